This is an optimization exercise on Yosys and OpenROAD, whose aim is small area, not a production implementation.
Where RTL was checked, it was by simulation tests only, not by an equivalence proof against the original.
Order is by start time. A run may have started before the one above it ended, and the first run may already hold edits.
Not every run is shown, and edits may drop behaviour that the tests do not exercise.
For runs 7 to 10, 12, 21, 26, 33 and 35, only the layout was checked, not whether the RTL still works.
The clock port is modelled as an ideal driver; clocking choices that lean on that would not hold on a real chip.

## config.mk

```make
export PLATFORM = sky130hd
export DESIGN_NAME = rp_acq
export DESIGN_NICKNAME = rp_acq
export VERILOG_FILES = /design/flow/design.v
export SDC_FILE = /design/flow/constraint.sdc
export NUM_CORES = 8
export LEC_CHECK = 0
export CAP_MARGIN = 20
export CORE_MARGIN = 2
export CORE_UTILIZATION = 40
export SLEW_MARGIN = 20
```

## constraint.sdc

```tcl
create_clock -name core_clock -period 8.0 [get_ports {clk}]
set_input_delay 1.6000 -clock core_clock [delete_from_list [all_inputs] [get_ports {clk}]]
set_output_delay 1.6000 -clock core_clock [all_outputs]
set_load 0.01 [all_outputs]
```

## design.v

```verilog
`timescale 1ns / 1ps
module controller(
    input clk,
    input rst_n,
    input [31:0] data_input,
    output reg cpu_trig,
    output reg [23:0] repetitions,
    output reg [23:0] samples,
    output reg [23:0] generator_hops,
    output reg [7:0] led_o
);
reg state;
reg prev_new_data_flag;
always @(posedge clk) begin
  if (!rst_n) begin
    state <= 1'd0;
    prev_new_data_flag <= 1'b0;
    cpu_trig <= 1'b0;
    repetitions <= 24'd0;
    samples <= 24'd0;
    generator_hops <= 24'd0;
    led_o <= 8'b0;
  end else begin
    prev_new_data_flag <= data_input[31];
    led_o[7] <= data_input[31];
    case (state)
        1'b0: 
            begin 
                cpu_trig <= 0;             
                if (data_input[31] != prev_new_data_flag)  
                    state <=  1'b1;               
                else                
                    state <= 1'b0;               
            end
        1'b1: 
            begin
                if (data_input[30:25] == 0 && data_input[24] == 1)  
                    begin
                    cpu_trig <= 1;
                    led_o[6:0] <= {1'b1, 6'b0};
                    state <= 1'b0;
                    end
                else if (data_input[30:25] == 6'b111111)  
                    begin
                    cpu_trig <= 0;
                    repetitions <= data_input[23:0];
                    led_o[6:0] <= {1'b0, data_input[5:0]};
                    state <= 1'b0;
                    end
                else if (data_input[30:25] == 6'b111110)  
                    begin
                    cpu_trig <= 0;
                    samples <= data_input[23:0];
                    led_o[6:0] <= {1'b0, data_input[5:0]};
                    state <= 1'b0;
                    end
                else if (data_input[30:25] == 6'b111101)  
                    begin
                    cpu_trig <= 0; 
                    generator_hops <= data_input[23:0];
                    led_o[6:0] <= {1'b0, data_input[5:0]};
                    state <= 1'b0;
                    end
                else  
                    begin
                    state <= 1'b0;
                    led_o[6:0] <= 7'b0;
                    end
            end
    endcase
  end
end
endmodule
`timescale 1ns / 1ps
module trigger_FSM(
    input clk,
    input rst_n,
    input [13:0] adc_A,  
    input trig,
    input sniff_trig,
    input [23:0] max_sample_cnt,  
    input [23:0] max_repetition_cnt,
    output reg [13:0] data_out_A,
    output reg write_enable,
    output [7:0] led
);
reg [1:0] state;
reg last_trig;
reg [23:0] sample_cnt;
reg [23:0] rep_cnt;
assign led[1:0] = state; 
assign led[7:2] = 6'd0;
always @(posedge clk) begin
    last_trig <= trig;
  if (!rst_n) begin
    state <= 2'd0;
    sample_cnt <= 24'd0;
    rep_cnt <= 24'd0;
    data_out_A <= 14'd0;
    write_enable <= 1'd0;
  end else begin
    case (state)
        2'b0: 
            begin
                rep_cnt <= max_repetition_cnt;
                if (sniff_trig == 1)
                begin
                    state <=  2'b1;
                end
                else
                begin
                    state <= 2'b0;
                end
                write_enable <= 1'b0;
            end
        2'b1: 
            begin
                sample_cnt <= 24'd5;     
                write_enable <= 1'b0;
                if (rep_cnt == 0)
                    state <= 2'b0;
                else if (trig == 1'b1 && last_trig == 1'b0)
                    state <= 2'b10;
                else
                    state <= 2'b1;
            end
        2'b10:
            begin 
                if (sample_cnt == 24'd0)
                    begin
                    state <= 2'b11;  
                    sample_cnt <= max_sample_cnt;
                    data_out_A <= adc_A;
                    write_enable <= 1'b1;
                    end
                else
                    begin
                    state <= 2'b10;
                    sample_cnt <= sample_cnt - 24'd1;
                    write_enable <= 1'b0;
                    end
            end
        2'b11:
            begin 
            if (sample_cnt == 24'd0)
                begin
                state <= 2'b1;
                write_enable <= 1'b0;
                rep_cnt <= rep_cnt - 24'd1;
                end
            else
                begin
                state <= 2'b11;
                sample_cnt <= sample_cnt - 24'd1;
                write_enable <= 1'b1;
                end
            data_out_A <= adc_A;
            end
    endcase
  end
end
endmodule
`timescale 1ps / 1ps
module sin_cos_gen #(
    parameter OUTPUT_WIDTH = 16,
    parameter lut_path = "values.hex"
) (
    input gen_clk,
    input [5:0] hop_amount,
    input rst_active_low,
    output reg [OUTPUT_WIDTH-1:0] sine_value,
    output reg [OUTPUT_WIDTH-1:0] cosine_value
);
reg [5:0] sine_phase;
reg [5:0] cosine_phase;
reg [OUTPUT_WIDTH-1:0] trig_table [0:63];
initial	begin
	$readmemh("values.hex", trig_table);
end
always @(posedge gen_clk) begin
    if (rst_active_low != 0) begin
        sine_phase <= sine_phase + hop_amount;
        cosine_phase <= cosine_phase + hop_amount;
    end else begin
        sine_phase <= 6'd0;
        cosine_phase <= 6'd17;
    end
    sine_value <= trig_table[sine_phase];
    cosine_value <= trig_table[cosine_phase];
end
endmodule
`timescale 1ns / 1ps
module mult_gen_0 (
    input CLK,
    input signed [13:0] A,
    input signed [15:0] B,
    output reg signed [31:0] P
);
always @(posedge CLK) begin
    P <= A * B;
end
endmodule
`timescale 1ns / 1ps
module multiplier_wrapper(
    input clk,
    input write_enable_in,
    input [13:0] adc_in,
    input [15:0] trigonometry_in,
    output [31:0] product,
    output write_enable_out
);
mult_gen_0 u0 (clk, {adc_in[13], ~adc_in[12:0]}, trigonometry_in, product);
assign write_enable_out = write_enable_in;
endmodule
`timescale 1ns / 1ps
module BRAM_Store(
    input clk,
    input rst_n,
    input [31:0] data_in,
    input write_enable,
    output reg [31:0] BRAM_write_address,
    output [31:0] BRAM_write_data,
    output [3:0] BRAM_wren
);
always @(posedge clk) begin
    if (!rst_n) begin
        BRAM_write_address <= 32'd0 - 32'd4;
    end else if (write_enable == 1'b1) begin
        BRAM_write_address <= BRAM_write_address + 32'd4;
    end else begin
        BRAM_write_address <= 32'd0 - 32'd4;
    end 
end
    assign BRAM_write_data = data_in;
    assign BRAM_wren[0] = write_enable;
    assign BRAM_wren[1] = write_enable;
    assign BRAM_wren[2] = write_enable;
    assign BRAM_wren[3] = write_enable;
endmodule
`timescale 1ns / 1ps
module rp_acq #(
    parameter TRIGONOMETRY_GENERATOR_OUTPUT_WIDTH = 16
) (
    input clk,
    input rst_n,
    input [31:0] gpio_data,
    input [13:0] adc_dat_a_in,
    input ext_trig,
    output [7:0] led_o,
    output [31:0] BRAM_write_address,
    output [31:0] BRAM_write_data,
    output [3:0] BRAM_wren
);
    wire controller_trigger_to_trigger_fsm;
    wire [23:0] sample_cnt;
    wire [23:0] repetition_cnt;
    wire [23:0] trigonometry_sample_hop_cnt;
    wire trigger_fsm_wr_en_to_muliplier;
    wire [13:0] trigger_fsm_adc_dat_to_multiplier;
    wire [TRIGONOMETRY_GENERATOR_OUTPUT_WIDTH-1:0] sine_value;
    wire [31:0] value_to_bram;
    wire muliplier_wr_en_to_bram_store_controller;
    controller u_controller (
        .clk(clk),
        .rst_n(rst_n),
        .data_input(gpio_data),
        .cpu_trig(controller_trigger_to_trigger_fsm),
        .repetitions(repetition_cnt),
        .samples(sample_cnt),
        .generator_hops(trigonometry_sample_hop_cnt),
        .led_o()
    );
    trigger_FSM u_trigger_fsm (
        .clk(clk),
        .rst_n(rst_n),
        .adc_A(adc_dat_a_in),
        .trig(ext_trig),
        .sniff_trig(controller_trigger_to_trigger_fsm),
        .max_sample_cnt(sample_cnt),
        .max_repetition_cnt(repetition_cnt),
        .data_out_A(trigger_fsm_adc_dat_to_multiplier),
        .write_enable(trigger_fsm_wr_en_to_muliplier),
        .led(led_o)
    );
    sin_cos_gen #(
        .OUTPUT_WIDTH(TRIGONOMETRY_GENERATOR_OUTPUT_WIDTH)
    ) u_sin_cos_gen (
        .gen_clk(clk),
        .hop_amount(trigonometry_sample_hop_cnt[5:0]),
        .rst_active_low(rst_n),
        .sine_value(sine_value),
        .cosine_value()
    );
    multiplier_wrapper u_multiplier (
        .clk(clk),
        .write_enable_in(trigger_fsm_wr_en_to_muliplier),
        .adc_in(trigger_fsm_adc_dat_to_multiplier),
        .trigonometry_in(sine_value),
        .product(value_to_bram),
        .write_enable_out(muliplier_wr_en_to_bram_store_controller)
    );
    BRAM_Store u_bram_store (
        .clk(clk),
        .rst_n(rst_n),
        .data_in(value_to_bram),
        .write_enable(muliplier_wr_en_to_bram_store_controller),
        .BRAM_write_address(BRAM_write_address),
        .BRAM_write_data(BRAM_write_data),
        .BRAM_wren(BRAM_wren)
    );
endmodule
```

## values.hex

```
@0000
0000
0664
0cb7
12ea
18ec
1eaf
2423
293b
2de9
3222
35db
390a
3ba7
3dab
3f12
3fd7
4000
3fae
3eb9
3d24
3af3
382a
34d2
30f3
2c97
27c8
2294
1d08
1731
111f
0ae1
0487
0000
f99c
f349
ed16
e714
e151
dbdd
d6c5
d217
cdde
ca25
c6f6
c459
c255
c0ee
c029
c000
c052
c147
c2dc
c50d
c7d6
cb2e
cf0d
d369
d838
dd6c
e2f8
e8cf
eee1
f51f
fb79
```

## run.sh

```bash
#!/bin/bash
# synth_recipe.tcl (not shown) runs the flow's synth.tcl, then flattens the netlist and writes it again
# the make line also repeats each setting of config.mk as NAME=value (left out here)
make -C /OpenROAD-flow-scripts/flow DESIGN_CONFIG=/design/flow/config.mk WORK_HOME=/design/flow/orfs CLKGATE_MAP_FILE= SYNTH_SCRIPT=/design/flow/synth_recipe.tcl finish
```

==> reports/qor_table.md, run 1 <==
| Item | Value | Unit |
|:---|:---|:---|
| Pin count of the biggest net entering global routing | 67 | - |
| Worst setup skew after layout | 0.0291 | ns |
| # diodes | 0 | - |
| CTS H-Tree Depth | 1 | - |
| Final layout net count | 2595 | - |
| Hold Violations, Final | 0 | - |
| Worst min path class | flop to flop | - |
| Cell type contributing the most total cell area after synthesis | sky130_fd_sc_hd__fa_1 | - |
| Total Routing Usage GR | 0.203 | - |
| Total Routed Length | 47.7 | mm |
| Routed len/inst | 16.7 | um |
| Overall die area | 48300 | um^2 |
| Proportion of layout cells with a drive suffix above 1 | 0.0414 | - |
| Sequential share of the synthesized area | 0.220 | - |
| Number of buffers created by CTS | 26 | - |
| Total negative setup slack | 0 | ns |
| Boundary pin count | 125 | - |
| Number of non-filler instances in the completed layout | 2852 | - |
| Required @ worst endpoint | 8.43 | ns |
| CP endpoint | u_multiplier.u0.P[30] | - |
| Number of antenna violations at the first check in global routing | 0 | - |
| Synthesized flop and latch total | 205 | - |
| Initial DRC count | 911 | - |
| Main synth FF type | sky130_fd_sc_hd__dfxtp_1 | - |
| Clock sink count | 205 | - |
| Minimum clock period after layout | 6.97 | ns |
| Synth warnings | 5 | - |
| Dominant combinational cell family by area after synthesis | adder cells | - |
| Overflow after GRT | 0 | - |
| Placeable core region | 46300 | um^2 |
| Initial Utilization | 0.403 | - |
| DRC violations left | 0 | - |
| Number of max-slew violations in the final report | 0 | - |
| Final setup violating endpoints | 0 | - |
| Cell types with the largest area share after synthesis | sky130_fd_sc_hd__fa_1 24%, sky130_fd_sc_hd__dfxtp_1 22%, sky130_fd_sc_hd__ha_1 6.7% | - |
| Routability congestion estimate from global placement | 0.848 | - |
| Xor and xnor fraction of the mapped netlist area | 0.0282 | - |
| Synthesized-area fraction occupied by ao, oa, aoi and oai cells | 0.139 | - |
| Synthesized-area fraction occupied by and/or/nand/nor cells | 0.212 | - |
| Remaining number of nets flagged by the antenna check after routing | 0 | - |
| TritonCTS clock tree | yes | - |
| Adder-cell share of the synthesized area | 0.304 | - |
| Via-per-instance ratio | 5.28 | - |
| Launch point of the worst reg-to-reg path | u_trigger_fsm.data_out_A[0] | - |
| Critical-path maximum fanout | 17 | - |
| Via count of the first global-routing pass | 15300 | - |
| PortBufs | 116 | - |
| Worst slew margin | 0.245 | - |
| Setup slack of the worst register-to-register path | 1.03 | ns |
| Launching element of the worst setup path | u_trigger_fsm.data_out_A[0] | - |
| Number of synthesized flops with an enable pin | 0 | - |
| Area share of the leading cell type in the synthesized netlist | 0.236 | - |
| Cells on worst reg2reg path | 19 | - |
| Pre-antenna DRT Iters | 5 | - |
| Maxcap violations | 0 | - |
| Setup repair bufs after CTS | 0 | - |
| Yosys cell types | 87 | - |
| Endpoint class of the critical path | flop | - |
| Peak Freq | 143 | MHz |
| Post-synthesis instance total | 2190 | - |
| Element type at the critical path start | flop | - |
| Cell at the root of the clock tree | sky130_fd_sc_hd__clkbuf_16 | - |
| Height of the die | 220 | um |
| Share of the clock period used by the worst path after layout | 0.872 | - |
| Post-synth design cell area | 18600 | um^2 |
| Horizontal extent of the die | 220 | um |
| Clock Pin Slew Worst Setup and Hold Paths | 0.06 | ns |
| Measured slew at the worst slew-check pin | 1.12 | ns |
| Multiplexer fraction of the synthesized cell area | 0.0129 | - |
| Num rows | 79 | - |
| Mean area per synthesized cell | 8.51 | um^2 |
| Count of placed standard cells including taps | 2805 | - |
| Number of instances resized during post-cts repair | 0 | - |
| Async S/R FF share, synth | 0 | - |
| Clk buf depth | 3 | - |
| HPWL after detailed placement | 35.8 | mm |
| Layout overhead on the synthesized area | 12.4 | % |
| RR Endpoint | u_multiplier.u0.P[30] | - |
| Result of the run | no timing/DRC/antenna violations | - |
| Setup repair after global routing missed its margin | no | - |
| Endpoint arrival time on the critical path | 7.40 | ns |
| Via count of the routed design | 15100 | - |
| Global-route wire length before repair | 78.9 | mm |
| Hold Buf Count CTS | 0 | - |
| Clock latency reported for the late side of the worst-skew pair | 0.57 | ns |
| Setup Crit Path Kind | flop to flop | - |
[layer usage]
| layer | vias to the layer above | share of wire | track usage |
|---|---|---|---|
| met5 | - | 0 | 0 |
| met4 | 0 | 0.020 | 0.0494 |
| met3 | 63 | 0.058 | 0.0288 |
| met2 | 417 | 0.49 | 0.352 |
| met1 | 7383 | 0.43 | 0.266 |
| li1 | 7208 | - | - |
[worst max-delay path: stages, from the launching register on]
cell,delay [ns]
sky130_fd_sc_hd__dfxtp_1,0.78
sky130_fd_sc_hd__nor2b_1,0.16
sky130_fd_sc_hd__ha_1,0.48
sky130_fd_sc_hd__inv_1,0.10
sky130_fd_sc_hd__fa_1,0.72
sky130_fd_sc_hd__inv_1,0.21
sky130_fd_sc_hd__fa_1,0.49
sky130_fd_sc_hd__fa_1,0.45
sky130_fd_sc_hd__fa_1,0.51
sky130_fd_sc_hd__inv_1,0.05
sky130_fd_sc_hd__fa_1,0.49
sky130_fd_sc_hd__inv_1,0.04
sky130_fd_sc_hd__ha_1,0.39
sky130_fd_sc_hd__nand4_1,0.23
sky130_fd_sc_hd__nor3_1,0.64
sky130_fd_sc_hd__nand4b_1,0.44
sky130_fd_sc_hd__nand4bb_1,0.28
sky130_fd_sc_hd__a31o_2,0.18
sky130_fd_sc_hd__a21oi_1,0.07
sky130_fd_sc_hd__xnor2_1,0.12
[through the flow]
| stage | utilization | cell area (um^2) | hold slack, ns | worst slack, ns |
|---|---|---|---|---|
| floorplan | - | 18700 | 0.412 | 2.26 |
| global placement | 0.434 | 20100 | 0.421 | 1.10 |
| detailed placement | 0.435 | 20100 | 0.421 | 1.03 |
| CTS | 0.453 | 20900 | 0.435 | 1.00 |
| global route | 0.453 | 20900 | 0.447 | 0.564 |
| finish | 0.453 | 20900 | 0.436 | 1.03 |
[cells by family after synthesis]
family / Yosys count
compound gates: 428
buf+inv: 389
xor+xnor: 60
mux: 20
other cells: 1
simple gates: 767
flops: 205
fa+ha+maj: 320
[registers in the layout (all words and copies together), names as in the netlist]
name                             flops
u_bram_store.BRAM_write_address     30
u_controller.cpu_trig                1
u_controller.generator_hops          6
u_controller.prev_new_data_flag      1
u_controller.repetitions            24
u_controller.samples                24
u_controller.state                   1
u_multiplier.u0.P                   30
u_sin_cos_gen.sine_phase             6
u_sin_cos_gen.sine_value            16
u_trigger_fsm.data_out_A            14
u_trigger_fsm.last_trig              1
u_trigger_fsm.rep_cnt               24
u_trigger_fsm.sample_cnt            24
u_trigger_fsm.state                  2
u_trigger_fsm.write_enable           1
[how the worst min path moves through the flow]
stage	startpoint	cells past startpoint	to
after global placement	u_bram_store.BRAM_write_address[2]	1	u_bram_store.BRAM_write_address[2]
after CTS	u_bram_store.BRAM_write_address[2]	1	u_bram_store.BRAM_write_address[2]
after floorplan	u_controller.state	2	u_controller.cpu_trig
after detailed placement	u_bram_store.BRAM_write_address[2]	1	u_bram_store.BRAM_write_address[2]
after global routing	u_bram_store.BRAM_write_address[2]	1	u_bram_store.BRAM_write_address[2]
final	u_bram_store.BRAM_write_address[2]	1	u_bram_store.BRAM_write_address[2]
[cells in the mapped netlist (18+ instances only)]
master and n:
sky130_fd_sc_hd__a21oi_1 171, sky130_fd_sc_hd__and3_1 18, sky130_fd_sc_hd__nor2b_1 126, sky130_fd_sc_hd__nor3_1 37, sky130_fd_sc_hd__fa_1 220, sky130_fd_sc_hd__nor2_1 128, sky130_fd_sc_hd__dfxtp_1 205, sky130_fd_sc_hd__ha_1 100
sky130_fd_sc_hd__xor2_1 26, sky130_fd_sc_hd__xnor2_1 34, sky130_fd_sc_hd__nand2_1 229, sky130_fd_sc_hd__nand3_1 33, sky130_fd_sc_hd__nand2b_1 108, sky130_fd_sc_hd__o21ai_0 102, sky130_fd_sc_hd__inv_1 260, sky130_fd_sc_hd__clkbuf_1 89
[layout by cell type, fill, tap and decap left out, types with 6 or more instances in the layout]
cell type	netlist	final
sky130_fd_sc_hd__or3_1	9	9
sky130_fd_sc_hd__o22ai_1	13	13
sky130_fd_sc_hd__xnor2_1	34	34
sky130_fd_sc_hd__or2_2	10	10
sky130_fd_sc_hd__nor3_1	37	36
sky130_fd_sc_hd__nand2b_1	108	108
sky130_fd_sc_hd__fa_1	220	220
sky130_fd_sc_hd__nor2b_1	126	126
sky130_fd_sc_hd__nand2_1	229	229
sky130_fd_sc_hd__a21o_1	15	15
sky130_fd_sc_hd__clkbuf_16	0	26
sky130_fd_sc_hd__mux2i_1	15	15
sky130_fd_sc_hd__clkdlybuf4s50_1	0	116
sky130_fd_sc_hd__a21oi_1	171	171
sky130_fd_sc_hd__a221oi_1	9	9
sky130_fd_sc_hd__xor2_1	26	26
sky130_fd_sc_hd__nor4_1	8	8
sky130_fd_sc_hd__nor2_1	128	128
sky130_fd_sc_hd__nand4_1	12	12
sky130_fd_sc_hd__inv_1	260	260
sky130_fd_sc_hd__conb_1	1	8
sky130_fd_sc_hd__buf_4	15	10
sky130_fd_sc_hd__o21ai_0	102	102
sky130_fd_sc_hd__and3_1	18	18
sky130_fd_sc_hd__and2_1	13	13
sky130_fd_sc_hd__nand3_1	33	33
sky130_fd_sc_hd__a211oi_1	14	14
sky130_fd_sc_hd__a32oi_1	6	6
sky130_fd_sc_hd__o31ai_1	7	7
sky130_fd_sc_hd__o311a_1	6	6
sky130_fd_sc_hd__a31oi_1	13	13
sky130_fd_sc_hd__ha_1	100	99
sky130_fd_sc_hd__dfxtp_1	205	205
sky130_fd_sc_hd__o211ai_1	10	10
sky130_fd_sc_hd__a21boi_0	8	8
sky130_fd_sc_hd__clkbuf_1	89	10
[area by class of cell]
class	count	area [um^2]
repair buffers	126	1240
inverters	264	991
flip-flops and latches	205	4100
multi-input cells	1603	13000
fillers	4576	25300
well taps	607	759
clock buffers	40	743
clock inverters	7	98.8
Power of run 1 is not shown: the default activity estimate is doubtful for this run.
==> inputs of run 2 (changes only) <==
==> design.v (replaced) <==
`timescale 1ns / 1ps
module rp_acq (
    input clk,
    input rst_n,
    input [31:0] gpio_data,
    input [13:0] adc_dat_a_in,
    input ext_trig,
    output [7:0] led_o,
    output [31:0] BRAM_write_address,
    output [31:0] BRAM_write_data,
    output [3:0] BRAM_wren
);
    reg c_st;             
    reg c_prev;           
    reg c_start;          
    reg [23:0] samples;
    reg [23:0] reps;
    reg [5:0] hops;       
    always @(posedge clk) begin
        c_prev <= rst_n & gpio_data[31];
        if (!rst_n) begin
            c_st <= 1'b0;
            c_start <= 1'b0;
            samples <= 24'd0;
            reps <= 24'd0;
            hops <= 6'd0;
        end else begin
            c_st <= ~c_st & (gpio_data[31] ^ c_prev);
            c_start <= c_st & (gpio_data[30:24] == 7'b0000001);
            if (c_st && gpio_data[30:25] == 6'b111110) samples <= gpio_data[23:0];
            if (c_st && gpio_data[30:25] == 6'b111111) reps <= gpio_data[23:0];
            if (c_st && gpio_data[30:25] == 6'b111101) hops <= gpio_data[5:0];
        end
    end
    reg [1:0] st;
    reg last_trig;
    reg [2:0] pc;         
    reg [23:0] slat;      
    reg [23:0] rcnt;      
    reg [13:0] x;         
    reg [24:0] widx;      
    wire run = st[1] & st[0];
    wire [25:0] wc;
    wire [24:0] winc;
    assign wc[0] = 1'b1;
    genvar gi;
    generate for (gi = 0; gi < 25; gi = gi + 1) begin : g_winc
        assign winc[gi] = widx[gi] ^ wc[gi];
        assign wc[gi + 1] = widx[gi] & wc[gi];
    end endgenerate
    wire last = (winc[23:0] == slat);
    wire [24:0] rb;
    wire [23:0] rdec;
    assign rb[0] = 1'b1;
    generate for (gi = 0; gi < 24; gi = gi + 1) begin : g_rdec
        assign rdec[gi] = rcnt[gi] ^ rb[gi];
        assign rb[gi + 1] = rb[gi] & ~rcnt[gi];
    end endgenerate
    always @(posedge clk) begin
        last_trig <= ext_trig;
        if (!rst_n) begin
            st <= 2'd0;
            x <= 14'h1fff;
        end else begin
            case (st)
                2'd0: begin
                    rcnt <= reps;
                    if (c_start) st <= 2'd1;
                end
                2'd1: begin
                    pc <= 3'd0;
                    if (rcnt == 24'd0) st <= 2'd0;
                    else if (ext_trig & ~last_trig) st <= 2'd2;
                end
                2'd2: begin
                    if (pc == 3'd5) begin
                        st <= 2'd3;
                        slat <= samples;
                        x <= {adc_dat_a_in[13], ~adc_dat_a_in[12:0]};
                    end else begin
                        pc <= pc + 3'd1;
                    end
                end
                2'd3: begin
                    x <= {adc_dat_a_in[13], ~adc_dat_a_in[12:0]};
                    if (last) begin
                        st <= 2'd1;
                        rcnt <= rdec;
                    end
                end
            endcase
        end
    end
    always @(posedge clk) begin
        if (rst_n & run) widx <= winc;
        else widx <= {25{1'b1}};
    end
    reg [5:0] ph;         
    reg [5:0] ph1;        
    wire [6:0] pcy;
    wire [5:0] pnext;
    assign pcy[0] = 1'b0;
    generate for (gi = 0; gi < 6; gi = gi + 1) begin : g_ph
        assign pnext[gi] = ph[gi] ^ hops[gi] ^ pcy[gi];
        assign pcy[gi + 1] = (ph[gi] & hops[gi]) | (ph[gi] & pcy[gi]) | (hops[gi] & pcy[gi]);
    end endgenerate
    always @(posedge clk) begin
        if (!rst_n) ph <= 6'd0;
        else ph <= pnext;
        ph1 <= ph;
    end
    reg [14:0] mag;
    always @(*) begin
        case (ph1[4:0])
            5'd0: mag = 15'd0;
            5'd1: mag = 15'd1636;
            5'd2: mag = 15'd3255;
            5'd3: mag = 15'd4842;
            5'd4: mag = 15'd6380;
            5'd5: mag = 15'd7855;
            5'd6: mag = 15'd9251;
            5'd7: mag = 15'd10555;
            5'd8: mag = 15'd11753;
            5'd9: mag = 15'd12834;
            5'd10: mag = 15'd13787;
            5'd11: mag = 15'd14602;
            5'd12: mag = 15'd15271;
            5'd13: mag = 15'd15787;
            5'd14: mag = 15'd16146;
            5'd15: mag = 15'd16343;
            5'd16: mag = 15'd16384;
            5'd17: mag = 15'd16302;
            5'd18: mag = 15'd16057;
            5'd19: mag = 15'd15652;
            5'd20: mag = 15'd15091;
            5'd21: mag = 15'd14378;
            5'd22: mag = 15'd13522;
            5'd23: mag = 15'd12531;
            5'd24: mag = 15'd11415;
            5'd25: mag = 15'd10184;
            5'd26: mag = 15'd8852;
            5'd27: mag = 15'd7432;
            5'd28: mag = 15'd5937;
            5'd29: mag = 15'd4383;
            5'd30: mag = 15'd2785;
            5'd31: mag = 15'd1159;
        endcase
    end
    wire s = ph1[5];
    wire [14:0] xb = {x, 1'b0};
    wire one0 = xb[1] ^ xb[0];
    wire two0 = (xb[2] & ~xb[1] & ~xb[0]) | (~xb[2] & xb[1] & xb[0]);
    wire neg0 = xb[2] ^ s;
    wire one1 = xb[3] ^ xb[2];
    wire two1 = (xb[4] & ~xb[3] & ~xb[2]) | (~xb[4] & xb[3] & xb[2]);
    wire neg1 = xb[4] ^ s;
    wire one2 = xb[5] ^ xb[4];
    wire two2 = (xb[6] & ~xb[5] & ~xb[4]) | (~xb[6] & xb[5] & xb[4]);
    wire neg2 = xb[6] ^ s;
    wire one3 = xb[7] ^ xb[6];
    wire two3 = (xb[8] & ~xb[7] & ~xb[6]) | (~xb[8] & xb[7] & xb[6]);
    wire neg3 = xb[8] ^ s;
    wire one4 = xb[9] ^ xb[8];
    wire two4 = (xb[10] & ~xb[9] & ~xb[8]) | (~xb[10] & xb[9] & xb[8]);
    wire neg4 = xb[10] ^ s;
    wire one5 = xb[11] ^ xb[10];
    wire two5 = (xb[12] & ~xb[11] & ~xb[10]) | (~xb[12] & xb[11] & xb[10]);
    wire neg5 = xb[12] ^ s;
    wire one6 = xb[13] ^ xb[12];
    wire two6 = (xb[14] & ~xb[13] & ~xb[12]) | (~xb[14] & xb[13] & xb[12]);
    wire neg6 = xb[14] ^ s;
    wire w0 = ((one0 & mag[0]) | (two0 & 1'b0)) ^ neg0;
    wire w1 = ((one0 & mag[1]) | (two0 & mag[0])) ^ neg0;
    wire w2 = ((one0 & mag[2]) | (two0 & mag[1])) ^ neg0;
    wire w3 = ((one0 & mag[3]) | (two0 & mag[2])) ^ neg0;
    wire w4 = ((one0 & mag[4]) | (two0 & mag[3])) ^ neg0;
    wire w5 = ((one0 & mag[5]) | (two0 & mag[4])) ^ neg0;
    wire w6 = ((one0 & mag[6]) | (two0 & mag[5])) ^ neg0;
    wire w7 = ((one0 & mag[7]) | (two0 & mag[6])) ^ neg0;
    wire w8 = ((one0 & mag[8]) | (two0 & mag[7])) ^ neg0;
    wire w9 = ((one0 & mag[9]) | (two0 & mag[8])) ^ neg0;
    wire w10 = ((one0 & mag[10]) | (two0 & mag[9])) ^ neg0;
    wire w11 = ((one0 & mag[11]) | (two0 & mag[10])) ^ neg0;
    wire w12 = ((one0 & mag[12]) | (two0 & mag[11])) ^ neg0;
    wire w13 = ((one0 & mag[13]) | (two0 & mag[12])) ^ neg0;
    wire w14 = ((one0 & mag[14]) | (two0 & mag[13])) ^ neg0;
    wire w15 = ((one0 & 1'b0) | (two0 & mag[14])) ^ neg0;
    wire w16 = ~neg0;
    wire w17 = ((one1 & mag[0]) | (two1 & 1'b0)) ^ neg1;
    wire w18 = ((one1 & mag[1]) | (two1 & mag[0])) ^ neg1;
    wire w19 = ((one1 & mag[2]) | (two1 & mag[1])) ^ neg1;
    wire w20 = ((one1 & mag[3]) | (two1 & mag[2])) ^ neg1;
    wire w21 = ((one1 & mag[4]) | (two1 & mag[3])) ^ neg1;
    wire w22 = ((one1 & mag[5]) | (two1 & mag[4])) ^ neg1;
    wire w23 = ((one1 & mag[6]) | (two1 & mag[5])) ^ neg1;
    wire w24 = ((one1 & mag[7]) | (two1 & mag[6])) ^ neg1;
    wire w25 = ((one1 & mag[8]) | (two1 & mag[7])) ^ neg1;
    wire w26 = ((one1 & mag[9]) | (two1 & mag[8])) ^ neg1;
    wire w27 = ((one1 & mag[10]) | (two1 & mag[9])) ^ neg1;
    wire w28 = ((one1 & mag[11]) | (two1 & mag[10])) ^ neg1;
    wire w29 = ((one1 & mag[12]) | (two1 & mag[11])) ^ neg1;
    wire w30 = ((one1 & mag[13]) | (two1 & mag[12])) ^ neg1;
    wire w31 = ((one1 & mag[14]) | (two1 & mag[13])) ^ neg1;
    wire w32 = ((one1 & 1'b0) | (two1 & mag[14])) ^ neg1;
    wire w33 = ~neg1;
    wire w34 = ((one2 & mag[0]) | (two2 & 1'b0)) ^ neg2;
    wire w35 = ((one2 & mag[1]) | (two2 & mag[0])) ^ neg2;
    wire w36 = ((one2 & mag[2]) | (two2 & mag[1])) ^ neg2;
    wire w37 = ((one2 & mag[3]) | (two2 & mag[2])) ^ neg2;
    wire w38 = ((one2 & mag[4]) | (two2 & mag[3])) ^ neg2;
    wire w39 = ((one2 & mag[5]) | (two2 & mag[4])) ^ neg2;
    wire w40 = ((one2 & mag[6]) | (two2 & mag[5])) ^ neg2;
    wire w41 = ((one2 & mag[7]) | (two2 & mag[6])) ^ neg2;
    wire w42 = ((one2 & mag[8]) | (two2 & mag[7])) ^ neg2;
    wire w43 = ((one2 & mag[9]) | (two2 & mag[8])) ^ neg2;
    wire w44 = ((one2 & mag[10]) | (two2 & mag[9])) ^ neg2;
    wire w45 = ((one2 & mag[11]) | (two2 & mag[10])) ^ neg2;
    wire w46 = ((one2 & mag[12]) | (two2 & mag[11])) ^ neg2;
    wire w47 = ((one2 & mag[13]) | (two2 & mag[12])) ^ neg2;
    wire w48 = ((one2 & mag[14]) | (two2 & mag[13])) ^ neg2;
    wire w49 = ((one2 & 1'b0) | (two2 & mag[14])) ^ neg2;
    wire w50 = ~neg2;
    wire w51 = ((one3 & mag[0]) | (two3 & 1'b0)) ^ neg3;
    wire w52 = ((one3 & mag[1]) | (two3 & mag[0])) ^ neg3;
    wire w53 = ((one3 & mag[2]) | (two3 & mag[1])) ^ neg3;
    wire w54 = ((one3 & mag[3]) | (two3 & mag[2])) ^ neg3;
    wire w55 = ((one3 & mag[4]) | (two3 & mag[3])) ^ neg3;
    wire w56 = ((one3 & mag[5]) | (two3 & mag[4])) ^ neg3;
    wire w57 = ((one3 & mag[6]) | (two3 & mag[5])) ^ neg3;
    wire w58 = ((one3 & mag[7]) | (two3 & mag[6])) ^ neg3;
    wire w59 = ((one3 & mag[8]) | (two3 & mag[7])) ^ neg3;
    wire w60 = ((one3 & mag[9]) | (two3 & mag[8])) ^ neg3;
    wire w61 = ((one3 & mag[10]) | (two3 & mag[9])) ^ neg3;
    wire w62 = ((one3 & mag[11]) | (two3 & mag[10])) ^ neg3;
    wire w63 = ((one3 & mag[12]) | (two3 & mag[11])) ^ neg3;
    wire w64 = ((one3 & mag[13]) | (two3 & mag[12])) ^ neg3;
    wire w65 = ((one3 & mag[14]) | (two3 & mag[13])) ^ neg3;
    wire w66 = ((one3 & 1'b0) | (two3 & mag[14])) ^ neg3;
    wire w67 = ~neg3;
    wire w68 = ((one4 & mag[0]) | (two4 & 1'b0)) ^ neg4;
    wire w69 = ((one4 & mag[1]) | (two4 & mag[0])) ^ neg4;
    wire w70 = ((one4 & mag[2]) | (two4 & mag[1])) ^ neg4;
    wire w71 = ((one4 & mag[3]) | (two4 & mag[2])) ^ neg4;
    wire w72 = ((one4 & mag[4]) | (two4 & mag[3])) ^ neg4;
    wire w73 = ((one4 & mag[5]) | (two4 & mag[4])) ^ neg4;
    wire w74 = ((one4 & mag[6]) | (two4 & mag[5])) ^ neg4;
    wire w75 = ((one4 & mag[7]) | (two4 & mag[6])) ^ neg4;
    wire w76 = ((one4 & mag[8]) | (two4 & mag[7])) ^ neg4;
    wire w77 = ((one4 & mag[9]) | (two4 & mag[8])) ^ neg4;
    wire w78 = ((one4 & mag[10]) | (two4 & mag[9])) ^ neg4;
    wire w79 = ((one4 & mag[11]) | (two4 & mag[10])) ^ neg4;
    wire w80 = ((one4 & mag[12]) | (two4 & mag[11])) ^ neg4;
    wire w81 = ((one4 & mag[13]) | (two4 & mag[12])) ^ neg4;
    wire w82 = ((one4 & mag[14]) | (two4 & mag[13])) ^ neg4;
    wire w83 = ((one4 & 1'b0) | (two4 & mag[14])) ^ neg4;
    wire w84 = ~neg4;
    wire w85 = ((one5 & mag[0]) | (two5 & 1'b0)) ^ neg5;
    wire w86 = ((one5 & mag[1]) | (two5 & mag[0])) ^ neg5;
    wire w87 = ((one5 & mag[2]) | (two5 & mag[1])) ^ neg5;
    wire w88 = ((one5 & mag[3]) | (two5 & mag[2])) ^ neg5;
    wire w89 = ((one5 & mag[4]) | (two5 & mag[3])) ^ neg5;
    wire w90 = ((one5 & mag[5]) | (two5 & mag[4])) ^ neg5;
    wire w91 = ((one5 & mag[6]) | (two5 & mag[5])) ^ neg5;
    wire w92 = ((one5 & mag[7]) | (two5 & mag[6])) ^ neg5;
    wire w93 = ((one5 & mag[8]) | (two5 & mag[7])) ^ neg5;
    wire w94 = ((one5 & mag[9]) | (two5 & mag[8])) ^ neg5;
    wire w95 = ((one5 & mag[10]) | (two5 & mag[9])) ^ neg5;
    wire w96 = ((one5 & mag[11]) | (two5 & mag[10])) ^ neg5;
    wire w97 = ((one5 & mag[12]) | (two5 & mag[11])) ^ neg5;
    wire w98 = ((one5 & mag[13]) | (two5 & mag[12])) ^ neg5;
    wire w99 = ((one5 & mag[14]) | (two5 & mag[13])) ^ neg5;
    wire w100 = ((one5 & 1'b0) | (two5 & mag[14])) ^ neg5;
    wire w101 = ~neg5;
    wire w102 = ((one6 & mag[0]) | (two6 & 1'b0)) ^ neg6;
    wire w103 = ((one6 & mag[1]) | (two6 & mag[0])) ^ neg6;
    wire w104 = ((one6 & mag[2]) | (two6 & mag[1])) ^ neg6;
    wire w105 = ((one6 & mag[3]) | (two6 & mag[2])) ^ neg6;
    wire w106 = ((one6 & mag[4]) | (two6 & mag[3])) ^ neg6;
    wire w107 = ((one6 & mag[5]) | (two6 & mag[4])) ^ neg6;
    wire w108 = ((one6 & mag[6]) | (two6 & mag[5])) ^ neg6;
    wire w109 = ((one6 & mag[7]) | (two6 & mag[6])) ^ neg6;
    wire w110 = ((one6 & mag[8]) | (two6 & mag[7])) ^ neg6;
    wire w111 = ((one6 & mag[9]) | (two6 & mag[8])) ^ neg6;
    wire w112 = ((one6 & mag[10]) | (two6 & mag[9])) ^ neg6;
    wire w113 = ((one6 & mag[11]) | (two6 & mag[10])) ^ neg6;
    wire w114 = ((one6 & mag[12]) | (two6 & mag[11])) ^ neg6;
    wire w115 = ((one6 & mag[13]) | (two6 & mag[12])) ^ neg6;
    wire w116 = ((one6 & mag[14]) | (two6 & mag[13])) ^ neg6;
    wire w117 = ((one6 & 1'b0) | (two6 & mag[14])) ^ neg6;
    wire w118 = ~neg6;
    wire w119 = neg5 ^ w10;
    wire w120 = neg5 & w10;
    wire w121 = w11 ^ w26;
    wire w122 = w11 & w26;
    wire w123 = neg6 ^ w12 ^ w27;
    wire w124 = (neg6 & w12) | (neg6 & w27) | (w12 & w27);
    wire w125 = w42 ^ w57;
    wire w126 = w42 & w57;
    wire w127 = w13 ^ w28 ^ w43;
    wire w128 = (w13 & w28) | (w13 & w43) | (w28 & w43);
    wire w129 = w58 ^ w73;
    wire w130 = w58 & w73;
    wire w131 = w14 ^ w29 ^ w44;
    wire w132 = (w14 & w29) | (w14 & w44) | (w29 & w44);
    wire w133 = w59 ^ w74;
    wire w134 = w59 & w74;
    wire w135 = w15 ^ w30 ^ w45;
    wire w136 = (w15 & w30) | (w15 & w45) | (w30 & w45);
    wire w137 = w60 ^ w75;
    wire w138 = w60 & w75;
    wire w139 = neg0 ^ w31 ^ w46;
    wire w140 = (neg0 & w31) | (neg0 & w46) | (w31 & w46);
    wire w141 = w61 ^ w76;
    wire w142 = w61 & w76;
    wire w143 = neg0 ^ w32 ^ w47;
    wire w144 = (neg0 & w32) | (neg0 & w47) | (w32 & w47);
    wire w145 = w62 ^ w77;
    wire w146 = w62 & w77;
    wire w147 = w16 ^ w33 ^ w48;
    wire w148 = (w16 & w33) | (w16 & w48) | (w33 & w48);
    wire w149 = w63 ^ w78;
    wire w150 = w63 & w78;
    wire w151 = 1'b1 ^ w49 ^ w64;
    wire w152 = (1'b1 & w49) | (1'b1 & w64) | (w49 & w64);
    wire w153 = neg3 ^ w6;
    wire w154 = neg3 & w6;
    wire w155 = w7 ^ w22;
    wire w156 = w7 & w22;
    wire w157 = neg4 ^ w8 ^ w23;
    wire w158 = (neg4 & w8) | (neg4 & w23) | (w8 & w23);
    wire w159 = w38 ^ w53;
    wire w160 = w38 & w53;
    wire w161 = w9 ^ w24 ^ w39;
    wire w162 = (w9 & w24) | (w9 & w39) | (w24 & w39);
    wire w163 = w54 ^ w69;
    wire w164 = w54 & w69;
    wire w165 = w25 ^ w40 ^ w55;
    wire w166 = (w25 & w40) | (w25 & w55) | (w40 & w55);
    wire w167 = w70 ^ w85 ^ w119;
    wire w168 = (w70 & w85) | (w70 & w119) | (w85 & w119);
    wire w169 = w41 ^ w56 ^ w71;
    wire w170 = (w41 & w56) | (w41 & w71) | (w56 & w71);
    wire w171 = w86 ^ w120 ^ w121;
    wire w172 = (w86 & w120) | (w86 & w121) | (w120 & w121);
    wire w173 = w72 ^ w87 ^ w102;
    wire w174 = (w72 & w87) | (w72 & w102) | (w87 & w102);
    wire w175 = w122 ^ w125 ^ w123;
    wire w176 = (w122 & w125) | (w122 & w123) | (w125 & w123);
    wire w177 = w88 ^ w103 ^ w126;
    wire w178 = (w88 & w103) | (w88 & w126) | (w103 & w126);
    wire w179 = w129 ^ w124 ^ w127;
    wire w180 = (w129 & w124) | (w129 & w127) | (w124 & w127);
    wire w181 = w89 ^ w104 ^ w130;
    wire w182 = (w89 & w104) | (w89 & w130) | (w104 & w130);
    wire w183 = w133 ^ w128 ^ w131;
    wire w184 = (w133 & w128) | (w133 & w131) | (w128 & w131);
    wire w185 = w90 ^ w105 ^ w134;
    wire w186 = (w90 & w105) | (w90 & w134) | (w105 & w134);
    wire w187 = w137 ^ w132 ^ w135;
    wire w188 = (w137 & w132) | (w137 & w135) | (w132 & w135);
    wire w189 = w91 ^ w106 ^ w138;
    wire w190 = (w91 & w106) | (w91 & w138) | (w106 & w138);
    wire w191 = w141 ^ w136 ^ w139;
    wire w192 = (w141 & w136) | (w141 & w139) | (w136 & w139);
    wire w193 = w92 ^ w107 ^ w142;
    wire w194 = (w92 & w107) | (w92 & w142) | (w107 & w142);
    wire w195 = w145 ^ w140 ^ w143;
    wire w196 = (w145 & w140) | (w145 & w143) | (w140 & w143);
    wire w197 = w93 ^ w108 ^ w146;
    wire w198 = (w93 & w108) | (w93 & w146) | (w108 & w146);
    wire w199 = w149 ^ w144 ^ w147;
    wire w200 = (w149 & w144) | (w149 & w147) | (w144 & w147);
    wire w201 = w79 ^ w94 ^ w109;
    wire w202 = (w79 & w94) | (w79 & w109) | (w94 & w109);
    wire w203 = w150 ^ w148 ^ w151;
    wire w204 = (w150 & w148) | (w150 & w151) | (w148 & w151);
    wire w205 = w50 ^ w65 ^ w80;
    wire w206 = (w50 & w65) | (w50 & w80) | (w65 & w80);
    wire w207 = w95 ^ w110 ^ w152;
    wire w208 = (w95 & w110) | (w95 & w152) | (w110 & w152);
    wire w209 = 1'b1 ^ w66 ^ w81;
    wire w210 = (1'b1 & w66) | (1'b1 & w81) | (w66 & w81);
    wire w211 = w96 ^ w111;
    wire w212 = w96 & w111;
    wire w213 = w67 ^ w82 ^ w97;
    wire w214 = (w67 & w82) | (w67 & w97) | (w82 & w97);
    wire w215 = 1'b1 ^ w83;
    wire w216 = 1'b1 & w83;
    wire w217 = neg2 ^ w4;
    wire w218 = neg2 & w4;
    wire w219 = w5 ^ w20;
    wire w220 = w5 & w20;
    wire w221 = w21 ^ w36 ^ w51;
    wire w222 = (w21 & w36) | (w21 & w51) | (w36 & w51);
    wire w223 = w37 ^ w52 ^ w154;
    wire w224 = (w37 & w52) | (w37 & w154) | (w52 & w154);
    wire w225 = w68 ^ w156 ^ w159;
    wire w226 = (w68 & w156) | (w68 & w159) | (w156 & w159);
    wire w227 = w160 ^ w163 ^ w158;
    wire w228 = (w160 & w163) | (w160 & w158) | (w163 & w158);
    wire w229 = w164 ^ w162 ^ w165;
    wire w230 = (w164 & w162) | (w164 & w165) | (w162 & w165);
    wire w231 = w166 ^ w169 ^ w168;
    wire w232 = (w166 & w169) | (w166 & w168) | (w169 & w168);
    wire w233 = w170 ^ w173 ^ w172;
    wire w234 = (w170 & w173) | (w170 & w172) | (w173 & w172);
    wire w235 = w174 ^ w177 ^ w176;
    wire w236 = (w174 & w177) | (w174 & w176) | (w177 & w176);
    wire w237 = w178 ^ w181 ^ w180;
    wire w238 = (w178 & w181) | (w178 & w180) | (w181 & w180);
    wire w239 = w182 ^ w185 ^ w184;
    wire w240 = (w182 & w185) | (w182 & w184) | (w185 & w184);
    wire w241 = w186 ^ w189 ^ w188;
    wire w242 = (w186 & w189) | (w186 & w188) | (w189 & w188);
    wire w243 = w190 ^ w193 ^ w192;
    wire w244 = (w190 & w193) | (w190 & w192) | (w193 & w192);
    wire w245 = w194 ^ w197 ^ w196;
    wire w246 = (w194 & w197) | (w194 & w196) | (w197 & w196);
    wire w247 = w201 ^ w198 ^ w200;
    wire w248 = (w201 & w198) | (w201 & w200) | (w198 & w200);
    wire w249 = w202 ^ w205 ^ w204;
    wire w250 = (w202 & w205) | (w202 & w204) | (w205 & w204);
    wire w251 = w211 ^ w206 ^ w209;
    wire w252 = (w211 & w206) | (w211 & w209) | (w206 & w209);
    wire w253 = w112 ^ w212 ^ w210;
    wire w254 = (w112 & w212) | (w112 & w210) | (w212 & w210);
    wire w255 = w98 ^ w113 ^ w215;
    wire w256 = (w98 & w113) | (w98 & w215) | (w113 & w215);
    wire w257 = w84 ^ w99 ^ w114;
    wire w258 = (w84 & w99) | (w84 & w114) | (w99 & w114);
    wire w259 = 1'b1 ^ w100;
    wire w260 = 1'b1 & w100;
    wire w261 = neg1 ^ w2;
    wire w262 = neg1 & w2;
    wire w263 = w3 ^ w18;
    wire w264 = w3 & w18;
    wire w265 = w19 ^ w34 ^ w217;
    wire w266 = (w19 & w34) | (w19 & w217) | (w34 & w217);
    wire w267 = w35 ^ w218 ^ w219;
    wire w268 = (w35 & w218) | (w35 & w219) | (w218 & w219);
    wire w269 = w220 ^ w153 ^ w221;
    wire w270 = (w220 & w153) | (w220 & w221) | (w153 & w221);
    wire w271 = w155 ^ w222 ^ w223;
    wire w272 = (w155 & w222) | (w155 & w223) | (w222 & w223);
    wire w273 = w157 ^ w224 ^ w225;
    wire w274 = (w157 & w224) | (w157 & w225) | (w224 & w225);
    wire w275 = w161 ^ w226 ^ w227;
    wire w276 = (w161 & w226) | (w161 & w227) | (w226 & w227);
    wire w277 = w167 ^ w228 ^ w229;
    wire w278 = (w167 & w228) | (w167 & w229) | (w228 & w229);
    wire w279 = w171 ^ w230 ^ w231;
    wire w280 = (w171 & w230) | (w171 & w231) | (w230 & w231);
    wire w281 = w175 ^ w232 ^ w233;
    wire w282 = (w175 & w232) | (w175 & w233) | (w232 & w233);
    wire w283 = w179 ^ w234 ^ w235;
    wire w284 = (w179 & w234) | (w179 & w235) | (w234 & w235);
    wire w285 = w183 ^ w236 ^ w237;
    wire w286 = (w183 & w236) | (w183 & w237) | (w236 & w237);
    wire w287 = w187 ^ w238 ^ w239;
    wire w288 = (w187 & w238) | (w187 & w239) | (w238 & w239);
    wire w289 = w191 ^ w240 ^ w241;
    wire w290 = (w191 & w240) | (w191 & w241) | (w240 & w241);
    wire w291 = w195 ^ w242 ^ w243;
    wire w292 = (w195 & w242) | (w195 & w243) | (w242 & w243);
    wire w293 = w199 ^ w244 ^ w245;
    wire w294 = (w199 & w244) | (w199 & w245) | (w244 & w245);
    wire w295 = w203 ^ w246 ^ w247;
    wire w296 = (w203 & w246) | (w203 & w247) | (w246 & w247);
    wire w297 = w207 ^ w248 ^ w249;
    wire w298 = (w207 & w248) | (w207 & w249) | (w248 & w249);
    wire w299 = w208 ^ w251 ^ w250;
    wire w300 = (w208 & w251) | (w208 & w250) | (w251 & w250);
    wire w301 = w213 ^ w252 ^ w253;
    wire w302 = (w213 & w252) | (w213 & w253) | (w252 & w253);
    wire w303 = w214 ^ w255 ^ w254;
    wire w304 = (w214 & w255) | (w214 & w254) | (w255 & w254);
    wire w305 = w216 ^ w257 ^ w256;
    wire w306 = (w216 & w257) | (w216 & w256) | (w257 & w256);
    wire w307 = w115 ^ w259 ^ w258;
    wire w308 = (w115 & w259) | (w115 & w258) | (w259 & w258);
    wire w309 = w101 ^ w116 ^ w260;
    wire w310 = (w101 & w116) | (w101 & w260) | (w116 & w260);
    wire w311 = 1'b1 ^ w117;
    wire w312 = 1'b1 & w117;
    wire w313 = neg0 ^ w0;
    wire w314 = neg0 & w0;
    wire w315 = w1 ^ w314;
    wire w316 = w1 & w314;
    wire w317 = w17 ^ w261 ^ w316;
    wire w318 = (w17 & w261) | (w17 & w316) | (w261 & w316);
    wire w319 = w262 ^ w263 ^ w318;
    wire w320 = (w262 & w263) | (w262 & w318) | (w263 & w318);
    wire w321 = w264 ^ w265 ^ w320;
    wire w322 = (w264 & w265) | (w264 & w320) | (w265 & w320);
    wire w323 = w266 ^ w267 ^ w322;
    wire w324 = (w266 & w267) | (w266 & w322) | (w267 & w322);
    wire w325 = w268 ^ w269 ^ w324;
    wire w326 = (w268 & w269) | (w268 & w324) | (w269 & w324);
    wire w327 = w270 ^ w271 ^ w326;
    wire w328 = (w270 & w271) | (w270 & w326) | (w271 & w326);
    wire w329 = w272 ^ w273 ^ w328;
    wire w330 = (w272 & w273) | (w272 & w328) | (w273 & w328);
    wire w331 = w274 ^ w275;
    wire w332 = w274 & w275;
    wire w333 = w276 ^ w277 ^ w332;
    wire w334 = (w276 & w277) | (w276 & w332) | (w277 & w332);
    wire w335 = w278 ^ w279 ^ w334;
    wire w336 = (w278 & w279) | (w278 & w334) | (w279 & w334);
    wire w337 = w280 ^ w281 ^ w336;
    wire w338 = (w280 & w281) | (w280 & w336) | (w281 & w336);
    wire w339 = w282 ^ w283 ^ w338;
    wire w340 = (w282 & w283) | (w282 & w338) | (w283 & w338);
    wire w341 = w331 ^ w330;
    wire w342 = w330 & w331;
    wire w343 = w333 ^ w342;
    wire w344 = w331 & w333;
    wire w345 = w330 & w344;
    wire w346 = w335 ^ w345;
    wire w347 = w344 & w335;
    wire w348 = w330 & w347;
    wire w349 = w337 ^ w348;
    wire w350 = w347 & w337;
    wire w351 = w330 & w350;
    wire w352 = w339 ^ w351;
    wire w353 = w350 & w339;
    wire w354 = w330 & w353;
    wire w355 = w340 | w354;
    wire w356 = w284 ^ w285;
    wire w357 = w284 & w285;
    wire w358 = w286 ^ w287 ^ w357;
    wire w359 = (w286 & w287) | (w286 & w357) | (w287 & w357);
    wire w360 = w288 ^ w289 ^ w359;
    wire w361 = (w288 & w289) | (w288 & w359) | (w289 & w359);
    wire w362 = w290 ^ w291 ^ w361;
    wire w363 = (w290 & w291) | (w290 & w361) | (w291 & w361);
    wire w364 = w292 ^ w293 ^ w363;
    wire w365 = (w292 & w293) | (w292 & w363) | (w293 & w363);
    wire w366 = w356 ^ w355;
    wire w367 = w355 & w356;
    wire w368 = w358 ^ w367;
    wire w369 = w356 & w358;
    wire w370 = w355 & w369;
    wire w371 = w360 ^ w370;
    wire w372 = w369 & w360;
    wire w373 = w355 & w372;
    wire w374 = w362 ^ w373;
    wire w375 = w372 & w362;
    wire w376 = w355 & w375;
    wire w377 = w364 ^ w376;
    wire w378 = w375 & w364;
    wire w379 = w355 & w378;
    wire w380 = w365 | w379;
    wire w381 = w294 ^ w295;
    wire w382 = w294 & w295;
    wire w383 = w296 ^ w297 ^ w382;
    wire w384 = (w296 & w297) | (w296 & w382) | (w297 & w382);
    wire w385 = w298 ^ w299 ^ w384;
    wire w386 = (w298 & w299) | (w298 & w384) | (w299 & w384);
    wire w387 = w301 ^ w300 ^ w386;
    wire w388 = (w301 & w300) | (w301 & w386) | (w300 & w386);
    wire w389 = w302 ^ w303 ^ w388;
    wire w390 = (w302 & w303) | (w302 & w388) | (w303 & w388);
    wire w391 = w381 ^ w380;
    wire w392 = w380 & w381;
    wire w393 = w383 ^ w392;
    wire w394 = w381 & w383;
    wire w395 = w380 & w394;
    wire w396 = w385 ^ w395;
    wire w397 = w394 & w385;
    wire w398 = w380 & w397;
    wire w399 = w387 ^ w398;
    wire w400 = w397 & w387;
    wire w401 = w380 & w400;
    wire w402 = w389 ^ w401;
    wire w403 = w400 & w389;
    wire w404 = w380 & w403;
    wire w405 = w390 | w404;
    wire w406 = w305 ^ w304;
    wire w407 = w305 & w304;
    wire w408 = w307 ^ w306 ^ w407;
    wire w409 = (w307 & w306) | (w307 & w407) | (w306 & w407);
    wire w410 = w309 ^ w308 ^ w409;
    wire w411 = (w309 & w308) | (w309 & w409) | (w308 & w409);
    wire w412 = w311 ^ w310 ^ w411;
    wire w413 = (w311 & w310) | (w311 & w411) | (w310 & w411);
    wire w414 = w118 ^ w312 ^ w413;
    wire w415 = (w118 & w312) | (w118 & w413) | (w312 & w413);
    wire w416 = w406 ^ w405;
    wire w417 = w405 & w406;
    wire w418 = w408 ^ w417;
    wire w419 = w406 & w408;
    wire w420 = w405 & w419;
    wire w421 = w410 ^ w420;
    wire w422 = w419 & w410;
    wire w423 = w405 & w422;
    wire w424 = w412 ^ w423;
    wire w425 = w422 & w412;
    wire w426 = w405 & w425;
    wire w427 = w414 ^ w426;
    wire w428 = w425 & w414;
    wire [28:0] pm = {w427, w424, w421, w418, w416, w402, w399, w396, w393, w391, w377, w374, w371, w368, w366, w352, w349, w346, w343, w341, w329, w327, w325, w323, w321, w319, w317, w315, w313};
    reg [28:0] prod;
    always @(posedge clk) prod <= pm;
    assign led_o = {6'd0, st};
    assign BRAM_wren = {4{run}};
    assign BRAM_write_address = {{5{widx[24]}}, widx, 2'b00};
    assign BRAM_write_data = {{3{prod[28]}}, prod};
endmodule
--- a/config.mk
+++ b/config.mk
@@ -6,4 +6,5 @@
 export NUM_CORES = 8
 export LEC_CHECK = 0
+export ABC_AREA = 1
 export CAP_MARGIN = 20
 export CORE_MARGIN = 2
removed: values.hex
==> run 2 against run 1 <==
Against the previous run:
- cell count decreased by 25%
- cell area is 24% lower
- still clean
- register-to-register slack improved by 0.30 ns
- routed wire length fell by 31%
- area after synthesis shrank 26%
- critical path depth is 4 higher
- sequential share of layout area increased by 8.9 points
- sequential cell count down 4
- critical path type unchanged
- maximum frequency increased by 4.5%
- worst hold slack worse by 0.021 ns
==> reports/qor_table.md, run 2 <==
| Item | Value | Unit |
|:---|:---|:---|
| Result of the run | no timing/DRC/antenna violations | - |
| Setup repair bufs after CTS | 0 | - |
| Placeable core region | 33700 | um^2 |
| Measured slew at the worst slew-check pin | 0.901 | ns |
| Synthesized flop and latch total | 201 | - |
| DRC violations left | 0 | - |
| Via-per-instance ratio | 4.88 | - |
| Post-placement worst setup slack | 1.29 | ns |
| Endpoint class of the critical path | flop | - |
| Mean area per synthesized cell | 8.66 | um^2 |
| Crit-path max cell delay | 0.71 | ns |
| Async S/R FF share, synth | 0 | - |
| Initial DRC count | 813 | - |
| Routability congestion estimate from global placement | 0.897 | - |
| HPWL after detailed placement | 24.2 | mm |
| Peak Freq | 150 | MHz |
| Remaining number of nets flagged by the antenna check after routing | 0 | - |
| Clock sink count | 201 | - |
| Main synth FF type | sky130_fd_sc_hd__dfxtp_1 | - |
| Cell types with the largest area share after synthesis | sky130_fd_sc_hd__dfxtp_1 22%, sky130_fd_sc_hd__fa_1 14%, sky130_fd_sc_hd__edfxtp_1 11% | - |
| Share of the clock period used by the worst path after layout | 0.834 | - |
| Proportion of layout cells with a drive suffix above 1 | 0.0495 | - |
| Worst min path class | flop to flop | - |
| Worst slew margin | 0.399 | - |
| Setup repair after global routing missed its margin | no | - |
| Yosys cell types | 47 | - |
| Most numerous cell in the Yosys netlist | sky130_fd_sc_hd__inv_1 | - |
| Overflow after GRT | 0 | - |
| Global-route wire length before repair | 53.2 | mm |
| Most used cells in the layout excluding fill and tap cells | 301 x sky130_fd_sc_hd__inv_1, 222 x sky130_fd_sc_hd__nand2_1, 150 x sky130_fd_sc_hd__dfxtp_1 | - |
| Setup Crit Path Kind | flop to flop | - |
| Sequential share of the synthesized area | 0.330 | - |
| Num rows | 67 | - |
| Overall die area | 35800 | um^2 |
| Clk buf depth | 3 | - |
| Final setup violating endpoints | 0 | - |
| Horizontal extent of the die | 189 | um |
| Total negative setup slack | 0 | ns |
| Hold Buf Count CTS | 0 | - |
| PortBufs | 116 | - |
| Most common cell after layout, fill and taps aside | sky130_fd_sc_hd__inv_1 | - |
| Area share of the leading cell type in the synthesized netlist | 0.219 | - |
| Register with the highest flop count | prod | - |
| CTS H-Tree Depth | 1 | - |
| Top post-synthesis cells by count | 301 x sky130_fd_sc_hd__inv_1, 222 x sky130_fd_sc_hd__nand2_1, 150 x sky130_fd_sc_hd__dfxtp_1 | - |
| Max FFs per register | 29 | - |
| Element type at the critical path start | flop | - |
| Number of buffers created by CTS | 24 | - |
| Final layout net count | 1900 | - |
| Initial Utilization | 0.408 | - |
| Post-synthesis instance total | 1587 | - |
| Via count of the routed design | 10400 | - |
| Endpoint arrival time on the critical path | 7.10 | ns |
| Cell-by-cell trace of the critical path | xor2_2 -> inv_2 -> xor2_1 -> fa_1 -> fa_1 -> fa_1 -> inv_1 -> fa_1 -> ha_1 -> inv_1 -> fa_1 -> inv_1 -> fa_1 -> inv_1 -> fa_1 -> fa_1 -> nor2_1 -> nand2_1 -> nand2_2 -> nand2_1 -> nand2_1 -> ha_1 -> xor2_1 | - |
| Post-synth design cell area | 13700 | um^2 |
| Least setup slack across all paths after layout | 1.33 | ns |
| Boundary pin count | 125 | - |
| FILL cells | 3287 | - |
| Number of antenna violations at the first check in global routing | 0 | - |
| Number of synthesized flops with an enable pin | 51 | - |
| Total Routed Length | 32.7 | mm |
| Height of the die | 189 | um |
| Pin count of the biggest net entering global routing | 81 | - |
| Clock latency reported for the late side of the worst-skew pair | 0.56 | ns |
| Via count of the first global-routing pass | 10200 | - |
| Cell at the root of the clock tree | sky130_fd_sc_hd__clkbuf_16 | - |
| # diodes | 0 | - |
| Clock Pin Slew Worst Setup and Hold Paths | 0.06 | ns |
| Crit-path slowest cell | sky130_fd_sc_hd__dfxtp_1 | - |
| Total Routing Usage GR | 0.186 | - |
| Layout overhead on the synthesized area | 15.8 | % |
| Required @ worst endpoint | 8.43 | ns |
| Cell type contributing the most total cell area after synthesis | sky130_fd_sc_hd__dfxtp_1 | - |
| Maxcap violations | 0 | - |
| Synth warnings | 1 | - |
| Largest registers ranked by flip-flop count | prod (29), widx (25) | - |
| Pre-antenna DRT Iters | 5 | - |
| Worst path most repeated cell | sky130_fd_sc_hd__fa_1 | - |
| Routed len/inst | 15.4 | um |
| Critical-path maximum fanout | 12 | - |
| Number of max-slew violations in the final report | 0 | - |
| Minimum clock period after layout | 6.67 | ns |
| Worst setup skew after layout | 0.0268 | ns |
| Number of instances resized during post-cts repair | 0 | - |
| Hold Violations, Final | 0 | - |
| TritonCTS clock tree | yes | - |
run 2: area by class of cell:
class	count	area, um^2	share of cell area
sequential	201	4530	0.285
tap	448	561	0.0352
timing repair buffer	129	1250	0.0788
multi-input combinational	992	7590	0.477
clock buffer	28	626	0.0393
inverter	311	1170	0.0734
clock inverter	16	178	0.0112
run 2: worst max-delay path, delay by kind of cell (launching register included):
| kind | cells | cell delay (ns) |
|---|---|---|
| flip-flops | 1 | 0.71 |
| AND/OR/NAND/NOR | 5 | 0.43 |
| adder cells (fa/ha/maj) | 10 | 4.03 |
| XOR/XNOR | 3 | 0.86 |
| buffers and inverters | 5 | 0.51 |
run 2: logic make-up (layout without fill, tap and decap cells):
group,after synthesis,count (layout),share of synthesized area
buf+inv,401,484,0.119
simple gates,362,362,0.106
compound gates,293,293,0.123
flops,201,201,0.330
fa+ha+maj,192,192,0.228
xor+xnor,137,137,0.0931
other cells,1,8,0.000273
run 2: routing by layer:
| layer | global-route usage | routed length [um] |
|---|---|---|
| met2 | 0.295 | 14300 |
| met3 | 0.0237 | 1770 |
| met1 | 0.265 | 15800 |
| met5 | 0 | 0 |
| met4 | 0.0519 | 762 |
run 2: worst paths after layout:
kind,startpoint,end,slack [ns],cells past startpoint
worst max-delay path,ph1[5],prod[25],1.33,23
worst min-delay path,ph[5],ph1[5],0.41,0
worst max register to register,ph1[5],prod[25],1.33,23
worst min register to register,ph[5],ph1[5],0.41,0
run 2: metrics by stage:
stage               cell area [um^2]  instances  utilization  hold WS [ns]
finish                         15900       2125        0.472         0.415
floorplan                      13800       1594            -         0.349
global placement               15100       2081        0.448         0.390
CTS                            15900       2125        0.472         0.403
detailed placement             15100       2081        0.448         0.389
global route                   15900       2125        0.472         0.413
Power of run 2 is not shown: the default activity estimate is doubtful for this run.
==> inputs of run 3 (changes only) <==
--- a/config.mk
+++ b/config.mk
@@ -9,4 +9,4 @@
 export CAP_MARGIN = 20
 export CORE_MARGIN = 2
-export CORE_UTILIZATION = 40
+export CORE_UTILIZATION = 65
 export SLEW_MARGIN = 20
==> run 3 against run 2 <==
Against the previous run:
- area after synthesis stayed put
- worst hold slack got worse by 0.043 ns
- clock-buffer cell count grew 2
- routed wire length down 5.9%
- cell count shrank 8.3%
- maximum frequency up 0.93%
- critical path depth grew 11
- synthesized cell count unchanged
==> reports/qor_table.md, run 3 <==
| Item | Value | Unit |
|:---|:---|:---|
| Cell types with the largest area share after synthesis | sky130_fd_sc_hd__dfxtp_1 22%, sky130_fd_sc_hd__fa_1 14%, sky130_fd_sc_hd__edfxtp_1 11% | - |
| Worst setup skew after layout | 0.0238 | ns |
| Maxcap violations | 0 | - |
| Top post-synthesis cells by count | 301 x sky130_fd_sc_hd__inv_1, 222 x sky130_fd_sc_hd__nand2_1, 150 x sky130_fd_sc_hd__dfxtp_1 | - |
| Minimum clock period after layout | 6.61 | ns |
| Element type at the critical path start | flop | - |
| Height of the die | 149 | um |
| Cells on worst reg2reg path | 34 | - |
| Overflow after GRT | 0 | - |
| Number of synthesized flops with an enable pin | 51 | - |
| Clock Pin Slew Worst Setup and Hold Paths | 0.06 | ns |
| Launch point of the worst reg-to-reg path | widx[0] | - |
| TritonCTS clock tree | yes | - |
| HPWL after detailed placement | 22.9 | mm |
| Worst path most repeated cell | sky130_fd_sc_hd__ha_1 | - |
| Result of the run | no timing/DRC/antenna violations | - |
| Routed len/inst | 15.8 | um |
| Yosys cell types | 47 | - |
| Final layout net count | 1897 | - |
| CTS H-Tree Depth | 1 | - |
| Crit-path slowest cell | sky130_fd_sc_hd__nor2_1 | - |
| Main synth FF type | sky130_fd_sc_hd__dfxtp_1 | - |
| Most numerous cell in the Yosys netlist | sky130_fd_sc_hd__inv_1 | - |
| Register with the highest flop count | prod | - |
| FILL cells | 1566 | - |
| Synth warnings | 1 | - |
| Mean area per synthesized cell | 8.66 | um^2 |
| Number of max-slew violations in the final report | 0 | - |
| Peak Freq | 151 | MHz |
| Hold Buf Count CTS | 0 | - |
| Global-route wire length before repair | 50.6 | mm |
| Pre-antenna DRT Iters | 6 | - |
| Worst slew margin | 0.429 | - |
| Async S/R FF share, synth | 0 | - |
| Clk buf depth | 3 | - |
| Endpoint arrival time on the critical path | 6.82 | ns |
| Routability congestion estimate from global placement | 0.909 | - |
| Number of buffers created by CTS | 23 | - |
| Endpoint class of the critical path | flop | - |
| Synthesized flop and latch total | 201 | - |
| Clock sink count | 201 | - |
| Num rows | 53 | - |
| Via count of the first global-routing pass | 10200 | - |
| Number of instances resized during post-cts repair | 0 | - |
| Via-per-instance ratio | 5.44 | - |
| Pin count of the biggest net entering global routing | 51 | - |
| Measured slew at the worst slew-check pin | 0.856 | ns |
| Proportion of layout cells with a drive suffix above 1 | 0.0484 | - |
| Largest registers ranked by flip-flop count | prod (29), widx (25) | - |
| Remaining number of nets flagged by the antenna check after routing | 0 | - |
| Worst hold path stage count | 0 | - |
| Overall die area | 22300 | um^2 |
| Hold Violations, Final | 0 | - |
| PortBufs | 116 | - |
| Initial Utilization | 0.658 | - |
| Post-synthesis instance total | 1587 | - |
| Cell type contributing the most total cell area after synthesis | sky130_fd_sc_hd__dfxtp_1 | - |
| Total Routing Usage GR | 0.284 | - |
| Clock latency reported for the late side of the worst-skew pair | 0.52 | ns |
| Boundary pin count | 125 | - |
| Max FFs per register | 29 | - |
| Layout overhead on the synthesized area | 14.1 | % |
| DRC violations left | 0 | - |
| Sequential share of the synthesized area | 0.330 | - |
| Setup Crit Path Kind | flop to flop | - |
| Cell at the root of the clock tree | sky130_fd_sc_hd__clkbuf_16 | - |
| Setup repair after global routing missed its margin | no | - |
| Setup repair bufs after CTS | 0 | - |
| Post-synth design cell area | 13700 | um^2 |
| Initial DRC count | 826 | - |
| Final setup violating endpoints | 0 | - |
| Worst Min Path Start | ph[5] | - |
| Critical-path maximum fanout | 15 | - |
| Storage cell area | 4530 | um^2 |
| Area share of the leading cell type in the synthesized netlist | 0.219 | - |
| Required @ worst endpoint | 8.20 | ns |
| Total Routed Length | 30.7 | mm |
| Number of antenna violations at the first check in global routing | 1 | - |
| Crit-path max cell delay | 0.56 | ns |
| Area of combinational cells with multiple inputs | 7600 | um^2 |
| Total negative setup slack | 0 | ns |
| Horizontal extent of the die | 149 | um |
| Share of the clock period used by the worst path after layout | 0.827 | - |
| Worst min path class | flop to flop | - |
| Most common cell after layout, fill and taps aside | sky130_fd_sc_hd__inv_1 | - |
| Via count of the routed design | 10600 | - |
| Most used cells in the layout excluding fill and tap cells | 301 x sky130_fd_sc_hd__inv_1, 222 x sky130_fd_sc_hd__nand2_1, 150 x sky130_fd_sc_hd__dfxtp_1 | - |
| Launching element of the worst setup path | widx[0] | - |
| Placeable core region | 20900 | um^2 |
[run 3: cell types whose count changed in the layout (fill, tap and decap cells not counted), sizes merged]
cell      previous run  this run
inv                308       313
clkinvlp             2         4
clkinv              15         5
clkbuf              28        30
diode                0         1
bufinv               2         1
buf                 14        12
[run 3: cells by family after synthesis]
logic type | Yosys count | share of synthesized area
compound gates | 293 | 0.123
flops | 201 | 0.330
xor+xnor | 137 | 0.0931
simple gates | 362 | 0.106
other cells | 1 | 0.000273
fa+ha+maj | 192 | 0.228
buf+inv | 401 | 0.119
[run 3: per-layer routing]
layer	vias up	part of all wire	global-route usage	wire length, um
met5	-	0	0	0
met4	0	0.027	0.0890	826
met3	72	0.067	0.0492	2070
met2	435	0.45	0.445	13800
met1	4934	0.46	0.403	14100
li1	5154	-	-	-
[run 3: final timing paths]
kind                            endpoint  slack, ns
worst min register to register    ph1[5]       0.37
worst min-delay path              ph1[5]       0.37
worst max-delay path             rcnt[4]       1.39
worst max register to register   rcnt[4]       1.39
[run 3: cell type report]
cell class	count	share of cell area
multi-input cells	992	0.485
diodes	1	0.000160
clock buffers	30	0.0430
flip-flops and latches	201	0.289
clock inverters	12	0.00734
repair buffers	127	0.0790
well taps	275	0.0220
inverters	311	0.0745
[run 3: critical path: cells and delay by family, from the launching register on]
kind | cells | cell delay [ns]
AND/OR/NAND/NOR | 9 | 1.18
flip-flops | 1 | 0.35
adder cells (fa/ha/maj) | 23 | 4.36
buffers and inverters | 2 | 0.42
[run 3: per-stage QoR]
step	setup slack [ns]	cell area, um^2	util	hold WS [ns]	cells
final	1.39	15700	0.750	0.372	1949
after global routing	0.951	15700	0.750	0.380	1949
after CTS	1.35	15700	0.750	0.374	1948
after detailed placement	1.41	14900	0.712	0.364	1906
after global placement	1.55	14900	0.712	0.360	1906
after floorplan	1.61	13800	-	0.349	1594
Power of run 3 is not shown: the default activity estimate is doubtful for this run.
==> inputs of run 4 (changes only) <==
--- a/config.mk
+++ b/config.mk
@@ -9,4 +9,6 @@
 export CAP_MARGIN = 20
 export CORE_MARGIN = 2
-export CORE_UTILIZATION = 65
+export CORE_UTILIZATION = 40
+export CTS_BUF_LIST = sky130_fd_sc_hd__clkbuf_2 sky130_fd_sc_hd__clkbuf_4
+export CTS_CLUSTER_SIZE = 30
 export SLEW_MARGIN = 20
==> run 4 against run 3 <==
Against the previous run:
- still clean on timing, DRC and antenna
- global-route usage down 9.7 points
- setup slack better by 0.032 ns
- clock-buffer cell count up 50
- critical path depth down 11
- register-to-register slack better by 0.03 ns
- via count down 0.51%
- highest routed layer is now met5
- largest cell class unchanged
- utilization down 28 points
- routed wire length up 6.2%
- worst hold slack better by 0.022 ns
- critical endpoint is now prod[25]
==> reports/qor_table.md, run 4 <==
| Item | Value | Unit |
|:---|:---|:---|
| Number of synthesized flops with an enable pin | 51 | - |
| Number of antenna violations at the first check in global routing | 2 | - |
| Boundary pin count | 125 | - |
| Area after DPL | 15100 | um^2 |
| Clk buf depth | 3 | - |
| PortBufs | 116 | - |
| Top post-synthesis cells by count | 301 x sky130_fd_sc_hd__inv_1, 222 x sky130_fd_sc_hd__nand2_1, 150 x sky130_fd_sc_hd__dfxtp_1 | - |
| Worst setup skew after layout | 0.0597 | ns |
| Total negative setup slack | 0 | ns |
| Via-per-instance ratio | 4.84 | - |
| Overall die area | 35800 | um^2 |
| Clock latency reported for the late side of the worst-skew pair | 0.72 | ns |
| Max FFs per register | 29 | - |
| Global-route wire length before repair | 53.6 | mm |
| Pre-antenna DRT Iters | 5 | - |
| Finished Cell Area | 15800 | um^2 |
| Initial Utilization | 0.408 | - |
| Remaining number of nets flagged by the antenna check after routing | 0 | - |
| Crit-path max cell delay | 0.72 | ns |
| Hold Violations, Final | 0 | - |
| Overflow after GRT | 0 | - |
| Height of the die | 189 | um |
| Most used cells in the layout excluding fill and tap cells | 301 x sky130_fd_sc_hd__inv_1, 222 x sky130_fd_sc_hd__nand2_1, 150 x sky130_fd_sc_hd__dfxtp_1 | - |
| Cell type contributing the most total cell area after synthesis | sky130_fd_sc_hd__dfxtp_1 | - |
| Mean area per synthesized cell | 8.66 | um^2 |
| Total Routed Length | 32.6 | mm |
| Num rows | 67 | - |
| Critical-path maximum fanout | 12 | - |
| Hold_ws | 0.394 | ns |
| Async S/R FF share, synth | 0 | - |
| Worst min path class | flop to flop | - |
| Proportion of layout cells with a drive suffix above 1 | 0.0740 | - |
| Maxcap violations | 0 | - |
| Post-synth design cell area | 13700 | um^2 |
| FILL cells | 3324 | - |
| Clock sink count | 201 | - |
| Number of instances resized during post-cts repair | 0 | - |
| Synth warnings | 1 | - |
| Layout overhead on the synthesized area | 15.1 | % |
| Yosys cell types | 47 | - |
| Number of max-slew violations in the final report | 0 | - |
| Element type at the critical path start | flop | - |
| CTS H-Tree Depth | 2 | - |
| Measured slew at the worst slew-check pin | 0.889 | ns |
| Total Routing Usage GR | 0.187 | - |
| Area share of the leading cell type in the synthesized netlist | 0.219 | - |
| Clock Pin Slew Worst Setup and Hold Paths | 0.06 | ns |
| Via count of the routed design | 10500 | - |
| Peak Freq | 152 | MHz |
| Storage cell area | 4530 | um^2 |
| HPWL after detailed placement | 24.2 | mm |
| Setup repair bufs after CTS | 0 | - |
| Placeable core region | 33700 | um^2 |
| Hold Buf Count CTS | 0 | - |
| Most common cell after layout, fill and taps aside | sky130_fd_sc_hd__inv_1 | - |
| Cell at the root of the clock tree | sky130_fd_sc_hd__clkbuf_4 | - |
| Routability congestion estimate from global placement | 0.897 | - |
| Cell-by-cell trace of the critical path | xor2_2 -> inv_2 -> xor2_1 -> fa_1 -> fa_1 -> fa_1 -> inv_1 -> fa_1 -> ha_1 -> inv_1 -> fa_1 -> inv_1 -> fa_1 -> inv_1 -> fa_1 -> fa_1 -> nor2_1 -> nand2_1 -> nand2_2 -> nand2_1 -> nand2_1 -> ha_1 -> xor2_1 | - |
| Area of combinational cells with multiple inputs | 7590 | um^2 |
| TritonCTS clock tree | yes | - |
| Synthesized flop and latch total | 201 | - |
| Sequential share of the synthesized area | 0.330 | - |
| Post-route core utilization | 0.469 | - |
| Number of buffers created by CTS | 53 | - |
| Pin count of the biggest net entering global routing | 81 | - |
| Via count of the first global-routing pass | 10500 | - |
| Worst path most repeated cell | sky130_fd_sc_hd__fa_1 | - |
| Main synth FF type | sky130_fd_sc_hd__dfxtp_1 | - |
| Largest registers ranked by flip-flop count | prod (29), widx (25) | - |
| Register with the highest flop count | prod | - |
| Routed len/inst | 15.0 | um |
| Worst slew margin | 0.408 | - |
| Minimum clock period after layout | 6.58 | ns |
| Setup repair after global routing missed its margin | no | - |
| Crit-path slowest cell | sky130_fd_sc_hd__dfxtp_1 | - |
| Result of the run | no timing/DRC/antenna violations | - |
| Final setup violating endpoints | 0 | - |
| Setup Crit Path Kind | flop to flop | - |
| Cell types with the largest area share after synthesis | sky130_fd_sc_hd__dfxtp_1 22%, sky130_fd_sc_hd__fa_1 14%, sky130_fd_sc_hd__edfxtp_1 11% | - |
| DRC violations left | 0 | - |
| Required @ worst endpoint | 8.61 | ns |
| Horizontal extent of the die | 189 | um |
| Endpoint class of the critical path | flop | - |
| Initial DRC count | 782 | - |
| Most numerous cell in the Yosys netlist | sky130_fd_sc_hd__inv_1 | - |
| Share of the clock period used by the worst path after layout | 0.823 | - |
| Post-synthesis instance total | 1587 | - |
| Final layout net count | 1929 | - |
| Endpoint arrival time on the critical path | 7.19 | ns |
run 4: logic make-up (layout without fill, tap and decap cells):
logic type                 after synthesis  count (layout)  synth area share
and+or+nand+nor                        362             362             0.106
other                                    1               9          0.000273
AOI/OAI and AO/OA                      293             293             0.123
buffers and inverters                  401             537             0.119
xor gates and xnor gates               137             137            0.0931
adders and majority gates              192             192             0.228
DFF                                    201             201             0.330
run 4: worst paths after layout:
kind	cells after the start	slack (ns)	start	endpoint
worst min register to register	0	0.39	samples[0]	slat[0]
worst max register to register	23	1.42	ph1[5]	prod[25]
worst min-delay path	0	0.39	samples[0]	slat[0]
worst max-delay path	23	1.42	ph1[5]	prod[25]
run 4: area by class of cell:
type	instances	area share
sequential	201	0.287
inverter	311	0.0738
antenna	1	0.000158
clock inverter	17	0.00617
timing repair buffer	129	0.0793
clock buffer	80	0.0380
tap	448	0.0355
multi-input combinational	992	0.480
run 4: through the flow:
step / worst slack [ns] / std cells
after floorplan: 1.61 / 1594
after global placement: 1.45 / 2081
after detailed placement: 1.29 / 2081
after CTS: 1.33 / 2178
after global routing: 0.997 / 2179
final: 1.42 / 2179
run 4: critical path: cells and delay by family, from the launching register on:
kind / cells / cell delay (ns)
xor+xnor: 3 / 0.84
fa+ha+maj: 10 / 4.03
buf+inv: 5 / 0.51
flops: 1 / 0.72
simple gates: 5 / 0.43
run 4: routing by layer:
layer / global-route usage / part of all wire / vias to the layer above
li1: - / - / 5262
met1: 0.260 / 0.48 / 4902
met2: 0.296 / 0.44 / 308
met3: 0.0317 / 0.060 / 67
met4: 0.0599 / 0.026 / 2
met5: 0 / 0.00040 / -
Power of run 4 is not shown: the default activity estimate is doubtful for this run.
==> inputs of run 5 (changes only) <==
==> flow/run.sh (new file) <==
#!/bin/bash
# Own layout flow: the standard synthesis, then the combinational logic
# between the standard synthesis's registers and adder cells is re-mapped for
# area with ABC (registers, full and half adders and tie cells are kept as
# they are), then the standard layout with a minimum-size buffer on every
# port.  Each tool writes its full output to a log file in this folder.
set -euo pipefail
W=$PWD
F=$W/flow
R=$W/orfs/results/${FLOW_PLATFORM}/rp_acq/base
YOSYS=${FLOW_HOME}/../tools/install/yosys/bin/yosys
[ -x "$YOSYS" ] || YOSYS=yosys
LIB=${FLOW_HOME}/platforms/${FLOW_PLATFORM}/lib/sky130_fd_sc_hd__tt_025C_1v80.lib

bash standard.sh synth > $W/log_1_standard_synth.log 2>&1
cp $R/1_2_yosys.v $W/standard_synth.v

python3 $F/reopt.py $W/standard_synth.v $W/reopt_in.v > $W/log_2_reopt_py.log 2>&1
$YOSYS -p "read_liberty -lib $LIB; read_verilog $W/reopt_in.v; hierarchy -top ${FLOW_TOP}; opt -purge; techmap; opt -fast; abc -liberty $LIB -dont_use *probe* -dont_use *lpflow* -script $F/reopt.abc; opt_clean -purge; setundef -zero; hilomap -singleton -hicell sky130_fd_sc_hd__conb_1 HI -locell sky130_fd_sc_hd__conb_1 LO; splitnets; opt_clean -purge; check; stat -liberty $LIB; write_verilog -noattr -nohex -nodec $W/reopt_out.v" > $W/log_3_reopt_yosys.log 2>&1
cp $W/reopt_out.v $R/1_2_yosys.v

bash standard.sh BUFFER_PORTS_ARGS="-buffer_cell sky130_fd_sc_hd__buf_1" finish > $W/log_4_standard_layout.log 2>&1
==> flow/libfunc.py (new file) <==
"""Read combinational cell functions from the sky130hd liberty file and turn
an ABC-mapped gate netlist into Verilog assign statements."""
import re

def lib_functions(path):
    txt = open(path).read()
    funcs = {}
    for m in re.finditer(r'\n\s*cell\s*\(\s*"?(\w+)"?\s*\)\s*\{', txt):
        name = m.group(1)
        start = m.end()
        nxt = txt.find('\n    cell (', start)
        body = txt[start:nxt if nxt > 0 else len(txt)]
        outs = {}
        for pm in re.finditer(r'pin\s*\(\s*"?(\w+)"?\s*\)\s*\{', body):
            pb = body[pm.end():pm.end() + 4000]
            d = re.search(r'direction\s*:\s*"?(\w+)"?', pb)
            f = re.search(r'function\s*:\s*"([^"]*)"', pb)
            if d and d.group(1) == 'output' and f:
                outs[pm.group(1)] = f.group(1)
        if outs:
            funcs[name] = outs
    return funcs

def to_verilog_expr(f, pins):
    # liberty: ! not, & or space and, | or + or, ^ xor
    e = f.replace('!', '~').replace('+', '|')
    e = re.sub(r'\)\s+\(', ')&(', e)
    e = re.sub(r'(\w)\s+(\w)', r'\1&\2', e)
    e = re.sub(r'(\w)\s+\(', r'\1&(', e)
    e = re.sub(r'\)\s+(\w)', r')&\1', e)
    e = re.sub(r'\b([A-Z]\w*)\b', lambda m: '(%s)' % pins[m.group(1)] if m.group(1) in pins else m.group(0), e)
    return e

import subprocess, os, tempfile
ABC = '/OpenROAD-flow-scripts/tools/install/yosys/bin/yosys-abc'
LIB = '/OpenROAD-flow-scripts/flow/platforms/sky130hd/lib/sky130_fd_sc_hd__tt_025C_1v80.lib'
DONT = ['sky130_fd_sc_hd__probe_p_8', 'sky130_fd_sc_hd__probec_p_8']

def abc_map(blif_text, script, prefix):
    """Optimize and map a BLIF with ABC; return (verilog assign lines, area)."""
    d = tempfile.mkdtemp()
    fi = os.path.join(d, 'in.blif'); fo = os.path.join(d, 'out.blif')
    open(fi, 'w').write(blif_text)
    cmd = 'read_lib -w %s; read %s; %s; print_stats; write_blif %s' % (LIB, fi, script, fo)
    r = subprocess.run([ABC, '-c', cmd], capture_output=True, text=True)
    area = re.findall(r'area\s*=\s*([0-9.]+)', r.stdout)
    funcs = lib_functions(LIB)
    lines = []
    txt = open(fo).read().replace('\\\n', ' ')
    n = 0
    for ln in txt.split('\n'):
        ln = ln.strip()
        if ln.startswith('.gate'):
            parts = ln.split()[1:]
            cell = parts[0]
            pins = dict(p.split('=') for p in parts[1:])
            outs = funcs[cell]
            for op, f in outs.items():
                if op in pins:
                    lines.append('    assign %s = %s;' % (pins[op], to_verilog_expr(f, pins)))
        elif ln.startswith('.names'):
            parts = ln.split()[1:]
            lines.append(('NAMES', parts))
    # handle .names (constants / buffers) simply
    out = []
    tl = txt.split('\n')
    i = 0
    while i < len(tl):
        ln = tl[i].strip()
        if ln.startswith('.names'):
            parts = ln.split()[1:]
            rows = []
            i += 1
            while i < len(tl) and tl[i].strip() and not tl[i].strip().startswith('.'):
                rows.append(tl[i].strip()); i += 1
            if len(parts) == 1:
                out.append("    assign %s = 1'b%d;" % (parts[0], 1 if rows and rows[0] == '1' else 0))
            elif len(parts) == 2 and rows in (['1 1'],):
                out.append('    assign %s = %s;' % (parts[1], parts[0]))
            elif len(parts) == 2 and rows in (['0 1'],):
                out.append('    assign %s = ~%s;' % (parts[1], parts[0]))
            else:
                raise Exception('names %s %s' % (parts, rows))
            continue
        i += 1
    return [l for l in lines if not isinstance(l, tuple)] + out, float(area[-1]) if area else None
==> flow/reopt.abc (new file) <==
strash
&get -n
&dch
&nf -a
&put
==> flow/reopt.py (new file) <==
#!/usr/bin/env python3
"""Turn a mapped sky130 netlist (flat, one module) into Verilog where the
combinational single-output cells become assign statements, while flip-flops,
full/half adders and tie cells stay as cell instances.  Also normalizes full
adders whose inputs are mostly inverted (FA(~a,~b,c) = ~FA(a,b,~c)).
usage: reopt.py in.v out.v"""
import re, sys
sys.path.insert(0, __file__.rsplit('/', 1)[0])
import libfunc

KEEP = re.compile(r'sky130_fd_sc_hd__(fa|ha|dfxtp|edfxtp|dfrtp|conb|dfstp|sdf|edf)')

def parse(net):
    m = re.search(r'module\s+(\w+)\s*\((.*?)\);(.*)endmodule', net, re.S)
    top, ports, body = m.group(1), m.group(2), m.group(3)
    stmts = [s.strip() for s in body.split(';')]
    return top, ports, stmts

def main(fi, fo):
    net = open(fi).read()
    funcs = libfunc.lib_functions(libfunc.LIB)
    top, ports, stmts = parse(net)
    out = ['module %s(%s);' % (top, ports)]
    for s in stmts:
        if not s:
            continue
        mi = re.match(r'(sky130_fd_sc_hd__\w+)\s+(\S+)\s*\((.*)\)$', s, re.S)
        if mi and not KEEP.match(mi.group(1)):
            cell = mi.group(1)
            pins = dict((a, b.strip() + (' ' if b.strip().startswith('\\') else '')) for a, b in re.findall(r'\.(\w+)\(([^()]*)\)', mi.group(3)))
            for op, f in funcs[cell].items():
                if op in pins and pins[op]:
                    out.append('  assign %s = %s;' % (pins[op], libfunc.to_verilog_expr(f, pins)))
        else:
            out.append('  ' + s + ' ;')
    out.append('endmodule')
    open(fo, 'w').write('\n'.join(out) + '\n')

if __name__ == '__main__':
    main(sys.argv[1], sys.argv[2])
==> standard.sh (new file) <==
#!/bin/bash
# synth_recipe.tcl (not shown) runs the flow's synth.tcl, then flattens the netlist and writes it again
# the make line also repeats each setting of config.mk as NAME=value (left out here)
make -C /OpenROAD-flow-scripts/flow DESIGN_CONFIG=/design/flow/config.mk WORK_HOME=/design/flow/orfs CLKGATE_MAP_FILE= SYNTH_SCRIPT=/design/flow/synth_recipe.tcl "${@:-finish}"
--- a/config.mk
+++ b/config.mk
@@ -10,5 +10,3 @@
 export CORE_MARGIN = 2
 export CORE_UTILIZATION = 40
-export CTS_BUF_LIST = sky130_fd_sc_hd__clkbuf_2 sky130_fd_sc_hd__clkbuf_4
-export CTS_CLUSTER_SIZE = 30
 export SLEW_MARGIN = 20
removed: run.sh
==> run 5 against run 4 <==
Against the previous run:
- maximum frequency decreased by 8.0%
- routed wire length fell by 5.2%
- register-to-register slack worse by 0.57 ns
- clock-buffer cell count down 49
- still clean
- utilization up 0.40 points
- highest routed layer is now met4
- non-clock buffer count is 20 higher
==> reports/qor_table.md, run 5 <==
| Item | Value | Unit |
|:---|:---|:---|
| Required @ worst endpoint | 8.16 | ns |
| Clock latency reported for the late side of the worst-skew pair | 0.54 | ns |
| Pin count of the biggest net entering global routing | 55 | - |
| Layout overhead on the synthesized area | 16.5 | % |
| Endpoint arrival time on the critical path | 7.31 | ns |
| Endpoint class of the critical path | flop | - |
| Cell at the root of the clock tree | sky130_fd_sc_hd__clkbuf_16 | - |
| Via-per-instance ratio | 5.12 | - |
| Worst slew margin | 0.311 | - |
| Hold Violations, Final | 0 | - |
| Share of the clock period used by the worst path after layout | 0.894 | - |
| HPWL after detailed placement | 23.1 | mm |
| Total Routing Usage GR | 0.187 | - |
| Clock Pin Slew Worst Setup and Hold Paths | 0.06 | ns |
| DRC violations left | 0 | - |
| # diodes | 0 | - |
| Number of instances resized during post-cts repair | 0 | - |
| Register with the highest flop count | prod | - |
| Measured slew at the worst slew-check pin | 1.03 | ns |
| Post-synthesis instance total | 1290 | - |
| Routability congestion estimate from global placement | 0.868 | - |
| Area after DPL | 14000 | um^2 |
| Number of antenna violations at the first check in global routing | 0 | - |
| Via count of the first global-routing pass | 9422 | - |
| Global-route wire length before repair | 50.2 | mm |
| Overflow after GRT | 0 | - |
| Post-synth design cell area | 12800 | um^2 |
| Number of max-slew violations in the final report | 0 | - |
| Routed len/inst | 16.4 | um |
| CTS H-Tree Depth | 1 | - |
| Via count of the routed design | 9681 | - |
| Setup Crit Path Kind | flop to flop | - |
| Proportion of layout cells with a drive suffix above 1 | 0.0510 | - |
| Placeable core region | 31500 | um^2 |
| Number of buffers created by CTS | 24 | - |
| Remaining number of nets flagged by the antenna check after routing | 0 | - |
| Final layout net count | 1713 | - |
| Most used cells in the layout excluding fill and tap cells | 161 x sky130_fd_sc_hd__nor2_1, 150 x sky130_fd_sc_hd__dfxtp_1, 149 x sky130_fd_sc_hd__clkinv_1 | - |
| Setup repair after global routing missed its margin | no | - |
| Total Routed Length | 31.0 | mm |
| Worst min path class | flop to flop | - |
| Crit-path max cell delay | 0.89 | ns |
| Final setup violating endpoints | 0 | - |
| Boundary pin count | 125 | - |
| Initial DRC count | 672 | - |
| Mean area per synthesized cell | 9.91 | um^2 |
| PortBufs | 116 | - |
| Total negative setup slack | 0 | ns |
| Crit-path slowest cell | sky130_fd_sc_hd__o211a_1 | - |
| Largest registers ranked by flip-flop count | prod (29), widx (25) | - |
| Synth warnings | 1 | - |
| Overall die area | 33400 | um^2 |
| Maxcap violations | 0 | - |
| Minimum clock period after layout | 7.15 | ns |
| Max FFs per register | 29 | - |
| Setup repair bufs after CTS | 0 | - |
| Element type at the critical path start | flop | - |
| Worst setup skew after layout | 0.0228 | ns |
| Clk buf depth | 3 | - |
| Initial Utilization | 0.406 | - |
| TritonCTS clock tree | yes | - |
| Num rows | 65 | - |
| Result of the run | no timing/DRC/antenna violations | - |
| Clock sink count | 201 | - |
| Critical-path maximum fanout | 24 | - |
| Hold Buf Count CTS | 0 | - |
| Worst path most repeated cell | sky130_fd_sc_hd__ha_1 | - |
| Finished Cell Area | 14900 | um^2 |
| Peak Freq | 140 | MHz |
| Height of the die | 183 | um |
| Horizontal extent of the die | 183 | um |
| Pre-antenna DRT Iters | 5 | - |
| Most common cell after layout, fill and taps aside | sky130_fd_sc_hd__nor2_1 | - |
## run 5: critical path, delay by kind of cell (launching register included)
family / cells / cell delay, ns
fa+ha+maj: 23 / 4.31
compound gates: 2 / 1.54
simple gates: 2 / 0.40
flops: 1 / 0.35
xor+xnor: 1 / 0.17
## run 5: final timing paths
path,slack (ns),endpoint,from,depth (start not counted)
max,0.85,rcnt[2],widx[0],28
max reg2reg,0.85,rcnt[2],widx[0],28
min,0.43,slat[23],samples[23],0
min reg2reg,0.43,slat[23],samples[23],0
## run 5: through the flow
stage | cells | hold slack, ns | worst slack, ns | util
2_1_floorplan | 1297 | 0.349 | 0.975 | -
6_report | 1891 | 0.430 | 0.846 | 0.473
3_3_place_gp | 1847 | 0.416 | 0.873 | 0.445
5_1_grt | 1891 | 0.447 | 0.444 | 0.473
4_1_cts | 1890 | 0.434 | 0.783 | 0.472
3_5_place_dp | 1847 | 0.418 | 0.806 | 0.445
## run 5: area by class of cell
cell class	instances	area (um^2)
fillers	2984	16600
well taps	402	503
clock inverters	12	191
multi-input cells	948	7750
flip-flops and latches	201	4530
inverters	148	556
repair buffers	149	692
clock buffers	31	658
## run 5: per-layer routing
layer,share of wire,GRT usage,routed length [um],vias up
met3,0.060,0.0312,1870,35
met2,0.46,0.302,14200,260
li1,-,-,-,4739
met1,0.46,0.264,14400,4647
met5,0,0,0,-
met4,0.017,0.0445,538,0
Power of run 5 is not shown: default switching activity piles up to over one toggle a cycle in this logic, so the estimate is an artifact.
==> inputs of run 6 (changes only) <==
==> run.sh (new file) <==
#!/bin/bash
# synth_recipe.tcl (not shown) runs the flow's synth.tcl, then flattens the netlist and writes it again
# the make line also repeats each setting of config.mk as NAME=value (left out here)
make -C /OpenROAD-flow-scripts/flow DESIGN_CONFIG=/design/flow/config.mk WORK_HOME=/design/flow/orfs CLKGATE_MAP_FILE= SYNTH_SCRIPT=/design/flow/synth_recipe.tcl finish
--- a/config.mk
+++ b/config.mk
@@ -10,3 +10,6 @@
 export CORE_MARGIN = 2
 export CORE_UTILIZATION = 40
+export CTS_BUF_LIST = sky130_fd_sc_hd__clkbuf_8
+export CTS_CLUSTER_DIAMETER = 60
+export CTS_CLUSTER_SIZE = 40
 export SLEW_MARGIN = 20
removed: flow/run.sh
removed: flow/libfunc.py
removed: flow/reopt.abc
removed: flow/reopt.py
removed: standard.sh
==> run 6 against run 5 <==
Against the previous run:
- cell count up 12%
- maximum frequency increased by 7.1%
- routed wire length increased by 4.4%
- first-iteration DRC count increased by 21%
- utilization is 0.67 points lower
- global-route usage shrank 0.35 points
- critical path depth decreased by 5
- critical endpoint is now prod[25]
==> reports/qor_table.md, run 6 <==
| Item | Value | Unit |
|:---|:---|:---|
| Number of max-slew violations in the final report | 0 | - |
| TritonCTS clock tree | yes | - |
| Pre-antenna DRT Iters | 5 | - |
| Routed len/inst | 15.2 | um |
| Area of combinational cells with multiple inputs | 7590 | um^2 |
| Most numerous cell in the Yosys netlist | sky130_fd_sc_hd__inv_1 | - |
| Setup repair bufs after CTS | 0 | - |
| # diodes | 0 | - |
| Sequential share of the synthesized area | 0.330 | - |
| Endpoint arrival time on the critical path | 7.16 | ns |
| Global Route met2 Usage | 0.293 | - |
| Met1 global-route usage | 0.263 | - |
| Remaining number of nets flagged by the antenna check after routing | 0 | - |
| Measured slew at the worst slew-check pin | 0.875 | ns |
| Pin count of the biggest net entering global routing | 81 | - |
| Total Routed Length | 32.3 | mm |
| CP delay by family, top | adder cells | - |
| Mean area per synthesized cell | 8.66 | um^2 |
| Initial DRC count | 811 | - |
| Overflow after GRT | 0 | - |
| Main synth FF type | sky130_fd_sc_hd__dfxtp_1 | - |
| Num rows | 67 | - |
| Global-route track usage on met3 | 0.0258 | - |
| Crit-path slowest cell | sky130_fd_sc_hd__dfxtp_1 | - |
| Worst setup skew after layout | 0.0212 | ns |
| Peak Freq | 150 | MHz |
| Placeable core region | 33700 | um^2 |
| Setup Crit Path Kind | flop to flop | - |
| Minimum clock period after layout | 6.68 | ns |
| FILL cells | 3311 | - |
| Proportion of layout cells with a drive suffix above 1 | 0.0530 | - |
| HPWL after detailed placement | 24.2 | mm |
| Final layout net count | 1901 | - |
| Number of instances resized during post-cts repair | 0 | - |
| Via count of the first global-routing pass | 10200 | - |
| Via-per-instance ratio | 4.86 | - |
| Total negative setup slack | 0 | ns |
| Clock sink count | 201 | - |
| Top post-synthesis cells by count | 301 x sky130_fd_sc_hd__inv_1, 222 x sky130_fd_sc_hd__nand2_1, 150 x sky130_fd_sc_hd__dfxtp_1 | - |
| Share of the clock period used by the worst path after layout | 0.835 | - |
| Clk buf depth | 3 | - |
| Async S/R FF share, synth | 0 | - |
| Number of antenna violations at the first check in global routing | 0 | - |
| Required @ worst endpoint | 8.48 | ns |
| Combined buffer and inverter count along the critical path | 5 | - |
| Endpoint class of the critical path | flop | - |
| Area share of the leading cell type in the synthesized netlist | 0.219 | - |
| Height of the die | 189 | um |
| Storage cell area | 4530 | um^2 |
| Number of buffers created by CTS | 25 | - |
| Synthesized flop and latch total | 201 | - |
| Maxcap violations | 0 | - |
| Cell types with the largest area share after synthesis | sky130_fd_sc_hd__dfxtp_1 22%, sky130_fd_sc_hd__fa_1 14%, sky130_fd_sc_hd__edfxtp_1 11% | - |
| Most used cells in the layout excluding fill and tap cells | 301 x sky130_fd_sc_hd__inv_1, 222 x sky130_fd_sc_hd__nand2_1, 150 x sky130_fd_sc_hd__dfxtp_1 | - |
| Routing layer with the top usage in global route | met2 | - |
| Clock Pin Slew Worst Setup and Hold Paths | 0.10 | ns |
| Hold Buf Count CTS | 0 | - |
| DRC violations left | 0 | - |
| Synth warnings | 1 | - |
| Setup repair after global routing missed its margin | no | - |
| Number of synthesized flops with an enable pin | 51 | - |
| Worst slew margin | 0.417 | - |
| Cell-by-cell trace of the critical path | xor2_2 -> inv_2 -> xor2_1 -> fa_1 -> fa_1 -> fa_1 -> inv_1 -> fa_1 -> ha_1 -> inv_1 -> fa_1 -> inv_1 -> fa_1 -> inv_1 -> fa_1 -> fa_1 -> nor2_1 -> nand2_1 -> nand2_2 -> nand2_1 -> nand2_1 -> ha_1 -> xor2_1 | - |
| Layout overhead on the synthesized area | 14.4 | % |
| Result of the run | no timing/DRC/antenna violations | - |
| Final setup violating endpoints | 0 | - |
| Setup slack of the worst register-to-register path | 1.32 | ns |
| Post-synth design cell area | 13700 | um^2 |
| Total Routing Usage GR | 0.184 | - |
| Horizontal extent of the die | 189 | um |
| PortBufs | 116 | - |
| Largest registers ranked by flip-flop count | prod (29), widx (25) | - |
| Register with the highest flop count | prod | - |
| Hold Violations, Final | 0 | - |
| Cell type contributing the most total cell area after synthesis | sky130_fd_sc_hd__dfxtp_1 | - |
| Critical-path maximum fanout | 12 | - |
| Yosys cell types | 47 | - |
| Routability congestion estimate from global placement | 0.897 | - |
| Overall die area | 35800 | um^2 |
| Cell at the root of the clock tree | sky130_fd_sc_hd__clkbuf_8 | - |
| Boundary pin count | 125 | - |
| Count of placed standard cells including taps | 2081 | - |
| Initial Utilization | 0.408 | - |
| Number of non-filler instances in the completed layout | 2127 | - |
| Element type at the critical path start | flop | - |
| Global-route wire length before repair | 53.0 | mm |
| Most common cell after layout, fill and taps aside | sky130_fd_sc_hd__inv_1 | - |
| Max FFs per register | 29 | - |
| Crit-path max cell delay | 0.73 | ns |
| CTS H-Tree Depth | 1 | - |
| Post-synthesis instance total | 1587 | - |
| Worst path most repeated cell | sky130_fd_sc_hd__fa_1 | - |
| Worst min path class | flop to flop | - |
| Clock latency reported for the late side of the worst-skew pair | 0.60 | ns |
| Via count of the routed design | 10300 | - |
run 6: final cells by class:
type,instances,share of cell area
Clock buffer,25,0.0219
Clock inverter,21,0.0168
Inverter,311,0.0743
Multi-Input combinational cell,992,0.483
Sequential cell,201,0.289
Tap cell,448,0.0357
Timing Repair Buffer,129,0.0798
run 6: path summary, 6_finish.rpt:
check               from  endpoint  cells past startpoint
hold / removal     ph[5]    ph1[5]                      0
setup / recovery  ph1[5]  prod[25]                     23
setup reg to reg  ph1[5]  prod[25]                     23
hold reg to reg    ph[5]    ph1[5]                      0
run 6: cell families (layout without fill, tap and decap cells):
group	after synthesis	in the layout	share of synthesized area
flip-flops	201	201	0.330
AO/OA/AOI/OAI	293	293	0.123
XOR/XNOR	137	137	0.0931
buffers and inverters	401	486	0.119
other	1	8	0.000273
adder cells (fa/ha/maj)	192	192	0.228
AND/OR/NAND/NOR	362	362	0.106
run 6: through the flow:
stage	cell area, um^2	utilization	setup WS, ns	hold WS (ns)
after global routing	15700	0.466	0.901	0.423
after floorplan	13800	-	1.61	0.349
after CTS	15700	0.466	1.28	0.399
after global placement	15100	0.448	1.45	0.390
final	15700	0.466	1.32	0.402
after detailed placement	15100	0.448	1.29	0.389
run 6: layer usage:
metal / vias up / share of wire
met5: - / 0
met4: 0 / 0.020
met3: 49 / 0.059
met2: 285 / 0.44
met1: 4842 / 0.48
li1: 5171 / -
Power of run 6 is not shown: the default activity estimate is doubtful for this run.
==> inputs of run 7 (changes only) <==
--- a/design.v
+++ b/design.v
@@ -15,5 +15,5 @@
     reg c_start;          
     reg [23:0] samples;
-    reg [23:0] reps;
+    reg [23:0] repsn;     
     reg [5:0] hops;       
     always @(posedge clk) begin
@@ -23,5 +23,5 @@
             c_start <= 1'b0;
             samples <= 24'd0;
-            reps <= 24'd0;
+            repsn <= 24'hffffff;
             hops <= 6'd0;
         end else begin
@@ -29,5 +29,5 @@
             c_start <= c_st & (gpio_data[30:24] == 7'b0000001);
             if (c_st && gpio_data[30:25] == 6'b111110) samples <= gpio_data[23:0];
-            if (c_st && gpio_data[30:25] == 6'b111111) reps <= gpio_data[23:0];
+            if (c_st && gpio_data[30:25] == 6'b111111) repsn <= ~gpio_data[23:0];
             if (c_st && gpio_data[30:25] == 6'b111101) hops <= gpio_data[5:0];
         end
@@ -37,6 +37,6 @@
     reg [2:0] pc;         
     reg [23:0] slat;      
-    reg [23:0] rcnt;      
-    reg [13:0] x;         
+    reg [23:0] rcn;       
+    reg [13:0] xr;        
     reg [24:0] widx;      
     wire run = st[1] & st[0];
@@ -54,37 +54,37 @@
     assign rb[0] = 1'b1;
     generate for (gi = 0; gi < 24; gi = gi + 1) begin : g_rdec
-        assign rdec[gi] = rcnt[gi] ^ rb[gi];
-        assign rb[gi + 1] = rb[gi] & ~rcnt[gi];
+        assign rdec[gi] = rcn[gi] ^ rb[gi];
+        assign rb[gi + 1] = rcn[gi] & rb[gi];
     end endgenerate
+    wire pc_last = pc[2] & ~pc[1];
     always @(posedge clk) begin
         last_trig <= ext_trig;
         if (!rst_n) begin
             st <= 2'd0;
-            x <= 14'h1fff;
+            xr <= 14'd0;
         end else begin
             case (st)
                 2'd0: begin
-                    rcnt <= reps;
+                    rcn <= repsn;
                     if (c_start) st <= 2'd1;
                 end
                 2'd1: begin
                     pc <= 3'd0;
-                    if (rcnt == 24'd0) st <= 2'd0;
+                    if (&rcn) st <= 2'd0;
                     else if (ext_trig & ~last_trig) st <= 2'd2;
                 end
                 2'd2: begin
-                    if (pc == 3'd5) begin
+                    pc <= {pc[1:0], ~pc[2]};
+                    if (pc_last) begin
                         st <= 2'd3;
                         slat <= samples;
-                        x <= {adc_dat_a_in[13], ~adc_dat_a_in[12:0]};
-                    end else begin
-                        pc <= pc + 3'd1;
+                        xr <= adc_dat_a_in;
                     end
                 end
                 2'd3: begin
-                    x <= {adc_dat_a_in[13], ~adc_dat_a_in[12:0]};
+                    xr <= adc_dat_a_in;
                     if (last) begin
                         st <= 2'd1;
-                        rcnt <= rdec;
+                        rcn <= rdec;
                     end
                 end
@@ -98,4 +98,5 @@
     reg [5:0] ph;         
     reg [5:0] ph1;        
+    wire [13:0] x = {xr[13], ~xr[12:0]};    
     wire [6:0] pcy;
     wire [5:0] pnext;
@@ -110,41 +111,25 @@
         ph1 <= ph;
     end
-    reg [14:0] mag;
-    always @(*) begin
-        case (ph1[4:0])
-            5'd0: mag = 15'd0;
-            5'd1: mag = 15'd1636;
-            5'd2: mag = 15'd3255;
-            5'd3: mag = 15'd4842;
-            5'd4: mag = 15'd6380;
-            5'd5: mag = 15'd7855;
-            5'd6: mag = 15'd9251;
-            5'd7: mag = 15'd10555;
-            5'd8: mag = 15'd11753;
-            5'd9: mag = 15'd12834;
-            5'd10: mag = 15'd13787;
-            5'd11: mag = 15'd14602;
-            5'd12: mag = 15'd15271;
-            5'd13: mag = 15'd15787;
-            5'd14: mag = 15'd16146;
-            5'd15: mag = 15'd16343;
-            5'd16: mag = 15'd16384;
-            5'd17: mag = 15'd16302;
-            5'd18: mag = 15'd16057;
-            5'd19: mag = 15'd15652;
-            5'd20: mag = 15'd15091;
-            5'd21: mag = 15'd14378;
-            5'd22: mag = 15'd13522;
-            5'd23: mag = 15'd12531;
-            5'd24: mag = 15'd11415;
-            5'd25: mag = 15'd10184;
-            5'd26: mag = 15'd8852;
-            5'd27: mag = 15'd7432;
-            5'd28: mag = 15'd5937;
-            5'd29: mag = 15'd4383;
-            5'd30: mag = 15'd2785;
-            5'd31: mag = 15'd1159;
-        endcase
-    end
+    wire [31:0] pdec;
+    genvar gp;
+    generate for (gp = 0; gp < 32; gp = gp + 1) begin : g_pdec
+        assign pdec[gp] = (ph1[4:0] == gp);
+    end endgenerate
+    wire [14:0] mag;
+    assign mag[0] = |(pdec & 32'hf194b5e4);
+    assign mag[1] = |(pdec & 32'ha1f2feec);
+    assign mag[2] = |(pdec & 32'ha50a9036);
+    assign mag[3] = |(pdec & 32'h2a262db8);
+    assign mag[4] = |(pdec & 32'h35d4c484);
+    assign mag[5] = |(pdec & 32'h50be33fe);
+    assign mag[6] = |(pdec & 32'h42d0851a);
+    assign mag[7] = |(pdec & 32'hc7d6b53c);
+    assign mag[8] = |(pdec & 32'h3a0afd80);
+    assign mag[9] = |(pdec & 32'h5616d22a);
+    assign mag[10] = |(pdec & 32'h9b4ee566);
+    assign mag[11] = |(pdec & 32'h493ef9b4);
+    assign mag[12] = |(pdec & 32'h38fefe38);
+    assign mag[13] = |(pdec & 32'h07feffc0);
+    assign mag[14] = |(pdec & 32'h00010000);
     wire s = ph1[5];
     wire [14:0] xb = {x, 1'b0};
==> flow/run.sh (new file) <==
#!/bin/bash
# Own layout flow: the standard synthesis, then the combinational logic
# between the standard synthesis's registers and adder cells is re-mapped for
# area with ABC (registers, full and half adders and tie cells are kept as
# they are), then the standard layout with a minimum-size buffer on every
# port.  Each tool writes its full output to a log file in this folder.
set -euo pipefail
W=$PWD
F=$W/flow
R=$W/orfs/results/${FLOW_PLATFORM}/rp_acq/base
YOSYS=${FLOW_HOME}/../tools/install/yosys/bin/yosys
[ -x "$YOSYS" ] || YOSYS=yosys
LIB=${FLOW_HOME}/platforms/${FLOW_PLATFORM}/lib/sky130_fd_sc_hd__tt_025C_1v80.lib

bash standard.sh synth > $W/log_1_standard_synth.log 2>&1
cp $R/1_2_yosys.v $W/standard_synth.v

python3 $F/reopt.py $W/standard_synth.v $W/reopt_in.v > $W/log_2_reopt_py.log 2>&1
$YOSYS -p "read_liberty -lib $LIB; read_verilog $W/reopt_in.v; hierarchy -top ${FLOW_TOP}; opt -purge; techmap; opt -fast; abc -liberty $LIB -dont_use *probe* -dont_use *lpflow* -script $F/reopt.abc; opt_clean -purge; setundef -zero; hilomap -singleton -hicell sky130_fd_sc_hd__conb_1 HI -locell sky130_fd_sc_hd__conb_1 LO; splitnets; opt_clean -purge; check; stat -liberty $LIB; write_verilog -noattr -nohex -nodec $W/reopt_out.v" > $W/log_3_reopt_yosys.log 2>&1
cp $W/reopt_out.v $R/1_2_yosys.v

bash standard.sh BUFFER_PORTS_ARGS="-buffer_cell sky130_fd_sc_hd__buf_1" finish > $W/log_4_standard_layout.log 2>&1
==> flow/libfunc.py: back to that of run 5 <==
==> flow/reopt.abc (new file) <==
strash
&get -n
&dch
&nf -a
&put
==> flow/reopt.py (new file) <==
#!/usr/bin/env python3
"""Prepare a mapped sky130 netlist (flat, one module) for re-mapping its
combinational logic: single-output combinational cells become assign
statements; flip-flops, full/half adders and tie cells stay as instances.
Full adders with two or three inverted inputs are flipped
(FA(~a,~b,~c) = ~FA(a,b,c)), so the inverters can cancel; half adders with
an unused output become a plain gate.
usage: reopt.py in.v out.v"""
import re, sys
sys.path.insert(0, __file__.rsplit('/', 1)[0])
import libfunc

KEEP = re.compile(r'sky130_fd_sc_hd__(fa|ha|dfxtp|edfxtp|dfrtp|conb|dfstp|sdf|edf)')
INV = re.compile(r'sky130_fd_sc_hd__(inv|clkinv)_\d+$')

def esc(n):
    return n + ' ' if n.startswith('\\') else n

def main(fi, fo):
    net = open(fi).read()
    funcs = libfunc.lib_functions(libfunc.LIB)
    m = re.search(r'module\s+(\w+)\s*\((.*?)\);(.*)endmodule', net, re.S)
    top, ports, body = m.group(1), m.group(2), m.group(3)
    stmts = [s.strip() for s in body.split(';') if s.strip()]
    cells = []   # [type, name, pins dict] or None for plain statements
    other = []
    for s in stmts:
        mi = re.match(r'(sky130_fd_sc_hd__\w+)\s+(\S+)\s*\((.*)\)$', s, re.S)
        if mi:
            pins = dict((a, b.strip()) for a, b in re.findall(r'\.(\w+)\(([^()]*)\)', mi.group(3)))
            cells.append([mi.group(1), mi.group(2), pins])
        else:
            other.append(s)
    outpins = ('X', 'Y', 'Q', 'Q_N', 'SUM', 'COUT', 'HI', 'LO')
    use = {}
    for t, n, p in cells:
        for k, v in p.items():
            if k not in outpins and v:
                use[v] = use.get(v, 0) + 1
    for s in other:
        if s.startswith('assign'):
            rhs = s.split('=', 1)[1]
            for v in re.findall(r'(\\\S+|[A-Za-z_][\w$]*(?:\s*\[\d+\])?)', rhs):
                v = v.strip()
                use[v] = use.get(v, 0) + 1
    inv_of = {}
    for t, n, p in cells:
        if INV.match(t):
            inv_of[p['Y']] = p['A']
    extra = []
    wires = []
    cnt = [0]
    def newnet():
        cnt[0] += 1
        w = 'reopt_n%d' % cnt[0]
        wires.append(w)
        return w
    # Choose a polarity for every full adder (flipped: it gets complemented
    # inputs and gives complemented outputs) to need as few inverters as
    # possible.  A net's value is traced back through inverters to a base
    # net; a base driven by other logic is taken to be free in either
    # polarity, one driven by a flip-flop or half adder is true only.
    drv = {}
    for i, (t, n, p) in enumerate(cells):
        for k, v in p.items():
            if k in outpins and v:
                drv[v] = i
    def base(v):
        r = 0
        while v in inv_of:
            v = inv_of[v]; r ^= 1
        return v, r
    fas = [i for i, c in enumerate(cells) if re.match(r'sky130_fd_sc_hd__fa_\d', c[0])]
    fa_idx = dict((i, j) for j, i in enumerate(fas))
    pol = [0] * len(fas)
    # requirements: base -> list of (kind, fa index or None, parity)
    req = {}
    for i, (t, n, p) in enumerate(cells):
        if INV.match(t):
            continue
        generic = not KEEP.match(t)
        for k, v in p.items():
            if k in outpins or not v:
                continue
            b, r = base(v)
            if i in fa_idx:
                req.setdefault(b, []).append((fa_idx[i], r))
            elif not generic:
                req.setdefault(b, []).append((None, r))
    for s_ in other:
        if s_.startswith('assign'):
            rhs = s_.split('=', 1)[1].strip()
            b, r = base(rhs)
            req.setdefault(b, []).append((None, r))
    def src_pol(b):
        j = drv.get(b)
        if j is None:
            return 0
        if j in fa_idx:
            return ('fa', fa_idx[j])
        if KEEP.match(cells[j][0]):
            return 0
        return None   # generic logic: free
    bases = list(req.keys())
    bsrc = dict((b, src_pol(b)) for b in bases)
    def cost_of(b):
        sp = bsrc[b]
        if sp is None:
            return 0
        have = pol[sp[1]] if isinstance(sp, tuple) else 0
        need = set((r ^ (pol[j] if j is not None else 0)) for j, r in req[b])
        return 1 if any(x != have for x in need) else 0
    touch = {}
    for b in bases:
        sp = bsrc[b]
        if isinstance(sp, tuple):
            touch.setdefault(sp[1], set()).add(b)
        for j, r in req[b]:
            if j is not None:
                touch.setdefault(j, set()).add(b)
    improved = True
    rounds = 0
    while improved and rounds < 50:
        improved = False
        rounds += 1
        for j in range(len(fas)):
            bs = touch.get(j, ())
            before = sum(cost_of(b) for b in bs)
            pol[j] ^= 1
            after = sum(cost_of(b) for b in bs)
            if after < before:
                improved = True
            else:
                pol[j] ^= 1
    flips = 0
    for j, i in enumerate(fas):
        if not pol[j]:
            continue
        flips += 1
        t, n, p = cells[i]
        new = []
        for k in ('A', 'B', 'CIN'):
            w = newnet()
            extra.append('assign %s = ~%s;' % (w, esc(p[k])))
            p[k] = w
        for k in ('SUM', 'COUT'):
            o = p.get(k, '')
            if o:
                w = newnet()
                extra.append('assign %s = ~%s;' % (esc(o), w))
                p[k] = w
    out = ['module %s(%s);' % (top, ports)]
    for s in other:
        out.append('  ' + s + ' ;')
    for w in wires:
        out.append('  wire %s;' % w)
    ha_fixed = 0
    for t, n, p in cells:
        if re.match(r'sky130_fd_sc_hd__ha_\d', t):
            s_, c_ = p.get('SUM', ''), p.get('COUT', '')
            if not s_ or use.get(s_, 0) == 0:
                out.append('  assign %s = %s & %s;' % (esc(c_), esc(p['A']), esc(p['B'])))
                ha_fixed += 1
                continue
            if not c_ or use.get(c_, 0) == 0:
                out.append('  assign %s = %s ^ %s;' % (esc(s_), esc(p['A']), esc(p['B'])))
                ha_fixed += 1
                continue
        if KEEP.match(t):
            out.append('  %s %s (%s);' % (t, n, ', '.join('.%s(%s)' % (k, esc(v)) for k, v in p.items())))
            continue
        pe = dict((k, esc(v)) for k, v in p.items())
        for op, f in funcs[t].items():
            if op in p and p[op]:
                out.append('  assign %s = %s;' % (pe[op], libfunc.to_verilog_expr(f, pe)))
    for s in extra:
        out.append('  ' + s)
    out.append('endmodule')
    open(fo, 'w').write('\n'.join(out) + '\n')
    print('full adders flipped: %d, half adders made plain gates: %d' % (flips, ha_fixed))

if __name__ == '__main__':
    main(sys.argv[1], sys.argv[2])
==> standard.sh (new file) <==
#!/bin/bash
# synth_recipe.tcl (not shown) runs the flow's synth.tcl, then flattens the netlist and writes it again
# the make line also repeats each setting of config.mk as NAME=value (left out here)
make -C /OpenROAD-flow-scripts/flow DESIGN_CONFIG=/design/flow/config.mk WORK_HOME=/design/flow/orfs CLKGATE_MAP_FILE= SYNTH_SCRIPT=/design/flow/synth_recipe.tcl "${@:-finish}"
--- a/config.mk
+++ b/config.mk
@@ -10,6 +10,3 @@
 export CORE_MARGIN = 2
 export CORE_UTILIZATION = 40
-export CTS_BUF_LIST = sky130_fd_sc_hd__clkbuf_8
-export CTS_CLUSTER_DIAMETER = 60
-export CTS_CLUSTER_SIZE = 40
 export SLEW_MARGIN = 20
removed: run.sh
==> run 7 against run 6 <==
Against the previous run:
- sequential cell count fell by 10
- setup slack got worse by 0.93 ns
- sequential share of layout area rose by 1.1 points
- cell count fell by 15%
- critical path depth rose by 2
- worst hold slack got worse by 0.046 ns
- non-clock buffer count rose by 57
- critical path type unchanged
==> reports/qor_table.md, run 7 <==
| Item | Value | Unit |
|:---|:---|:---|
| Initial Utilization | 0.404 | - |
| Maxcap violations | 0 | - |
| Critical-path maximum fanout | 11 | - |
| Number of antenna violations at the first check in global routing | 0 | - |
| Combined buffer and inverter count along the critical path | 5 | - |
| Routed len/inst | 18.0 | um |
| Remaining number of nets flagged by the antenna check after routing | 0 | - |
| Post-synth design cell area | 12300 | um^2 |
| Number of buffers created by CTS | 17 | - |
| Boundary pin count | 125 | - |
| Pin count of the biggest net entering global routing | 49 | - |
| TritonCTS clock tree | yes | - |
| Clock latency reported for the late side of the worst-skew pair | 0.46 | ns |
| Synth warnings | 1 | - |
| Horizontal extent of the die | 179 | um |
| Mean area per synthesized cell | 10.4 | um^2 |
| Via count of the routed design | 9542 | - |
| Overall die area | 32100 | um^2 |
| PortBufs | 116 | - |
| Setup repair bufs after CTS | 0 | - |
| CTS H-Tree Depth | 4 | - |
| Initial DRC count | 645 | - |
| Result of the run | no timing/DRC/antenna violations | - |
| Worst setup skew after layout | 0.0220 | ns |
| Setup repair after global routing missed its margin | no | - |
| Number of max-slew violations in the final report | 0 | - |
| Most common cell after layout, fill and taps aside | sky130_fd_sc_hd__dfxtp_1 | - |
| Overflow after GRT | 0 | - |
| Max FFs per register | 29 | - |
| Pre-antenna DRT Iters | 5 | - |
| Worst slew margin | 0.321 | - |
| Register with the highest flop count | prod | - |
| Peak Freq | 131 | MHz |
| Placeable core region | 30300 | um^2 |
| Required @ worst endpoint | 8.33 | ns |
| Most used cells in the layout excluding fill and tap cells | 137 x sky130_fd_sc_hd__dfxtp_1, 134 x sky130_fd_sc_hd__nor2_1, 130 x sky130_fd_sc_hd__xnor2_1 | - |
| Endpoint class of the critical path | flop | - |
| FILL cells | 2871 | - |
| Share of the clock period used by the worst path after layout | 0.952 | - |
| Final layout net count | 1614 | - |
| # diodes | 0 | - |
| Setup Crit Path Kind | flop to flop | - |
| Clock sink count | 191 | - |
| Via count of the first global-routing pass | 9524 | - |
| Total negative setup slack | 0 | ns |
| HPWL after detailed placement | 25.5 | mm |
| Element type at the critical path start | flop | - |
| Crit-path max cell delay | 0.63 | ns |
| Clk buf depth | 2 | - |
| Post-synthesis instance total | 1178 | - |
| Worst min path class | flop to flop | - |
| Cell at the root of the clock tree | sky130_fd_sc_hd__clkbuf_16 | - |
| Largest registers ranked by flip-flop count | prod (29), widx (25) | - |
| Minimum clock period after layout | 7.61 | ns |
| Worst path most repeated cell | sky130_fd_sc_hd__fa_1 | - |
| DRC violations left | 0 | - |
| Clock Pin Slew Worst Setup and Hold Paths | 0.07 | ns |
| Via-per-instance ratio | 5.30 | - |
| Hold Buf Count CTS | 0 | - |
| CP delay by family, top | adder cells | - |
| Measured slew at the worst slew-check pin | 1.01 | ns |
| Final setup violating endpoints | 0 | - |
| Routability congestion estimate from global placement | 0.923 | - |
| Global-route wire length before repair | 51.5 | mm |
| Endpoint arrival time on the critical path | 7.94 | ns |
| Total Routed Length | 32.4 | mm |
| Proportion of layout cells with a drive suffix above 1 | 0.0855 | - |
| Hold Violations, Final | 0 | - |
| Layout overhead on the synthesized area | 18.0 | % |
| Crit-path slowest cell | sky130_fd_sc_hd__or4_1 | - |
| Height of the die | 179 | um |
| Total Routing Usage GR | 0.210 | - |
| Num rows | 64 | - |
-- run 7: cell count changes in the layout (fill, tap and decap cells not counted), sizes merged, moves of 24 or more --
cell / delta
inv: -314
buf: +171
nand2: -154
clkdlybuf4s50: -115
xnor2: +105
xor2: -74
a21oi: -47
clkinv: +45
o22ai: -39
nor2: +38
o21ai: -37
a22oi: +29
or2: +24
-- run 7: worst paths after layout --
| kind | to | cells after the start | start | slack [ns] |
|---|---|---|---|---|
| worst min register to register | ph1[0] | 0 | ph[0] | 0.36 |
| worst min-delay path | ph1[0] | 0 | ph[0] | 0.36 |
| worst max-delay path | prod[28] | 25 | ph1[3] | 0.39 |
| worst max register to register | prod[28] | 25 | ph1[3] | 0.39 |
-- run 7: worst reg2reg max path: stages, from the launching register on --
cell and delay (ns):
sky130_fd_sc_hd__dfxtp_1 0.43, sky130_fd_sc_hd__buf_4 0.22, sky130_fd_sc_hd__and3_1 0.22, sky130_fd_sc_hd__nand2_1 0.18
sky130_fd_sc_hd__o21ai_1 0.16, sky130_fd_sc_hd__or4_1 0.63, sky130_fd_sc_hd__a22oi_1 0.26, sky130_fd_sc_hd__xnor2_1 0.16
sky130_fd_sc_hd__fa_1 0.47, sky130_fd_sc_hd__fa_1 0.48, sky130_fd_sc_hd__fa_1 0.52, sky130_fd_sc_hd__fa_1 0.49
sky130_fd_sc_hd__clkinv_1 0.06, sky130_fd_sc_hd__ha_1 0.14, sky130_fd_sc_hd__clkinv_1 0.08, sky130_fd_sc_hd__fa_1 0.45
sky130_fd_sc_hd__fa_1 0.46, sky130_fd_sc_hd__fa_1 0.44, sky130_fd_sc_hd__fa_1 0.44, sky130_fd_sc_hd__clkinv_1 0.07
sky130_fd_sc_hd__a31oi_1 0.15, sky130_fd_sc_hd__or3_1 0.40, sky130_fd_sc_hd__o21ai_0 0.18, sky130_fd_sc_hd__buf_4 0.15
sky130_fd_sc_hd__nand3_1 0.11, sky130_fd_sc_hd__xnor2_1 0.15
-- run 7: repair_timing --
action / in CTS / in global routing
endpoints found under the setup margin: 0 / 8
gates resized for setup: 0 / 8
hold endpoints to repair: 0 / 0
-- run 7: routing by layer --
layer,up-vias,share of wire,global-route usage
met3,53,0.045,0.0428
met4,0,0.030,0.0820
met5,-,0,0
li1,4592,-,-
met1,4641,0.43,0.259
met2,256,0.50,0.362
-- run 7: cell type report --
cell class | count | area [um^2] | area share
clock buffer | 18 | 429 | 0.0297
clock inverter | 14 | 174 | 0.0120
inverter | 49 | 184 | 0.0127
multi-input combinational | 945 | 7870 | 0.544
sequential | 191 | 4340 | 0.300
tap | 396 | 495 | 0.0343
timing repair buffer | 186 | 975 | 0.0674
-- run 7: metrics by stage --
stage	worst slack (ns)	utilization	instances	hold WS, ns	instance area, um^2
after floorplan	0.0667	-	1185	0.334	12300
after global placement	0.215	0.456	1767	0.355	13800
after detailed placement	0.124	0.456	1767	0.349	13800
after CTS	0.0789	0.476	1799	0.362	14400
after global routing	0.0251	0.477	1799	0.373	14500
final	0.386	0.477	1799	0.356	14500
Power of run 7 is not shown: the default activity estimate is doubtful for this run.
==> inputs of run 8 (changes only) <==
--- a/flow/run.sh
+++ b/flow/run.sh
@@ -20,3 +20,4 @@
 cp $W/reopt_out.v $R/1_2_yosys.v
 
-bash standard.sh BUFFER_PORTS_ARGS="-buffer_cell sky130_fd_sc_hd__buf_1" finish > $W/log_4_standard_layout.log 2>&1
+CTS="-sink_clustering_enable -repair_clock_nets -dont_use_dummy_load -buf_list sky130_fd_sc_hd__clkbuf_8 -sink_clustering_size 30 -sink_clustering_max_diameter 60"
+bash standard.sh BUFFER_PORTS_ARGS="-buffer_cell sky130_fd_sc_hd__buf_1" CTS_ARGS="$CTS" finish > $W/log_4_standard_layout.log 2>&1
==> run 8 against run 7 <==
Against the previous run:
- die area is the same
- worst hold slack worse by 0.0029 ns
- register-to-register slack lost 0.04 ns
- cell count is 0.83% lower
- clock-buffer cell count is 1 lower
- maximum frequency shrank 0.58%
- utilization is 1.2 points lower
- sequential share of layout area grew 0.79 points
- routed wire length decreased by 0.58%
- critical endpoint unchanged
- largest cell class unchanged
==> reports/qor_table.md, run 8 <==
| Item | Value | Unit |
|:---|:---|:---|
| Setup Crit Path Kind | flop to flop | - |
| Hold Violations, Final | 0 | - |
| Worst Min Path Start | ph[0] | - |
| Total Routed Length | 32.2 | mm |
| Setup slack of the worst register-to-register path | 0.34 | ns |
| Measured slew at the worst slew-check pin | 0.997 | ns |
| Critical-path maximum fanout | 11 | - |
| Max FFs per register | 29 | - |
| Worst hold path stage count | 0 | - |
| Result of the run | no timing/DRC/antenna violations | - |
| RR Endpoint | prod[28] | - |
| Launch point of the worst reg-to-reg path | ph1[3] | - |
| TritonCTS clock tree | yes | - |
| Required @ worst endpoint | 8.33 | ns |
| Layout overhead on the synthesized area | 15.0 | % |
| Mean area per synthesized cell | 10.4 | um^2 |
| Cell at the root of the clock tree | sky130_fd_sc_hd__clkbuf_8 | - |
| Peak Freq | 131 | MHz |
| Via-per-instance ratio | 5.32 | - |
| Endpoint arrival time on the critical path | 7.99 | ns |
| Most common cell after layout, fill and taps aside | sky130_fd_sc_hd__dfxtp_1 | - |
| Clock latency reported for the late side of the worst-skew pair | 0.48 | ns |
| Placeable core region | 30300 | um^2 |
| Crit-path slowest cell | sky130_fd_sc_hd__or4_1 | - |
| Clock Pin Slew Worst Setup and Hold Paths | 0.06 | ns |
| Synth warnings | 1 | - |
| Horizontal extent of the die | 179 | um |
| Global-route wire length before repair | 51.2 | mm |
| Pre-antenna DRT Iters | 5 | - |
| Endpoint, Worst Hold | ph1[0] | - |
| Number of cells on the critical path | 25 | - |
| Final layout net count | 1614 | - |
| Share of the clock period used by the worst path after layout | 0.957 | - |
| Num rows | 64 | - |
| Hold Buf Count CTS | 0 | - |
| Setup repair after global routing missed its margin | no | - |
| CTS H-Tree Depth | 4 | - |
| Endpoint class of the critical path | flop | - |
| Worst path most repeated cell | sky130_fd_sc_hd__fa_1 | - |
| Maxcap violations | 0 | - |
| DRC violations left | 0 | - |
| Number of max-slew violations in the final report | 0 | - |
| Largest registers ranked by flip-flop count | prod (29), widx (25) | - |
| Proportion of layout cells with a drive suffix above 1 | 0.0764 | - |
| Cells on worst reg2reg path | 25 | - |
| Element type at the critical path start | flop | - |
| Via count of the routed design | 9490 | - |
| Register with the highest flop count | prod | - |
| Clock sink count | 191 | - |
| HPWL after detailed placement | 25.5 | mm |
| Final setup violating endpoints | 0 | - |
| Combined buffer and inverter count along the critical path | 5 | - |
| Minimum clock period after layout | 7.66 | ns |
| Hold_ws | 0.353 | ns |
| Boundary pin count | 125 | - |
| Routability congestion estimate from global placement | 0.923 | - |
| Remaining number of nets flagged by the antenna check after routing | 0 | - |
| Initial DRC count | 653 | - |
| Worst setup skew after layout | 0.0403 | ns |
| Total negative setup slack | 0 | ns |
| Total Routing Usage GR | 0.209 | - |
| Routed len/inst | 18.1 | um |
| Number of buffers created by CTS | 17 | - |
| Post-synth design cell area | 12300 | um^2 |
| Post-synthesis instance total | 1178 | - |
| FILL cells | 2906 | - |
| # diodes | 0 | - |
| CP delay by family, top | adder cells | - |
| Worst slew margin | 0.333 | - |
| Most used cells in the layout excluding fill and tap cells | 137 x sky130_fd_sc_hd__dfxtp_1, 134 x sky130_fd_sc_hd__nor2_1, 130 x sky130_fd_sc_hd__xnor2_1 | - |
| Pin count of the biggest net entering global routing | 49 | - |
| Clk buf depth | 2 | - |
| Initial Utilization | 0.404 | - |
| Overall die area | 32100 | um^2 |
| Overflow after GRT | 0 | - |
| Number of antenna violations at the first check in global routing | 0 | - |
| Height of the die | 179 | um |
| Crit-path max cell delay | 0.64 | ns |
| Via count of the first global-routing pass | 9475 | - |
| Worst min path class | flop to flop | - |
| PortBufs | 116 | - |
==> run 8: layer usage <==
metal | vias up | routed length (um) | GRT usage
met3 | 62 | 1350 | 0.0358
met2 | 243 | 15900 | 0.359
met4 | 0 | 1090 | 0.0877
li1 | 4578 | - | -
met1 | 4607 | 13900 | 0.259
met5 | - | 0 | 0
==> run 8: cell type report <==
class,instances,area (um^2),share of cell area
Clock buffer,17,234,0.0166
Inverter,49,184,0.0131
Multi-Input combinational cell,945,7870,0.558
Sequential cell,191,4340,0.308
Tap cell,396,495,0.0352
Timing Repair Buffer,186,975,0.0692
==> run 8: stage by stage <==
step	instance area [um^2]	worst slack, ns	std cells	utilization
after floorplan	12300	0.0667	1185	-
after global placement	13800	0.215	1767	0.456
after detailed placement	13800	0.124	1767	0.456
after CTS	14100	0.0717	1784	0.463
after global routing	14100	0.0175	1784	0.464
final	14100	0.341	1784	0.464
==> run 8: worst max path at each step <==
stage	slack, ns	endpoint	startpoint
final	0.34	prod[28]	ph1[3]
after global routing	0.02	prod[28]	ph1[3]
after CTS	0.07	prod[28]	ph1[0]
after detailed placement	0.12	prod[28]	ph1[0]
after global placement	0.22	prod[25]	ph1[0]
after floorplan	0.07	prod[28]	ph1[1]
==> run 8: what timing repair did <==
item | CTS | global route
buffers inserted | 0 | 0
gates resized for setup | 0 | 8
endpoints found under the setup margin | 0 | 7
Power of run 8 is not shown: the default activity estimate is doubtful for this run.
==> inputs of run 9 (changes only) <==
--- a/config.mk
+++ b/config.mk
@@ -7,6 +7,7 @@
 export LEC_CHECK = 0
 export ABC_AREA = 1
-export CAP_MARGIN = 20
+export CAP_MARGIN = 0
 export CORE_MARGIN = 2
 export CORE_UTILIZATION = 40
-export SLEW_MARGIN = 20
+export GPL_TIMING_DRIVEN = 0
+export SLEW_MARGIN = 0
==> run 9 against run 8 <==
Against the previous run:
- critical path depth down 2
- highest routed layer unchanged
- sequential share of layout area up 0.42 points
- worst hold slack better by 0.013 ns
- register-to-register slack better by 0.09 ns
- global-route usage down 1.1 points
- area after synthesis unchanged
- sequential cell count unchanged
- utilization down 0.45 points
- cell count down 2.6%
- die area unchanged
- largest cell class unchanged
- clock-buffer cell count unchanged
==> reports/qor_table.md, run 9 <==
| Item | Value | Unit |
|:---|:---|:---|
| Post-synth design cell area | 12300 | um^2 |
| Height of the die | 179 | um |
| Share of the clock period used by the worst path after layout | 0.947 | - |
| Worst min path class | flop to flop | - |
| Total Routed Length | 30.2 | mm |
| Clk buf depth | 2 | - |
| PortBufs | 116 | - |
| Setup repair after global routing missed its margin | no | - |
| Horizontal extent of the die | 179 | um |
| Remaining number of nets flagged by the antenna check after routing | 0 | - |
| Number of antenna violations at the first check in global routing | 0 | - |
| Peak Freq | 132 | MHz |
| Total Routing Usage GR | 0.198 | - |
| Final setup violating endpoints | 0 | - |
| DRC violations left | 0 | - |
| Placeable core region | 30300 | um^2 |
| Pre-antenna DRT Iters | 5 | - |
| Global-route wire length before repair | 49.0 | mm |
| Routed len/inst | 17.4 | um |
| TritonCTS clock tree | yes | - |
| Most common cell after layout, fill and taps aside | sky130_fd_sc_hd__dfxtp_1 | - |
| Required @ worst endpoint | 8.33 | ns |
| Endpoint class of the critical path | flop | - |
| Largest registers ranked by flip-flop count | prod (29), widx (25) | - |
| Clock latency reported for the late side of the worst-skew pair | 0.50 | ns |
| Worst setup skew after layout | 0.0531 | ns |
| Worst path most repeated cell | sky130_fd_sc_hd__fa_1 | - |
| Total negative setup slack | 0 | ns |
| Most used cells in the layout excluding fill and tap cells | 134 x sky130_fd_sc_hd__dfxtp_1, 133 x sky130_fd_sc_hd__nor2_1, 128 x sky130_fd_sc_hd__xnor2_1 | - |
| Cell at the root of the clock tree | sky130_fd_sc_hd__clkbuf_8 | - |
| Proportion of layout cells with a drive suffix above 1 | 0.0552 | - |
| Routability congestion estimate from global placement | 0.895 | - |
| Cell-by-cell trace of the critical path | nor2_1 -> nand2_1 -> o21ai_0 -> or4_4 -> a22oi_1 -> xnor2_1 -> fa_1 -> fa_1 -> fa_1 -> fa_1 -> clkinv_1 -> ha_1 -> clkinv_1 -> fa_1 -> fa_1 -> fa_1 -> fa_1 -> clkinv_1 -> a31oi_1 -> or3_1 -> o21ai_2 -> nand3_1 -> xnor2_1 | - |
| Combined buffer and inverter count along the critical path | 3 | - |
| Layout overhead on the synthesized area | 13.9 | % |
| Overflow after GRT | 0 | - |
| Setup Crit Path Kind | flop to flop | - |
| HPWL after detailed placement | 23.1 | mm |
| Mean area per synthesized cell | 10.4 | um^2 |
| Minimum clock period after layout | 7.57 | ns |
| CTS H-Tree Depth | 4 | - |
| Post-placement worst setup slack | -1.13 | ns |
| Max FFs per register | 29 | - |
| Pin count of the biggest net entering global routing | 46 | - |
| Crit-path max cell delay | 0.73 | ns |
| Final layout net count | 1567 | - |
| Area after DPL | 13500 | um^2 |
| Hold Violations, Final | 0 | - |
| Element type at the critical path start | flop | - |
| CP delay by family, top | adder cells | - |
| Least setup slack across all paths after layout | 0.427 | ns |
| Initial Utilization | 0.404 | - |
| Finished Cell Area | 14000 | um^2 |
| Clock sink count | 191 | - |
| Number of buffers created by CTS | 17 | - |
| Number of max-slew violations in the final report | 0 | - |
| Register with the highest flop count | prod | - |
| Boundary pin count | 125 | - |
| Overall die area | 32100 | um^2 |
| Endpoint arrival time on the critical path | 7.90 | ns |
| Crit-path slowest cell | sky130_fd_sc_hd__or4_4 | - |
| Clock Pin Slew Worst Setup and Hold Paths | 0.08 | ns |
| Via count of the routed design | 9350 | - |
| Setup slack of the worst register-to-register path | 0.43 | ns |
| Via count of the first global-routing pass | 9233 | - |
| Num rows | 64 | - |
| Critical-path maximum fanout | 20 | - |
| Result of the run | no timing/DRC/antenna violations | - |
| Via-per-instance ratio | 5.38 | - |
| Post-synthesis instance total | 1178 | - |
| Synth warnings | 1 | - |
| Maxcap violations | 0 | - |
| Measured slew at the worst slew-check pin | 1.20 | ns |
| Initial DRC count | 780 | - |
| Worst slew margin | 0.189 | - |
run 9: cell types whose count changed in the layout (fill, tap and decap cells not counted), moves of 2 or more:
| cell | previous run | this run |
|---|---|---|
| sky130_fd_sc_hd__buf_4 | 69 | 13 |
| sky130_fd_sc_hd__buf_6 | 0 | 5 |
| sky130_fd_sc_hd__dfxtp_4 | 0 | 5 |
| sky130_fd_sc_hd__buf_8 | 0 | 3 |
| sky130_fd_sc_hd__dfxtp_1 | 137 | 134 |
| sky130_fd_sc_hd__nor4_2 | 5 | 2 |
| sky130_fd_sc_hd__nor4_4 | 2 | 5 |
| sky130_fd_sc_hd__xor2_1 | 35 | 32 |
| sky130_fd_sc_hd__dfxtp_2 | 3 | 1 |
| sky130_fd_sc_hd__xnor2_1 | 130 | 128 |
| sky130_fd_sc_hd__xor2_2 | 1 | 3 |
run 9: layer usage:
layer / wire length, um / up-vias / global-route usage / part of all wire
met5: 0 / - / 0 / 0
met4: 845 / 0 / 0.0772 / 0.028
met3: 1550 / 59 / 0.0327 / 0.051
met2: 14400 / 302 / 0.326 / 0.48
met1: 13400 / 4500 / 0.260 / 0.45
li1: - / 4489 / - / -
run 9: final timing paths:
| path | start | end | cells past startpoint |
|---|---|---|---|
| worst max register to register | ph1[0] | prod[28] | 23 |
| worst min-delay path | ph[5] | ph1[5] | 0 |
| worst max-delay path | ph1[0] | prod[28] | 23 |
| worst min register to register | ph[5] | ph1[5] | 0 |
run 9: stage by stage:
stage | utilization | std cells | hold WS [ns]
after CTS | 0.456 | 1734 | 0.372
after global placement | 0.435 | 1697 | 0.360
after global routing | 0.460 | 1737 | 0.376
after floorplan | - | 1185 | 0.334
after detailed placement | 0.445 | 1714 | 0.366
final | 0.460 | 1738 | 0.366
run 9: cell type report:
cell class / instances / area [um^2]
fillers: 2925 / 16400
multi-input cells: 945 / 8000
flip-flops and latches: 191 / 4350
repair buffers: 139 / 683
well taps: 396 / 495
clock buffers: 17 / 234
inverters: 49 / 185
diodes: 1 / 2.50
run 9: repair_timing:
item | in CTS | in global routing
pin swaps | 1 | 5
buffers inserted | 3 | 3
setup endpoints to repair | 12 | 6
hold buffers | 0 | 0
endpoints found under the hold margin | 0 | 0
gates resized for setup | 17 | 16
gates cloned | 0 | 0
run 9: worst register-to-register path, cell delays in order, from the launching register on:
cell                       delay (ns)
sky130_fd_sc_hd__dfxtp_4         0.48
sky130_fd_sc_hd__nor2_1          0.18
sky130_fd_sc_hd__nand2_1         0.16
sky130_fd_sc_hd__o21ai_0         0.25
sky130_fd_sc_hd__or4_4           0.73
sky130_fd_sc_hd__a22oi_1         0.27
sky130_fd_sc_hd__xnor2_1         0.18
sky130_fd_sc_hd__fa_1            0.48
sky130_fd_sc_hd__fa_1            0.47
sky130_fd_sc_hd__fa_1            0.52
sky130_fd_sc_hd__fa_1            0.48
sky130_fd_sc_hd__clkinv_1        0.06
sky130_fd_sc_hd__ha_1            0.14
sky130_fd_sc_hd__clkinv_1        0.08
sky130_fd_sc_hd__fa_1            0.45
sky130_fd_sc_hd__fa_1            0.46
sky130_fd_sc_hd__fa_1            0.44
sky130_fd_sc_hd__fa_1            0.43
sky130_fd_sc_hd__clkinv_1        0.08
sky130_fd_sc_hd__a31oi_1         0.15
sky130_fd_sc_hd__or3_1           0.42
sky130_fd_sc_hd__o21ai_2         0.21
sky130_fd_sc_hd__nand3_1         0.15
sky130_fd_sc_hd__xnor2_1         0.16
Power of run 9 is not shown: the default activity estimate is doubtful for this run.
==> inputs of run 10 (changes only) <==
--- a/design.v
+++ b/design.v
@@ -50,13 +50,18 @@
     end endgenerate
     wire last = (winc[23:0] == slat);
+    wire rdc = run & last;
     wire [24:0] rb;
-    wire [23:0] rdec;
-    assign rb[0] = 1'b1;
+    wire [23:0] rnext;
+    assign rb[0] = rdc;
     generate for (gi = 0; gi < 24; gi = gi + 1) begin : g_rdec
-        assign rdec[gi] = rcn[gi] ^ rb[gi];
+        assign rnext[gi] = rcn[gi] ^ rb[gi];
         assign rb[gi + 1] = rcn[gi] & rb[gi];
     end endgenerate
     wire pc_last = pc[2] & ~pc[1];
     always @(posedge clk) begin
+        if (st == 2'd0) rcn <= repsn;
+        else rcn <= rnext;
+    end
+    always @(posedge clk) begin
         last_trig <= ext_trig;
         if (!rst_n) begin
@@ -66,5 +71,4 @@
             case (st)
                 2'd0: begin
-                    rcn <= repsn;
                     if (c_start) st <= 2'd1;
                 end
@@ -86,5 +90,4 @@
                     if (last) begin
                         st <= 2'd1;
-                        rcn <= rdec;
                     end
                 end
--- a/flow/run.sh
+++ b/flow/run.sh
@@ -20,4 +20,4 @@
 cp $W/reopt_out.v $R/1_2_yosys.v
 
-CTS="-sink_clustering_enable -repair_clock_nets -dont_use_dummy_load -buf_list sky130_fd_sc_hd__clkbuf_8 -sink_clustering_size 30 -sink_clustering_max_diameter 60"
+CTS="-sink_clustering_enable -repair_clock_nets -dont_use_dummy_load -buf_list sky130_fd_sc_hd__clkbuf_8 -sink_clustering_size 24 -sink_clustering_max_diameter 50"
 bash standard.sh BUFFER_PORTS_ARGS="-buffer_cell sky130_fd_sc_hd__buf_1" CTS_ARGS="$CTS" finish > $W/log_4_standard_layout.log 2>&1
==> run 10 against run 9 <==
Against the previous run:
- the layout now fails its checks (setup timing)
- first-iteration DRC count shrank 9.7%
- sequential cell count is the same
- synthesized cell count grew 0.25%
- die area shrank 2.2%
- non-clock buffer count grew 1
- highest routed layer unchanged
- cell count shrank 0.17%
- critical endpoint is now rcn[22]
- via count shrank 1.0%
- setup slack lost 0.97 ns
==> reports/qor_table.md, run 10 <==
| Item | Value | Unit |
|:---|:---|:---|
| Number of max-slew violations in the final report | 0 | - |
| Remaining number of nets flagged by the antenna check after routing | 0 | - |
| DRC violations left | 0 | - |
| Clock latency reported for the late side of the worst-skew pair | 0.48 | ns |
| Initial DRC count | 704 | - |
| Height of the die | 177 | um |
| Most used cells in the layout excluding fill and tap cells | 157 x sky130_fd_sc_hd__dfxtp_1, 119 x sky130_fd_sc_hd__nor2_1, 115 x sky130_fd_sc_hd__buf_1 | - |
| Endpoint arrival time on the critical path | 8.92 | ns |
| Via-per-instance ratio | 5.33 | - |
| Post-synthesis instance total | 1181 | - |
| Number of buffers created by CTS | 17 | - |
| DRT met1 WL | 13.1 | mm |
| Crit-path max cell delay | 0.36 | ns |
| Clock Pin Slew Worst Setup and Hold Paths | 0.09 | ns |
| Worst setup skew after layout | 0.0268 | ns |
| Number of antenna violations at the first check in global routing | 0 | - |
| Worst path most repeated cell | sky130_fd_sc_hd__ha_4 | - |
| Mean area per synthesized cell | 10.1 | um^2 |
| Final setup violating endpoints | 5 | - |
| TritonCTS clock tree | yes | - |
| Synth warnings | 1 | - |
| FILL cells | 2833 | - |
| Routed len/inst | 17.2 | um |
| HPWL after detailed placement | 22.9 | mm |
| Total Routed Length | 29.8 | mm |
| Num rows | 63 | - |
| Least setup slack across all paths after layout | -0.544 | ns |
| Length of routed met2 wiring | 14.5 | mm |
| Measured slew at the worst slew-check pin | 1.24 | ns |
| Most common cell after layout, fill and taps aside | sky130_fd_sc_hd__dfxtp_1 | - |
| Setup slack of the worst register-to-register path | -0.54 | ns |
| Worst slew margin | 0.174 | - |
| Initial Utilization | 0.405 | - |
| PortBufs | 116 | - |
| Total negative setup slack | -1.80 | ns |
| Via count of the first global-routing pass | 9169 | - |
| Final layout net count | 1572 | - |
| Cell at the root of the clock tree | sky130_fd_sc_hd__clkbuf_8 | - |
| Peak Freq | 117 | MHz |
| Worst min path class | flop to flop | - |
| Result of the run | finished with violations | - |
| Pin count of the biggest net entering global routing | 56 | - |
| CTS H-Tree Depth | 4 | - |
| Failed layout checks | setup timing | - |
| Share of the clock period used by the worst path after layout | 1.07 | - |
| Element type at the critical path start | flop | - |
| Post-synth design cell area | 12000 | um^2 |
| Endpoint class of the critical path | flop | - |
| Clock sink count | 191 | - |
| Via count of the routed design | 9255 | - |
| Setup Crit Path Kind | flop to flop | - |
| Overall die area | 31400 | um^2 |
| Maxcap violations | 0 | - |
| Pre-antenna DRT Iters | 5 | - |
| Proportion of layout cells with a drive suffix above 1 | 0.0907 | - |
| Layout overhead on the synthesized area | 18.7 | % |
| Setup repair after global routing missed its margin | yes | - |
| Total Routing Usage GR | 0.198 | - |
| # diodes | 0 | - |
| Boundary pin count | 125 | - |
| Critical-path maximum fanout | 3 | - |
| Highest metal used | met4 | - |
| Max FFs per register | 29 | - |
| Sum of met3 wire segment lengths after detailed routing | 1.46 | mm |
| Placeable core region | 29600 | um^2 |
| Clk buf depth | 2 | - |
| Overflow after GRT | 0 | - |
| Hold Violations, Final | 0 | - |
| Global-route wire length before repair | 48.6 | mm |
| Register with the highest flop count | prod | - |
| Horizontal extent of the die | 177 | um |
| Largest registers ranked by flip-flop count | prod (29), widx (25) | - |
| Routability congestion estimate from global placement | 0.857 | - |
| Crit-path slowest cell | sky130_fd_sc_hd__dfxtp_4 | - |
| Minimum clock period after layout | 8.54 | ns |
| Required @ worst endpoint | 8.37 | ns |
==> run 10: final timing paths <==
check	to	cells after the start	startpoint
max	rcn[22]	51	widx[1]
max reg2reg	rcn[22]	51	widx[1]
min	ph1[0]	0	ph[0]
min reg2reg	ph1[0]	0	ph[0]
==> run 10: timing repair <==
action,4_1_cts,5_1_grt
pin swaps,24,4
hold buffers,0,0
endpoints found under the setup margin,17,17
buffers inserted,3,3
gates resized for setup,16,12
==> run 10: final cells by class <==
type	count	area (um^2)	share of cell area
Multi-Input combinational cell	933	8480	0.596
Clock buffer	17	234	0.0165
Inverter	64	240	0.0169
Tap cell	390	488	0.0343
Sequential cell	191	4110	0.289
Timing Repair Buffer	140	668	0.0470
==> run 10: critical path, delay by kind of cell, from the launching register on <==
family | cells | cell delay (ns)
compound gates | 2 | 0.14
fa+ha+maj | 46 | 7.20
flops | 1 | 0.36
mux | 1 | 0.26
simple gates | 2 | 0.43
==> run 10: per-stage QoR <==
step                std cells  hold slack, ns  setup WS (ns)  utilization  cell area, um^2
detailed placement       1712           0.363         -0.780        0.467            13800
floorplan                1188           0.334         -0.431            -            12600
CTS                      1732           0.378         -0.577        0.478            14100
global placement         1694           0.352          -2.22        0.457            13500
global route             1735           0.388         -0.732        0.481            14200
finish                   1735           0.369         -0.544        0.481            14200
==> run 10: metal layers <==
metal / up-vias / track usage
li1: 4506 / -
met1: 4454 / 0.254
met2: 246 / 0.331
met3: 49 / 0.0397
met4: 0 / 0.0692
met5: - / 0
Power of run 10 is not shown: the default activity estimate is doubtful for this run.
==> inputs of run 11 (changes only) <==
--- a/design.v
+++ b/design.v
@@ -53,7 +53,7 @@
     wire [24:0] rb;
     wire [23:0] rnext;
-    assign rb[0] = rdc;
+    assign rb[0] = 1'b1;
     generate for (gi = 0; gi < 24; gi = gi + 1) begin : g_rdec
-        assign rnext[gi] = rcn[gi] ^ rb[gi];
+        assign rnext[gi] = rcn[gi] ^ (rb[gi] & rdc);
         assign rb[gi + 1] = rcn[gi] & rb[gi];
     end endgenerate
--- a/flow/run.sh
+++ b/flow/run.sh
@@ -20,4 +20,4 @@
 cp $W/reopt_out.v $R/1_2_yosys.v
 
-CTS="-sink_clustering_enable -repair_clock_nets -dont_use_dummy_load -buf_list sky130_fd_sc_hd__clkbuf_8 -sink_clustering_size 24 -sink_clustering_max_diameter 50"
+CTS="-sink_clustering_enable -repair_clock_nets -dont_use_dummy_load -buf_list sky130_fd_sc_hd__clkbuf_8 -sink_clustering_size 20 -sink_clustering_max_diameter 40"
 bash standard.sh BUFFER_PORTS_ARGS="-buffer_cell sky130_fd_sc_hd__buf_1" CTS_ARGS="$CTS" finish > $W/log_4_standard_layout.log 2>&1
==> run 11 against run 10 <==
Against the previous run:
- now clean on timing, DRC and antenna
- clock skew grew 0.016 ns
- worst hold slack lost 0.0079 ns
- utilization shrank 2.2 points
- cell count grew 2.4%
- routed wire length grew 2.5%
- synthesized cell count grew 4.1%
- cell area shrank 4.0%
- critical endpoint is now prod[25]
==> reports/qor_table.md, run 11 <==
| Item | Value | Unit |
|:---|:---|:---|
| TritonCTS clock tree | yes | - |
| Setup slack of the worst register-to-register path | 0.40 | ns |
| Mean area per synthesized cell | 9.87 | um^2 |
| Cell at the root of the clock tree | sky130_fd_sc_hd__clkbuf_8 | - |
| Post-placement worst setup slack | -0.587 | ns |
| Max FFs per register | 29 | - |
| Setup repair after global routing missed its margin | no | - |
| Minimum clock period after layout | 7.60 | ns |
| Num rows | 63 | - |
| Hold Violations, Final | 0 | - |
| Height of the die | 178 | um |
| Worst min path class | flop to flop | - |
| Number of non-filler instances in the completed layout | 1776 | - |
| Count of placed standard cells including taps | 1753 | - |
| Area after DPL | 13300 | um^2 |
| Initial DRC count | 711 | - |
| Pre-antenna DRT Iters | 5 | - |
| Number of max-slew violations in the final report | 0 | - |
| Worst setup skew after layout | 0.0424 | ns |
| Final setup violating endpoints | 0 | - |
| Register with the highest flop count | prod | - |
| Total Routed Length | 30.6 | mm |
| Most common cell after layout, fill and taps aside | sky130_fd_sc_hd__dfxtp_1 | - |
| Boundary pin count | 125 | - |
| Clk buf depth | 2 | - |
| Proportion of layout cells with a drive suffix above 1 | 0.0440 | - |
| Required @ worst endpoint | 8.39 | ns |
| PortBufs | 116 | - |
| # diodes | 0 | - |
| RR Endpoint | prod[25] | - |
| Total Routing Usage GR | 0.203 | - |
| DRC violations left | 0 | - |
| Critical-path maximum fanout | 19 | - |
| Finished Cell Area | 13700 | um^2 |
| Routed len/inst | 17.2 | um |
| Measured slew at the worst slew-check pin | 1.25 | ns |
| Remaining number of nets flagged by the antenna check after routing | 0 | - |
| Cells on worst reg2reg path | 22 | - |
| Peak Freq | 132 | MHz |
| Global-route wire length before repair | 50.0 | mm |
| Horizontal extent of the die | 178 | um |
| Element type at the critical path start | flop | - |
| Launch point of the worst reg-to-reg path | ph1[2] | - |
| Setup Crit Path Kind | flop to flop | - |
| CTS H-Tree Depth | 4 | - |
| Least setup slack across all paths after layout | 0.404 | ns |
| Clock latency reported for the late side of the worst-skew pair | 0.50 | ns |
| Worst slew margin | 0.163 | - |
| Via count of the first global-routing pass | 9309 | - |
| Placeable core region | 29700 | um^2 |
| Routability congestion estimate from global placement | 0.926 | - |
| Most used cells in the layout excluding fill and tap cells | 159 x sky130_fd_sc_hd__dfxtp_1, 149 x sky130_fd_sc_hd__xnor2_1, 135 x sky130_fd_sc_hd__nor2_1 | - |
| Initial Utilization | 0.408 | - |
| Share of the clock period used by the worst path after layout | 0.949 | - |
| Post-synthesis instance total | 1229 | - |
| Clock Pin Slew Worst Setup and Hold Paths | 0.07 | ns |
| Via-per-instance ratio | 5.33 | - |
| FILL cells | 2895 | - |
| Overflow after GRT | 0 | - |
| Endpoint arrival time on the critical path | 7.98 | ns |
| Result of the run | no timing/DRC/antenna violations | - |
| Pin count of the biggest net entering global routing | 51 | - |
| Clock sink count | 191 | - |
| Maxcap violations | 0 | - |
| Number of buffers created by CTS | 17 | - |
| Launching element of the worst setup path | ph1[2] | - |
| Total negative setup slack | 0 | ns |
| Overall die area | 31700 | um^2 |
| Synth warnings | 1 | - |
| Via count of the routed design | 9473 | - |
| Final layout net count | 1591 | - |
| Endpoint class of the critical path | flop | - |
| Post-synth design cell area | 12100 | um^2 |
| Layout overhead on the synthesized area | 12.6 | % |
| Hold Buf Count CTS | 0 | - |
| Largest registers ranked by flip-flop count | prod (29), widx (25) | - |
| HPWL after detailed placement | 23.6 | mm |
| CP endpoint | prod[25] | - |
| Number of antenna violations at the first check in global routing | 0 | - |
-- run 11: layout make-up --
cell class,instances,area [um^2],share of cell area
clock buffer,17,234,0.0171
tap,390,488,0.0357
multi-input combinational,989,7990,0.585
timing repair buffer,133,623,0.0456
sequential,191,4110,0.301
inverter,56,210,0.0154
-- run 11: how the worst min path moves through the flow --
stage / from / endpoint / slack (ns) / cells after the start
after floorplan: ph[0] / ph1[0] / 0.33 / 0
after global placement: ph[0] / ph1[0] / 0.36 / 0
after detailed placement: ph[0] / ph1[0] / 0.35 / 0
after CTS: ph[0] / ph1[0] / 0.37 / 0
after global routing: ph[1] / ph1[1] / 0.38 / 0
final: ph[0] / ph1[0] / 0.36 / 0
-- run 11: metal layers --
layer,vias to the layer above,share of wire,track usage
met5,-,0,0
met4,0,0.018,0.0686
met3,36,0.045,0.0322
met2,246,0.48,0.332
met1,4552,0.46,0.272
li1,4639,-,-
-- run 11: repair_timing --
item	CTS	global route
setup endpoints to repair	10	10
setup buffers	0	6
gates resized for setup	10	14
pin swaps	0	3
hold endpoints to repair	0	0
gates cloned	0	0
-- run 11: worst max-delay path, cell delays in order (launching register included) --
cell and delay [ns]:
sky130_fd_sc_hd__dfxtp_2 0.54, sky130_fd_sc_hd__or3b_1 0.46, sky130_fd_sc_hd__nor2_1 0.30, sky130_fd_sc_hd__nor2_1 0.15, sky130_fd_sc_hd__nand4_1 0.11, sky130_fd_sc_hd__or3_1 0.51
sky130_fd_sc_hd__a22oi_1 0.16, sky130_fd_sc_hd__xor2_1 0.23, sky130_fd_sc_hd__fa_1 0.55, sky130_fd_sc_hd__clkinv_1 0.09, sky130_fd_sc_hd__fa_1 0.51, sky130_fd_sc_hd__fa_1 0.57
sky130_fd_sc_hd__fa_1 0.18, sky130_fd_sc_hd__clkinv_1 0.09, sky130_fd_sc_hd__fa_1 0.45, sky130_fd_sc_hd__fa_1 0.47, sky130_fd_sc_hd__fa_1 0.54, sky130_fd_sc_hd__o31ai_2 0.42
sky130_fd_sc_hd__nand4bb_1 0.29, sky130_fd_sc_hd__o31ai_4 0.37, sky130_fd_sc_hd__a21bo_1 0.22, sky130_fd_sc_hd__ha_1 0.17, sky130_fd_sc_hd__xor2_1 0.14
-- run 11: through the flow --
stage,util,hold slack [ns]
2_1_floorplan,-,0.334
3_3_place_gp,0.440,0.355
3_5_place_dp,0.447,0.352
4_1_cts,0.456,0.366
5_1_grt,0.459,0.384
6_report,0.459,0.361
Power of run 11 is not shown: the default activity estimate is doubtful for this run.
==> inputs of run 12 (changes only) <==
--- a/design.v
+++ b/design.v
@@ -50,18 +50,13 @@
     end endgenerate
     wire last = (winc[23:0] == slat);
-    wire rdc = run & last;
     wire [24:0] rb;
-    wire [23:0] rnext;
+    wire [23:0] rdec;
     assign rb[0] = 1'b1;
     generate for (gi = 0; gi < 24; gi = gi + 1) begin : g_rdec
-        assign rnext[gi] = rcn[gi] ^ (rb[gi] & rdc);
+        assign rdec[gi] = rcn[gi] ^ rb[gi];
         assign rb[gi + 1] = rcn[gi] & rb[gi];
     end endgenerate
     wire pc_last = pc[2] & ~pc[1];
     always @(posedge clk) begin
-        if (st == 2'd0) rcn <= repsn;
-        else rcn <= rnext;
-    end
-    always @(posedge clk) begin
         last_trig <= ext_trig;
         if (!rst_n) begin
@@ -71,4 +66,5 @@
             case (st)
                 2'd0: begin
+                    rcn <= repsn;
                     if (c_start) st <= 2'd1;
                 end
@@ -90,4 +86,5 @@
                     if (last) begin
                         st <= 2'd1;
+                        rcn <= rdec;
                     end
                 end
==> run 12 against run 11 <==
Against the previous run:
- register-to-register slack better by 0.02 ns
- utilization about the same
- via count decreased by 1.3%
- setup slack better by 0.023 ns
- die area rose by 1.1%
- critical path depth increased by 1
- highest routed layer unchanged
- largest cell class unchanged
- maximum frequency grew 0.30%
- cell area grew 2.2%
- cell count is 2.1% lower
- critical path type unchanged
- non-clock buffer count is 6 higher
==> reports/qor_table.md, run 12 <==
| Item | Value | Unit |
|:---|:---|:---|
| Initial DRC count | 780 | - |
| Pin count of the biggest net entering global routing | 46 | - |
| Post-synth design cell area | 12300 | um^2 |
| Hold Violations, Final | 0 | - |
| Share of the clock period used by the worst path after layout | 0.947 | - |
| Worst min path class | flop to flop | - |
| Num rows | 64 | - |
| TritonCTS clock tree | yes | - |
| Least setup slack across all paths after layout | 0.427 | ns |
| Cell at the root of the clock tree | sky130_fd_sc_hd__clkbuf_8 | - |
| Layout overhead on the synthesized area | 13.9 | % |
| Clock latency reported for the late side of the worst-skew pair | 0.50 | ns |
| Most common cell after layout, fill and taps aside | sky130_fd_sc_hd__dfxtp_1 | - |
| CTS H-Tree Depth | 4 | - |
| Largest registers ranked by flip-flop count | prod (29), widx (25) | - |
| Clock sink count | 191 | - |
| Boundary pin count | 125 | - |
| Post-placement worst setup slack | -1.13 | ns |
| Setup slack of the worst register-to-register path | 0.43 | ns |
| DRC violations left | 0 | - |
| Via count of the routed design | 9350 | - |
| Endpoint arrival time on the critical path | 7.90 | ns |
| Register with the highest flop count | prod | - |
| HPWL after detailed placement | 23.1 | mm |
| Number of antenna violations at the first check in global routing | 0 | - |
| Post-synthesis instance total | 1178 | - |
| Setup Crit Path Kind | flop to flop | - |
| Horizontal extent of the die | 179 | um |
| Overall die area | 32100 | um^2 |
| Area after DPL | 13500 | um^2 |
| Final setup violating endpoints | 0 | - |
| Endpoint class of the critical path | flop | - |
| Mean area per synthesized cell | 10.4 | um^2 |
| Final layout net count | 1567 | - |
| Initial Utilization | 0.404 | - |
| Number of max-slew violations in the final report | 0 | - |
| Global-route wire length before repair | 49.0 | mm |
| Clk buf depth | 2 | - |
| Peak Freq | 132 | MHz |
| Setup repair after global routing missed its margin | no | - |
| Max FFs per register | 29 | - |
| Routed len/inst | 17.4 | um |
| Height of the die | 179 | um |
| Via-per-instance ratio | 5.38 | - |
| Total Routed Length | 30.2 | mm |
| Pre-antenna DRT Iters | 5 | - |
| Clock Pin Slew Worst Setup and Hold Paths | 0.08 | ns |
| Post-route core utilization | 0.460 | - |
| Minimum clock period after layout | 7.57 | ns |
| Total Routing Usage GR | 0.198 | - |
| Number of buffers created by CTS | 17 | - |
| PortBufs | 116 | - |
| Hold Buf Count CTS | 0 | - |
| Synth warnings | 1 | - |
| Proportion of layout cells with a drive suffix above 1 | 0.0552 | - |
| Remaining number of nets flagged by the antenna check after routing | 0 | - |
| Measured slew at the worst slew-check pin | 1.20 | ns |
| Element type at the critical path start | flop | - |
| Required @ worst endpoint | 8.33 | ns |
| Maxcap violations | 0 | - |
| Critical-path maximum fanout | 20 | - |
| Via count of the first global-routing pass | 9233 | - |
| Result of the run | no timing/DRC/antenna violations | - |
| Worst slew margin | 0.189 | - |
| Placeable core region | 30300 | um^2 |
| Routability congestion estimate from global placement | 0.895 | - |
| Overflow after GRT | 0 | - |
| Worst setup skew after layout | 0.0531 | ns |
| Finished Cell Area | 14000 | um^2 |
| Most used cells in the layout excluding fill and tap cells | 134 x sky130_fd_sc_hd__dfxtp_1, 133 x sky130_fd_sc_hd__nor2_1, 128 x sky130_fd_sc_hd__xnor2_1 | - |
## run 12: per-layer routing
metal,track usage,vias to the layer above,part of all wire
met5,0,-,0
met4,0.0772,0,0.028
met3,0.0327,59,0.051
met2,0.326,302,0.48
met1,0.260,4500,0.45
li1,-,4489,-
## run 12: worst paths after layout
| check | startpoint | to | cells past startpoint |
|---|---|---|---|
| worst max-delay path | ph1[0] | prod[28] | 23 |
| worst min-delay path | ph[5] | ph1[5] | 0 |
| worst max register to register | ph1[0] | prod[28] | 23 |
| worst min register to register | ph[5] | ph1[5] | 0 |
## run 12: area by class of cell
class / count / area (um^2)
repair buffers: 139 / 683
clock buffers: 17 / 234
inverters: 49 / 185
multi-input cells: 945 / 8000
well taps: 396 / 495
flip-flops and latches: 191 / 4350
fillers: 2925 / 16400
diodes: 1 / 2.50
## run 12: critical path, stage by stage (launching register included)
cell	delay (ns)
sky130_fd_sc_hd__dfxtp_4	0.48
sky130_fd_sc_hd__nor2_1	0.17
sky130_fd_sc_hd__nand2_1	0.16
sky130_fd_sc_hd__o21ai_0	0.25
sky130_fd_sc_hd__or4_4	0.73
sky130_fd_sc_hd__a22oi_1	0.27
sky130_fd_sc_hd__xnor2_1	0.18
sky130_fd_sc_hd__fa_1	0.48
sky130_fd_sc_hd__fa_1	0.47
sky130_fd_sc_hd__fa_1	0.52
sky130_fd_sc_hd__fa_1	0.48
sky130_fd_sc_hd__clkinv_1	0.06
sky130_fd_sc_hd__ha_1	0.14
sky130_fd_sc_hd__clkinv_1	0.08
sky130_fd_sc_hd__fa_1	0.45
sky130_fd_sc_hd__fa_1	0.46
sky130_fd_sc_hd__fa_1	0.44
sky130_fd_sc_hd__fa_1	0.43
sky130_fd_sc_hd__clkinv_1	0.08
sky130_fd_sc_hd__a31oi_1	0.15
sky130_fd_sc_hd__or3_1	0.42
sky130_fd_sc_hd__o21ai_2	0.21
sky130_fd_sc_hd__nand3_1	0.15
sky130_fd_sc_hd__xnor2_1	0.16
## run 12: metrics by stage
| stage | hold slack [ns] | std cells | setup TNS [ns] |
|---|---|---|---|
| finish | 0.366 | 1738 | 0 |
| global route | 0.376 | 1737 | 0 |
| CTS | 0.372 | 1734 | 0 |
| detailed placement | 0.366 | 1714 | -7.49 |
| global placement | 0.360 | 1697 | -23.92 |
| floorplan | 0.334 | 1185 | 0 |
## run 12: timing repair
action | 4_1_cts | 5_1_grt
setup buffers | 3 | 3
endpoints found under the setup margin | 12 | 6
hold endpoints to repair | 0 | 0
resized for setup | 17 | 16
pin swaps | 1 | 5
Power of run 12 is not shown: the default activity estimate is doubtful for this run.
==> inputs of run 13 (changes only) <==
--- a/design.v
+++ b/design.v
@@ -50,13 +50,18 @@
     end endgenerate
     wire last = (winc[23:0] == slat);
+    wire rdc = run & last;
     wire [24:0] rb;
-    wire [23:0] rdec;
+    wire [23:0] rnext;
     assign rb[0] = 1'b1;
     generate for (gi = 0; gi < 24; gi = gi + 1) begin : g_rdec
-        assign rdec[gi] = rcn[gi] ^ rb[gi];
+        assign rnext[gi] = rcn[gi] ^ (rb[gi] & rdc);
         assign rb[gi + 1] = rcn[gi] & rb[gi];
     end endgenerate
     wire pc_last = pc[2] & ~pc[1];
     always @(posedge clk) begin
+        if (st == 2'd0) rcn <= repsn;
+        else rcn <= rnext;
+    end
+    always @(posedge clk) begin
         last_trig <= ext_trig;
         if (!rst_n) begin
@@ -66,5 +71,4 @@
             case (st)
                 2'd0: begin
-                    rcn <= repsn;
                     if (c_start) st <= 2'd1;
                 end
@@ -86,5 +90,4 @@
                     if (last) begin
                         st <= 2'd1;
-                        rcn <= rdec;
                     end
                 end
--- a/flow/run.sh
+++ b/flow/run.sh
@@ -20,4 +20,4 @@
 cp $W/reopt_out.v $R/1_2_yosys.v
 
-CTS="-sink_clustering_enable -repair_clock_nets -dont_use_dummy_load -buf_list sky130_fd_sc_hd__clkbuf_8 -sink_clustering_size 20 -sink_clustering_max_diameter 40"
+CTS="-sink_clustering_enable -repair_clock_nets -dont_use_dummy_load -buf_list sky130_fd_sc_hd__clkbuf_16"
 bash standard.sh BUFFER_PORTS_ARGS="-buffer_cell sky130_fd_sc_hd__buf_1" CTS_ARGS="$CTS" finish > $W/log_4_standard_layout.log 2>&1
==> run 13 against run 12 <==
Against the previous run:
- register-to-register slack about the same
- cell area decreased by 0.81%
- worst hold slack got worse by 0.010 ns
- still clean
- critical path depth decreased by 1
- area after synthesis decreased by 1.1%
- sequential cell count unchanged
- critical path type unchanged
- critical endpoint is now prod[25]
==> reports/qor_table.md, run 13 <==
| Item | Value | Unit |
|:---|:---|:---|
| PortBufs | 116 | - |
| Remaining number of nets flagged by the antenna check after routing | 0 | - |
| Routed len/inst | 17.2 | um |
| Pin count of the biggest net entering global routing | 51 | - |
| Setup Crit Path Kind | flop to flop | - |
| Cell at the root of the clock tree | sky130_fd_sc_hd__clkbuf_16 | - |
| Largest registers ranked by flip-flop count | prod (29), widx (25) | - |
| Horizontal extent of the die | 178 | um |
| Endpoint arrival time on the critical path | 7.93 | ns |
| Total Routed Length | 30.5 | mm |
| Clock sink count | 191 | - |
| Max FFs per register | 29 | - |
| Final setup violating endpoints | 0 | - |
| Peak Freq | 132 | MHz |
| Clk buf depth | 2 | - |
| Initial Utilization | 0.408 | - |
| Cell-by-cell trace of the critical path | or3b_1 -> nor2_1 -> nor2_1 -> nand4_1 -> or3_1 -> a22oi_1 -> xor2_1 -> fa_1 -> clkinv_1 -> fa_1 -> fa_1 -> fa_1 -> clkinv_1 -> fa_1 -> fa_1 -> fa_1 -> o31ai_2 -> nand4bb_1 -> o31ai_4 -> a21bo_1 -> ha_1 -> xor2_1 | - |
| Num rows | 63 | - |
| DRC violations left | 0 | - |
| Synth warnings | 1 | - |
| Proportion of layout cells with a drive suffix above 1 | 0.0440 | - |
| Via count of the first global-routing pass | 9308 | - |
| Initial DRC count | 672 | - |
| Measured slew at the worst slew-check pin | 1.29 | ns |
| Number of buffers created by CTS | 17 | - |
| Number of max-slew violations in the final report | 0 | - |
| Routability congestion estimate from global placement | 0.926 | - |
| Post-synth design cell area | 12100 | um^2 |
| Most common cell after layout, fill and taps aside | sky130_fd_sc_hd__dfxtp_1 | - |
| Height of the die | 178 | um |
| Least setup slack across all paths after layout | 0.424 | ns |
| Post-placement worst setup slack | -0.587 | ns |
| Via-per-instance ratio | 5.34 | - |
| Worst path most repeated cell | sky130_fd_sc_hd__fa_1 | - |
| Hold Violations, Final | 0 | - |
| Maxcap violations | 0 | - |
| Most used cells in the layout excluding fill and tap cells | 159 x sky130_fd_sc_hd__dfxtp_1, 149 x sky130_fd_sc_hd__xnor2_1, 135 x sky130_fd_sc_hd__nor2_1 | - |
| Via count of the routed design | 9477 | - |
| CP delay by family, top | adder cells | - |
| Share of the clock period used by the worst path after layout | 0.947 | - |
| Worst slew margin | 0.136 | - |
| Crit-path slowest cell | sky130_fd_sc_hd__fa_1 | - |
| Register with the highest flop count | prod | - |
| Overall die area | 31700 | um^2 |
| Overflow after GRT | 0 | - |
| Required @ worst endpoint | 8.36 | ns |
| Clock latency reported for the late side of the worst-skew pair | 0.46 | ns |
| Setup repair after global routing missed its margin | no | - |
| Total Routing Usage GR | 0.203 | - |
| Layout overhead on the synthesized area | 14.2 | % |
| Worst min path class | flop to flop | - |
| Boundary pin count | 125 | - |
| Critical-path maximum fanout | 19 | - |
| Crit-path max cell delay | 0.57 | ns |
| Worst setup skew after layout | 0.0261 | ns |
| Placeable core region | 29700 | um^2 |
| # diodes | 0 | - |
| Combined buffer and inverter count along the critical path | 2 | - |
| Global-route wire length before repair | 50.2 | mm |
| Final layout net count | 1591 | - |
| TritonCTS clock tree | yes | - |
| Result of the run | no timing/DRC/antenna violations | - |
| Clock Pin Slew Worst Setup and Hold Paths | 0.05 | ns |
| Hold Buf Count CTS | 0 | - |
| Mean area per synthesized cell | 9.87 | um^2 |
| HPWL after detailed placement | 23.6 | mm |
| CTS H-Tree Depth | 4 | - |
| Number of antenna violations at the first check in global routing | 0 | - |
| Endpoint class of the critical path | flop | - |
| Pre-antenna DRT Iters | 6 | - |
| Element type at the critical path start | flop | - |
| Minimum clock period after layout | 7.58 | ns |
| Post-route core utilization | 0.466 | - |
| Post-synthesis instance total | 1229 | - |
[run 13: cell types whose count changed in the layout (fill, tap and decap cells not counted), moves of 22 or more]
| cell | before | now |
|---|---|---|
| sky130_fd_sc_hd__nand2_1 | 73 | 97 |
| sky130_fd_sc_hd__a22oi_1 | 31 | 85 |
| sky130_fd_sc_hd__ha_1 | 77 | 55 |
| sky130_fd_sc_hd__dfxtp_1 | 134 | 159 |
| sky130_fd_sc_hd__edfxtp_1 | 51 | 27 |
| sky130_fd_sc_hd__o22ai_1 | 59 | 15 |
[run 13: path summary, 6_finish.rpt]
check          from  endpoint  slack, ns  cells after the start
min           ph[0]    ph1[0]       0.36                      0
max          ph1[2]  prod[25]       0.42                     22
min reg2reg   ph[0]    ph1[0]       0.36                      0
max reg2reg  ph1[2]  prod[25]       0.42                     22
[run 13: layout make-up]
class,count,area [um^2]
multi-input combinational,989,7990
clock buffer,17,425
fill,2873,15900
sequential,191,4110
tap,390,488
inverter,56,210
timing repair buffer,133,623
[run 13: metrics by stage]
stage | TNS, ns | hold WS, ns | cells | instance area, um^2
3_5_place_dp | -4.89 | 0.352 | 1753 | 13300
2_1_floorplan | 0 | 0.334 | 1236 | 12200
6_report | 0 | 0.356 | 1776 | 13800
4_1_cts | 0 | 0.361 | 1770 | 13700
5_1_grt | 0 | 0.376 | 1776 | 13800
3_3_place_gp | -10.63 | 0.355 | 1742 | 13100
[run 13: what timing repair did]
action | CTS | global route
endpoints found under the hold margin | 0 | 0
resized for setup | 8 | 16
setup buffers | 0 | 6
pin swaps | 0 | 3
setup endpoints to repair | 10 | 10
[run 13: layer usage]
layer / vias to the layer above / GRT usage / routed length (um)
met5: - / 0 / 0
met4: 0 / 0.0714 / 603
li1: 4631 / - / -
met1: 4574 / 0.272 / 14100
met3: 43 / 0.0347 / 1350
met2: 229 / 0.332 / 14500
Power of run 13 is not shown: the default activity estimate is doubtful for this run.
==> inputs of run 14 (changes only) <==
--- a/flow/run.sh
+++ b/flow/run.sh
@@ -20,4 +20,4 @@
 cp $W/reopt_out.v $R/1_2_yosys.v
 
-CTS="-sink_clustering_enable -repair_clock_nets -dont_use_dummy_load -buf_list sky130_fd_sc_hd__clkbuf_16"
+CTS="-sink_clustering_enable -repair_clock_nets -dont_use_dummy_load -buf_list sky130_fd_sc_hd__clkbuf_8 -sink_clustering_size 10 -sink_clustering_max_diameter 30 -sink_clustering_levels 2"
 bash standard.sh BUFFER_PORTS_ARGS="-buffer_cell sky130_fd_sc_hd__buf_1" CTS_ARGS="$CTS" finish > $W/log_4_standard_layout.log 2>&1
==> run 14 against run 13 <==
Against the previous run:
- die area is the same
- critical path depth is the same
- synthesized cell count is the same
- non-clock buffer count is the same
- cell count is the same
- routed wire length grew 0.14%
- first-iteration DRC count grew 5.8%
- highest routed layer unchanged
- utilization shrank 0.64 points
- global-route usage shrank 0.092 points
- register-to-register slack lost 0.02 ns
- setup slack lost 0.020 ns
- still clean
- critical path type unchanged
==> reports/qor_table.md, run 14 <==
| Item | Value | Unit |
|:---|:---|:---|
| Largest registers ranked by flip-flop count | prod (29), widx (25) | - |
| Crit-path max cell delay | 0.57 | ns |
| Worst setup skew after layout | 0.0424 | ns |
| Overflow after GRT | 0 | - |
| CTS H-Tree Depth | 4 | - |
| Number of antenna violations at the first check in global routing | 0 | - |
| Cells on worst reg2reg path | 22 | - |
| Cell-by-cell trace of the critical path | or3b_1 -> nor2_1 -> nor2_1 -> nand4_1 -> or3_1 -> a22oi_1 -> xor2_1 -> fa_1 -> clkinv_1 -> fa_1 -> fa_1 -> fa_1 -> clkinv_1 -> fa_1 -> fa_1 -> fa_1 -> o31ai_2 -> nand4bb_1 -> o31ai_4 -> a21bo_1 -> ha_1 -> xor2_1 | - |
| Register with the highest flop count | prod | - |
| Mean area per synthesized cell | 9.87 | um^2 |
| Endpoint arrival time on the critical path | 7.98 | ns |
| Max FFs per register | 29 | - |
| Boundary pin count | 125 | - |
| PortBufs | 116 | - |
| Result of the run | no timing/DRC/antenna violations | - |
| Number of max-slew violations in the final report | 0 | - |
| Clock Pin Slew Worst Setup and Hold Paths | 0.07 | ns |
| Pin count of the biggest net entering global routing | 51 | - |
| Synth warnings | 1 | - |
| Via count of the routed design | 9473 | - |
| Critical-path maximum fanout | 19 | - |
| Endpoint class of the critical path | flop | - |
| Layout overhead on the synthesized area | 12.6 | % |
| Worst hold path stage count | 0 | - |
| Required @ worst endpoint | 8.39 | ns |
| Setup repair after global routing missed its margin | no | - |
| Crit-path slowest cell | sky130_fd_sc_hd__fa_1 | - |
| Worst path most repeated cell | sky130_fd_sc_hd__fa_1 | - |
| Cell at the root of the clock tree | sky130_fd_sc_hd__clkbuf_8 | - |
| Maxcap violations | 0 | - |
| Num rows | 63 | - |
| Hold Violations, Final | 0 | - |
| Post-synthesis instance total | 1229 | - |
| Height of the die | 178 | um |
| Clk buf depth | 2 | - |
| # diodes | 0 | - |
| Peak Freq | 132 | MHz |
| CP delay by family, top | adder cells | - |
| Placeable core region | 29700 | um^2 |
| Most common cell after layout, fill and taps aside | sky130_fd_sc_hd__dfxtp_1 | - |
| Element type at the critical path start | flop | - |
| Horizontal extent of the die | 178 | um |
| Final layout net count | 1591 | - |
| Overall die area | 31700 | um^2 |
| Number of cells on the critical path | 22 | - |
| Clock latency reported for the late side of the worst-skew pair | 0.50 | ns |
| Global-route wire length before repair | 50.0 | mm |
| Via count of the first global-routing pass | 9309 | - |
| Share of the clock period used by the worst path after layout | 0.949 | - |
| Via-per-instance ratio | 5.33 | - |
| Worst min path class | flop to flop | - |
| Measured slew at the worst slew-check pin | 1.25 | ns |
| Number of buffers created by CTS | 17 | - |
| Final setup violating endpoints | 0 | - |
| Worst slew margin | 0.163 | - |
| Total Routing Usage GR | 0.203 | - |
| Total Routed Length | 30.6 | mm |
| Post-synth design cell area | 12100 | um^2 |
| Hold_ws | 0.361 | ns |
| Minimum clock period after layout | 7.60 | ns |
| Pre-antenna DRT Iters | 5 | - |
| Setup Crit Path Kind | flop to flop | - |
| Remaining number of nets flagged by the antenna check after routing | 0 | - |
| Combined buffer and inverter count along the critical path | 2 | - |
| Initial Utilization | 0.408 | - |
| DRC violations left | 0 | - |
| Hold Buf Count CTS | 0 | - |
| Initial DRC count | 711 | - |
| Proportion of layout cells with a drive suffix above 1 | 0.0440 | - |
| TritonCTS clock tree | yes | - |
| HPWL after detailed placement | 23.6 | mm |
| Routed len/inst | 17.2 | um |
| Routability congestion estimate from global placement | 0.926 | - |
| Most used cells in the layout excluding fill and tap cells | 159 x sky130_fd_sc_hd__dfxtp_1, 149 x sky130_fd_sc_hd__xnor2_1, 135 x sky130_fd_sc_hd__nor2_1 | - |
| Clock sink count | 191 | - |
run 14: worst paths after layout:
check,end,from,slack (ns)
worst max-delay path,prod[25],ph1[2],0.40
worst min register to register,ph1[0],ph[0],0.36
worst min-delay path,ph1[0],ph[0],0.36
worst max register to register,prod[25],ph1[2],0.40
run 14: stage by stage:
stage | cell area, um^2 | worst slack [ns] | setup TNS [ns] | util | cells
floorplan | 12200 | 0.354 | 0 | - | 1236
finish | 13700 | 0.404 | 0 | 0.459 | 1776
CTS | 13500 | 0.000627 | 0 | 0.456 | 1770
global placement | 13100 | -1.14 | -10.63 | 0.440 | 1742
global route | 13700 | 0.0237 | 0 | 0.459 | 1776
detailed placement | 13300 | -0.587 | -4.89 | 0.447 | 1753
run 14: worst reg2reg max path: stages, from the launching register on:
cell and delay [ns]:
sky130_fd_sc_hd__dfxtp_2 0.54, sky130_fd_sc_hd__or3b_1 0.46, sky130_fd_sc_hd__nor2_1 0.30, sky130_fd_sc_hd__nor2_1 0.15, sky130_fd_sc_hd__nand4_1 0.11, sky130_fd_sc_hd__or3_1 0.51
sky130_fd_sc_hd__a22oi_1 0.17, sky130_fd_sc_hd__xor2_1 0.23, sky130_fd_sc_hd__fa_1 0.55, sky130_fd_sc_hd__clkinv_1 0.09, sky130_fd_sc_hd__fa_1 0.51, sky130_fd_sc_hd__fa_1 0.57
sky130_fd_sc_hd__fa_1 0.18, sky130_fd_sc_hd__clkinv_1 0.09, sky130_fd_sc_hd__fa_1 0.45, sky130_fd_sc_hd__fa_1 0.47, sky130_fd_sc_hd__fa_1 0.54, sky130_fd_sc_hd__o31ai_2 0.42
sky130_fd_sc_hd__nand4bb_1 0.29, sky130_fd_sc_hd__o31ai_4 0.37, sky130_fd_sc_hd__a21bo_1 0.22, sky130_fd_sc_hd__ha_1 0.17, sky130_fd_sc_hd__xor2_1 0.14
run 14: cell type report:
| cell class | count | area [um^2] |
|---|---|---|
| multi-input combinational | 989 | 7990 |
| tap | 390 | 488 |
| fill | 2895 | 16100 |
| sequential | 191 | 4110 |
| timing repair buffer | 133 | 623 |
| clock buffer | 17 | 234 |
| inverter | 56 | 210 |
run 14: routing by layer:
| metal | part of all wire | global-route usage | vias up | wire [um] |
|---|---|---|---|---|
| li1 | - | - | 4639 | - |
| met1 | 0.46 | 0.272 | 4552 | 14100 |
| met2 | 0.48 | 0.332 | 246 | 14600 |
| met3 | 0.045 | 0.0322 | 36 | 1370 |
| met4 | 0.018 | 0.0686 | 0 | 564 |
| met5 | 0 | 0 | - | 0 |
run 14: what timing repair did:
action / CTS / global route
pin swaps: 0 / 3
setup buffers: 0 / 6
cloned: 0 / 0
setup endpoints to repair: 10 / 10
gates resized for setup: 10 / 14
Power of run 14 is not shown: the default activity estimate is doubtful for this run.
==> inputs of run 15 (changes only) <==
--- a/flow/run.sh
+++ b/flow/run.sh
@@ -20,4 +20,4 @@
 cp $W/reopt_out.v $R/1_2_yosys.v
 
-CTS="-sink_clustering_enable -repair_clock_nets -dont_use_dummy_load -buf_list sky130_fd_sc_hd__clkbuf_8 -sink_clustering_size 10 -sink_clustering_max_diameter 30 -sink_clustering_levels 2"
+CTS="-sink_clustering_enable -repair_clock_nets -dont_use_dummy_load -buf_list \"sky130_fd_sc_hd__clkbuf_4 sky130_fd_sc_hd__clkbuf_8 sky130_fd_sc_hd__clkbuf_16\""
 bash standard.sh BUFFER_PORTS_ARGS="-buffer_cell sky130_fd_sc_hd__buf_1" CTS_ARGS="$CTS" finish > $W/log_4_standard_layout.log 2>&1
==> run 15 against run 14 <==
Against the previous run:
- the run now fails in clock tree synthesis
- synthesized cell count stayed put
- area after synthesis unchanged
==> reports/qor_table.md, run 15 <==
| Item | Value | Unit |
|:---|:---|:---|
| Last step reached | clock tree synthesis | - |
| Horizontal extent of the die | 178 | um |
| Synth warnings | 1 | - |
| Boundary pin count | 125 | - |
| Initial Utilization | 0.408 | - |
| Post-synth design cell area | 12100 | um^2 |
| Error text reported by the tool | [ERROR STA-0564] clock_tree_synthesis positional arguments not supported. | - |
| HPWL after detailed placement | 23.6 | mm |
| Num rows | 63 | - |
| Height of the die | 178 | um |
| Post-placement worst setup slack | -0.587 | ns |
| Mean area per synthesized cell | 9.87 | um^2 |
| Post-synthesis instance total | 1229 | - |
| Result of the run | did not finish | - |
| Routability congestion estimate from global placement | 0.926 | - |
| PortBufs | 116 | - |
run 15: per-stage QoR:
stage | cell area (um^2) | std cells | TNS, ns | hold WS [ns]
after floorplan | 12200 | 1236 | 0 | 0.334
after global placement | 13100 | 1742 | -10.63 | 0.355
after detailed placement | 13300 | 1753 | -4.89 | 0.352
run 15: worst min path at each step:
stage / start / to / slack (ns)
3_3_place_gp: ph[0] / ph1[0] / 0.36
3_5_place_dp: ph[0] / ph1[0] / 0.35
2_1_floorplan: ph[0] / ph1[0] / 0.33
==> inputs of run 16 (changes only) <==
--- a/flow/run.sh
+++ b/flow/run.sh
@@ -20,4 +20,4 @@
 cp $W/reopt_out.v $R/1_2_yosys.v
 
-CTS="-sink_clustering_enable -repair_clock_nets -dont_use_dummy_load -buf_list \"sky130_fd_sc_hd__clkbuf_4 sky130_fd_sc_hd__clkbuf_8 sky130_fd_sc_hd__clkbuf_16\""
+CTS="-sink_clustering_enable -repair_clock_nets -dont_use_dummy_load -buf_list \"sky130_fd_sc_hd__clkbuf_8 sky130_fd_sc_hd__clkbuf_16\""
 bash standard.sh BUFFER_PORTS_ARGS="-buffer_cell sky130_fd_sc_hd__buf_1" CTS_ARGS="$CTS" finish > $W/log_4_standard_layout.log 2>&1
==> run 16 against run 15 <==
Against the previous run:
- the flow again stops in clock tree synthesis
- area after synthesis is the same
- synthesized cell count is the same
==> reports/qor_table.md, run 16 <==
| Item | Value | Unit |
|:---|:---|:---|
| Result of the run | did not finish | - |
| Last step reached | clock tree synthesis | - |
| Error text reported by the tool | [ERROR STA-0564] clock_tree_synthesis positional arguments not supported. | - |
| Post-placement worst setup slack | -0.587 | ns |
| HPWL after detailed placement | 23.6 | mm |
| Mean area per synthesized cell | 9.87 | um^2 |
| Horizontal extent of the die | 178 | um |
| Count of placed standard cells including taps | 1753 | - |
| PortBufs | 116 | - |
| Post-synth design cell area | 12100 | um^2 |
| Area after DPL | 13300 | um^2 |
| Boundary pin count | 125 | - |
| Routability congestion estimate from global placement | 0.926 | - |
| Synth warnings | 1 | - |
| Post-synthesis instance total | 1229 | - |
| Height of the die | 178 | um |
| Num rows | 63 | - |
| Initial Utilization | 0.408 | - |
[run 16: how the worst max path moves through the flow]
stage	startpoint	end	slack [ns]	cells after the start
detailed placement	ph1[0]	prod[25]	-0.59	22
global placement	ph1[4]	prod[28]	-1.14	22
floorplan	ph1[4]	prod[28]	0.35	22
[run 16: stage by stage]
step / utilization / setup TNS [ns] / hold WS [ns]
floorplan: - / 0 / 0.334
detailed placement: 0.447 / -4.89 / 0.352
global placement: 0.440 / -10.63 / 0.355
==> inputs of run 17 (changes only) <==
--- a/flow/run.sh
+++ b/flow/run.sh
@@ -20,4 +20,4 @@
 cp $W/reopt_out.v $R/1_2_yosys.v
 
-CTS="-sink_clustering_enable -repair_clock_nets -dont_use_dummy_load -buf_list \"sky130_fd_sc_hd__clkbuf_8 sky130_fd_sc_hd__clkbuf_16\""
+CTS="-sink_clustering_enable -repair_clock_nets -dont_use_dummy_load -buf_list {sky130_fd_sc_hd__clkbuf_4 sky130_fd_sc_hd__clkbuf_8 sky130_fd_sc_hd__clkbuf_16}"
 bash standard.sh BUFFER_PORTS_ARGS="-buffer_cell sky130_fd_sc_hd__buf_1" CTS_ARGS="$CTS" finish > $W/log_4_standard_layout.log 2>&1
==> run 17 against run 16 <==
Against the previous run:
- the run now finishes clean
- area after synthesis is the same
- synthesized cell count is the same
==> reports/qor_table.md, run 17 <==
| Item | Value | Unit |
|:---|:---|:---|
| Routability congestion estimate from global placement | 0.926 | - |
| Height of the die | 178 | um |
| PortBufs | 116 | - |
| Hold Violations, Final | 0 | - |
| Max FFs per register | 29 | - |
| Post-placement worst setup slack | -0.587 | ns |
| Global-route wire length before repair | 50.2 | mm |
| Launching element of the worst setup path | ph1[2] | - |
| Crit-path max cell delay | 0.57 | ns |
| Critical-path maximum fanout | 19 | - |
| Measured slew at the worst slew-check pin | 1.29 | ns |
| Peak Freq | 132 | MHz |
| Routed len/inst | 17.2 | um |
| CTS H-Tree Depth | 4 | - |
| Setup Crit Path Kind | flop to flop | - |
| Worst min path class | flop to flop | - |
| Register with the highest flop count | prod | - |
| Setup repair after global routing missed its margin | no | - |
| Clk buf depth | 2 | - |
| Sum of met3 wire segment lengths after detailed routing | 1.35 | mm |
| # diodes | 0 | - |
| Area after DPL | 13300 | um^2 |
| Minimum clock period after layout | 7.58 | ns |
| Launch point of the worst reg-to-reg path | ph1[2] | - |
| Least setup slack across all paths after layout | 0.424 | ns |
| Number of max-slew violations in the final report | 0 | - |
| Proportion of layout cells with a drive suffix above 1 | 0.0440 | - |
| Post-synth design cell area | 12100 | um^2 |
| Num rows | 63 | - |
| Post-route core utilization | 0.466 | - |
| DRT met1 WL | 14.1 | mm |
| Length of routed met2 wiring | 14.5 | mm |
| Finished Cell Area | 13800 | um^2 |
| Boundary pin count | 125 | - |
| Pin count of the biggest net entering global routing | 51 | - |
| Worst path most repeated cell | sky130_fd_sc_hd__fa_1 | - |
| Overflow after GRT | 0 | - |
| Hold Buf Count CTS | 0 | - |
| Hold_ws | 0.356 | ns |
| RR Endpoint | prod[25] | - |
| Number of buffers created by CTS | 17 | - |
| Via count of the first global-routing pass | 9308 | - |
| Endpoint arrival time on the critical path | 7.93 | ns |
| Cell-by-cell trace of the critical path | or3b_1 -> nor2_1 -> nor2_1 -> nand4_1 -> or3_1 -> a22oi_1 -> xor2_1 -> fa_1 -> clkinv_1 -> fa_1 -> fa_1 -> fa_1 -> clkinv_1 -> fa_1 -> fa_1 -> fa_1 -> o31ai_2 -> nand4bb_1 -> o31ai_4 -> a21bo_1 -> ha_1 -> xor2_1 | - |
| Endpoint class of the critical path | flop | - |
| Cells on worst reg2reg path | 22 | - |
| Setup slack of the worst register-to-register path | 0.42 | ns |
| Worst setup skew after layout | 0.0261 | ns |
| Clock latency reported for the late side of the worst-skew pair | 0.46 | ns |
| Total Routed Length | 30.5 | mm |
| Remaining number of nets flagged by the antenna check after routing | 0 | - |
| Element type at the critical path start | flop | - |
| Highest metal used | met4 | - |
| Crit-path slowest cell | sky130_fd_sc_hd__fa_1 | - |
| DRC violations left | 0 | - |
| Final layout net count | 1591 | - |
| Cell at the root of the clock tree | sky130_fd_sc_hd__clkbuf_16 | - |
| Most common cell after layout, fill and taps aside | sky130_fd_sc_hd__dfxtp_1 | - |
| Placeable core region | 29700 | um^2 |
| CP endpoint | prod[25] | - |
| Result of the run | no timing/DRC/antenna violations | - |
| Largest registers ranked by flip-flop count | prod (29), widx (25) | - |
| Most used cells in the layout excluding fill and tap cells | 159 x sky130_fd_sc_hd__dfxtp_1, 149 x sky130_fd_sc_hd__xnor2_1, 135 x sky130_fd_sc_hd__nor2_1 | - |
| Synth warnings | 1 | - |
| Initial DRC count | 672 | - |
| Via-per-instance ratio | 5.34 | - |
| TritonCTS clock tree | yes | - |
| Final setup violating endpoints | 0 | - |
| Number of antenna violations at the first check in global routing | 0 | - |
| Initial Utilization | 0.408 | - |
| Via count of the routed design | 9477 | - |
| Clock sink count | 191 | - |
| Clock Pin Slew Worst Setup and Hold Paths | 0.05 | ns |
| Post-synthesis instance total | 1229 | - |
| Pre-antenna DRT Iters | 6 | - |
| Worst slew margin | 0.136 | - |
| Overall die area | 31700 | um^2 |
| Share of the clock period used by the worst path after layout | 0.947 | - |
| HPWL after detailed placement | 23.6 | mm |
| Maxcap violations | 0 | - |
| Horizontal extent of the die | 178 | um |
| Required @ worst endpoint | 8.36 | ns |
| Total Routing Usage GR | 0.203 | - |
| Mean area per synthesized cell | 9.87 | um^2 |
| Layout overhead on the synthesized area | 14.2 | % |
run 17: stage by stage:
step                TNS [ns]  std cells
floorplan                  0       1236
global placement      -10.63       1742
detailed placement     -4.89       1753
CTS                        0       1770
global route               0       1776
finish                     0       1776
run 17: how the worst min path moves through the flow:
stage	start	to	slack, ns	depth (start not counted)
after floorplan	ph[0]	ph1[0]	0.33	0
after global placement	ph[0]	ph1[0]	0.36	0
after detailed placement	ph[0]	ph1[0]	0.35	0
after CTS	ph[0]	ph1[0]	0.36	0
after global routing	ph[0]	ph1[0]	0.38	0
final	ph[0]	ph1[0]	0.36	0
run 17: layout make-up:
type,instances,area (um^2)
fillers,2873,15900
inverters,56,210
flip-flops and latches,191,4110
well taps,390,488
multi-input cells,989,7990
clock buffers,17,425
repair buffers,133,623
run 17: repair_timing:
item	in CTS	in global routing
pin swaps	0	3
setup endpoints to repair	10	10
resized for setup	8	16
setup buffers	0	6
run 17: per-layer routing:
layer	vias up	track usage
li1	4631	-
met1	4574	0.272
met2	229	0.332
met3	43	0.0347
met4	0	0.0714
met5	-	0
run 17: critical path: cells and delay by family (launching register included):
family                     cells  cell delay (ns)
DFF                            1             0.54
adders and majority gates      8             3.44
xor gates and xnor gates       2             0.37
and+or+nand+nor                6             1.79
AOI/OAI and AO/OA              4             1.16
buffers and inverters          2             0.18
Power of run 17 is not shown: the default activity estimate is doubtful for this run.
==> inputs of run 18 (changes only) <==
--- a/flow/run.sh
+++ b/flow/run.sh
@@ -20,4 +20,4 @@
 cp $W/reopt_out.v $R/1_2_yosys.v
 
-CTS="-sink_clustering_enable -repair_clock_nets -dont_use_dummy_load -buf_list {sky130_fd_sc_hd__clkbuf_4 sky130_fd_sc_hd__clkbuf_8 sky130_fd_sc_hd__clkbuf_16}"
+CTS="-sink_clustering_enable -repair_clock_nets -dont_use_dummy_load -buf_list {sky130_fd_sc_hd__clkbuf_8 sky130_fd_sc_hd__clkbuf_16}"
 bash standard.sh BUFFER_PORTS_ARGS="-buffer_cell sky130_fd_sc_hd__buf_1" CTS_ARGS="$CTS" finish > $W/log_4_standard_layout.log 2>&1
==> run 18 against run 17 <==
Against the previous run:
- still clean on timing, DRC and antenna
- utilization is the same
- critical path type unchanged
- sequential share of layout area is the same
- worst hold slack is the same
- global-route usage is the same
- die area is the same
- register-to-register slack is essentially flat
- clock skew is the same
- non-clock buffer count is the same
- area after synthesis is the same
- setup slack is the same
- cell count is the same
- critical path depth is the same
- largest cell class unchanged
==> reports/qor_table.md, run 18 <==
| Item | Value | Unit |
|:---|:---|:---|
| Result of the run | no timing/DRC/antenna violations | - |
| Most used cells in the layout excluding fill and tap cells | 159 x sky130_fd_sc_hd__dfxtp_1, 149 x sky130_fd_sc_hd__xnor2_1, 135 x sky130_fd_sc_hd__nor2_1 | - |
| Pre-antenna DRT Iters | 6 | - |
| Highest metal used | met4 | - |
| Hold_ws | 0.356 | ns |
| Global-route wire length before repair | 50.2 | mm |
| Total Routed Length | 30.5 | mm |
| FILL cells | 2873 | - |
| Post-synth design cell area | 12100 | um^2 |
| Total negative setup slack | 0 | ns |
| Worst setup skew after layout | 0.0261 | ns |
| Max FFs per register | 29 | - |
| HPWL after detailed placement | 23.6 | mm |
| Cells on worst reg2reg path | 22 | - |
| Area after DPL | 13300 | um^2 |
| Layout overhead on the synthesized area | 14.2 | % |
| DRC violations left | 0 | - |
| Clk buf depth | 2 | - |
| Cell at the root of the clock tree | sky130_fd_sc_hd__clkbuf_16 | - |
| Post-synthesis instance total | 1229 | - |
| Number of max-slew violations in the final report | 0 | - |
| Total Routing Usage GR | 0.203 | - |
| Critical-path maximum fanout | 19 | - |
| Measured slew at the worst slew-check pin | 1.29 | ns |
| Element type at the critical path start | flop | - |
| Peak Freq | 132 | MHz |
| Overflow after GRT | 0 | - |
| Mean area per synthesized cell | 9.87 | um^2 |
| Initial Utilization | 0.408 | - |
| Crit-path max cell delay | 0.57 | ns |
| Sum of met3 wire segment lengths after detailed routing | 1.35 | mm |
| Pin count of the biggest net entering global routing | 51 | - |
| Height of the die | 178 | um |
| Share of the clock period used by the worst path after layout | 0.947 | - |
| Worst min path class | flop to flop | - |
| Endpoint arrival time on the critical path | 7.93 | ns |
| Routability congestion estimate from global placement | 0.926 | - |
| Via count of the first global-routing pass | 9308 | - |
| Remaining number of nets flagged by the antenna check after routing | 0 | - |
| Synth warnings | 1 | - |
| Worst hold path stage count | 0 | - |
| Clock latency reported for the late side of the worst-skew pair | 0.46 | ns |
| Final layout net count | 1591 | - |
| Number of buffers created by CTS | 17 | - |
| Required @ worst endpoint | 8.36 | ns |
| Boundary pin count | 125 | - |
| Initial DRC count | 672 | - |
| Via count of the routed design | 9477 | - |
| Largest registers ranked by flip-flop count | prod (29), widx (25) | - |
| Num rows | 63 | - |
| Setup repair after global routing missed its margin | no | - |
| Final setup violating endpoints | 0 | - |
| Overall die area | 31700 | um^2 |
| Routed len/inst | 17.2 | um |
| Worst path most repeated cell | sky130_fd_sc_hd__fa_1 | - |
| Register with the highest flop count | prod | - |
| Placeable core region | 29700 | um^2 |
| Length of routed met2 wiring | 14.5 | mm |
| PortBufs | 116 | - |
| TritonCTS clock tree | yes | - |
| Minimum clock period after layout | 7.58 | ns |
| Finished Cell Area | 13800 | um^2 |
| Hold Buf Count CTS | 0 | - |
| Setup Crit Path Kind | flop to flop | - |
| Endpoint class of the critical path | flop | - |
| Number of antenna violations at the first check in global routing | 0 | - |
| Clock Pin Slew Worst Setup and Hold Paths | 0.05 | ns |
| Maxcap violations | 0 | - |
| Proportion of layout cells with a drive suffix above 1 | 0.0440 | - |
| # diodes | 0 | - |
| CTS H-Tree Depth | 4 | - |
| Clock sink count | 191 | - |
| Horizontal extent of the die | 178 | um |
| Most common cell after layout, fill and taps aside | sky130_fd_sc_hd__dfxtp_1 | - |
| Crit-path slowest cell | sky130_fd_sc_hd__fa_1 | - |
| Worst slew margin | 0.136 | - |
| Hold Violations, Final | 0 | - |
| Cell-by-cell trace of the critical path | or3b_1 -> nor2_1 -> nor2_1 -> nand4_1 -> or3_1 -> a22oi_1 -> xor2_1 -> fa_1 -> clkinv_1 -> fa_1 -> fa_1 -> fa_1 -> clkinv_1 -> fa_1 -> fa_1 -> fa_1 -> o31ai_2 -> nand4bb_1 -> o31ai_4 -> a21bo_1 -> ha_1 -> xor2_1 | - |
| DRT met1 WL | 14.1 | mm |
| Via-per-instance ratio | 5.34 | - |
==> run 18: final timing paths <==
kind	start	endpoint	slack (ns)
setup / recovery	ph1[2]	prod[25]	0.42
hold / removal	ph[0]	ph1[0]	0.36
setup reg to reg	ph1[2]	prod[25]	0.42
hold reg to reg	ph[0]	ph1[0]	0.36
==> run 18: layer usage <==
layer  vias up  track usage
li1       4631            -
met1      4574        0.272
met2       229        0.332
met3        43       0.0347
met4         0       0.0714
met5         -            0
==> run 18: repair_timing <==
action,in CTS,in global routing
endpoints found under the hold margin,0,0
setup buffers,0,6
resized for setup,8,16
pin swaps,0,3
endpoints found under the setup margin,10,10
==> run 18: layout make-up <==
cell class	count	area [um^2]	share of cell area
multi-input cells	989	7990	0.577
flip-flops and latches	191	4110	0.297
repair buffers	133	623	0.0450
well taps	390	488	0.0353
clock buffers	17	425	0.0307
inverters	56	210	0.0152
==> run 18: worst max-delay path, delay by kind of cell, from the launching register on <==
| kind | cells | cell delay (ns) |
|---|---|---|
| adder cells (fa/ha/maj) | 8 | 3.44 |
| AND/OR/NAND/NOR | 6 | 1.79 |
| flip-flops | 1 | 0.54 |
| buffers and inverters | 2 | 0.18 |
| AO/OA/AOI/OAI | 4 | 1.16 |
| XOR/XNOR | 2 | 0.37 |
==> run 18: through the flow <==
step            util  setup WS (ns)  instances
6_report       0.466          0.424       1776
5_1_grt        0.466         0.0242       1776
4_1_cts        0.462        0.00129       1770
3_5_place_dp   0.447         -0.587       1753
3_3_place_gp   0.440          -1.14       1742
2_1_floorplan      -          0.354       1236
Power of run 18 is not shown: the default activity estimate is doubtful for this run.
==> inputs of run 19 (changes only) <==
--- a/flow/run.sh
+++ b/flow/run.sh
@@ -20,4 +20,7 @@
 cp $W/reopt_out.v $R/1_2_yosys.v
 
-CTS="-sink_clustering_enable -repair_clock_nets -dont_use_dummy_load -buf_list {sky130_fd_sc_hd__clkbuf_8 sky130_fd_sc_hd__clkbuf_16}"
-bash standard.sh BUFFER_PORTS_ARGS="-buffer_cell sky130_fd_sc_hd__buf_1" CTS_ARGS="$CTS" finish > $W/log_4_standard_layout.log 2>&1
+CTS="-sink_clustering_enable -repair_clock_nets -dont_use_dummy_load -buf_list sky130_fd_sc_hd__clkbuf_8 -sink_clustering_size 20 -sink_clustering_max_diameter 40"
+MK=(BUFFER_PORTS_ARGS="-buffer_cell sky130_fd_sc_hd__buf_1" CTS_ARGS="$CTS")
+bash standard.sh "${MK[@]}" cts > $W/log_4_standard_to_cts.log 2>&1
+CTS_ODB=$R/4_cts.odb CTS_BIG=16 CTS_SMALL=8 openroad -no_init -exit $F/cts_resize.tcl > $W/log_5_cts_resize.log 2>&1
+bash standard.sh "${MK[@]}" finish > $W/log_6_standard_layout.log 2>&1
==> flow/cts_resize.tcl (new file) <==
# Size each clock tree buffer by the number of flip-flop clock pins it
# drives, so no clock pin sees a slow edge, then re-legalize the placement.
read_db $::env(CTS_ODB)
set block [ord::get_db_block]
set db [ord::get_db]
proc master {name} { return [[ord::get_db] findMaster $name] }
set changed 0
foreach inst [$block getInsts] {
  set m [[$inst getMaster] getName]
  if {![string match "sky130_fd_sc_hd__clkbuf_*" $m]} { continue }
  set out [$inst findITerm X]
  if {$out == "NULL"} { continue }
  set net [$out getNet]
  if {$net == "NULL" || [$net getSigType] != "CLOCK"} { continue }
  set ff 0
  set bufs 0
  foreach it [$net getITerms] {
    if {[$it isOutputSignal]} { continue }
    set mm [[$it getInst] getMaster]
    if {[string match "*clkbuf*" [$mm getName]]} { incr bufs } else { incr ff }
  }
  if {$bufs > 0} { continue }
  if {$ff >= $::env(CTS_BIG)} {
    set want sky130_fd_sc_hd__clkbuf_16
  } elseif {$ff <= $::env(CTS_SMALL)} {
    set want sky130_fd_sc_hd__clkbuf_4
  } else {
    set want sky130_fd_sc_hd__clkbuf_8
  }
  if {$want != $m} {
    puts "[$inst getName]: $ff flip-flops, $m -> $want"
    $inst swapMaster [master $want]
    incr changed
  }
}
puts "clock buffers resized: $changed"
detailed_placement
check_placement -verbose
write_db $::env(CTS_ODB)
==> run 19 against run 18 <==
Against the previous run:
- register-to-register slack lost 0.02 ns
- critical endpoint unchanged
- synthesized cell count stayed put
- non-clock buffer count unchanged
- critical path depth unchanged
- sequential share of layout area up 0.40 points
- still clean on timing, DRC and antenna
- critical path type unchanged
- area after synthesis did not move
- first-iteration DRC count grew 2.8%
- clock-buffer cell count did not move
- maximum frequency down 0.26%
- cell count unchanged
- cell area is 1.4% lower
==> reports/qor_table.md, run 19 <==
| Item | Value | Unit |
|:---|:---|:---|
| Result of the run | no timing/DRC/antenna violations | - |
| # diodes | 0 | - |
| Layout overhead on the synthesized area | 12.6 | % |
| PortBufs | 116 | - |
| Number of buffers created by CTS | 17 | - |
| Cell at the root of the clock tree | sky130_fd_sc_hd__clkbuf_8 | - |
| Height of the die | 178 | um |
| Crit-path slowest cell | sky130_fd_sc_hd__fa_1 | - |
| TritonCTS clock tree | yes | - |
| HPWL after detailed placement | 23.6 | mm |
| Setup Crit Path Kind | flop to flop | - |
| Share of the clock period used by the worst path after layout | 0.949 | - |
| Endpoint class of the critical path | flop | - |
| Overall die area | 31700 | um^2 |
| Most used cells in the layout excluding fill and tap cells | 159 x sky130_fd_sc_hd__dfxtp_1, 149 x sky130_fd_sc_hd__xnor2_1, 135 x sky130_fd_sc_hd__nor2_1 | - |
| Global-route wire length before repair | 50.0 | mm |
| Pin count of the biggest net entering global routing | 51 | - |
| DRC violations left | 0 | - |
| Worst path most repeated cell | sky130_fd_sc_hd__fa_1 | - |
| Proportion of layout cells with a drive suffix above 1 | 0.0440 | - |
| Storage cell area | 4110 | um^2 |
| Total negative setup slack | 0 | ns |
| Hold Violations, Final | 0 | - |
| Num rows | 63 | - |
| Finished Cell Area | 13700 | um^2 |
| Post-synthesis instance total | 1229 | - |
| Placeable core region | 29700 | um^2 |
| Hold_ws | 0.323 | ns |
| Area after DPL | 13300 | um^2 |
| Via count of the first global-routing pass | 9313 | - |
| Worst setup skew after layout | 0.0300 | ns |
| Measured slew at the worst slew-check pin | 1.25 | ns |
| Element type at the critical path start | flop | - |
| Global-route track usage on met3 | 0.0322 | - |
| Final layout net count | 1591 | - |
| Clock sink count | 191 | - |
| Required @ worst endpoint | 8.43 | ns |
| Routability congestion estimate from global placement | 0.926 | - |
| Crit-path max cell delay | 0.57 | ns |
| Clock latency reported for the late side of the worst-skew pair | 0.50 | ns |
| Number of antenna violations at the first check in global routing | 0 | - |
| Area of combinational cells with multiple inputs | 7980 | um^2 |
| Met1 global-route usage | 0.272 | - |
| Clock Pin Slew Worst Setup and Hold Paths | 0.09 | ns |
| Routed len/inst | 17.2 | um |
| Maxcap violations | 0 | - |
| Global Route met2 Usage | 0.333 | - |
| Setup repair after global routing missed its margin | no | - |
| Minimum clock period after layout | 7.60 | ns |
| Remaining number of nets flagged by the antenna check after routing | 0 | - |
| Number of max-slew violations in the final report | 0 | - |
| Max FFs per register | 29 | - |
| Total Routing Usage GR | 0.203 | - |
| Endpoint arrival time on the critical path | 8.03 | ns |
| Synth warnings | 1 | - |
| Clk buf depth | 2 | - |
| Boundary pin count | 125 | - |
| Largest registers ranked by flip-flop count | prod (29), widx (25) | - |
| Horizontal extent of the die | 178 | um |
| Final setup violating endpoints | 0 | - |
| Mean area per synthesized cell | 9.87 | um^2 |
| Via count of the routed design | 9505 | - |
| Cell-by-cell trace of the critical path | or3b_1 -> nor2_1 -> nor2_1 -> nand4_1 -> or3_1 -> a22oi_1 -> xor2_1 -> fa_1 -> clkinv_1 -> fa_1 -> fa_1 -> fa_1 -> clkinv_1 -> fa_1 -> fa_1 -> fa_1 -> o31ai_2 -> nand4bb_1 -> o31ai_4 -> a21bo_1 -> ha_1 -> xor2_1 | - |
| Critical-path maximum fanout | 19 | - |
| Post-synth design cell area | 12100 | um^2 |
| Initial Utilization | 0.408 | - |
| Post-placement worst setup slack | -0.587 | ns |
| Worst slew margin | 0.167 | - |
| FILL cells | 2895 | - |
| Total Routed Length | 30.5 | mm |
| Most common cell after layout, fill and taps aside | sky130_fd_sc_hd__dfxtp_1 | - |
| CTS H-Tree Depth | 4 | - |
| Worst min path class | flop to flop | - |
| Peak Freq | 132 | MHz |
| Hold Buf Count CTS | 0 | - |
| Routing layer with the top usage in global route | met2 | - |
| Register with the highest flop count | prod | - |
| Initial DRC count | 691 | - |
| Least setup slack across all paths after layout | 0.404 | ns |
| Pre-antenna DRT Iters | 6 | - |
| Via-per-instance ratio | 5.35 | - |
| Overflow after GRT | 0 | - |
==> run 19: worst max-delay path: cells and delay by family (launching register included) <==
| family | cells | cell delay [ns] |
|---|---|---|
| compound gates | 4 | 1.17 |
| xor+xnor | 2 | 0.37 |
| fa+ha+maj | 8 | 3.44 |
| buf+inv | 2 | 0.18 |
| simple gates | 6 | 1.79 |
| flops | 1 | 0.56 |
==> run 19: through the flow <==
stage	utilization	cells
after detailed placement	0.447	1753
after global placement	0.440	1742
final	0.459	1776
after CTS	0.456	1770
after floorplan	-	1236
after global routing	0.459	1776
==> run 19: area by class of cell <==
cell class | instances | area share
Inverter | 56 | 0.0154
Tap cell | 390 | 0.0357
Multi-Input combinational cell | 989 | 0.584
Timing Repair Buffer | 133 | 0.0456
Clock buffer | 17 | 0.0182
Sequential cell | 191 | 0.301
==> run 19: what timing repair did <==
action	CTS	global route
setup endpoints to repair	10	10
buffers inserted	0	6
gates resized for setup	10	12
pin swaps	0	3
==> run 19: final timing paths <==
| path | endpoint | startpoint | slack, ns | cells after the start |
|---|---|---|---|---|
| setup / recovery | prod[25] | ph1[2] | 0.40 | 22 |
| hold / removal | ph1[0] | ph[0] | 0.32 | 0 |
| setup reg to reg | prod[25] | ph1[2] | 0.40 | 22 |
| hold reg to reg | ph1[0] | ph[0] | 0.32 | 0 |
==> run 19: routing by layer <==
layer / share of wire / wire length [um]
met1: 0.46 / 14000
met2: 0.48 / 14600
met3: 0.044 / 1350
met4: 0.019 / 575
met5: 0 / 0
Power of run 19 is not shown: the default activity estimate is doubtful for this run.
==> inputs of run 20 (changes only) <==
==> design.v (replaced) <==
`timescale 1ns / 1ps
module rp_acq (
    input clk,
    input rst_n,
    input [31:0] gpio_data,
    input [13:0] adc_dat_a_in,
    input ext_trig,
    output [7:0] led_o,
    output [31:0] BRAM_write_address,
    output [31:0] BRAM_write_data,
    output [3:0] BRAM_wren
);
    reg c_st;             
    reg c_prev;           
    reg c_start;          
    reg [23:0] samples;
    reg [23:0] repsn;     
    reg [5:0] hops;       
    always @(posedge clk) begin
        c_prev <= rst_n & gpio_data[31];
        if (!rst_n) begin
            c_st <= 1'b0;
            c_start <= 1'b0;
            samples <= 24'd0;
            repsn <= 24'hffffff;
            hops <= 6'd0;
        end else begin
            c_st <= ~c_st & (gpio_data[31] ^ c_prev);
            c_start <= c_st & (gpio_data[30:24] == 7'b0000001);
            if (c_st && gpio_data[30:25] == 6'b111110) samples <= gpio_data[23:0];
            if (c_st && gpio_data[30:25] == 6'b111111) repsn <= ~gpio_data[23:0];
            if (c_st && gpio_data[30:25] == 6'b111101) hops <= gpio_data[5:0];
        end
    end
    reg [1:0] st;
    reg last_trig;
    reg [2:0] pc;         
    reg [23:0] slat;      
    reg [23:0] rcn;       
    reg [13:0] xr;        
    reg [24:0] widx;      
    wire run = st[1] & st[0];
    wire [25:0] wc;
    wire [24:0] winc;
    assign wc[0] = 1'b1;
    genvar gi;
    generate for (gi = 0; gi < 25; gi = gi + 1) begin : g_winc
        assign winc[gi] = widx[gi] ^ wc[gi];
        assign wc[gi + 1] = widx[gi] & wc[gi];
    end endgenerate
    wire last = (winc[23:0] == slat);
    wire rdc = run & last;
    wire [24:0] rb;
    wire [23:0] rnext;
    assign rb[0] = 1'b1;
    generate for (gi = 0; gi < 24; gi = gi + 1) begin : g_rdec
        assign rnext[gi] = rcn[gi] ^ (rb[gi] & rdc);
        assign rb[gi + 1] = rcn[gi] & rb[gi];
    end endgenerate
    wire pc_last = pc[2] & ~pc[1];
    always @(posedge clk) begin
        if (st == 2'd0) rcn <= repsn;
        else rcn <= rnext;
    end
    always @(posedge clk) begin
        last_trig <= ext_trig;
        if (!rst_n) begin
            st <= 2'd0;
            xr <= 14'd0;
        end else begin
            case (st)
                2'd0: begin
                    if (c_start) st <= 2'd1;
                end
                2'd1: begin
                    pc <= 3'd0;
                    if (&rcn) st <= 2'd0;
                    else if (ext_trig & ~last_trig) st <= 2'd2;
                end
                2'd2: begin
                    pc <= {pc[1:0], ~pc[2]};
                    if (pc_last) begin
                        st <= 2'd3;
                        slat <= samples;
                        xr <= adc_dat_a_in;
                    end
                end
                2'd3: begin
                    xr <= adc_dat_a_in;
                    if (last) begin
                        st <= 2'd1;
                    end
                end
            endcase
        end
    end
    always @(posedge clk) begin
        if (rst_n & run) widx <= winc;
        else widx <= {25{1'b1}};
    end
    reg [5:0] ph;         
    reg [5:0] ph1;        
    wire [13:0] x = {xr[13], ~xr[12:0]};    
    wire [6:0] pcy;
    wire [5:0] pnext;
    assign pcy[0] = 1'b0;
    generate for (gi = 0; gi < 6; gi = gi + 1) begin : g_ph
        assign pnext[gi] = ph[gi] ^ hops[gi] ^ pcy[gi];
        assign pcy[gi + 1] = (ph[gi] & hops[gi]) | (ph[gi] & pcy[gi]) | (hops[gi] & pcy[gi]);
    end endgenerate
    always @(posedge clk) begin
        if (!rst_n) ph <= 6'd0;
        else ph <= pnext;
        ph1 <= ph;
    end
    wire [31:0] pdec;
    genvar gp;
    generate for (gp = 0; gp < 32; gp = gp + 1) begin : g_pdec
        assign pdec[gp] = (ph1[4:0] == gp);
    end endgenerate
    wire [14:0] mag;
    assign mag[0] = |(pdec & 32'hf194b5e4);
    assign mag[1] = |(pdec & 32'ha1f2feec);
    assign mag[2] = |(pdec & 32'ha50a9036);
    assign mag[3] = |(pdec & 32'h2a262db8);
    assign mag[4] = |(pdec & 32'h35d4c484);
    assign mag[5] = |(pdec & 32'h50be33fe);
    assign mag[6] = |(pdec & 32'h42d0851a);
    assign mag[7] = |(pdec & 32'hc7d6b53c);
    assign mag[8] = |(pdec & 32'h3a0afd80);
    assign mag[9] = |(pdec & 32'h5616d22a);
    assign mag[10] = |(pdec & 32'h9b4ee566);
    assign mag[11] = |(pdec & 32'h493ef9b4);
    assign mag[12] = |(pdec & 32'h38fefe38);
    assign mag[13] = |(pdec & 32'h07feffc0);
    assign mag[14] = |(pdec & 32'h00010000);
    wire s = ph1[5];
    wire [14:0] xb = {x, 1'b0};
    wire one0 = xb[1] ^ xb[0];
    wire two0 = (xb[2] & ~xb[1] & ~xb[0]) | (~xb[2] & xb[1] & xb[0]);
    wire neg0 = xb[2] ^ s;
    wire one1 = xb[3] ^ xb[2];
    wire two1 = (xb[4] & ~xb[3] & ~xb[2]) | (~xb[4] & xb[3] & xb[2]);
    wire neg1 = xb[4] ^ s;
    wire one2 = xb[5] ^ xb[4];
    wire two2 = (xb[6] & ~xb[5] & ~xb[4]) | (~xb[6] & xb[5] & xb[4]);
    wire neg2 = xb[6] ^ s;
    wire one3 = xb[7] ^ xb[6];
    wire two3 = (xb[8] & ~xb[7] & ~xb[6]) | (~xb[8] & xb[7] & xb[6]);
    wire neg3 = xb[8] ^ s;
    wire one4 = xb[9] ^ xb[8];
    wire two4 = (xb[10] & ~xb[9] & ~xb[8]) | (~xb[10] & xb[9] & xb[8]);
    wire neg4 = xb[10] ^ s;
    wire one5 = xb[11] ^ xb[10];
    wire two5 = (xb[12] & ~xb[11] & ~xb[10]) | (~xb[12] & xb[11] & xb[10]);
    wire neg5 = xb[12] ^ s;
    wire one6 = xb[13] ^ xb[12];
    wire two6 = (xb[14] & ~xb[13] & ~xb[12]) | (~xb[14] & xb[13] & xb[12]);
    wire neg6 = xb[14] ^ s;
    wire w0 = one0 & mag[0];
    wire w1 = neg0 & ~(one0 & mag[0]);
    wire w2 = ((one0 & mag[1]) | (two0 & mag[0])) ^ neg0;
    wire w3 = ((one0 & mag[2]) | (two0 & mag[1])) ^ neg0;
    wire w4 = ((one0 & mag[3]) | (two0 & mag[2])) ^ neg0;
    wire w5 = ((one0 & mag[4]) | (two0 & mag[3])) ^ neg0;
    wire w6 = ((one0 & mag[5]) | (two0 & mag[4])) ^ neg0;
    wire w7 = ((one0 & mag[6]) | (two0 & mag[5])) ^ neg0;
    wire w8 = ((one0 & mag[7]) | (two0 & mag[6])) ^ neg0;
    wire w9 = ((one0 & mag[8]) | (two0 & mag[7])) ^ neg0;
    wire w10 = ((one0 & mag[9]) | (two0 & mag[8])) ^ neg0;
    wire w11 = ((one0 & mag[10]) | (two0 & mag[9])) ^ neg0;
    wire w12 = ((one0 & mag[11]) | (two0 & mag[10])) ^ neg0;
    wire w13 = ((one0 & mag[12]) | (two0 & mag[11])) ^ neg0;
    wire w14 = ((one0 & mag[13]) | (two0 & mag[12])) ^ neg0;
    wire w15 = ((one0 & mag[14]) | (two0 & mag[13])) ^ neg0;
    wire w16 = ((one0 & 1'b0) | (two0 & mag[14])) ^ neg0;
    wire w17 = ~neg0;
    wire w18 = one1 & mag[0];
    wire w19 = neg1 & ~(one1 & mag[0]);
    wire w20 = ((one1 & mag[1]) | (two1 & mag[0])) ^ neg1;
    wire w21 = ((one1 & mag[2]) | (two1 & mag[1])) ^ neg1;
    wire w22 = ((one1 & mag[3]) | (two1 & mag[2])) ^ neg1;
    wire w23 = ((one1 & mag[4]) | (two1 & mag[3])) ^ neg1;
    wire w24 = ((one1 & mag[5]) | (two1 & mag[4])) ^ neg1;
    wire w25 = ((one1 & mag[6]) | (two1 & mag[5])) ^ neg1;
    wire w26 = ((one1 & mag[7]) | (two1 & mag[6])) ^ neg1;
    wire w27 = ((one1 & mag[8]) | (two1 & mag[7])) ^ neg1;
    wire w28 = ((one1 & mag[9]) | (two1 & mag[8])) ^ neg1;
    wire w29 = ((one1 & mag[10]) | (two1 & mag[9])) ^ neg1;
    wire w30 = ((one1 & mag[11]) | (two1 & mag[10])) ^ neg1;
    wire w31 = ((one1 & mag[12]) | (two1 & mag[11])) ^ neg1;
    wire w32 = ((one1 & mag[13]) | (two1 & mag[12])) ^ neg1;
    wire w33 = ((one1 & mag[14]) | (two1 & mag[13])) ^ neg1;
    wire w34 = ((one1 & 1'b0) | (two1 & mag[14])) ^ neg1;
    wire w35 = ~neg1;
    wire w36 = one2 & mag[0];
    wire w37 = neg2 & ~(one2 & mag[0]);
    wire w38 = ((one2 & mag[1]) | (two2 & mag[0])) ^ neg2;
    wire w39 = ((one2 & mag[2]) | (two2 & mag[1])) ^ neg2;
    wire w40 = ((one2 & mag[3]) | (two2 & mag[2])) ^ neg2;
    wire w41 = ((one2 & mag[4]) | (two2 & mag[3])) ^ neg2;
    wire w42 = ((one2 & mag[5]) | (two2 & mag[4])) ^ neg2;
    wire w43 = ((one2 & mag[6]) | (two2 & mag[5])) ^ neg2;
    wire w44 = ((one2 & mag[7]) | (two2 & mag[6])) ^ neg2;
    wire w45 = ((one2 & mag[8]) | (two2 & mag[7])) ^ neg2;
    wire w46 = ((one2 & mag[9]) | (two2 & mag[8])) ^ neg2;
    wire w47 = ((one2 & mag[10]) | (two2 & mag[9])) ^ neg2;
    wire w48 = ((one2 & mag[11]) | (two2 & mag[10])) ^ neg2;
    wire w49 = ((one2 & mag[12]) | (two2 & mag[11])) ^ neg2;
    wire w50 = ((one2 & mag[13]) | (two2 & mag[12])) ^ neg2;
    wire w51 = ((one2 & mag[14]) | (two2 & mag[13])) ^ neg2;
    wire w52 = ((one2 & 1'b0) | (two2 & mag[14])) ^ neg2;
    wire w53 = ~neg2;
    wire w54 = one3 & mag[0];
    wire w55 = neg3 & ~(one3 & mag[0]);
    wire w56 = ((one3 & mag[1]) | (two3 & mag[0])) ^ neg3;
    wire w57 = ((one3 & mag[2]) | (two3 & mag[1])) ^ neg3;
    wire w58 = ((one3 & mag[3]) | (two3 & mag[2])) ^ neg3;
    wire w59 = ((one3 & mag[4]) | (two3 & mag[3])) ^ neg3;
    wire w60 = ((one3 & mag[5]) | (two3 & mag[4])) ^ neg3;
    wire w61 = ((one3 & mag[6]) | (two3 & mag[5])) ^ neg3;
    wire w62 = ((one3 & mag[7]) | (two3 & mag[6])) ^ neg3;
    wire w63 = ((one3 & mag[8]) | (two3 & mag[7])) ^ neg3;
    wire w64 = ((one3 & mag[9]) | (two3 & mag[8])) ^ neg3;
    wire w65 = ((one3 & mag[10]) | (two3 & mag[9])) ^ neg3;
    wire w66 = ((one3 & mag[11]) | (two3 & mag[10])) ^ neg3;
    wire w67 = ((one3 & mag[12]) | (two3 & mag[11])) ^ neg3;
    wire w68 = ((one3 & mag[13]) | (two3 & mag[12])) ^ neg3;
    wire w69 = ((one3 & mag[14]) | (two3 & mag[13])) ^ neg3;
    wire w70 = ((one3 & 1'b0) | (two3 & mag[14])) ^ neg3;
    wire w71 = ~neg3;
    wire w72 = one4 & mag[0];
    wire w73 = neg4 & ~(one4 & mag[0]);
    wire w74 = ((one4 & mag[1]) | (two4 & mag[0])) ^ neg4;
    wire w75 = ((one4 & mag[2]) | (two4 & mag[1])) ^ neg4;
    wire w76 = ((one4 & mag[3]) | (two4 & mag[2])) ^ neg4;
    wire w77 = ((one4 & mag[4]) | (two4 & mag[3])) ^ neg4;
    wire w78 = ((one4 & mag[5]) | (two4 & mag[4])) ^ neg4;
    wire w79 = ((one4 & mag[6]) | (two4 & mag[5])) ^ neg4;
    wire w80 = ((one4 & mag[7]) | (two4 & mag[6])) ^ neg4;
    wire w81 = ((one4 & mag[8]) | (two4 & mag[7])) ^ neg4;
    wire w82 = ((one4 & mag[9]) | (two4 & mag[8])) ^ neg4;
    wire w83 = ((one4 & mag[10]) | (two4 & mag[9])) ^ neg4;
    wire w84 = ((one4 & mag[11]) | (two4 & mag[10])) ^ neg4;
    wire w85 = ((one4 & mag[12]) | (two4 & mag[11])) ^ neg4;
    wire w86 = ((one4 & mag[13]) | (two4 & mag[12])) ^ neg4;
    wire w87 = ((one4 & mag[14]) | (two4 & mag[13])) ^ neg4;
    wire w88 = ((one4 & 1'b0) | (two4 & mag[14])) ^ neg4;
    wire w89 = ~neg4;
    wire w90 = one5 & mag[0];
    wire w91 = neg5 & ~(one5 & mag[0]);
    wire w92 = ((one5 & mag[1]) | (two5 & mag[0])) ^ neg5;
    wire w93 = ((one5 & mag[2]) | (two5 & mag[1])) ^ neg5;
    wire w94 = ((one5 & mag[3]) | (two5 & mag[2])) ^ neg5;
    wire w95 = ((one5 & mag[4]) | (two5 & mag[3])) ^ neg5;
    wire w96 = ((one5 & mag[5]) | (two5 & mag[4])) ^ neg5;
    wire w97 = ((one5 & mag[6]) | (two5 & mag[5])) ^ neg5;
    wire w98 = ((one5 & mag[7]) | (two5 & mag[6])) ^ neg5;
    wire w99 = ((one5 & mag[8]) | (two5 & mag[7])) ^ neg5;
    wire w100 = ((one5 & mag[9]) | (two5 & mag[8])) ^ neg5;
    wire w101 = ((one5 & mag[10]) | (two5 & mag[9])) ^ neg5;
    wire w102 = ((one5 & mag[11]) | (two5 & mag[10])) ^ neg5;
    wire w103 = ((one5 & mag[12]) | (two5 & mag[11])) ^ neg5;
    wire w104 = ((one5 & mag[13]) | (two5 & mag[12])) ^ neg5;
    wire w105 = ((one5 & mag[14]) | (two5 & mag[13])) ^ neg5;
    wire w106 = ((one5 & 1'b0) | (two5 & mag[14])) ^ neg5;
    wire w107 = ~neg5;
    wire w108 = one6 & mag[0];
    wire w109 = neg6 & ~(one6 & mag[0]);
    wire w110 = ((one6 & mag[1]) | (two6 & mag[0])) ^ neg6;
    wire w111 = ((one6 & mag[2]) | (two6 & mag[1])) ^ neg6;
    wire w112 = ((one6 & mag[3]) | (two6 & mag[2])) ^ neg6;
    wire w113 = ((one6 & mag[4]) | (two6 & mag[3])) ^ neg6;
    wire w114 = ((one6 & mag[5]) | (two6 & mag[4])) ^ neg6;
    wire w115 = ((one6 & mag[6]) | (two6 & mag[5])) ^ neg6;
    wire w116 = ((one6 & mag[7]) | (two6 & mag[6])) ^ neg6;
    wire w117 = ((one6 & mag[8]) | (two6 & mag[7])) ^ neg6;
    wire w118 = ((one6 & mag[9]) | (two6 & mag[8])) ^ neg6;
    wire w119 = ((one6 & mag[10]) | (two6 & mag[9])) ^ neg6;
    wire w120 = ((one6 & mag[11]) | (two6 & mag[10])) ^ neg6;
    wire w121 = ((one6 & mag[12]) | (two6 & mag[11])) ^ neg6;
    wire w122 = ((one6 & mag[13]) | (two6 & mag[12])) ^ neg6;
    wire w123 = ((one6 & mag[14]) | (two6 & mag[13])) ^ neg6;
    wire w124 = ((one6 & 1'b0) | (two6 & mag[14])) ^ neg6;
    wire w125 = ~neg6;
    wire w126 = w12 ^ w28;
    wire w127 = w12 & w28;
    wire w128 = w13 ^ w29 ^ w45;
    wire w129 = (w13 & w29) | (w13 & w45) | (w29 & w45);
    wire w130 = w14 ^ w30 ^ w46;
    wire w131 = (w14 & w30) | (w14 & w46) | (w30 & w46);
    wire w132 = w62 ^ w78;
    wire w133 = w62 & w78;
    wire w134 = w15 ^ w31 ^ w47;
    wire w135 = (w15 & w31) | (w15 & w47) | (w31 & w47);
    wire w136 = w63 ^ w79;
    wire w137 = w63 & w79;
    wire w138 = w16 ^ w32 ^ w48;
    wire w139 = (w16 & w32) | (w16 & w48) | (w32 & w48);
    wire w140 = w64 ^ w80;
    wire w141 = w64 & w80;
    wire w142 = neg0 ^ w33 ^ w49;
    wire w143 = (neg0 & w33) | (neg0 & w49) | (w33 & w49);
    wire w144 = w65 ^ w81;
    wire w145 = w65 & w81;
    wire w146 = neg0 ^ w34 ^ w50;
    wire w147 = (neg0 & w34) | (neg0 & w50) | (w34 & w50);
    wire w148 = w66 ^ w82;
    wire w149 = w66 & w82;
    wire w150 = w17 ^ w35 ^ w51;
    wire w151 = (w17 & w35) | (w17 & w51) | (w35 & w51);
    wire w152 = w67 ^ w83;
    wire w153 = w67 & w83;
    wire w154 = 1'b1 ^ w52 ^ w68;
    wire w155 = (1'b1 & w52) | (1'b1 & w68) | (w52 & w68);
    wire w156 = w8 ^ w24;
    wire w157 = w8 & w24;
    wire w158 = w9 ^ w25 ^ w41;
    wire w159 = (w9 & w25) | (w9 & w41) | (w25 & w41);
    wire w160 = w10 ^ w26 ^ w42;
    wire w161 = (w10 & w26) | (w10 & w42) | (w26 & w42);
    wire w162 = w58 ^ w73;
    wire w163 = w58 & w73;
    wire w164 = w11 ^ w27 ^ w43;
    wire w165 = (w11 & w27) | (w11 & w43) | (w27 & w43);
    wire w166 = w59 ^ w75 ^ w90;
    wire w167 = (w59 & w75) | (w59 & w90) | (w75 & w90);
    wire w168 = w44 ^ w60 ^ w76;
    wire w169 = (w44 & w60) | (w44 & w76) | (w60 & w76);
    wire w170 = w91 ^ w92 ^ w126;
    wire w171 = (w91 & w92) | (w91 & w126) | (w92 & w126);
    wire w172 = w61 ^ w77 ^ w93;
    wire w173 = (w61 & w77) | (w61 & w93) | (w77 & w93);
    wire w174 = w108 ^ w127 ^ w128;
    wire w175 = (w108 & w127) | (w108 & w128) | (w127 & w128);
    wire w176 = w94 ^ w109 ^ w110;
    wire w177 = (w94 & w109) | (w94 & w110) | (w109 & w110);
    wire w178 = w132 ^ w129 ^ w130;
    wire w179 = (w132 & w129) | (w132 & w130) | (w129 & w130);
    wire w180 = w95 ^ w111 ^ w133;
    wire w181 = (w95 & w111) | (w95 & w133) | (w111 & w133);
    wire w182 = w136 ^ w131 ^ w134;
    wire w183 = (w136 & w131) | (w136 & w134) | (w131 & w134);
    wire w184 = w96 ^ w112 ^ w137;
    wire w185 = (w96 & w112) | (w96 & w137) | (w112 & w137);
    wire w186 = w140 ^ w135 ^ w138;
    wire w187 = (w140 & w135) | (w140 & w138) | (w135 & w138);
    wire w188 = w97 ^ w113 ^ w141;
    wire w189 = (w97 & w113) | (w97 & w141) | (w113 & w141);
    wire w190 = w144 ^ w139 ^ w142;
    wire w191 = (w144 & w139) | (w144 & w142) | (w139 & w142);
    wire w192 = w98 ^ w114 ^ w145;
    wire w193 = (w98 & w114) | (w98 & w145) | (w114 & w145);
    wire w194 = w148 ^ w143 ^ w146;
    wire w195 = (w148 & w143) | (w148 & w146) | (w143 & w146);
    wire w196 = w99 ^ w115 ^ w149;
    wire w197 = (w99 & w115) | (w99 & w149) | (w115 & w149);
    wire w198 = w152 ^ w147 ^ w150;
    wire w199 = (w152 & w147) | (w152 & w150) | (w147 & w150);
    wire w200 = w84 ^ w100 ^ w116;
    wire w201 = (w84 & w100) | (w84 & w116) | (w100 & w116);
    wire w202 = w153 ^ w151 ^ w154;
    wire w203 = (w153 & w151) | (w153 & w154) | (w151 & w154);
    wire w204 = w53 ^ w69 ^ w85;
    wire w205 = (w53 & w69) | (w53 & w85) | (w69 & w85);
    wire w206 = w101 ^ w117 ^ w155;
    wire w207 = (w101 & w117) | (w101 & w155) | (w117 & w155);
    wire w208 = 1'b1 ^ w70 ^ w86;
    wire w209 = (1'b1 & w70) | (1'b1 & w86) | (w70 & w86);
    wire w210 = w102 ^ w118;
    wire w211 = w102 & w118;
    wire w212 = w71 ^ w87 ^ w103;
    wire w213 = (w71 & w87) | (w71 & w103) | (w87 & w103);
    wire w214 = 1'b1 ^ w88;
    wire w215 = 1'b1 & w88;
    wire w216 = w6 ^ w22;
    wire w217 = w6 & w22;
    wire w218 = w7 ^ w23 ^ w39;
    wire w219 = (w7 & w23) | (w7 & w39) | (w23 & w39);
    wire w220 = w40 ^ w55 ^ w56;
    wire w221 = (w40 & w55) | (w40 & w56) | (w55 & w56);
    wire w222 = w57 ^ w72 ^ w157;
    wire w223 = (w57 & w72) | (w57 & w157) | (w72 & w157);
    wire w224 = w74 ^ w162 ^ w159;
    wire w225 = (w74 & w162) | (w74 & w159) | (w162 & w159);
    wire w226 = w163 ^ w161 ^ w164;
    wire w227 = (w163 & w161) | (w163 & w164) | (w161 & w164);
    wire w228 = w165 ^ w167 ^ w168;
    wire w229 = (w165 & w167) | (w165 & w168) | (w167 & w168);
    wire w230 = w169 ^ w172 ^ w171;
    wire w231 = (w169 & w172) | (w169 & w171) | (w172 & w171);
    wire w232 = w173 ^ w176 ^ w175;
    wire w233 = (w173 & w176) | (w173 & w175) | (w176 & w175);
    wire w234 = w177 ^ w180 ^ w179;
    wire w235 = (w177 & w180) | (w177 & w179) | (w180 & w179);
    wire w236 = w181 ^ w184 ^ w183;
    wire w237 = (w181 & w184) | (w181 & w183) | (w184 & w183);
    wire w238 = w185 ^ w188 ^ w187;
    wire w239 = (w185 & w188) | (w185 & w187) | (w188 & w187);
    wire w240 = w189 ^ w192 ^ w191;
    wire w241 = (w189 & w192) | (w189 & w191) | (w192 & w191);
    wire w242 = w193 ^ w196 ^ w195;
    wire w243 = (w193 & w196) | (w193 & w195) | (w196 & w195);
    wire w244 = w200 ^ w197 ^ w199;
    wire w245 = (w200 & w197) | (w200 & w199) | (w197 & w199);
    wire w246 = w201 ^ w204 ^ w203;
    wire w247 = (w201 & w204) | (w201 & w203) | (w204 & w203);
    wire w248 = w210 ^ w205 ^ w208;
    wire w249 = (w210 & w205) | (w210 & w208) | (w205 & w208);
    wire w250 = w119 ^ w211 ^ w209;
    wire w251 = (w119 & w211) | (w119 & w209) | (w211 & w209);
    wire w252 = w104 ^ w120 ^ w214;
    wire w253 = (w104 & w120) | (w104 & w214) | (w120 & w214);
    wire w254 = w89 ^ w105 ^ w121;
    wire w255 = (w89 & w105) | (w89 & w121) | (w105 & w121);
    wire w256 = 1'b1 ^ w106;
    wire w257 = 1'b1 & w106;
    wire w258 = w4 ^ w19;
    wire w259 = w4 & w19;
    wire w260 = w5 ^ w21 ^ w36;
    wire w261 = (w5 & w21) | (w5 & w36) | (w21 & w36);
    wire w262 = w37 ^ w38 ^ w216;
    wire w263 = (w37 & w38) | (w37 & w216) | (w38 & w216);
    wire w264 = w54 ^ w217 ^ w218;
    wire w265 = (w54 & w217) | (w54 & w218) | (w217 & w218);
    wire w266 = w156 ^ w219 ^ w220;
    wire w267 = (w156 & w219) | (w156 & w220) | (w219 & w220);
    wire w268 = w221 ^ w158 ^ w222;
    wire w269 = (w221 & w158) | (w221 & w222) | (w158 & w222);
    wire w270 = w160 ^ w223 ^ w224;
    wire w271 = (w160 & w223) | (w160 & w224) | (w223 & w224);
    wire w272 = w166 ^ w225 ^ w226;
    wire w273 = (w166 & w225) | (w166 & w226) | (w225 & w226);
    wire w274 = w170 ^ w227 ^ w228;
    wire w275 = (w170 & w227) | (w170 & w228) | (w227 & w228);
    wire w276 = w229 ^ w174 ^ w230;
    wire w277 = (w229 & w174) | (w229 & w230) | (w174 & w230);
    wire w278 = w178 ^ w231 ^ w232;
    wire w279 = (w178 & w231) | (w178 & w232) | (w231 & w232);
    wire w280 = w182 ^ w233 ^ w234;
    wire w281 = (w182 & w233) | (w182 & w234) | (w233 & w234);
    wire w282 = w186 ^ w235 ^ w236;
    wire w283 = (w186 & w235) | (w186 & w236) | (w235 & w236);
    wire w284 = w190 ^ w237 ^ w238;
    wire w285 = (w190 & w237) | (w190 & w238) | (w237 & w238);
    wire w286 = w194 ^ w239 ^ w240;
    wire w287 = (w194 & w239) | (w194 & w240) | (w239 & w240);
    wire w288 = w198 ^ w241 ^ w242;
    wire w289 = (w198 & w241) | (w198 & w242) | (w241 & w242);
    wire w290 = w202 ^ w243 ^ w244;
    wire w291 = (w202 & w243) | (w202 & w244) | (w243 & w244);
    wire w292 = w206 ^ w245 ^ w246;
    wire w293 = (w206 & w245) | (w206 & w246) | (w245 & w246);
    wire w294 = w207 ^ w248 ^ w247;
    wire w295 = (w207 & w248) | (w207 & w247) | (w248 & w247);
    wire w296 = w212 ^ w249 ^ w250;
    wire w297 = (w212 & w249) | (w212 & w250) | (w249 & w250);
    wire w298 = w213 ^ w252 ^ w251;
    wire w299 = (w213 & w252) | (w213 & w251) | (w252 & w251);
    wire w300 = w215 ^ w254 ^ w253;
    wire w301 = (w215 & w254) | (w215 & w253) | (w254 & w253);
    wire w302 = w122 ^ w256 ^ w255;
    wire w303 = (w122 & w256) | (w122 & w255) | (w256 & w255);
    wire w304 = w107 ^ w123 ^ w257;
    wire w305 = (w107 & w123) | (w107 & w257) | (w123 & w257);
    wire w306 = 1'b1 ^ w124;
    wire w307 = 1'b1 & w124;
    wire w308 = w1 ^ w2;
    wire w309 = w1 & w2;
    wire w310 = w3 ^ w18 ^ w309;
    wire w311 = (w3 & w18) | (w3 & w309) | (w18 & w309);
    wire w312 = w20 ^ w258 ^ w311;
    wire w313 = (w20 & w258) | (w20 & w311) | (w258 & w311);
    wire w314 = w259 ^ w260 ^ w313;
    wire w315 = (w259 & w260) | (w259 & w313) | (w260 & w313);
    wire w316 = w261 ^ w262 ^ w315;
    wire w317 = (w261 & w262) | (w261 & w315) | (w262 & w315);
    wire w318 = w263 ^ w264 ^ w317;
    wire w319 = (w263 & w264) | (w263 & w317) | (w264 & w317);
    wire w320 = w265 ^ w266 ^ w319;
    wire w321 = (w265 & w266) | (w265 & w319) | (w266 & w319);
    wire w322 = w267 ^ w268 ^ w321;
    wire w323 = (w267 & w268) | (w267 & w321) | (w268 & w321);
    wire w324 = w269 ^ w270;
    wire w325 = w269 & w270;
    wire w326 = w271 ^ w272 ^ w325;
    wire w327 = (w271 & w272) | (w271 & w325) | (w272 & w325);
    wire w328 = w273 ^ w274 ^ w327;
    wire w329 = (w273 & w274) | (w273 & w327) | (w274 & w327);
    wire w330 = w275 ^ w276 ^ w329;
    wire w331 = (w275 & w276) | (w275 & w329) | (w276 & w329);
    wire w332 = w277 ^ w278 ^ w331;
    wire w333 = (w277 & w278) | (w277 & w331) | (w278 & w331);
    wire w334 = w324 ^ w323;
    wire w335 = w323 & w324;
    wire w336 = w326 ^ w335;
    wire w337 = w324 & w326;
    wire w338 = w323 & w337;
    wire w339 = w328 ^ w338;
    wire w340 = w337 & w328;
    wire w341 = w323 & w340;
    wire w342 = w330 ^ w341;
    wire w343 = w340 & w330;
    wire w344 = w323 & w343;
    wire w345 = w332 ^ w344;
    wire w346 = w343 & w332;
    wire w347 = w323 & w346;
    wire w348 = w333 | w347;
    wire w349 = w279 ^ w280;
    wire w350 = w279 & w280;
    wire w351 = w281 ^ w282 ^ w350;
    wire w352 = (w281 & w282) | (w281 & w350) | (w282 & w350);
    wire w353 = w283 ^ w284 ^ w352;
    wire w354 = (w283 & w284) | (w283 & w352) | (w284 & w352);
    wire w355 = w285 ^ w286 ^ w354;
    wire w356 = (w285 & w286) | (w285 & w354) | (w286 & w354);
    wire w357 = w287 ^ w288 ^ w356;
    wire w358 = (w287 & w288) | (w287 & w356) | (w288 & w356);
    wire w359 = w349 ^ w348;
    wire w360 = w348 & w349;
    wire w361 = w351 ^ w360;
    wire w362 = w349 & w351;
    wire w363 = w348 & w362;
    wire w364 = w353 ^ w363;
    wire w365 = w362 & w353;
    wire w366 = w348 & w365;
    wire w367 = w355 ^ w366;
    wire w368 = w365 & w355;
    wire w369 = w348 & w368;
    wire w370 = w357 ^ w369;
    wire w371 = w368 & w357;
    wire w372 = w348 & w371;
    wire w373 = w358 | w372;
    wire w374 = w289 ^ w290;
    wire w375 = w289 & w290;
    wire w376 = w291 ^ w292 ^ w375;
    wire w377 = (w291 & w292) | (w291 & w375) | (w292 & w375);
    wire w378 = w293 ^ w294 ^ w377;
    wire w379 = (w293 & w294) | (w293 & w377) | (w294 & w377);
    wire w380 = w296 ^ w295 ^ w379;
    wire w381 = (w296 & w295) | (w296 & w379) | (w295 & w379);
    wire w382 = w297 ^ w298 ^ w381;
    wire w383 = (w297 & w298) | (w297 & w381) | (w298 & w381);
    wire w384 = w374 ^ w373;
    wire w385 = w373 & w374;
    wire w386 = w376 ^ w385;
    wire w387 = w374 & w376;
    wire w388 = w373 & w387;
    wire w389 = w378 ^ w388;
    wire w390 = w387 & w378;
    wire w391 = w373 & w390;
    wire w392 = w380 ^ w391;
    wire w393 = w390 & w380;
    wire w394 = w373 & w393;
    wire w395 = w382 ^ w394;
    wire w396 = w393 & w382;
    wire w397 = w373 & w396;
    wire w398 = w383 | w397;
    wire w399 = w300 ^ w299;
    wire w400 = w300 & w299;
    wire w401 = w302 ^ w301 ^ w400;
    wire w402 = (w302 & w301) | (w302 & w400) | (w301 & w400);
    wire w403 = w304 ^ w303 ^ w402;
    wire w404 = (w304 & w303) | (w304 & w402) | (w303 & w402);
    wire w405 = w306 ^ w305 ^ w404;
    wire w406 = (w306 & w305) | (w306 & w404) | (w305 & w404);
    wire w407 = w125 ^ w307 ^ w406;
    wire w408 = (w125 & w307) | (w125 & w406) | (w307 & w406);
    wire w409 = w399 ^ w398;
    wire w410 = w398 & w399;
    wire w411 = w401 ^ w410;
    wire w412 = w399 & w401;
    wire w413 = w398 & w412;
    wire w414 = w403 ^ w413;
    wire w415 = w412 & w403;
    wire w416 = w398 & w415;
    wire w417 = w405 ^ w416;
    wire w418 = w415 & w405;
    wire w419 = w398 & w418;
    wire w420 = w407 ^ w419;
    wire w421 = w418 & w407;
    wire [28:0] pm = {w420, w417, w414, w411, w409, w395, w392, w389, w386, w384, w370, w367, w364, w361, w359, w345, w342, w339, w336, w334, w322, w320, w318, w316, w314, w312, w310, w308, w0};
    reg [28:0] prod;
    always @(posedge clk) prod <= pm;
    assign led_o = {6'd0, st};
    assign BRAM_wren = {4{run}};
    assign BRAM_write_address = {{5{widx[24]}}, widx, 2'b00};
    assign BRAM_write_data = {{3{prod[28]}}, prod};
endmodule
--- a/flow/run.sh
+++ b/flow/run.sh
@@ -17,5 +17,5 @@
 
 python3 $F/reopt.py $W/standard_synth.v $W/reopt_in.v > $W/log_2_reopt_py.log 2>&1
-$YOSYS -p "read_liberty -lib $LIB; read_verilog $W/reopt_in.v; hierarchy -top ${FLOW_TOP}; opt -purge; techmap; opt -fast; abc -liberty $LIB -dont_use *probe* -dont_use *lpflow* -script $F/reopt.abc; opt_clean -purge; setundef -zero; hilomap -singleton -hicell sky130_fd_sc_hd__conb_1 HI -locell sky130_fd_sc_hd__conb_1 LO; splitnets; opt_clean -purge; check; stat -liberty $LIB; write_verilog -noattr -nohex -nodec $W/reopt_out.v" > $W/log_3_reopt_yosys.log 2>&1
+bash $F/reopt.sh $W/reopt_in.v $W/reopt_out.v $W > $W/log_3_reopt.log 2>&1
 cp $W/reopt_out.v $R/1_2_yosys.v
 
==> flow/reopt.sh (new file) <==
#!/bin/bash
# Re-map the combinational logic of $1 (prepared by reopt.py) with several
# ABC scripts in parallel (deepsyn is randomized: several seeds) and keep the
# smallest result as $2.  Each run's full output goes to a log in $3.
set -uo pipefail
IN=$1; OUT=$2; LOGDIR=$3
F=$(cd "$(dirname "$0")" && pwd)
YOSYS=${FLOW_HOME}/../tools/install/yosys/bin/yosys
[ -x "$YOSYS" ] || YOSYS=yosys
LIB=${FLOW_HOME}/platforms/${FLOW_PLATFORM}/lib/sky130_fd_sc_hd__tt_025C_1v80.lib
T=${REOPT_SECONDS:-90}
N=${REOPT_SEEDS:-6}
scripts=("strash; &get -n; &dch -f; &nf -a -R 1000; &put")
for s in $(seq 1 $N); do
  scripts+=("strash; &get -n; &deepsyn -T $T -S $s; &dch -f; &nf -a -R 1000; &put")
done
pids=()
for i in "${!scripts[@]}"; do
  d=$LOGDIR/reopt_$i; mkdir -p $d
  echo "${scripts[$i]}" | tr ';' '\n' | sed 's/^ *//' > $d/script.abc
  ( $YOSYS -p "read_liberty -lib $LIB; read_verilog $IN; hierarchy -top ${FLOW_TOP}; opt -purge; techmap; opt -fast; abc -liberty $LIB -dont_use *probe* -dont_use *lpflow* -script $d/script.abc; opt_clean -purge; setundef -zero; hilomap -singleton -hicell sky130_fd_sc_hd__conb_1 HI -locell sky130_fd_sc_hd__conb_1 LO; splitnets; opt_clean -purge; check; tee -o $d/stat.txt stat -liberty $LIB; write_verilog -noattr -nohex -nodec $d/out.v" > $LOGDIR/log_3_reopt_run$i.log 2>&1 ) &
  pids+=($!)
done
for p in "${pids[@]}"; do wait $p || true; done
best=""; bestA=""
for i in "${!scripts[@]}"; do
  d=$LOGDIR/reopt_$i
  a=$(grep "Chip area" $d/stat.txt 2>/dev/null | awk '{print $NF}')
  [ -n "$a" ] && [ -s $d/out.v ] || continue
  echo "run $i: area $a: ${scripts[$i]}"
  if [ -z "$bestA" ] || awk "BEGIN{exit !($a < $bestA)}"; then best=$i; bestA=$a; fi
done
echo "kept run $best, area $bestA"
cp $LOGDIR/reopt_$best/out.v $OUT
--- a/config.mk
+++ b/config.mk
@@ -7,7 +7,7 @@
 export LEC_CHECK = 0
 export ABC_AREA = 1
-export CAP_MARGIN = 0
+export CAP_MARGIN = 10
 export CORE_MARGIN = 2
 export CORE_UTILIZATION = 40
 export GPL_TIMING_DRIVEN = 0
-export SLEW_MARGIN = 0
+export SLEW_MARGIN = 10
removed: flow/reopt.abc
==> run 20 against run 19 <==
Against the previous run:
- via count shrank 5.3%
- clock-buffer cell count is the same
- sequential cell count is the same
- global-route usage shrank 1.2 points
- utilization grew 2.2 points
==> reports/qor_table.md, run 20 <==
| Item | Value | Unit |
|:---|:---|:---|
| Result of the run | no timing/DRC/antenna violations | - |
| Overflow after GRT | 0 | - |
| Routability congestion estimate from global placement | 0.884 | - |
| TritonCTS clock tree | yes | - |
| Number of cells on the critical path | 28 | - |
| Cell at the root of the clock tree | sky130_fd_sc_hd__clkbuf_8 | - |
| Via count of the routed design | 9005 | - |
| Post-synth design cell area | 11500 | um^2 |
| Final setup violating endpoints | 0 | - |
| Count of placed standard cells including taps | 1609 | - |
| Register with the highest flop count | prod | - |
| Via-per-instance ratio | 5.41 | - |
| Hold Violations, Final | 0 | - |
| Required @ worst endpoint | 8.35 | ns |
| Number of antenna violations at the first check in global routing | 0 | - |
| Crit-path slowest cell | sky130_fd_sc_hd__fa_1 | - |
| Finished Cell Area | 13500 | um^2 |
| Number of non-filler instances in the completed layout | 1666 | - |
| Global-route wire length before repair | 46.1 | mm |
| CP endpoint | prod[28] | - |
| Total Routing Usage GR | 0.190 | - |
| # diodes | 0 | - |
| Post-synthesis instance total | 1092 | - |
| Worst min path class | flop to flop | - |
| Overall die area | 30100 | um^2 |
| Maxcap violations | 0 | - |
| Minimum clock period after layout | 7.84 | ns |
| Clock sink count | 191 | - |
| Most used cells in the layout excluding fill and tap cells | 159 x sky130_fd_sc_hd__dfxtp_1, 115 x sky130_fd_sc_hd__buf_1, 93 x sky130_fd_sc_hd__a22oi_1 | - |
| Worst slew margin | 0.115 | - |
| Launch point of the worst reg-to-reg path | ph1[2] | - |
| Max FFs per register | 29 | - |
| Horizontal extent of the die | 173 | um |
| Setup repair after global routing missed its margin | yes | - |
| DRC violations left | 0 | - |
| Placeable core region | 28000 | um^2 |
| Worst path most repeated cell | sky130_fd_sc_hd__fa_2 | - |
| Setup Crit Path Kind | flop to flop | - |
| Total Routed Length | 28.2 | mm |
| Clk buf depth | 2 | - |
| Via count of the first global-routing pass | 8873 | - |
| Setup slack of the worst register-to-register path | 0.16 | ns |
| HPWL after detailed placement | 21.0 | mm |
| Proportion of layout cells with a drive suffix above 1 | 0.114 | - |
| Height of the die | 173 | um |
| CP delay by family, top | adder cells | - |
| RR Endpoint | prod[28] | - |
| Cells on worst reg2reg path | 28 | - |
| Worst Min Path Start | ph[0] | - |
| Pre-antenna DRT Iters | 5 | - |
| Combined buffer and inverter count along the critical path | 2 | - |
| Routed len/inst | 16.9 | um |
| Launching element of the worst setup path | ph1[2] | - |
| Peak Freq | 128 | MHz |
| Endpoint arrival time on the critical path | 8.19 | ns |
| Area after DPL | 12700 | um^2 |
| Share of the clock period used by the worst path after layout | 0.980 | - |
| Number of buffers created by CTS | 17 | - |
| Pin count of the biggest net entering global routing | 49 | - |
| Remaining number of nets flagged by the antenna check after routing | 0 | - |
| FILL cells | 2649 | - |
| Num rows | 61 | - |
| Initial DRC count | 703 | - |
| Clock latency reported for the late side of the worst-skew pair | 0.49 | ns |
| Measured slew at the worst slew-check pin | 1.32 | ns |
| Final layout net count | 1486 | - |
| Largest registers ranked by flip-flop count | prod (29), widx (25) | - |
| Synth warnings | 1 | - |
| Layout overhead on the synthesized area | 17.4 | % |
| Least setup slack across all paths after layout | 0.157 | ns |
| Mean area per synthesized cell | 10.5 | um^2 |
| Crit-path max cell delay | 0.56 | ns |
| Hold Buf Count CTS | 0 | - |
| CTS H-Tree Depth | 4 | - |
| Element type at the critical path start | flop | - |
| Number of max-slew violations in the final report | 0 | - |
| Boundary pin count | 125 | - |
| Clock Pin Slew Worst Setup and Hold Paths | 0.08 | ns |
| Initial Utilization | 0.410 | - |
| Post-placement worst setup slack | -1.16 | ns |
| Hold_ws | 0.355 | ns |
| Endpoint class of the critical path | flop | - |
| PortBufs | 116 | - |
| Most common cell after layout, fill and taps aside | sky130_fd_sc_hd__dfxtp_1 | - |
| Worst setup skew after layout | 0.0471 | ns |
| Critical-path maximum fanout | 9 | - |
run 20: worst min path at each step:
stage                  end  cells past startpoint
global placement    ph1[0]                      0
CTS                 ph1[5]                      0
finish              ph1[0]                      0
global route        ph1[0]                      0
detailed placement  ph1[0]                      0
floorplan           ph1[0]                      0
run 20: cell type report:
type | instances | area, um^2 | share of cell area
sequential | 191 | 4110 | 0.305
multi-input combinational | 843 | 7480 | 0.555
inverter | 65 | 250 | 0.0186
clock buffer | 17 | 243 | 0.0180
tap | 378 | 473 | 0.0351
timing repair buffer | 172 | 915 | 0.0679
run 20: routing by layer:
layer,vias up,GRT usage,part of all wire
li1,4291,-,-
met1,4391,0.268,0.47
met2,278,0.298,0.46
met3,45,0.0333,0.052
met4,0,0.0611,0.020
met5,-,0,0
run 20: repair_timing:
action                                  in CTS  in global routing
setup buffers                               23                 17
pin swaps                                   16                 42
resized for setup                           21                 43
endpoints found under the setup margin      11                 11
run 20: metrics by stage:
step / utilization / setup TNS, ns
after floorplan: - / 0
after global placement: 0.445 / -9.35
after detailed placement: 0.453 / -7.50
after CTS: 0.470 / 0
after global routing: 0.481 / -0.372
final: 0.481 / 0
Power of run 20 is not shown: the default activity estimate is doubtful for this run.
==> inputs of run 21 (changes only) <==
--- a/design.v
+++ b/design.v
@@ -117,23 +117,28 @@
     genvar gp;
     generate for (gp = 0; gp < 32; gp = gp + 1) begin : g_pdec
-        assign pdec[gp] = (ph1[4:0] == gp);
+        assign pdec[gp] = (ph[4:0] == gp);
     end endgenerate
-    wire [14:0] mag;
-    assign mag[0] = |(pdec & 32'hf194b5e4);
-    assign mag[1] = |(pdec & 32'ha1f2feec);
-    assign mag[2] = |(pdec & 32'ha50a9036);
-    assign mag[3] = |(pdec & 32'h2a262db8);
-    assign mag[4] = |(pdec & 32'h35d4c484);
-    assign mag[5] = |(pdec & 32'h50be33fe);
-    assign mag[6] = |(pdec & 32'h42d0851a);
-    assign mag[7] = |(pdec & 32'hc7d6b53c);
-    assign mag[8] = |(pdec & 32'h3a0afd80);
-    assign mag[9] = |(pdec & 32'h5616d22a);
-    assign mag[10] = |(pdec & 32'h9b4ee566);
-    assign mag[11] = |(pdec & 32'h493ef9b4);
-    assign mag[12] = |(pdec & 32'h38fefe38);
-    assign mag[13] = |(pdec & 32'h07feffc0);
-    assign mag[14] = |(pdec & 32'h00010000);
-    wire s = ph1[5];
+    wire [14:0] mag_d;
+    assign mag_d[0] = |(pdec & 32'hf194b5e4);
+    assign mag_d[1] = |(pdec & 32'ha1f2feec);
+    assign mag_d[2] = |(pdec & 32'ha50a9036);
+    assign mag_d[3] = |(pdec & 32'h2a262db8);
+    assign mag_d[4] = |(pdec & 32'h35d4c484);
+    assign mag_d[5] = |(pdec & 32'h50be33fe);
+    assign mag_d[6] = |(pdec & 32'h42d0851a);
+    assign mag_d[7] = |(pdec & 32'hc7d6b53c);
+    assign mag_d[8] = |(pdec & 32'h3a0afd80);
+    assign mag_d[9] = |(pdec & 32'h5616d22a);
+    assign mag_d[10] = |(pdec & 32'h9b4ee566);
+    assign mag_d[11] = |(pdec & 32'h493ef9b4);
+    assign mag_d[12] = |(pdec & 32'h38fefe38);
+    assign mag_d[13] = |(pdec & 32'h07feffc0);
+    assign mag_d[14] = |(pdec & 32'h00010000);
+    reg [14:0] mag;
+    reg s;
+    always @(posedge clk) begin
+        mag <= mag_d;
+        s <= ph[5];
+    end
     wire [14:0] xb = {x, 1'b0};
     wire one0 = xb[1] ^ xb[0];
@@ -482,103 +487,94 @@
     wire w322 = w267 ^ w268 ^ w321;
     wire w323 = (w267 & w268) | (w267 & w321) | (w268 & w321);
-    wire w324 = w269 ^ w270;
-    wire w325 = w269 & w270;
+    wire w324 = w269 ^ w270 ^ w323;
+    wire w325 = (w269 & w270) | (w269 & w323) | (w270 & w323);
     wire w326 = w271 ^ w272 ^ w325;
     wire w327 = (w271 & w272) | (w271 & w325) | (w272 & w325);
     wire w328 = w273 ^ w274 ^ w327;
     wire w329 = (w273 & w274) | (w273 & w327) | (w274 & w327);
-    wire w330 = w275 ^ w276 ^ w329;
-    wire w331 = (w275 & w276) | (w275 & w329) | (w276 & w329);
+    wire w330 = w275 ^ w276;
+    wire w331 = w275 & w276;
     wire w332 = w277 ^ w278 ^ w331;
     wire w333 = (w277 & w278) | (w277 & w331) | (w278 & w331);
-    wire w334 = w324 ^ w323;
-    wire w335 = w323 & w324;
-    wire w336 = w326 ^ w335;
-    wire w337 = w324 & w326;
-    wire w338 = w323 & w337;
-    wire w339 = w328 ^ w338;
-    wire w340 = w337 & w328;
-    wire w341 = w323 & w340;
-    wire w342 = w330 ^ w341;
-    wire w343 = w340 & w330;
-    wire w344 = w323 & w343;
-    wire w345 = w332 ^ w344;
-    wire w346 = w343 & w332;
-    wire w347 = w323 & w346;
-    wire w348 = w333 | w347;
-    wire w349 = w279 ^ w280;
-    wire w350 = w279 & w280;
-    wire w351 = w281 ^ w282 ^ w350;
-    wire w352 = (w281 & w282) | (w281 & w350) | (w282 & w350);
-    wire w353 = w283 ^ w284 ^ w352;
-    wire w354 = (w283 & w284) | (w283 & w352) | (w284 & w352);
-    wire w355 = w285 ^ w286 ^ w354;
-    wire w356 = (w285 & w286) | (w285 & w354) | (w286 & w354);
-    wire w357 = w287 ^ w288 ^ w356;
-    wire w358 = (w287 & w288) | (w287 & w356) | (w288 & w356);
-    wire w359 = w349 ^ w348;
-    wire w360 = w348 & w349;
-    wire w361 = w351 ^ w360;
-    wire w362 = w349 & w351;
-    wire w363 = w348 & w362;
-    wire w364 = w353 ^ w363;
-    wire w365 = w362 & w353;
-    wire w366 = w348 & w365;
-    wire w367 = w355 ^ w366;
-    wire w368 = w365 & w355;
-    wire w369 = w348 & w368;
-    wire w370 = w357 ^ w369;
-    wire w371 = w368 & w357;
-    wire w372 = w348 & w371;
-    wire w373 = w358 | w372;
-    wire w374 = w289 ^ w290;
-    wire w375 = w289 & w290;
-    wire w376 = w291 ^ w292 ^ w375;
-    wire w377 = (w291 & w292) | (w291 & w375) | (w292 & w375);
-    wire w378 = w293 ^ w294 ^ w377;
-    wire w379 = (w293 & w294) | (w293 & w377) | (w294 & w377);
-    wire w380 = w296 ^ w295 ^ w379;
-    wire w381 = (w296 & w295) | (w296 & w379) | (w295 & w379);
-    wire w382 = w297 ^ w298 ^ w381;
-    wire w383 = (w297 & w298) | (w297 & w381) | (w298 & w381);
-    wire w384 = w374 ^ w373;
-    wire w385 = w373 & w374;
-    wire w386 = w376 ^ w385;
-    wire w387 = w374 & w376;
-    wire w388 = w373 & w387;
-    wire w389 = w378 ^ w388;
-    wire w390 = w387 & w378;
-    wire w391 = w373 & w390;
-    wire w392 = w380 ^ w391;
-    wire w393 = w390 & w380;
-    wire w394 = w373 & w393;
-    wire w395 = w382 ^ w394;
-    wire w396 = w393 & w382;
-    wire w397 = w373 & w396;
-    wire w398 = w383 | w397;
-    wire w399 = w300 ^ w299;
-    wire w400 = w300 & w299;
-    wire w401 = w302 ^ w301 ^ w400;
-    wire w402 = (w302 & w301) | (w302 & w400) | (w301 & w400);
-    wire w403 = w304 ^ w303 ^ w402;
-    wire w404 = (w304 & w303) | (w304 & w402) | (w303 & w402);
-    wire w405 = w306 ^ w305 ^ w404;
-    wire w406 = (w306 & w305) | (w306 & w404) | (w305 & w404);
-    wire w407 = w125 ^ w307 ^ w406;
-    wire w408 = (w125 & w307) | (w125 & w406) | (w307 & w406);
-    wire w409 = w399 ^ w398;
-    wire w410 = w398 & w399;
-    wire w411 = w401 ^ w410;
-    wire w412 = w399 & w401;
-    wire w413 = w398 & w412;
-    wire w414 = w403 ^ w413;
-    wire w415 = w412 & w403;
-    wire w416 = w398 & w415;
-    wire w417 = w405 ^ w416;
-    wire w418 = w415 & w405;
-    wire w419 = w398 & w418;
-    wire w420 = w407 ^ w419;
-    wire w421 = w418 & w407;
-    wire [28:0] pm = {w420, w417, w414, w411, w409, w395, w392, w389, w386, w384, w370, w367, w364, w361, w359, w345, w342, w339, w336, w334, w322, w320, w318, w316, w314, w312, w310, w308, w0};
+    wire w334 = w279 ^ w280 ^ w333;
+    wire w335 = (w279 & w280) | (w279 & w333) | (w280 & w333);
+    wire w336 = w281 ^ w282 ^ w335;
+    wire w337 = (w281 & w282) | (w281 & w335) | (w282 & w335);
+    wire w338 = w283 ^ w284 ^ w337;
+    wire w339 = (w283 & w284) | (w283 & w337) | (w284 & w337);
+    wire w340 = w285 ^ w286 ^ w339;
+    wire w341 = (w285 & w286) | (w285 & w339) | (w286 & w339);
+    wire w342 = w330 ^ w329;
+    wire w343 = w329 & w330;
+    wire w344 = w332 ^ w343;
+    wire w345 = w330 & w332;
+    wire w346 = w329 & w345;
+    wire w347 = w334 ^ w346;
+    wire w348 = w345 & w334;
+    wire w349 = w329 & w348;
+    wire w350 = w336 ^ w349;
+    wire w351 = w348 & w336;
+    wire w352 = w329 & w351;
+    wire w353 = w338 ^ w352;
+    wire w354 = w351 & w338;
+    wire w355 = w329 & w354;
+    wire w356 = w340 ^ w355;
+    wire w357 = w354 & w340;
+    wire w358 = w329 & w357;
+    wire w359 = w341 | w358;
+    wire w360 = w287 ^ w288;
+    wire w361 = w287 & w288;
+    wire w362 = w289 ^ w290 ^ w361;
+    wire w363 = (w289 & w290) | (w289 & w361) | (w290 & w361);
+    wire w364 = w291 ^ w292 ^ w363;
+    wire w365 = (w291 & w292) | (w291 & w363) | (w292 & w363);
+    wire w366 = w293 ^ w294 ^ w365;
+    wire w367 = (w293 & w294) | (w293 & w365) | (w294 & w365);
+    wire w368 = w296 ^ w295 ^ w367;
+    wire w369 = (w296 & w295) | (w296 & w367) | (w295 & w367);
+    wire w370 = w297 ^ w298 ^ w369;
+    wire w371 = (w297 & w298) | (w297 & w369) | (w298 & w369);
+    wire w372 = w360 ^ w359;
+    wire w373 = w359 & w360;
+    wire w374 = w362 ^ w373;
+    wire w375 = w360 & w362;
+    wire w376 = w359 & w375;
+    wire w377 = w364 ^ w376;
+    wire w378 = w375 & w364;
+    wire w379 = w359 & w378;
+    wire w380 = w366 ^ w379;
+    wire w381 = w378 & w366;
+    wire w382 = w359 & w381;
+    wire w383 = w368 ^ w382;
+    wire w384 = w381 & w368;
+    wire w385 = w359 & w384;
+    wire w386 = w370 ^ w385;
+    wire w387 = w384 & w370;
+    wire w388 = w359 & w387;
+    wire w389 = w371 | w388;
+    wire w390 = w300 ^ w299;
+    wire w391 = w300 & w299;
+    wire w392 = w302 ^ w301 ^ w391;
+    wire w393 = (w302 & w301) | (w302 & w391) | (w301 & w391);
+    wire w394 = w304 ^ w303 ^ w393;
+    wire w395 = (w304 & w303) | (w304 & w393) | (w303 & w393);
+    wire w396 = w306 ^ w305 ^ w395;
+    wire w397 = (w306 & w305) | (w306 & w395) | (w305 & w395);
+    wire w398 = w125 ^ w307 ^ w397;
+    wire w399 = (w125 & w307) | (w125 & w397) | (w307 & w397);
+    wire w400 = w390 ^ w389;
+    wire w401 = w389 & w390;
+    wire w402 = w392 ^ w401;
+    wire w403 = w390 & w392;
+    wire w404 = w389 & w403;
+    wire w405 = w394 ^ w404;
+    wire w406 = w403 & w394;
+    wire w407 = w389 & w406;
+    wire w408 = w396 ^ w407;
+    wire w409 = w406 & w396;
+    wire w410 = w389 & w409;
+    wire w411 = w398 ^ w410;
+    wire w412 = w409 & w398;
+    wire [28:0] pm = {w411, w408, w405, w402, w400, w386, w383, w380, w377, w374, w372, w356, w353, w350, w347, w344, w342, w328, w326, w324, w322, w320, w318, w316, w314, w312, w310, w308, w0};
     reg [28:0] prod;
     always @(posedge clk) prod <= pm;
--- a/flow/run.sh
+++ b/flow/run.sh
@@ -23,4 +23,4 @@
 MK=(BUFFER_PORTS_ARGS="-buffer_cell sky130_fd_sc_hd__buf_1" CTS_ARGS="$CTS")
 bash standard.sh "${MK[@]}" cts > $W/log_4_standard_to_cts.log 2>&1
-CTS_ODB=$R/4_cts.odb CTS_BIG=16 CTS_SMALL=8 openroad -no_init -exit $F/cts_resize.tcl > $W/log_5_cts_resize.log 2>&1
+CTS_ODB=$R/4_cts.odb CTS_BIG=13 CTS_SMALL=8 openroad -no_init -exit $F/cts_resize.tcl > $W/log_5_cts_resize.log 2>&1
 bash standard.sh "${MK[@]}" finish > $W/log_6_standard_layout.log 2>&1
==> run 21 against run 20 <==
Against the previous run:
- clock skew increased by 0.048 ns
- highest routed layer unchanged
- via count rose by 2.8%
- critical path type unchanged
- setup slack gained 0.30 ns
- register-to-register slack improved by 0.30 ns
- critical endpoint unchanged
==> reports/qor_table.md, run 21 <==
| Item | Value | Unit |
|:---|:---|:---|
| Global-route wire length before repair | 48.6 | mm |
| Via count of the routed design | 9255 | - |
| Critical-path maximum fanout | 15 | - |
| Initial DRC count | 782 | - |
| Area after DPL | 13000 | um^2 |
| Clock latency reported for the late side of the worst-skew pair | 0.59 | ns |
| Initial Utilization | 0.409 | - |
| PortBufs | 116 | - |
| Total Routing Usage GR | 0.193 | - |
| Placeable core region | 28900 | um^2 |
| Cells on worst reg2reg path | 19 | - |
| Overall die area | 31000 | um^2 |
| Boundary pin count | 125 | - |
| Post-synthesis instance total | 1141 | - |
| Via-per-instance ratio | 5.43 | - |
| DRC violations left | 0 | - |
| Mean area per synthesized cell | 10.4 | um^2 |
| Worst slew margin | 0.347 | - |
| Clk buf depth | 3 | - |
| Post-synth design cell area | 11800 | um^2 |
| Pin count of the biggest net entering global routing | 46 | - |
| Remaining number of nets flagged by the antenna check after routing | 0 | - |
| Endpoint class of the critical path | flop | - |
| TritonCTS clock tree | yes | - |
| Final setup violating endpoints | 0 | - |
| Combined buffer and inverter count along the critical path | 0 | - |
| Height of the die | 176 | um |
| Overflow after GRT | 0 | - |
| Layout overhead on the synthesized area | 14.7 | % |
| Total Routed Length | 29.7 | mm |
| Max FFs per register | 29 | - |
| Clock Pin Slew Worst Setup and Hold Paths | 0.08 | ns |
| Routability congestion estimate from global placement | 0.867 | - |
| Endpoint arrival time on the critical path | 8.02 | ns |
| Worst hold path stage count | 0 | - |
| Synth warnings | 1 | - |
| Number of cells on the critical path | 19 | - |
| Cell at the root of the clock tree | sky130_fd_sc_hd__clkbuf_8 | - |
| Cell-by-cell trace of the critical path | xor2_4 -> a22oi_1 -> xor2_1 -> fa_1 -> fa_1 -> fa_1 -> fa_1 -> fa_1 -> fa_1 -> fa_1 -> fa_1 -> fa_1 -> o31ai_2 -> nand2_1 -> or3_1 -> o41ai_2 -> and3_1 -> nand3_1 -> xnor2_1 | - |
| Crit-path slowest cell | sky130_fd_sc_hd__fa_1 | - |
| Num rows | 62 | - |
| Finished Cell Area | 13600 | um^2 |
| Number of max-slew violations in the final report | 0 | - |
| Final layout net count | 1516 | - |
| Total negative setup slack | 0 | ns |
| Routed len/inst | 17.5 | um |
| CTS H-Tree Depth | 1 | - |
| Hold Violations, Final | 0 | - |
| Most used cells in the layout excluding fill and tap cells | 166 x sky130_fd_sc_hd__dfxtp_1, 116 x sky130_fd_sc_hd__buf_1, 99 x sky130_fd_sc_hd__fa_1 | - |
| Setup repair after global routing missed its margin | no | - |
| Element type at the critical path start | flop | - |
| CP delay by family, top | adder cells | - |
| Number of antenna violations at the first check in global routing | 1 | - |
| Largest registers ranked by flip-flop count | prod (29), widx (25) | - |
| Result of the run | no timing/DRC/antenna violations | - |
| Measured slew at the worst slew-check pin | 0.954 | ns |
| Register with the highest flop count | prod | - |
| Worst setup skew after layout | 0.0949 | ns |
| Pre-antenna DRT Iters | 5 | - |
| Share of the clock period used by the worst path after layout | 0.943 | - |
| Crit-path max cell delay | 0.55 | ns |
| Worst min path class | flop to flop | - |
| Peak Freq | 133 | MHz |
| Clock sink count | 201 | - |
| Via count of the first global-routing pass | 9239 | - |
| Proportion of layout cells with a drive suffix above 1 | 0.0675 | - |
| HPWL after detailed placement | 22.6 | mm |
| Maxcap violations | 0 | - |
| Required @ worst endpoint | 8.48 | ns |
| Setup Crit Path Kind | flop to flop | - |
| Number of buffers created by CTS | 30 | - |
| Minimum clock period after layout | 7.54 | ns |
| Most common cell after layout, fill and taps aside | sky130_fd_sc_hd__dfxtp_1 | - |
| Horizontal extent of the die | 176 | um |
| Worst path most repeated cell | sky130_fd_sc_hd__fa_1 | - |
run 21: cell count changes in the layout (fill, tap and decap cells not counted), moves of 13 or more:
cell and change:
sky130_fd_sc_hd__nor3_1 +17, sky130_fd_sc_hd__clkinv_1 -13, sky130_fd_sc_hd__nor2_1 +16, sky130_fd_sc_hd__fa_1 +14, sky130_fd_sc_hd__fa_2 -13, sky130_fd_sc_hd__nor2b_1 +21, sky130_fd_sc_hd__a21oi_1 +23, sky130_fd_sc_hd__clkbuf_4 +17
sky130_fd_sc_hd__or3_1 +20, sky130_fd_sc_hd__buf_4 -29
run 21: layout make-up:
type	instances	area [um^2]
Tap cell	384	480
Antenna cell	1	2.50
Fill cell	2737	15400
Inverter	49	189
Sequential cell	201	4310
Clock buffer	30	304
Multi-Input combinational cell	898	7620
Timing Repair Buffer	141	676
run 21: worst paths after layout:
path,slack (ns),to,from
max,0.46,prod[28],xr[3]
min,0.40,s,ph[5]
max reg2reg,0.46,prod[28],xr[3]
min reg2reg,0.40,s,ph[5]
run 21: metrics by stage:
step	std cells	hold slack, ns	worst slack [ns]	util
after floorplan	1148	0.349	0.145	-
after global placement	1648	0.362	-1.17	0.442
after detailed placement	1665	0.380	-1.19	0.451
after CTS	1695	0.392	0.00649	0.469
after global routing	1703	0.422	0.00992	0.469
final	1704	0.396	0.459	0.469
run 21: what timing repair did:
action                                  in CTS  in global routing
gates resized for setup                     20                 12
endpoints found under the setup margin      17                  5
setup buffers                                0                  8
pin swaps                                    1                  3
hold buffers                                 0                  0
run 21: metal layers:
metal,vias to the layer above,GRT usage,share of wire
met2,283,0.308,0.45
met5,-,0,0
met3,53,0.0276,0.054
li1,4417,-,-
met4,0,0.0579,0.026
met1,4502,0.273,0.47
Power of run 21 is not shown: the default activity estimate is doubtful for this run.
==> inputs of run 22 (changes only) <==
==> design.v: back to that of run 20 <==
==> run 22 against run 21 <==
Against the previous run:
- still clean
- first-iteration DRC count is 20% lower
- maximum frequency down 4.0%
- non-clock buffer count up 31
- clock skew decreased by 0.048 ns
- area after synthesis is 3.1% lower
- die area down 3.0%
- via count is 2.4% lower
- register-to-register slack lost 0.32 ns
==> reports/qor_table.md, run 22 <==
| Item | Value | Unit |
|:---|:---|:---|
| Mean area per synthesized cell | 10.5 | um^2 |
| Number of antenna violations at the first check in global routing | 0 | - |
| Routing layer with the top usage in global route | met2 | - |
| TritonCTS clock tree | yes | - |
| Global Route met2 Usage | 0.299 | - |
| Total Routing Usage GR | 0.191 | - |
| Routability congestion estimate from global placement | 0.884 | - |
| Cell at the root of the clock tree | sky130_fd_sc_hd__clkbuf_8 | - |
| Via-per-instance ratio | 5.42 | - |
| Result of the run | no timing/DRC/antenna violations | - |
| Count of placed standard cells including taps | 1609 | - |
| Routed len/inst | 17.0 | um |
| Final setup violating endpoints | 0 | - |
| Initial Utilization | 0.410 | - |
| CP endpoint | prod[28] | - |
| Endpoint arrival time on the critical path | 8.23 | ns |
| HPWL after detailed placement | 21.0 | mm |
| Layout overhead on the synthesized area | 17.8 | % |
| Endpoint class of the critical path | flop | - |
| Overall die area | 30100 | um^2 |
| Boundary pin count | 125 | - |
| Largest registers ranked by flip-flop count | prod (29), widx (25) | - |
| Worst slew margin | 0.0931 | - |
| Final layout net count | 1486 | - |
| # diodes | 0 | - |
| Crit-path slowest cell | sky130_fd_sc_hd__fa_1 | - |
| Required @ worst endpoint | 8.37 | ns |
| Pin count of the biggest net entering global routing | 49 | - |
| Setup slack of the worst register-to-register path | 0.14 | ns |
| Initial DRC count | 628 | - |
| RR Endpoint | prod[28] | - |
| Maxcap violations | 0 | - |
| Number of buffers created by CTS | 17 | - |
| Post-synth design cell area | 11500 | um^2 |
| Met1 global-route usage | 0.268 | - |
| Total Routed Length | 28.3 | mm |
| Height of the die | 173 | um |
| Global-route wire length before repair | 46.2 | mm |
| Max FFs per register | 29 | - |
| Critical-path maximum fanout | 9 | - |
| Clock Pin Slew Worst Setup and Hold Paths | 0.08 | ns |
| Clock sink count | 191 | - |
| Launch point of the worst reg-to-reg path | ph1[2] | - |
| Overflow after GRT | 0 | - |
| Setup repair after global routing missed its margin | yes | - |
| Register with the highest flop count | prod | - |
| Global-route track usage on met3 | 0.0327 | - |
| Number of cells on the critical path | 28 | - |
| Launching element of the worst setup path | ph1[2] | - |
| Element type at the critical path start | flop | - |
| Measured slew at the worst slew-check pin | 1.36 | ns |
| Peak Freq | 127 | MHz |
| Proportion of layout cells with a drive suffix above 1 | 0.113 | - |
| Hold Violations, Final | 0 | - |
| Number of max-slew violations in the final report | 0 | - |
| Via count of the first global-routing pass | 8887 | - |
| Worst path most repeated cell | sky130_fd_sc_hd__fa_2 | - |
| Worst setup skew after layout | 0.0471 | ns |
| Most used cells in the layout excluding fill and tap cells | 159 x sky130_fd_sc_hd__dfxtp_1, 115 x sky130_fd_sc_hd__buf_1, 93 x sky130_fd_sc_hd__a22oi_1 | - |
| Worst min path class | flop to flop | - |
| CP delay by family, top | adder cells | - |
| Clock latency reported for the late side of the worst-skew pair | 0.51 | ns |
| Horizontal extent of the die | 173 | um |
| Clk buf depth | 2 | - |
| Remaining number of nets flagged by the antenna check after routing | 0 | - |
| Combined buffer and inverter count along the critical path | 2 | - |
| Setup Crit Path Kind | flop to flop | - |
| Crit-path max cell delay | 0.56 | ns |
| Share of the clock period used by the worst path after layout | 0.982 | - |
| Placeable core region | 28000 | um^2 |
| Minimum clock period after layout | 7.86 | ns |
| Cells on worst reg2reg path | 28 | - |
| Most common cell after layout, fill and taps aside | sky130_fd_sc_hd__dfxtp_1 | - |
| Pre-antenna DRT Iters | 8 | - |
| DRC violations left | 0 | - |
| CTS H-Tree Depth | 4 | - |
| PortBufs | 116 | - |
| Num rows | 61 | - |
| Synth warnings | 1 | - |
| Post-synthesis instance total | 1092 | - |
| Via count of the routed design | 9036 | - |
| Number of non-filler instances in the completed layout | 1666 | - |
## run 22: through the flow
stage	utilization	hold WS (ns)	area [um^2]	setup WS [ns]	setup TNS, ns
after floorplan	-	0.334	11500	0.0191	0
after global placement	0.445	0.350	12500	-1.34	-9.35
after detailed placement	0.453	0.359	12700	-1.16	-7.50
after CTS	0.470	0.362	13200	0.00338	0
after global routing	0.482	0.356	13500	-0.132	-0.371
final	0.482	0.355	13500	0.144	0
## run 22: timing repair
item,in CTS,in global routing
buffers inserted,23,17
hold buffers,0,0
resized for setup,21,42
setup endpoints to repair,11,11
pin swaps,16,42
cloned,0,0
## run 22: worst min path at each step
stage               start     end  slack (ns)  depth (start not counted)
floorplan           ph[0]  ph1[0]        0.33                          0
global placement    ph[0]  ph1[0]        0.35                          0
detailed placement  ph[0]  ph1[0]        0.36                          0
CTS                 ph[5]  ph1[5]        0.36                          0
global route        ph[0]  ph1[0]        0.36                          0
finish              ph[0]  ph1[0]        0.36                          0
## run 22: metal layers
metal | part of all wire | routed length, um
met1 | 0.46 | 13100
met4 | 0.019 | 534
met5 | 0 | 0
met3 | 0.057 | 1620
met2 | 0.46 | 13100
## run 22: worst register-to-register path: cells and delay by family (launching register included)
family / cells / cell delay, ns
AO/OA/AOI/OAI: 7 / 1.67
XOR/XNOR: 2 / 0.28
adder cells (fa/ha/maj): 8 / 3.49
buffers and inverters: 2 / 0.25
flip-flops: 1 / 0.40
AND/OR/NAND/NOR: 9 / 1.67
## run 22: layout make-up
type | count | area [um^2]
clock buffer | 17 | 288
fill | 2648 | 14500
inverter | 65 | 250
multi-input combinational | 843 | 7470
sequential | 191 | 4110
tap | 378 | 473
timing repair buffer | 172 | 915
Power of run 22 is not shown: the default activity estimate is doubtful for this run.
==> inputs of run 23 (changes only) <==
--- a/flow/run.sh
+++ b/flow/run.sh
@@ -23,4 +23,4 @@
 MK=(BUFFER_PORTS_ARGS="-buffer_cell sky130_fd_sc_hd__buf_1" CTS_ARGS="$CTS")
 bash standard.sh "${MK[@]}" cts > $W/log_4_standard_to_cts.log 2>&1
-CTS_ODB=$R/4_cts.odb CTS_BIG=13 CTS_SMALL=8 openroad -no_init -exit $F/cts_resize.tcl > $W/log_5_cts_resize.log 2>&1
+CTS_ODB=$R/4_cts.odb CTS_BIG=50 CTS_SMALL=25 openroad -no_init -exit $F/cts_resize.tcl > $W/log_5_cts_resize.log 2>&1
 bash standard.sh "${MK[@]}" finish > $W/log_6_standard_layout.log 2>&1
--- a/flow/cts_resize.tcl
+++ b/flow/cts_resize.tcl
@@ -15,5 +15,10 @@
   set ff 0
   set bufs 0
+  set xs {}
+  set ys {}
   foreach it [$net getITerms] {
+    set bb [[$it getInst] getBBox]
+    lappend xs [$bb xMin]
+    lappend ys [$bb yMin]
     if {[$it isOutputSignal]} { continue }
     set mm [[$it getInst] getMaster]
@@ -21,7 +26,11 @@
   }
   if {$bufs > 0} { continue }
-  if {$ff >= $::env(CTS_BIG)} {
+  # estimated load in fF: about 2 fF per clock pin and 0.25 fF per um of
+  # the pins' half perimeter
+  set hpwl [expr {([tcl::mathfunc::max {*}$xs] - [tcl::mathfunc::min {*}$xs] + [tcl::mathfunc::max {*}$ys] - [tcl::mathfunc::min {*}$ys]) / 1000.0}]
+  set load [expr {2.0 * $ff + 0.25 * $hpwl}]
+  if {$load > $::env(CTS_BIG)} {
     set want sky130_fd_sc_hd__clkbuf_16
-  } elseif {$ff <= $::env(CTS_SMALL)} {
+  } elseif {$load <= $::env(CTS_SMALL)} {
     set want sky130_fd_sc_hd__clkbuf_4
   } else {
@@ -29,5 +38,5 @@
   }
   if {$want != $m} {
-    puts "[$inst getName]: $ff flip-flops, $m -> $want"
+    puts "[$inst getName]: $ff flip-flops, load about $load fF, $m -> $want"
     $inst swapMaster [master $want]
     incr changed
--- a/config.mk
+++ b/config.mk
@@ -11,3 +11,4 @@
 export CORE_UTILIZATION = 40
 export GPL_TIMING_DRIVEN = 0
+export SETUP_SLACK_MARGIN = 0.1
 export SLEW_MARGIN = 10
==> run 23 against run 22 <==
Against the previous run:
- register-to-register slack improved by 0.15 ns
- die area unchanged
- critical path type unchanged
- critical path depth increased by 3
- sequential cell count unchanged
- area after synthesis unchanged
- utilization increased by 0.26 points
- cell count increased by 0.48%
==> reports/qor_table.md, run 23 <==
| Item | Value | Unit |
|:---|:---|:---|
| Result of the run | no timing/DRC/antenna violations | - |
| Clock sink count | 191 | - |
| FILL cells | 2686 | - |
| Number of buffers created by CTS | 17 | - |
| Total Routed Length | 28.4 | mm |
| Initial Utilization | 0.410 | - |
| DRC violations left | 0 | - |
| Post-synthesis instance total | 1092 | - |
| Mean area per synthesized cell | 10.5 | um^2 |
| Clk buf depth | 2 | - |
| Launching element of the worst setup path | ph1[2] | - |
| CP delay by family, top | adder cells | - |
| Routability congestion estimate from global placement | 0.844 | - |
| Crit-path slowest cell | sky130_fd_sc_hd__fa_1 | - |
| Launch point of the worst reg-to-reg path | ph1[2] | - |
| Synth warnings | 1 | - |
| Max FFs per register | 29 | - |
| Endpoint class of the critical path | flop | - |
| Post-route core utilization | 0.485 | - |
| Cell at the root of the clock tree | sky130_fd_sc_hd__clkbuf_8 | - |
| Overflow after GRT | 0 | - |
| Global-route wire length before repair | 46.8 | mm |
| Most common cell after layout, fill and taps aside | sky130_fd_sc_hd__dfxtp_1 | - |
| Minimum clock period after layout | 7.71 | ns |
| Placeable core region | 28000 | um^2 |
| Worst Min Path Start | ph[5] | - |
| Height of the die | 173 | um |
| TritonCTS clock tree | yes | - |
| Clock Pin Slew Worst Setup and Hold Paths | 0.09 | ns |
| Number of cells on the critical path | 31 | - |
| Hold Violations, Final | 0 | - |
| HPWL after detailed placement | 21.0 | mm |
| Setup Crit Path Kind | flop to flop | - |
| Worst setup skew after layout | 0.0292 | ns |
| Maxcap violations | 0 | - |
| Via count of the routed design | 8997 | - |
| Crit-path max cell delay | 0.52 | ns |
| Initial DRC count | 691 | - |
| Register with the highest flop count | prod | - |
| Clock latency reported for the late side of the worst-skew pair | 0.48 | ns |
| Largest registers ranked by flip-flop count | prod (29), widx (25) | - |
| Final layout net count | 1494 | - |
| Post-synth design cell area | 11500 | um^2 |
| Layout overhead on the synthesized area | 18.4 | % |
| Worst min path class | flop to flop | - |
| Share of the clock period used by the worst path after layout | 0.963 | - |
| Total Routing Usage GR | 0.194 | - |
| Via-per-instance ratio | 5.37 | - |
| Number of max-slew violations in the final report | 0 | - |
| Count of placed standard cells including taps | 1609 | - |
| PortBufs | 116 | - |
| Worst slew margin | 0.171 | - |
| Required @ worst endpoint | 8.35 | ns |
| Most used cells in the layout excluding fill and tap cells | 159 x sky130_fd_sc_hd__dfxtp_1, 115 x sky130_fd_sc_hd__buf_1, 93 x sky130_fd_sc_hd__a22oi_1 | - |
| Worst path most repeated cell | sky130_fd_sc_hd__fa_2 | - |
| Routed len/inst | 17.0 | um |
| # diodes | 0 | - |
| CTS H-Tree Depth | 4 | - |
| Combined buffer and inverter count along the critical path | 4 | - |
| Peak Freq | 130 | MHz |
| Final setup violating endpoints | 0 | - |
| Number of non-filler instances in the completed layout | 1674 | - |
| Measured slew at the worst slew-check pin | 1.24 | ns |
| Via count of the first global-routing pass | 8692 | - |
| Cells on worst reg2reg path | 31 | - |
| Num rows | 61 | - |
| Pre-antenna DRT Iters | 5 | - |
| Element type at the critical path start | flop | - |
| Overall die area | 30100 | um^2 |
| Critical-path maximum fanout | 5 | - |
| Horizontal extent of the die | 173 | um |
| Boundary pin count | 125 | - |
| Number of antenna violations at the first check in global routing | 0 | - |
| Total negative setup slack | 0 | ns |
| Pin count of the biggest net entering global routing | 49 | - |
| Worst hold path stage count | 0 | - |
| Proportion of layout cells with a drive suffix above 1 | 0.123 | - |
| Endpoint arrival time on the critical path | 8.05 | ns |
| Setup repair after global routing missed its margin | yes | - |
| Remaining number of nets flagged by the antenna check after routing | 0 | - |
==> run 23: area by class of cell <==
| cell class | instances | area, um^2 | area share |
|---|---|---|---|
| Multi-Input combinational cell | 843 | 7490 | 0.551 |
| Sequential cell | 191 | 4110 | 0.303 |
| Timing Repair Buffer | 180 | 993 | 0.0731 |
| Tap cell | 378 | 473 | 0.0348 |
| Clock buffer | 17 | 268 | 0.0197 |
| Inverter | 65 | 248 | 0.0182 |
==> run 23: layer usage <==
| layer | vias up | track usage | wire length, um |
|---|---|---|---|
| li1 | 4319 | - | - |
| met4 | 0 | 0.0508 | 425 |
| met1 | 4399 | 0.285 | 13800 |
| met5 | - | 0 | 0 |
| met2 | 246 | 0.296 | 13000 |
| met3 | 33 | 0.0298 | 1240 |
==> run 23: metrics by stage <==
stage | worst slack [ns] | cell area (um^2) | hold slack (ns)
2_1_floorplan | 0.122 | 11600 | 0.334
3_3_place_gp | -1.27 | 12500 | 0.353
3_5_place_dp | -1.14 | 12700 | 0.359
4_1_cts | 0.101 | 13200 | 0.370
5_1_grt | -0.00664 | 13600 | 0.378
6_report | 0.292 | 13600 | 0.367
==> run 23: path summary, 6_finish.rpt <==
kind | endpoint | slack [ns]
setup / recovery | prod[28] | 0.29
hold reg to reg | ph1[5] | 0.37
hold / removal | ph1[5] | 0.37
setup reg to reg | prod[28] | 0.29
==> run 23: what timing repair did <==
action                     CTS  global route
gates resized for setup     26            41
buffers inserted            26            22
pin swaps                   22            43
gates cloned                 0             0
setup endpoints to repair   12            13
hold buffers                 0             0
==> run 23: worst reg2reg max path: cells and delay by family, from the launching register on <==
kind | cells | cell delay, ns
compound gates | 7 | 1.61
xor+xnor | 2 | 0.27
fa+ha+maj | 9 | 3.45
buf+inv | 4 | 0.32
flops | 1 | 0.39
simple gates | 9 | 1.58
Power of run 23 is not shown: the default activity estimate is doubtful for this run.
==> inputs of run 24 (changes only) <==
==> flow/abc.constr (new file) <==
set_driving_cell sky130_fd_sc_hd__buf_1
set_load 5
--- a/flow/reopt.sh
+++ b/flow/reopt.sh
@@ -11,7 +11,8 @@
 T=${REOPT_SECONDS:-90}
 N=${REOPT_SEEDS:-6}
-scripts=("strash; &get -n; &dch -f; &nf -a -R 1000; &put")
+POST="; topo; stime -c; buffer -c; upsize -c; dnsize -c"
+scripts=("strash; &get -n; &dch -f; &nf -a -R 1000; &put$POST")
 for s in $(seq 1 $N); do
-  scripts+=("strash; &get -n; &deepsyn -T $T -S $s; &dch -f; &nf -a -R 1000; &put")
+  scripts+=("strash; &get -n; &deepsyn -T $T -S $s; &dch -f; &nf -a -R 1000; &put$POST")
 done
 pids=()
@@ -19,5 +20,5 @@
   d=$LOGDIR/reopt_$i; mkdir -p $d
   echo "${scripts[$i]}" | tr ';' '\n' | sed 's/^ *//' > $d/script.abc
-  ( $YOSYS -p "read_liberty -lib $LIB; read_verilog $IN; hierarchy -top ${FLOW_TOP}; opt -purge; techmap; opt -fast; abc -liberty $LIB -dont_use *probe* -dont_use *lpflow* -script $d/script.abc; opt_clean -purge; setundef -zero; hilomap -singleton -hicell sky130_fd_sc_hd__conb_1 HI -locell sky130_fd_sc_hd__conb_1 LO; splitnets; opt_clean -purge; check; tee -o $d/stat.txt stat -liberty $LIB; write_verilog -noattr -nohex -nodec $d/out.v" > $LOGDIR/log_3_reopt_run$i.log 2>&1 ) &
+  ( $YOSYS -p "read_liberty -lib $LIB; read_verilog $IN; hierarchy -top ${FLOW_TOP}; opt -purge; techmap; opt -fast; abc -liberty $LIB -dont_use *probe* -dont_use *lpflow* -D 8000 -constr $F/abc.constr -script $d/script.abc; opt_clean -purge; setundef -zero; hilomap -singleton -hicell sky130_fd_sc_hd__conb_1 HI -locell sky130_fd_sc_hd__conb_1 LO; splitnets; opt_clean -purge; check; tee -o $d/stat.txt stat -liberty $LIB; write_verilog -noattr -nohex -nodec $d/out.v" > $LOGDIR/log_3_reopt_run$i.log 2>&1 ) &
   pids+=($!)
 done
==> run 24 against run 23 <==
Against the previous run:
- register-to-register slack improved by 0.09 ns
- via count increased by 4.9%
- clock-buffer cell count did not move
- worst hold slack worse by 0.0015 ns
- critical path type unchanged
- critical endpoint unchanged
- largest cell class unchanged
==> reports/qor_table.md, run 24 <==
| Item | Value | Unit |
|:---|:---|:---|
| Most used cells in the layout excluding fill and tap cells | 160 x sky130_fd_sc_hd__dfxtp_1, 121 x sky130_fd_sc_hd__buf_1, 108 x sky130_fd_sc_hd__xnor2_1 | - |
| Overall die area | 30800 | um^2 |
| Max FFs per register | 29 | - |
| Post-synthesis instance total | 1182 | - |
| Via-per-instance ratio | 5.45 | - |
| Element type at the critical path start | flop | - |
| Boundary pin count | 125 | - |
| Final layout net count | 1547 | - |
| Clock Pin Slew Worst Setup and Hold Paths | 0.08 | ns |
| Largest registers ranked by flip-flop count | prod (29), widx (25) | - |
| Worst slew margin | 0.282 | - |
| Crit-path max cell delay | 0.51 | ns |
| Number of max-slew violations in the final report | 0 | - |
| FILL cells | 2768 | - |
| Worst setup skew after layout | 0.0270 | ns |
| Global-route wire length before repair | 51.4 | mm |
| Storage cell area | 4110 | um^2 |
| Most common cell after layout, fill and taps aside | sky130_fd_sc_hd__dfxtp_1 | - |
| Result of the run | no timing/DRC/antenna violations | - |
| Area of combinational cells with multiple inputs | 7670 | um^2 |
| Via count of the first global-routing pass | 9384 | - |
| Synth warnings | 1 | - |
| Worst path most repeated cell | sky130_fd_sc_hd__fa_1 | - |
| CP delay by family, top | adder cells | - |
| Height of the die | 176 | um |
| Post-route core utilization | 0.475 | - |
| Count of placed standard cells including taps | 1689 | - |
| DRC violations left | 0 | - |
| HPWL after detailed placement | 24.9 | mm |
| Crit-path slowest cell | sky130_fd_sc_hd__fa_1 | - |
| Measured slew at the worst slew-check pin | 1.07 | ns |
| Post-synth design cell area | 11800 | um^2 |
| Endpoint class of the critical path | flop | - |
| Pre-antenna DRT Iters | 5 | - |
| Layout overhead on the synthesized area | 16.4 | % |
| Proportion of layout cells with a drive suffix above 1 | 0.120 | - |
| Remaining number of nets flagged by the antenna check after routing | 0 | - |
| TritonCTS clock tree | yes | - |
| Clk buf depth | 2 | - |
| Endpoint arrival time on the critical path | 8.00 | ns |
| Mean area per synthesized cell | 9.97 | um^2 |
| Critical-path maximum fanout | 10 | - |
| Via count of the routed design | 9441 | - |
| Initial DRC count | 704 | - |
| Setup Crit Path Kind | flop to flop | - |
| Placeable core region | 28900 | um^2 |
| Hold Violations, Final | 0 | - |
| Setup repair after global routing missed its margin | yes | - |
| Worst min path class | flop to flop | - |
| Hold Buf Count CTS | 0 | - |
| Pin count of the biggest net entering global routing | 25 | - |
| Number of non-filler instances in the completed layout | 1733 | - |
| Total Routed Length | 32.6 | mm |
| # diodes | 0 | - |
| Initial Utilization | 0.408 | - |
| Total Routing Usage GR | 0.216 | - |
| Number of buffers created by CTS | 17 | - |
| Minimum clock period after layout | 7.62 | ns |
| Peak Freq | 131 | MHz |
| Maxcap violations | 0 | - |
| Routed len/inst | 18.8 | um |
| Required @ worst endpoint | 8.38 | ns |
| PortBufs | 116 | - |
| Hold_ws | 0.366 | ns |
| Routability congestion estimate from global placement | 0.941 | - |
| Overflow after GRT | 0 | - |
| Number of antenna violations at the first check in global routing | 1 | - |
| Share of the clock period used by the worst path after layout | 0.952 | - |
| Cell at the root of the clock tree | sky130_fd_sc_hd__clkbuf_8 | - |
| Final setup violating endpoints | 0 | - |
| Clock sink count | 191 | - |
| Combined buffer and inverter count along the critical path | 5 | - |
| Num rows | 62 | - |
| Register with the highest flop count | prod | - |
| Horizontal extent of the die | 176 | um |
| Clock latency reported for the late side of the worst-skew pair | 0.50 | ns |
| CTS H-Tree Depth | 4 | - |
==> run 24: cell count changes in the layout (fill, tap and decap cells not counted), sizes merged, moves of 10 or more <==
cell,delta
a21oi,+13
a22oi,-72
buf,-21
clkbuf,+52
clkinv,-62
inv,+53
nor2,+19
o22ai,+71
xnor2,+16
xor2,-10
==> run 24: worst register-to-register path, delay by kind of cell, from the launching register on <==
kind	cells	cell delay (ns)
AO/OA/AOI/OAI	4	0.91
XOR/XNOR	2	0.30
adder cells (fa/ha/maj)	9	3.77
buffers and inverters	5	0.62
flip-flops	1	0.38
AND/OR/NAND/NOR	8	1.49
==> run 24: layout make-up <==
cell class | instances | share of cell area
Multi-Input combinational cell | 874 | 0.559
Sequential cell | 191 | 0.299
Clock buffer | 17 | 0.0187
Buffer | 68 | 0.0259
Inverter | 56 | 0.0153
Tap cell | 384 | 0.0350
Timing Repair Buffer | 143 | 0.0465
==> run 24: final timing paths <==
path          start       end  slack (ns)  depth (start not counted)
max          ph1[2]  prod[28]        0.38                         28
min           ph[0]    ph1[0]        0.37                          0
max reg2reg  ph1[2]  prod[28]        0.38                         28
min reg2reg   ph[0]    ph1[0]        0.37                          0
==> run 24: per-stage QoR <==
stage / setup slack (ns) / instance area, um^2 / TNS [ns]
final: 0.383 / 13700 / 0
after global routing: 0.0670 / 13700 / 0
after CTS: 0.105 / 13400 / 0
after detailed placement: -1.57 / 12800 / -12.10
after global placement: -1.61 / 12700 / -12.70
after floorplan: 0.156 / 11800 / 0
==> run 24: what timing repair did <==
item | in CTS | in global routing
endpoints found under the setup margin | 13 | 18
gates resized for setup | 71 | 72
buffers inserted | 11 | 16
pin swaps | 14 | 32
==> run 24: routing by layer <==
metal	up-vias	track usage	share of wire
li1	4452	-	-
met1	4569	0.284	0.44
met2	335	0.340	0.46
met3	83	0.0403	0.064
met4	2	0.109	0.039
met5	-	0	0.00037
Power of run 24 is not shown: the default activity estimate is doubtful for this run.
==> inputs of run 25 (changes only) <==
--- a/flow/reopt.sh
+++ b/flow/reopt.sh
@@ -10,9 +10,8 @@
 LIB=${FLOW_HOME}/platforms/${FLOW_PLATFORM}/lib/sky130_fd_sc_hd__tt_025C_1v80.lib
 T=${REOPT_SECONDS:-90}
-N=${REOPT_SEEDS:-6}
-POST="; topo; stime -c; buffer -c; upsize -c; dnsize -c"
-scripts=("strash; &get -n; &dch -f; &nf -a -R 1000; &put$POST")
+N=${REOPT_SEEDS:-0}
+scripts=("strash; &get -n; &dch -f; &nf -a -R 1000; &put")
 for s in $(seq 1 $N); do
-  scripts+=("strash; &get -n; &deepsyn -T $T -S $s; &dch -f; &nf -a -R 1000; &put$POST")
+  scripts+=("strash; &get -n; &deepsyn -T $T -S $s; &dch -f; &nf -a -R 1000; &put")
 done
 pids=()
@@ -20,5 +19,5 @@
   d=$LOGDIR/reopt_$i; mkdir -p $d
   echo "${scripts[$i]}" | tr ';' '\n' | sed 's/^ *//' > $d/script.abc
-  ( $YOSYS -p "read_liberty -lib $LIB; read_verilog $IN; hierarchy -top ${FLOW_TOP}; opt -purge; techmap; opt -fast; abc -liberty $LIB -dont_use *probe* -dont_use *lpflow* -D 8000 -constr $F/abc.constr -script $d/script.abc; opt_clean -purge; setundef -zero; hilomap -singleton -hicell sky130_fd_sc_hd__conb_1 HI -locell sky130_fd_sc_hd__conb_1 LO; splitnets; opt_clean -purge; check; tee -o $d/stat.txt stat -liberty $LIB; write_verilog -noattr -nohex -nodec $d/out.v" > $LOGDIR/log_3_reopt_run$i.log 2>&1 ) &
+  ( $YOSYS -p "read_liberty -lib $LIB; read_verilog $IN; hierarchy -top ${FLOW_TOP}; opt -purge; techmap; opt -fast; abc -liberty $LIB -dont_use *probe* -dont_use *lpflow* -script $d/script.abc; opt_clean -purge; setundef -zero; hilomap -singleton -hicell sky130_fd_sc_hd__conb_1 HI -locell sky130_fd_sc_hd__conb_1 LO; splitnets; opt_clean -purge; check; tee -o $d/stat.txt stat -liberty $LIB; write_verilog -noattr -nohex -nodec $d/out.v" > $LOGDIR/log_3_reopt_run$i.log 2>&1 ) &
   pids+=($!)
 done
removed: flow/abc.constr
==> run 25 against run 24 <==
Against the previous run:
- cell count increased by 0.46%
- utilization decreased by 0.92 points
- clock-buffer cell count unchanged
- synthesized cell count increased by 0.85%
- via count decreased by 0.83%
- register-to-register slack improved by 0.099 ns
- clock skew increased by 0.0012 ns
- routed wire length decreased by 13%
- setup slack improved by 0.099 ns
- cell area decreased by 1.9%
- non-clock buffer count decreased by 70
- largest cell class unchanged
- highest routed layer is now met4
==> reports/qor_table.md, run 25 <==
| Item | Value | Unit |
|:---|:---|:---|
| Result of the run | no timing/DRC/antenna violations | - |
| Final layout net count | 1555 | - |
| Mean area per synthesized cell | 9.89 | um^2 |
| Worst slew margin | 0.167 | - |
| HPWL after detailed placement | 21.4 | mm |
| Proportion of layout cells with a drive suffix above 1 | 0.0590 | - |
| Post-synth design cell area | 11800 | um^2 |
| Global-route wire length before repair | 46.4 | mm |
| Setup slack of the worst register-to-register path | 0.48 | ns |
| Placeable core region | 28900 | um^2 |
| Hold Violations, Final | 0 | - |
| Clk buf depth | 2 | - |
| Clock Pin Slew Worst Setup and Hold Paths | 0.09 | ns |
| Register with the highest flop count | prod | - |
| CTS H-Tree Depth | 4 | - |
| Hold_ws | 0.358 | ns |
| Boundary pin count | 125 | - |
| TritonCTS clock tree | yes | - |
| Via count of the first global-routing pass | 8882 | - |
| Num rows | 62 | - |
| Endpoint arrival time on the critical path | 7.92 | ns |
| Element type at the critical path start | flop | - |
| Measured slew at the worst slew-check pin | 1.25 | ns |
| Pre-antenna DRT Iters | 6 | - |
| Clock sink count | 191 | - |
| Via-per-instance ratio | 5.38 | - |
| Clock latency reported for the late side of the worst-skew pair | 0.48 | ns |
| Initial Utilization | 0.409 | - |
| Synth warnings | 1 | - |
| Crit-path max cell delay | 0.52 | ns |
| Max FFs per register | 29 | - |
| Met1 global-route usage | 0.280 | - |
| Crit-path slowest cell | sky130_fd_sc_hd__fa_1 | - |
| Number of buffers created by CTS | 17 | - |
| DRC violations left | 0 | - |
| Pin count of the biggest net entering global routing | 48 | - |
| Horizontal extent of the die | 176 | um |
| Post-synthesis instance total | 1192 | - |
| Global Route met2 Usage | 0.281 | - |
| Routing layer with the top usage in global route | met2 | - |
| Share of the clock period used by the worst path after layout | 0.940 | - |
| Worst path most repeated cell | sky130_fd_sc_hd__fa_1 | - |
| CP delay by family, top | adder cells | - |
| Cell at the root of the clock tree | sky130_fd_sc_hd__clkbuf_8 | - |
| Worst min path class | flop to flop | - |
| Worst setup skew after layout | 0.0282 | ns |
| Overflow after GRT | 0 | - |
| Most used cells in the layout excluding fill and tap cells | 159 x sky130_fd_sc_hd__dfxtp_1, 126 x sky130_fd_sc_hd__nor2_1, 115 x sky130_fd_sc_hd__buf_1 | - |
| Combined buffer and inverter count along the critical path | 3 | - |
| Total Routed Length | 28.3 | mm |
| Endpoint class of the critical path | flop | - |
| Setup repair after global routing missed its margin | yes | - |
| Final setup violating endpoints | 0 | - |
| Number of antenna violations at the first check in global routing | 1 | - |
| Layout overhead on the synthesized area | 14.1 | % |
| Peak Freq | 133 | MHz |
| Area of combinational cells with multiple inputs | 7710 | um^2 |
| Most common cell after layout, fill and taps aside | sky130_fd_sc_hd__dfxtp_1 | - |
| Height of the die | 176 | um |
| PortBufs | 116 | - |
| Via count of the routed design | 9363 | - |
| # diodes | 0 | - |
| Remaining number of nets flagged by the antenna check after routing | 0 | - |
| Minimum clock period after layout | 7.52 | ns |
| Maxcap violations | 0 | - |
| Required @ worst endpoint | 8.40 | ns |
| Routability congestion estimate from global placement | 0.864 | - |
| Routed len/inst | 16.3 | um |
| Setup Crit Path Kind | flop to flop | - |
| Largest registers ranked by flip-flop count | prod (29), widx (25) | - |
| Global-route track usage on met3 | 0.0266 | - |
| Total Routing Usage GR | 0.187 | - |
| Initial DRC count | 798 | - |
| Total negative setup slack | 0 | ns |
| Overall die area | 30900 | um^2 |
| FILL cells | 2850 | - |
| Storage cell area | 4110 | um^2 |
| Critical-path maximum fanout | 14 | - |
| Number of max-slew violations in the final report | 0 | - |
-- run 25: per-stage QoR --
stage | setup WS (ns) | instance area, um^2 | utilization | cells
after floorplan | 0.604 | 11800 | - | 1199
after global placement | -0.649 | 12700 | 0.441 | 1699
after detailed placement | -0.610 | 13000 | 0.450 | 1717
after CTS | 0.163 | 13300 | 0.461 | 1740
after global routing | -0.0227 | 13500 | 0.466 | 1741
final | 0.482 | 13500 | 0.466 | 1741
-- run 25: routing by layer --
| metal | vias up | share of wire | routed length (um) |
|---|---|---|---|
| met3 | 36 | 0.054 | 1520 |
| met5 | - | 0 | 0 |
| met1 | 4487 | 0.49 | 13900 |
| met2 | 299 | 0.44 | 12400 |
| met4 | 0 | 0.019 | 533 |
| li1 | 4541 | - | - |
-- run 25: cell type report --
cell class	instances	share of cell area
Tap cell	384	0.0357
Timing Repair Buffer	141	0.0517
Clock buffer	17	0.0199
Inverter	49	0.0138
Multi-Input combinational cell	959	0.573
Sequential cell	191	0.306
-- run 25: what timing repair did --
action / 4_1_cts / 5_1_grt
hold buffers: 0 / 0
gates resized for setup: 15 / 18
pin swaps: 3 / 3
setup endpoints to repair: 10 / 11
setup buffers: 6 / 1
cloned: 0 / 0
-- run 25: path summary, 6_finish.rpt --
kind	from	to	cells past startpoint
worst max-delay path	ph1[3]	prod[25]	25
worst min-delay path	ph[0]	ph1[0]	0
worst max register to register	ph1[3]	prod[25]	25
worst min register to register	ph[0]	ph1[0]	0
Power of run 25 is not shown: the default activity estimate is doubtful for this run.
==> inputs of run 26 (changes only) <==
--- a/design.v
+++ b/design.v
@@ -476,109 +476,118 @@
     wire w316 = w261 ^ w262 ^ w315;
     wire w317 = (w261 & w262) | (w261 & w315) | (w262 & w315);
-    wire w318 = w263 ^ w264 ^ w317;
-    wire w319 = (w263 & w264) | (w263 & w317) | (w264 & w317);
+    wire w318 = w263 ^ w264;
+    wire w319 = w263 & w264;
     wire w320 = w265 ^ w266 ^ w319;
     wire w321 = (w265 & w266) | (w265 & w319) | (w266 & w319);
     wire w322 = w267 ^ w268 ^ w321;
     wire w323 = (w267 & w268) | (w267 & w321) | (w268 & w321);
-    wire w324 = w269 ^ w270;
-    wire w325 = w269 & w270;
-    wire w326 = w271 ^ w272 ^ w325;
-    wire w327 = (w271 & w272) | (w271 & w325) | (w272 & w325);
-    wire w328 = w273 ^ w274 ^ w327;
-    wire w329 = (w273 & w274) | (w273 & w327) | (w274 & w327);
-    wire w330 = w275 ^ w276 ^ w329;
-    wire w331 = (w275 & w276) | (w275 & w329) | (w276 & w329);
-    wire w332 = w277 ^ w278 ^ w331;
-    wire w333 = (w277 & w278) | (w277 & w331) | (w278 & w331);
-    wire w334 = w324 ^ w323;
-    wire w335 = w323 & w324;
-    wire w336 = w326 ^ w335;
-    wire w337 = w324 & w326;
-    wire w338 = w323 & w337;
-    wire w339 = w328 ^ w338;
-    wire w340 = w337 & w328;
-    wire w341 = w323 & w340;
-    wire w342 = w330 ^ w341;
-    wire w343 = w340 & w330;
-    wire w344 = w323 & w343;
-    wire w345 = w332 ^ w344;
-    wire w346 = w343 & w332;
-    wire w347 = w323 & w346;
-    wire w348 = w333 | w347;
-    wire w349 = w279 ^ w280;
-    wire w350 = w279 & w280;
-    wire w351 = w281 ^ w282 ^ w350;
-    wire w352 = (w281 & w282) | (w281 & w350) | (w282 & w350);
-    wire w353 = w283 ^ w284 ^ w352;
-    wire w354 = (w283 & w284) | (w283 & w352) | (w284 & w352);
-    wire w355 = w285 ^ w286 ^ w354;
-    wire w356 = (w285 & w286) | (w285 & w354) | (w286 & w354);
-    wire w357 = w287 ^ w288 ^ w356;
-    wire w358 = (w287 & w288) | (w287 & w356) | (w288 & w356);
-    wire w359 = w349 ^ w348;
-    wire w360 = w348 & w349;
-    wire w361 = w351 ^ w360;
-    wire w362 = w349 & w351;
-    wire w363 = w348 & w362;
-    wire w364 = w353 ^ w363;
-    wire w365 = w362 & w353;
-    wire w366 = w348 & w365;
-    wire w367 = w355 ^ w366;
-    wire w368 = w365 & w355;
-    wire w369 = w348 & w368;
-    wire w370 = w357 ^ w369;
-    wire w371 = w368 & w357;
-    wire w372 = w348 & w371;
-    wire w373 = w358 | w372;
-    wire w374 = w289 ^ w290;
-    wire w375 = w289 & w290;
-    wire w376 = w291 ^ w292 ^ w375;
-    wire w377 = (w291 & w292) | (w291 & w375) | (w292 & w375);
-    wire w378 = w293 ^ w294 ^ w377;
-    wire w379 = (w293 & w294) | (w293 & w377) | (w294 & w377);
-    wire w380 = w296 ^ w295 ^ w379;
-    wire w381 = (w296 & w295) | (w296 & w379) | (w295 & w379);
-    wire w382 = w297 ^ w298 ^ w381;
-    wire w383 = (w297 & w298) | (w297 & w381) | (w298 & w381);
-    wire w384 = w374 ^ w373;
-    wire w385 = w373 & w374;
-    wire w386 = w376 ^ w385;
-    wire w387 = w374 & w376;
-    wire w388 = w373 & w387;
-    wire w389 = w378 ^ w388;
-    wire w390 = w387 & w378;
-    wire w391 = w373 & w390;
-    wire w392 = w380 ^ w391;
-    wire w393 = w390 & w380;
-    wire w394 = w373 & w393;
-    wire w395 = w382 ^ w394;
-    wire w396 = w393 & w382;
-    wire w397 = w373 & w396;
-    wire w398 = w383 | w397;
-    wire w399 = w300 ^ w299;
-    wire w400 = w300 & w299;
-    wire w401 = w302 ^ w301 ^ w400;
-    wire w402 = (w302 & w301) | (w302 & w400) | (w301 & w400);
-    wire w403 = w304 ^ w303 ^ w402;
-    wire w404 = (w304 & w303) | (w304 & w402) | (w303 & w402);
-    wire w405 = w306 ^ w305 ^ w404;
-    wire w406 = (w306 & w305) | (w306 & w404) | (w305 & w404);
-    wire w407 = w125 ^ w307 ^ w406;
-    wire w408 = (w125 & w307) | (w125 & w406) | (w307 & w406);
-    wire w409 = w399 ^ w398;
-    wire w410 = w398 & w399;
-    wire w411 = w401 ^ w410;
-    wire w412 = w399 & w401;
-    wire w413 = w398 & w412;
-    wire w414 = w403 ^ w413;
-    wire w415 = w412 & w403;
-    wire w416 = w398 & w415;
-    wire w417 = w405 ^ w416;
-    wire w418 = w415 & w405;
-    wire w419 = w398 & w418;
-    wire w420 = w407 ^ w419;
-    wire w421 = w418 & w407;
-    wire [28:0] pm = {w420, w417, w414, w411, w409, w395, w392, w389, w386, w384, w370, w367, w364, w361, w359, w345, w342, w339, w336, w334, w322, w320, w318, w316, w314, w312, w310, w308, w0};
+    wire w324 = w269 ^ w270 ^ w323;
+    wire w325 = (w269 & w270) | (w269 & w323) | (w270 & w323);
+    wire w326 = w318 ^ w317;
+    wire w327 = w317 & w318;
+    wire w328 = w320 ^ w327;
+    wire w329 = w318 & w320;
+    wire w330 = w317 & w329;
+    wire w331 = w322 ^ w330;
+    wire w332 = w329 & w322;
+    wire w333 = w317 & w332;
+    wire w334 = w324 ^ w333;
+    wire w335 = w332 & w324;
+    wire w336 = w317 & w335;
+    wire w337 = w325 | w336;
+    wire w338 = w271 ^ w272;
+    wire w339 = w271 & w272;
+    wire w340 = w273 ^ w274 ^ w339;
+    wire w341 = (w273 & w274) | (w273 & w339) | (w274 & w339);
+    wire w342 = w275 ^ w276 ^ w341;
+    wire w343 = (w275 & w276) | (w275 & w341) | (w276 & w341);
+    wire w344 = w277 ^ w278 ^ w343;
+    wire w345 = (w277 & w278) | (w277 & w343) | (w278 & w343);
+    wire w346 = w338 ^ w337;
+    wire w347 = w337 & w338;
+    wire w348 = w340 ^ w347;
+    wire w349 = w338 & w340;
+    wire w350 = w337 & w349;
+    wire w351 = w342 ^ w350;
+    wire w352 = w349 & w342;
+    wire w353 = w337 & w352;
+    wire w354 = w344 ^ w353;
+    wire w355 = w352 & w344;
+    wire w356 = w337 & w355;
+    wire w357 = w345 | w356;
+    wire w358 = w279 ^ w280;
+    wire w359 = w279 & w280;
+    wire w360 = w281 ^ w282 ^ w359;
+    wire w361 = (w281 & w282) | (w281 & w359) | (w282 & w359);
+    wire w362 = w283 ^ w284 ^ w361;
+    wire w363 = (w283 & w284) | (w283 & w361) | (w284 & w361);
+    wire w364 = w285 ^ w286 ^ w363;
+    wire w365 = (w285 & w286) | (w285 & w363) | (w286 & w363);
+    wire w366 = w358 ^ w357;
+    wire w367 = w357 & w358;
+    wire w368 = w360 ^ w367;
+    wire w369 = w358 & w360;
+    wire w370 = w357 & w369;
+    wire w371 = w362 ^ w370;
+    wire w372 = w369 & w362;
+    wire w373 = w357 & w372;
+    wire w374 = w364 ^ w373;
+    wire w375 = w372 & w364;
+    wire w376 = w357 & w375;
+    wire w377 = w365 | w376;
+    wire w378 = w287 ^ w288;
+    wire w379 = w287 & w288;
+    wire w380 = w289 ^ w290 ^ w379;
+    wire w381 = (w289 & w290) | (w289 & w379) | (w290 & w379);
+    wire w382 = w291 ^ w292 ^ w381;
+    wire w383 = (w291 & w292) | (w291 & w381) | (w292 & w381);
+    wire w384 = w293 ^ w294 ^ w383;
+    wire w385 = (w293 & w294) | (w293 & w383) | (w294 & w383);
+    wire w386 = w378 ^ w377;
+    wire w387 = w377 & w378;
+    wire w388 = w380 ^ w387;
+    wire w389 = w378 & w380;
+    wire w390 = w377 & w389;
+    wire w391 = w382 ^ w390;
+    wire w392 = w389 & w382;
+    wire w393 = w377 & w392;
+    wire w394 = w384 ^ w393;
+    wire w395 = w392 & w384;
+    wire w396 = w377 & w395;
+    wire w397 = w385 | w396;
+    wire w398 = w296 ^ w295;
+    wire w399 = w296 & w295;
+    wire w400 = w297 ^ w298 ^ w399;
+    wire w401 = (w297 & w298) | (w297 & w399) | (w298 & w399);
+    wire w402 = w300 ^ w299 ^ w401;
+    wire w403 = (w300 & w299) | (w300 & w401) | (w299 & w401);
+    wire w404 = w302 ^ w301 ^ w403;
+    wire w405 = (w302 & w301) | (w302 & w403) | (w301 & w403);
+    wire w406 = w398 ^ w397;
+    wire w407 = w397 & w398;
+    wire w408 = w400 ^ w407;
+    wire w409 = w398 & w400;
+    wire w410 = w397 & w409;
+    wire w411 = w402 ^ w410;
+    wire w412 = w409 & w402;
+    wire w413 = w397 & w412;
+    wire w414 = w404 ^ w413;
+    wire w415 = w412 & w404;
+    wire w416 = w397 & w415;
+    wire w417 = w405 | w416;
+    wire w418 = w304 ^ w303;
+    wire w419 = w304 & w303;
+    wire w420 = w306 ^ w305 ^ w419;
+    wire w421 = (w306 & w305) | (w306 & w419) | (w305 & w419);
+    wire w422 = w125 ^ w307 ^ w421;
+    wire w423 = (w125 & w307) | (w125 & w421) | (w307 & w421);
+    wire w424 = w418 ^ w417;
+    wire w425 = w417 & w418;
+    wire w426 = w420 ^ w425;
+    wire w427 = w418 & w420;
+    wire w428 = w417 & w427;
+    wire w429 = w422 ^ w428;
+    wire w430 = w427 & w422;
+    wire [28:0] pm = {w429, w426, w424, w414, w411, w408, w406, w394, w391, w388, w386, w374, w371, w368, w366, w354, w351, w348, w346, w334, w331, w328, w326, w316, w314, w312, w310, w308, w0};
     reg [28:0] prod;
     always @(posedge clk) prod <= pm;
==> run 26 against run 25 <==
Against the previous run:
- setup slack gained 0.032 ns
- sequential share of layout area decreased by 0.47 points
- via count grew 3.5%
- first-iteration DRC count fell by 11%
- non-clock buffer count increased by 1
- worst hold slack lost 0.0052 ns
- global-route usage increased by 1.4 points
- critical endpoint is now prod[27]
- die area is 1.1% higher
- routed wire length rose by 6.6%
==> reports/qor_table.md, run 26 <==
| Item | Value | Unit |
|:---|:---|:---|
| Result of the run | no timing/DRC/antenna violations | - |
| Number of buffers created by CTS | 17 | - |
| Total Routed Length | 30.2 | mm |
| Critical-path maximum fanout | 20 | - |
| Clock sink count | 191 | - |
| Crit-path slowest cell | sky130_fd_sc_hd__or4_1 | - |
| Worst slew margin | 0.171 | - |
| Overall die area | 31200 | um^2 |
| Post-placement worst setup slack | -0.420 | ns |
| Num rows | 63 | - |
| Peak Freq | 134 | MHz |
| Initial Utilization | 0.405 | - |
| Pre-antenna DRT Iters | 6 | - |
| Cell at the root of the clock tree | sky130_fd_sc_hd__clkbuf_8 | - |
| Endpoint class of the critical path | flop | - |
| Height of the die | 177 | um |
| Worst Min Path Start | ph[0] | - |
| Launching element of the worst setup path | ph1[0] | - |
| Register with the highest flop count | prod | - |
| Finished Cell Area | 13600 | um^2 |
| Synth warnings | 1 | - |
| Endpoint arrival time on the critical path | 7.93 | ns |
| Post-route core utilization | 0.463 | - |
| Launch point of the worst reg-to-reg path | ph1[0] | - |
| Global-route wire length before repair | 49.3 | mm |
| Area after DPL | 13100 | um^2 |
| Mean area per synthesized cell | 9.73 | um^2 |
| Layout overhead on the synthesized area | 14.4 | % |
| Horizontal extent of the die | 177 | um |
| Placeable core region | 29500 | um^2 |
| CP delay by family, top | adder cells | - |
| Sum of met3 wire segment lengths after detailed routing | 1.67 | mm |
| Final layout net count | 1591 | - |
| Post-synthesis instance total | 1225 | - |
| Via-per-instance ratio | 5.44 | - |
| Required @ worst endpoint | 8.44 | ns |
| HPWL after detailed placement | 23.0 | mm |
| Setup Crit Path Kind | flop to flop | - |
| Crit-path max cell delay | 0.56 | ns |
| DRC violations left | 0 | - |
| Number of antenna violations at the first check in global routing | 0 | - |
| Worst setup skew after layout | 0.0242 | ns |
| Most used cells in the layout excluding fill and tap cells | 160 x sky130_fd_sc_hd__dfxtp_1, 147 x sky130_fd_sc_hd__nor2_1, 116 x sky130_fd_sc_hd__xnor2_1 | - |
| Setup repair after global routing missed its margin | no | - |
| CTS H-Tree Depth | 4 | - |
| Total Routing Usage GR | 0.201 | - |
| Number of non-filler instances in the completed layout | 1781 | - |
| Hold Violations, Final | 0 | - |
| Remaining number of nets flagged by the antenna check after routing | 0 | - |
| Boundary pin count | 125 | - |
| Count of placed standard cells including taps | 1748 | - |
| Minimum clock period after layout | 7.49 | ns |
| Pin count of the biggest net entering global routing | 55 | - |
| Post-synth design cell area | 11900 | um^2 |
| Routed len/inst | 17.0 | um |
| Hold Buf Count CTS | 0 | - |
| Measured slew at the worst slew-check pin | 1.24 | ns |
| Highest metal used | met4 | - |
| Clock Pin Slew Worst Setup and Hold Paths | 0.08 | ns |
| Clk buf depth | 2 | - |
| Worst path most repeated cell | sky130_fd_sc_hd__fa_1 | - |
| Worst min path class | flop to flop | - |
| Length of routed met2 wiring | 14.5 | mm |
| Least setup slack across all paths after layout | 0.514 | ns |
| DRT met1 WL | 13.3 | mm |
| Final setup violating endpoints | 0 | - |
| Via count of the routed design | 9691 | - |
| TritonCTS clock tree | yes | - |
| Proportion of layout cells with a drive suffix above 1 | 0.0590 | - |
| Share of the clock period used by the worst path after layout | 0.936 | - |
| Clock latency reported for the late side of the worst-skew pair | 0.51 | ns |
| Number of max-slew violations in the final report | 0 | - |
| Overflow after GRT | 0 | - |
| PortBufs | 116 | - |
| # diodes | 0 | - |
| Largest registers ranked by flip-flop count | prod (29), widx (25) | - |
| Routability congestion estimate from global placement | 0.873 | - |
| Max FFs per register | 29 | - |
| Element type at the critical path start | flop | - |
| Combined buffer and inverter count along the critical path | 3 | - |
| Initial DRC count | 710 | - |
| FILL cells | 2949 | - |
| Via count of the first global-routing pass | 9522 | - |
| Maxcap violations | 0 | - |
| Most common cell after layout, fill and taps aside | sky130_fd_sc_hd__dfxtp_1 | - |
==> run 26: layer usage <==
layer / track usage / vias up
met3: 0.0389 / 44
li1: - / 4669
met4: 0.0740 / 0
met2: 0.327 / 284
met1: 0.267 / 4694
met5: 0 / -
==> run 26: what timing repair did <==
action	in CTS	in global routing
pin swaps	2	5
setup buffers	5	11
endpoints found under the setup margin	11	10
resized for setup	8	29
==> run 26: final timing paths <==
check | slack (ns) | end | cells past startpoint
worst max-delay path | 0.51 | prod[27] | 26
worst min-delay path | 0.35 | ph1[0] | 0
worst max register to register | 0.51 | prod[27] | 26
worst min register to register | 0.35 | ph1[0] | 0
==> run 26: area by class of cell <==
class	count	area, um^2	share of cell area
Timing Repair Buffer	142	667	0.0489
Tap cell	390	488	0.0358
Sequential cell	191	4110	0.301
Multi-Input combinational cell	994	7910	0.580
Inverter	47	176	0.0129
Clock buffer	17	290	0.0213
==> run 26: per-stage QoR <==
step           hold slack (ns)  TNS, ns
6_report                 0.352        0
3_5_place_dp             0.353    -1.59
2_1_floorplan            0.334        0
5_1_grt                  0.360        0
3_3_place_gp             0.345   -13.11
4_1_cts                  0.358        0
Power of run 26 is not shown: the default activity estimate is doubtful for this run.
==> inputs of run 27 (changes only) <==
==> design.v: back to that of run 20 <==
--- a/config.mk
+++ b/config.mk
@@ -9,5 +9,5 @@
 export CAP_MARGIN = 10
 export CORE_MARGIN = 2
-export CORE_UTILIZATION = 40
+export CORE_UTILIZATION = 55
 export GPL_TIMING_DRIVEN = 0
 export SETUP_SLACK_MARGIN = 0.1
==> run 27 against run 26 <==
Against the previous run:
- highest routed layer unchanged
- die area fell by 28%
- cell count fell by 7.7%
- global-route usage rose by 5.7 points
- register-to-register slack barely moved
- synthesized cell count shrank 2.7%
- still clean on timing, DRC and antenna
- first-iteration DRC count decreased by 7.5%
- critical path depth is 1 higher
- maximum frequency grew 0.18%
- clock skew rose by 0.0066 ns
- setup slack improved by 0.013 ns
- area after synthesis decreased by 1.1%
==> reports/qor_table.md, run 27 <==
| Item | Value | Unit |
|:---|:---|:---|
| Launch point of the worst reg-to-reg path | ph1[3] | - |
| Routed len/inst | 16.9 | um |
| Height of the die | 150 | um |
| Max FFs per register | 29 | - |
| Initial Utilization | 0.561 | - |
| Endpoint arrival time on the critical path | 7.83 | ns |
| Clock latency reported for the late side of the worst-skew pair | 0.47 | ns |
| CTS H-Tree Depth | 4 | - |
| Required @ worst endpoint | 8.36 | ns |
| Register with the highest flop count | prod | - |
| Endpoint class of the critical path | flop | - |
| Worst min path class | flop to flop | - |
| Remaining number of nets flagged by the antenna check after routing | 0 | - |
| Cell at the root of the clock tree | sky130_fd_sc_hd__clkbuf_8 | - |
| Clock Pin Slew Worst Setup and Hold Paths | 0.08 | ns |
| HPWL after detailed placement | 20.8 | mm |
| Most common cell after layout, fill and taps aside | sky130_fd_sc_hd__dfxtp_1 | - |
| Element type at the critical path start | flop | - |
| Via count of the first global-routing pass | 8896 | - |
| Placeable core region | 21000 | um^2 |
| Initial DRC count | 657 | - |
| Final layout net count | 1566 | - |
| Largest registers ranked by flip-flop count | prod (29), widx (25) | - |
| Most used cells in the layout excluding fill and tap cells | 159 x sky130_fd_sc_hd__dfxtp_1, 126 x sky130_fd_sc_hd__nor2_1, 115 x sky130_fd_sc_hd__buf_1 | - |
| Proportion of layout cells with a drive suffix above 1 | 0.0673 | - |
| Total Routed Length | 27.8 | mm |
| Post-placement worst setup slack | -0.795 | ns |
| Final setup violating endpoints | 0 | - |
| Post-synthesis instance total | 1192 | - |
| DRC violations left | 0 | - |
| Synth warnings | 1 | - |
| Number of buffers created by CTS | 17 | - |
| TritonCTS clock tree | yes | - |
| Number of antenna violations at the first check in global routing | 0 | - |
| Mean area per synthesized cell | 9.89 | um^2 |
| Measured slew at the worst slew-check pin | 1.25 | ns |
| # diodes | 0 | - |
| PortBufs | 116 | - |
| Total Routing Usage GR | 0.258 | - |
| Setup Crit Path Kind | flop to flop | - |
| Routability congestion estimate from global placement | 0.909 | - |
| Number of max-slew violations in the final report | 0 | - |
| Layout overhead on the synthesized area | 13.7 | % |
| Clk buf depth | 2 | - |
| Boundary pin count | 125 | - |
| Launching element of the worst setup path | ph1[3] | - |
| Result of the run | no timing/DRC/antenna violations | - |
| Hold Violations, Final | 0 | - |
| Share of the clock period used by the worst path after layout | 0.934 | - |
| Worst slew margin | 0.165 | - |
| Num rows | 53 | - |
| Horizontal extent of the die | 150 | um |
| Least setup slack across all paths after layout | 0.528 | ns |
| Pre-antenna DRT Iters | 6 | - |
| Via-per-instance ratio | 5.73 | - |
| Overall die area | 22600 | um^2 |
| Maxcap violations | 0 | - |
| Setup repair after global routing missed its margin | no | - |
| Critical-path maximum fanout | 14 | - |
| Post-synth design cell area | 11800 | um^2 |
| Worst setup skew after layout | 0.0308 | ns |
| Peak Freq | 134 | MHz |
| Pin count of the biggest net entering global routing | 51 | - |
| Worst Min Path Start | ph[0] | - |
| Overflow after GRT | 0 | - |
| Minimum clock period after layout | 7.47 | ns |
| Via count of the routed design | 9419 | - |
| Global-route wire length before repair | 46.3 | mm |
| Clock sink count | 191 | - |
run 27: final timing paths:
path / endpoint / slack, ns / cells after the start
hold reg to reg: ph1[0] / 0.35 / 0
hold / removal: ph1[0] / 0.35 / 0
setup reg to reg: prod[27] / 0.53 / 27
setup / recovery: prod[27] / 0.53 / 27
run 27: layout make-up:
cell class / instances / area [um^2]
clock buffer: 17 / 268
fill: 1783 / 7610
inverter: 49 / 185
multi-input combinational: 959 / 7730
sequential: 191 / 4110
tap: 275 / 344
timing repair buffer: 152 / 769
run 27: what timing repair did:
item	CTS	global route
resized for setup	10	27
setup endpoints to repair	10	10
buffers inserted	2	17
hold buffers	0	0
endpoints found under the hold margin	0	0
pin swaps	2	5
run 27: per-stage QoR:
step	hold WS [ns]	TNS, ns	area, um^2	std cells	util
after global routing	0.363	0	13400	1643	0.638
final	0.353	0	13400	1643	0.638
after detailed placement	0.349	-6.11	12800	1606	0.610
after floorplan	0.334	0	11800	1199	-
after global placement	0.346	-8.96	12600	1590	0.599
after CTS	0.353	0	13100	1625	0.623
run 27: critical path, stage by stage (launching register included):
cell	delay (ns)
sky130_fd_sc_hd__dfxtp_4	0.40
sky130_fd_sc_hd__clkinv_1	0.09
sky130_fd_sc_hd__nor2_1	0.08
sky130_fd_sc_hd__and2_0	0.26
sky130_fd_sc_hd__nand2_1	0.18
sky130_fd_sc_hd__nand2_1	0.14
sky130_fd_sc_hd__a211o_1	0.27
sky130_fd_sc_hd__or4_4	0.64
sky130_fd_sc_hd__a22oi_1	0.21
sky130_fd_sc_hd__xnor2_1	0.11
sky130_fd_sc_hd__ha_1	0.23
sky130_fd_sc_hd__fa_1	0.45
sky130_fd_sc_hd__fa_1	0.47
sky130_fd_sc_hd__fa_1	0.47
sky130_fd_sc_hd__fa_1	0.47
sky130_fd_sc_hd__fa_1	0.46
sky130_fd_sc_hd__fa_1	0.46
sky130_fd_sc_hd__fa_1	0.48
sky130_fd_sc_hd__nand4_1	0.18
sky130_fd_sc_hd__o31ai_1	0.13
sky130_fd_sc_hd__nand3b_1	0.14
sky130_fd_sc_hd__or2_0	0.28
sky130_fd_sc_hd__o31ai_4	0.09
sky130_fd_sc_hd__and3_4	0.20
sky130_fd_sc_hd__nand2_1	0.07
sky130_fd_sc_hd__nand2_1	0.10
sky130_fd_sc_hd__and2_0	0.17
sky130_fd_sc_hd__o21a_1	0.17
run 27: layer usage:
layer	GRT usage	vias to the layer above	routed length [um]
met5	0	-	0
met4	0.0679	0	467
met3	0.0418	34	1670
met2	0.377	324	12100
met1	0.397	4513	13600
li1	-	4548	-
Power of run 27 is not shown: the default activity estimate is doubtful for this run.
==> inputs of run 28 (changes only) <==
--- a/design.v
+++ b/design.v
@@ -15,21 +15,17 @@
     reg c_start;          
     reg [23:0] samples;
-    reg [23:0] repsn;     
+    reg [23:0] reps;
     reg [5:0] hops;       
+    wire [23:0] gd = gpio_data[23:0] & {24{rst_n}};
+    wire cmd_s = c_st & (gpio_data[30:25] == 6'b111110);
+    wire cmd_r = c_st & (gpio_data[30:25] == 6'b111111);
+    wire cmd_h = c_st & (gpio_data[30:25] == 6'b111101);
     always @(posedge clk) begin
         c_prev <= rst_n & gpio_data[31];
-        if (!rst_n) begin
-            c_st <= 1'b0;
-            c_start <= 1'b0;
-            samples <= 24'd0;
-            repsn <= 24'hffffff;
-            hops <= 6'd0;
-        end else begin
-            c_st <= ~c_st & (gpio_data[31] ^ c_prev);
-            c_start <= c_st & (gpio_data[30:24] == 7'b0000001);
-            if (c_st && gpio_data[30:25] == 6'b111110) samples <= gpio_data[23:0];
-            if (c_st && gpio_data[30:25] == 6'b111111) repsn <= ~gpio_data[23:0];
-            if (c_st && gpio_data[30:25] == 6'b111101) hops <= gpio_data[5:0];
-        end
+        c_st <= rst_n & ~c_st & (gpio_data[31] ^ c_prev);
+        c_start <= rst_n & c_st & (gpio_data[30:24] == 7'b0000001);
+        if (cmd_s | ~rst_n) samples <= gd;
+        if (cmd_r | ~rst_n) reps <= gd;
+        if (cmd_h | ~rst_n) hops <= gd[5:0];
     end
     reg [1:0] st;
@@ -60,5 +56,5 @@
     wire pc_last = pc[2] & ~pc[1];
     always @(posedge clk) begin
-        if (st == 2'd0) rcn <= repsn;
+        if (st == 2'd0) rcn <= ~reps;
         else rcn <= rnext;
     end
==> flow/reopt.sh (replaced) <==
#!/bin/bash
# Re-map the combinational logic of $1 (prepared by reopt.py) with several
# ABC scripts in parallel, then keep as $2 the smallest result whose worst
# setup slack (without wires) is at least REOPT_MIN_WNS ns, or the one with
# the best slack if none is.  Each run's full output goes to a log in $3.
set -uo pipefail
IN=$1; OUT=$2; LOGDIR=$3
F=$(cd "$(dirname "$0")" && pwd)
YOSYS=${FLOW_HOME}/../tools/install/yosys/bin/yosys
[ -x "$YOSYS" ] || YOSYS=yosys
P=${FLOW_HOME}/platforms/${FLOW_PLATFORM}
export LIB=$P/lib/sky130_fd_sc_hd__tt_025C_1v80.lib
export TECH_LEF=$P/lef/sky130_fd_sc_hd.tlef
export SC_LEF=$P/lef/sky130_fd_sc_hd_merged.lef
MINWNS=${REOPT_MIN_WNS:-0.3}
T=${REOPT_SECONDS:-60}
scripts=(
  "strash; &get -n; &dch -f; &nf -a -R 1000; &put"
  "strash; &get -n; &dch -f; &nf -R 1000; &put"
  "strash; &get -n; &syn2; &dch -f; &nf -R 1000; &put"
  "strash; &get -n; &syn2; &dch -f; &nf -a -R 1000; &put"
  "strash; &get -n; &dch -f; &nf -R 1000; &put; strash; &get -n; &dch -f; &nf -a -R 1000; &put"
  "strash; dc2; &get -n; &dch -f; &nf -R 1000; &put"
  "strash; &get -n; &deepsyn -T $T -S 1; &dch -f; &nf -R 1000; &put"
  "strash; &get -n; &deepsyn -T $T -S 2; &dch -f; &nf -R 1000; &put"
  "strash; &get -n; &deepsyn -T $T -S 3; &dch -f; &nf -R 1000; &put"
  "strash; &get -n; &deepsyn -T $T -S 4; &dch -f; &nf -R 1000; &put"
)
pids=()
for i in "${!scripts[@]}"; do
  d=$LOGDIR/reopt_$i; mkdir -p $d
  echo "${scripts[$i]}" | tr ';' '\n' | sed 's/^ *//' > $d/script.abc
  ( $YOSYS -p "read_liberty -lib $LIB; read_verilog $IN; hierarchy -top ${FLOW_TOP}; opt -purge; techmap; opt -fast; abc -liberty $LIB -dont_use *probe* -dont_use *lpflow* -script $d/script.abc; opt_clean -purge; setundef -zero; hilomap -singleton -hicell sky130_fd_sc_hd__conb_1 HI -locell sky130_fd_sc_hd__conb_1 LO; splitnets; opt_clean -purge; check; tee -o $d/stat.txt stat -liberty $LIB; write_verilog -noattr -nohex -nodec $d/out.v" > $LOGDIR/log_3_reopt_run$i.log 2>&1
    NET=$d/out.v openroad -no_init -exit $F/reopt_sta.tcl > $LOGDIR/log_3_reopt_sta$i.log 2>&1 ) &
  pids+=($!)
done
for p in "${pids[@]}"; do wait $p || true; done
best=""; bestA=""; bestW=""; fb=""; fbW=""
for i in "${!scripts[@]}"; do
  d=$LOGDIR/reopt_$i
  a=$(grep "Chip area" $d/stat.txt 2>/dev/null | awk '{print $NF}')
  w=$(grep "^WNS" $LOGDIR/log_3_reopt_sta$i.log 2>/dev/null | awk '{print $2}')
  [ -n "$a" ] && [ -n "$w" ] && [ -s $d/out.v ] || continue
  echo "run $i: area $a, slack $w: ${scripts[$i]}"
  if [ -z "$fbW" ] || awk "BEGIN{exit !($w > $fbW)}"; then fb=$i; fbW=$w; fi
  if awk "BEGIN{exit !($w >= $MINWNS)}"; then
    if [ -z "$bestA" ] || awk "BEGIN{exit !($a < $bestA)}"; then best=$i; bestA=$a; bestW=$w; fi
  fi
done
if [ -z "$best" ]; then best=$fb; fi
echo "kept run $best"
cp $LOGDIR/reopt_$best/out.v $OUT
==> flow/reopt_sta.tcl (new file) <==
# Worst setup slack of a re-mapped netlist, without wires (used only to
# choose among the re-mapping candidates).
read_lef $::env(TECH_LEF)
read_lef $::env(SC_LEF)
read_liberty $::env(LIB)
read_verilog $::env(NET)
link_design $::env(FLOW_TOP)
read_sdc $::env(FLOW_SDC)
puts "WNS [worst_slack -max]"
--- a/config.mk
+++ b/config.mk
@@ -9,5 +9,5 @@
 export CAP_MARGIN = 10
 export CORE_MARGIN = 2
-export CORE_UTILIZATION = 55
+export CORE_UTILIZATION = 40
 export GPL_TIMING_DRIVEN = 0
 export SETUP_SLACK_MARGIN = 0.1
==> run 28 against run 27 <==
Against the previous run:
- via count decreased by 5.5%
- critical path depth fell by 1
- sequential share of layout area increased by 2.9 points
- setup slack got worse by 0.19 ns
- synthesized cell count is 7.6% lower
- maximum frequency fell by 2.5%
- routed wire length rose by 7.2%
- sequential cell count did not move
- die area increased by 39%
- worst hold slack worse by 0.0078 ns
- utilization fell by 17 points
==> reports/qor_table.md, run 28 <==
| Item | Value | Unit |
|:---|:---|:---|
| Minimum clock period after layout | 7.67 | ns |
| # diodes | 0 | - |
| Pin count of the biggest net entering global routing | 36 | - |
| Layout overhead on the synthesized area | 15.7 | % |
| Register with the highest flop count | prod | - |
| Endpoint arrival time on the critical path | 8.03 | ns |
| Via count of the routed design | 8905 | - |
| Overall die area | 31400 | um^2 |
| Routed len/inst | 17.8 | um |
| Horizontal extent of the die | 177 | um |
| Cell at the root of the clock tree | sky130_fd_sc_hd__clkbuf_8 | - |
| Clk buf depth | 2 | - |
| Maxcap violations | 0 | - |
| Worst slew margin | 0.223 | - |
| Global-route wire length before repair | 47.2 | mm |
| Post-synth design cell area | 12000 | um^2 |
| Clock Pin Slew Worst Setup and Hold Paths | 0.08 | ns |
| Largest registers ranked by flip-flop count | prod (29), widx (25) | - |
| Num rows | 63 | - |
| Share of the clock period used by the worst path after layout | 0.958 | - |
| Worst min path class | flop to flop | - |
| DRC violations left | 0 | - |
| Critical-path maximum fanout | 13 | - |
| Required @ worst endpoint | 8.36 | ns |
| Pre-antenna DRT Iters | 5 | - |
| Max FFs per register | 29 | - |
| Clock sink count | 191 | - |
| Element type at the critical path start | flop | - |
| PortBufs | 116 | - |
| Final setup violating endpoints | 0 | - |
| Proportion of layout cells with a drive suffix above 1 | 0.0836 | - |
| Via-per-instance ratio | 5.33 | - |
| Peak Freq | 130 | MHz |
| TritonCTS clock tree | yes | - |
| Total Routed Length | 29.8 | mm |
| RR Endpoint | prod[28] | - |
| CTS H-Tree Depth | 4 | - |
| Setup slack of the worst register-to-register path | 0.33 | ns |
| Placeable core region | 29600 | um^2 |
| Worst hold path stage count | 0 | - |
| Final layout net count | 1478 | - |
| Result of the run | no timing/DRC/antenna violations | - |
| Count of placed standard cells including taps | 1625 | - |
| Number of max-slew violations in the final report | 0 | - |
| Hold Violations, Final | 0 | - |
| Post-synthesis instance total | 1101 | - |
| Overflow after GRT | 0 | - |
| Launching element of the worst setup path | ph1[2] | - |
| Setup Crit Path Kind | flop to flop | - |
| Number of buffers created by CTS | 17 | - |
| Endpoint class of the critical path | flop | - |
| Most used cells in the layout excluding fill and tap cells | 115 x sky130_fd_sc_hd__buf_1, 108 x sky130_fd_sc_hd__xnor2_1, 104 x sky130_fd_sc_hd__dfxtp_1 | - |
| Hold Buf Count CTS | 0 | - |
| Most common cell after layout, fill and taps aside | sky130_fd_sc_hd__buf_1 | - |
| Remaining number of nets flagged by the antenna check after routing | 0 | - |
| Total Routing Usage GR | 0.196 | - |
| Launch point of the worst reg-to-reg path | ph1[2] | - |
| Worst setup skew after layout | 0.0306 | ns |
| Height of the die | 177 | um |
| Initial DRC count | 800 | - |
| Boundary pin count | 125 | - |
| Routability congestion estimate from global placement | 0.872 | - |
| Endpoint, Worst Hold | ph1[0] | - |
| Cells on worst reg2reg path | 26 | - |
| Synth warnings | 1 | - |
| Mean area per synthesized cell | 10.9 | um^2 |
| Initial Utilization | 0.405 | - |
| Worst Min Path Start | ph[0] | - |
| Number of antenna violations at the first check in global routing | 0 | - |
| Measured slew at the worst slew-check pin | 1.16 | ns |
| Clock latency reported for the late side of the worst-skew pair | 0.50 | ns |
| Hold_ws | 0.345 | ns |
| Via count of the first global-routing pass | 8644 | - |
| HPWL after detailed placement | 22.0 | mm |
| Number of non-filler instances in the completed layout | 1670 | - |
==> run 28: cell types whose count changed in the layout (fill, tap and decap cells not counted), moves of 18 or more <==
cell,before,now
sky130_fd_sc_hd__a22oi_1,98,75
sky130_fd_sc_hd__a21oi_1,18,37
sky130_fd_sc_hd__or2_0,4,25
sky130_fd_sc_hd__dfxtp_1,159,104
sky130_fd_sc_hd__nand2_1,105,45
sky130_fd_sc_hd__o21ai_0,66,40
sky130_fd_sc_hd__nand2b_1,4,22
sky130_fd_sc_hd__edfxtp_1,27,81
sky130_fd_sc_hd__nor2_1,126,80
sky130_fd_sc_hd__o22ai_1,2,24
sky130_fd_sc_hd__o211ai_1,24,1
==> run 28: metrics by stage <==
stage                     worst slack, ns   util  TNS [ns]  instance area (um^2)
after floorplan                     0.221      -         0                 12000
final                               0.335  0.469         0                 13900
after global routing              -0.0199  0.469   -0.0199                 13900
after detailed placement            -1.20  0.445     -7.93                 13100
after CTS                           0.102  0.461         0                 13600
after global placement              -1.98  0.437    -18.67                 12900
==> run 28: worst max-delay path, cell delays in order, from the launching register on <==
cell,delay (ns)
sky130_fd_sc_hd__dfxtp_4,0.39
sky130_fd_sc_hd__nor2b_2,0.20
sky130_fd_sc_hd__nand2_2,0.14
sky130_fd_sc_hd__nor2_1,0.11
sky130_fd_sc_hd__nor3_2,0.30
sky130_fd_sc_hd__nand3_2,0.15
sky130_fd_sc_hd__or4_4,0.60
sky130_fd_sc_hd__a22oi_2,0.23
sky130_fd_sc_hd__xor2_1,0.12
sky130_fd_sc_hd__fa_2,0.42
sky130_fd_sc_hd__fa_1,0.49
sky130_fd_sc_hd__fa_1,0.51
sky130_fd_sc_hd__ha_1,0.23
sky130_fd_sc_hd__fa_1,0.45
sky130_fd_sc_hd__fa_1,0.44
sky130_fd_sc_hd__clkinv_1,0.07
sky130_fd_sc_hd__fa_1,0.21
sky130_fd_sc_hd__fa_2,0.47
sky130_fd_sc_hd__o31ai_4,0.24
sky130_fd_sc_hd__nand2_2,0.09
sky130_fd_sc_hd__or3_4,0.37
sky130_fd_sc_hd__o31ai_4,0.33
sky130_fd_sc_hd__nand4_1,0.22
sky130_fd_sc_hd__o31ai_2,0.30
sky130_fd_sc_hd__and3_4,0.23
sky130_fd_sc_hd__nand3_1,0.09
sky130_fd_sc_hd__xnor2_1,0.14
==> run 28: timing repair <==
item	in CTS	in global routing
setup endpoints to repair	10	7
buffers inserted	18	10
gates resized for setup	29	27
pin swaps	8	13
cloned	0	0
==> run 28: how the worst max path moves through the flow <==
stage / to / slack (ns) / cells past startpoint
final: prod[28] / 0.33 / 26
after global routing: prod[28] / -0.02 / 27
after CTS: prod[28] / 0.10 / 26
after detailed placement: prod[28] / -1.20 / 26
after global placement: prod[28] / -1.98 / 25
after floorplan: prod[28] / 0.22 / 25
==> run 28: cell type report <==
class                   instances  area [um^2]
flip-flops and latches        191         4650
well taps                     390          488
multi-input cells             867         7480
inverters                      50          188
fillers                      2789        15700
clock buffers                  17          250
repair buffers                155          801
==> run 28: per-layer routing <==
metal	vias up	wire [um]	global-route usage
met5	-	0	0
met4	0	671	0.0610
met3	41	1690	0.0434
met2	297	13700	0.307
met1	4304	13700	0.269
li1	4263	-	-
Power of run 28 is left out: the tool's default activity adds up to more than one toggle a clock period on the data nets, which glitch-free logic cannot reach.
==> inputs of run 29 (changes only) <==
==> flow/reopt.sh (replaced) <==
#!/bin/bash
# Re-map the combinational logic of $1 (prepared by reopt.py) with several
# ABC scripts in parallel, then keep as $2 the result with the smallest area
# after OpenROAD's resizer has repaired it (slew, and setup with a margin of
# REOPT_MARGIN ns, without wires).  Each run's full output goes to a log in $3.
set -uo pipefail
IN=$1; OUT=$2; LOGDIR=$3
F=$(cd "$(dirname "$0")" && pwd)
YOSYS=${FLOW_HOME}/../tools/install/yosys/bin/yosys
[ -x "$YOSYS" ] || YOSYS=yosys
P=${FLOW_HOME}/platforms/${FLOW_PLATFORM}
export LIB=$P/lib/sky130_fd_sc_hd__tt_025C_1v80.lib
export TECH_LEF=$P/lef/sky130_fd_sc_hd.tlef
export SC_LEF=$P/lef/sky130_fd_sc_hd_merged.lef
export EST_MARGIN=${REOPT_MARGIN:-0.3}
export PLATFORM_DIR=$P
T=${REOPT_SECONDS:-60}
scripts=(
  "strash; &get -n; &dch -f; &nf -R 1000; &put"
  "strash; &get -n; &dch -f; &nf; &put"
  "strash; &get -n; &syn2; &dch -f; &nf -R 1000; &put"
  "strash; dc2; &get -n; &dch -f; &nf -R 1000; &put"
  "strash; &get -n; &dch -f; &nf; &put; strash; &get -n; &dch -f; &nf -R 1000; &put"
)
for s in 1 2 3 4 5; do
  scripts+=("strash; &get -n; &deepsyn -T $T -S $s; &dch -f; &nf -R 1000; &put")
done
pids=()
for i in "${!scripts[@]}"; do
  d=$LOGDIR/reopt_$i; mkdir -p $d
  echo "${scripts[$i]}" | tr ';' '\n' | sed 's/^ *//' > $d/script.abc
  ( $YOSYS -p "read_liberty -lib $LIB; read_verilog $IN; hierarchy -top ${FLOW_TOP}; opt -purge; techmap; opt -fast; abc -liberty $LIB -dont_use *probe* -dont_use *lpflow* -script $d/script.abc; opt_clean -purge; setundef -zero; hilomap -singleton -hicell sky130_fd_sc_hd__conb_1 HI -locell sky130_fd_sc_hd__conb_1 LO; splitnets; opt_clean -purge; check; tee -o $d/stat.txt stat -liberty $LIB; write_verilog -noattr -nohex -nodec $d/out.v" > $LOGDIR/log_3_reopt_run$i.log 2>&1
    NET=$d/out.v openroad -no_init -exit $F/reopt_est.tcl > $LOGDIR/log_3_reopt_est$i.log 2>&1 ) &
  pids+=($!)
done
for p in "${pids[@]}"; do wait $p || true; done
best=""; bestE=""
for i in "${!scripts[@]}"; do
  d=$LOGDIR/reopt_$i
  a=$(grep "Chip area" $d/stat.txt 2>/dev/null | awk '{print $NF}')
  e=$(grep "^EST" $LOGDIR/log_3_reopt_est$i.log 2>/dev/null | awk '{print $2}')
  w=$(grep "^WNS1" $LOGDIR/log_3_reopt_est$i.log 2>/dev/null | awk '{print $2}')
  [ -n "$a" ] && [ -n "$e" ] && [ -s $d/out.v ] || continue
  echo "run $i: area $a, after repair $e (slack $w): ${scripts[$i]}"
  if [ -z "$bestE" ] || awk "BEGIN{exit !($e < $bestE)}"; then best=$i; bestE=$e; fi
done
echo "kept run $best"
cp $LOGDIR/reopt_$best/out.v $OUT
==> flow/reopt_est.tcl (new file) <==
# Area of a re-mapped netlist after the resizer has repaired it for slew and
# for setup with a margin, without wires: used only to choose among the
# re-mapping candidates.
read_lef $::env(TECH_LEF)
read_lef $::env(SC_LEF)
read_liberty $::env(LIB)
read_verilog $::env(NET)
link_design $::env(FLOW_TOP)
read_sdc $::env(FLOW_SDC)
source $::env(PLATFORM_DIR)/setRC.tcl
set_dont_use {sky130_fd_sc_hd__probe_p_8 sky130_fd_sc_hd__probec_p_8 *lpflow*}
puts "WNS0 [worst_slack -max]"
repair_design
repair_timing -setup -setup_margin $::env(EST_MARGIN)
puts "WNS1 [worst_slack -max]"
set a 0
foreach inst [get_cells *] { set a [expr {$a + [get_property [get_lib_cells -of_objects $inst] area]}] }
puts "EST $a"
removed: flow/reopt_sta.tcl
==> run 29 against run 28 <==
Against the previous run:
- setup slack improved by 0.12 ns
- cell area decreased by 3.6%
- sequential cell count unchanged
- non-clock buffer count decreased by 17
- critical path type unchanged
- largest cell class unchanged
==> reports/qor_table.md, run 29 <==
| Item | Value | Unit |
|:---|:---|:---|
| Overflow after GRT | 0 | - |
| Post-placement worst setup slack | -0.531 | ns |
| Via count of the routed design | 8613 | - |
| Element type at the critical path start | flop | - |
| Num rows | 62 | - |
| Height of the die | 175 | um |
| Crit-path max cell delay | 0.53 | ns |
| Crit-path slowest cell | sky130_fd_sc_hd__fa_1 | - |
| Post-synthesis instance total | 1072 | - |
| Result of the run | no timing/DRC/antenna violations | - |
| Hold Violations, Final | 0 | - |
| Final layout net count | 1432 | - |
| HPWL after detailed placement | 20.2 | mm |
| DRC violations left | 0 | - |
| Worst slew margin | 0.187 | - |
| Share of the clock period used by the worst path after layout | 0.943 | - |
| Number of antenna violations at the first check in global routing | 0 | - |
| Post-route core utilization | 0.466 | - |
| Pin count of the biggest net entering global routing | 35 | - |
| Clock sink count | 191 | - |
| Total Routing Usage GR | 0.181 | - |
| Critical-path maximum fanout | 14 | - |
| Initial DRC count | 484 | - |
| Setup slack of the worst register-to-register path | 0.46 | ns |
| Number of buffers created by CTS | 17 | - |
| Most used cells in the layout excluding fill and tap cells | 115 x sky130_fd_sc_hd__buf_1, 105 x sky130_fd_sc_hd__dfxtp_1, 100 x sky130_fd_sc_hd__o22ai_1 | - |
| Mean area per synthesized cell | 10.9 | um^2 |
| Post-synth design cell area | 11700 | um^2 |
| CTS H-Tree Depth | 4 | - |
| Clk buf depth | 2 | - |
| Worst setup skew after layout | 0.0271 | ns |
| Required @ worst endpoint | 8.39 | ns |
| Endpoint class of the critical path | flop | - |
| CP delay by family, top | adder cells | - |
| Max FFs per register | 29 | - |
| Minimum clock period after layout | 7.54 | ns |
| Cell at the root of the clock tree | sky130_fd_sc_hd__clkbuf_8 | - |
| Final setup violating endpoints | 0 | - |
| Endpoint arrival time on the critical path | 7.93 | ns |
| Worst min path class | flop to flop | - |
| Global-route wire length before repair | 43.9 | mm |
| Initial Utilization | 0.406 | - |
| Routability congestion estimate from global placement | 0.884 | - |
| Least setup slack across all paths after layout | 0.459 | ns |
| Area after DPL | 12900 | um^2 |
| Placeable core region | 28700 | um^2 |
| FILL cells | 2667 | - |
| Setup repair after global routing missed its margin | no | - |
| Via count of the first global-routing pass | 8639 | - |
| Pre-antenna DRT Iters | 5 | - |
| Remaining number of nets flagged by the antenna check after routing | 0 | - |
| Hold Buf Count CTS | 0 | - |
| Worst path most repeated cell | sky130_fd_sc_hd__fa_1 | - |
| PortBufs | 116 | - |
| Clock latency reported for the late side of the worst-skew pair | 0.48 | ns |
| Horizontal extent of the die | 175 | um |
| Count of placed standard cells including taps | 1596 | - |
| Setup Crit Path Kind | flop to flop | - |
| Boundary pin count | 125 | - |
| Total Routed Length | 26.7 | mm |
| Peak Freq | 133 | MHz |
| Cell-by-cell trace of the critical path | clkinvlp_4 -> nand2_2 -> nor2_1 -> o21ai_0 -> o2111ai_1 -> nor2_4 -> o22ai_1 -> xor2_1 -> fa_1 -> fa_1 -> fa_1 -> fa_1 -> clkinv_1 -> ha_1 -> clkinv_1 -> fa_1 -> fa_1 -> fa_1 -> fa_1 -> o31ai_4 -> nand2_1 -> nand2_1 -> ha_1 -> xor2_1 | - |
| Combined buffer and inverter count along the critical path | 3 | - |
| Via-per-instance ratio | 5.32 | - |
| Most common cell after layout, fill and taps aside | sky130_fd_sc_hd__buf_1 | - |
| Synth warnings | 1 | - |
| Finished Cell Area | 13400 | um^2 |
| # diodes | 0 | - |
| TritonCTS clock tree | yes | - |
| Routed len/inst | 16.5 | um |
| Maxcap violations | 0 | - |
| Clock Pin Slew Worst Setup and Hold Paths | 0.07 | ns |
| Overall die area | 30500 | um^2 |
| Measured slew at the worst slew-check pin | 1.22 | ns |
| Number of max-slew violations in the final report | 0 | - |
| Proportion of layout cells with a drive suffix above 1 | 0.0689 | - |
| Number of non-filler instances in the completed layout | 1618 | - |
| Register with the highest flop count | prod | - |
| Layout overhead on the synthesized area | 14.7 | % |
| Largest registers ranked by flip-flop count | prod (29), widx (25) | - |
## run 29: final cells by class
type	instances	area [um^2]	share of cell area
Sequential cell	191	4640	0.347
Clock buffer	17	279	0.0209
Inverter	43	166	0.0125
Timing Repair Buffer	138	661	0.0494
Multi-Input combinational cell	845	7140	0.534
Tap cell	384	480	0.0359
## run 29: worst paths after layout
| check | startpoint | to | cells after the start |
|---|---|---|---|
| worst max register to register | ph1[2] | prod[25] | 24 |
| worst min register to register | ph[5] | ph1[5] | 0 |
| worst max-delay path | ph1[2] | prod[25] | 24 |
| worst min-delay path | ph[5] | ph1[5] | 0 |
## run 29: metrics by stage
stage / hold slack, ns / TNS, ns
5_1_grt: 0.372 / 0
3_3_place_gp: 0.350 / -21.05
3_5_place_dp: 0.357 / -4.05
6_report: 0.365 / 0
2_1_floorplan: 0.334 / 0
4_1_cts: 0.368 / 0
## run 29: worst reg2reg max path, stage by stage, from the launching register on
cell and delay [ns]:
sky130_fd_sc_hd__dfxtp_2 0.45, sky130_fd_sc_hd__clkinvlp_4 0.19, sky130_fd_sc_hd__nand2_2 0.16, sky130_fd_sc_hd__nor2_1 0.14, sky130_fd_sc_hd__o21ai_0 0.38, sky130_fd_sc_hd__o2111ai_1 0.26, sky130_fd_sc_hd__nor2_4 0.41, sky130_fd_sc_hd__o22ai_1 0.14
sky130_fd_sc_hd__xor2_1 0.20, sky130_fd_sc_hd__fa_1 0.53, sky130_fd_sc_hd__fa_1 0.49, sky130_fd_sc_hd__fa_1 0.52, sky130_fd_sc_hd__fa_1 0.48, sky130_fd_sc_hd__clkinv_1 0.06, sky130_fd_sc_hd__ha_1 0.15, sky130_fd_sc_hd__clkinv_1 0.08
sky130_fd_sc_hd__fa_1 0.45, sky130_fd_sc_hd__fa_1 0.46, sky130_fd_sc_hd__fa_1 0.45, sky130_fd_sc_hd__fa_1 0.53, sky130_fd_sc_hd__o31ai_4 0.35, sky130_fd_sc_hd__nand2_1 0.11, sky130_fd_sc_hd__nand2_1 0.14, sky130_fd_sc_hd__ha_1 0.17
sky130_fd_sc_hd__xor2_1 0.14
## run 29: timing repair
action / 4_1_cts / 5_1_grt
gates resized for setup: 12 / 21
endpoints found under the setup margin: 10 / 23
pin swaps: 2 / 2
setup buffers: 2 / 3
cloned: 0 / 0
## run 29: routing by layer
metal  share of wire  global-route usage  vias to the layer above  wire length (um)
li1                -                   -                     4111                 -
met1            0.46               0.241                     4226             12200
met2            0.47               0.293                      221             12600
met3           0.035              0.0239                       55               928
met4           0.035              0.0816                        0               933
met5               0                   0                        -                 0
Power of run 29 is left out for the same reason.
==> inputs of run 30 (changes only) <==
--- a/config.mk
+++ b/config.mk
@@ -10,5 +10,7 @@
 export CORE_MARGIN = 2
 export CORE_UTILIZATION = 40
+export GPL_ROUTABILITY_DRIVEN = 0
 export GPL_TIMING_DRIVEN = 0
+export PLACE_DENSITY = 0.8
 export SETUP_SLACK_MARGIN = 0.1
 export SLEW_MARGIN = 10
==> run 30 against run 29 <==
Against the previous run:
- global-route usage fell by 0.45 points
- still clean on timing, DRC and antenna
- first-iteration DRC count up 120%
- critical path type unchanged
- highest routed layer unchanged
- routed wire length is 0.51% higher
==> reports/qor_table.md, run 30 <==
| Item | Value | Unit |
|:---|:---|:---|
| Clock latency reported for the late side of the worst-skew pair | 0.49 | ns |
| Num rows | 62 | - |
| Largest registers ranked by flip-flop count | prod (29), widx (25) | - |
| Via-per-instance ratio | 5.54 | - |
| Final layout net count | 1429 | - |
| Horizontal extent of the die | 175 | um |
| Total Routed Length | 26.8 | mm |
| Total Routing Usage GR | 0.176 | - |
| TritonCTS clock tree | yes | - |
| Post-synthesis instance total | 1072 | - |
| Proportion of layout cells with a drive suffix above 1 | 0.0642 | - |
| Required @ worst endpoint | 8.36 | ns |
| Initial Utilization | 0.406 | - |
| Maxcap violations | 0 | - |
| Endpoint class of the critical path | flop | - |
| Hold Violations, Final | 0 | - |
| Post-placement worst setup slack | -0.329 | ns |
| Total negative setup slack | 0 | ns |
| Peak Freq | 133 | MHz |
| Post-synth design cell area | 11700 | um^2 |
| Clock Pin Slew Worst Setup and Hold Paths | 0.09 | ns |
| Worst min path class | flop to flop | - |
| Register with the highest flop count | prod | - |
| Launching element of the worst setup path | ph1[4] | - |
| Number of buffers created by CTS | 17 | - |
| DRC violations left | 0 | - |
| Cell at the root of the clock tree | sky130_fd_sc_hd__clkbuf_8 | - |
| Pin count of the biggest net entering global routing | 38 | - |
| Measured slew at the worst slew-check pin | 1.31 | ns |
| Max FFs per register | 29 | - |
| Share of the clock period used by the worst path after layout | 0.942 | - |
| FILL cells | 2551 | - |
| Minimum clock period after layout | 7.54 | ns |
| Layout overhead on the synthesized area | 14.3 | % |
| Most used cells in the layout excluding fill and tap cells | 115 x sky130_fd_sc_hd__buf_1, 105 x sky130_fd_sc_hd__dfxtp_1, 100 x sky130_fd_sc_hd__o22ai_1 | - |
| Result of the run | no timing/DRC/antenna violations | - |
| RR Endpoint | prod[28] | - |
| Endpoint arrival time on the critical path | 7.90 | ns |
| Worst slew margin | 0.126 | - |
| Setup slack of the worst register-to-register path | 0.46 | ns |
| # diodes | 0 | - |
| Overflow after GRT | 0 | - |
| Via count of the routed design | 8940 | - |
| Overall die area | 30500 | um^2 |
| Initial DRC count | 1069 | - |
| Number of antenna violations at the first check in global routing | 0 | - |
| Synth warnings | 1 | - |
| CTS H-Tree Depth | 4 | - |
| Launch point of the worst reg-to-reg path | ph1[4] | - |
| Boundary pin count | 125 | - |
| Setup Crit Path Kind | flop to flop | - |
| Placeable core region | 28700 | um^2 |
| Most common cell after layout, fill and taps aside | sky130_fd_sc_hd__buf_1 | - |
| Height of the die | 175 | um |
| Least setup slack across all paths after layout | 0.462 | ns |
| Cells on worst reg2reg path | 24 | - |
| Clock sink count | 191 | - |
| Clk buf depth | 2 | - |
| Element type at the critical path start | flop | - |
| Setup repair after global routing missed its margin | no | - |
| PortBufs | 116 | - |
| Global-route wire length before repair | 43.3 | mm |
| Critical-path maximum fanout | 18 | - |
| Remaining number of nets flagged by the antenna check after routing | 0 | - |
| Routed len/inst | 16.6 | um |
| Mean area per synthesized cell | 10.9 | um^2 |
| HPWL after detailed placement | 20.1 | mm |
| Final setup violating endpoints | 0 | - |
| Number of max-slew violations in the final report | 0 | - |
| Worst setup skew after layout | 0.0290 | ns |
| Pre-antenna DRT Iters | 6 | - |
| CP endpoint | prod[28] | - |
| Via count of the first global-routing pass | 8750 | - |
-- run 30: worst min path at each step --
stage                      from     end  slack (ns)  cells past startpoint
final                     ph[0]  ph1[0]        0.35                      0
after global routing      ph[0]  ph1[0]        0.36                      0
after CTS                 ph[0]  ph1[0]        0.36                      0
after detailed placement  ph[0]  ph1[0]        0.34                      0
after global placement    ph[0]  ph1[0]        0.35                      0
after floorplan           ph[0]  ph1[0]        0.33                      0
-- run 30: area by class of cell --
| class | count | area [um^2] | share of cell area |
|---|---|---|---|
| tap | 384 | 480 | 0.0361 |
| multi-input combinational | 845 | 7150 | 0.536 |
| sequential | 191 | 4650 | 0.349 |
| timing repair buffer | 135 | 626 | 0.0470 |
| clock buffer | 17 | 256 | 0.0193 |
| inverter | 43 | 165 | 0.0124 |
-- run 30: per-layer routing --
| metal | wire [um] | vias up | track usage |
|---|---|---|---|
| met5 | 0 | - | 0 |
| met3 | 1550 | 111 | 0.0252 |
| met2 | 13000 | 418 | 0.292 |
| met4 | 1110 | 0 | 0.0837 |
| li1 | - | 4100 | - |
| met1 | 11100 | 4311 | 0.227 |
-- run 30: what timing repair did --
item	CTS	global route
setup endpoints to repair	10	21
pin swaps	2	3
setup buffers	1	4
gates resized for setup	10	25
hold buffers	0	0
cloned	0	0
-- run 30: critical path, stage by stage, from the launching register on --
cell	delay (ns)
sky130_fd_sc_hd__dfxtp_4	0.42
sky130_fd_sc_hd__nor3_1	0.57
sky130_fd_sc_hd__nand2_1	0.20
sky130_fd_sc_hd__a21oi_2	0.34
sky130_fd_sc_hd__nor4_1	0.10
sky130_fd_sc_hd__and4_1	0.42
sky130_fd_sc_hd__o22ai_1	0.27
sky130_fd_sc_hd__xnor2_1	0.13
sky130_fd_sc_hd__fa_1	0.45
sky130_fd_sc_hd__fa_1	0.52
sky130_fd_sc_hd__fa_1	0.49
sky130_fd_sc_hd__ha_1	0.23
sky130_fd_sc_hd__fa_1	0.45
sky130_fd_sc_hd__fa_1	0.43
sky130_fd_sc_hd__clkinv_1	0.07
sky130_fd_sc_hd__fa_1	0.19
sky130_fd_sc_hd__fa_1	0.46
sky130_fd_sc_hd__o31ai_4	0.32
sky130_fd_sc_hd__nand3b_1	0.14
sky130_fd_sc_hd__or2_0	0.33
sky130_fd_sc_hd__o31ai_4	0.35
sky130_fd_sc_hd__nand2_1	0.10
sky130_fd_sc_hd__nand2_1	0.15
sky130_fd_sc_hd__nand3_1	0.14
sky130_fd_sc_hd__xnor2_1	0.15
-- run 30: stage by stage --
step	instance area (um^2)	std cells	utilization	hold WS, ns
floorplan	11700	1079	-	0.334
detailed placement	12900	1592	0.448	0.344
global placement	12600	1579	0.439	0.347
finish	13300	1615	0.464	0.350
global route	13300	1615	0.464	0.359
CTS	13200	1610	0.458	0.355
Power of run 30 is left out for the same reason.
==> inputs of run 31 (changes only) <==
--- a/config.mk
+++ b/config.mk
@@ -12,5 +12,4 @@
 export GPL_ROUTABILITY_DRIVEN = 0
 export GPL_TIMING_DRIVEN = 0
-export PLACE_DENSITY = 0.8
 export SETUP_SLACK_MARGIN = 0.1
 export SLEW_MARGIN = 10
==> run 31 against run 30 <==
Against the previous run:
- critical path depth up 2
- cell count is 0.12% higher
- clock skew decreased by 0.0016 ns
- register-to-register slack better by 0.11 ns
- utilization grew 0.18 points
- die area unchanged
- global-route usage up 0.26 points
==> reports/qor_table.md, run 31 <==
| Item | Value | Unit |
|:---|:---|:---|
| Global-route wire length before repair | 43.8 | mm |
| Element type at the critical path start | flop | - |
| Required @ worst endpoint | 8.38 | ns |
| Count of placed standard cells including taps | 1598 | - |
| HPWL after detailed placement | 20.0 | mm |
| CP delay by family, top | adder cells | - |
| Post-synthesis instance total | 1072 | - |
| Area after DPL | 13000 | um^2 |
| CP endpoint | prod[25] | - |
| Synth warnings | 1 | - |
| Num rows | 62 | - |
| Maxcap violations | 0 | - |
| PortBufs | 116 | - |
| Overflow after GRT | 0 | - |
| Total Routed Length | 26.4 | mm |
| RR Endpoint | prod[25] | - |
| Worst slew margin | 0.240 | - |
| Critical-path maximum fanout | 14 | - |
| Crit-path slowest cell | sky130_fd_sc_hd__fa_1 | - |
| Max FFs per register | 29 | - |
| FILL cells | 2715 | - |
| Peak Freq | 135 | MHz |
| Setup Crit Path Kind | flop to flop | - |
| Boundary pin count | 125 | - |
| Combined buffer and inverter count along the critical path | 3 | - |
| Layout overhead on the synthesized area | 14.7 | % |
| Most common cell after layout, fill and taps aside | sky130_fd_sc_hd__buf_1 | - |
| Final setup violating endpoints | 0 | - |
| Most used cells in the layout excluding fill and tap cells | 115 x sky130_fd_sc_hd__buf_1, 105 x sky130_fd_sc_hd__dfxtp_1, 100 x sky130_fd_sc_hd__o22ai_1 | - |
| # diodes | 0 | - |
| Worst setup skew after layout | 0.0274 | ns |
| Share of the clock period used by the worst path after layout | 0.928 | - |
| Launching element of the worst setup path | ph1[1] | - |
| Worst path most repeated cell | sky130_fd_sc_hd__fa_1 | - |
| Minimum clock period after layout | 7.43 | ns |
| Clock latency reported for the late side of the worst-skew pair | 0.48 | ns |
| Clock sink count | 191 | - |
| Overall die area | 30500 | um^2 |
| Crit-path max cell delay | 0.54 | ns |
| Cell at the root of the clock tree | sky130_fd_sc_hd__clkbuf_8 | - |
| Number of cells on the critical path | 26 | - |
| Number of buffers created by CTS | 17 | - |
| Endpoint arrival time on the critical path | 7.81 | ns |
| Measured slew at the worst slew-check pin | 1.14 | ns |
| Launch point of the worst reg-to-reg path | ph1[1] | - |
| Routed len/inst | 16.4 | um |
| Clk buf depth | 2 | - |
| Setup repair after global routing missed its margin | no | - |
| Hold Violations, Final | 0 | - |
| DRC violations left | 0 | - |
| Cells on worst reg2reg path | 26 | - |
| Mean area per synthesized cell | 10.9 | um^2 |
| Pre-antenna DRT Iters | 5 | - |
| Total Routing Usage GR | 0.179 | - |
| Worst min path class | flop to flop | - |
| Largest registers ranked by flip-flop count | prod (29), widx (25) | - |
| Final layout net count | 1431 | - |
| Endpoint class of the critical path | flop | - |
| Height of the die | 175 | um |
| Proportion of layout cells with a drive suffix above 1 | 0.0665 | - |
| Pin count of the biggest net entering global routing | 33 | - |
| Via-per-instance ratio | 5.26 | - |
| Post-synth design cell area | 11700 | um^2 |
| Number of max-slew violations in the final report | 0 | - |
| Placeable core region | 28700 | um^2 |
| Result of the run | no timing/DRC/antenna violations | - |
| Remaining number of nets flagged by the antenna check after routing | 0 | - |
| Register with the highest flop count | prod | - |
| Initial Utilization | 0.406 | - |
| Finished Cell Area | 13400 | um^2 |
| TritonCTS clock tree | yes | - |
| Clock Pin Slew Worst Setup and Hold Paths | 0.08 | ns |
| Via count of the first global-routing pass | 8556 | - |
| Horizontal extent of the die | 175 | um |
| Via count of the routed design | 8512 | - |
| Number of antenna violations at the first check in global routing | 0 | - |
| Number of non-filler instances in the completed layout | 1617 | - |
| Initial DRC count | 563 | - |
| Setup slack of the worst register-to-register path | 0.57 | ns |
| CTS H-Tree Depth | 4 | - |
| Worst hold path stage count | 0 | - |
run 31: final cells by class:
type,instances,area [um^2],share of cell area
Clock buffer,17,279,0.0209
Inverter,43,163,0.0122
Multi-Input combinational cell,845,7120,0.532
Sequential cell,191,4650,0.347
Tap cell,384,480,0.0359
Timing Repair Buffer,137,683,0.0511
run 31: worst min-delay path by stage:
stage          start     end
3_3_place_gp   ph[0]  ph1[0]
3_5_place_dp   ph[0]  ph1[0]
4_1_cts        ph[5]  ph1[5]
5_1_grt        ph[5]  ph1[5]
6_report       ph[5]  ph1[5]
2_1_floorplan  ph[0]  ph1[0]
run 31: repair_timing:
| item | in CTS | in global routing |
|---|---|---|
| endpoints found under the setup margin | 10 | 16 |
| hold buffers | 0 | 0 |
| pin swaps | 0 | 1 |
| gates resized for setup | 7 | 22 |
| buffers inserted | 0 | 2 |
run 31: routing by layer:
| metal | global-route usage | vias up | wire length, um |
|---|---|---|---|
| met5 | 0 | - | 0 |
| met4 | 0.0535 | 0 | 506 |
| met3 | 0.0255 | 42 | 1320 |
| met2 | 0.298 | 266 | 12600 |
| met1 | 0.242 | 4095 | 12000 |
| li1 | - | 4109 | - |
run 31: through the flow:
stage                     hold slack [ns]   util  setup WS, ns  TNS [ns]
after CTS                           0.367  0.460         0.156         0
after floorplan                     0.334      -         0.151         0
final                               0.366  0.466         0.572         0
after global routing                0.374  0.466         0.115         0
after detailed placement            0.355  0.451        -0.288     -1.66
after global placement              0.348  0.439         -1.60    -17.12
Power of run 31 is left out for the same reason.
==> inputs of run 32 (changes only) <==
--- a/config.mk
+++ b/config.mk
@@ -12,4 +12,5 @@
 export GPL_ROUTABILITY_DRIVEN = 0
 export GPL_TIMING_DRIVEN = 0
+export PLACE_DENSITY = 0.92
 export SETUP_SLACK_MARGIN = 0.1
 export SLEW_MARGIN = 10
==> run 32 against run 31 <==
Against the previous run:
- area after synthesis unchanged
- routed wire length increased by 9.2%
- utilization decreased by 0.17 points
- setup slack got worse by 0.22 ns
- via count increased by 9.7%
- still clean
- maximum frequency decreased by 2.8%
- critical path depth unchanged
- worst hold slack improved by 0.0064 ns
==> reports/qor_table.md, run 32 <==
| Item | Value | Unit |
|:---|:---|:---|
| Remaining number of nets flagged by the antenna check after routing | 0 | - |
| Sum of met3 wire segment lengths after detailed routing | 2.52 | mm |
| Least setup slack across all paths after layout | 0.355 | ns |
| DRT met1 WL | 10.6 | mm |
| Critical-path maximum fanout | 14 | - |
| Cells on worst reg2reg path | 26 | - |
| Endpoint class of the critical path | flop | - |
| Worst slew margin | 0.169 | - |
| Clk buf depth | 2 | - |
| Overall die area | 30500 | um^2 |
| Total Routing Usage GR | 0.190 | - |
| Most common cell after layout, fill and taps aside | sky130_fd_sc_hd__buf_1 | - |
| Worst setup skew after layout | 0.0311 | ns |
| PortBufs | 116 | - |
| Layout overhead on the synthesized area | 14.3 | % |
| Launch point of the worst reg-to-reg path | ph1[1] | - |
| Post-placement worst setup slack | -0.606 | ns |
| Finished Cell Area | 13300 | um^2 |
| Crit-path slowest cell | sky130_fd_sc_hd__fa_1 | - |
| Storage cell area | 4650 | um^2 |
| Global-route wire length before repair | 46.5 | mm |
| Endpoint arrival time on the critical path | 8.04 | ns |
| Clock Pin Slew Worst Setup and Hold Paths | 0.09 | ns |
| Clock latency reported for the late side of the worst-skew pair | 0.48 | ns |
| Num rows | 62 | - |
| Final setup violating endpoints | 0 | - |
| Length of routed met2 wiring | 14.3 | mm |
| Pin count of the biggest net entering global routing | 38 | - |
| FILL cells | 2487 | - |
| Register with the highest flop count | prod | - |
| Worst path most repeated cell | sky130_fd_sc_hd__fa_1 | - |
| Setup Crit Path Kind | flop to flop | - |
| Via count of the first global-routing pass | 9293 | - |
| Post-synthesis instance total | 1072 | - |
| Area of combinational cells with multiple inputs | 7140 | um^2 |
| Required @ worst endpoint | 8.40 | ns |
| Horizontal extent of the die | 175 | um |
| Via count of the routed design | 9335 | - |
| Crit-path max cell delay | 0.52 | ns |
| Overflow after GRT | 0 | - |
| Element type at the critical path start | flop | - |
| Proportion of layout cells with a drive suffix above 1 | 0.0681 | - |
| Minimum clock period after layout | 7.65 | ns |
| Highest metal used | met4 | - |
| Area after DPL | 12900 | um^2 |
| Result of the run | no timing/DRC/antenna violations | - |
| Initial DRC count | 1402 | - |
| Launching element of the worst setup path | ph1[1] | - |
| Max FFs per register | 29 | - |
| Peak Freq | 131 | MHz |
| Mean area per synthesized cell | 10.9 | um^2 |
| Cell at the root of the clock tree | sky130_fd_sc_hd__clkbuf_8 | - |
| Largest registers ranked by flip-flop count | prod (29), widx (25) | - |
| Number of antenna violations at the first check in global routing | 0 | - |
| Most used cells in the layout excluding fill and tap cells | 115 x sky130_fd_sc_hd__buf_1, 105 x sky130_fd_sc_hd__dfxtp_1, 100 x sky130_fd_sc_hd__o22ai_1 | - |
| Synth warnings | 1 | - |
| Hold Buf Count CTS | 0 | - |
| Number of buffers created by CTS | 17 | - |
| Clock sink count | 191 | - |
| Height of the die | 175 | um |
| Initial Utilization | 0.406 | - |
| TritonCTS clock tree | yes | - |
| Worst Min Path Start | ph[0] | - |
| Total Routed Length | 28.9 | mm |
| # diodes | 0 | - |
| Setup repair after global routing missed its margin | no | - |
| DRC violations left | 0 | - |
| Post-synth design cell area | 11700 | um^2 |
| Routed len/inst | 17.9 | um |
| CTS H-Tree Depth | 4 | - |
| Share of the clock period used by the worst path after layout | 0.956 | - |
| Final layout net count | 1431 | - |
| Boundary pin count | 125 | - |
| Number of max-slew violations in the final report | 0 | - |
| Hold Violations, Final | 0 | - |
| Maxcap violations | 0 | - |
| RR Endpoint | prod[25] | - |
| Setup slack of the worst register-to-register path | 0.35 | ns |
| Measured slew at the worst slew-check pin | 1.25 | ns |
| Via-per-instance ratio | 5.77 | - |
| Pre-antenna DRT Iters | 11 | - |
| HPWL after detailed placement | 21.1 | mm |
| Hold_ws | 0.372 | ns |
| CP endpoint | prod[25] | - |
| Placeable core region | 28700 | um^2 |
| Worst min path class | flop to flop | - |
==> run 32: area by class of cell <==
class                           count  share of cell area
Multi-Input combinational cell    845               0.536
Timing Repair Buffer              137              0.0487
Clock buffer                       17              0.0179
Sequential cell                   191               0.349
Tap cell                          384              0.0361
Inverter                           43              0.0127
==> run 32: how the worst min path moves through the flow <==
stage / end / slack [ns] / cells past startpoint
after detailed placement: ph1[0] / 0.35 / 0
final: ph1[0] / 0.37 / 0
after global placement: ph1[0] / 0.35 / 0
after global routing: ph1[0] / 0.38 / 0
after CTS: ph1[1] / 0.35 / 0
after floorplan: ph1[0] / 0.33 / 0
==> run 32: repair_timing <==
item                                    in CTS  in global routing
gates resized for setup                      9                 29
pin swaps                                    3                  2
endpoints found under the setup margin      10                 20
buffers inserted                             4                  1
==> run 32: layer usage <==
layer / GRT usage / vias up
li1: - / 4107
met1: 0.228 / 4432
met2: 0.322 / 618
met3: 0.0383 / 178
met4: 0.105 / 0
met5: 0 / -
==> run 32: stage by stage <==
step            util  cells  setup TNS (ns)
3_5_place_dp   0.449   1595           -4.59
3_3_place_gp   0.439   1579          -14.58
5_1_grt        0.464   1617               0
6_report       0.464   1617               0
2_1_floorplan      -   1079               0
4_1_cts        0.459   1616               0
==> run 32: worst max-delay path: cells and delay by family (launching register included) <==
| family | cells | cell delay, ns |
|---|---|---|
| fa+ha+maj | 9 | 3.45 |
| simple gates | 8 | 1.89 |
| compound gates | 5 | 1.18 |
| flops | 1 | 0.40 |
| xor+xnor | 2 | 0.34 |
| buf+inv | 2 | 0.30 |
Power of run 32 is left out for the same reason.
==> inputs of run 33 (changes only) <==
--- a/design.v
+++ b/design.v
@@ -37,9 +37,9 @@
     reg [24:0] widx;      
     wire run = st[1] & st[0];
-    wire [25:0] wc;
-    wire [24:0] winc;
+    wire [24:0] wc;
+    wire [23:0] winc;
     assign wc[0] = 1'b1;
     genvar gi;
-    generate for (gi = 0; gi < 25; gi = gi + 1) begin : g_winc
+    generate for (gi = 0; gi < 24; gi = gi + 1) begin : g_winc
         assign winc[gi] = widx[gi] ^ wc[gi];
         assign wc[gi + 1] = widx[gi] & wc[gi];
@@ -92,5 +92,5 @@
     end
     always @(posedge clk) begin
-        if (rst_n & run) widx <= winc;
+        if (rst_n & run) widx <= {1'b0, winc};
         else widx <= {25{1'b1}};
     end
--- a/config.mk
+++ b/config.mk
@@ -12,5 +12,5 @@
 export GPL_ROUTABILITY_DRIVEN = 0
 export GPL_TIMING_DRIVEN = 0
-export PLACE_DENSITY = 0.92
+export PLACE_DENSITY = 0.8
 export SETUP_SLACK_MARGIN = 0.1
 export SLEW_MARGIN = 10
==> run 33 against run 32 <==
Against the previous run:
- sequential cell count did not move
- non-clock buffer count up 2
- still clean on timing, DRC and antenna
- clock-buffer cell count unchanged
- worst hold slack got worse by 0.0021 ns
- sequential share of layout area fell by 0.47 points
- routed wire length is 2.5% lower
- via count is 2.5% lower
- critical endpoint is now prod[28]
- area after synthesis increased by 1.7%
==> reports/qor_table.md, run 33 <==
| Item | Value | Unit |
|:---|:---|:---|
| Measured slew at the worst slew-check pin | 1.15 | ns |
| Initial DRC count | 1238 | - |
| Setup slack of the worst register-to-register path | 0.31 | ns |
| Via count of the routed design | 9099 | - |
| Storage cell area | 4650 | um^2 |
| Cell at the root of the clock tree | sky130_fd_sc_hd__clkbuf_8 | - |
| Worst path most repeated cell | sky130_fd_sc_hd__fa_1 | - |
| RR Endpoint | prod[28] | - |
| Launching element of the worst setup path | ph1[0] | - |
| Area after DPL | 13100 | um^2 |
| Endpoint arrival time on the critical path | 8.05 | ns |
| Endpoint class of the critical path | flop | - |
| Max FFs per register | 29 | - |
| Worst hold path stage count | 0 | - |
| Layout overhead on the synthesized area | 14.0 | % |
| Count of placed standard cells including taps | 1616 | - |
| Peak Freq | 130 | MHz |
| Clk buf depth | 2 | - |
| Required @ worst endpoint | 8.36 | ns |
| Number of antenna violations at the first check in global routing | 0 | - |
| Synth warnings | 1 | - |
| Crit-path max cell delay | 0.56 | ns |
| Final layout net count | 1448 | - |
| Crit-path slowest cell | sky130_fd_sc_hd__or4_4 | - |
| Placeable core region | 29400 | um^2 |
| Share of the clock period used by the worst path after layout | 0.961 | - |
| Most common cell after layout, fill and taps aside | sky130_fd_sc_hd__buf_1 | - |
| Largest registers ranked by flip-flop count | prod (29), widx (25) | - |
| # diodes | 0 | - |
| Via count of the first global-routing pass | 8918 | - |
| Proportion of layout cells with a drive suffix above 1 | 0.0639 | - |
| Finished Cell Area | 13500 | um^2 |
| Number of non-filler instances in the completed layout | 1641 | - |
| HPWL after detailed placement | 21.1 | mm |
| Height of the die | 176 | um |
| Final setup violating endpoints | 0 | - |
| Remaining number of nets flagged by the antenna check after routing | 0 | - |
| Post-synthesis instance total | 1088 | - |
| Routed len/inst | 17.2 | um |
| Clock latency reported for the late side of the worst-skew pair | 0.49 | ns |
| Pin count of the biggest net entering global routing | 35 | - |
| Endpoint, Worst Hold | ph1[2] | - |
| Most used cells in the layout excluding fill and tap cells | 115 x sky130_fd_sc_hd__buf_1, 105 x sky130_fd_sc_hd__dfxtp_1, 101 x sky130_fd_sc_hd__xnor2_1 | - |
| Initial Utilization | 0.403 | - |
| Global-route wire length before repair | 45.2 | mm |
| Total Routed Length | 28.2 | mm |
| Via-per-instance ratio | 5.54 | - |
| Maxcap violations | 0 | - |
| Clock Pin Slew Worst Setup and Hold Paths | 0.07 | ns |
| Cells on worst reg2reg path | 25 | - |
| CTS H-Tree Depth | 4 | - |
| Worst Min Path Start | ph[2] | - |
| Register with the highest flop count | prod | - |
| Boundary pin count | 125 | - |
| Critical-path maximum fanout | 14 | - |
| Overflow after GRT | 0 | - |
| Worst slew margin | 0.236 | - |
| Post-synth design cell area | 11900 | um^2 |
| FILL cells | 2619 | - |
| Hold_ws | 0.370 | ns |
| Area of combinational cells with multiple inputs | 7290 | um^2 |
| Total Routing Usage GR | 0.184 | - |
| Number of max-slew violations in the final report | 0 | - |
| Number of buffers created by CTS | 17 | - |
| Minimum clock period after layout | 7.69 | ns |
| TritonCTS clock tree | yes | - |
| Num rows | 63 | - |
| Worst setup skew after layout | 0.0367 | ns |
| DRC violations left | 0 | - |
| PortBufs | 116 | - |
| Result of the run | no timing/DRC/antenna violations | - |
| Mean area per synthesized cell | 10.9 | um^2 |
| Launch point of the worst reg-to-reg path | ph1[0] | - |
| Hold Violations, Final | 0 | - |
| Element type at the critical path start | flop | - |
| Setup repair after global routing missed its margin | yes | - |
| Setup Crit Path Kind | flop to flop | - |
| Worst min path class | flop to flop | - |
| Clock sink count | 191 | - |
| Overall die area | 31000 | um^2 |
| Pre-antenna DRT Iters | 6 | - |
| Horizontal extent of the die | 176 | um |
==> run 33: cell types whose count changed in the layout (fill, tap and decap cells not counted), moves of 8 or more <==
| cell | change |
|---|---|
| sky130_fd_sc_hd__xnor2_1 | +11 |
| sky130_fd_sc_hd__nor2b_1 | +8 |
| sky130_fd_sc_hd__nand3_1 | -16 |
| sky130_fd_sc_hd__a22oi_1 | +53 |
| sky130_fd_sc_hd__o22ai_1 | -54 |
==> run 33: metrics by stage <==
stage,util,setup WS (ns),setup TNS (ns)
2_1_floorplan,-,0.233,0
3_3_place_gp,0.436,-1.19,-7.43
3_5_place_dp,0.445,-0.687,-2.83
4_1_cts,0.455,0.106,0
5_1_grt,0.460,0.00774,0
6_report,0.460,0.309,0
==> run 33: per-layer routing <==
layer	up-vias	part of all wire	GRT usage
met5	-	0	0
met4	0	0.040	0.0875
met3	101	0.084	0.0373
met2	464	0.46	0.293
met1	4360	0.42	0.243
li1	4174	-	-
==> run 33: worst max-delay path by stage <==
| stage | slack (ns) | end |
|---|---|---|
| floorplan | 0.23 | prod[28] |
| global placement | -1.19 | prod[28] |
| detailed placement | -0.69 | prod[28] |
| CTS | 0.11 | prod[28] |
| global route | 0.008 | prod[28] |
| finish | 0.31 | prod[28] |
==> run 33: layout make-up <==
class,count,area share
clock buffers,17,0.0181
inverters,45,0.0125
multi-input cells,859,0.539
flip-flops and latches,191,0.344
well taps,390,0.0361
repair buffers,139,0.0500
==> run 33: worst max-delay path: cells and delay by family, from the launching register on <==
kind,cells,cell delay [ns]
DFF,1,0.43
xor gates and xnor gates,2,0.31
adders and majority gates,9,4.00
and+or+nand+nor,7,1.54
buffers and inverters,2,0.14
AOI/OAI and AO/OA,5,1.18
==> run 33: timing repair <==
item	4_1_cts	5_1_grt
buffers inserted	3	5
hold buffers	0	0
setup endpoints to repair	8	11
pin swaps	2	3
resized for setup	16	19
Power of run 33 is left out for the same reason.
==> inputs of run 34 (changes only) <==
--- a/design.v
+++ b/design.v
@@ -37,9 +37,9 @@
     reg [24:0] widx;      
     wire run = st[1] & st[0];
-    wire [24:0] wc;
-    wire [23:0] winc;
+    wire [25:0] wc;
+    wire [24:0] winc;
     assign wc[0] = 1'b1;
     genvar gi;
-    generate for (gi = 0; gi < 24; gi = gi + 1) begin : g_winc
+    generate for (gi = 0; gi < 25; gi = gi + 1) begin : g_winc
         assign winc[gi] = widx[gi] ^ wc[gi];
         assign wc[gi + 1] = widx[gi] & wc[gi];
@@ -92,5 +92,5 @@
     end
     always @(posedge clk) begin
-        if (rst_n & run) widx <= {1'b0, winc};
+        if (rst_n & run) widx <= winc;
         else widx <= {25{1'b1}};
     end
==> flow/reopt.sh (replaced) <==
#!/bin/bash
# Re-map the combinational logic of $1 (prepared by reopt.py) with a set of
# Yosys/ABC script variants (at most NUM_CORES at a time), then keep as $2
# the result with the smallest area after OpenROAD's resizer has repaired it
# (slew, and setup with a margin of REOPT_MARGIN ns, without wires).  Each
# run's full output goes to a log in $3.
set -uo pipefail
IN=$1; OUT=$2; LOGDIR=$3
F=$(cd "$(dirname "$0")" && pwd)
YOSYS=${FLOW_HOME}/../tools/install/yosys/bin/yosys
[ -x "$YOSYS" ] || YOSYS=yosys
P=${FLOW_HOME}/platforms/${FLOW_PLATFORM}
export LIB=$P/lib/sky130_fd_sc_hd__tt_025C_1v80.lib
export TECH_LEF=$P/lef/sky130_fd_sc_hd.tlef
export SC_LEF=$P/lef/sky130_fd_sc_hd_merged.lef
export EST_MARGIN=${REOPT_MARGIN:-0.3}
export PLATFORM_DIR=$P
export IN LOGDIR F YOSYS
T=${REOPT_SECONDS:-45}
R="strash; &get -n; &dch -f; &nf -R 1000; &put"
scripts=(
  "$R"
  "$R; $R"
  "$R; $R; $R"
  "strash; &get -n; &syn2; &dch -f; &nf -R 1000; &put"
  "strash; dc2; &get -n; &dch -f; &nf -R 1000; &put"
  "strash; &get -n; &dch -f; &nf -R 1000 -F 8 -A 4; &put"
  "strash; &get -n; &dch -f; &nf -R 1000 -p; &put"
  "strash; &get -n; &deepsyn -T $T -S 1; &dch -f; &nf -R 1000; &put"
  "strash; &get -n; &deepsyn -T $T -S 2; &dch -f; &nf -R 1000; &put"
)
pres=("" "abc -g AND,NAND,OR,NOR,XOR,XNOR,MUX; opt;" "freduce; opt;")
run_one() {
  i=$1; pre=$2; scr=$3
  d=$LOGDIR/reopt_$i; mkdir -p $d
  echo "$scr" | tr ';' '\n' | sed 's/^ *//' > $d/script.abc
  $YOSYS -p "read_liberty -lib $LIB; read_verilog $IN; hierarchy -top ${FLOW_TOP}; opt -purge; techmap; opt -fast; $pre abc -liberty $LIB -dont_use *probe* -dont_use *lpflow* -script $d/script.abc; opt_clean -purge; setundef -zero; hilomap -singleton -hicell sky130_fd_sc_hd__conb_1 HI -locell sky130_fd_sc_hd__conb_1 LO; splitnets; opt_clean -purge; check; tee -o $d/stat.txt stat -liberty $LIB; write_verilog -noattr -nohex -nodec $d/out.v" > $LOGDIR/log_3_reopt_run$i.log 2>&1
  NET=$d/out.v openroad -no_init -exit $F/reopt_est.tcl > $LOGDIR/log_3_reopt_est$i.log 2>&1
}
export -f run_one
jobs=$LOGDIR/reopt_jobs.txt
: > $jobs
n=0
for pre in "${pres[@]}"; do
  for scr in "${scripts[@]}"; do
    printf '%s|%s|%s\n' "$n" "$pre" "$scr" >> $jobs
    n=$((n+1))
  done
done
tr '\n' '\0' < $jobs | xargs -0 -P ${NUM_CORES:-8} -I{} bash -c 'IFS="|" read -r i pre scr <<< "$1"; run_one "$i" "$pre" "$scr"' _ {}
best=""; bestE=""
while IFS='|' read -r i pre scr; do
  d=$LOGDIR/reopt_$i
  a=$(grep "Chip area" $d/stat.txt 2>/dev/null | awk '{print $NF}')
  e=$(grep "^EST" $LOGDIR/log_3_reopt_est$i.log 2>/dev/null | awk '{print $2}')
  w=$(grep "^WNS1" $LOGDIR/log_3_reopt_est$i.log 2>/dev/null | awk '{print $2}')
  [ -n "$a" ] && [ -n "$e" ] && [ -s $d/out.v ] || continue
  echo "run $i: area $a, after repair $e (slack $w): $pre $scr"
  if [ -z "$bestE" ] || awk "BEGIN{exit !($e < $bestE)}"; then best=$i; bestE=$e; fi
done < $jobs
echo "kept run $best"
cp $LOGDIR/reopt_$best/out.v $OUT
==> run 34 against run 33 <==
Against the previous run:
- global-route usage decreased by 0.97 points
- highest routed layer is now met5
- critical path depth down 2
- critical path type unchanged
- first-iteration DRC count down 19%
- clock-buffer cell count stayed put
==> reports/qor_table.md, run 34 <==
| Item | Value | Unit |
|:---|:---|:---|
| Most common cell after layout, fill and taps aside | sky130_fd_sc_hd__buf_1 | - |
| Peak Freq | 132 | MHz |
| Required @ worst endpoint | 8.35 | ns |
| HPWL after detailed placement | 19.8 | mm |
| Via-per-instance ratio | 5.45 | - |
| Height of the die | 175 | um |
| Worst min path class | flop to flop | - |
| Final setup violating endpoints | 0 | - |
| Placeable core region | 28700 | um^2 |
| Worst setup skew after layout | 0.0274 | ns |
| Clk buf depth | 2 | - |
| Post-synthesis instance total | 1070 | - |
| Worst hold path stage count | 0 | - |
| Initial DRC count | 1006 | - |
| Critical-path maximum fanout | 20 | - |
| Proportion of layout cells with a drive suffix above 1 | 0.0648 | - |
| Number of antenna violations at the first check in global routing | 1 | - |
| Clock Pin Slew Worst Setup and Hold Paths | 0.09 | ns |
| Setup slack of the worst register-to-register path | 0.45 | ns |
| Launch point of the worst reg-to-reg path | ph1[0] | - |
| Mean area per synthesized cell | 10.9 | um^2 |
| Remaining number of nets flagged by the antenna check after routing | 0 | - |
| Routed len/inst | 16.2 | um |
| Minimum clock period after layout | 7.55 | ns |
| Total Routed Length | 26.3 | mm |
| Crit-path max cell delay | 0.55 | ns |
| Share of the clock period used by the worst path after layout | 0.944 | - |
| Endpoint, Worst Hold | ph1[0] | - |
| CTS H-Tree Depth | 4 | - |
| Initial Utilization | 0.406 | - |
| RR Endpoint | prod[28] | - |
| DRC violations left | 0 | - |
| FILL cells | 2602 | - |
| Setup repair after global routing missed its margin | no | - |
| Total Routing Usage GR | 0.175 | - |
| Num rows | 62 | - |
| Number of buffers created by CTS | 17 | - |
| Largest registers ranked by flip-flop count | prod (29), widx (25) | - |
| Hold Violations, Final | 0 | - |
| Result of the run | no timing/DRC/antenna violations | - |
| Number of max-slew violations in the final report | 0 | - |
| TritonCTS clock tree | yes | - |
| Global-route wire length before repair | 42.9 | mm |
| Boundary pin count | 125 | - |
| Worst Min Path Start | ph[0] | - |
| Most used cells in the layout excluding fill and tap cells | 115 x sky130_fd_sc_hd__buf_1, 106 x sky130_fd_sc_hd__dfxtp_1, 99 x sky130_fd_sc_hd__o22ai_1 | - |
| Horizontal extent of the die | 175 | um |
| Measured slew at the worst slew-check pin | 1.30 | ns |
| Clock sink count | 191 | - |
| Cell at the root of the clock tree | sky130_fd_sc_hd__clkbuf_8 | - |
| Pin count of the biggest net entering global routing | 38 | - |
| Synth warnings | 1 | - |
| Max FFs per register | 29 | - |
| Area of combinational cells with multiple inputs | 7110 | um^2 |
| Element type at the critical path start | flop | - |
| Overflow after GRT | 0 | - |
| Setup Crit Path Kind | flop to flop | - |
| Register with the highest flop count | prod | - |
| Endpoint class of the critical path | flop | - |
| Cell-by-cell trace of the critical path | nor2b_1 -> nand3_1 -> and3_1 -> nand2_1 -> nor3_4 -> o22ai_1 -> xnor2_1 -> fa_1 -> fa_1 -> fa_1 -> fa_1 -> clkinv_1 -> ha_1 -> clkinv_1 -> fa_1 -> fa_1 -> fa_1 -> fa_1 -> o31ai_4 -> nand2_1 -> nand2_1 -> nand3_1 -> xnor2_1 | - |
| Hold Buf Count CTS | 0 | - |
| Worst path most repeated cell | sky130_fd_sc_hd__fa_1 | - |
| Via count of the routed design | 8824 | - |
| Endpoint arrival time on the critical path | 7.90 | ns |
| Clock latency reported for the late side of the worst-skew pair | 0.47 | ns |
| Layout overhead on the synthesized area | 14.4 | % |
| Post-synth design cell area | 11600 | um^2 |
| PortBufs | 116 | - |
| Overall die area | 30500 | um^2 |
| Via count of the first global-routing pass | 8590 | - |
| Pre-antenna DRT Iters | 6 | - |
| Maxcap violations | 0 | - |
| Worst slew margin | 0.134 | - |
| Storage cell area | 4640 | um^2 |
| # diodes | 0 | - |
| Cells on worst reg2reg path | 23 | - |
| Post-route core utilization | 0.464 | - |
| Final layout net count | 1432 | - |
| Crit-path slowest cell | sky130_fd_sc_hd__dfxtp_2 | - |
-- run 34: repair_timing --
| action | 4_1_cts | 5_1_grt |
|---|---|---|
| pin swaps | 1 | 5 |
| setup buffers | 2 | 10 |
| endpoints found under the setup margin | 10 | 19 |
| resized for setup | 12 | 17 |
-- run 34: worst max path at each step --
stage	startpoint	to	slack, ns
after floorplan	ph1[0]	prod[28]	0.20
final	ph1[0]	prod[28]	0.45
after detailed placement	ph1[4]	prod[28]	-0.61
after CTS	ph1[1]	prod[28]	0.11
after global placement	ph1[0]	prod[28]	-1.01
after global routing	ph1[2]	prod[28]	0.1
-- run 34: metal layers --
metal,vias up,share of wire,track usage
met3,94,0.062,0.0302
met1,4252,0.42,0.229
met5,-,0.00049,0
met2,380,0.48,0.285
li1,4096,-,-
met4,2,0.039,0.0788
-- run 34: worst max-delay path: cells and delay by family, from the launching register on --
kind                       cells  cell delay (ns)
adders and majority gates      9             4.01
and+or+nand+nor                8             1.75
AOI/OAI and AO/OA              2             0.62
DFF                            1             0.55
xor gates and xnor gates       2             0.35
buffers and inverters          2             0.14
-- run 34: final cells by class --
type / count / share of cell area
multi-input cells: 842 / 0.534
clock buffers: 17 / 0.0184
repair buffers: 140 / 0.0507
inverters: 44 / 0.0124
flip-flops and latches: 191 / 0.348
well taps: 384 / 0.0361
-- run 34: metrics by stage --
stage          hold WS, ns  setup TNS (ns)  cell area [um^2]  setup slack [ns]  instances
2_1_floorplan        0.334               0             11700             0.203       1077
3_3_place_gp         0.350           -8.86             12600             -1.01       1577
3_5_place_dp         0.360           -4.58             12800            -0.611       1589
4_1_cts              0.366               0             13100             0.111       1608
5_1_grt              0.376               0             13300            0.0991       1618
6_report             0.364               0             13300             0.450       1618
Power of run 34 is left out for the same reason.
==> inputs of run 35 (changes only) <==
--- a/design.v
+++ b/design.v
@@ -37,9 +37,9 @@
     reg [24:0] widx;      
     wire run = st[1] & st[0];
-    wire [25:0] wc;
-    wire [24:0] winc;
+    wire [24:0] wc;
+    wire [23:0] winc;
     assign wc[0] = 1'b1;
     genvar gi;
-    generate for (gi = 0; gi < 25; gi = gi + 1) begin : g_winc
+    generate for (gi = 0; gi < 24; gi = gi + 1) begin : g_winc
         assign winc[gi] = widx[gi] ^ wc[gi];
         assign wc[gi + 1] = widx[gi] & wc[gi];
@@ -92,5 +92,5 @@
     end
     always @(posedge clk) begin
-        if (rst_n & run) widx <= winc;
+        if (rst_n & run) widx <= {1'b0, winc};
         else widx <= {25{1'b1}};
     end
==> run 35 against run 34 <==
Against the previous run:
- maximum frequency down 0.78%
- sequential cell count unchanged
- global-route usage up 0.72 points
- cell area up 1.3%
- worst hold slack worse by 0.0057 ns
- sequential share of layout area down 0.42 points
==> reports/qor_table.md, run 35 <==
| Item | Value | Unit |
|:---|:---|:---|
| Finished Cell Area | 13500 | um^2 |
| Launching element of the worst setup path | ph1[3] | - |
| Required @ worst endpoint | 8.37 | ns |
| DRC violations left | 0 | - |
| Final setup violating endpoints | 0 | - |
| CP endpoint | prod[28] | - |
| Result of the run | no timing/DRC/antenna violations | - |
| Via count of the routed design | 8980 | - |
| Crit-path max cell delay | 0.57 | ns |
| Global-route wire length before repair | 44.6 | mm |
| Measured slew at the worst slew-check pin | 1.06 | ns |
| Worst slew margin | 0.287 | - |
| Share of the clock period used by the worst path after layout | 0.951 | - |
| Clock Pin Slew Worst Setup and Hold Paths | 0.09 | ns |
| RR Endpoint | prod[28] | - |
| Number of max-slew violations in the final report | 0 | - |
| Mean area per synthesized cell | 10.8 | um^2 |
| Sum of met3 wire segment lengths after detailed routing | 2.25 | mm |
| Overflow after GRT | 0 | - |
| Remaining number of nets flagged by the antenna check after routing | 0 | - |
| Hold Buf Count CTS | 0 | - |
| Max FFs per register | 29 | - |
| Worst setup skew after layout | 0.0238 | ns |
| Worst path most repeated cell | sky130_fd_sc_hd__fa_1 | - |
| Overall die area | 30600 | um^2 |
| Length of routed met2 wiring | 12.8 | mm |
| Horizontal extent of the die | 175 | um |
| CTS H-Tree Depth | 4 | - |
| Total Routing Usage GR | 0.182 | - |
| Endpoint arrival time on the critical path | 7.98 | ns |
| Final layout net count | 1449 | - |
| Post-synthesis instance total | 1081 | - |
| Via count of the first global-routing pass | 8921 | - |
| Number of buffers created by CTS | 17 | - |
| Via-per-instance ratio | 5.49 | - |
| Largest registers ranked by flip-flop count | prod (29), widx (25) | - |
| HPWL after detailed placement | 20.2 | mm |
| Clk buf depth | 2 | - |
| Most used cells in the layout excluding fill and tap cells | 115 x sky130_fd_sc_hd__xnor2_1, 115 x sky130_fd_sc_hd__buf_1, 106 x sky130_fd_sc_hd__dfxtp_1 | - |
| Element type at the critical path start | flop | - |
| Worst min path class | flop to flop | - |
| Maxcap violations | 0 | - |
| Clock latency reported for the late side of the worst-skew pair | 0.49 | ns |
| Cells on worst reg2reg path | 28 | - |
| Least setup slack across all paths after layout | 0.391 | ns |
| Area after DPL | 12900 | um^2 |
| Placeable core region | 28700 | um^2 |
| PortBufs | 116 | - |
| Cell at the root of the clock tree | sky130_fd_sc_hd__clkbuf_8 | - |
| Minimum clock period after layout | 7.61 | ns |
| Initial DRC count | 1015 | - |
| Setup repair after global routing missed its margin | yes | - |
| Pin count of the biggest net entering global routing | 43 | - |
| Highest metal used | met5 | - |
| Boundary pin count | 125 | - |
| Num rows | 62 | - |
| Register with the highest flop count | prod | - |
| Height of the die | 175 | um |
| Critical-path maximum fanout | 9 | - |
| Crit-path slowest cell | sky130_fd_sc_hd__fa_1 | - |
| Routed len/inst | 16.7 | um |
| Initial Utilization | 0.407 | - |
| Number of non-filler instances in the completed layout | 1636 | - |
| Pre-antenna DRT Iters | 8 | - |
| # diodes | 0 | - |
| Proportion of layout cells with a drive suffix above 1 | 0.0735 | - |
| DRT met1 WL | 11.3 | mm |
| Total negative setup slack | 0 | ns |
| Post-placement worst setup slack | -0.792 | ns |
| Count of placed standard cells including taps | 1600 | - |
| Endpoint class of the critical path | flop | - |
| Clock sink count | 191 | - |
| Layout overhead on the synthesized area | 15.4 | % |
| Number of antenna violations at the first check in global routing | 1 | - |
| Setup Crit Path Kind | flop to flop | - |
| Setup slack of the worst register-to-register path | 0.39 | ns |
| Peak Freq | 131 | MHz |
| Post-synth design cell area | 11700 | um^2 |
| TritonCTS clock tree | yes | - |
| Launch point of the worst reg-to-reg path | ph1[3] | - |
| Synth warnings | 1 | - |
| Total Routed Length | 27.4 | mm |
| Hold Violations, Final | 0 | - |
## run 35: final cells by class
type	instances	area (um^2)
fill	2579	15200
multi-input combinational	851	7210
sequential	191	4640
timing repair buffer	147	711
tap	384	480
clock buffer	17	262
inverter	46	180
## run 35: worst min path at each step
stage           from      to  cells after the start
2_1_floorplan  ph[0]  ph1[0]                      0
3_3_place_gp   ph[0]  ph1[0]                      0
3_5_place_dp   ph[0]  ph1[0]                      0
4_1_cts        ph[0]  ph1[0]                      0
5_1_grt        ph[0]  ph1[0]                      0
6_report       ph[0]  ph1[0]                      0
## run 35: stage by stage
stage          hold slack [ns]   util
2_1_floorplan            0.334      -
3_3_place_gp             0.348  0.441
3_5_place_dp             0.344  0.449
4_1_cts                  0.355  0.463
5_1_grt                  0.371  0.470
6_report                 0.358  0.470
## run 35: what timing repair did
action | 4_1_cts | 5_1_grt
endpoints found under the hold margin | 0 | 0
endpoints found under the setup margin | 10 | 15
pin swaps | 5 | 4
gates resized for setup | 11 | 20
buffers inserted | 11 | 7
## run 35: metal layers
| layer | vias up | global-route usage |
|---|---|---|
| met5 | - | 0 |
| met4 | 2 | 0.0757 |
| met3 | 93 | 0.0459 |
| met2 | 446 | 0.292 |
| met1 | 4287 | 0.235 |
| li1 | 4152 | - |
## run 35: critical path: cells and delay by family, from the launching register on
family | cells | cell delay, ns
compound gates | 2 | 0.41
xor+xnor | 2 | 0.32
fa+ha+maj | 9 | 3.73
buf+inv | 5 | 0.63
flops | 1 | 0.52
simple gates | 10 | 1.85
Power of run 35 is left out for the same reason.
==> inputs of run 36 (changes only) <==
--- a/design.v
+++ b/design.v
@@ -37,9 +37,9 @@
     reg [24:0] widx;      
     wire run = st[1] & st[0];
-    wire [24:0] wc;
-    wire [23:0] winc;
+    wire [25:0] wc;
+    wire [24:0] winc;
     assign wc[0] = 1'b1;
     genvar gi;
-    generate for (gi = 0; gi < 24; gi = gi + 1) begin : g_winc
+    generate for (gi = 0; gi < 25; gi = gi + 1) begin : g_winc
         assign winc[gi] = widx[gi] ^ wc[gi];
         assign wc[gi + 1] = widx[gi] & wc[gi];
@@ -92,5 +92,5 @@
     end
     always @(posedge clk) begin
-        if (rst_n & run) widx <= {1'b0, winc};
+        if (rst_n & run) widx <= winc;
         else widx <= {25{1'b1}};
     end
--- a/flow/reopt.sh
+++ b/flow/reopt.sh
@@ -35,5 +35,5 @@
   d=$LOGDIR/reopt_$i; mkdir -p $d
   echo "$scr" | tr ';' '\n' | sed 's/^ *//' > $d/script.abc
-  $YOSYS -p "read_liberty -lib $LIB; read_verilog $IN; hierarchy -top ${FLOW_TOP}; opt -purge; techmap; opt -fast; $pre abc -liberty $LIB -dont_use *probe* -dont_use *lpflow* -script $d/script.abc; opt_clean -purge; setundef -zero; hilomap -singleton -hicell sky130_fd_sc_hd__conb_1 HI -locell sky130_fd_sc_hd__conb_1 LO; splitnets; opt_clean -purge; check; tee -o $d/stat.txt stat -liberty $LIB; write_verilog -noattr -nohex -nodec $d/out.v" > $LOGDIR/log_3_reopt_run$i.log 2>&1
+  $YOSYS -p "read_liberty -lib $LIB; read_verilog $IN; hierarchy -top ${FLOW_TOP}; opt -purge; techmap; opt -fast; $pre abc -liberty $LIB -dont_use *probe* -dont_use *lpflow* -dont_use *_0 -script $d/script.abc; opt_clean -purge; setundef -zero; hilomap -singleton -hicell sky130_fd_sc_hd__conb_1 HI -locell sky130_fd_sc_hd__conb_1 LO; splitnets; opt_clean -purge; check; tee -o $d/stat.txt stat -liberty $LIB; write_verilog -noattr -nohex -nodec $d/out.v" > $LOGDIR/log_3_reopt_run$i.log 2>&1
   NET=$d/out.v openroad -no_init -exit $F/reopt_est.tcl > $LOGDIR/log_3_reopt_est$i.log 2>&1
 }
==> run 36 against run 35 <==
Against the previous run:
- first-iteration DRC count down 14%
- utilization shrank 0.65 points
- maximum frequency fell by 0.33%
- via count decreased by 1.8%
- critical endpoint is now prod[25]
==> reports/qor_table.md, run 36 <==
| Item | Value | Unit |
|:---|:---|:---|
| Layout overhead on the synthesized area | 14.3 | % |
| Minimum clock period after layout | 7.63 | ns |
| Required @ worst endpoint | 8.39 | ns |
| CTS H-Tree Depth | 4 | - |
| Hold Violations, Final | 0 | - |
| Total Routed Length | 26.7 | mm |
| Largest registers ranked by flip-flop count | prod (29), widx (25) | - |
| RR Endpoint | prod[25] | - |
| TritonCTS clock tree | yes | - |
| Launching element of the worst setup path | ph1[2] | - |
| Register with the highest flop count | prod | - |
| Post-synth design cell area | 11600 | um^2 |
| Cell at the root of the clock tree | sky130_fd_sc_hd__clkbuf_8 | - |
| Storage cell area | 4640 | um^2 |
| Setup repair after global routing missed its margin | yes | - |
| Setup Crit Path Kind | flop to flop | - |
| Pin count of the biggest net entering global routing | 33 | - |
| Setup slack of the worst register-to-register path | 0.37 | ns |
| Max FFs per register | 29 | - |
| Final layout net count | 1431 | - |
| Launch point of the worst reg-to-reg path | ph1[2] | - |
| Num rows | 62 | - |
| Horizontal extent of the die | 175 | um |
| Worst setup skew after layout | 0.0247 | ns |
| Total Routing Usage GR | 0.177 | - |
| Number of max-slew violations in the final report | 0 | - |
| Clk buf depth | 2 | - |
| PortBufs | 116 | - |
| Routed len/inst | 16.5 | um |
| Element type at the critical path start | flop | - |
| Mean area per synthesized cell | 10.9 | um^2 |
| Endpoint arrival time on the critical path | 8.02 | ns |
| Via-per-instance ratio | 5.45 | - |
| FILL cells | 2584 | - |
| Worst slew margin | 0.121 | - |
| Clock sink count | 191 | - |
| Most common cell after layout, fill and taps aside | sky130_fd_sc_hd__buf_1 | - |
| Measured slew at the worst slew-check pin | 1.32 | ns |
| HPWL after detailed placement | 19.7 | mm |
| Via count of the first global-routing pass | 8656 | - |
| Clock Pin Slew Worst Setup and Hold Paths | 0.09 | ns |
| Overflow after GRT | 0 | - |
| Number of buffers created by CTS | 17 | - |
| Result of the run | no timing/DRC/antenna violations | - |
| Final setup violating endpoints | 0 | - |
| Cells on worst reg2reg path | 25 | - |
| Proportion of layout cells with a drive suffix above 1 | 0.0624 | - |
| # diodes | 0 | - |
| Global-route wire length before repair | 43.4 | mm |
| Most used cells in the layout excluding fill and tap cells | 115 x sky130_fd_sc_hd__buf_1, 107 x sky130_fd_sc_hd__dfxtp_1, 99 x sky130_fd_sc_hd__o22ai_1 | - |
| Height of the die | 175 | um |
| Area of combinational cells with multiple inputs | 7110 | um^2 |
| Hold Buf Count CTS | 0 | - |
| Endpoint class of the critical path | flop | - |
| Initial DRC count | 868 | - |
| Maxcap violations | 0 | - |
| Total negative setup slack | 0 | ns |
| Critical-path maximum fanout | 7 | - |
| Boundary pin count | 125 | - |
| Placeable core region | 28700 | um^2 |
| Finished Cell Area | 13300 | um^2 |
| Pre-antenna DRT Iters | 7 | - |
| Number of antenna violations at the first check in global routing | 1 | - |
| CP endpoint | prod[25] | - |
| Peak Freq | 131 | MHz |
| Overall die area | 30500 | um^2 |
| Worst min path class | flop to flop | - |
| Clock latency reported for the late side of the worst-skew pair | 0.48 | ns |
| Remaining number of nets flagged by the antenna check after routing | 0 | - |
| Initial Utilization | 0.406 | - |
| DRC violations left | 0 | - |
| Synth warnings | 1 | - |
| Post-synthesis instance total | 1070 | - |
| Via count of the routed design | 8817 | - |
| Share of the clock period used by the worst path after layout | 0.954 | - |
| Area after DPL | 12800 | um^2 |
## run 36: cell count changes in the layout (fill, tap and decap cells not counted), moves of 11 or more
cell and delta:
sky130_fd_sc_hd__and2_0 -34, sky130_fd_sc_hd__and2_1 +34, sky130_fd_sc_hd__nand2_1 -11, sky130_fd_sc_hd__nand3_1 +14, sky130_fd_sc_hd__o21ai_0 -40, sky130_fd_sc_hd__o21ai_1 +38, sky130_fd_sc_hd__or2_0 -31, sky130_fd_sc_hd__or2_1 +27
sky130_fd_sc_hd__xnor2_1 -24, sky130_fd_sc_hd__xor2_1 +28
## run 36: how the worst min path moves through the flow
stage               start  endpoint  slack, ns  depth (start not counted)
floorplan           ph[0]    ph1[0]       0.33                          0
global placement    ph[0]    ph1[0]       0.35                          0
detailed placement  ph[0]    ph1[0]       0.36                          0
CTS                 ph[0]    ph1[0]       0.36                          0
global route        ph[0]    ph1[0]       0.37                          0
finish              ph[4]    ph1[4]       0.35                          0
## run 36: metrics by stage
stage | hold slack [ns] | worst slack [ns] | cells | utilization
2_1_floorplan | 0.334 | 0.195 | 1077 | -
3_3_place_gp | 0.348 | -1.04 | 1577 | 0.439
3_5_place_dp | 0.356 | -0.584 | 1586 | 0.446
4_1_cts | 0.364 | 0.168 | 1606 | 0.457
5_1_grt | 0.366 | 0.00367 | 1617 | 0.463
6_report | 0.352 | 0.366 | 1617 | 0.463
## run 36: routing by layer
| layer | part of all wire | GRT usage | vias to the layer above |
|---|---|---|---|
| li1 | - | - | 4091 |
| met1 | 0.42 | 0.226 | 4175 |
| met2 | 0.47 | 0.292 | 447 |
| met3 | 0.069 | 0.0350 | 102 |
| met4 | 0.045 | 0.0826 | 2 |
| met5 | 0.00049 | 0 | - |
## run 36: worst max-delay path, cell delays in order (launching register included)
cell and delay (ns):
sky130_fd_sc_hd__dfxtp_1 0.46, sky130_fd_sc_hd__clkinv_1 0.22, sky130_fd_sc_hd__nand2_1 0.21, sky130_fd_sc_hd__nor2_1 0.15, sky130_fd_sc_hd__a21oi_1 0.34, sky130_fd_sc_hd__nand2_1 0.20, sky130_fd_sc_hd__nor4b_4 0.29, sky130_fd_sc_hd__buf_4 0.22
sky130_fd_sc_hd__o22ai_1 0.10, sky130_fd_sc_hd__xor2_1 0.20, sky130_fd_sc_hd__fa_1 0.52, sky130_fd_sc_hd__fa_1 0.49, sky130_fd_sc_hd__fa_1 0.52, sky130_fd_sc_hd__fa_1 0.50, sky130_fd_sc_hd__clkinv_1 0.06, sky130_fd_sc_hd__ha_1 0.15
sky130_fd_sc_hd__clkinv_1 0.08, sky130_fd_sc_hd__fa_1 0.45, sky130_fd_sc_hd__fa_1 0.46, sky130_fd_sc_hd__fa_1 0.45, sky130_fd_sc_hd__fa_1 0.54, sky130_fd_sc_hd__o31ai_4 0.35, sky130_fd_sc_hd__nand2_1 0.12, sky130_fd_sc_hd__nand2_1 0.14
sky130_fd_sc_hd__ha_1 0.17, sky130_fd_sc_hd__xor2_1 0.16
## run 36: layout make-up
| cell class | instances | area share |
|---|---|---|
| Sequential cell | 191 | 0.349 |
| Clock buffer | 17 | 0.0188 |
| Multi-Input combinational cell | 842 | 0.534 |
| Timing Repair Buffer | 139 | 0.0496 |
| Inverter | 44 | 0.0124 |
| Tap cell | 384 | 0.0361 |
## run 36: repair_timing
| action | in CTS | in global routing |
|---|---|---|
| endpoints found under the hold margin | 0 | 0 |
| setup buffers | 3 | 11 |
| pin swaps | 1 | 5 |
| gates resized for setup | 12 | 13 |
| endpoints found under the setup margin | 10 | 25 |
Power of run 36 is left out for the same reason.
==> inputs of run 37 (changes only) <==
--- a/flow/reopt.sh
+++ b/flow/reopt.sh
@@ -35,5 +35,5 @@
   d=$LOGDIR/reopt_$i; mkdir -p $d
   echo "$scr" | tr ';' '\n' | sed 's/^ *//' > $d/script.abc
-  $YOSYS -p "read_liberty -lib $LIB; read_verilog $IN; hierarchy -top ${FLOW_TOP}; opt -purge; techmap; opt -fast; $pre abc -liberty $LIB -dont_use *probe* -dont_use *lpflow* -dont_use *_0 -script $d/script.abc; opt_clean -purge; setundef -zero; hilomap -singleton -hicell sky130_fd_sc_hd__conb_1 HI -locell sky130_fd_sc_hd__conb_1 LO; splitnets; opt_clean -purge; check; tee -o $d/stat.txt stat -liberty $LIB; write_verilog -noattr -nohex -nodec $d/out.v" > $LOGDIR/log_3_reopt_run$i.log 2>&1
+  $YOSYS -p "read_liberty -lib $LIB; read_verilog $IN; hierarchy -top ${FLOW_TOP}; opt -purge; techmap; opt -fast; $pre abc -liberty $LIB -dont_use *probe* -dont_use *lpflow* -script $d/script.abc; opt_clean -purge; setundef -zero; hilomap -singleton -hicell sky130_fd_sc_hd__conb_1 HI -locell sky130_fd_sc_hd__conb_1 LO; splitnets; opt_clean -purge; check; tee -o $d/stat.txt stat -liberty $LIB; write_verilog -noattr -nohex -nodec $d/out.v" > $LOGDIR/log_3_reopt_run$i.log 2>&1
   NET=$d/out.v openroad -no_init -exit $F/reopt_est.tcl > $LOGDIR/log_3_reopt_est$i.log 2>&1
 }
--- a/config.mk
+++ b/config.mk
@@ -13,4 +13,4 @@
 export GPL_TIMING_DRIVEN = 0
 export PLACE_DENSITY = 0.8
-export SETUP_SLACK_MARGIN = 0.1
+export SETUP_SLACK_MARGIN = 0.0
 export SLEW_MARGIN = 10
==> run 37 against run 36 <==
Against the previous run:
- sequential share of layout area shrank 0.14 points
- still clean
- register-to-register slack lost 0.03 ns
- area after synthesis is essentially flat
- critical endpoint unchanged
==> reports/qor_table.md, run 37 <==
| Item | Value | Unit |
|:---|:---|:---|
| Post-synth design cell area | 11600 | um^2 |
| DRC violations left | 0 | - |
| Worst setup skew after layout | 0.0322 | ns |
| Launch point of the worst reg-to-reg path | ph1[2] | - |
| Initial DRC count | 914 | - |
| RR Endpoint | prod[25] | - |
| # diodes | 0 | - |
| Proportion of layout cells with a drive suffix above 1 | 0.0679 | - |
| Global-route track usage on met3 | 0.0313 | - |
| HPWL after detailed placement | 20.1 | mm |
| Setup repair after global routing missed its margin | no | - |
| Storage cell area | 4640 | um^2 |
| Global-route wire length before repair | 43.9 | mm |
| Num rows | 62 | - |
| Minimum clock period after layout | 7.66 | ns |
| Required @ worst endpoint | 8.39 | ns |
| Layout overhead on the synthesized area | 14.7 | % |
| Maxcap violations | 0 | - |
| CTS H-Tree Depth | 4 | - |
| Worst min path class | flop to flop | - |
| Mean area per synthesized cell | 10.9 | um^2 |
| Horizontal extent of the die | 175 | um |
| Cells on worst reg2reg path | 25 | - |
| Height of the die | 175 | um |
| Number of buffers created by CTS | 17 | - |
| Most used cells in the layout excluding fill and tap cells | 115 x sky130_fd_sc_hd__buf_1, 107 x sky130_fd_sc_hd__dfxtp_1, 99 x sky130_fd_sc_hd__o22ai_1 | - |
| Area of combinational cells with multiple inputs | 7120 | um^2 |
| Clock Pin Slew Worst Setup and Hold Paths | 0.09 | ns |
| FILL cells | 2593 | - |
| Via-per-instance ratio | 5.52 | - |
| Worst slew margin | 0.226 | - |
| Setup Crit Path Kind | flop to flop | - |
| Critical-path maximum fanout | 7 | - |
| Final setup violating endpoints | 0 | - |
| Most common cell after layout, fill and taps aside | sky130_fd_sc_hd__buf_1 | - |
| Boundary pin count | 125 | - |
| Max FFs per register | 29 | - |
| Post-synthesis instance total | 1070 | - |
| TritonCTS clock tree | yes | - |
| Peak Freq | 131 | MHz |
| Synth warnings | 1 | - |
| Placeable core region | 28700 | um^2 |
| Hold Violations, Final | 0 | - |
| Final layout net count | 1435 | - |
| Clk buf depth | 2 | - |
| Setup slack of the worst register-to-register path | 0.34 | ns |
| Number of antenna violations at the first check in global routing | 1 | - |
| Overall die area | 30500 | um^2 |
| Overflow after GRT | 0 | - |
| Register with the highest flop count | prod | - |
| Total Routing Usage GR | 0.178 | - |
| Via count of the routed design | 8950 | - |
| Initial Utilization | 0.406 | - |
| Endpoint arrival time on the critical path | 8.05 | ns |
| Number of max-slew violations in the final report | 0 | - |
| Total Routed Length | 26.7 | mm |
| Met1 global-route usage | 0.228 | - |
| Share of the clock period used by the worst path after layout | 0.958 | - |
| Crit-path slowest cell | sky130_fd_sc_hd__fa_1 | - |
| Crit-path max cell delay | 0.53 | ns |
| Post-route core utilization | 0.465 | - |
| Remaining number of nets flagged by the antenna check after routing | 0 | - |
| Clock latency reported for the late side of the worst-skew pair | 0.47 | ns |
| Pre-antenna DRT Iters | 9 | - |
| Global Route met2 Usage | 0.297 | - |
| Via count of the first global-routing pass | 8827 | - |
| Worst path most repeated cell | sky130_fd_sc_hd__fa_1 | - |
| Largest registers ranked by flip-flop count | prod (29), widx (25) | - |
| Launching element of the worst setup path | ph1[2] | - |
| Cell at the root of the clock tree | sky130_fd_sc_hd__clkbuf_8 | - |
| Routing layer with the top usage in global route | met2 | - |
| Element type at the critical path start | flop | - |
| Endpoint class of the critical path | flop | - |
| PortBufs | 116 | - |
| Pin count of the biggest net entering global routing | 37 | - |
| Measured slew at the worst slew-check pin | 1.16 | ns |
| CP endpoint | prod[25] | - |
| Routed len/inst | 16.5 | um |
| Clock sink count | 191 | - |
| Result of the run | no timing/DRC/antenna violations | - |
run 37: changes by cell type in the layout (fill, tap and decap cells not counted), sizes merged:
cell and change:
buf +4
run 37: critical path: cells and delay by family (launching register included):
family / cells / cell delay [ns]
and+or+nand+nor: 6 / 1.10
buffers and inverters: 4 / 0.56
adders and majority gates: 10 / 4.24
AOI/OAI and AO/OA: 3 / 0.83
xor gates and xnor gates: 2 / 0.34
DFF: 1 / 0.50
run 37: worst min path at each step:
stage               startpoint  endpoint  slack (ns)  cells past startpoint
finish                   ph[0]    ph1[0]        0.36                      0
floorplan                ph[0]    ph1[0]        0.33                      0
global placement         ph[0]    ph1[0]        0.35                      0
CTS                      ph[0]    ph1[0]        0.37                      0
detailed placement       ph[5]    ph1[5]        0.36                      0
global route             ph[1]    ph1[1]        0.37                      0
run 37: per-layer routing:
layer,wire (um),share of wire,vias up
li1,-,-,4106
met1,10800,0.40,4264
met2,12800,0.48,460
met3,2050,0.077,118
met4,1080,0.040,2
met5,12,0.00045,-
run 37: through the flow:
| step | hold WS, ns | cell area [um^2] | std cells | worst slack, ns | setup TNS, ns |
|---|---|---|---|---|---|
| after floorplan | 0.334 | 11700 | 1077 | 0.0398 | 0 |
| after global placement | 0.350 | 12600 | 1577 | -1.32 | -12.68 |
| after detailed placement | 0.355 | 12800 | 1590 | -0.265 | -1.50 |
| after CTS | 0.366 | 13100 | 1607 | 0.0357 | 0 |
| after global routing | 0.374 | 13400 | 1621 | 0.00252 | 0 |
| final | 0.360 | 13400 | 1621 | 0.339 | 0 |
run 37: timing repair:
action | in CTS | in global routing
pin swaps | 1 | 6
endpoints found under the setup margin | 10 | 20
resized for setup | 9 | 19
hold buffers | 0 | 0
buffers inserted | 0 | 14
run 37: final cells by class:
cell class | instances | area share
Clock buffer | 17 | 0.0192
Inverter | 44 | 0.0124
Multi-Input combinational cell | 842 | 0.533
Sequential cell | 191 | 0.347
Tap cell | 384 | 0.0360
Timing Repair Buffer | 143 | 0.0522
Power of run 37 is left out for the same reason.
==> inputs of run 38 (changes only) <==
--- a/flow/reopt.sh
+++ b/flow/reopt.sh
@@ -27,6 +27,4 @@
   "strash; &get -n; &dch -f; &nf -R 1000 -F 8 -A 4; &put"
   "strash; &get -n; &dch -f; &nf -R 1000 -p; &put"
-  "strash; &get -n; &deepsyn -T $T -S 1; &dch -f; &nf -R 1000; &put"
-  "strash; &get -n; &deepsyn -T $T -S 2; &dch -f; &nf -R 1000; &put"
 )
 pres=("" "abc -g AND,NAND,OR,NOR,XOR,XNOR,MUX; opt;" "freduce; opt;")
--- a/config.mk
+++ b/config.mk
@@ -13,4 +13,4 @@
 export GPL_TIMING_DRIVEN = 0
 export PLACE_DENSITY = 0.8
-export SETUP_SLACK_MARGIN = 0.0
+export SETUP_SLACK_MARGIN = 0.1
 export SLEW_MARGIN = 10
==> run 38 against run 37 <==
Against the previous run:
- worst hold slack improved by 0.0035 ns
- setup slack improved by 0.11 ns
- via count fell by 1.4%
- clock skew fell by 0.0048 ns
- utilization fell by 0.15 points
- critical path type unchanged
==> reports/qor_table.md, run 38 <==
| Item | Value | Unit |
|:---|:---|:---|
| Result of the run | no timing/DRC/antenna violations | - |
| Worst min path class | flop to flop | - |
| Worst slew margin | 0.134 | - |
| Number of max-slew violations in the final report | 0 | - |
| Final layout net count | 1432 | - |
| Pre-antenna DRT Iters | 6 | - |
| Critical-path maximum fanout | 20 | - |
| Setup Crit Path Kind | flop to flop | - |
| Number of non-filler instances in the completed layout | 1618 | - |
| Share of the clock period used by the worst path after layout | 0.944 | - |
| Proportion of layout cells with a drive suffix above 1 | 0.0648 | - |
| Post-synthesis instance total | 1070 | - |
| Area of combinational cells with multiple inputs | 7110 | um^2 |
| DRC violations left | 0 | - |
| Initial Utilization | 0.406 | - |
| Area after DPL | 12800 | um^2 |
| Number of buffers created by CTS | 17 | - |
| PortBufs | 116 | - |
| Total Routed Length | 26.3 | mm |
| HPWL after detailed placement | 19.8 | mm |
| Overall die area | 30500 | um^2 |
| Worst setup skew after layout | 0.0274 | ns |
| Final setup violating endpoints | 0 | - |
| Endpoint arrival time on the critical path | 7.90 | ns |
| Count of placed standard cells including taps | 1589 | - |
| Element type at the critical path start | flop | - |
| # diodes | 0 | - |
| Measured slew at the worst slew-check pin | 1.30 | ns |
| Clock latency reported for the late side of the worst-skew pair | 0.47 | ns |
| Max FFs per register | 29 | - |
| Largest registers ranked by flip-flop count | prod (29), widx (25) | - |
| Hold Violations, Final | 0 | - |
| Global-route wire length before repair | 42.9 | mm |
| Maxcap violations | 0 | - |
| Height of the die | 175 | um |
| Synth warnings | 1 | - |
| Num rows | 62 | - |
| Remaining number of nets flagged by the antenna check after routing | 0 | - |
| Hold Buf Count CTS | 0 | - |
| Endpoint class of the critical path | flop | - |
| Worst Min Path Start | ph[0] | - |
| Boundary pin count | 125 | - |
| Post-synth design cell area | 11600 | um^2 |
| Pin count of the biggest net entering global routing | 38 | - |
| Clock sink count | 191 | - |
| Register with the highest flop count | prod | - |
| Total Routing Usage GR | 0.175 | - |
| Overflow after GRT | 0 | - |
| Placeable core region | 28700 | um^2 |
| Required @ worst endpoint | 8.35 | ns |
| Storage cell area | 4640 | um^2 |
| Via count of the first global-routing pass | 8590 | - |
| TritonCTS clock tree | yes | - |
| Launch point of the worst reg-to-reg path | ph1[0] | - |
| Via count of the routed design | 8824 | - |
| Initial DRC count | 1006 | - |
| Layout overhead on the synthesized area | 14.4 | % |
| Finished Cell Area | 13300 | um^2 |
| Most common cell after layout, fill and taps aside | sky130_fd_sc_hd__buf_1 | - |
| Horizontal extent of the die | 175 | um |
| Setup repair after global routing missed its margin | no | - |
| Number of antenna violations at the first check in global routing | 1 | - |
| Post-route core utilization | 0.464 | - |
| Via-per-instance ratio | 5.45 | - |
| Cell at the root of the clock tree | sky130_fd_sc_hd__clkbuf_8 | - |
| Launching element of the worst setup path | ph1[0] | - |
| Routed len/inst | 16.2 | um |
| Total negative setup slack | 0 | ns |
| Clk buf depth | 2 | - |
| CTS H-Tree Depth | 4 | - |
| Mean area per synthesized cell | 10.9 | um^2 |
| FILL cells | 2602 | - |
| Minimum clock period after layout | 7.55 | ns |
| Clock Pin Slew Worst Setup and Hold Paths | 0.09 | ns |
| Most used cells in the layout excluding fill and tap cells | 115 x sky130_fd_sc_hd__buf_1, 106 x sky130_fd_sc_hd__dfxtp_1, 99 x sky130_fd_sc_hd__o22ai_1 | - |
| Peak Freq | 132 | MHz |
==> run 38: cell type report <==
cell class	count	share of cell area
Multi-Input combinational cell	842	0.534
Tap cell	384	0.0361
Clock buffer	17	0.0184
Inverter	44	0.0124
Timing Repair Buffer	140	0.0507
Sequential cell	191	0.348
==> run 38: critical path: stages, from the launching register on <==
cell and delay (ns):
sky130_fd_sc_hd__dfxtp_2 0.55, sky130_fd_sc_hd__nor2b_1 0.50, sky130_fd_sc_hd__nand3_1 0.26, sky130_fd_sc_hd__and3_1 0.29
sky130_fd_sc_hd__nand2_1 0.19, sky130_fd_sc_hd__nor3_4 0.06, sky130_fd_sc_hd__o22ai_1 0.26, sky130_fd_sc_hd__xnor2_1 0.20
sky130_fd_sc_hd__fa_1 0.48, sky130_fd_sc_hd__fa_1 0.49, sky130_fd_sc_hd__fa_1 0.52, sky130_fd_sc_hd__fa_1 0.48
sky130_fd_sc_hd__clkinv_1 0.06, sky130_fd_sc_hd__ha_1 0.14, sky130_fd_sc_hd__clkinv_1 0.08, sky130_fd_sc_hd__fa_1 0.45
sky130_fd_sc_hd__fa_1 0.46, sky130_fd_sc_hd__fa_1 0.45, sky130_fd_sc_hd__fa_1 0.54, sky130_fd_sc_hd__o31ai_4 0.36
sky130_fd_sc_hd__nand2_1 0.13, sky130_fd_sc_hd__nand2_1 0.17, sky130_fd_sc_hd__nand3_1 0.15, sky130_fd_sc_hd__xnor2_1 0.15
==> run 38: repair_timing <==
item,CTS,global route
gates cloned,0,0
pin swaps,1,5
gates resized for setup,12,17
endpoints found under the setup margin,10,19
setup buffers,2,10
==> run 38: path summary, 6_finish.rpt <==
| check | cells after the start | end | slack [ns] |
|---|---|---|---|
| hold reg to reg | 0 | ph1[0] | 0.36 |
| setup reg to reg | 23 | prod[28] | 0.45 |
| setup / recovery | 23 | prod[28] | 0.45 |
| hold / removal | 0 | ph1[0] | 0.36 |
==> run 38: stage by stage <==
stage | hold slack, ns | setup WS (ns)
floorplan | 0.334 | 0.203
global placement | 0.350 | -1.01
detailed placement | 0.360 | -0.611
CTS | 0.366 | 0.111
global route | 0.376 | 0.0991
finish | 0.364 | 0.450
==> run 38: routing by layer <==
layer	track usage	routed length [um]	vias to the layer above
met5	0	13	-
met2	0.285	12500	380
met1	0.229	11100	4252
met3	0.0302	1640	94
met4	0.0788	1020	2
li1	-	-	4096
Power of run 38 is left out for the same reason.

[port drivers added, routing unchanged]
Ports are ideal in the flow. The routed layouts listed here were re-timed in OpenROAD.
Step 1 assumes that a clkbuf_16 drives the clock port and a buf_2 every other input.
Step 2 also shifts input and output timing later by t, the mid clock arrival at the registers, as if the neighbouring blocks saw the same clock.
Three values: no drivers, after step 1, after step 2; two values: the first two.
run	t (ns)	slack for setup (ns)	worst register clock-pin slew, ns	worst slew at a driven data input, ns	pins driven straight from the clock port
run 1	0.611	1.025 / 1.025 / 1.025	0.07 / 0.07	0.06	1
run 2	0.599	1.326 / 1.326 / 1.326	0.07 / 0.07	0.07	1
run 3	0.552	1.388 / 1.387 / 1.387	0.06 / 0.06	0.07	1
run 4	0.734	1.419 / 1.419 / 1.419	0.08 / 0.08	0.07	1
run 5	0.580	0.846 / 0.846 / 0.846	0.07 / 0.07	0.06	1
run 6	0.631	1.317 / 1.317 / 1.317	0.11 / 0.11	0.06	1
run 7	0.495	0.386 / 0.386 / 0.386	0.09 / 0.09	0.06	1
run 8	0.518	0.341 / 0.341 / 0.341	0.11 / 0.11	0.06	1
run 9	0.523	0.427 / 0.427 / 0.427	0.13 / 0.13	0.07	1
run 10	0.504	-0.544 / -0.544 / -0.544	0.10 / 0.10	0.04	1
run 11	0.524	0.404 / 0.404 / 0.404	0.12 / 0.12	0.07	1
run 12	0.523	0.427 / 0.427 / 0.427	0.13 / 0.13	0.07	1
run 13	0.487	0.424 / 0.424 / 0.424	0.08 / 0.08	0.07	1
run 14	0.524	0.404 / 0.404 / 0.404	0.12 / 0.12	0.07	1
run 17	0.487	0.424 / 0.424 / 0.424	0.08 / 0.08	0.07	1
run 18	0.487	0.424 / 0.424 / 0.424	0.08 / 0.08	0.07	1
run 19	0.533	0.404 / 0.404 / 0.404	0.10 / 0.10	0.07	1
run 20	0.512	0.157 / 0.157 / 0.157	0.12 / 0.12	0.06	1
run 21	0.580	0.459 / 0.459 / 0.459	0.09 / 0.09	0.05	1
run 22	0.534	0.144 / 0.144 / 0.144	0.12 / 0.12	0.06	1
run 23	0.499	0.292 / 0.292 / 0.292	0.10 / 0.10	0.05	1
run 24	0.530	0.383 / 0.383 / 0.383	0.10 / 0.10	0.06	1
run 25	0.508	0.482 / 0.482 / 0.482	0.10 / 0.10	0.07	1
run 26	0.546	0.514 / 0.514 / 0.514	0.09 / 0.09	0.09	1
run 27	0.500	0.528 / 0.528 / 0.528	0.10 / 0.10	0.06	1
run 28	0.528	0.335 / 0.335 / 0.335	0.10 / 0.10	0.04	1
run 29	0.510	0.459 / 0.459 / 0.459	0.09 / 0.09	0.06	1
run 30	0.509	0.462 / 0.462 / 0.462	0.10 / 0.10	0.04	1
run 31	0.506	0.572 / 0.572 / 0.572	0.09 / 0.09	0.05	1
run 32	0.508	0.355 / 0.355 / 0.355	0.09 / 0.09	0.04	1
run 33	0.516	0.309 / 0.309 / 0.309	0.10 / 0.10	0.06	1
run 34	0.497	0.450 / 0.450 / 0.450	0.10 / 0.10	0.06	1
run 35	0.526	0.391 / 0.391 / 0.391	0.10 / 0.10	0.06	1
run 36	0.507	0.366 / 0.366 / 0.366	0.09 / 0.09	0.05	1
run 37	0.496	0.339 / 0.339 / 0.339	0.10 / 0.10	0.06	1
run 38	0.497	0.450 / 0.450 / 0.450	0.10 / 0.10	0.06	1
For run 3, which loses most, drivers alone change the setup slack by -0.001 ns; drivers and shift together by -0.001 ns.
